This is an optimization exercise on Yosys and OpenROAD, whose aim is a short achievable clock period and few clock cycles, not a production implementation. RTL that was checked went through simulation tests only; none was proved equivalent to the original. Runs are listed by start time; runs that overlapped did not see each other's results, and the first one shown may already differ from the original design. The series may have gaps, and a smaller design here may also do less where the tests do not look. Function not checked in run 4: the RTL went through the layout flow alone. Power is estimated from default activity; no workload was simulated.

`flow/design.v`:
```
package definesPkg;
   parameter IF_ID_WIDTH = 32;
   parameter ID_EX_WIDTH = (16 * 6) + (2 * 3) + (2 * 1);
   parameter EX_WB_WIDTH = (16 * 5);
endpackage
module ALU(
	clk,
	reset,
   ALUop,
   ALUop1,
   ALUop2,
   o_N,
   o_Z,
	N,
	Z,
	update_flags,
   ALUout
);
	input clk, reset;
   input [2:0] ALUop;
   input [15:0] ALUop1;
   input [15:0] ALUop2;
   output logic o_N;
   output logic o_Z;
	output logic N;
	output logic Z;
	input update_flags;
   output logic [15:0] ALUout;
   assign o_Z = ~|{ALUout};
   assign o_N = ALUout[15];
	always_ff @(posedge clk or posedge reset) begin
		if(reset) begin
			N <= '0;
			Z <= '0;
		end else begin
			if(update_flags) begin
				N <= o_N;
				Z <= o_Z;
			end
		end
	end
   always_comb begin
      case(ALUop)
         'b000: ALUout = ALUop1 + ALUop2;
         'b001: ALUout = ALUop1 - ALUop2;
         'b010: ALUout = ALUop1 + (ALUop2 << 1);                
         'b011: ALUout = ALUop1;                                
         'b100: ALUout = (ALUop2 << 8) | {8'b0, ALUop1[7:0]};  
         default: ALUout = '0;
      endcase
   end
endmodule
module RF
(
   clk, 
   reset,
   reg1,
   reg2,
   regw,
   dataw,
   data2,
   data1,
   RFWrite,
	regs
);
   input clk;
   input reset;
   output logic [7:0][15:0] regs;
   input [2:0] reg1;  
   input [2:0] reg2;  
   input [2:0] regw;  
   input RFWrite;
   input [15:0] dataw;
   output [15:0] data1;
   output [15:0] data2;
   assign data1 = regs[reg1];
   assign data2 = regs[reg2];
   always_ff @(posedge clk) begin
      if(reset) begin
         regs <= {16'hBADD, 16'hCAFE, 16'hBADD, 16'hCAFE, 16'hBADD, 16'hCAFE, 16'hBADD, 16'hCAFE};
      end else begin
         if(RFWrite) begin
            regs[regw] <= dataw;
         end
      end
   end
endmodule
import definesPkg::*;
module datapath_fetch
(
   clk,
   reset,
   BT,
   i_pc_rddata,
   IF_ID,
   PC,
	taken,
	f_valid
);
   input clk;
   input reset;
   input [15:0] BT;
	input taken;
   input [15:0] i_pc_rddata;
	output logic f_valid;
	assign f_valid = 1'b1;
   output logic [15:0] PC;
   output logic [IF_ID_WIDTH-1:0] IF_ID;
	wire [15:0] PC_input = (taken == 1'b1) ? (BT) : (PC + 16'd2); 
   always_ff @(posedge clk or posedge reset) begin
      if(reset) begin
         PC <= '0;
         IF_ID <= '0;
      end else begin
         PC <= PC_input;
         IF_ID[31:16] <= PC_input;
         IF_ID[15:0] <= '0;
      end
   end
endmodule
import definesPkg::*;
module datapath_RF_Read
(
   clk,
   reset,
	i_pc_rddata,
   Rx,
   Ry,
   data1,
   data2,
   IF_ID,
   ID_EX,
	dataw,
	regw,
	RFWrite,
	taken,
	f_valid,
	d_valid
);
	input clk;
	input reset;
	input taken;
	input f_valid;
	output d_valid;
	input [15:0] i_pc_rddata;
	input          [IF_ID_WIDTH-1:0] IF_ID;
	output logic   [ID_EX_WIDTH-1:0] ID_EX;   
	wire [15:0] PC = IF_ID[31:16];
	wire [15:0] instr = i_pc_rddata[15:0];
	output logic [2:0] Rx;
	output logic [2:0] Ry;
	logic Rx_valid, Ry_valid;
	input [15:0] data1;  
	input [15:0] data2;  
	logic [15:0] s_ext_imm8;
	logic [15:0] s_ext_imm11;
	logic d_valid;
	always_ff @(posedge clk or posedge reset) begin
		if(reset) begin
			d_valid <= '0;
		end else begin
			d_valid <= (taken) ? '0 : f_valid;
		end
	end
	wire [4:0] opcode = instr[4:0];
	input [15:0] dataw;
	input [2:0] regw;
	input RFWrite;
	logic [15:0] operand1;
	logic [15:0] operand2;
   always_comb begin
      Ry = instr[10:8];		
      Rx = instr[7:5];
		casex(opcode) 
			5'bx00xx, 5'b0010x, 5'b10110, 5'b0100x, 5'b01010, 5'b01100: Rx_valid = '1;
			default: Rx_valid = '0;
		endcase
		casex(opcode) 
			5'b000xx, 5'b0010x: Ry_valid = '1;
			default: Ry_valid = '0;
		endcase
   end
	always_comb begin
		operand1 = data1;
		operand2 = data2;
		if(RFWrite && (regw == Rx)) begin
			operand1 = dataw;
		end
		if(RFWrite && (regw == Ry)) begin
			operand2 = dataw;
		end
	end
   always_comb begin
      s_ext_imm8 = {{8{instr[15]}}, instr[15:8]};
   end
   always_comb begin
      s_ext_imm11 = {{5{instr[15]}}, instr[15:5]};
   end
   always_ff @(posedge clk or posedge reset) begin
      if(reset) begin
         ID_EX <= '0;   
      end else begin
         ID_EX <= {Rx_valid, Ry_valid, Rx, Ry, s_ext_imm8, s_ext_imm11, operand1, operand2, PC, instr};  
      end
   end
endmodule
import definesPkg::*;
module datapath_execute
(
   clk,
   reset,
   ID_EX,
   EX_WB,
	ALUop,
	ALUop1,
	ALUop2,
	ALUout,
	Z,
	N,
	update_flags,
   o_ldst_addr,
   o_ldst_rd,
   o_ldst_wr,
   o_ldst_wrdata,
	dataw,
	regw,
	RFWrite,
	BT,
	taken,
	d_valid,
	ex_valid
);
   input clk;
   input reset;   
   input d_valid;
	output logic [15:0] BT;
	output logic taken;
   input [ID_EX_WIDTH-1:0] ID_EX;
   output logic [EX_WB_WIDTH-1:0] EX_WB;
   wire [15:0] PC;
   wire [15:0] instr;
   wire [15:0] data1;  
   wire [15:0] data2;  
   wire [15:0] s_ext_imm8;
   wire [15:0] s_ext_imm11;
	output logic ex_valid;
	wire [2:0] Rx;
	wire [2:0] Ry;
	wire Rx_valid, Ry_valid;
   assign {Rx_valid, Ry_valid, Rx, Ry, s_ext_imm8, s_ext_imm11, data1, data2, PC, instr} = ID_EX;
	always_ff @(posedge clk or posedge reset) begin
		if(reset) begin
			ex_valid <= '0;
		end else begin
			ex_valid <= (taken) ? '0 : d_valid;
		end
	end
   output logic [2:0] ALUop;	
   output logic [15:0] ALUop1;
   output logic [15:0] ALUop2;
	input [15:0] ALUout;
	input Z, N;
	output logic update_flags;
	output logic [15:0] o_ldst_addr;
   output logic o_ldst_rd;
   output logic o_ldst_wr;
   output logic [15:0] o_ldst_wrdata;
	wire [4:0] opcode = instr[4:0];
	input [15:0] dataw;
	input [2:0] regw;
	input RFWrite;
	logic [15:0] operand1;
	logic [15:0] operand2;
	always_comb begin
		operand1 = data1;
		operand2 = data2;
		if((regw == Rx) & Rx_valid & RFWrite) begin
			operand1 = dataw;
		end
		if((regw == Ry) & Ry_valid & RFWrite) begin
			operand2 = dataw;
		end
	end
	always_comb begin
		taken = '0;
		if(ex_valid) begin
			casex(opcode)
				5'bx1x00: begin 
					taken = '1;
				end
				5'bx1001: begin
					taken = Z;
				end
				5'bx1010: begin
					taken = N;
				end
				default: begin
					taken = '0;
				end
			endcase
		end
	end
	always_comb begin
		BT = ALUout;
	end
	always_comb begin
		update_flags = '0;
		casex(opcode)
			5'b00000: begin
				ALUop1 = '0;
				ALUop2 = operand2;
			end
			5'b00001: begin
				ALUop1 = operand1;
				ALUop2 = operand2;
				update_flags = ex_valid;
			end
			5'b0001x: begin
				ALUop1 = operand1;
				ALUop2 = operand2;
				update_flags = ex_valid;
			end
			5'b10000: begin
				ALUop1 = '0;
				ALUop2 = s_ext_imm8;
			end
			5'b10001: begin
				ALUop1 = operand1;
				ALUop2 = s_ext_imm8;
				update_flags = ex_valid;
			end
			5'b1001x: begin
				ALUop1 = operand1;
				ALUop2 = s_ext_imm8;
				update_flags = ex_valid;
			end
			5'b10110: begin
				ALUop1 = operand1;
				ALUop2 = instr[15:8];  
			end
			5'b11100, 5'b11000, 5'b11001, 5'b11010: begin
				ALUop1 = PC;
				ALUop2 = s_ext_imm11;
			end
			5'b01100, 5'b01000, 5'b01001, 5'b01010: begin
				ALUop1 = operand1;
				ALUop2 = 'x;
			end
			default: begin
				ALUop1 = 'x;
				ALUop2 = 'x;
			end
		endcase
	end
   always_comb begin
      casex(opcode) 
         5'bx000x: ALUop = 3'b000; 
         5'bx001x: ALUop = 3'b001;
			5'b10110: ALUop = 3'b100;
			5'b1100x, 5'b11010, 5'b11100: ALUop = 3'b010;
			5'b0100x, 5'b01010, 5'b01100: ALUop = 3'b011;
         default: ALUop = '0;
      endcase
   end
	always_comb begin
		if(ex_valid) begin
			case(opcode)
				5'b00100: begin
					o_ldst_addr = operand2;
					o_ldst_rd = 1'b1;
					o_ldst_wr = 1'b0;
					o_ldst_wrdata = 'x;
				end
				5'b00101: begin
					o_ldst_addr = operand2;
					o_ldst_rd = 1'b0;
					o_ldst_wr = 1'b1;
					o_ldst_wrdata = operand1;
				end
				default: begin
					o_ldst_addr = 'x;
					o_ldst_wrdata = 'x;
					o_ldst_wr = '0;
					o_ldst_rd = '0;
				end
			endcase
		end else begin
			o_ldst_addr = 'x;
			o_ldst_wrdata = 'x;
			o_ldst_wr = '0;
			o_ldst_rd = '0;
		end
	end
	always_ff @(posedge clk or posedge reset) begin
		if(reset) begin
			EX_WB <= '0;
		end else begin
			EX_WB <= {PC, data1, data2, ALUout, instr};
		end
	end
endmodule
import definesPkg::*;
module datapath_writeback
(
   clk,
   reset,
   EX_WB,
	i_ldst_rddata,
	RFWrite,
	dataw,
	regw,
	ex_valid,
	wb_valid
);
   input clk;
   input reset;
	input ex_valid;
   input [EX_WB_WIDTH-1:0] EX_WB;
   input [15:0] i_ldst_rddata;
	wire [15:0] instr;
	wire [15:0] ALUout;
   wire [15:0] data1;  
   wire [15:0] data2;  
	output logic wb_valid;
	output logic RFWrite;
	output logic [15:0] dataw;
	output logic [2:0] regw;
	logic[15:0] PC;
	assign {PC, data1, data2, ALUout, instr} = EX_WB;
	wire [4:0] opcode = instr[4:0];
	always_ff @(posedge clk or posedge reset) begin
		if(reset) begin
			wb_valid <= '0;
		end else begin
			wb_valid <= ex_valid;
		end
	end
	always_comb begin
		RFWrite = 1'b0;
		if(wb_valid) begin
			casex(opcode)
				5'b0000x, 5'b00010, 5'b1000x, 5'b10010, 5'b10110: begin
					RFWrite = 1'b1;
					dataw = ALUout;
					regw = instr[7:5];
				end
				5'b11100, 5'b01100: begin
					RFWrite = 1'b1;
					dataw = PC;
					regw = 3'd7;
				end
				5'b00100: begin
					RFWrite = 1'b1;
					dataw = i_ldst_rddata;  
					regw = instr[7:5];  
				end
				default: begin
					RFWrite = 1'b0;
					dataw = 'x;
					regw = 'x;
				end
			endcase
		end else begin
			RFWrite = 1'b0;
			dataw = 'x;
			regw = 'x;
		end
	end
endmodule
import definesPkg::*;
module cpu
(
   input clk,
   input reset,
   output [15:0] o_pc_addr,
   output o_pc_rd,
   input [15:0] i_pc_rddata,
   output [15:0] o_ldst_addr,
   output o_ldst_rd,
   output o_ldst_wr,
   input [15:0] i_ldst_rddata,
   output [15:0] o_ldst_wrdata,
   output [127:0] o_tb_regs
);
   wire [15:0] PC;
   wire [15:0] BT;
   wire [IF_ID_WIDTH-1:0] IF_ID;
	wire taken;
   datapath_fetch f0(.*);
   assign o_pc_rd = '1;
   assign o_pc_addr = PC;
	wire f_valid;
   wire [15:0] data1;
   wire [15:0] data2;
   wire [15:0] dataw;
   wire [2:0] reg1; 
   wire [2:0] reg2; 
   wire [2:0] regw; 
	wire [7:0][15:0] regs;
   wire RFWrite;
   RF rf0(.*);
   assign o_tb_regs = regs;
	wire d_valid;
   wire [ID_EX_WIDTH-1:0] ID_EX;
   wire [2:0] Rx;
   wire [2:0] Ry;
   assign reg1 = Rx;
   assign reg2 = Ry;
   datapath_RF_Read r0(.*);
	wire ex_valid;
   wire [EX_WB_WIDTH-1:0] EX_WB;
   datapath_execute ex0(.*);
   wire [2:0] ALUop;
   wire [15:0] ALUop1;
   wire [15:0] ALUop2;
   wire logic o_N;
   wire logic o_Z;
	wire N, Z, update_flags;
   wire [15:0] ALUout;  
   ALU a0(.*);
   wire wb_valid;
   datapath_writeback wb0(.*);
endmodule
```
`flow/run.sh`:
```
#!/bin/bash
# synth_recipe.tcl (not shown) runs the flow's synth.tcl, then flattens the netlist and writes it again
# the make line also repeats each setting of config.mk as NAME=value (left out here)
make -C /OpenROAD-flow-scripts/flow DESIGN_CONFIG=/design/flow/config.mk WORK_HOME=/design/flow/orfs CLKGATE_MAP_FILE= SYNTH_SCRIPT=/design/flow/synth_recipe.tcl finish
```
`flow/config.mk`:
```
export PLATFORM = sky130hd
export DESIGN_NAME = cpu
export DESIGN_NICKNAME = cpu
export VERILOG_FILES = /design/flow/design.v
export SDC_FILE = /design/flow/constraint.sdc
export NUM_CORES = 4
export LEC_CHECK = 0
export CAP_MARGIN = 20
export CORE_MARGIN = 2
export CORE_UTILIZATION = 40
export PLACE_DENSITY = 0.6
export SLEW_MARGIN = 20
```
`flow/constraint.sdc`:
```
create_clock -name core_clock -period 5.6 [get_ports {clk}]
set_input_delay 1.1200 -clock core_clock [delete_from_list [all_inputs] [get_ports {clk}]]
set_output_delay 1.1200 -clock core_clock [all_outputs]
set_load 0.01 [all_outputs]
```
==> results.sh, run 1 <==
export IMPL_maxSlewHeadroom=0.286
export IMPL_yosysWarnings=6
export IMPL_use_met3=0.0442
export IMPL_vias=12500
export IMPL_cts_path_max_buffers=3
export IMPL_endpoint_kind="flip-flop"
export IMPL_grt_max_degree=69
export IMPL_synthFlopType="dfxtp_1"
export IMPL_synth_top_area_frac=0.226
export IMPL_synth_area_leaders="dfrtp_1 (23%), dfxtp_1 (18%), mux4_2 (10%)"
export IMPL_outcome="timing/DRC/antenna clean"
export IMPL_fp_coreArea_mm2=0.0345
export IMPL_drive_gt1_frac=0.207
export IMPL_finalPower_w=0.00654
export IMPL_yosysTopAreaCell="dfrtp_1"
export IMPL_p_sw_w=0.00225
export IMPL_fp_dieW_um=191
export IMPL_clk_pin_slew_ns=0.06
export IMPL_dp_hpwl_mm=39.3
export IMPL_swShare=0.344
export IMPL_cts_tree="yes"
export IMPL_hold_violations=0
export IMPL_ios=213
export IMPL_max_freq_mhz=184
export IMPL_drtAntennaViolNets=0
export IMPL_p_int_w=0.00429
export IMPL_diodes=0
export IMPL_seq_area_frac_synth=0.409
export IMPL_synth_seq_cells=255
export IMPL_async_reset_ff_frac=0.498
export IMPL_ys_types=91
export IMPL_grt_pass1_vias=12300
export IMPL_slew_viol_final=0
export IMPL_met2_usage=0.456
export IMPL_numCtsBuffers=28
export IMPL_worstPathRequired_ns=6.09
export IMPL_use_met1=0.402
export IMPL_clk_latency_ns=0.57
export IMPL_chipHeight_um=191
export IMPL_synth_edff_count=0
export IMPL_place_congestion=0.916
export IMPL_power_density_mw_per_mm2=353
export IMPL_cap_violations=0
export IMPL_dr_pass1_iters=7
export IMPL_synth_avg_cell_area_um2=10.7
export IMPL_grt_pass1_wl_mm=78.3
export IMPL_worstMarginPinSlew_ns=1.07
export IMPL_cts_root_buf="clkbuf_16"
export IMPL_arrival_ns=5.93
export IMPL_synthesis_area_mm2=0.0140
export IMPL_start_kind="flip-flop"
export IMPL_overflow=0
export IMPL_fp_dieArea_mm2=0.0366
export IMPL_nets=1679
export IMPL_drtIter0Drc=1183
export IMPL_clkSinkCount=255
export IMPL_crit_path_max_fanout=5
export IMPL_synthCells=1317
export IMPL_routed_wl_mm=53.1
export IMPL_pwr_share_comb=0.339
export IMPL_setup_viol=0
export IMPL_syn_to_final_growth_pct=31.9
export IMPL_top_usage_layer="met2"
export IMPL_dpl_worst_slack_ns=0.0209
export IMPL_antenna_found_initial=0
export IMPL_leakagePower_nw=7.28
export IMPL_initial_core_util=0.406
export IMPL_rsz0062_at_grt="yes"
export IMPL_pwr_share_seq=0.361
export IMPL_fin_crit_ns=5.44
export IMPL_h_tree_depth=1
export IMPL_post_route_drc_count=0
export IMPL_crit_type="flip-flop to flip-flop"
export IMPL_wl_per_cell_um=25.5
export IMPL_period_share=0.971
export IMPL_viasPerCell=6.01
export IMPL_track_usage=0.286
export IMPL_io_buffers=211
export IMPL_clockPowerShare=0.299
export IMPL_peakVddDrop_mv=0.244
export IMPL_fp_row_count=68
export IMPL_num_fill_cells=3099
export IMPL_min_delay_path_class="flip-flop to flip-flop"
export IMPL_clock_skew_ns=0.0260
export IMPL_setup_ws_ns=0.160
-- worst max-delay path: stages, from the launching register on --
cell       delay [ns]
dfrtp_2          0.41
buf_4            0.17
a2111oi_2        0.35
a21o_1           0.22
buf_4            0.14
inv_2            0.06
xnor2_2          0.22
a41oi_1          0.23
a211oi_1         0.37
nor2_1           0.11
ha_1             0.29
a21oi_1          0.08
buf_4            0.17
fa_1             0.43
a211oi_2         0.34
o21a_1           0.27
o21bai_1         0.11
xor2_1           0.15
a222oi_1         0.21
o21ai_0          0.18
nor4_1           0.29
nand4_1          0.18
nor4_2           0.21
nand4_1          0.11
nand2_1          0.08
-- cell usage after synthesis, drive strengths merged (6+ instances only) --
master    n
a21oi    46
a22o     11
or2       7
and2     15
a31oi     6
nor2     97
mux2i    45
o21ai    71
nor3     19
mux2     16
nor4     11
or3      12
dfrtp   127
nand2   100
a211oi    6
buf      18
a221o    98
xnor2    34
a21o     15
dfxtp   128
mux4     64
nand3    14
a22oi    56
nand4    11
xor2     32
nor2b    16
clkbuf   75
ha       38
inv      38
o211ai    6
o21a      8
nand2b    6
-- layout by cell type, fill, tap and decap left out, types with 36 or more instances in the layout --
cell / Yosys / final
dfxtp_1: 128 / 128
o21ai_0: 67 / 65
buf_4: 3 / 138
a221o_1: 98 / 98
ha_1: 38 / 38
a21oi_1: 43 / 43
nand2_1: 100 / 100
inv_1: 37 / 36
mux4_2: 64 / 64
nor2_1: 96 / 94
a22oi_1: 56 / 56
mux2i_1: 45 / 45
dfrtp_1: 127 / 124
clkdlybuf4s50_1: 0 / 206
-- power groups by stage --
stage / Combinational, W / Sequential (W) / Clock [W]
2_1_floorplan: 0.00115 / 0.00233 / 0
3_3_place_gp: 0.00214 / 0.00239 / 0
3_5_place_dp: 0.00214 / 0.00240 / 0
4_1_cts: 0.00215 / 0.00236 / 0.00198
5_1_grt: 0.00238 / 0.00239 / 0.00207
6_report: 0.00222 / 0.00236 / 0.00196
-- cell type report --
| cell class | instances | area, um^2 | share of cell area |
|---|---|---|---|
| clock buffer | 43 | 860 | 0.0464 |
| clock inverter | 9 | 124 | 0.00669 |
| tap | 455 | 569 | 0.0307 |
| inverter | 38 | 145 | 0.00784 |
| multi-input combinational | 930 | 7900 | 0.426 |
| sequential | 255 | 5740 | 0.310 |
| timing repair buffer | 352 | 3180 | 0.172 |
-- final timing paths --
| check | start | end | slack, ns | cells past startpoint |
|---|---|---|---|---|
| max in group asynchronous | reset | ex0.EX_WB[3] | 3.75 | 3 |
| worst max register to register | ex0.EX_WB[0] | a0.Z | 0.16 | 24 |
| worst min register to register | r0.ID_EX[21] | ex0.EX_WB[69] | 0.39 | 0 |
| worst max-delay path | ex0.EX_WB[0] | a0.Z | 0.16 | 24 |
| min in group asynchronous | reset | r0.ID_EX[43] | 1.00 | 2 |
| worst min-delay path | r0.ID_EX[21] | ex0.EX_WB[69] | 0.39 | 0 |
-- per-layer routing --
layer / vias up / part of all wire
met5: - / 0
met4: 0 / 0.029
met3: 101 / 0.076
met2: 594 / 0.46
met1: 6222 / 0.43
li1: 5593 / -
-- per-stage QoR --
step | TNS [ns] | cell area [um^2] | util | hold slack, ns | cells
2_1_floorplan | 0 | 14000 | - | 0.352 | 1317
3_3_place_gp | 0 | 17400 | 0.502 | 0.364 | 2022
3_5_place_dp | 0 | 17400 | 0.502 | 0.373 | 2022
4_1_cts | 0 | 18300 | 0.531 | 0.387 | 2074
5_1_grt | -0.114 | 18500 | 0.536 | 0.389 | 2082
6_report | 0 | 18500 | 0.536 | 0.385 | 2082
-- kinds of logic after synthesis --
kind of cell | share of synthesized area
compound gates | 0.210
simple gates | 0.112
flops | 0.409
buf+inv | 0.0390
mux | 0.148
xor+xnor | 0.0447
fa+ha+maj | 0.0374
other cells | 0.000267
-- flip-flops by register name, indices dropped and copies added (netlist names) --
name / cells
a0.N: 1
a0.Z: 1
ex0.EX_WB: 40
ex0.ex_valid: 1
f0.IF_ID: 1
f0.PC: 15
r0.ID_EX: 66
r0.d_valid: 1
rf0.regs: 128
wb0.wb_valid: 1
-- what timing repair did --
action	in CTS	in global routing
hold buffers	0	0
resized for setup	0	25
hold endpoints to repair	0	0
buffers inserted	0	8
setup endpoints to repair	0	8
Testbench counts, summed over its fixed seeds: cycles 64,986.
==> inputs of run 2 (changes only) <==
==> flow/design.v (replaced) <==
package definesPkg;
endpackage
module cpu
(
   input clk,
   input reset,
   output [15:0] o_pc_addr,
   output o_pc_rd,
   input [15:0] i_pc_rddata,
   output [15:0] o_ldst_addr,
   output o_ldst_rd,
   output o_ldst_wr,
   input [15:0] i_ldst_rddata,
   output [15:0] o_ldst_wrdata,
   output [127:0] o_tb_regs
);
   logic [15:0] pc;             
   logic        d_valid;
   logic [15:0] d_fa;           
   logic [15:0] d_pc;           
   logic        e_valid;
   logic [15:0] e_A, e_B;
   logic        e_sadd, e_ssub, e_sb, e_smrg;
   logic        e_wr;           
   logic [2:0]  e_rd;
   logic        e_flags;
   logic        e_ld, e_st;
   logic        e_br;
   logic        e_calw, e_calz, e_caln;
   logic        e_pred;
   logic [15:0] e_fix;
   logic        e_useA;
   logic        w_ld;
   logic [2:0]  w_rd;
   logic        fN, fZ;
   logic [15:0] regs [0:7];
   wire [15:0] sum  = e_A + e_B;
   wire [15:0] diff = e_A - e_B;
   wire [15:0] res = ({16{e_sadd}} & sum) | ({16{e_ssub}} & diff) |
                     ({16{e_sb}} & e_B) | ({16{e_smrg}} & {e_B[15:8], e_A[7:0]});
   wire        res_N = e_ssub ? diff[15] : sum[15];
   wire        res_Z = e_ssub ? (e_A == e_B) : (sum == 16'd0);
   wire taken = e_calw | (e_calz & fZ) | (e_caln & fN);
   wire mispE = e_valid & e_br & (taken ^ e_pred);
   wire [15:0] fixpc = e_useA ? e_A : e_fix;
   wire [15:0] instr = i_pc_rddata;
   wire [4:0]  op = instr[4:0];
   wire [2:0]  rx = instr[7:5];
   wire [2:0]  ry = instr[10:8];
   wire dv = d_valid & ~mispE;
   wire isMV    = op == 5'b00000;
   wire isADD   = op == 5'b00001;
   wire isSUB   = op == 5'b00010;
   wire isCMP   = op == 5'b00011;
   wire isLD    = op == 5'b00100;
   wire isST    = op == 5'b00101;
   wire isMVI   = op == 5'b10000;
   wire isADDI  = op == 5'b10001;
   wire isSUBI  = op == 5'b10010;
   wire isCMPI  = op == 5'b10011;
   wire isMVHI  = op == 5'b10110;
   wire isJR    = op == 5'b01000;
   wire isJZR   = op == 5'b01001;
   wire isJNR   = op == 5'b01010;
   wire isCALLR = op == 5'b01100;
   wire isJ     = op == 5'b11000;
   wire isJZ    = op == 5'b11001;
   wire isJN    = op == 5'b11010;
   wire isCALL  = op == 5'b11100;
   wire readA = isADD | isSUB | isCMP | isST | isADDI | isSUBI | isCMPI | isMVHI |
                isJR | isJZR | isJNR | isCALLR;
   wire readB = isMV | isADD | isSUB | isCMP | isLD | isST;
   wire regjump = isJR | isJZR | isJNR | isCALLR;
   wire dirjump = isJ | isJZ | isJN | isCALL;
   wire eA = e_valid & e_wr & (e_rd == rx);
   wire eB = e_valid & e_wr & (e_rd == ry);
   wire wA = w_ld & (w_rd == rx);
   wire wB = w_ld & (w_rd == ry);
   wire [15:0] rfA = regs[rx];
   wire [15:0] rfB = regs[ry];
   wire [15:0] A_early = wA ? i_ldst_rddata : rfA;
   wire [15:0] B_early = wB ? i_ldst_rddata : rfB;
   wire [15:0] A_val = eA ? res : A_early;
   wire [15:0] B_val = eB ? res : B_early;
   wire [15:0] imm8s = {{8{instr[15]}}, instr[15:8]};
   wire [15:0] B_next = readB ? B_val :
                        (isMVHI ? {instr[15:8], 8'd0} :
                        ((isCALL | isCALLR) ? d_pc : imm8s));
   wire [15:0] tgtD = d_pc + {{4{instr[15]}}, instr[15:5], 1'b0};
   wire stall = dv & e_valid & e_ld &
                ((readA & (e_rd == rx)) | (readB & (e_rd == ry)));
   wire eAany = e_valid & (e_wr | e_ld) & (e_rd == rx);
   wire predT_dir = isJ | isCALL | ((isJZ | isJN) & instr[15]);
   wire predT_reg = (isJR | isCALLR) & ~eAany;
   wire redirD = dv & ~stall & (predT_dir | predT_reg);
   wire [15:0] tgt_redir = predT_dir ? tgtD : A_early;
   wire [15:0] pc_inc = pc + 16'd2;
   wire [15:0] pc_next = mispE ? fixpc : (stall ? d_fa : (redirD ? tgt_redir : pc_inc));
   always_ff @(posedge clk or posedge reset) begin
      if (reset) begin
         pc <= '0;
         d_valid <= 1'b0;
         e_valid <= 1'b0;
         w_ld <= 1'b0;
         fN <= 1'b0;
         fZ <= 1'b0;
      end else begin
         pc <= pc_next;
         d_valid <= ~(mispE | stall | redirD);
         e_valid <= dv & ~stall;
         w_ld <= e_valid & e_ld;
         if (e_valid & e_flags) begin
            fN <= res_N;
            fZ <= res_Z;
         end
      end
   end
   always_ff @(posedge clk) begin
      d_fa <= pc;
      d_pc <= pc_inc;
      e_A <= A_val;
      e_B <= B_next;
      e_sadd <= isADD | isADDI;
      e_ssub <= isSUB | isCMP | isSUBI | isCMPI;
      e_sb <= isMV | isMVI | isCALL | isCALLR;
      e_smrg <= isMVHI;
      e_wr <= isMV | isADD | isSUB | isMVI | isADDI | isSUBI | isMVHI | isCALL | isCALLR;
      e_rd <= (isCALL | isCALLR) ? 3'd7 : rx;
      e_flags <= isADD | isSUB | isCMP | isADDI | isSUBI | isCMPI;
      e_ld <= isLD;
      e_st <= isST;
      e_br <= regjump | dirjump;
      e_calw <= isJR | isCALLR | isJ | isCALL;
      e_calz <= isJZR | isJZ;
      e_caln <= isJNR | isJN;
      e_pred <= predT_dir | predT_reg;
      e_fix <= (predT_dir | predT_reg) ? d_pc : tgtD;
      e_useA <= regjump & ~predT_reg;
      w_rd <= e_rd;
      if (reset) begin
         regs[0] <= 16'hCAFE; regs[1] <= 16'hBADD; regs[2] <= 16'hCAFE; regs[3] <= 16'hBADD;
         regs[4] <= 16'hCAFE; regs[5] <= 16'hBADD; regs[6] <= 16'hCAFE; regs[7] <= 16'hBADD;
      end else begin
         if (w_ld) regs[w_rd] <= i_ldst_rddata;
         if (e_valid & e_wr) regs[e_rd] <= res;
      end
   end
   assign o_pc_addr = pc;
   assign o_pc_rd = 1'b1;
   assign o_ldst_addr = e_B;
   assign o_ldst_wrdata = e_A;
   assign o_ldst_rd = 1'b1;
   assign o_ldst_wr = e_valid & e_st;
   assign o_tb_regs = {regs[7], regs[6], regs[5], regs[4], regs[3], regs[2], regs[1], regs[0]};
endmodule
--- a/flow/config.mk
+++ b/flow/config.mk
@@ -11,2 +11,4 @@
 export PLACE_DENSITY = 0.6
+export SETUP_SLACK_MARGIN = 3.0
 export SLEW_MARGIN = 20
+export TNS_END_PERCENT = 100
==> results.sh, run 2 <==
export IMPL_synth_avg_cell_area_um2=10.1
export IMPL_worstMarginPinSlew_ns=1.05
export IMPL_drtIter0Drc=1974
export IMPL_synth_top_area_frac=0.244
export IMPL_max_freq_mhz=341
export IMPL_fp_dieW_um=203
export IMPL_clk_pin_slew_ns=0.06
export IMPL_fp_dieArea_mm2=0.0410
export IMPL_hold_violations=0
export IMPL_ios=213
export IMPL_dp_hpwl_mm=45.6
export IMPL_power_density_mw_per_mm2=327
export IMPL_synthFlopType="edfxtp_1"
export IMPL_min_delay_path_class="flip-flop to flip-flop"
export IMPL_crit_type="flip-flop to flip-flop"
export IMPL_drtAntennaViolNets=0
export IMPL_crit_path_max_fanout=5
export IMPL_synthesis_area_mm2=0.0158
export IMPL_num_fill_cells=3329
export IMPL_wl_per_cell_um=28.8
export IMPL_nets=1945
export IMPL_worstPathRequired_ns=5.87
export IMPL_seq_area_frac_synth=0.403
export IMPL_fp_row_count=72
export IMPL_period_share=0.524
export IMPL_peakVddDrop_mv=0.220
export IMPL_setup_viol=0
export IMPL_yosysWarnings=1
export IMPL_fin_util=0.575
export IMPL_grt_pass1_wl_mm=98.2
export IMPL_leakagePower_nw=7.79
export IMPL_h_tree_depth=1
export IMPL_endpoint_kind="flip-flop"
export IMPL_arrival_ns=3.21
export IMPL_track_usage=0.319
export IMPL_start_kind="flip-flop"
export IMPL_cts_root_buf="clkbuf_16"
export IMPL_yosysTopAreaCell="edfxtp_1"
export IMPL_synth_seq_cells=248
export IMPL_clock_skew_ns=0.0293
export IMPL_clk_latency_ns=0.56
export IMPL_chipHeight_um=203
export IMPL_syn_to_final_growth_pct=41.6
export IMPL_place_congestion=0.927
export IMPL_synthCells=1564
export IMPL_rsz0062_at_grt="yes"
export IMPL_vias=15400
export IMPL_outcome="timing/DRC/antenna clean"
export IMPL_final_cell_mix="dlygate4sd2_1 (171), buf_4 (130), edfxtp_1 (128), nor3_1 (105), nand2_1 (87)"
export IMPL_regMostFlops="regs"
export IMPL_synth_area_leaders="edfxtp_1 (24%), dfxtp_1 (13%), mux4_2 (9.1%)"
export IMPL_clkSinkCount=248
export IMPL_finalPower_w=0.00732
export IMPL_post_route_drc_count=0
export IMPL_io_buffers=210
export IMPL_cap_violations=0
export IMPL_maxSlewHeadroom=0.291
export IMPL_multi_input_area_mm2=0.0102
export IMPL_viasPerCell=6.43
export IMPL_netlist_top_cells_count="edfxtp_1 (128), a21oi_1 (125), nor3_1 (118), o21ai_0 (113), dfxtp_1 (99)"
export IMPL_initial_core_util=0.406
export IMPL_cts_path_max_buffers=3
export IMPL_hold_buffers=0
export IMPL_largest_register_ffs=128
export IMPL_fin_crit_ns=2.94
export IMPL_tns_ns=0
export IMPL_layout_commonest_cell="dlygate4sd2_1"
export IMPL_dr_pass1_iters=6
export IMPL_drive_gt1_frac=0.341
export IMPL_grt_pass1_vias=14900
export IMPL_dpl_cell_count=2191
export IMPL_async_reset_ff_frac=0.0847
export IMPL_slew_viol_final=0
export IMPL_routed_wl_mm=69.1
export IMPL_grt_max_degree=33
export IMPL_register_area_mm2=0.00646
export IMPL_antenna_found_initial=2
export IMPL_yosysMostFrequentCell="edfxtp_1"
export IMPL_numCtsBuffers=27
export IMPL_fp_coreArea_mm2=0.0388
export IMPL_overflow=0
export IMPL_synth_edff_count=128
export IMPL_stdcell_count=2403
export IMPL_cts_tree="yes"
export IMPL_ys_types=94
==> run 2: cell count changes in the layout (fill, tap and decap cells not counted), moves of 34 or more <==
| cell | previous run | this run |
|---|---|---|
| dlygate4sd2_1 | 0 | 171 |
| a21oi_1 | 43 | 78 |
| a21oi_2 | 0 | 44 |
| nor3_1 | 15 | 105 |
| a22oi_1 | 56 | 3 |
| dfrtp_1 | 124 | 13 |
| clkdlybuf4s50_1 | 206 | 19 |
| nor2_1 | 94 | 48 |
| dfxtp_1 | 128 | 65 |
| nand3_1 | 14 | 57 |
| o21ai_1 | 2 | 36 |
| edfxtp_1 | 0 | 128 |
| a221o_1 | 98 | 7 |
==> run 2: final cells by class <==
type,count,share of cell area
clock buffer,36,0.0335
tap,518,0.0290
clock inverter,14,0.00442
multi-input combinational,1134,0.457
inverter,51,0.0104
timing repair buffer,401,0.177
sequential,248,0.289
antenna,1,0.000112
==> run 2: metal layers <==
layer  share of wire  track usage  vias to the layer above
met3            0.11       0.0547                      209
met2            0.46        0.504                     1079
met5               0            0                        -
li1                -            -                     6601
met4           0.046        0.122                        0
met1            0.38        0.438                     7554
==> run 2: final timing paths <==
path                       startpoint           to  slack, ns  cells past startpoint
min reg2reg                     pc[0]      d_pc[0]       0.41                      0
max in group asynchronous       reset        pc[9]       4.64                      2
max reg2reg                    e_A[0]  regs[4][10]       2.66                     14
min                             pc[0]      d_pc[0]       0.41                      0
min in group asynchronous       reset         w_ld       0.71                      2
max                            e_A[0]  regs[4][10]       2.66                     14
==> run 2: what timing repair did <==
| action | 4_1_cts | 5_1_grt |
|---|---|---|
| setup buffers | 99 | 45 |
| pin swaps | 58 | 90 |
| gates resized for setup | 472 | 210 |
| setup endpoints to repair | 481 | 284 |
| gates cloned | 8 | 9 |
==> run 2: kinds of logic (layout without fill, tap and decap cells) <==
family,count (synthesis),count (layout),synth area share
AND/OR/NAND/NOR,439,439,0.137
adder cells (fa/ha/maj),49,49,0.0401
buffers and inverters,185,502,0.0531
multiplexers,156,156,0.152
flip-flops,248,248,0.403
AO/OA/AOI/OAI,439,441,0.188
XOR/XNOR,47,47,0.0261
other,1,3,0.000238
==> run 2: critical path: stages (launching register included) <==
cell and delay (ns):
dfxtp_4 0.36, inv_4 0.06, ha_4 0.12, inv_2 0.04, fa_2 0.42, a21oi_4 0.17, o221ai_4 0.14, a21oi_4 0.20
buf_6 0.13, o221ai_2 0.12, a221o_1 0.33, a22oi_2 0.14, buf_6 0.18, buf_12 0.15, o21ai_0 0.12
==> run 2: power breakdown <==
part           switching [W]  internal (W)  total, W
logic                0.00160       0.00144   0.00304
registers           0.000312       0.00222   0.00253
clock network       0.000769      0.000984   0.00175
==> run 2: metrics by stage <==
step | setup WS [ns] | cell area (um^2) | hold WS, ns
floorplan | 2.65 | 16100 | 0.351
global placement | 1.46 | 18400 | 0.413
detailed placement | 1.35 | 18400 | 0.411
CTS | 2.77 | 21100 | 0.415
global route | 2.61 | 22300 | 0.412
finish | 2.66 | 22300 | 0.412
Testbench counts for the RTL of run 2, summed over its fixed seeds: cycles 62,127.
==> inputs of run 3 (changes only) <==
--- a/flow/config.mk
+++ b/flow/config.mk
@@ -11,4 +11,2 @@
 export PLACE_DENSITY = 0.6
-export SETUP_SLACK_MARGIN = 3.0
 export SLEW_MARGIN = 20
-export TNS_END_PERCENT = 100
==> results.sh, run 3 <==
export IMPL_synthSimpleGateAreaFrac=0.137
export IMPL_track_usage=0.295
export IMPL_antenna_found_initial=1
export IMPL_routed_wl_mm=62.2
export IMPL_yosysTopAreaCell="edfxtp_1"
export IMPL_num_fill_cells=3544
export IMPL_worstPathRequired_ns=5.91
export IMPL_drtIter0Drc=1583
export IMPL_p_sw_w=0.00231
export IMPL_leakagePower_nw=6.54
export IMPL_fp_dieArea_mm2=0.0410
export IMPL_register_area_mm2=0.00635
export IMPL_drive_gt1_frac=0.129
export IMPL_h_tree_depth=1
export IMPL_yosysWarnings=1
export IMPL_diodes=0
export IMPL_ys_types=94
export IMPL_regMostFlops="regs"
export IMPL_synth_area_leaders="edfxtp_1 (24%), dfxtp_1 (13%), mux4_2 (9.1%)"
export IMPL_outcome="timing/DRC/antenna clean"
export IMPL_synth_area_mux_share=0.152
export IMPL_ios=213
export IMPL_async_reset_ff_frac=0.0847
export IMPL_chipHeight_um=203
export IMPL_setup_viol=0
export IMPL_finalPower_w=0.00651
export IMPL_dr_pass1_iters=10
export IMPL_max_freq_mhz=230
export IMPL_synthCells=1564
export IMPL_cap_violations=0
export IMPL_cts_resized=0
export IMPL_crit_type="flip-flop to flip-flop"
export IMPL_fin_crit_ns=4.36
export IMPL_numCtsBuffers=29
export IMPL_synthFlopType="edfxtp_1"
export IMPL_slowest_delay_ns=0.83
export IMPL_grt_pass1_wl_mm=90.2
export IMPL_syn_to_final_growth_pct=21.3
export IMPL_clk_pin_slew_ns=0.06
export IMPL_synth_compound_area_frac=0.188
export IMPL_critical_path_slowest_cell="a21oi_1"
export IMPL_setup_ws_ns=1.24
export IMPL_start_kind="flip-flop"
export IMPL_synth_edff_count=128
export IMPL_initial_core_util=0.406
export IMPL_overflow=0
export IMPL_power_density_mw_per_mm2=340
export IMPL_cts_tree="yes"
export IMPL_clk_latency_ns=0.55
export IMPL_synth_xor_area_frac=0.0261
export IMPL_pwr_share_comb=0.329
export IMPL_cts_root_buf="clkbuf_16"
export IMPL_p_int_w=0.00420
export IMPL_yosysMostFrequentCell="edfxtp_1"
export IMPL_synth_fa_ha_area_frac=0.0401
export IMPL_grt_pass1_vias=13700
export IMPL_seq_area_frac_synth=0.403
export IMPL_drtAntennaViolNets=0
export IMPL_pwr_share_seq=0.386
export IMPL_worstMarginPinSlew_ns=1.17
export IMPL_fp_coreArea_mm2=0.0388
export IMPL_r2r_slack_ns=1.24
export IMPL_cts_setup_buffers=0
export IMPL_clkSinkCount=248
export IMPL_synthesis_area_mm2=0.0158
export IMPL_io_buffers=210
export IMPL_cp_cell_sequence="inv_1, ha_1, nor2b_1, o21ai_0, nand3_1, a31o_2, a21oi_1, a21oi_1, o21ai_0"
export IMPL_nets=1798
export IMPL_synth_avg_cell_area_um2=10.1
export IMPL_dpl_worst_slack_ns=1.15
export IMPL_peakVddDrop_mv=0.248
export IMPL_grt_max_degree=34
export IMPL_clock_skew_ns=0.0258
export IMPL_dp_hpwl_mm=46.2
export IMPL_swShare=0.356
export IMPL_viasPerCell=6.31
export IMPL_fp_dieW_um=203
export IMPL_hold_buffers=0
export IMPL_clockPowerShare=0.285
export IMPL_tns_ns=0
export IMPL_fp_row_count=72
export IMPL_vias=14200
export IMPL_place_congestion=0.942
export IMPL_period_share=0.778
export IMPL_multi_input_area_mm2=0.00861
export IMPL_synth_seq_cells=248
export IMPL_layout_commonest_cell="clkdlybuf4s50_1"
export IMPL_maxSlewHeadroom=0.211
export IMPL_rsz0062_at_grt="no"
export IMPL_endpoint_kind="flip-flop"
export IMPL_arrival_ns=4.67
export IMPL_netlist_top_cells_count="edfxtp_1 (128), a21oi_1 (125), nor3_1 (118), o21ai_0 (113), dfxtp_1 (99)"
export IMPL_crit_path_max_fanout=12
export IMPL_post_route_drc_count=0
export IMPL_largest_register_ffs=128
export IMPL_cts_path_max_buffers=3
export IMPL_final_cell_mix="clkdlybuf4s50_1 (206), edfxtp_1 (128), a21oi_1 (125), nor3_1 (116), o21ai_0 (113)"
export IMPL_hold_violations=0
export IMPL_slew_viol_final=0
export IMPL_synth_top_family_by_area="compound AO/OA/AOI/OAI gates"
export IMPL_min_delay_path_class="flip-flop to flip-flop"
export IMPL_synth_top_area_frac=0.244
export IMPL_wl_per_cell_um=27.6
run 3: cell types whose count changed in the layout (fill, tap and decap cells not counted), sizes merged, moves of 3 or more:
cell / change
buf: -144
bufbuf: -3
clkbuf: -6
clkdlybuf4s50: +187
clkinv: -4
dlygate4sd2: -171
dlymetal6s2s: -6
inv: +3
run 3: layout make-up:
type / instances / share of cell area
Clock inverter: 14 / 0.00667
Tap cell: 518 / 0.0339
Sequential cell: 248 / 0.332
Timing Repair Buffer: 254 / 0.126
Multi-Input combinational cell: 1132 / 0.450
Inverter: 51 / 0.0101
Clock buffer: 39 / 0.0415
run 3: metrics by stage:
step           area [um^2]  hold WS [ns]   util  cells
3_3_place_gp         18200         0.420  0.469   2203
5_1_grt              19100         0.441  0.493   2256
6_report             19100         0.430  0.493   2256
4_1_cts              19100         0.431  0.493   2256
2_1_floorplan        15800         0.351      -   1565
3_5_place_dp         18200         0.415  0.469   2203
run 3: path summary, 6_finish.rpt:
| check | start | endpoint | cells past startpoint |
|---|---|---|---|
| worst min register to register | pc[14] | d_fa[14] | 0 |
| worst min-delay path | pc[14] | d_fa[14] | 0 |
| min in group asynchronous | reset | w_ld | 2 |
| max in group asynchronous | reset | pc[15] | 2 |
| worst max register to register | e_B[3] | regs[0][13] | 9 |
| worst max-delay path | e_B[3] | regs[0][13] | 9 |
run 3: cell families (layout without fill, tap and decap cells):
family / after synthesis / in the layout
flops: 248 / 248
xor+xnor: 47 / 47
mux: 156 / 156
fa+ha+maj: 49 / 49
other cells: 1 / 2
simple gates: 439 / 439
buf+inv: 185 / 358
compound gates: 439 / 439
run 3: power groups by stage:
stage / sequential [W] / clock [W] / combinational (W)
floorplan: 0.00244 / 0 / 0.00137
global placement: 0.00254 / 0 / 0.00208
detailed placement: 0.00254 / 0 / 0.00209
CTS: 0.00251 / 0.00186 / 0.00211
global route: 0.00255 / 0.00194 / 0.00230
finish: 0.00251 / 0.00186 / 0.00214
run 3: routing by layer:
metal | wire length (um) | track usage | vias up
met2 | 29300 | 0.487 | 867
li1 | - | - | 6277
met4 | 2490 | 0.105 | 2
met5 | 13 | 0 | -
met3 | 5530 | 0.0372 | 150
met1 | 24900 | 0.399 | 6944
run 3: worst max-delay path: cells and delay by family (launching register included):
| kind | cells | cell delay [ns] |
|---|---|---|
| and+or+nand+nor | 2 | 0.37 |
| AOI/OAI and AO/OA | 5 | 2.67 |
| DFF | 1 | 0.45 |
| adders and majority gates | 1 | 0.55 |
| buffers and inverters | 1 | 0.09 |
==> inputs of run 4 (changes only) <==
--- a/flow/design.v
+++ b/flow/design.v
@@ -2,3 +2,3 @@
 endpackage
-module cpu
+module cpu #(parameter BTB_N = 8)
 (
@@ -18,2 +18,3 @@
    logic        d_valid;
+   logic        d_btb;          
    logic [15:0] d_fa;           
@@ -32,4 +33,6 @@
    logic        e_useA;
-   logic        w_ld;
+   logic        w_wr;           
+   logic        w_isld;         
    logic [2:0]  w_rd;
+   logic [15:0] w_res;          
    logic        fN, fZ;
@@ -38,4 +41,5 @@
    wire [15:0] diff = e_A - e_B;
-   wire [15:0] res = ({16{e_sadd}} & sum) | ({16{e_ssub}} & diff) |
-                     ({16{e_sb}} & e_B) | ({16{e_smrg}} & {e_B[15:8], e_A[7:0]});
+   wire e_simple = e_sb | e_smrg;
+   wire [15:0] res_simple = e_smrg ? {e_B[15:8], e_A[7:0]} : e_B;
+   wire [15:0] res = ({16{e_sadd}} & sum) | ({16{e_ssub}} & diff) | ({16{e_simple}} & res_simple);
    wire        res_N = e_ssub ? diff[15] : sum[15];
@@ -76,14 +80,18 @@
    wire eB = e_valid & e_wr & (e_rd == ry);
-   wire wA = w_ld & (w_rd == rx);
-   wire wB = w_ld & (w_rd == ry);
+   wire wA = w_wr & (w_rd == rx);
+   wire wB = w_wr & (w_rd == ry);
+   wire [15:0] w_val = w_isld ? i_ldst_rddata : w_res;
    wire [15:0] rfA = regs[rx];
    wire [15:0] rfB = regs[ry];
-   wire [15:0] A_early = wA ? i_ldst_rddata : rfA;
-   wire [15:0] B_early = wB ? i_ldst_rddata : rfB;
-   wire [15:0] A_val = eA ? res : A_early;
-   wire [15:0] B_val = eB ? res : B_early;
+   wire [15:0] A_early = wA ? w_val : rfA;
+   wire [15:0] B_early = wB ? w_val : rfB;
    wire [15:0] imm8s = {{8{instr[15]}}, instr[15:8]};
-   wire [15:0] B_next = readB ? B_val :
-                        (isMVHI ? {instr[15:8], 8'd0} :
-                        ((isCALL | isCALLR) ? d_pc : imm8s));
+   wire [15:0] B_other = readB ? B_early :
+                         (isMVHI ? {instr[15:8], 8'd0} :
+                         ((isCALL | isCALLR) ? d_pc : imm8s));
+   wire fB = readB & eB;
+   wire [15:0] A_next = ({16{eA & e_sadd}} & sum) | ({16{eA & e_ssub}} & diff) |
+                        ({16{eA & e_simple}} & res_simple) | ({16{~eA}} & A_early);
+   wire [15:0] B_next = ({16{fB & e_sadd}} & sum) | ({16{fB & e_ssub}} & diff) |
+                        ({16{fB & e_simple}} & res_simple) | ({16{~fB}} & B_other);
    wire [15:0] tgtD = d_pc + {{4{instr[15]}}, instr[15:5], 1'b0};
@@ -91,9 +99,26 @@
                 ((readA & (e_rd == rx)) | (readB & (e_rd == ry)));
-   wire eAany = e_valid & (e_wr | e_ld) & (e_rd == rx);
+   wire eAslow = e_valid & ((e_wr & ~e_simple) | e_ld) & (e_rd == rx);
    wire predT_dir = isJ | isCALL | ((isJZ | isJN) & instr[15]);
-   wire predT_reg = (isJR | isCALLR) & ~eAany;
-   wire redirD = dv & ~stall & (predT_dir | predT_reg);
-   wire [15:0] tgt_redir = predT_dir ? tgtD : A_early;
+   wire predT_reg = (isJR | isCALLR) & ~eAslow;
+   wire predT = d_btb | predT_dir | predT_reg;
+   wire redirD = dv & ~stall & ~d_btb & (predT_dir | predT_reg);
+   wire [15:0] tgt_redir = predT_dir ? tgtD : (eA ? res_simple : A_early);
+   localparam NB = BTB_N;
+   logic [NB-1:0]  btb_v;
+   logic [14:0]    btb_tag [0:NB-1];
+   logic [14:0]    btb_tgt [0:NB-1];
+   logic [$clog2(NB)-1:0] btb_ptr;
+   logic [NB-1:0]  btb_hitv;
+   logic [14:0]    btb_t;
+   always_comb begin
+      btb_t = '0;
+      for (int i = 0; i < NB; i++) begin
+         btb_hitv[i] = btb_v[i] & (btb_tag[i] == pc[15:1]);
+         btb_t = btb_t | ({15{btb_hitv[i]}} & btb_tgt[i]);
+      end
+   end
+   wire btb_hit = |btb_hitv;
+   wire btb_alloc = redirD & predT_dir;
    wire [15:0] pc_inc = pc + 16'd2;
-   wire [15:0] pc_next = mispE ? fixpc : (stall ? d_fa : (redirD ? tgt_redir : pc_inc));
+   wire [15:0] pc_next = mispE ? fixpc : (stall ? d_fa : (redirD ? tgt_redir : (btb_hit ? {btb_t, 1'b0} : pc_inc)));
    always_ff @(posedge clk or posedge reset) begin
@@ -103,3 +128,5 @@
          e_valid <= 1'b0;
-         w_ld <= 1'b0;
+         w_wr <= 1'b0;
+         btb_v <= '0;
+         btb_ptr <= '0;
          fN <= 1'b0;
@@ -110,3 +137,7 @@
          e_valid <= dv & ~stall;
-         w_ld <= e_valid & e_ld;
+         w_wr <= e_valid & (e_wr | e_ld);
+         if (btb_alloc) begin
+            btb_v[btb_ptr] <= 1'b1;
+            btb_ptr <= btb_ptr + 1'b1;
+         end
          if (e_valid & e_flags) begin
@@ -119,4 +150,9 @@
       d_fa <= pc;
+      d_btb <= btb_hit;
+      if (btb_alloc) begin
+         btb_tag[btb_ptr] <= d_fa[15:1];
+         btb_tgt[btb_ptr] <= tgtD[15:1];
+      end
       d_pc <= pc_inc;
-      e_A <= A_val;
+      e_A <= A_next;
       e_B <= B_next;
@@ -135,6 +171,8 @@
       e_caln <= isJNR | isJN;
-      e_pred <= predT_dir | predT_reg;
-      e_fix <= (predT_dir | predT_reg) ? d_pc : tgtD;
+      e_pred <= predT;
+      e_fix <= predT ? d_pc : tgtD;
       e_useA <= regjump & ~predT_reg;
       w_rd <= e_rd;
+      w_isld <= e_ld;
+      w_res <= res;
       if (reset) begin
@@ -143,4 +181,3 @@
       end else begin
-         if (w_ld) regs[w_rd] <= i_ldst_rddata;
-         if (e_valid & e_wr) regs[e_rd] <= res;
+         if (w_wr) regs[w_rd] <= w_val;
       end
--- a/flow/config.mk
+++ b/flow/config.mk
@@ -11,2 +11,4 @@
 export PLACE_DENSITY = 0.6
+export SETUP_SLACK_MARGIN = 2.8
 export SLEW_MARGIN = 20
+export TNS_END_PERCENT = 100
==> results.sh, run 4 <==
export IMPL_ios=213
export IMPL_hold_violations=0
export IMPL_synth_edff_count=368
export IMPL_drtIter0Drc=2180
export IMPL_final_cell_mix="edfxtp_1 (368), nand2_1 (193), buf_4 (161), clkdlybuf4s50_1 (160), xnor2_1 (145)"
export IMPL_fin_util=0.537
export IMPL_cts_path_max_buffers=3
export IMPL_peakVddDrop_mv=0.308
export IMPL_antenna_found_initial=11
export IMPL_synth_area_leaders="edfxtp_1 (45%), dfxtp_1 (9.5%), mux4_2 (5.8%)"
export IMPL_fp_dieW_um=253
export IMPL_clock_skew_ns=0.0635
export IMPL_clkSinkCount=517
export IMPL_p_int_w=0.00897
export IMPL_grt_pass1_vias=18700
export IMPL_power_density_mw_per_mm2=419
export IMPL_clockPowerShare=0.263
export IMPL_regMostFlops="regs"
export IMPL_numCtsBuffers=55
export IMPL_tns_ns=0
export IMPL_yosysMostFrequentCell="edfxtp_1"
export IMPL_clk_latency_ns=0.65
export IMPL_crit_type="flip-flop to flip-flop"
export IMPL_dr_pass1_iters=6
export IMPL_rsz0062_at_grt="yes"
export IMPL_syn_to_final_growth_pct=33.4
export IMPL_pwr_share_seq=0.410
export IMPL_seq_area_frac_synth=0.573
export IMPL_start_kind="flip-flop"
export IMPL_setup_viol=0
export IMPL_cap_violations=0
export IMPL_synthCells=1986
export IMPL_yosysTopAreaCell="edfxtp_1"
export IMPL_fp_dieArea_mm2=0.0639
export IMPL_grt_pass1_wl_mm=132
export IMPL_synth_avg_cell_area_um2=12.5
export IMPL_min_delay_path_class="flip-flop to flip-flop"
export IMPL_drive_gt1_frac=0.286
export IMPL_wl_per_cell_um=29.8
export IMPL_synth_seq_cells=517
export IMPL_synth_top_area_frac=0.446
export IMPL_viasPerCell=6.11
export IMPL_layout_commonest_cell="edfxtp_1"
export IMPL_hold_buffers=0
export IMPL_cts_root_buf="clkbuf_16"
export IMPL_slew_viol_final=0
export IMPL_clk_pin_slew_ns=0.06
export IMPL_dpl_cell_count=2912
export IMPL_leakagePower_nw=11.7
export IMPL_max_freq_mhz=318
export IMPL_initial_core_util=0.403
export IMPL_outcome="timing/DRC/antenna clean"
export IMPL_post_route_drc_count=0
export IMPL_track_usage=0.287
export IMPL_io_buffers=210
export IMPL_period_share=0.561
export IMPL_fp_row_count=91
export IMPL_overflow=0
export IMPL_swShare=0.353
export IMPL_biggestRegsByFlops="regs (128), btb_tag (120), btb_tgt (120)"
export IMPL_maxSlewHeadroom=0.228
export IMPL_pwr_share_comb=0.327
export IMPL_ys_types=76
export IMPL_endpoint_kind="flip-flop"
export IMPL_largest_register_ffs=128
export IMPL_place_congestion=0.916
export IMPL_yosysWarnings=1
export IMPL_stdcell_count=3196
export IMPL_routed_wl_mm=95.3
export IMPL_fp_coreArea_mm2=0.0615
export IMPL_arrival_ns=3.72
export IMPL_drtAntennaViolNets=0
export IMPL_netlist_top_cells_count="edfxtp_1 (368), nand2_1 (207), xnor2_1 (160), nor2_1 (124), dfxtp_1 (117)"
export IMPL_dp_hpwl_mm=60.7
export IMPL_vias=19500
export IMPL_h_tree_depth=2
export IMPL_crit_path_max_fanout=2
export IMPL_worstMarginPinSlew_ns=1.15
export IMPL_grt_max_degree=41
export IMPL_hold_ws_ns=0.441
export IMPL_synthesis_area_mm2=0.0248
export IMPL_chipHeight_um=253
export IMPL_cts_tree="yes"
export IMPL_num_fill_cells=5095
export IMPL_fin_crit_ns=3.14
export IMPL_async_reset_ff_frac=0.0619
export IMPL_worstPathRequired_ns=6.18
export IMPL_nets=2445
export IMPL_synthFlopType="edfxtp_1"
export IMPL_p_sw_w=0.00488
run 4: final cells by class:
cell class | count | area (um^2) | area share
sequential | 517 | 14300 | 0.434
multi-input combinational | 1294 | 11300 | 0.342
timing repair buffer | 432 | 4360 | 0.132
clock buffer | 72 | 1540 | 0.0467
tap | 790 | 988 | 0.0299
clock inverter | 31 | 269 | 0.00815
inverter | 59 | 229 | 0.00693
antenna | 1 | 2.50 | 0.0000758
run 4: kinds of logic (layout without fill, tap and decap cells):
| family | count (synthesis) | after routing | share of synthesized area |
|---|---|---|---|
| xor+xnor | 184 | 185 | 0.0651 |
| mux | 171 | 171 | 0.104 |
| other cells | 1 | 3 | 0.000152 |
| simple gates | 521 | 522 | 0.0990 |
| buf+inv | 178 | 594 | 0.0295 |
| compound gates | 362 | 362 | 0.102 |
| flops | 517 | 517 | 0.573 |
| fa+ha+maj | 52 | 52 | 0.0272 |
run 4: power groups by stage:
stage,sequential [W],combinational [W],clock [W]
6_report,0.00567,0.00453,0.00365
5_1_grt,0.00567,0.00475,0.00382
4_1_cts,0.00566,0.00404,0.00367
3_5_place_dp,0.00601,0.00304,0
3_3_place_gp,0.00600,0.00298,0
2_1_floorplan,0.00523,0.00228,0
run 4: path summary, 6_finish.rpt:
path                          from      end  slack, ns  cells past startpoint
max                         e_A[0]       fZ       2.46                      8
min                        e_rd[1]  w_rd[1]       0.44                      0
min in group asynchronous    reset  d_valid       1.20                      3
max in group asynchronous    reset    pc[1]       3.83                      3
max reg2reg                 e_A[0]       fZ       2.46                      8
min reg2reg                e_rd[1]  w_rd[1]       0.44                      0
run 4: critical path, stage by stage, from the launching register on:
cell	delay [ns]
dfxtp_4	0.37
ha_4	0.16
fa_2	0.37
xnor2_2	0.16
or4b_4	0.52
or4_4	0.43
or4_4	0.44
or4_4	0.51
o21ai_2	0.14
run 4: timing repair:
action,CTS,global route
gates cloned,5,9
resized for setup,289,161
pin swaps,43,90
setup endpoints to repair,590,382
setup buffers,96,70
run 4: metal layers:
metal	vias to the layer above	wire [um]	track usage
li1	8183	-	-
met1	9874	37700	0.390
met2	1186	44400	0.455
met3	255	8810	0.0549
met4	20	4240	0.113
met5	-	123	0
run 4: per-stage QoR:
step / worst slack (ns) / total power (W) / instance area [um^2]
6_report: 2.46 / 0.0139 / 33000
5_1_grt: 2.39 / 0.0142 / 33000
4_1_cts: 2.44 / 0.0134 / 31600
3_5_place_dp: 0.980 / 0.00905 / 28000
3_3_place_gp: 1.05 / 0.00899 / 28000
2_1_floorplan: 1.84 / 0.00751 / 25200
==> inputs of run 5 (changes only) <==
--- a/flow/design.v
+++ b/flow/design.v
@@ -2,3 +2,3 @@
 endpackage
-module cpu #(parameter BTB_N = 8)
+module cpu
 (
@@ -105,3 +105,3 @@
    wire [15:0] tgt_redir = predT_dir ? tgtD : (eA ? res_simple : A_early);
-   localparam NB = BTB_N;
+   localparam NB = 8;
    logic [NB-1:0]  btb_v;
@@ -109,3 +109,3 @@
    logic [14:0]    btb_tgt [0:NB-1];
-   logic [$clog2(NB)-1:0] btb_ptr;
+   logic [2:0]     btb_ptr;        
    logic [NB-1:0]  btb_hitv;
--- a/flow/config.mk
+++ b/flow/config.mk
@@ -11,3 +11,3 @@
 export PLACE_DENSITY = 0.6
-export SETUP_SLACK_MARGIN = 2.8
+export SETUP_SLACK_MARGIN = 3.3
 export SLEW_MARGIN = 20
==> results.sh, run 5 <==
export IMPL_fp_dieArea_mm2=0.0639
export IMPL_route_met2_wl_mm=47.6
export IMPL_min_delay_path_class="flip-flop to flip-flop"
export IMPL_holdCritStartpoint="e_ld"
export IMPL_grt_pass1_wl_mm=143
export IMPL_synth_edff_count=368
export IMPL_rsz0062_at_grt="yes"
export IMPL_seq_area_frac_synth=0.573
export IMPL_fin_crit_ns=3.22
export IMPL_drtIter0Drc=2562
export IMPL_place_congestion=0.932
export IMPL_clkSinkCount=517
export IMPL_synth_area_leaders="edfxtp_1 (45%), dfxtp_1 (9.5%), mux4_2 (5.8%)"
export IMPL_maxSlewHeadroom=0.206
export IMPL_arrival_ns=3.75
export IMPL_yosysTopAreaCell="edfxtp_1"
export IMPL_routed_top_layer="met5"
export IMPL_synthFlopType="edfxtp_1"
export IMPL_crit_path_max_fanout=2
export IMPL_final_cell_mix="edfxtp_1 (368), buf_4 (275), buf_6 (199), nand2_1 (179), xnor2_1 (140)"
export IMPL_clockPowerShare=0.243
export IMPL_vias=21100
export IMPL_async_reset_ff_frac=0.0619
export IMPL_slew_viol_final=0
export IMPL_fp_coreArea_mm2=0.0615
export IMPL_largest_register_ffs=128
export IMPL_hold_violations=0
export IMPL_endpoint_kind="flip-flop"
export IMPL_cts_root_buf="clkbuf_16"
export IMPL_syn_to_final_growth_pct=47.5
export IMPL_power_density_mw_per_mm2=407
export IMPL_overflow=0
export IMPL_start_kind="flip-flop"
export IMPL_synth_top_area_frac=0.446
export IMPL_drive_gt1_frac=0.459
export IMPL_pwr_share_comb=0.379
export IMPL_p_sw_w=0.00527
export IMPL_swShare=0.355
export IMPL_pwr_share_seq=0.378
export IMPL_peakVddDrop_mv=0.290
export IMPL_cap_violations=0
export IMPL_max_freq_mhz=310
export IMPL_grt_pass1_vias=20500
export IMPL_tns_ns=0
export IMPL_ys_types=76
export IMPL_h_tree_depth=2
export IMPL_leakagePower_nw=13.5
export IMPL_chipHeight_um=253
export IMPL_nets=2715
export IMPL_yosysMostFrequentCell="edfxtp_1"
export IMPL_dp_hpwl_mm=61.5
export IMPL_synth_seq_cells=517
export IMPL_setup_viol=0
export IMPL_clk_pin_slew_ns=0.07
export IMPL_biggestRegsByFlops="regs (128), btb_tag (120), btb_tgt (120)"
export IMPL_fp_dieW_um=253
export IMPL_netlist_top_cells_count="edfxtp_1 (368), nand2_1 (207), xnor2_1 (160), nor2_1 (124), dfxtp_1 (117)"
export IMPL_ios=213
export IMPL_clock_skew_ns=0.0630
export IMPL_synthesis_area_mm2=0.0248
export IMPL_antenna_found_initial=8
export IMPL_startpoint="e_B[0]"
export IMPL_cts_tree="yes"
export IMPL_multi_input_area_mm2=0.0121
export IMPL_p_int_w=0.00958
export IMPL_numCtsBuffers=55
export IMPL_num_fill_cells=4764
export IMPL_viasPerCell=6.08
export IMPL_dr_pass1_iters=8
export IMPL_clk_latency_ns=0.66
export IMPL_yosysWarnings=1
export IMPL_wl_per_cell_um=29.9
export IMPL_regToRegStartpoint="e_B[0]"
export IMPL_grt_max_degree=37
export IMPL_drtAntennaViolNets=0
export IMPL_register_area_mm2=0.0144
export IMPL_outcome="timing/DRC/antenna clean"
export IMPL_crit_type="flip-flop to flip-flop"
export IMPL_fin_util=0.594
export IMPL_routed_wl_mm=103
export IMPL_synthCells=1986
export IMPL_io_buffers=210
export IMPL_synth_avg_cell_area_um2=12.5
export IMPL_worstMarginPinSlew_ns=1.16
export IMPL_layout_commonest_cell="edfxtp_1"
export IMPL_initial_core_util=0.403
export IMPL_post_route_drc_count=0
export IMPL_period_share=0.575
export IMPL_track_usage=0.311
export IMPL_diodes=0
export IMPL_route_met3_wl_mm=11.0
export IMPL_fp_row_count=91
export IMPL_cts_path_max_buffers=3
export IMPL_regMostFlops="regs"
export IMPL_worstPathRequired_ns=6.13
export IMPL_wl_met1_mm=39.2
export IMPL_hold_buffers=0
==> run 5: through the flow <==
| step | cell area (um^2) | cells | hold WS [ns] | worst slack, ns | power [W] |
|---|---|---|---|---|---|
| 3_3_place_gp | 28300 | 2913 | 0.411 | 1.07 | 0.00911 |
| 2_1_floorplan | 25700 | 1987 | 0.345 | 1.84 | 0.00760 |
| 5_1_grt | 36500 | 3464 | 0.456 | 2.30 | 0.0152 |
| 3_5_place_dp | 28300 | 2913 | 0.414 | 0.973 | 0.00918 |
| 4_1_cts | 35000 | 3380 | 0.439 | 2.40 | 0.0143 |
| 6_report | 36500 | 3464 | 0.454 | 2.38 | 0.0149 |
==> run 5: worst max-delay path, stage by stage, from the launching register on <==
cell and delay [ns]:
dfxtp_4 0.36, ha_4 0.16, fa_2 0.39, xnor2_2 0.16, or4b_4 0.52, or4_4 0.43
or4_4 0.44, or4_4 0.51, o21ai_1 0.13
==> run 5: per-layer routing <==
metal | global-route usage | vias up
li1 | - | 8758
met1 | 0.406 | 10600
met2 | 0.494 | 1401
met3 | 0.0729 | 320
met4 | 0.140 | 14
met5 | 0 | -
==> run 5: final cells by class <==
type	instances	area share
Clock buffer	69	0.0391
Tap cell	790	0.0271
Clock inverter	33	0.00867
Timing Repair Buffer	703	0.195
Sequential cell	517	0.393
Multi-Input combinational cell	1293	0.330
Inverter	59	0.00634
==> run 5: power by group through the flow <==
stage / sequential, W / combinational (W) / clock [W]
floorplan: 0.00523 / 0.00237 / 0
global placement: 0.00587 / 0.00324 / 0
detailed placement: 0.00589 / 0.00329 / 0
CTS: 0.00557 / 0.00506 / 0.00362
global route: 0.00561 / 0.00584 / 0.00377
finish: 0.00561 / 0.00563 / 0.00361
==> run 5: timing repair <==
| item | 4_1_cts | 5_1_grt |
|---|---|---|
| pin swaps | 125 | 86 |
| buffers inserted | 333 | 76 |
| endpoints found under the setup margin | 850 | 633 |
| cloned | 32 | 8 |
| gates resized for setup | 1304 | 190 |
==> run 5: cell families after synthesis <==
logic type / Yosys count / synth area share
XOR/XNOR: 184 / 0.0651
AO/OA/AOI/OAI: 362 / 0.102
AND/OR/NAND/NOR: 521 / 0.0990
multiplexers: 171 / 0.104
flip-flops: 517 / 0.573
buffers and inverters: 178 / 0.0295
adder cells (fa/ha/maj): 52 / 0.0272
other: 1 / 0.000152
==> run 5: path summary, 6_finish.rpt <==
check | endpoint | slack [ns] | cells past startpoint
worst max-delay path | fZ | 2.38 | 8
worst min-delay path | w_isld | 0.45 | 0
worst max register to register | fZ | 2.38 | 8
worst min register to register | w_isld | 0.45 | 0
max in group asynchronous | pc[9] | 4.21 | 5
min in group asynchronous | w_wr | 0.97 | 4
Testbench counts for the RTL of run 5, summed over its fixed seeds: cycles 59,437.
==> inputs of run 6 (changes only) <==
--- a/flow/design.v
+++ b/flow/design.v
@@ -19,2 +19,4 @@
    logic        d_btb;          
+   logic        d_replay;       
+   logic [15:0] d_hold;
    logic [15:0] d_fa;           
@@ -39,4 +41,25 @@
    logic [15:0] regs [0:7];
-   wire [15:0] sum  = e_A + e_B;
-   wire [15:0] diff = e_A - e_B;
+   function automatic [15:0] ks_add(input [15:0] a, input [15:0] b, input cin);
+      logic [15:0] g, p, x;
+      logic [15:0] gn, pn;
+      g = a & b;
+      p = a | b;
+      x = a ^ b;
+      g[0] = g[0] | (p[0] & cin);
+      for (int d = 1; d < 16; d = d * 2) begin
+         gn = g;
+         pn = p;
+         for (int i = d; i < 16; i++) begin
+            gn[i] = g[i] | (p[i] & g[i-d]);
+            pn[i] = p[i] & p[i-d];
+         end
+         g = gn;
+         p = pn;
+      end
+      ks_add = x ^ {g[14:0], cin};
+   endfunction
+   wire [15:0] sum  = ks_add(e_A, e_B, 1'b0);
+   wire [15:0] diff = ks_add(e_A, ~e_B, 1'b1);
+   wire [15:0] e_or = e_A | e_B;
+   wire        sum_zero = &(~((e_A ^ e_B) ^ {e_or[14:0], 1'b0}));
    wire e_simple = e_sb | e_smrg;
@@ -45,3 +68,3 @@
    wire        res_N = e_ssub ? diff[15] : sum[15];
-   wire        res_Z = e_ssub ? (e_A == e_B) : (sum == 16'd0);
+   wire        res_Z = e_ssub ? (e_A == e_B) : sum_zero;
    wire taken = e_calw | (e_calz & fZ) | (e_caln & fN);
@@ -49,3 +72,3 @@
    wire [15:0] fixpc = e_useA ? e_A : e_fix;
-   wire [15:0] instr = i_pc_rddata;
+   wire [15:0] instr = d_replay ? d_hold : i_pc_rddata;
    wire [4:0]  op = instr[4:0];
@@ -96,3 +119,3 @@
                         ({16{fB & e_simple}} & res_simple) | ({16{~fB}} & B_other);
-   wire [15:0] tgtD = d_pc + {{4{instr[15]}}, instr[15:5], 1'b0};
+   wire [15:0] tgtD = ks_add(d_pc, {{4{instr[15]}}, instr[15:5], 1'b0}, 1'b0);
    wire stall = dv & e_valid & e_ld &
@@ -109,2 +132,3 @@
    logic [14:0]    btb_tgt [0:NB-1];
+   logic [NB-1:0]  btb_r7;         
    logic [2:0]     btb_ptr;        
@@ -119,6 +143,15 @@
    end
-   wire btb_hit = |btb_hitv;
-   wire btb_alloc = redirD & predT_dir;
+   wire hit_dir = |(btb_hitv & ~btb_r7);
+   wire hit_r7 = |(btb_hitv & btb_r7);
+   wire dWr7 = dv & ((((isMV | isADD | isSUB | isLD | isMVI | isADDI | isSUBI | isMVHI)) & (rx == 3'd7)) |
+                     isCALL | isCALLR);
+   wire r7_busy = dWr7 | (e_valid & (e_wr | e_ld) & (e_rd == 3'd7)) | (w_wr & (w_rd == 3'd7));
+   wire btb_pred = hit_dir | (hit_r7 & ~r7_busy);
+   wire [15:0] btb_target = hit_r7 ? regs[7] : {btb_t, 1'b0};
+   wire alloc_r7 = predT_reg & (rx == 3'd7);
+   wire btb_alloc = redirD & (predT_dir | alloc_r7);
+   logic        al_q, al_r7;
+   logic [14:0] al_tag, al_tgt;
    wire [15:0] pc_inc = pc + 16'd2;
-   wire [15:0] pc_next = mispE ? fixpc : (stall ? d_fa : (redirD ? tgt_redir : (btb_hit ? {btb_t, 1'b0} : pc_inc)));
+   wire [15:0] pc_next = mispE ? fixpc : (stall ? pc : (redirD ? tgt_redir : (btb_pred ? btb_target : pc_inc)));
    always_ff @(posedge clk or posedge reset) begin
@@ -127,2 +160,3 @@
          d_valid <= 1'b0;
+         d_replay <= 1'b0;
          e_valid <= 1'b0;
@@ -130,2 +164,4 @@
          btb_v <= '0;
+         al_q <= 1'b0;
+         btb_r7 <= '0;
          btb_ptr <= '0;
@@ -135,7 +171,10 @@
          pc <= pc_next;
-         d_valid <= ~(mispE | stall | redirD);
+         d_valid <= ~(mispE | redirD);
+         d_replay <= stall;
          e_valid <= dv & ~stall;
          w_wr <= e_valid & (e_wr | e_ld);
-         if (btb_alloc) begin
+         al_q <= btb_alloc;
+         if (al_q) begin
             btb_v[btb_ptr] <= 1'b1;
+            btb_r7[btb_ptr] <= al_r7;
             btb_ptr <= btb_ptr + 1'b1;
@@ -149,9 +188,15 @@
    always_ff @(posedge clk) begin
-      d_fa <= pc;
-      d_btb <= btb_hit;
-      if (btb_alloc) begin
-         btb_tag[btb_ptr] <= d_fa[15:1];
-         btb_tgt[btb_ptr] <= tgtD[15:1];
-      end
-      d_pc <= pc_inc;
+      d_hold <= instr;
+      if (!stall) begin
+         d_fa <= pc;
+         d_pc <= pc_inc;
+            d_btb <= btb_pred;
+      end
+      al_r7 <= alloc_r7;
+      al_tag <= d_fa[15:1];
+      al_tgt <= tgtD[15:1];
+      if (al_q) begin
+         btb_tag[btb_ptr] <= al_tag;
+         btb_tgt[btb_ptr] <= al_tgt;
+      end
       e_A <= A_next;
==> results.sh, run 6 <==
export IMPL_yosysWarnings=1
export IMPL_grt_pass1_vias=24000
export IMPL_yosysTopAreaCell="edfxtp_1"
export IMPL_power_density_mw_per_mm2=376
export IMPL_worstPathRequired_ns=6.16
export IMPL_hold_violations=0
export IMPL_setup_viol=0
export IMPL_fp_row_count=97
export IMPL_clkSinkCount=574
export IMPL_chipHeight_um=270
export IMPL_dr_pass1_iters=6
export IMPL_diodes=0
export IMPL_synth_avg_cell_area_um2=11.3
export IMPL_cts_root_buf="clkbuf_16"
export IMPL_layout_commonest_cell="buf_4"
export IMPL_crit_type="input pin to flip-flop"
export IMPL_cts_tree="yes"
export IMPL_dp_hpwl_mm=76.9
export IMPL_drtAntennaViolNets=0
export IMPL_netlist_top_cells_count="edfxtp_1 (400), nand2_1 (370), nor2_1 (140), dfxtp_1 (132), xnor2_1 (124)"
export IMPL_ios=213
export IMPL_largest_register_ffs=128
export IMPL_fin_crit_ns=3.19
export IMPL_outcome="timing/DRC/antenna clean"
export IMPL_synth_edff_count=400
export IMPL_clock_skew_ns=0.0623
export IMPL_vias=25000
export IMPL_crit_path_max_fanout=8
export IMPL_reg2reg_depth=12
export IMPL_leakagePower_nw=15.7
export IMPL_arrival_ns=3.76
export IMPL_maxSlewHeadroom=0.158
export IMPL_fp_coreArea_mm2=0.0701
export IMPL_regMostFlops="regs"
export IMPL_holdPathEnd="al_tag[0]"
export IMPL_regToRegStartpoint="d_replay"
export IMPL_period_share=0.570
export IMPL_place_congestion=0.980
export IMPL_nets=3374
export IMPL_fp_dieArea_mm2=0.0730
export IMPL_synth_top_area_frac=0.424
export IMPL_rsz0062_at_grt="yes"
export IMPL_wl_per_cell_um=28.3
export IMPL_syn_to_final_growth_pct=46.0
export IMPL_yosysMostFrequentCell="edfxtp_1"
export IMPL_holdCritStartpoint="d_fa[1]"
export IMPL_fp_dieW_um=270
export IMPL_drtIter0Drc=2680
export IMPL_fin_util=0.590
export IMPL_seq_area_frac_synth=0.554
export IMPL_min_delay_path_class="flip-flop to flip-flop"
export IMPL_track_usage=0.309
export IMPL_viasPerCell=5.90
export IMPL_synthFlopType="edfxtp_1"
export IMPL_grt_pass1_wl_mm=166
export IMPL_initial_core_util=0.404
export IMPL_cap_violations=0
export IMPL_worstReg2RegEnd="pc[12]"
export IMPL_drive_gt1_frac=0.425
export IMPL_r2r_slack_ns=2.42
export IMPL_biggestRegsByFlops="regs (128), btb_tag (120), btb_tgt (120)"
export IMPL_fin_area_mm2=0.0414
export IMPL_critical_path_slowest_cell="mux4_2"
export IMPL_start_kind="input pin"
export IMPL_endpoint_kind="flip-flop"
export IMPL_max_freq_mhz=313
export IMPL_synthCells=2498
export IMPL_synth_seq_cells=574
export IMPL_synth_area_leaders="edfxtp_1 (42%), dfxtp_1 (9.3%), nand2_1 (4.9%)"
export IMPL_grt_max_degree=66
export IMPL_tns_ns=0
export IMPL_worstMarginPinSlew_ns=1.24
export IMPL_slowest_delay_ns=0.49
export IMPL_synthesis_area_mm2=0.0283
export IMPL_holdPathStages=0
export IMPL_antenna_found_initial=0
export IMPL_detailed_place_area_mm2=0.0321
export IMPL_peakVddDrop_mv=0.280
export IMPL_cts_path_max_buffers=3
export IMPL_clk_pin_slew_ns=0.06
export IMPL_final_cell_mix="buf_4 (426), edfxtp_1 (400), nand2_1 (353), buf_2 (133), buf_6 (132)"
export IMPL_routed_wl_mm=120
export IMPL_cp_cell_sequence="clkdlybuf4s15_2, mux2i_4, buf_12, buf_4, mux4_2, nand2_1, nand2_1, o21ai_1, o211ai_1, o21ai_1, a221oi_1, a22o_1"
export IMPL_post_route_drc_count=0
export IMPL_io_buffers=210
export IMPL_ys_types=85
export IMPL_async_reset_ff_frac=0.0732
export IMPL_slew_viol_final=0
export IMPL_overflow=0
export IMPL_numCtsBuffers=59
export IMPL_h_tree_depth=2
export IMPL_clk_latency_ns=0.68
run 6: cell families after synthesis:
group,count (synthesis),synth area share
mux,120,0.0600
compound gates,419,0.104
xor+xnor,199,0.0618
flops,574,0.554
buf+inv,250,0.0392
other cells,1,0.000132
simple gates,841,0.139
fa+ha+maj,94,0.0423
run 6: power by group:
part	switching (W)	total, W	internal, W	leakage [nW]
Clock	0.00176	0.00418	0.00242	0.988
Sequential	0.000766	0.00609	0.00533	5.17
Combinational	0.00287	0.00529	0.00242	9.51
run 6: how the worst max path moves through the flow:
stage                   startpoint  slack (ns)  endpoint
floorplan           i_pc_rddata[5]        1.89    pc[15]
global placement    i_pc_rddata[7]        1.07    pc[15]
detailed placement  i_pc_rddata[7]        1.02    pc[15]
CTS                       d_replay        2.48    pc[15]
global route              d_replay        2.36    pc[14]
finish              i_pc_rddata[6]        2.41    pc[12]
run 6: layout make-up:
cell class / count / area (um^2)
clock buffer: 78 / 1590
clock inverter: 33 / 459
fill: 5660 / 28800
inverter: 126 / 534
multi-input combinational: 1682 / 14400
sequential: 574 / 15900
tap: 940 / 1180
timing repair buffer: 798 / 7250
timing repair inverter: 5 / 80.1
run 6: repair_timing:
| action | in CTS | in global routing |
|---|---|---|
| setup buffers | 385 | 124 |
| hold endpoints to repair | 0 | 0 |
| resized for setup | 1236 | 262 |
| gates cloned | 17 | 11 |
| pin swaps | 116 | 109 |
| endpoints found under the setup margin | 599 | 346 |
| hold buffers | 0 | 0 |
run 6: stage by stage:
stage | worst slack (ns) | instances | power [W] | hold WS [ns]
6_report | 2.41 | 4236 | 0.0156 | 0.338
5_1_grt | 2.36 | 4236 | 0.0160 | 0.342
4_1_cts | 2.48 | 4101 | 0.0149 | 0.340
3_5_place_dp | 1.02 | 3588 | 0.00946 | 0.327
3_3_place_gp | 1.07 | 3588 | 0.00944 | 0.324
2_1_floorplan | 1.89 | 2499 | 0.00793 | 0.323
run 6: critical path: cells and delay by family:
kind | cells | cell delay, ns
AO/OA/AOI/OAI | 5 | 0.93
buffers and inverters | 3 | 0.56
multiplexers | 2 | 0.82
AND/OR/NAND/NOR | 2 | 0.32
run 6: layer usage:
metal / wire [um] / track usage
met3: 10100 / 0.0454
met4: 7920 / 0.172
met2: 56500 / 0.508
met1: 45400 / 0.393
met5: 0 / 0
Testbench counts for the RTL of run 6, summed over its fixed seeds: cycles 58,138.
==> inputs of run 7 (changes only) <==
--- a/flow/design.v
+++ b/flow/design.v
@@ -119,3 +119,3 @@
                         ({16{fB & e_simple}} & res_simple) | ({16{~fB}} & B_other);
-   wire [15:0] tgtD = ks_add(d_pc, {{4{instr[15]}}, instr[15:5], 1'b0}, 1'b0);
+   wire [15:0] tgtD = ks_add(d_pc, {{4{i_pc_rddata[15]}}, i_pc_rddata[15:5], 1'b0}, 1'b0);
    wire stall = dv & e_valid & e_ld &
@@ -123,3 +123,5 @@
    wire eAslow = e_valid & ((e_wr & ~e_simple) | e_ld) & (e_rd == rx);
-   wire predT_dir = isJ | isCALL | ((isJZ | isJN) & instr[15]);
+      wire [4:0] op_raw = i_pc_rddata[4:0];
+   wire predT_dir = ~d_replay & ((op_raw == 5'b11000) | (op_raw == 5'b11100) |
+                                 (((op_raw == 5'b11001) | (op_raw == 5'b11010)) & i_pc_rddata[15]));
    wire predT_reg = (isJR | isCALLR) & ~eAslow;
@@ -127,3 +129,3 @@
    wire redirD = dv & ~stall & ~d_btb & (predT_dir | predT_reg);
-   wire [15:0] tgt_redir = predT_dir ? tgtD : (eA ? res_simple : A_early);
+   wire [15:0] tgt_reg = eA ? res_simple : A_early;
    localparam NB = 8;
@@ -155,3 +157,5 @@
    wire [15:0] pc_inc = pc + 16'd2;
-   wire [15:0] pc_next = mispE ? fixpc : (stall ? pc : (redirD ? tgt_redir : (btb_pred ? btb_target : pc_inc)));
+   wire sel_tgtD = redirD & predT_dir;
+   wire [15:0] pc_other = mispE ? fixpc : (stall ? pc : (redirD ? tgt_reg : (btb_pred ? btb_target : pc_inc)));
+   wire [15:0] pc_next = sel_tgtD ? tgtD : pc_other;
    always_ff @(posedge clk or posedge reset) begin
==> results.sh, run 7 <==
export IMPL_nets=3462
export IMPL_io_buffers=210
export IMPL_seq_area_frac_synth=0.552
export IMPL_synth_top_area_frac=0.422
export IMPL_fp_dieW_um=271
export IMPL_fp_row_count=97
export IMPL_outcome="timing/DRC/antenna clean"
export IMPL_worstPathRequired_ns=6.08
export IMPL_dp_hpwl_mm=77.0
export IMPL_yosysMostFrequentCell="nand2_1"
export IMPL_multi_input_area_mm2=0.0150
export IMPL_slew_viol_final=0
export IMPL_clk_pin_slew_ns=0.07
export IMPL_regToRegStartpoint="pc[4]"
export IMPL_overflow=0
export IMPL_clkSinkCount=574
export IMPL_fp_coreArea_mm2=0.0703
export IMPL_r2r_slack_ns=2.51
export IMPL_synthFlopType="edfxtp_1"
export IMPL_fin_crit_ns=3.09
export IMPL_post_route_drc_count=0
export IMPL_dr_pass1_iters=6
export IMPL_place_congestion=0.961
export IMPL_cap_violations=0
export IMPL_chipHeight_um=271
export IMPL_routed_wl_mm=120
export IMPL_reg2reg_depth=13
export IMPL_yosysTopAreaCell="edfxtp_1"
export IMPL_clock_skew_ns=0.0305
export IMPL_vias=25900
export IMPL_antenna_found_initial=6
export IMPL_synth_edff_count=400
export IMPL_track_usage=0.316
export IMPL_setup_viol=0
export IMPL_synth_avg_cell_area_um2=10.9
export IMPL_synthesis_area_mm2=0.0285
export IMPL_layout_commonest_cell="edfxtp_1"
export IMPL_yosysWarnings=1
export IMPL_leakagePower_nw=15.9
export IMPL_grt_max_degree=35
export IMPL_holdPathStages=0
export IMPL_clk_latency_ns=0.62
export IMPL_cts_root_buf="clkbuf_16"
export IMPL_fin_area_mm2=0.0420
export IMPL_setup_ws_ns=2.51
export IMPL_power_density_mw_per_mm2=382
export IMPL_peakVddDrop_mv=0.196
export IMPL_min_delay_path_class="flip-flop to flip-flop"
export IMPL_worstMarginPinSlew_ns=1.14
export IMPL_detailed_place_area_mm2=0.0324
export IMPL_register_area_mm2=0.0159
export IMPL_drtAntennaViolNets=0
export IMPL_holdCritStartpoint="d_fa[9]"
export IMPL_crit_type="flip-flop to flip-flop"
export IMPL_async_reset_ff_frac=0.0732
export IMPL_hold_ws_ns=0.337
export IMPL_synthCells=2602
export IMPL_ios=213
export IMPL_grt_pass1_vias=25100
export IMPL_finalPower_w=0.0160
export IMPL_drtIter0Drc=3203
export IMPL_regMostFlops="regs"
export IMPL_worstReg2RegEnd="pc[1]"
export IMPL_grt_pass1_wl_mm=171
export IMPL_max_freq_mhz=324
export IMPL_viasPerCell=5.98
export IMPL_hold_violations=0
export IMPL_period_share=0.551
export IMPL_holdPathEnd="al_tag[8]"
export IMPL_initial_core_util=0.405
export IMPL_hold_buffers=0
export IMPL_final_cell_mix="edfxtp_1 (400), buf_4 (399), nand2_1 (325), buf_6 (142), buf_2 (138)"
export IMPL_tns_ns=0
export IMPL_fp_dieArea_mm2=0.0733
export IMPL_rsz0062_at_grt="yes"
export IMPL_cts_tree="yes"
export IMPL_cts_path_max_buffers=3
export IMPL_start_kind="flip-flop"
export IMPL_h_tree_depth=3
export IMPL_numCtsBuffers=66
export IMPL_crit_path_max_fanout=6
export IMPL_netlist_top_cells_count="nand2_1 (411), edfxtp_1 (400), nor2_1 (135), inv_1 (133), dfxtp_1 (132)"
export IMPL_syn_to_final_growth_pct=47.5
export IMPL_ys_types=84
export IMPL_arrival_ns=3.57
export IMPL_dpl_worst_slack_ns=0.951
export IMPL_synth_seq_cells=574
export IMPL_biggestRegsByFlops="regs (128), btb_tag (120), btb_tgt (120)"
export IMPL_drive_gt1_frac=0.428
export IMPL_endpoint_kind="flip-flop"
export IMPL_synth_area_leaders="edfxtp_1 (42%), dfxtp_1 (9.3%), nand2_1 (5.4%)"
export IMPL_wl_per_cell_um=27.8
export IMPL_largest_register_ffs=128
export IMPL_maxSlewHeadroom=0.242
export IMPL_num_fill_cells=5573
run 7: metal layers:
metal	global-route usage	up-vias	part of all wire
li1	-	11000	-
met1	0.415	13000	0.40
met2	0.506	1486	0.46
met3	0.0552	365	0.086
met4	0.155	4	0.056
met5	0	-	0.00016
run 7: power by group:
group | switching [W] | internal (W) | leakage [nW]
Clock | 0.00181 | 0.00241 | 1.02
Combinational | 0.00314 | 0.00254 | 9.68
Sequential | 0.000762 | 0.00536 | 5.15
run 7: cell type report:
type                            count  share of cell area
Clock inverter                     28             0.00554
Sequential cell                   574               0.378
Multi-Input combinational cell   1768               0.358
Tap cell                          940              0.0280
Inverter                          138              0.0141
Timing Repair Buffer              786               0.172
Clock buffer                       92              0.0438
Antenna cell                        4            0.000238
run 7: repair_timing:
| action | 4_1_cts | 5_1_grt |
|---|---|---|
| buffers inserted | 386 | 118 |
| gates cloned | 23 | 2 |
| pin swaps | 131 | 114 |
| resized for setup | 1387 | 223 |
| endpoints found under the setup margin | 538 | 401 |
run 7: worst max path at each step:
stage | start | slack [ns] | end
detailed placement | i_pc_rddata[6] | 0.95 | pc[14]
finish | pc[4] | 2.51 | pc[1]
floorplan | i_pc_rddata[5] | 2.34 | pc[14]
global placement | i_pc_rddata[6] | 0.99 | pc[14]
global route | d_replay | 2.42 | pc[2]
CTS | pc[7] | 2.49 | pc[14]
run 7: kinds of logic after synthesis:
family | after synthesis | synth area share
AOI/OAI and AO/OA | 434 | 0.105
xor gates and xnor gates | 200 | 0.0615
adders and majority gates | 94 | 0.0421
buffers and inverters | 268 | 0.0375
DFF | 574 | 0.552
muxes | 81 | 0.0441
other | 1 | 0.000132
and+or+nand+nor | 950 | 0.158
run 7: critical path: stages (launching register included):
cell and delay (ns):
dfrtp_4 0.56, xor2_1 0.20, or4_4 0.58, or3_4 0.36, o22ai_4 0.18, nor4_4 0.09
o211ai_1 0.17, buf_4 0.18, buf_8 0.14, buf_12 0.12, buf_12 0.10, o211ai_1 0.07
a31oi_1 0.15, a21oi_1 0.05
run 7: through the flow:
| step | std cells | utilization |
|---|---|---|
| 2_1_floorplan | 2603 | - |
| 3_3_place_gp | 3674 | 0.460 |
| 3_5_place_dp | 3677 | 0.460 |
| 4_1_cts | 4206 | 0.568 |
| 5_1_grt | 4328 | 0.597 |
| 6_report | 4330 | 0.597 |
Testbench counts for the RTL of run 7, summed over its fixed seeds: cycles 58,138.
==> inputs of run 8 (changes only) <==
--- a/flow/design.v
+++ b/flow/design.v
@@ -106,4 +106,4 @@
    wire [15:0] w_val = w_isld ? i_ldst_rddata : w_res;
-   wire [15:0] rfA = regs[rx];
-   wire [15:0] rfB = regs[ry];
+   wire [15:0] rfA = d_replay ? regs[d_hold[7:5]] : regs[i_pc_rddata[7:5]];
+   wire [15:0] rfB = d_replay ? regs[d_hold[10:8]] : regs[i_pc_rddata[10:8]];
    wire [15:0] A_early = wA ? w_val : rfA;
@@ -122,3 +122,6 @@
                 ((readA & (e_rd == rx)) | (readB & (e_rd == ry)));
-   wire eAslow = e_valid & ((e_wr & ~e_simple) | e_ld) & (e_rd == rx);
+   wire e7 = e_valid & (e_wr | e_ld) & (e_rd == 3'd7);
+   wire e7slow = e7 & ~e_simple;
+   wire w7 = w_wr & (w_rd == 3'd7);
+   wire [15:0] r7_fwd = e7 ? res_simple : (w7 ? w_val : regs[7]);
       wire [4:0] op_raw = i_pc_rddata[4:0];
@@ -126,6 +129,6 @@
                                  (((op_raw == 5'b11001) | (op_raw == 5'b11010)) & i_pc_rddata[15]));
-   wire predT_reg = (isJR | isCALLR) & ~eAslow;
+   wire predT_reg = (isJR | isCALLR) & (rx == 3'd7) & ~e7slow;
    wire predT = d_btb | predT_dir | predT_reg;
    wire redirD = dv & ~stall & ~d_btb & (predT_dir | predT_reg);
-   wire [15:0] tgt_reg = eA ? res_simple : A_early;
+   wire [15:0] tgt_reg = r7_fwd;
    localparam NB = 8;
@@ -149,6 +152,6 @@
                      isCALL | isCALLR);
-   wire r7_busy = dWr7 | (e_valid & (e_wr | e_ld) & (e_rd == 3'd7)) | (w_wr & (w_rd == 3'd7));
+   wire r7_busy = dWr7 | e7 | w7;
    wire btb_pred = hit_dir | (hit_r7 & ~r7_busy);
    wire [15:0] btb_target = hit_r7 ? regs[7] : {btb_t, 1'b0};
-   wire alloc_r7 = predT_reg & (rx == 3'd7);
+   wire alloc_r7 = predT_reg;
    wire btb_alloc = redirD & (predT_dir | alloc_r7);
--- a/flow/config.mk
+++ b/flow/config.mk
@@ -11,3 +11,3 @@
 export PLACE_DENSITY = 0.6
-export SETUP_SLACK_MARGIN = 3.3
+export SETUP_SLACK_MARGIN = 3.0
 export SLEW_MARGIN = 20
==> results.sh, run 8 <==
export IMPL_synth_top_area_frac=0.402
export IMPL_clk_pin_slew_ns=0.06
export IMPL_chipHeight_um=277
export IMPL_grt_pass1_wl_mm=164
export IMPL_clkSinkCount=574
export IMPL_ys_types=84
export IMPL_fin_crit_ns=3.23
export IMPL_synthFlopType="edfxtp_1"
export IMPL_overflow=0
export IMPL_holdPathEnd="al_tag[11]"
export IMPL_pwr_share_comb=0.309
export IMPL_regMostFlops="regs"
export IMPL_vias=24300
export IMPL_num_fill_cells=6212
export IMPL_track_usage=0.292
export IMPL_syn_to_final_growth_pct=31.9
export IMPL_endpoint_kind="flip-flop"
export IMPL_period_share=0.576
export IMPL_setup_ws_ns=2.37
export IMPL_wl_per_cell_um=29.1
export IMPL_arrival_ns=3.73
export IMPL_rsz0062_at_grt="yes"
export IMPL_initial_core_util=0.403
export IMPL_yosysMostFrequentCell="edfxtp_1"
export IMPL_p_int_w=0.00987
export IMPL_io_buffers=210
export IMPL_synth_edff_count=400
export IMPL_dr_pass1_iters=6
export IMPL_holdCritStartpoint="d_fa[12]"
export IMPL_tns_ns=0
export IMPL_ios=213
export IMPL_crit_buf_inv=2
export IMPL_swShare=0.338
export IMPL_slew_viol_final=0
export IMPL_fp_dieArea_mm2=0.0770
export IMPL_cap_violations=0
export IMPL_finalPower_w=0.0149
export IMPL_netlist_top_cells_count="edfxtp_1 (400), nand2_1 (222), nor2_1 (178), xnor2_1 (162), dfxtp_1 (132)"
export IMPL_synthesis_area_mm2=0.0299
export IMPL_crit_path_max_fanout=10
export IMPL_post_route_drc_count=0
export IMPL_drtAntennaViolNets=0
export IMPL_routed_wl_mm=115
export IMPL_worstMarginPinSlew_ns=1.08
export IMPL_min_delay_path_class="flip-flop to flip-flop"
export IMPL_drtIter0Drc=3067
export IMPL_setup_viol=0
export IMPL_r2r_slack_ns=2.42
export IMPL_regToRegStartpoint="pc[12]"
export IMPL_clockPowerShare=0.274
export IMPL_power_density_mw_per_mm2=378
export IMPL_nets=3070
export IMPL_place_congestion=0.964
export IMPL_worstReg2RegEnd="pc[12]"
export IMPL_numCtsBuffers=59
export IMPL_synthCells=2461
export IMPL_fp_coreArea_mm2=0.0742
export IMPL_drive_gt1_frac=0.315
export IMPL_peakVddDrop_mv=0.284
export IMPL_cts_tree="yes"
export IMPL_critical_path_slowest_cell="fa_2"
export IMPL_viasPerCell=6.12
export IMPL_clock_skew_ns=0.0552
export IMPL_crit_type="input pin to flip-flop"
export IMPL_dp_hpwl_mm=74.9
export IMPL_leakagePower_nw=14.1
export IMPL_grt_pass1_vias=23400
export IMPL_path_delay_family="compound AO/OA/AOI/OAI gates"
export IMPL_clk_latency_ns=0.66
export IMPL_h_tree_depth=2
export IMPL_pwr_share_seq=0.417
export IMPL_yosysWarnings=1
export IMPL_synth_avg_cell_area_um2=12.1
export IMPL_grt_max_degree=43
export IMPL_fp_dieW_um=277
export IMPL_synth_area_leaders="edfxtp_1 (40%), mux4_2 (9.6%), dfxtp_1 (8.8%)"
export IMPL_seq_area_frac_synth=0.525
export IMPL_holdPathStages=0
export IMPL_cts_path_max_buffers=3
export IMPL_start_kind="input pin"
export IMPL_diodes=0
export IMPL_final_cell_mix="edfxtp_1 (400), buf_4 (280), nand2_1 (205), nor2_1 (162), xnor2_1 (150)"
export IMPL_slowest_delay_ns=0.41
export IMPL_outcome="timing/DRC/antenna clean"
export IMPL_biggestRegsByFlops="regs (128), btb_tag (120), btb_tgt (120)"
export IMPL_cpMostUsedCell="a221oi_2"
export IMPL_dpl_worst_slack_ns=1.03
export IMPL_hold_violations=0
export IMPL_worstPathRequired_ns=6.10
export IMPL_max_freq_mhz=310
export IMPL_largest_register_ffs=128
export IMPL_cp_cell_sequence="buf_12, inv_4, fa_2, o21ba_4, o311a_4, a211oi_4, a221oi_2, a221oi_2, a21oi_1, o21bai_1, xnor2_2, mux2_4"
export IMPL_reg2reg_depth=14
export IMPL_maxSlewHeadroom=0.279
export IMPL_cts_root_buf="clkbuf_16"
export IMPL_yosysTopAreaCell="edfxtp_1"
export IMPL_fp_row_count=100
export IMPL_synth_seq_cells=574
export IMPL_async_reset_ff_frac=0.0732
export IMPL_layout_commonest_cell="edfxtp_1"
export IMPL_p_sw_w=0.00505
export IMPL_antenna_found_initial=8
==> run 8: cell count changes after synthesis, moves of 50 or more <==
cell / previous run / this run
xor2_1: 98 / 35
nand2_1: 411 / 222
xnor2_1: 102 / 162
nor4_1: 57 / 7
mux4_2: 32 / 128
o22ai_1: 13 / 67
nand3_1: 97 / 36
==> run 8: timing repair <==
action                     CTS  global route
pin swaps                   92            59
hold buffers                 0             0
buffers inserted           249            41
setup endpoints to repair  497           219
gates cloned                 7             4
resized for setup          612           115
==> run 8: metrics by stage <==
step	cells	hold WS, ns	utilization	instance area, um^2
after floorplan	2462	0.323	-	30400
after global placement	3549	0.324	0.449	33300
final	3961	0.337	0.531	39400
after CTS	3916	0.338	0.521	38600
after global routing	3961	0.350	0.531	39400
after detailed placement	3549	0.331	0.449	33300
==> run 8: worst max-delay path by stage <==
| stage | start | slack, ns | endpoint | cells after the start |
|---|---|---|---|---|
| finish | i_pc_rddata[6] | 2.37 | e_fix[15] | 12 |
| global route | i_pc_rddata[5] | 2.29 | e_fix[15] | 13 |
| CTS | i_pc_rddata[5] | 2.41 | e_fix[15] | 13 |
| detailed placement | i_pc_rddata[1] | 1.03 | pc[2] | 10 |
| global placement | i_pc_rddata[1] | 1.14 | pc[11] | 10 |
| floorplan | i_pc_rddata[6] | 2.02 | pc[15] | 13 |
==> run 8: worst register-to-register path, delay by kind of cell (launching register included) <==
kind,cells,cell delay [ns]
muxes,2,0.37
and+or+nand+nor,3,0.78
buffers and inverters,5,0.70
AOI/OAI and AO/OA,3,0.59
DFF,1,0.52
xor gates and xnor gates,1,0.16
==> run 8: cells by family (layout without fill, tap and decap cells) <==
logic type               count (synthesis)  count (layout)  share of synthesized area
XOR/XNOR                               200             200                     0.0593
buffers and inverters                  282             808                     0.0411
adder cells (fa/ha/maj)                 95              95                     0.0404
other                                    1               2                   0.000125
AND/OR/NAND/NOR                        641             645                      0.105
flip-flops                             574             574                      0.525
multiplexers                           211             211                      0.126
AO/OA/AOI/OAI                          457             457                      0.103
==> run 8: routing by layer <==
layer  part of all wire  global-route usage  vias to the layer above  wire length [um]
met3               0.11              0.0622                      262             12900
met5            0.00058                   0                        -                67
met2               0.45               0.451                     1544             51700
met4              0.043               0.109                       10              4900
met1               0.40               0.403                    12200             45600
li1                   -                   -                    10200                 -
==> run 8: final cells by class <==
class / count / area (um^2) / share of cell area
repair inverters: 1 / 7.51 / 0.000190
inverters: 125 / 503 / 0.0128
well taps: 969 / 1210 / 0.0308
clock inverters: 24 / 319 / 0.00809
multi-input cells: 1610 / 14600 / 0.370
clock buffers: 87 / 1680 / 0.0427
repair buffers: 571 / 5250 / 0.133
flip-flops and latches: 574 / 15900 / 0.402
==> run 8: power by group through the flow <==
stage | clock [W] | combinational, W | sequential, W
global placement | 0 | 0.00320 | 0.00644
CTS | 0.00411 | 0.00427 | 0.00623
finish | 0.00409 | 0.00460 | 0.00622
detailed placement | 0 | 0.00322 | 0.00646
global route | 0.00428 | 0.00482 | 0.00628
floorplan | 0 | 0.00238 | 0.00585
Testbench counts for the RTL of run 8, summed over its fixed seeds: cycles 58,138.
==> inputs of run 9 (changes only) <==
--- a/flow/design.v
+++ b/flow/design.v
@@ -21,4 +21,7 @@
    logic [15:0] d_hold;
+   logic        d_hwr7;         
+   logic [15:0] pc_out;         
    logic [15:0] d_fa;           
    logic [15:0] d_pc;           
+   logic [3:0]  d_hip, d_him;   
    logic        e_valid;
@@ -33,3 +36,4 @@
    logic        e_pred;
-   logic [15:0] e_fix;
+   logic [15:0] e_pcf;          
+   logic [15:0] e_tgt;          
    logic        e_useA;
@@ -71,3 +75,3 @@
    wire mispE = e_valid & e_br & (taken ^ e_pred);
-   wire [15:0] fixpc = e_useA ? e_A : e_fix;
+   wire [15:0] fixpc = e_useA ? e_A : (e_pred ? e_pcf : e_tgt);
    wire [15:0] instr = d_replay ? d_hold : i_pc_rddata;
@@ -119,5 +123,17 @@
                         ({16{fB & e_simple}} & res_simple) | ({16{~fB}} & B_other);
-   wire [15:0] tgtD = ks_add(d_pc, {{4{i_pc_rddata[15]}}, i_pc_rddata[15:5], 1'b0}, 1'b0);
+   wire [11:0] tlo = {1'b0, d_pc[11:1]} + {1'b0, i_pc_rddata[15:5]};
+   wire [3:0]  thi = i_pc_rddata[15] ? (tlo[11] ? d_pc[15:12] : d_him) : (tlo[11] ? d_hip : d_pc[15:12]);
+   wire [15:0] tgtD = {thi, tlo[10:0], 1'b0};
+   wire [2:0] rx_r = i_pc_rddata[7:5];
+   wire [2:0] ry_r = i_pc_rddata[10:8];
+   wire readA_r = (op_raw == 5'b00001) | (op_raw == 5'b00010) | (op_raw == 5'b00011) | (op_raw == 5'b00101) |
+                  (op_raw == 5'b10001) | (op_raw == 5'b10010) | (op_raw == 5'b10011) | (op_raw == 5'b10110) |
+                  (op_raw == 5'b01000) | (op_raw == 5'b01001) | (op_raw == 5'b01010) | (op_raw == 5'b01100);
+   wire readB_r = (op_raw == 5'b00000) | (op_raw == 5'b00001) | (op_raw == 5'b00010) | (op_raw == 5'b00011) |
+                  (op_raw == 5'b00100) | (op_raw == 5'b00101);
+   wire wr7_r = ((((op_raw == 5'b00000) | (op_raw == 5'b00001) | (op_raw == 5'b00010) | (op_raw == 5'b00100) |
+                   (op_raw == 5'b10000) | (op_raw == 5'b10001) | (op_raw == 5'b10010) | (op_raw == 5'b10110)) &
+                  (rx_r == 3'd7)) | (op_raw == 5'b11100) | (op_raw == 5'b01100));
    wire stall = dv & e_valid & e_ld &
-                ((readA & (e_rd == rx)) | (readB & (e_rd == ry)));
+                ((readA_r & (e_rd == rx_r)) | (readB_r & (e_rd == ry_r)));
    wire e7 = e_valid & (e_wr | e_ld) & (e_rd == 3'd7);
@@ -129,3 +145,3 @@
                                  (((op_raw == 5'b11001) | (op_raw == 5'b11010)) & i_pc_rddata[15]));
-   wire predT_reg = (isJR | isCALLR) & (rx == 3'd7) & ~e7slow;
+   wire predT_reg = ~d_replay & ((op_raw == 5'b01000) | (op_raw == 5'b01100)) & (rx_r == 3'd7) & ~e7slow;
    wire predT = d_btb | predT_dir | predT_reg;
@@ -150,4 +166,3 @@
    wire hit_r7 = |(btb_hitv & btb_r7);
-   wire dWr7 = dv & ((((isMV | isADD | isSUB | isLD | isMVI | isADDI | isSUBI | isMVHI)) & (rx == 3'd7)) |
-                     isCALL | isCALLR);
+   wire dWr7 = dv & (d_replay ? d_hwr7 : wr7_r);
    wire r7_busy = dWr7 | e7 | w7;
@@ -158,3 +173,3 @@
    logic        al_q, al_r7;
-   logic [14:0] al_tag, al_tgt;
+   logic [14:0] al_tag;
    wire [15:0] pc_inc = pc + 16'd2;
@@ -196,2 +211,4 @@
       d_hold <= instr;
+      d_hwr7 <= wr7_r;
+      pc_out <= reset ? 16'd0 : pc_next;
       if (!stall) begin
@@ -199,2 +216,4 @@
          d_pc <= pc_inc;
+         d_hip <= pc_inc[15:12] + 4'd1;
+         d_him <= pc_inc[15:12] - 4'd1;
             d_btb <= btb_pred;
@@ -203,6 +222,5 @@
       al_tag <= d_fa[15:1];
-      al_tgt <= tgtD[15:1];
       if (al_q) begin
          btb_tag[btb_ptr] <= al_tag;
-         btb_tgt[btb_ptr] <= al_tgt;
+         btb_tgt[btb_ptr] <= e_tgt[15:1];
       end
@@ -224,3 +242,4 @@
       e_pred <= predT;
-      e_fix <= predT ? d_pc : tgtD;
+      e_pcf <= d_pc;
+      e_tgt <= tgtD;
       e_useA <= regjump & ~predT_reg;
@@ -236,3 +255,3 @@
    end
-   assign o_pc_addr = pc;
+   assign o_pc_addr = pc_out;
    assign o_pc_rd = 1'b1;
--- a/flow/config.mk
+++ b/flow/config.mk
@@ -11,3 +11,3 @@
 export PLACE_DENSITY = 0.6
-export SETUP_SLACK_MARGIN = 3.0
+export SETUP_SLACK_MARGIN = 3.3
 export SLEW_MARGIN = 20
==> results.sh, run 9 <==
export IMPL_hold_ws_ns=0.338
export IMPL_max_freq_mhz=334
export IMPL_layout_commonest_cell="buf_4"
export IMPL_crit_type="flip-flop to flip-flop"
export IMPL_leakagePower_nw=16.4
export IMPL_route_met2_wl_mm=58.0
export IMPL_synthCells=2680
export IMPL_finalPower_w=0.0174
export IMPL_fin_crit_ns=2.99
export IMPL_nets=3494
export IMPL_clock_skew_ns=0.0390
export IMPL_dp_hpwl_mm=84.9
export IMPL_synth_area_leaders="edfxtp_1 (39%), dfxtp_1 (9.4%), mux4_2 (9.1%)"
export IMPL_cts_path_max_buffers=3
export IMPL_numCtsBuffers=66
export IMPL_grt_pass1_wl_mm=185
export IMPL_io_buffers=210
export IMPL_synthesis_area_mm2=0.0317
export IMPL_outcome="timing/DRC/antenna clean"
export IMPL_hold_violations=0
export IMPL_endpoint_kind="flip-flop"
export IMPL_yosysWarnings=1
export IMPL_cap_violations=0
export IMPL_synth_seq_cells=598
export IMPL_synth_top_area_frac=0.385
export IMPL_antenna_found_initial=8
export IMPL_drive_gt1_frac=0.453
export IMPL_stdcell_count=4487
export IMPL_largest_register_ffs=128
export IMPL_worstPathRequired_ns=6.14
export IMPL_viasPerCell=6.08
export IMPL_h_tree_depth=3
export IMPL_vias=27300
export IMPL_arrival_ns=3.53
export IMPL_ios=213
export IMPL_synthFlopType="edfxtp_1"
export IMPL_tns_ns=0
export IMPL_synth_avg_cell_area_um2=11.8
export IMPL_rsz0062_at_grt="yes"
export IMPL_synth_edff_count=407
export IMPL_grt_max_degree=52
export IMPL_route_met3_wl_mm=15.0
export IMPL_wl_met1_mm=51.9
export IMPL_routed_wl_mm=131
export IMPL_chipHeight_um=286
export IMPL_fp_dieArea_mm2=0.0816
export IMPL_crit_path_max_fanout=6
export IMPL_routed_top_layer="met5"
export IMPL_setup_viol=0
export IMPL_num_fill_cells=6221
export IMPL_dpl_cell_count=3849
export IMPL_power_density_mw_per_mm2=384
export IMPL_peakVddDrop_mv=0.243
export IMPL_initial_core_util=0.403
export IMPL_drtIter0Drc=3604
export IMPL_fp_dieW_um=286
export IMPL_yosysMostFrequentCell="edfxtp_1"
export IMPL_fp_coreArea_mm2=0.0787
export IMPL_period_share=0.534
export IMPL_grt_pass1_vias=26000
export IMPL_clk_latency_ns=0.63
export IMPL_worstMarginPinSlew_ns=1.04
export IMPL_regMostFlops="regs"
export IMPL_post_route_drc_count=0
export IMPL_slew_viol_final=0
export IMPL_start_kind="flip-flop"
export IMPL_wl_per_cell_um=29.2
export IMPL_place_congestion=0.972
export IMPL_overflow=0
export IMPL_syn_to_final_growth_pct=42.5
export IMPL_final_cell_mix="buf_4 (426), edfxtp_1 (407), nand2_1 (224), nor2_1 (170), buf_2 (138)"
export IMPL_drtAntennaViolNets=0
export IMPL_clkSinkCount=598
export IMPL_dr_pass1_iters=5
export IMPL_netlist_top_cells_count="edfxtp_1 (407), nand2_1 (242), nor2_1 (192), xnor2_1 (154), dfxtp_1 (149)"
export IMPL_async_reset_ff_frac=0.0702
export IMPL_clk_pin_slew_ns=0.06
export IMPL_fp_row_count=103
export IMPL_fin_util=0.574
export IMPL_maxSlewHeadroom=0.296
export IMPL_cts_tree="yes"
export IMPL_seq_area_frac_synth=0.512
export IMPL_track_usage=0.311
export IMPL_yosysTopAreaCell="edfxtp_1"
export IMPL_ys_types=94
export IMPL_cts_root_buf="clkbuf_16"
export IMPL_biggestRegsByFlops="regs (128), btb_tag (120), btb_tgt (120)"
export IMPL_min_delay_path_class="flip-flop to flip-flop"
-- run 9: worst paths after layout --
path,from,endpoint,slack [ns],depth (start not counted)
worst max-delay path,pc[12],pc_out[2],2.61,11
worst min-delay path,d_fa[5],al_tag[4],0.34,0
worst max register to register,pc[12],pc_out[2],2.61,11
worst min register to register,d_fa[5],al_tag[4],0.34,0
max in group asynchronous,reset,pc[12],4.15,3
min in group asynchronous,reset,pc[3],0.96,3
-- run 9: power by group --
group          internal [W]  total, W  switching (W)
logic               0.00273   0.00586        0.00312
registers           0.00570   0.00682        0.00112
clock network       0.00276   0.00469        0.00193
-- run 9: through the flow --
stage / setup WS, ns / cell area (um^2)
2_1_floorplan: 2.12 / 32400
3_3_place_gp: 1.29 / 35400
3_5_place_dp: 1.18 / 35400
4_1_cts: 2.60 / 43100
5_1_grt: 2.51 / 45200
6_report: 2.61 / 45200
-- run 9: logic make-up after synthesis --
logic type,share of synthesized area
xor gates and xnor gates,0.0572
other,0.000118
buffers and inverters,0.0372
muxes,0.121
and+or+nand+nor,0.129
DFF,0.512
adders and majority gates,0.0326
AOI/OAI and AO/OA,0.111
-- run 9: worst max-delay path, stage by stage (launching register included) --
cell and delay (ns):
dfrtp_4 0.60, buf_12 0.21, xnor2_2 0.16, nand4_4 0.20, nor2_4 0.08, a2111oi_4 0.37
buf_6 0.22, a21oi_4 0.11, nor2_4 0.22, a211oi_1 0.08, or3_4 0.38, a221oi_2 0.25
-- run 9: repair_timing --
action / 4_1_cts / 5_1_grt
setup buffers: 374 / 125
resized for setup: 1382 / 206
gates cloned: 12 / 1
endpoints found under the setup margin: 633 / 323
pin swaps: 155 / 130
hold endpoints to repair: 0 / 0
hold buffers: 0 / 0
-- run 9: final cells by class --
cell class	count	area (um^2)	area share
Timing Repair Buffer	788	6970	0.154
Antenna cell	5	12.5	0.000277
Timing Repair inverter	1	7.51	0.000166
Multi-Input combinational cell	1821	17700	0.392
Inverter	103	420	0.00930
Clock buffer	85	1840	0.0406
Sequential cell	598	16500	0.364
Tap cell	1050	1310	0.0291
Clock inverter	36	473	0.0105
-- run 9: metal layers --
layer	track usage	vias up
met5	0	-
met4	0.126	4
met3	0.0747	314
met2	0.467	1770
met1	0.434	13700
li1	-	11500
Testbench counts for the RTL of run 9, summed over its fixed seeds: cycles 58,138.
==> inputs of run 10 (changes only) <==
--- a/flow/config.mk
+++ b/flow/config.mk
@@ -9,4 +9,4 @@
 export CORE_MARGIN = 2
-export CORE_UTILIZATION = 40
-export PLACE_DENSITY = 0.6
+export CORE_UTILIZATION = 55
+export PLACE_DENSITY = 0.7
 export SETUP_SLACK_MARGIN = 3.3
==> results.sh, run 10 <==
export IMPL_outcome="timing/DRC/antenna clean"
export IMPL_synthCells=2680
export IMPL_yosysMostFrequentCell="edfxtp_1"
export IMPL_regMostFlops="regs"
export IMPL_synth_top_area_frac=0.385
export IMPL_slowest_delay_ns=0.60
export IMPL_vias=28900
export IMPL_async_reset_ff_frac=0.0702
export IMPL_largest_register_ffs=128
export IMPL_cts_path_max_buffers=3
export IMPL_biggestRegsByFlops="regs (128), btb_tag (120), btb_tgt (120)"
export IMPL_antenna_found_initial=10
export IMPL_netlist_top_cells_count="edfxtp_1 (407), nand2_1 (242), nor2_1 (192), xnor2_1 (154), dfxtp_1 (149)"
export IMPL_grt_pass1_wl_mm=187
export IMPL_routed_top_layer="met5"
export IMPL_drtAntennaViolNets=0
export IMPL_rsz0062_at_grt="yes"
export IMPL_fin_area_mm2=0.0454
export IMPL_leakagePower_nw=16.7
export IMPL_grt_max_degree=52
export IMPL_p_int_w=0.0110
export IMPL_period_share=0.563
export IMPL_crit_type="flip-flop to flip-flop"
export IMPL_syn_to_final_growth_pct=43.0
export IMPL_synthFlopType="edfxtp_1"
export IMPL_viasPerCell=6.82
export IMPL_synthesis_area_mm2=0.0317
export IMPL_cts_root_buf="clkbuf_16"
export IMPL_nets=3540
export IMPL_endpoint_kind="flip-flop"
export IMPL_synth_top_family_by_area="simple AND/OR/NAND/NOR gates"
export IMPL_synth_seq_cells=598
export IMPL_maxSlewHeadroom=0.475
export IMPL_clk_pin_slew_ns=0.07
export IMPL_clk_latency_ns=0.70
export IMPL_h_tree_depth=2
export IMPL_slew_viol_final=0
export IMPL_io_buffers=210
export IMPL_synth_compound_area_frac=0.111
export IMPL_min_delay_path_class="flip-flop to flip-flop"
export IMPL_setup_ws_ns=2.44
export IMPL_drive_gt1_frac=0.474
export IMPL_synthSimpleGateAreaFrac=0.129
export IMPL_final_cell_mix="buf_4 (462), edfxtp_1 (407), nand2_1 (223), nor2_1 (165), buf_6 (152)"
export IMPL_detailed_place_area_mm2=0.0350
export IMPL_fin_crit_ns=3.16
export IMPL_finalPower_w=0.0174
export IMPL_arrival_ns=3.71
export IMPL_layout_commonest_cell="buf_4"
export IMPL_dp_hpwl_mm=82.9
export IMPL_peakVddDrop_mv=0.354
export IMPL_fp_row_count=88
export IMPL_wl_met1_mm=49.6
export IMPL_route_met2_wl_mm=57.6
export IMPL_tns_ns=0
export IMPL_synth_xor_area_frac=0.0572
export IMPL_max_freq_mhz=317
export IMPL_cp_cell_sequence="buf_12, buf_12, xnor2_4, nand4_1, buf_6, nor2_4, a2111oi_4, buf_6, buf_6, a21oi_4, o21ai_4, o21ai_2, a22oi_2, a211oi_2"
export IMPL_ys_types=94
export IMPL_synth_edff_count=407
export IMPL_setup_viol=0
export IMPL_yosysWarnings=1
export IMPL_dpl_worst_slack_ns=1.11
export IMPL_post_route_drc_count=0
export IMPL_grt_pass1_vias=26800
export IMPL_chipHeight_um=244
export IMPL_numCtsBuffers=61
export IMPL_cpMostUsedCell="buf_6"
export IMPL_cts_tree="yes"
export IMPL_pwr_share_seq=0.394
export IMPL_synth_area_leaders="edfxtp_1 (39%), dfxtp_1 (9.4%), mux4_2 (9.1%)"
export IMPL_pwr_share_comb=0.350
export IMPL_route_met3_wl_mm=21.5
export IMPL_drtIter0Drc=4627
export IMPL_track_usage=0.432
export IMPL_hold_violations=0
export IMPL_initial_core_util=0.553
export IMPL_fp_dieW_um=244
export IMPL_worstPathRequired_ns=6.16
export IMPL_synth_fa_ha_area_frac=0.0326
export IMPL_critical_path_slowest_cell="dfrtp_4"
export IMPL_cap_violations=0
export IMPL_dr_pass1_iters=6
export IMPL_power_density_mw_per_mm2=384
export IMPL_clockPowerShare=0.256
export IMPL_place_congestion=0.985
export IMPL_start_kind="flip-flop"
export IMPL_swShare=0.367
export IMPL_fp_dieArea_mm2=0.0596
export IMPL_fp_coreArea_mm2=0.0574
export IMPL_clkSinkCount=598
export IMPL_overflow=0
export IMPL_crit_path_max_fanout=6
export IMPL_worstMarginPinSlew_ns=0.786
export IMPL_p_sw_w=0.00640
export IMPL_routed_wl_mm=137
export IMPL_wl_per_cell_um=32.2
export IMPL_clock_skew_ns=0.0629
export IMPL_synth_area_mux_share=0.121
export IMPL_synth_avg_cell_area_um2=11.8
export IMPL_seq_area_frac_synth=0.512
export IMPL_yosysTopAreaCell="edfxtp_1"
export IMPL_ios=213
[run 10: cell types whose count changed in the layout (fill, tap and decap cells not counted), sizes merged]
cell | before | now
buf | 760 | 810
diode | 5 | 1
clkbuf | 89 | 86
clkinv | 18 | 21
dlygate4sd2 | 4 | 1
inv | 104 | 101
bufbuf | 1 | 3
clkinvlp | 9 | 11
bufinv | 9 | 8
dlymetal6s2s | 1 | 0
nand4 | 58 | 59
or4 | 5 | 4
[run 10: path summary, 6_finish.rpt]
check	slack (ns)	depth (start not counted)	end	start
worst max register to register	2.44	14	pc_out[13]	pc[7]
worst min register to register	0.34	0	al_tag[12]	d_fa[13]
worst max-delay path	2.44	14	pc_out[13]	pc[7]
worst min-delay path	0.34	0	al_tag[12]	d_fa[13]
min in group asynchronous	0.96	3	pc[3]	reset
max in group asynchronous	4.10	3	d_replay	reset
[run 10: final cells by class]
cell class,instances,area (um^2)
flip-flops and latches,598,16500
clock buffers,80,1710
diodes,1,2.50
multi-input cells,1821,17900
well taps,765,957
repair inverters,2,15.0
clock inverters,36,470
inverters,103,422
fillers,3345,12000
repair buffers,838,7450
[run 10: cells by family (layout without fill, tap and decap cells)]
kind of cell | Yosys count | count (layout)
AO/OA/AOI/OAI | 517 | 518
AND/OR/NAND/NOR | 796 | 799
multiplexers | 221 | 221
other | 1 | 3
XOR/XNOR | 200 | 200
flip-flops | 598 | 598
buffers and inverters | 266 | 1059
adder cells (fa/ha/maj) | 81 | 81
[run 10: power groups by stage]
stage,logic [W],clock network [W],registers [W]
2_1_floorplan,0.00277,0,0.00615
3_3_place_gp,0.00347,0,0.00688
3_5_place_dp,0.00354,0,0.00691
4_1_cts,0.00511,0.00439,0.00679
5_1_grt,0.00629,0.00458,0.00688
6_report,0.00610,0.00447,0.00687
[run 10: per-layer routing]
layer,vias to the layer above,global-route usage
met1,14100,0.606
met4,16,0.181
met2,2637,0.613
met5,-,0
met3,551,0.148
li1,11600,-
[run 10: through the flow]
stage          cells  utilization  hold WS [ns]
2_1_floorplan   2681            -         0.323
3_3_place_gp    3562        0.610         0.326
3_5_place_dp    3564        0.610         0.328
4_1_cts         4098        0.746         0.338
5_1_grt         4243        0.791         0.354
6_report        4244        0.791         0.343
[run 10: what timing repair did]
item                        CTS  global route
setup buffers               404           141
cloned                       14             4
pin swaps                   167           123
gates resized for setup    1401           276
setup endpoints to repair   626           325
hold buffers                  0             0
[run 10: critical path, delay by kind of cell (launching register included)]
family                    cells  cell delay (ns)
AOI/OAI and AO/OA             6             1.15
xor gates and xnor gates      1             0.14
buffers and inverters         5             0.79
DFF                           1             0.60
and+or+nand+nor               2             0.33
==> inputs of run 11 (changes only) <==
--- a/flow/config.mk
+++ b/flow/config.mk
@@ -9,5 +9,5 @@
 export CORE_MARGIN = 2
-export CORE_UTILIZATION = 55
-export PLACE_DENSITY = 0.7
-export SETUP_SLACK_MARGIN = 3.3
+export CORE_UTILIZATION = 40
+export PLACE_DENSITY = 0.6
+export SETUP_SLACK_MARGIN = 3.6
 export SLEW_MARGIN = 20
==> results.sh, run 11 <==
export IMPL_io_buffers=210
export IMPL_grt_pass1_wl_mm=187
export IMPL_start_kind="flip-flop"
export IMPL_multi_input_area_mm2=0.0185
export IMPL_cp_cell_sequence="buf_12, xnor2_2, nand4_1, buf_6, buf_6, nor4_4, a222oi_1, o211a_1, a21o_1, a221oi_2, o21ai_2, a211oi_2"
export IMPL_syn_to_final_growth_pct=47.2
export IMPL_clock_skew_ns=0.0229
export IMPL_leakagePower_nw=17.0
export IMPL_worstPathRequired_ns=6.14
export IMPL_crit_buf_inv=3
export IMPL_netlist_top_cells_count="edfxtp_1 (407), nand2_1 (242), nor2_1 (192), xnor2_1 (154), dfxtp_1 (149)"
export IMPL_synth_avg_cell_area_um2=11.8
export IMPL_antenna_found_initial=7
export IMPL_largest_register_ffs=128
export IMPL_grt_pass1_vias=26400
export IMPL_yosysMostFrequentCell="edfxtp_1"
export IMPL_numCtsBuffers=67
export IMPL_holdPathStages=0
export IMPL_crit_path_max_fanout=5
export IMPL_detailed_place_area_mm2=0.0357
export IMPL_register_area_mm2=0.0165
export IMPL_hold_violations=0
export IMPL_seq_area_frac_synth=0.512
export IMPL_fp_coreArea_mm2=0.0787
export IMPL_cpMostUsedCell="buf_6"
export IMPL_power_density_mw_per_mm2=382
export IMPL_min_delay_path_class="flip-flop to flip-flop"
export IMPL_fp_row_count=103
export IMPL_routed_wl_mm=133
export IMPL_track_usage=0.315
export IMPL_yosysWarnings=1
export IMPL_initial_core_util=0.403
export IMPL_max_freq_mhz=323
export IMPL_slowest_delay_ns=0.50
export IMPL_cts_root_buf="clkbuf_16"
export IMPL_rsz0062_at_grt="yes"
export IMPL_place_congestion=0.941
export IMPL_synth_area_leaders="edfxtp_1 (39%), dfxtp_1 (9.4%), mux4_2 (9.1%)"
export IMPL_slew_viol_final=0
export IMPL_peakVddDrop_mv=0.246
export IMPL_critical_path_slowest_cell="dfrtp_4"
export IMPL_fin_area_mm2=0.0467
export IMPL_ys_types=94
export IMPL_synthFlopType="edfxtp_1"
export IMPL_drtAntennaViolNets=0
export IMPL_drtIter0Drc=3898
export IMPL_post_route_drc_count=0
export IMPL_cts_path_max_buffers=3
export IMPL_crit_type="flip-flop to flip-flop"
export IMPL_cap_violations=0
export IMPL_endpoint_kind="flip-flop"
export IMPL_vias=27600
export IMPL_reg2reg_depth=12
export IMPL_viasPerCell=6.09
export IMPL_period_share=0.552
export IMPL_overflow=0
export IMPL_synthesis_area_mm2=0.0317
export IMPL_chipHeight_um=286
export IMPL_regMostFlops="regs"
export IMPL_synth_edff_count=407
export IMPL_synth_top_area_frac=0.385
export IMPL_hold_buffers=0
export IMPL_arrival_ns=3.63
export IMPL_synthCells=2680
export IMPL_dr_pass1_iters=8
export IMPL_worstMarginPinSlew_ns=0.785
export IMPL_cts_tree="yes"
export IMPL_async_reset_ff_frac=0.0702
export IMPL_fp_dieW_um=286
export IMPL_dp_hpwl_mm=85.3
export IMPL_tns_ns=0
export IMPL_clkSinkCount=598
export IMPL_nets=3537
export IMPL_fin_crit_ns=3.09
export IMPL_num_fill_cells=6051
export IMPL_setup_viol=0
export IMPL_biggestRegsByFlops="regs (128), btb_tag (120), btb_tgt (120)"
export IMPL_clk_latency_ns=0.64
export IMPL_maxSlewHeadroom=0.477
export IMPL_fp_dieArea_mm2=0.0816
export IMPL_path_delay_family="compound AO/OA/AOI/OAI gates"
export IMPL_synth_seq_cells=598
export IMPL_clk_pin_slew_ns=0.06
export IMPL_drive_gt1_frac=0.486
export IMPL_layout_commonest_cell="buf_4"
export IMPL_outcome="timing/DRC/antenna clean"
export IMPL_h_tree_depth=3
export IMPL_ios=213
export IMPL_final_cell_mix="buf_4 (438), edfxtp_1 (407), nand2_1 (211), nor2_1 (165), buf_6 (163)"
export IMPL_wl_per_cell_um=29.4
export IMPL_yosysTopAreaCell="edfxtp_1"
export IMPL_grt_max_degree=49
export IMPL_path_depth=12
run 11: cell count changes in the layout (fill, tap and decap cells not counted), sizes merged, moves of 3 or more:
cell | before | now
buf | 810 | 803
dlymetal6s2s | 0 | 3
clkbuf | 86 | 82
inv | 101 | 104
clkinvlp | 11 | 7
clkinv | 21 | 27
run 11: routing by layer:
metal | share of wire | vias to the layer above | routed length, um | GRT usage
met2 | 0.44 | 1826 | 59100 | 0.474
met4 | 0.045 | 2 | 6010 | 0.124
li1 | - | 11600 | - | -
met3 | 0.11 | 307 | 14800 | 0.0739
met1 | 0.40 | 13800 | 53200 | 0.440
met5 | 0.000098 | - | 13 | 0
run 11: kinds of logic after synthesis:
| kind of cell | synth area share |
|---|---|
| AO/OA/AOI/OAI | 0.111 |
| XOR/XNOR | 0.0572 |
| adder cells (fa/ha/maj) | 0.0326 |
| buffers and inverters | 0.0372 |
| flip-flops | 0.512 |
| multiplexers | 0.121 |
| other | 0.000118 |
| AND/OR/NAND/NOR | 0.129 |
run 11: timing repair:
action | 4_1_cts | 5_1_grt
endpoints found under the setup margin | 716 | 430
gates cloned | 15 | 0
pin swaps | 177 | 162
resized for setup | 1405 | 286
buffers inserted | 397 | 141
run 11: per-stage QoR:
step,hold WS [ns],utilization,worst slack [ns],power [W],instances
after floorplan,0.323,-,2.12,0.00898,2681
after global placement,0.324,0.453,1.32,0.0105,3848
after detailed placement,0.327,0.453,1.19,0.0105,3850
after CTS,0.332,0.560,2.58,0.0169,4385
after global routing,0.332,0.593,2.37,0.0183,4528
final,0.326,0.593,2.51,0.0178,4528
run 11: worst paths after layout:
path	start	end	slack [ns]
setup / recovery	pc[11]	pc_out[14]	2.51
hold / removal	d_fa[11]	al_tag[10]	0.33
min in group asynchronous	reset	w_wr	0.67
max in group asynchronous	reset	pc[12]	4.33
hold reg to reg	d_fa[11]	al_tag[10]	0.33
setup reg to reg	pc[11]	pc_out[14]	2.51
run 11: layout make-up:
cell class | count | share of cell area
multi-input combinational | 1820 | 0.396
sequential | 598 | 0.353
timing repair buffer | 831 | 0.165
clock buffer | 80 | 0.0374
tap | 1050 | 0.0281
clock inverter | 43 | 0.0112
inverter | 103 | 0.00940
timing repair inverter | 1 | 0.000161
antenna | 2 | 0.000107
run 11: power by group:
| part | switching, W | internal [W] |
|---|---|---|
| Sequential | 0.000990 | 0.00570 |
| Clock | 0.00196 | 0.00268 |
| Combinational | 0.00345 | 0.00305 |
| Total | 0.00640 | 0.0114 |
run 11: worst register-to-register path, cell delays in order, from the launching register on:
cell	delay [ns]
dfrtp_4	0.50
buf_12	0.17
xnor2_2	0.18
nand4_1	0.14
buf_6	0.17
buf_6	0.13
nor4_4	0.37
a222oi_1	0.23
o211a_1	0.19
a21o_1	0.25
a221oi_2	0.31
o21ai_2	0.11
a211oi_2	0.25
==> inputs of run 12 (changes only) <==
--- a/flow/config.mk
+++ b/flow/config.mk
@@ -7,2 +7,3 @@
 export LEC_CHECK = 0
+export ABC_CLOCK_PERIOD_IN_PS = 2800
 export CAP_MARGIN = 20
@@ -11,3 +12,3 @@
 export PLACE_DENSITY = 0.6
-export SETUP_SLACK_MARGIN = 3.6
+export SETUP_SLACK_MARGIN = 3.3
 export SLEW_MARGIN = 20
==> results.sh, run 12 <==
export IMPL_synthFlopType="edfxtp_1"
export IMPL_regMostFlops="regs"
export IMPL_routed_wl_mm=131
export IMPL_leakagePower_nw=16.4
export IMPL_nets=3494
export IMPL_clk_pin_slew_ns=0.06
export IMPL_clock_skew_ns=0.0390
export IMPL_fin_crit_ns=2.99
export IMPL_wl_per_cell_um=29.2
export IMPL_fp_dieArea_mm2=0.0816
export IMPL_synth_edff_count=407
export IMPL_clkSinkCount=598
export IMPL_holdCritStartpoint="d_fa[5]"
export IMPL_cts_tree="yes"
export IMPL_synth_xor_area_frac=0.0572
export IMPL_post_route_drc_count=0
export IMPL_syn_to_final_growth_pct=42.5
export IMPL_synth_top_area_frac=0.385
export IMPL_period_share=0.534
export IMPL_dp_hpwl_mm=84.9
export IMPL_antenna_found_initial=8
export IMPL_setup_ws_ns=2.61
export IMPL_synth_avg_cell_area_um2=11.8
export IMPL_synthSimpleGateAreaFrac=0.129
export IMPL_initial_core_util=0.403
export IMPL_endpoint_kind="flip-flop"
export IMPL_dr_pass1_iters=5
export IMPL_grt_pass1_vias=26000
export IMPL_synth_top_family_by_area="simple AND/OR/NAND/NOR gates"
export IMPL_crit_buf_inv=2
export IMPL_regToRegStartpoint="pc[12]"
export IMPL_synthCells=2680
export IMPL_synth_area_mux_share=0.121
export IMPL_biggestRegsByFlops="regs (128), btb_tag (120), btb_tgt (120)"
export IMPL_hold_violations=0
export IMPL_ios=213
export IMPL_cap_violations=0
export IMPL_outcome="timing/DRC/antenna clean"
export IMPL_grt_pass1_wl_mm=185
export IMPL_fp_row_count=103
export IMPL_stdcell_count=4487
export IMPL_yosysTopAreaCell="edfxtp_1"
export IMPL_async_reset_ff_frac=0.0702
export IMPL_fp_coreArea_mm2=0.0787
export IMPL_io_buffers=210
export IMPL_synth_compound_area_frac=0.111
export IMPL_fp_dieW_um=286
export IMPL_dpl_worst_slack_ns=1.18
export IMPL_maxSlewHeadroom=0.296
export IMPL_critical_path_slowest_cell="dfrtp_4"
export IMPL_largest_register_ffs=128
export IMPL_crit_type="flip-flop to flip-flop"
export IMPL_slowest_delay_ns=0.60
export IMPL_cp_cell_sequence="buf_12, xnor2_2, nand4_4, nor2_4, a2111oi_4, buf_6, a21oi_4, nor2_4, a211oi_1, or3_4, a221oi_2"
export IMPL_dpl_cell_count=3849
export IMPL_viasPerCell=6.08
export IMPL_grt_max_degree=52
export IMPL_min_delay_path_class="flip-flop to flip-flop"
export IMPL_layout_commonest_cell="buf_4"
export IMPL_synth_area_leaders="edfxtp_1 (39%), dfxtp_1 (9.4%), mux4_2 (9.1%)"
export IMPL_ys_types=94
export IMPL_numCtsBuffers=66
export IMPL_worstPathRequired_ns=6.14
export IMPL_arrival_ns=3.53
export IMPL_vias=27300
export IMPL_peakVddDrop_mv=0.243
export IMPL_place_congestion=0.972
export IMPL_yosysMostFrequentCell="edfxtp_1"
export IMPL_synth_fa_ha_area_frac=0.0326
export IMPL_worstMarginPinSlew_ns=1.04
export IMPL_crit_path_max_fanout=6
export IMPL_cpMostUsedCell="nor2_4"
export IMPL_synthesis_area_mm2=0.0317
export IMPL_drtIter0Drc=3604
export IMPL_startpoint="pc[12]"
export IMPL_track_usage=0.311
export IMPL_clk_latency_ns=0.63
export IMPL_drive_gt1_frac=0.453
export IMPL_seq_area_frac_synth=0.512
export IMPL_max_freq_mhz=334
export IMPL_yosysWarnings=1
export IMPL_power_density_mw_per_mm2=384
export IMPL_tns_ns=0
export IMPL_slew_viol_final=0
export IMPL_rsz0062_at_grt="yes"
export IMPL_finalPower_w=0.0174
export IMPL_drtAntennaViolNets=0
export IMPL_final_cell_mix="buf_4 (426), edfxtp_1 (407), nand2_1 (224), nor2_1 (170), buf_2 (138)"
export IMPL_hold_ws_ns=0.338
export IMPL_overflow=0
export IMPL_cts_path_max_buffers=3
export IMPL_start_kind="flip-flop"
export IMPL_chipHeight_um=286
export IMPL_path_delay_family="simple AND/OR/NAND/NOR gates"
export IMPL_netlist_top_cells_count="edfxtp_1 (407), nand2_1 (242), nor2_1 (192), xnor2_1 (154), dfxtp_1 (149)"
export IMPL_synth_seq_cells=598
export IMPL_h_tree_depth=3
export IMPL_setup_viol=0
export IMPL_cts_root_buf="clkbuf_16"
## run 12: what timing repair did
action	in CTS	in global routing
pin swaps	155	130
hold buffers	0	0
endpoints found under the setup margin	633	323
buffers inserted	374	125
gates resized for setup	1382	206
gates cloned	12	1
## run 12: logic make-up (layout without fill, tap and decap cells)
logic type	count (synthesis)	count (layout)
and+or+nand+nor	796	799
DFF	598	598
AOI/OAI and AO/OA	517	518
buffers and inverters	266	1013
muxes	221	221
xor gates and xnor gates	200	200
adders and majority gates	81	81
other	1	7
## run 12: routing by layer
layer,GRT usage,wire length (um),vias to the layer above
li1,-,-,11500
met1,0.434,51900,13700
met2,0.467,58000,1770
met3,0.0747,15000,314
met4,0.126,5950,4
met5,0,27,-
## run 12: cell type report
cell class | count | area (um^2)
multi-input cells | 1821 | 17700
well taps | 1050 | 1310
diodes | 5 | 12.5
repair buffers | 788 | 6970
clock inverters | 36 | 473
inverters | 103 | 420
repair inverters | 1 | 7.51
clock buffers | 85 | 1840
fillers | 6221 | 33500
flip-flops and latches | 598 | 16500
## run 12: final timing paths
check	to	slack (ns)	cells past startpoint
min in group asynchronous	pc[3]	0.96	3
worst min register to register	al_tag[4]	0.34	0
max in group asynchronous	pc[12]	4.15	3
worst max-delay path	pc_out[2]	2.61	11
worst min-delay path	al_tag[4]	0.34	0
worst max register to register	pc_out[2]	2.61	11
## run 12: power by group
group	switching [W]	leakage (nW)	internal, W
Sequential	0.00112	5.37	0.00570
Combinational	0.00312	9.93	0.00273
Clock	0.00193	1.13	0.00276
Total	0.00617	16.4	0.0112
## run 12: through the flow
stage                     cell area, um^2   util
after floorplan                     32400      -
after global placement              35400  0.449
after detailed placement            35400  0.449
after CTS                           43100  0.548
after global routing                45200  0.574
final                               45200  0.574
==> inputs of run 13 (changes only) <==
--- a/flow/design.v
+++ b/flow/design.v
@@ -119,6 +119,4 @@
    wire fB = readB & eB;
-   wire [15:0] A_next = ({16{eA & e_sadd}} & sum) | ({16{eA & e_ssub}} & diff) |
-                        ({16{eA & e_simple}} & res_simple) | ({16{~eA}} & A_early);
-   wire [15:0] B_next = ({16{fB & e_sadd}} & sum) | ({16{fB & e_ssub}} & diff) |
-                        ({16{fB & e_simple}} & res_simple) | ({16{~fB}} & B_other);
+   wire [15:0] A_next = eA ? res_simple : A_early;
+   wire [15:0] B_next = fB ? res_simple : B_other;
    wire [11:0] tlo = {1'b0, d_pc[11:1]} + {1'b0, i_pc_rddata[15:5]};
@@ -136,3 +134,3 @@
                   (rx_r == 3'd7)) | (op_raw == 5'b11100) | (op_raw == 5'b01100));
-   wire stall = dv & e_valid & e_ld &
+   wire stall = dv & e_valid & (e_ld | ((e_sadd | e_ssub) & e_wr)) &
                 ((readA_r & (e_rd == rx_r)) | (readB_r & (e_rd == ry_r)));
--- a/flow/config.mk
+++ b/flow/config.mk
@@ -7,3 +7,2 @@
 export LEC_CHECK = 0
-export ABC_CLOCK_PERIOD_IN_PS = 2800
 export CAP_MARGIN = 20
==> results.sh, run 13 <==
export IMPL_p_sw_w=0.00619
export IMPL_fin_crit_ns=3.09
export IMPL_fp_dieArea_mm2=0.0802
export IMPL_fin_area_mm2=0.0450
export IMPL_hold_buffers=0
export IMPL_worstPathRequired_ns=6.09
export IMPL_dp_hpwl_mm=82.5
export IMPL_maxSlewHeadroom=0.247
export IMPL_crit_type="flip-flop to flip-flop"
export IMPL_yosysTopAreaCell="edfxtp_1"
export IMPL_synth_seq_cells=598
export IMPL_numCtsBuffers=69
export IMPL_synth_area_leaders="edfxtp_1 (40%), mux4_2 (9.2%), dfxtp_1 (9.0%)"
export IMPL_arrival_ns=3.58
export IMPL_yosysMostFrequentCell="edfxtp_1"
export IMPL_initial_core_util=0.403
export IMPL_max_freq_mhz=324
export IMPL_start_kind="flip-flop"
export IMPL_power_density_mw_per_mm2=380
export IMPL_chipHeight_um=283
export IMPL_p_int_w=0.0109
export IMPL_layout_commonest_cell="edfxtp_1"
export IMPL_peakVddDrop_mv=0.249
export IMPL_cts_root_buf="clkbuf_16"
export IMPL_vias=27300
export IMPL_seq_area_frac_synth=0.524
export IMPL_track_usage=0.313
export IMPL_cp_cell_sequence="buf_4, buf_12, xor2_4, nor4_4, buf_4, nand2_4, o32ai_4, a2111o_1, a21o_4, buf_6, a41o_1, a2111oi_4, a21oi_1"
export IMPL_ys_types=89
export IMPL_clkSinkCount=598
export IMPL_setup_viol=0
export IMPL_min_delay_path_class="flip-flop to flip-flop"
export IMPL_synthesis_area_mm2=0.0312
export IMPL_synth_edff_count=415
export IMPL_ios=213
export IMPL_synthCells=2623
export IMPL_drtAntennaViolNets=0
export IMPL_grt_pass1_vias=25600
export IMPL_io_buffers=210
export IMPL_place_congestion=0.963
export IMPL_critical_path_slowest_cell="a2111o_1"
export IMPL_outcome="timing/DRC/antenna clean"
export IMPL_clk_latency_ns=0.63
export IMPL_fp_row_count=102
export IMPL_h_tree_depth=3
export IMPL_grt_max_degree=45
export IMPL_netlist_top_cells_count="edfxtp_1 (415), nand2_1 (252), nor2_1 (173), dfxtp_1 (141), mux4_2 (128)"
export IMPL_async_reset_ff_frac=0.0702
export IMPL_dr_pass1_iters=8
export IMPL_swShare=0.362
export IMPL_drive_gt1_frac=0.462
export IMPL_worstReg2RegEnd="pc[12]"
export IMPL_synth_avg_cell_area_um2=11.9
export IMPL_drtIter0Drc=4125
export IMPL_fp_coreArea_mm2=0.0773
export IMPL_final_cell_mix="edfxtp_1 (415), buf_4 (404), nand2_1 (228), buf_2 (153), nor2_1 (151)"
export IMPL_slew_viol_final=0
export IMPL_startpoint="pc[1]"
export IMPL_biggestRegsByFlops="regs (128), btb_tag (120), btb_tgt (120)"
export IMPL_path_delay_family="compound AO/OA/AOI/OAI gates"
export IMPL_cpMostUsedCell="buf_4"
export IMPL_reg2reg_depth=13
export IMPL_fp_dieW_um=283
export IMPL_nets=3439
export IMPL_overflow=0
export IMPL_routed_wl_mm=133
export IMPL_synthFlopType="edfxtp_1"
export IMPL_clockPowerShare=0.267
export IMPL_crit_buf_inv=4
export IMPL_synth_top_area_frac=0.399
export IMPL_clock_skew_ns=0.0314
export IMPL_worstMarginPinSlew_ns=1.12
export IMPL_r2r_slack_ns=2.51
export IMPL_path_depth=13
export IMPL_cap_violations=0
export IMPL_pwr_share_seq=0.399
export IMPL_finalPower_w=0.0171
export IMPL_leakagePower_nw=16.6
export IMPL_regMostFlops="regs"
export IMPL_endpoint_kind="flip-flop"
export IMPL_wl_per_cell_um=30.0
export IMPL_grt_pass1_wl_mm=183
export IMPL_viasPerCell=6.18
export IMPL_largest_register_ffs=128
export IMPL_antenna_found_initial=8
export IMPL_yosysWarnings=1
export IMPL_post_route_drc_count=0
export IMPL_crit_path_max_fanout=6
export IMPL_cts_tree="yes"
export IMPL_clk_pin_slew_ns=0.06
export IMPL_period_share=0.552
export IMPL_rsz0062_at_grt="yes"
export IMPL_regToRegStartpoint="pc[1]"
export IMPL_cts_path_max_buffers=3
export IMPL_detailed_place_area_mm2=0.0350
export IMPL_pwr_share_comb=0.334
export IMPL_fin_util=0.582
export IMPL_syn_to_final_growth_pct=44.4
export IMPL_slowest_delay_ns=0.52
export IMPL_tns_ns=0
export IMPL_crit_end="pc[12]"
export IMPL_hold_violations=0
[run 13: worst register-to-register path, stage by stage, from the launching register on]
cell,delay [ns]
dfrtp_2,0.50
buf_4,0.19
buf_12,0.12
xor2_4,0.21
nor4_4,0.07
buf_4,0.17
nand2_4,0.12
o32ai_4,0.10
a2111o_1,0.52
a21o_4,0.28
buf_6,0.14
a41o_1,0.25
a2111oi_4,0.24
a21oi_1,0.08
[run 13: cell families after synthesis]
logic type / after synthesis / synth area share
muxes: 240 / 0.129
other: 1 / 0.000120
xor gates and xnor gates: 205 / 0.0576
DFF: 598 / 0.524
buffers and inverters: 274 / 0.0369
and+or+nand+nor: 766 / 0.118
adders and majority gates: 81 / 0.0332
AOI/OAI and AO/OA: 458 / 0.101
[run 13: how the worst min path moves through the flow]
stage / startpoint / end / slack [ns] / cells after the start
detailed placement: d_fa[11] / al_tag[10] / 0.33 / 0
global route: d_fa[13] / al_tag[12] / 0.34 / 0
global placement: d_fa[11] / al_tag[10] / 0.33 / 0
CTS: d_fa[10] / al_tag[9] / 0.34 / 0
floorplan: d_fa[1] / al_tag[0] / 0.32 / 0
finish: d_fa[10] / al_tag[9] / 0.33 / 0
[run 13: what timing repair did]
item,in CTS,in global routing
pin swaps,163,154
setup buffers,377,109
setup endpoints to repair,602,367
resized for setup,1375,275
gates cloned,22,4
[run 13: final cells by class]
class	instances	area, um^2
inverters	101	425
repair buffers	794	7240
flip-flops and latches	598	16500
fillers	6058	32300
clock buffers	95	1910
well taps	1040	1300
multi-input cells	1760	17300
clock inverters	33	360
diodes	1	2.50
[run 13: power groups by stage]
stage	Clock, W	Combinational, W	Sequential [W]
after floorplan	0	0.00252	0.00618
after CTS	0.00458	0.00489	0.00680
final	0.00457	0.00572	0.00683
after global placement	0	0.00346	0.00695
after global routing	0.00477	0.00597	0.00686
after detailed placement	0	0.00349	0.00696
[run 13: through the flow]
step                      cells  hold WS [ns]  setup WS (ns)
after floorplan            2624         0.323           2.37
after global placement     3780         0.326           1.25
after detailed placement   3780         0.327           1.14
after CTS                  4307         0.337           2.58
after global routing       4421         0.342           2.41
final                      4422         0.329           2.51
[run 13: layer usage]
layer / part of all wire / global-route usage / routed length [um]
met5: 0.00037 / 0 / 49
met3: 0.12 / 0.0688 / 15600
met4: 0.056 / 0.126 / 7490
met1: 0.39 / 0.439 / 51600
met2: 0.44 / 0.473 / 58100
Testbench counts for the RTL of run 13, summed over its fixed seeds: cycles 59,059.
==> inputs of run 14 (changes only) <==
--- a/flow/config.mk
+++ b/flow/config.mk
@@ -10,3 +10,3 @@
 export CORE_UTILIZATION = 40
-export PLACE_DENSITY = 0.6
+export PLACE_DENSITY = 0.5
 export SETUP_SLACK_MARGIN = 3.3
==> results.sh, run 14 <==
export IMPL_outcome="timing/DRC/antenna clean"
export IMPL_cts_root_buf="clkbuf_16"
export IMPL_synth_avg_cell_area_um2=11.9
export IMPL_clk_latency_ns=0.63
export IMPL_synthFlopType="edfxtp_1"
export IMPL_grt_pass1_vias=25200
export IMPL_tns_ns=0
export IMPL_dp_hpwl_mm=88.3
export IMPL_hold_buffers=0
export IMPL_yosysWarnings=1
export IMPL_regMostFlops="regs"
export IMPL_reg2reg_depth=12
export IMPL_synthesis_area_mm2=0.0312
export IMPL_leakagePower_nw=16.3
export IMPL_cts_path_max_buffers=3
export IMPL_viasPerCell=6.09
export IMPL_num_fill_cells=6407
export IMPL_cpMostUsedCell="buf_4"
export IMPL_yosysTopAreaCell="edfxtp_1"
export IMPL_chipHeight_um=283
export IMPL_use_met1=0.505
export IMPL_cts_tree="yes"
export IMPL_drtIter0Drc=3567
export IMPL_startpoint="pc[3]"
export IMPL_slowest_delay_ns=0.53
export IMPL_crit_buf_inv=3
export IMPL_crit_end="pc_out[7]"
export IMPL_antenna_found_initial=7
export IMPL_wl_per_cell_um=31.5
export IMPL_worstReg2RegEnd="pc_out[7]"
export IMPL_dr_pass1_iters=7
export IMPL_finalPower_w=0.0174
export IMPL_fp_coreArea_mm2=0.0773
export IMPL_cp_cell_sequence="buf_4, xor2_2, nor4_4, buf_4, nand4_1, o2111ai_4, nor2_4, buf_6, and3_4, o211ai_1, o2111ai_2, a211oi_2"
export IMPL_rsz0062_at_grt="yes"
export IMPL_fp_row_count=102
export IMPL_post_route_drc_count=0
export IMPL_initial_core_util=0.403
export IMPL_clkSinkCount=598
export IMPL_clock_skew_ns=0.0177
export IMPL_drtAntennaViolNets=0
export IMPL_slew_viol_final=0
export IMPL_yosysMostFrequentCell="edfxtp_1"
export IMPL_peakVddDrop_mv=0.209
export IMPL_synth_area_leaders="edfxtp_1 (40%), mux4_2 (9.2%), dfxtp_1 (9.0%)"
export IMPL_final_cell_mix="edfxtp_1 (415), buf_4 (401), nand2_1 (225), nor2_1 (153), buf_6 (148)"
export IMPL_overflow=0
export IMPL_nets=3432
export IMPL_setup_ws_ns=2.38
export IMPL_fp_dieArea_mm2=0.0802
export IMPL_syn_to_final_growth_pct=43.7
export IMPL_critical_path_slowest_cell="dfrtp_4"
export IMPL_ys_types=89
export IMPL_min_delay_path_class="flip-flop to flip-flop"
export IMPL_synth_top_area_frac=0.399
export IMPL_dpl_worst_slack_ns=0.969
export IMPL_worstPathRequired_ns=6.14
export IMPL_path_delay_family="compound AO/OA/AOI/OAI gates"
export IMPL_netlist_top_cells_count="edfxtp_1 (415), nand2_1 (252), nor2_1 (173), dfxtp_1 (141), mux4_2 (128)"
export IMPL_max_freq_mhz=311
export IMPL_largest_register_ffs=128
export IMPL_met2_usage=0.487
export IMPL_endpoint_kind="flip-flop"
export IMPL_fin_crit_ns=3.22
export IMPL_crit_type="flip-flop to flip-flop"
export IMPL_use_met3=0.0622
export IMPL_worstMarginPinSlew_ns=0.932
export IMPL_vias=26900
export IMPL_path_depth=12
export IMPL_synth_edff_count=415
export IMPL_routed_wl_mm=139
export IMPL_synthCells=2623
export IMPL_async_reset_ff_frac=0.0702
export IMPL_synth_seq_cells=598
export IMPL_r2r_slack_ns=2.38
export IMPL_cap_violations=0
export IMPL_period_share=0.574
export IMPL_fp_dieW_um=283
export IMPL_h_tree_depth=3
export IMPL_grt_max_degree=35
export IMPL_ios=213
export IMPL_drive_gt1_frac=0.451
export IMPL_hold_violations=0
export IMPL_place_congestion=0.919
export IMPL_arrival_ns=3.76
export IMPL_io_buffers=210
export IMPL_power_density_mw_per_mm2=388
export IMPL_clk_pin_slew_ns=0.06
export IMPL_track_usage=0.334
export IMPL_regToRegStartpoint="pc[3]"
export IMPL_crit_path_max_fanout=6
export IMPL_numCtsBuffers=71
export IMPL_setup_viol=0
export IMPL_seq_area_frac_synth=0.524
export IMPL_layout_commonest_cell="edfxtp_1"
export IMPL_biggestRegsByFlops="regs (128), btb_tag (120), btb_tgt (120)"
export IMPL_start_kind="flip-flop"
export IMPL_maxSlewHeadroom=0.361
export IMPL_grt_pass1_wl_mm=192
export IMPL_top_usage_layer="met1"
## run 14: cell counts after synthesis
No cell type changed its count.
## run 14: where the power goes
part / switching, W / internal (W) / total, W
combinational: 0.00316 / 0.00260 / 0.00577
clock: 0.00199 / 0.00276 / 0.00475
sequential: 0.00115 / 0.00572 / 0.00687
## run 14: worst min-delay path by stage
stage | depth (start not counted) | from | endpoint
final | 0 | d_fa[8] | al_tag[7]
after global routing | 0 | d_fa[9] | al_tag[8]
after CTS | 0 | d_fa[9] | al_tag[8]
after detailed placement | 0 | d_fa[8] | al_tag[7]
after global placement | 0 | d_fa[11] | al_tag[10]
after floorplan | 0 | d_fa[1] | al_tag[0]
## run 14: worst register-to-register path: cells and delay by family, from the launching register on
| family | cells | cell delay (ns) |
|---|---|---|
| AO/OA/AOI/OAI | 4 | 1.08 |
| AND/OR/NAND/NOR | 4 | 0.79 |
| buffers and inverters | 3 | 0.54 |
| flip-flops | 1 | 0.53 |
| XOR/XNOR | 1 | 0.19 |
## run 14: layer usage
metal  vias up  wire, um
met1     13700     61000
li1      11300         -
met2      1645     59800
met5         -        22
met4         4      4620
met3       245     13700
## run 14: timing repair
item / in CTS / in global routing
endpoints found under the setup margin: 649 / 333
gates resized for setup: 1387 / 215
buffers inserted: 352 / 119
pin swaps: 180 / 128
gates cloned: 20 / 9
## run 14: logic make-up (layout without fill, tap and decap cells)
logic type                 after synthesis  count (layout)  share of synthesized area
AOI/OAI and AO/OA                      458             461                      0.101
xor gates and xnor gates               205             205                     0.0576
adders and majority gates               81              81                     0.0332
buffers and inverters                  274            1015                     0.0369
DFF                                    598             598                      0.524
muxes                                  240             240                      0.129
other                                    1               5                   0.000120
and+or+nand+nor                        766             772                      0.118
## run 14: area by class of cell
class	instances	area [um^2]	share of cell area
diodes	3	7.51	0.000167
clock buffers	85	1850	0.0413
clock inverters	45	497	0.0111
inverters	101	435	0.00971
multi-input cells	1761	17000	0.379
flip-flops and latches	598	16500	0.368
well taps	1040	1300	0.0290
repair buffers	783	7210	0.161
repair inverters	1	8.76	0.000195
## run 14: through the flow
step,util,std cells,instance area [um^2],hold WS [ns]
floorplan,-,2624,32000,0.323
global placement,0.453,3783,35000,0.325
detailed placement,0.453,3784,35100,0.327
CTS,0.551,4286,42600,0.340
global route,0.580,4415,44800,0.344
finish,0.580,4417,44800,0.339
==> inputs of run 15 (changes only) <==
--- a/flow/design.v
+++ b/flow/design.v
@@ -119,7 +119,9 @@
    wire fB = readB & eB;
-   wire [15:0] A_next = eA ? res_simple : A_early;
-   wire [15:0] B_next = fB ? res_simple : B_other;
+   wire [15:0] A_next = ({16{eA & e_sadd}} & sum) | ({16{eA & e_ssub}} & diff) |
+                        ({16{eA & e_simple}} & res_simple) | ({16{~eA}} & A_early);
+   wire [15:0] B_next = ({16{fB & e_sadd}} & sum) | ({16{fB & e_ssub}} & diff) |
+                        ({16{fB & e_simple}} & res_simple) | ({16{~fB}} & B_other);
    wire [11:0] tlo = {1'b0, d_pc[11:1]} + {1'b0, i_pc_rddata[15:5]};
    wire [3:0]  thi = i_pc_rddata[15] ? (tlo[11] ? d_pc[15:12] : d_him) : (tlo[11] ? d_hip : d_pc[15:12]);
-   wire [15:0] tgtD = {thi, tlo[10:0], 1'b0};
+   wire [15:0] tgtD = {thi, tlo[10:0], d_pc[0]};
    wire [2:0] rx_r = i_pc_rddata[7:5];
@@ -134,3 +136,3 @@
                   (rx_r == 3'd7)) | (op_raw == 5'b11100) | (op_raw == 5'b01100));
-   wire stall = dv & e_valid & (e_ld | ((e_sadd | e_ssub) & e_wr)) &
+   wire stall = dv & e_valid & e_ld &
                 ((readA_r & (e_rd == rx_r)) | (readB_r & (e_rd == ry_r)));
@@ -149,4 +151,4 @@
    logic [NB-1:0]  btb_v;
-   logic [14:0]    btb_tag [0:NB-1];
-   logic [14:0]    btb_tgt [0:NB-1];
+   logic [15:0]    btb_tag [0:NB-1];
+   logic [15:0]    btb_tgt [0:NB-1];
    logic [NB-1:0]  btb_r7;         
@@ -154,3 +156,3 @@
    logic [NB-1:0]  btb_hitv;
-   logic [14:0]    btb_t;
+   logic [15:0]    btb_t;
    always_comb begin
@@ -158,8 +160,10 @@
       for (int i = 0; i < NB; i++) begin
-         btb_hitv[i] = btb_v[i] & (btb_tag[i] == pc[15:1]);
-         btb_t = btb_t | ({15{btb_hitv[i]}} & btb_tgt[i]);
+         btb_hitv[i] = btb_v[i] & (btb_tag[i] == pc_inc);
+         btb_t = btb_t | ({16{btb_hitv[i]}} & btb_tgt[i]);
       end
    end
-   wire hit_dir = |(btb_hitv & ~btb_r7);
-   wire hit_r7 = |(btb_hitv & btb_r7);
+   logic        lk_seq, lk_dir, lk_r7;
+   logic [15:0] lk_t;
+   wire hit_dir = lk_seq & lk_dir;
+   wire hit_r7 = lk_seq & lk_r7;
    wire dWr7 = dv & (d_replay ? d_hwr7 : wr7_r);
@@ -167,3 +171,3 @@
    wire btb_pred = hit_dir | (hit_r7 & ~r7_busy);
-   wire [15:0] btb_target = hit_r7 ? regs[7] : {btb_t, 1'b0};
+   wire [15:0] btb_target = hit_r7 ? regs[7] : lk_t;
    wire alloc_r7 = predT_reg;
@@ -171,3 +175,3 @@
    logic        al_q, al_r7;
-   logic [14:0] al_tag;
+   logic [15:0] al_tag;
    wire [15:0] pc_inc = pc + 16'd2;
@@ -185,2 +189,3 @@
          al_q <= 1'b0;
+         lk_seq <= 1'b0;
          btb_r7 <= '0;
@@ -196,2 +201,3 @@
          al_q <= btb_alloc;
+         if (!stall) lk_seq <= ~(mispE | redirD | btb_pred);
          if (al_q) begin
@@ -209,2 +215,7 @@
       d_hold <= instr;
+      if (!stall) begin
+         lk_dir <= |(btb_hitv & ~btb_r7);
+         lk_r7 <= |(btb_hitv & btb_r7);
+         lk_t <= btb_t;
+      end
       d_hwr7 <= wr7_r;
@@ -219,6 +230,6 @@
       al_r7 <= alloc_r7;
-      al_tag <= d_fa[15:1];
+      al_tag <= d_fa;
       if (al_q) begin
          btb_tag[btb_ptr] <= al_tag;
-         btb_tgt[btb_ptr] <= e_tgt[15:1];
+         btb_tgt[btb_ptr] <= e_tgt;
       end
--- a/flow/config.mk
+++ b/flow/config.mk
@@ -10,3 +10,3 @@
 export CORE_UTILIZATION = 40
-export PLACE_DENSITY = 0.5
+export PLACE_DENSITY = 0.6
 export SETUP_SLACK_MARGIN = 3.3
==> results.sh, run 15 <==
export IMPL_outcome="timing/DRC/antenna clean"
export IMPL_maxSlewHeadroom=0.467
export IMPL_async_reset_ff_frac=0.0688
export IMPL_syn_to_final_growth_pct=40.2
export IMPL_nets=3643
export IMPL_max_freq_mhz=311
export IMPL_synth_seq_cells=625
export IMPL_worstMarginPinSlew_ns=0.799
export IMPL_wl_per_cell_um=29.8
export IMPL_drtAntennaViolNets=0
export IMPL_cap_violations=0
export IMPL_place_congestion=0.995
export IMPL_peakVddDrop_mv=0.321
export IMPL_post_route_drc_count=0
export IMPL_layout_commonest_cell="buf_4"
export IMPL_drtIter0Drc=4364
export IMPL_dp_hpwl_mm=87.0
export IMPL_startpoint="pc[2]"
export IMPL_cts_root_buf="clkbuf_16"
export IMPL_synthesis_area_mm2=0.0332
export IMPL_synth_top_area_frac=0.392
export IMPL_setup_ws_ns=2.39
export IMPL_ios=213
export IMPL_hold_violations=0
export IMPL_dpl_worst_slack_ns=1.07
export IMPL_clk_pin_slew_ns=0.06
export IMPL_crit_end="lk_t[3]"
export IMPL_routed_wl_mm=139
export IMPL_min_delay_path_class="flip-flop to flip-flop"
export IMPL_worstReg2RegEnd="lk_t[3]"
export IMPL_power_density_mw_per_mm2=379
export IMPL_chipHeight_um=292
export IMPL_numCtsBuffers=71
export IMPL_cts_tree="yes"
export IMPL_rsz0062_at_grt="yes"
export IMPL_start_kind="flip-flop"
export IMPL_antenna_found_initial=7
export IMPL_finalPower_w=0.0177
export IMPL_grt_pass1_vias=27900
export IMPL_leakagePower_nw=17.0
export IMPL_tns_ns=0
export IMPL_track_usage=0.312
export IMPL_drive_gt1_frac=0.434
export IMPL_slowest_delay_ns=0.68
export IMPL_crit_path_max_fanout=8
export IMPL_biggestRegsByFlops="btb_tag (128), regs (128), btb_tgt (120)"
export IMPL_endpoint_kind="flip-flop"
export IMPL_regToRegStartpoint="pc[2]"
export IMPL_vias=29300
export IMPL_num_fill_cells=6530
export IMPL_path_delay_family="simple AND/OR/NAND/NOR gates"
export IMPL_r2r_slack_ns=2.39
export IMPL_netlist_top_cells_count="edfxtp_1 (433), nand2_1 (227), nor2_1 (202), clkbuf_1 (157), dfxtp_1 (149)"
export IMPL_period_share=0.574
export IMPL_grt_max_degree=63
export IMPL_critical_path_slowest_cell="or4_4"
export IMPL_fp_dieArea_mm2=0.0853
export IMPL_cp_cell_sequence="ha_4, buf_4, xnor2_2, buf_6, xnor2_1, o22ai_2, o221ai_1, or4_4, buf_12, nor4b_4, a2111oi_2, nand3_1"
export IMPL_overflow=0
export IMPL_crit_type="flip-flop to flip-flop"
export IMPL_arrival_ns=3.69
export IMPL_fin_util=0.567
export IMPL_slew_viol_final=0
export IMPL_h_tree_depth=3
export IMPL_path_depth=12
export IMPL_synthCells=2839
export IMPL_final_cell_mix="buf_4 (453), edfxtp_1 (433), nand2_1 (207), nor2_1 (184), buf_6 (140)"
export IMPL_clock_skew_ns=0.0308
export IMPL_io_buffers=210
export IMPL_crit_buf_inv=3
export IMPL_clkSinkCount=625
export IMPL_synth_edff_count=433
export IMPL_viasPerCell=6.30
export IMPL_fp_row_count=105
export IMPL_reg2reg_depth=12
export IMPL_hold_ws_ns=0.341
export IMPL_ys_types=89
export IMPL_initial_core_util=0.404
export IMPL_yosysTopAreaCell="edfxtp_1"
export IMPL_fp_coreArea_mm2=0.0821
export IMPL_grt_pass1_wl_mm=195
export IMPL_clk_latency_ns=0.62
export IMPL_seq_area_frac_synth=0.514
export IMPL_yosysMostFrequentCell="edfxtp_1"
export IMPL_setup_viol=0
export IMPL_synth_avg_cell_area_um2=11.7
export IMPL_fin_crit_ns=3.21
export IMPL_yosysWarnings=1
export IMPL_synth_area_leaders="edfxtp_1 (39%), dfxtp_1 (9.0%), mux4_2 (8.7%)"
export IMPL_worstPathRequired_ns=6.08
export IMPL_cts_path_max_buffers=3
export IMPL_dr_pass1_iters=7
export IMPL_fp_dieW_um=292
export IMPL_synthFlopType="edfxtp_1"
[run 15: cell count changes after synthesis, sizes merged, moves of 20 or more]
cell / previous run / this run
inv: 100 / 142
xor2: 96 / 61
nand2: 252 / 227
clkbuf: 110 / 158
nand4: 46 / 23
a2111oi: 2 / 25
nand3: 35 / 75
buf: 63 / 43
nor2: 173 / 203
[run 15: cells by family after synthesis]
logic type	after synthesis	synth area share
AOI/OAI and AO/OA	541	0.113
other	1	0.000113
adders and majority gates	80	0.0308
xor gates and xnor gates	194	0.0591
muxes	232	0.119
and+or+nand+nor	819	0.124
buffers and inverters	347	0.0409
DFF	625	0.514
[run 15: worst min-delay path by stage]
stage	start	to	slack, ns	depth (start not counted)
6_report	d_fa[13]	al_tag[13]	0.34	0
2_1_floorplan	d_fa[10]	al_tag[10]	0.32	0
4_1_cts	d_fa[13]	al_tag[13]	0.34	0
5_1_grt	d_fa[14]	al_tag[14]	0.35	0
3_5_place_dp	d_fa[7]	al_tag[7]	0.33	0
3_3_place_gp	d_fa[11]	al_tag[11]	0.33	0
[run 15: final cells by class]
cell class / instances / area (um^2) / share of cell area
timing repair buffer: 813 / 7150 / 0.154
clock buffer: 93 / 1970 / 0.0424
sequential: 625 / 17300 / 0.371
clock inverter: 35 / 365 / 0.00785
tap: 1070 / 1340 / 0.0288
multi-input combinational: 1872 / 17900 / 0.384
inverter: 146 / 592 / 0.0127
antenna: 4 / 10.0 / 0.000215
[run 15: timing repair]
| item | in CTS | in global routing |
|---|---|---|
| hold buffers | 0 | 0 |
| setup buffers | 357 | 134 |
| gates cloned | 15 | 4 |
| pin swaps | 183 | 116 |
| resized for setup | 1336 | 216 |
| endpoints found under the setup margin | 770 | 318 |
[run 15: stage by stage]
step                area (um^2)  instances
floorplan                 34200       2840
global placement          37300       4016
detailed placement        37300       4016
CTS                       44500       4516
global route              46500       4654
finish                    46600       4658
[run 15: worst register-to-register path: stages (launching register included)]
cell	delay, ns
dfrtp_2	0.46
ha_4	0.22
buf_4	0.16
xnor2_2	0.19
buf_6	0.19
xnor2_1	0.08
o22ai_2	0.19
o221ai_1	0.20
or4_4	0.68
buf_12	0.21
nor4b_4	0.32
a2111oi_2	0.06
nand3_1	0.11
[run 15: layer usage]
metal,up-vias,GRT usage,share of wire
li1,12100,-,-
met1,14600,0.419,0.38
met2,2150,0.475,0.45
met3,472,0.0757,0.12
met4,6,0.147,0.058
met5,-,0,0.00030
[run 15: where the power goes]
part           leakage, nW  internal (W)  switching, W  total, W
combinational         10.2       0.00266       0.00336   0.00602
clock                 1.14       0.00277       0.00197   0.00475
sequential            5.69       0.00592      0.000968   0.00689
total                 17.0        0.0114       0.00630    0.0177
Testbench counts for the RTL of run 15, summed over its fixed seeds: cycles 58,398.
==> inputs of run 16 (changes only) <==
--- a/flow/design.v
+++ b/flow/design.v
@@ -119,6 +119,4 @@
    wire fB = readB & eB;
-   wire [15:0] A_next = ({16{eA & e_sadd}} & sum) | ({16{eA & e_ssub}} & diff) |
-                        ({16{eA & e_simple}} & res_simple) | ({16{~eA}} & A_early);
-   wire [15:0] B_next = ({16{fB & e_sadd}} & sum) | ({16{fB & e_ssub}} & diff) |
-                        ({16{fB & e_simple}} & res_simple) | ({16{~fB}} & B_other);
+   wire [15:0] A_next = eA ? res_simple : A_early;
+   wire [15:0] B_next = fB ? res_simple : B_other;
    wire [11:0] tlo = {1'b0, d_pc[11:1]} + {1'b0, i_pc_rddata[15:5]};
@@ -136,3 +134,3 @@
                   (rx_r == 3'd7)) | (op_raw == 5'b11100) | (op_raw == 5'b01100));
-   wire stall = dv & e_valid & e_ld &
+   wire stall = dv & e_valid & (e_ld | ((e_sadd | e_ssub) & e_wr)) &
                 ((readA_r & (e_rd == rx_r)) | (readB_r & (e_rd == ry_r)));
==> results.sh, run 16 <==
export IMPL_antenna_found_initial=6
export IMPL_critical_path_slowest_cell="or4_4"
export IMPL_endpoint_kind="flip-flop"
export IMPL_synthCells=2710
export IMPL_layout_commonest_cell="buf_4"
export IMPL_track_usage=0.305
export IMPL_netlist_top_cells_count="edfxtp_1 (441), nand2_1 (237), nor2_1 (180), clkbuf_1 (142), dfxtp_1 (141)"
export IMPL_hold_buffers=0
export IMPL_fp_row_count=105
export IMPL_max_freq_mhz=318
export IMPL_yosysMostFrequentCell="edfxtp_1"
export IMPL_synth_top_area_frac=0.402
export IMPL_biggestRegsByFlops="btb_tag (128), regs (128), btb_tgt (120)"
export IMPL_num_fill_cells=6496
export IMPL_period_share=0.561
export IMPL_tns_ns=0
export IMPL_drtAntennaViolNets=0
export IMPL_fp_coreArea_mm2=0.0818
export IMPL_chipHeight_um=291
export IMPL_wl_per_cell_um=29.3
export IMPL_drtIter0Drc=3479
export IMPL_cts_tree="yes"
export IMPL_finalPower_w=0.0179
export IMPL_peakVddDrop_mv=0.385
export IMPL_slowest_delay_ns=0.59
export IMPL_viasPerCell=6.03
export IMPL_min_delay_path_class="flip-flop to flip-flop"
export IMPL_outcome="timing/DRC/antenna clean"
export IMPL_io_buffers=210
export IMPL_hold_ws_ns=0.333
export IMPL_clock_skew_ns=0.0387
export IMPL_dp_hpwl_mm=85.8
export IMPL_yosysWarnings=1
export IMPL_nets=3548
export IMPL_grt_pass1_vias=26500
export IMPL_start_kind="flip-flop"
export IMPL_post_route_drc_count=0
export IMPL_dpl_worst_slack_ns=1.17
export IMPL_slew_viol_final=0
export IMPL_arrival_ns=3.48
export IMPL_async_reset_ff_frac=0.0688
export IMPL_synth_area_leaders="edfxtp_1 (40%), mux4_2 (8.7%), dfxtp_1 (8.6%)"
export IMPL_seq_area_frac_synth=0.520
export IMPL_multi_input_area_mm2=0.0175
export IMPL_clk_latency_ns=0.63
export IMPL_ys_types=82
export IMPL_dpl_cell_count=3895
export IMPL_crit_type="flip-flop to flip-flop"
export IMPL_crit_path_max_fanout=8
export IMPL_grt_pass1_wl_mm=188
export IMPL_clkSinkCount=625
export IMPL_fp_dieW_um=291
export IMPL_vias=27500
export IMPL_grt_max_degree=53
export IMPL_leakagePower_nw=17.8
export IMPL_setup_viol=0
export IMPL_hold_violations=0
export IMPL_fin_crit_ns=3.14
export IMPL_synth_avg_cell_area_um2=12.2
export IMPL_worstPathRequired_ns=5.94
export IMPL_overflow=0
export IMPL_fp_dieArea_mm2=0.0847
export IMPL_initial_core_util=0.403
export IMPL_syn_to_final_growth_pct=41.6
export IMPL_clk_pin_slew_ns=0.06
export IMPL_synth_seq_cells=625
export IMPL_dr_pass1_iters=6
export IMPL_cts_root_buf="clkbuf_16"
export IMPL_yosysTopAreaCell="edfxtp_1"
export IMPL_maxSlewHeadroom=0.370
export IMPL_power_density_mw_per_mm2=384
export IMPL_cts_path_max_buffers=3
export IMPL_ios=213
export IMPL_rsz0062_at_grt="yes"
export IMPL_place_congestion=0.946
export IMPL_cap_violations=0
export IMPL_setup_ws_ns=2.46
export IMPL_synthesis_area_mm2=0.0330
export IMPL_stdcell_count=4564
export IMPL_cp_cell_sequence="clkinvlp_4, or4_4, buf_4, xnor2_4, xnor2_2, and4_4, and4_4, buf_12, a22o_1, a2111o_1"
export IMPL_synthFlopType="edfxtp_1"
export IMPL_drive_gt1_frac=0.448
export IMPL_final_cell_mix="buf_4 (449), edfxtp_1 (441), nand2_1 (207), nor2_1 (155), buf_2 (136)"
export IMPL_worstMarginPinSlew_ns=0.944
export IMPL_register_area_mm2=0.0173
export IMPL_synth_edff_count=441
export IMPL_cpMostUsedCell="and4_4"
export IMPL_h_tree_depth=3
export IMPL_numCtsBuffers=73
export IMPL_routed_wl_mm=134
==> run 16: where the power goes <==
group | total (W) | internal (W) | switching (W)
combinational | 0.00605 | 0.00286 | 0.00319
clock | 0.00498 | 0.00295 | 0.00203
sequential | 0.00691 | 0.00595 | 0.000969
total | 0.0179 | 0.0118 | 0.00619
==> run 16: per-stage QoR <==
| stage | util | cell area [um^2] |
|---|---|---|
| after floorplan | - | 34200 |
| after global placement | 0.455 | 37200 |
| after detailed placement | 0.455 | 37200 |
| after CTS | 0.541 | 44300 |
| after global routing | 0.570 | 46700 |
| final | 0.570 | 46700 |
==> run 16: metal layers <==
metal	GRT usage	vias to the layer above	wire [um]
met5	0	-	25
met4	0.164	4	8190
met3	0.0638	422	13000
met2	0.491	1730	62900
met1	0.385	13700	49800
li1	-	11600	-
==> run 16: cell type report <==
cell class | count | area share
Multi-Input combinational cell | 1803 | 0.375
Sequential cell | 625 | 0.371
Timing Repair Buffer | 826 | 0.163
Clock buffer | 97 | 0.0446
Tap cell | 1070 | 0.0287
Inverter | 104 | 0.00925
Clock inverter | 35 | 0.00869
Timing Repair inverter | 1 | 0.000188
Antenna cell | 3 | 0.000161
==> run 16: final timing paths <==
kind                           from         end  slack, ns  depth (start not counted)
min                        d_fa[13]  al_tag[13]       0.33                          0
max                          pc[11]     lk_t[2]       2.46                         10
max reg2reg                  pc[11]     lk_t[2]       2.46                         10
min reg2reg                d_fa[13]  al_tag[13]       0.33                          0
max in group asynchronous     reset    d_replay       4.17                          3
min in group asynchronous     reset        w_wr       1.01                          3
==> run 16: kinds of logic (layout without fill, tap and decap cells) <==
family,Yosys count,after routing,share of synthesized area
AND/OR/NAND/NOR,797,800,0.119
flip-flops,625,625,0.520
AO/OA/AOI/OAI,449,450,0.0915
buffers and inverters,287,1063,0.0339
multiplexers,258,258,0.128
XOR/XNOR,213,213,0.0764
adder cells (fa/ha/maj),80,80,0.0310
other,1,5,0.000114
==> run 16: what timing repair did <==
action,in CTS,in global routing
setup endpoints to repair,800,465
hold endpoints to repair,0,0
resized for setup,1297,254
pin swaps,157,157
setup buffers,349,159
cloned,23,3
==> run 16: critical path, delay by kind of cell (launching register included) <==
kind	cells	cell delay, ns
AO/OA/AOI/OAI	2	0.65
AND/OR/NAND/NOR	3	0.93
buffers and inverters	3	0.53
XOR/XNOR	2	0.30
flip-flops	1	0.45
Testbench counts for the RTL of run 16, summed over its fixed seeds: cycles 59,323.
==> inputs of run 17 (changes only) <==
--- a/flow/design.v
+++ b/flow/design.v
@@ -158,3 +158,3 @@
       for (int i = 0; i < NB; i++) begin
-         btb_hitv[i] = btb_v[i] & (btb_tag[i] == pc_inc);
+         btb_hitv[i] = btb_v[i] & (btb_tag[i] == pc);
          btb_t = btb_t | ({16{btb_hitv[i]}} & btb_tgt[i]);
@@ -228,3 +228,3 @@
       al_r7 <= alloc_r7;
-      al_tag <= d_fa;
+      al_tag <= d_fa - 16'd2;    
       if (al_q) begin
==> results.sh, run 17 <==
export IMPL_synthSimpleGateAreaFrac=0.105
export IMPL_cts_path_max_buffers=3
export IMPL_clk_pin_slew_ns=0.06
export IMPL_power_density_mw_per_mm2=378
export IMPL_netlist_top_cells_count="edfxtp_1 (441), nand2_1 (235), xnor2_1 (157), dfxtp_1 (141), nor2_1 (130)"
export IMPL_tns_ns=0
export IMPL_async_reset_ff_frac=0.0688
export IMPL_clockPowerShare=0.281
export IMPL_stdcell_count=4431
export IMPL_period_share=0.490
export IMPL_ios=213
export IMPL_num_fill_cells=6211
export IMPL_worstMarginPinSlew_ns=0.824
export IMPL_synth_avg_cell_area_um2=12.3
export IMPL_endpoint_kind="flip-flop"
export IMPL_r2r_slack_ns=2.89
export IMPL_maxSlewHeadroom=0.449
export IMPL_synth_xor_area_frac=0.0625
export IMPL_synth_top_family_by_area="multiplexers"
export IMPL_initial_core_util=0.403
export IMPL_numCtsBuffers=69
export IMPL_holdPathEnd="w_isld"
export IMPL_crit_path_max_fanout=9
export IMPL_start_kind="input pin"
export IMPL_slew_viol_final=0
export IMPL_yosysTopAreaCell="edfxtp_1"
export IMPL_layout_commonest_cell="edfxtp_1"
export IMPL_clk_latency_ns=0.64
export IMPL_chipHeight_um=286
export IMPL_fp_coreArea_mm2=0.0789
export IMPL_swShare=0.349
export IMPL_p_sw_w=0.00605
export IMPL_drtAntennaViolNets=0
export IMPL_h_tree_depth=3
export IMPL_worstReg2RegEnd="pc_out[13]"
export IMPL_yosysWarnings=1
export IMPL_routed_wl_mm=135
export IMPL_max_freq_mhz=364
export IMPL_yosysMostFrequentCell="edfxtp_1"
export IMPL_final_cell_mix="edfxtp_1 (441), buf_4 (419), nand2_1 (214), buf_2 (149), buf_6 (143)"
export IMPL_leakagePower_nw=16.8
export IMPL_route_met2_wl_mm=61.2
export IMPL_pwr_share_seq=0.404
export IMPL_synth_compound_area_frac=0.0992
export IMPL_crit_type="input pin to flip-flop"
export IMPL_holdPathStages=0
export IMPL_register_area_mm2=0.0173
export IMPL_hold_buffers=0
export IMPL_clkSinkCount=625
export IMPL_critical_path_slowest_cell="nor4b_2"
export IMPL_ys_types=83
export IMPL_outcome="timing/DRC/antenna clean"
export IMPL_post_route_drc_count=0
export IMPL_fp_dieW_um=286
export IMPL_setup_viol=0
export IMPL_worstPathRequired_ns=6.16
export IMPL_route_met3_wl_mm=14.3
export IMPL_cts_tree="yes"
export IMPL_drive_gt1_frac=0.464
export IMPL_grt_pass1_vias=25800
export IMPL_dr_pass1_iters=6
export IMPL_min_delay_path_class="flip-flop to flip-flop"
export IMPL_fin_util=0.581
export IMPL_fp_row_count=103
export IMPL_syn_to_final_growth_pct=44.1
export IMPL_track_usage=0.317
export IMPL_seq_area_frac_synth=0.539
export IMPL_viasPerCell=6.17
export IMPL_cts_root_buf="clkbuf_16"
export IMPL_p_int_w=0.0113
export IMPL_biggestRegsByFlops="btb_tag (128), regs (128), btb_tgt (120)"
export IMPL_cp_cell_sequence="buf_2, a211oi_4, nand4_1, o31ai_4, buf_4, buf_6, a31oi_2, o211ai_1, a31oi_4, nor4b_2, and2_1"
export IMPL_wl_met1_mm=51.6
export IMPL_nets=3434
export IMPL_cap_violations=0
export IMPL_multi_input_area_mm2=0.0165
export IMPL_clock_skew_ns=0.0354
export IMPL_synth_area_mux_share=0.128
export IMPL_io_buffers=210
export IMPL_synth_edff_count=441
export IMPL_synth_seq_cells=625
export IMPL_wl_per_cell_um=30.5
export IMPL_regToRegStartpoint="w_wr"
export IMPL_synthFlopType="edfxtp_1"
export IMPL_slowest_delay_ns=0.33
export IMPL_routed_top_layer="met5"
export IMPL_peakVddDrop_mv=0.368
export IMPL_overflow=0
export IMPL_synth_fa_ha_area_frac=0.0326
export IMPL_dpl_cell_count=3755
export IMPL_place_congestion=0.986
export IMPL_fin_crit_ns=2.74
export IMPL_synth_top_area_frac=0.416
export IMPL_fp_dieArea_mm2=0.0818
export IMPL_antenna_found_initial=11
export IMPL_hold_violations=0
export IMPL_holdCritStartpoint="e_ld"
export IMPL_dp_hpwl_mm=84.7
export IMPL_synth_area_leaders="edfxtp_1 (42%), mux4_2 (9.1%), dfxtp_1 (8.9%)"
export IMPL_grt_max_degree=58
export IMPL_arrival_ns=3.30
export IMPL_synthCells=2583
export IMPL_pwr_share_comb=0.315
export IMPL_rsz0062_at_grt="yes"
export IMPL_synthesis_area_mm2=0.0318
export IMPL_drtIter0Drc=3555
export IMPL_grt_pass1_wl_mm=187
export IMPL_vias=27300
export IMPL_reg2reg_depth=9
run 17: changes by cell type after synthesis, moves of 25 or more:
cell and delta:
xnor3_1 -44, o21ai_0 -35, nand4_1 -25, nor2_1 -50, a21oi_1 -27, a221oi_1 +30, xnor2_1 +54, a22oi_1 +39
run 17: worst max path at each step:
stage,start,slack (ns),depth (start not counted),endpoint
after floorplan,i_pc_rddata[2],2.39,12,pc_out[10]
after global placement,i_pc_rddata[1],1.10,11,pc_out[13]
after detailed placement,i_pc_rddata[1],0.98,11,pc_out[13]
after CTS,e_A[0],2.85,12,w_res[12]
after global routing,e_smrg,2.81,10,pc_out[13]
final,i_pc_rddata[2],2.86,11,pc_out[13]
run 17: timing repair:
item	CTS	global route
setup buffers	356	151
setup endpoints to repair	695	407
resized for setup	1401	246
cloned	30	6
pin swaps	168	126
run 17: power groups by stage:
stage          clock [W]  combinational [W]  sequential (W)
2_1_floorplan          0            0.00253         0.00646
5_1_grt          0.00506            0.00570         0.00705
3_5_place_dp           0            0.00368         0.00715
3_3_place_gp           0            0.00364         0.00713
6_report         0.00486            0.00545         0.00700
4_1_cts          0.00486            0.00481         0.00698
run 17: final cells by class:
class / count / area share
tap: 1050 / 0.0287
timing repair inverter: 2 / 0.000355
antenna: 5 / 0.000273
timing repair buffer: 828 / 0.170
sequential: 625 / 0.377
multi-input combinational: 1692 / 0.361
clock inverter: 38 / 0.00999
inverter: 101 / 0.00952
clock buffer: 90 / 0.0426
run 17: stage by stage:
stage          hold slack (ns)  setup slack [ns]  cell area (um^2)  total power, W
3_5_place_dp             0.363             0.980             35600          0.0108
6_report                 0.380              2.86             45900          0.0173
4_1_cts                  0.381              2.85             43500          0.0166
5_1_grt                  0.391              2.81             45800          0.0178
2_1_floorplan            0.326              2.39             32500         0.00899
3_3_place_gp             0.361              1.10             35600          0.0108
run 17: per-layer routing:
layer  global-route usage  vias to the layer above
li1                     -                    11200
met1                0.423                    13700
met2                0.491                     1894
met3               0.0674                      489
met4                0.158                       12
met5                    0                        -
run 17: critical path: cells and delay by family:
| kind | cells | cell delay (ns) |
|---|---|---|
| AO/OA/AOI/OAI | 5 | 0.86 |
| AND/OR/NAND/NOR | 3 | 0.74 |
| buffers and inverters | 3 | 0.58 |
run 17: cells by family (layout without fill, tap and decap cells):
group                    count (synthesis)  count (layout)
XOR/XNOR                               227             227
other                                    1               7
AO/OA/AOI/OAI                          453             454
buffers and inverters                  273            1059
flip-flops                             625             625
AND/OR/NAND/NOR                        681             686
multiplexers                           242             242
adder cells (fa/ha/maj)                 81              81
Testbench counts for the RTL of run 17, summed over its fixed seeds: cycles 59,323.
==> inputs of run 18 (changes only) <==
--- a/flow/design.v
+++ b/flow/design.v
@@ -119,4 +119,6 @@
    wire fB = readB & eB;
-   wire [15:0] A_next = eA ? res_simple : A_early;
-   wire [15:0] B_next = fB ? res_simple : B_other;
+   wire [15:0] A_next = ({16{eA & e_sadd}} & sum) | ({16{eA & e_ssub}} & diff) |
+                        ({16{eA & e_simple}} & res_simple) | ({16{~eA}} & A_early);
+   wire [15:0] B_next = ({16{fB & e_sadd}} & sum) | ({16{fB & e_ssub}} & diff) |
+                        ({16{fB & e_simple}} & res_simple) | ({16{~fB}} & B_other);
    wire [11:0] tlo = {1'b0, d_pc[11:1]} + {1'b0, i_pc_rddata[15:5]};
@@ -134,3 +136,3 @@
                   (rx_r == 3'd7)) | (op_raw == 5'b11100) | (op_raw == 5'b01100));
-   wire stall = dv & e_valid & (e_ld | ((e_sadd | e_ssub) & e_wr)) &
+   wire stall = dv & e_valid & e_ld &
                 ((readA_r & (e_rd == rx_r)) | (readB_r & (e_rd == ry_r)));
==> results.sh, run 18 <==
export IMPL_routed_wl_mm=130
export IMPL_clkSinkCount=625
export IMPL_drive_gt1_frac=0.444
export IMPL_holdPathStages=0
export IMPL_diodes=0
export IMPL_place_congestion=0.947
export IMPL_synth_avg_cell_area_um2=12.2
export IMPL_ys_types=90
export IMPL_pwr_share_seq=0.417
export IMPL_cts_tree="yes"
export IMPL_chipHeight_um=285
export IMPL_cts_path_max_buffers=3
export IMPL_overflow=0
export IMPL_yosysMostFrequentCell="edfxtp_1"
export IMPL_max_freq_mhz=356
export IMPL_fp_dieArea_mm2=0.0814
export IMPL_p_int_w=0.0111
export IMPL_grt_pass1_vias=25600
export IMPL_synthesis_area_mm2=0.0316
export IMPL_period_share=0.501
export IMPL_pwr_share_comb=0.310
export IMPL_numCtsBuffers=70
export IMPL_post_route_drc_count=0
export IMPL_maxSlewHeadroom=0.382
export IMPL_r2r_slack_ns=2.80
export IMPL_yosysTopAreaCell="edfxtp_1"
export IMPL_synth_area_leaders="edfxtp_1 (41%), dfxtp_1 (9.4%), mux4_2 (9.1%)"
export IMPL_fin_crit_ns=2.81
export IMPL_drtIter0Drc=3856
export IMPL_regToRegStartpoint="w_rd[0]"
export IMPL_layout_commonest_cell="edfxtp_1"
export IMPL_setup_viol=0
export IMPL_netlist_top_cells_count="edfxtp_1 (433), nand2_1 (236), nor2_1 (192), dfxtp_1 (149), xnor2_1 (144)"
export IMPL_io_buffers=210
export IMPL_track_usage=0.301
export IMPL_hold_buffers=0
export IMPL_arrival_ns=3.37
export IMPL_clk_pin_slew_ns=0.06
export IMPL_grt_max_degree=35
export IMPL_num_fill_cells=6307
export IMPL_dp_hpwl_mm=80.4
export IMPL_vias=27100
export IMPL_ios=213
export IMPL_clk_latency_ns=0.65
export IMPL_reg2reg_depth=8
export IMPL_slew_viol_final=0
export IMPL_biggestRegsByFlops="btb_tag (128), regs (128), btb_tgt (120)"
export IMPL_startpoint="i_pc_rddata[7]"
export IMPL_holdCritStartpoint="e_ld"
export IMPL_nets=3418
export IMPL_p_sw_w=0.00579
export IMPL_fp_coreArea_mm2=0.0786
export IMPL_drtAntennaViolNets=0
export IMPL_cts_root_buf="clkbuf_16"
export IMPL_hold_violations=0
export IMPL_fp_row_count=103
export IMPL_synth_top_area_frac=0.411
export IMPL_antenna_found_initial=5
export IMPL_synth_seq_cells=625
export IMPL_syn_to_final_growth_pct=41.5
export IMPL_endpoint_kind="flip-flop"
export IMPL_clockPowerShare=0.273
export IMPL_h_tree_depth=3
export IMPL_fp_dieW_um=285
export IMPL_crit_type="input pin to flip-flop"
export IMPL_clock_skew_ns=0.0633
export IMPL_hold_ws_ns=0.418
export IMPL_worstPathRequired_ns=6.16
export IMPL_leakagePower_nw=16.4
export IMPL_viasPerCell=6.15
export IMPL_tns_ns=0
export IMPL_seq_area_frac_synth=0.539
export IMPL_start_kind="input pin"
export IMPL_peakVddDrop_mv=0.342
export IMPL_rsz0062_at_grt="yes"
export IMPL_outcome="timing/DRC/antenna clean"
export IMPL_synthCells=2601
export IMPL_initial_core_util=0.403
export IMPL_final_cell_mix="edfxtp_1 (433), buf_4 (409), nand2_1 (212), nor2_1 (172), buf_2 (155)"
export IMPL_dr_pass1_iters=6
export IMPL_synthFlopType="edfxtp_1"
export IMPL_cap_violations=0
export IMPL_power_density_mw_per_mm2=376
export IMPL_worstMarginPinSlew_ns=0.925
export IMPL_wl_per_cell_um=29.6
export IMPL_synth_edff_count=433
export IMPL_yosysWarnings=1
export IMPL_crit_path_max_fanout=6
export IMPL_min_delay_path_class="flip-flop to flip-flop"
export IMPL_async_reset_ff_frac=0.0688
export IMPL_finalPower_w=0.0169
export IMPL_swShare=0.343
export IMPL_grt_pass1_wl_mm=179
==> run 18: logic make-up after synthesis <==
logic type,count (synthesis),synth area share
XOR/XNOR,223,0.0617
AND/OR/NAND/NOR,707,0.107
other,1,0.000118
flip-flops,625,0.539
AO/OA/AOI/OAI,485,0.106
adder cells (fa/ha/maj),81,0.0327
multiplexers,214,0.119
buffers and inverters,265,0.0338
==> run 18: layout make-up <==
cell class,count,area (um^2),area share
timing repair buffer,787,7240,0.162
tap,1050,1310,0.0293
clock inverter,32,339,0.00757
multi-input combinational,1719,16300,0.363
clock buffer,95,1930,0.0430
sequential,625,17300,0.386
inverter,99,417,0.00930
timing repair inverter,1,11.3,0.000251
==> run 18: per-stage QoR <==
| stage | instance area (um^2) | setup slack [ns] | std cells | util |
|---|---|---|---|---|
| floorplan | 32500 | 1.99 | 2602 | - |
| global placement | 35400 | 1.20 | 3759 | 0.450 |
| detailed placement | 35400 | 1.11 | 3760 | 0.451 |
| CTS | 42000 | 2.78 | 4214 | 0.534 |
| global route | 44800 | 2.69 | 4408 | 0.570 |
| finish | 44800 | 2.79 | 4408 | 0.570 |
==> run 18: what timing repair did <==
action,in CTS,in global routing
gates resized for setup,1330,223
pin swaps,137,142
gates cloned,23,15
buffers inserted,304,178
setup endpoints to repair,664,467
==> run 18: power by group through the flow <==
stage	Combinational (W)	Clock, W	Sequential, W
floorplan	0.00250	0	0.00641
global placement	0.00329	0	0.00716
detailed placement	0.00334	0	0.00718
CTS	0.00448	0.00462	0.00698
global route	0.00549	0.00480	0.00708
finish	0.00523	0.00460	0.00703
==> run 18: per-layer routing <==
metal,global-route usage,up-vias,part of all wire
met2,0.489,1892,0.47
met1,0.385,13500,0.36
met4,0.163,8,0.067
met5,0,-,0.00042
li1,-,11200,-
met3,0.0538,479,0.098
==> run 18: critical path, cell delays in order <==
cell and delay [ns]:
buf_12 0.11, buf_8 0.13, ha_4 0.17, a211oi_4 0.20
o21ai_2 0.13, a2111oi_4 0.37, nor3_4 0.08, buf_6 0.15
buf_12 0.13, mux2i_1 0.11, mux2i_1 0.29, a2bb2oi_2 0.20
and2_1 0.15
==> run 18: final timing paths <==
check,to
min in group asynchronous,pc[10]
worst max register to register,pc_out[7]
worst min-delay path,w_isld
worst min register to register,w_isld
max in group asynchronous,pc[12]
worst max-delay path,pc_out[13]
Testbench counts for the RTL of run 18, summed over its fixed seeds: cycles 58,398.
==> inputs of run 19 (changes only) <==
--- a/flow/design.v
+++ b/flow/design.v
@@ -22,2 +22,3 @@
    logic        d_hwr7;         
+   logic        d_hreadB;       
    logic [15:0] pc_out;         
@@ -81,2 +82,13 @@
    wire dv = d_valid & ~mispE;
+   wire [4:0] op_raw = i_pc_rddata[4:0];
+   wire [2:0] rx_r = i_pc_rddata[7:5];
+   wire [2:0] ry_r = i_pc_rddata[10:8];
+   wire readA_r = (op_raw == 5'b00001) | (op_raw == 5'b00010) | (op_raw == 5'b00011) | (op_raw == 5'b00101) |
+                  (op_raw == 5'b10001) | (op_raw == 5'b10010) | (op_raw == 5'b10011) | (op_raw == 5'b10110) |
+                  (op_raw == 5'b01000) | (op_raw == 5'b01001) | (op_raw == 5'b01010) | (op_raw == 5'b01100);
+   wire readB_r = (op_raw == 5'b00000) | (op_raw == 5'b00001) | (op_raw == 5'b00010) | (op_raw == 5'b00011) |
+                  (op_raw == 5'b00100) | (op_raw == 5'b00101);
+   wire wr7_r = ((((op_raw == 5'b00000) | (op_raw == 5'b00001) | (op_raw == 5'b00010) | (op_raw == 5'b00100) |
+                   (op_raw == 5'b10000) | (op_raw == 5'b10001) | (op_raw == 5'b10010) | (op_raw == 5'b10110)) &
+                  (rx_r == 3'd7)) | (op_raw == 5'b11100) | (op_raw == 5'b01100));
    wire isMV    = op == 5'b00000;
@@ -105,6 +117,6 @@
    wire dirjump = isJ | isJZ | isJN | isCALL;
-   wire eA = e_valid & e_wr & (e_rd == rx);
-   wire eB = e_valid & e_wr & (e_rd == ry);
-   wire wA = w_wr & (w_rd == rx);
-   wire wB = w_wr & (w_rd == ry);
+   wire eA = ~d_replay & e_valid & e_wr & (e_rd == rx_r);
+   wire eB = ~d_replay & e_valid & e_wr & (e_rd == ry_r);
+   wire wA = w_wr & (d_replay ? (w_rd == d_hold[7:5]) : (w_rd == rx_r));
+   wire wB = w_wr & (d_replay ? (w_rd == d_hold[10:8]) : (w_rd == ry_r));
    wire [15:0] w_val = w_isld ? i_ldst_rddata : w_res;
@@ -118,7 +130,5 @@
                          ((isCALL | isCALLR) ? d_pc : imm8s));
-   wire fB = readB & eB;
-   wire [15:0] A_next = ({16{eA & e_sadd}} & sum) | ({16{eA & e_ssub}} & diff) |
-                        ({16{eA & e_simple}} & res_simple) | ({16{~eA}} & A_early);
-   wire [15:0] B_next = ({16{fB & e_sadd}} & sum) | ({16{fB & e_ssub}} & diff) |
-                        ({16{fB & e_simple}} & res_simple) | ({16{~fB}} & B_other);
+   wire fB = (d_replay ? d_hreadB : readB_r) & eB;
+   wire [15:0] A_next = eA ? res_simple : A_early;
+   wire [15:0] B_next = fB ? res_simple : B_other;
    wire [11:0] tlo = {1'b0, d_pc[11:1]} + {1'b0, i_pc_rddata[15:5]};
@@ -126,13 +136,3 @@
    wire [15:0] tgtD = {thi, tlo[10:0], d_pc[0]};
-   wire [2:0] rx_r = i_pc_rddata[7:5];
-   wire [2:0] ry_r = i_pc_rddata[10:8];
-   wire readA_r = (op_raw == 5'b00001) | (op_raw == 5'b00010) | (op_raw == 5'b00011) | (op_raw == 5'b00101) |
-                  (op_raw == 5'b10001) | (op_raw == 5'b10010) | (op_raw == 5'b10011) | (op_raw == 5'b10110) |
-                  (op_raw == 5'b01000) | (op_raw == 5'b01001) | (op_raw == 5'b01010) | (op_raw == 5'b01100);
-   wire readB_r = (op_raw == 5'b00000) | (op_raw == 5'b00001) | (op_raw == 5'b00010) | (op_raw == 5'b00011) |
-                  (op_raw == 5'b00100) | (op_raw == 5'b00101);
-   wire wr7_r = ((((op_raw == 5'b00000) | (op_raw == 5'b00001) | (op_raw == 5'b00010) | (op_raw == 5'b00100) |
-                   (op_raw == 5'b10000) | (op_raw == 5'b10001) | (op_raw == 5'b10010) | (op_raw == 5'b10110)) &
-                  (rx_r == 3'd7)) | (op_raw == 5'b11100) | (op_raw == 5'b01100));
-   wire stall = dv & e_valid & e_ld &
+   wire stall = dv & e_valid & (e_ld | ((e_sadd | e_ssub) & e_wr)) &
                 ((readA_r & (e_rd == rx_r)) | (readB_r & (e_rd == ry_r)));
@@ -142,3 +142,2 @@
    wire [15:0] r7_fwd = e7 ? res_simple : (w7 ? w_val : regs[7]);
-      wire [4:0] op_raw = i_pc_rddata[4:0];
    wire predT_dir = ~d_replay & ((op_raw == 5'b11000) | (op_raw == 5'b11100) |
@@ -221,2 +220,3 @@
       d_hwr7 <= wr7_r;
+      d_hreadB <= readB_r;
       pc_out <= reset ? 16'd0 : pc_next;
==> results.sh, run 19 <==
export IMPL_outcome="timing/DRC/antenna clean"
export IMPL_start_kind="input pin"
export IMPL_h_tree_depth=3
export IMPL_fp_dieArea_mm2=0.0815
export IMPL_overflow=0
export IMPL_setup_viol=0
export IMPL_layout_commonest_cell="edfxtp_1"
export IMPL_rsz0062_at_grt="yes"
export IMPL_drtIter0Drc=3298
export IMPL_chipHeight_um=285
export IMPL_min_delay_path_class="flip-flop to flip-flop"
export IMPL_drive_gt1_frac=0.441
export IMPL_numCtsBuffers=69
export IMPL_hold_buffers=0
export IMPL_synth_fa_ha_area_frac=0.0327
export IMPL_clock_skew_ns=0.0441
export IMPL_synthSimpleGateAreaFrac=0.106
export IMPL_fp_coreArea_mm2=0.0787
export IMPL_dr_pass1_iters=6
export IMPL_cts_tree="yes"
export IMPL_p_sw_w=0.00586
export IMPL_grt_pass1_wl_mm=184
export IMPL_leakagePower_nw=16.3
export IMPL_finalPower_w=0.0168
export IMPL_worstPathRequired_ns=6.09
export IMPL_synth_seq_cells=625
export IMPL_clk_latency_ns=0.64
export IMPL_wl_per_cell_um=30.0
export IMPL_synthFlopType="edfxtp_1"
export IMPL_arrival_ns=3.28
export IMPL_synthCells=2597
export IMPL_final_cell_mix="edfxtp_1 (441), buf_4 (399), nand2_1 (200), nor2_1 (151), xnor2_1 (141)"
export IMPL_synth_edff_count=441
export IMPL_synth_avg_cell_area_um2=12.2
export IMPL_synth_area_leaders="edfxtp_1 (42%), mux4_2 (9.1%), dfxtp_1 (8.9%)"
export IMPL_peakVddDrop_mv=0.320
export IMPL_yosysWarnings=1
export IMPL_biggestRegsByFlops="btb_tag (128), regs (128), btb_tgt (120)"
export IMPL_netlist_top_cells_count="edfxtp_1 (441), nand2_1 (220), nor2_1 (188), xnor2_1 (149), dfxtp_1 (141)"
export IMPL_place_congestion=0.938
export IMPL_ios=213
export IMPL_grt_pass1_vias=25600
export IMPL_pwr_share_seq=0.420
export IMPL_clockPowerShare=0.271
export IMPL_tns_ns=0
export IMPL_track_usage=0.311
export IMPL_synthesis_area_mm2=0.0317
export IMPL_initial_core_util=0.402
export IMPL_viasPerCell=6.09
export IMPL_yosysMostFrequentCell="edfxtp_1"
export IMPL_p_int_w=0.0109
export IMPL_slew_viol_final=0
export IMPL_io_buffers=210
export IMPL_pwr_share_comb=0.309
export IMPL_clkSinkCount=625
export IMPL_fin_crit_ns=2.79
export IMPL_swShare=0.350
export IMPL_hold_violations=0
export IMPL_drtAntennaViolNets=0
export IMPL_num_fill_cells=6327
export IMPL_crit_path_max_fanout=8
export IMPL_nets=3401
export IMPL_period_share=0.497
export IMPL_crit_type="input pin to flip-flop"
export IMPL_synth_top_family_by_area="multiplexers"
export IMPL_routed_wl_mm=132
export IMPL_synth_area_mux_share=0.124
export IMPL_max_freq_mhz=359
export IMPL_hold_ws_ns=0.426
export IMPL_syn_to_final_growth_pct=41.0
export IMPL_maxSlewHeadroom=0.519
export IMPL_ys_types=80
export IMPL_synth_xor_area_frac=0.0603
export IMPL_cts_path_max_buffers=3
export IMPL_cap_violations=0
export IMPL_clk_pin_slew_ns=0.06
export IMPL_synth_top_area_frac=0.418
export IMPL_synth_compound_area_frac=0.102
export IMPL_grt_max_degree=41
export IMPL_worstMarginPinSlew_ns=0.714
export IMPL_async_reset_ff_frac=0.0688
export IMPL_endpoint_kind="flip-flop"
export IMPL_dp_hpwl_mm=81.3
export IMPL_power_density_mw_per_mm2=375
export IMPL_antenna_found_initial=4
export IMPL_cts_root_buf="clkbuf_16"
export IMPL_yosysTopAreaCell="edfxtp_1"
export IMPL_vias=26800
export IMPL_fp_dieW_um=285
export IMPL_seq_area_frac_synth=0.541
export IMPL_fp_row_count=103
export IMPL_post_route_drc_count=0
==> run 19: changes by cell type after synthesis, sizes merged, moves of 9 or more <==
cell	delta
o22ai	-63
a21oi	+43
mux2i	+27
a211oi	+23
o21ai	-19
nand2	-18
nand3	+18
nor2b	+18
mux2	-10
xor2	-10
a221oi	+9
==> run 19: power by group through the flow <==
stage / sequential (W) / clock [W] / combinational, W
after floorplan: 0.00647 / 0 / 0.00257
after global placement: 0.00711 / 0 / 0.00357
after detailed placement: 0.00713 / 0 / 0.00360
after CTS: 0.00701 / 0.00454 / 0.00468
after global routing: 0.00710 / 0.00473 / 0.00544
final: 0.00704 / 0.00454 / 0.00518
==> run 19: routing by layer <==
metal	wire length, um	track usage
met1	48400	0.395
met2	61600	0.504
met3	13100	0.0627
met4	8730	0.165
met5	38	0
==> run 19: repair_timing <==
action	in CTS	in global routing
setup endpoints to repair	613	412
gates cloned	22	8
resized for setup	1350	223
buffers inserted	327	136
pin swaps	184	128
==> run 19: final cells by class <==
cell class	instances	area, um^2	share of cell area
multi-input combinational	1711	16100	0.361
timing repair buffer	779	7280	0.163
sequential	625	17300	0.388
clock buffer	99	1950	0.0437
inverter	99	442	0.00988
timing repair inverter	1	11.3	0.000252
antenna	1	2.50	0.0000560
clock inverter	28	256	0.00574
tap	1050	1310	0.0294
==> run 19: kinds of logic after synthesis <==
family | count (synthesis)
AOI/OAI and AO/OA | 475
xor gates and xnor gates | 218
adders and majority gates | 81
buffers and inverters | 264
DFF | 625
muxes | 231
other | 1
and+or+nand+nor | 702
==> run 19: final timing paths <==
check                               start  cells after the start  endpoint  slack (ns)
setup / recovery           i_pc_rddata[2]                     10    pc[14]        2.81
hold / removal                       e_ld                      0    w_isld        0.43
setup reg to reg                   e_sadd                     10    pc[14]        2.86
hold reg to reg                      e_ld                      0    w_isld        0.43
max in group asynchronous           reset                      5     pc[2]        4.02
min in group asynchronous           reset                      5    pc[11]        1.24
==> run 19: critical path: stages <==
cell	delay, ns
buf_6	0.12
a211oi_4	0.26
nor3b_2	0.10
or4_4	0.50
nand4b_4	0.21
buf_6	0.13
a21oi_1	0.04
a221o_1	0.32
a311oi_2	0.37
a211oi_1	0.11
==> run 19: metrics by stage <==
stage	worst slack (ns)	area [um^2]	util	instances
after floorplan	1.76	32600	-	2598
after global placement	1.14	35600	0.452	3771
after detailed placement	1.13	35600	0.452	3772
after CTS	2.89	42500	0.540	4248
after global routing	2.82	44700	0.568	4392
final	2.81	44700	0.568	4393
Testbench counts for the RTL of run 19, summed over its fixed seeds: cycles 59,323.
==> inputs of run 20 (changes only) <==
--- a/flow/design.v
+++ b/flow/design.v
@@ -131,4 +131,6 @@
    wire fB = (d_replay ? d_hreadB : readB_r) & eB;
-   wire [15:0] A_next = eA ? res_simple : A_early;
-   wire [15:0] B_next = fB ? res_simple : B_other;
+   wire [15:0] A_next = ({16{eA & e_sadd}} & sum) | ({16{eA & e_ssub}} & diff) |
+                        ({16{eA & e_simple}} & res_simple) | ({16{~eA}} & A_early);
+   wire [15:0] B_next = ({16{fB & e_sadd}} & sum) | ({16{fB & e_ssub}} & diff) |
+                        ({16{fB & e_simple}} & res_simple) | ({16{~fB}} & B_other);
    wire [11:0] tlo = {1'b0, d_pc[11:1]} + {1'b0, i_pc_rddata[15:5]};
@@ -136,3 +138,3 @@
    wire [15:0] tgtD = {thi, tlo[10:0], d_pc[0]};
-   wire stall = dv & e_valid & (e_ld | ((e_sadd | e_ssub) & e_wr)) &
+   wire stall = dv & e_valid & e_ld &
                 ((readA_r & (e_rd == rx_r)) | (readB_r & (e_rd == ry_r)));
==> results.sh, run 20 <==
export IMPL_synth_top_area_frac=0.413
export IMPL_hold_buffers=0
export IMPL_hold_violations=0
export IMPL_grt_pass1_wl_mm=179
export IMPL_drive_gt1_frac=0.425
export IMPL_numCtsBuffers=70
export IMPL_worstMarginPinSlew_ns=1.09
export IMPL_period_share=0.533
export IMPL_leakagePower_nw=16.2
export IMPL_cts_tree="yes"
export IMPL_initial_core_util=0.405
export IMPL_cp_cell_sequence="buf_4, buf_6, buf_6, buf_6, ha_4, fa_2, nand2b_1, a21oi_2, o31ai_2, buf_4, a21o_1, a21oi_2, or3_4, a311oi_4, a21oi_1"
export IMPL_slowest_delay_ns=0.36
export IMPL_synthFlopType="edfxtp_1"
export IMPL_worstPathRequired_ns=6.09
export IMPL_seq_area_frac_synth=0.542
export IMPL_drtIter0Drc=3615
export IMPL_swShare=0.339
export IMPL_overflow=0
export IMPL_grt_max_degree=52
export IMPL_ys_types=89
export IMPL_endpoint_kind="flip-flop"
export IMPL_synth_area_leaders="edfxtp_1 (41%), dfxtp_1 (9.5%), mux4_2 (9.2%)"
export IMPL_pwr_share_seq=0.415
export IMPL_max_freq_mhz=335
export IMPL_yosysWarnings=1
export IMPL_ios=213
export IMPL_peakVddDrop_mv=0.304
export IMPL_pwr_share_comb=0.291
export IMPL_yosysMostFrequentCell="edfxtp_1"
export IMPL_final_cell_mix="edfxtp_1 (433), buf_4 (426), nand2_1 (192), nor2_1 (159), buf_2 (144)"
export IMPL_io_buffers=210
export IMPL_syn_to_final_growth_pct=39.8
export IMPL_min_delay_path_class="flip-flop to flip-flop"
export IMPL_outcome="timing/DRC/antenna clean"
export IMPL_cpMostUsedCell="buf_6"
export IMPL_clk_latency_ns=0.65
export IMPL_cts_path_max_buffers=3
export IMPL_layout_commonest_cell="edfxtp_1"
export IMPL_viasPerCell=6.14
export IMPL_num_fill_cells=6206
export IMPL_post_route_drc_count=0
export IMPL_antenna_found_initial=4
export IMPL_grt_pass1_vias=25200
export IMPL_dr_pass1_iters=8
export IMPL_start_kind="flip-flop"
export IMPL_h_tree_depth=3
export IMPL_detailed_place_area_mm2=0.0357
export IMPL_drtAntennaViolNets=0
export IMPL_cts_root_buf="clkbuf_16"
export IMPL_crit_path_max_fanout=3
export IMPL_setup_viol=0
export IMPL_dp_hpwl_mm=81.9
export IMPL_synthCells=2567
export IMPL_crit_type="flip-flop to flip-flop"
export IMPL_netlist_top_cells_count="edfxtp_1 (433), nand2_1 (212), nor2_1 (188), dfxtp_1 (149), xnor2_1 (142)"
export IMPL_place_congestion=0.933
export IMPL_vias=26600
export IMPL_chipHeight_um=284
export IMPL_fp_row_count=102
export IMPL_cap_violations=0
export IMPL_clockPowerShare=0.294
export IMPL_routed_wl_mm=130
export IMPL_fp_coreArea_mm2=0.0777
export IMPL_yosysTopAreaCell="edfxtp_1"
export IMPL_nets=3357
export IMPL_p_int_w=0.0109
export IMPL_dpl_worst_slack_ns=0.807
export IMPL_p_sw_w=0.00561
export IMPL_clock_skew_ns=0.0521
export IMPL_maxSlewHeadroom=0.274
export IMPL_rsz0062_at_grt="yes"
export IMPL_tns_ns=0
export IMPL_track_usage=0.304
export IMPL_biggestRegsByFlops="btb_tag (128), regs (128), btb_tgt (120)"
export IMPL_synthesis_area_mm2=0.0315
export IMPL_clk_pin_slew_ns=0.06
export IMPL_power_density_mw_per_mm2=376
export IMPL_synth_seq_cells=625
export IMPL_synth_avg_cell_area_um2=12.3
export IMPL_setup_ws_ns=2.62
export IMPL_fin_crit_ns=2.98
export IMPL_critical_path_slowest_cell="dfxtp_4"
export IMPL_fp_dieArea_mm2=0.0809
export IMPL_synth_edff_count=433
export IMPL_wl_per_cell_um=30.0
export IMPL_arrival_ns=3.47
export IMPL_slew_viol_final=0
export IMPL_async_reset_ff_frac=0.0688
export IMPL_clkSinkCount=625
export IMPL_fin_area_mm2=0.0440
export IMPL_fp_dieW_um=284
[run 20: cell families after synthesis]
| logic type | share of synthesized area |
|---|---|
| multiplexers | 0.127 |
| AO/OA/AOI/OAI | 0.103 |
| flip-flops | 0.542 |
| adder cells (fa/ha/maj) | 0.0329 |
| other | 0.000119 |
| XOR/XNOR | 0.0610 |
| buffers and inverters | 0.0319 |
| AND/OR/NAND/NOR | 0.102 |
[run 20: cell type report]
class | instances | area, um^2 | area share
Clock inverter | 41 | 604 | 0.0137
Clock buffer | 86 | 1830 | 0.0416
Timing Repair inverter | 1 | 7.51 | 0.000171
Multi-Input combinational cell | 1689 | 15800 | 0.359
Inverter | 93 | 379 | 0.00862
Tap cell | 1040 | 1300 | 0.0296
Sequential cell | 625 | 17200 | 0.392
Antenna cell | 3 | 7.51 | 0.000171
Timing Repair Buffer | 762 | 6790 | 0.154
[run 20: worst paths after layout]
| check | slack, ns | startpoint | cells past startpoint | end |
|---|---|---|---|---|
| setup / recovery | 2.62 | e_B[0] | 15 | e_A[8] |
| hold / removal | 0.40 | e_ld | 0 | w_isld |
| setup reg to reg | 2.62 | e_B[0] | 15 | e_A[8] |
| hold reg to reg | 0.40 | e_ld | 0 | w_isld |
| max in group asynchronous | 4.13 | reset | 3 | e_valid |
| min in group asynchronous | 1.02 | reset | 3 | pc[4] |
[run 20: layer usage]
| layer | wire [um] | GRT usage |
|---|---|---|
| met3 | 14200 | 0.0629 |
| met2 | 59700 | 0.480 |
| met4 | 7710 | 0.144 |
| met1 | 48400 | 0.403 |
| met5 | 19 | 0 |
[run 20: timing repair]
action / CTS / global route
setup endpoints to repair: 666 / 323
buffers inserted: 322 / 123
gates cloned: 15 / 8
pin swaps: 155 / 83
resized for setup: 1193 / 180
[run 20: critical path: cells and delay by family (launching register included)]
family | cells | cell delay, ns
AO/OA/AOI/OAI | 6 | 0.89
buffers and inverters | 5 | 0.66
adder cells (fa/ha/maj) | 2 | 0.49
AND/OR/NAND/NOR | 2 | 0.44
flip-flops | 1 | 0.36
[run 20: power groups by stage]
stage	combinational [W]	sequential (W)	clock (W)
global route	0.00503	0.00692	0.00507
detailed placement	0.00345	0.00699	0
floorplan	0.00240	0.00641	0
global placement	0.00340	0.00697	0
finish	0.00481	0.00686	0.00487
CTS	0.00435	0.00683	0.00489
[run 20: metrics by stage]
stage                      util  instances  hold slack [ns]  total power (W)
after floorplan               -       2568            0.351          0.00881
after CTS                 0.541       4206            0.392           0.0161
final                     0.566       4340            0.395           0.0165
after global routing      0.566       4337            0.400           0.0170
after detailed placement  0.459       3742            0.381           0.0104
after global placement    0.459       3741            0.377           0.0104
Testbench counts for the RTL of run 20, summed over its fixed seeds: cycles 58,398.
==> inputs of run 21 (changes only) <==
--- a/flow/design.v
+++ b/flow/design.v
@@ -85,7 +85,4 @@
    wire [2:0] ry_r = i_pc_rddata[10:8];
-   wire readA_r = (op_raw == 5'b00001) | (op_raw == 5'b00010) | (op_raw == 5'b00011) | (op_raw == 5'b00101) |
-                  (op_raw == 5'b10001) | (op_raw == 5'b10010) | (op_raw == 5'b10011) | (op_raw == 5'b10110) |
-                  (op_raw == 5'b01000) | (op_raw == 5'b01001) | (op_raw == 5'b01010) | (op_raw == 5'b01100);
-   wire readB_r = (op_raw == 5'b00000) | (op_raw == 5'b00001) | (op_raw == 5'b00010) | (op_raw == 5'b00011) |
-                  (op_raw == 5'b00100) | (op_raw == 5'b00101);
+   wire readA_r = ~((op_raw == 5'b00000) | (op_raw == 5'b00100) | (op_raw == 5'b10000) | (op_raw[4:3] == 2'b11));
+   wire readB_r = (op_raw[4:3] == 2'b00) & ~(op_raw[2] & op_raw[1]);
    wire wr7_r = ((((op_raw == 5'b00000) | (op_raw == 5'b00001) | (op_raw == 5'b00010) | (op_raw == 5'b00100) |
@@ -131,6 +128,4 @@
    wire fB = (d_replay ? d_hreadB : readB_r) & eB;
-   wire [15:0] A_next = ({16{eA & e_sadd}} & sum) | ({16{eA & e_ssub}} & diff) |
-                        ({16{eA & e_simple}} & res_simple) | ({16{~eA}} & A_early);
-   wire [15:0] B_next = ({16{fB & e_sadd}} & sum) | ({16{fB & e_ssub}} & diff) |
-                        ({16{fB & e_simple}} & res_simple) | ({16{~fB}} & B_other);
+   wire [15:0] A_next = eA ? res_simple : A_early;
+   wire [15:0] B_next = fB ? res_simple : B_other;
    wire [11:0] tlo = {1'b0, d_pc[11:1]} + {1'b0, i_pc_rddata[15:5]};
@@ -138,3 +133,3 @@
    wire [15:0] tgtD = {thi, tlo[10:0], d_pc[0]};
-   wire stall = dv & e_valid & e_ld &
+   wire stall = dv & e_valid & (e_ld | ((e_sadd | e_ssub) & e_wr)) &
                 ((readA_r & (e_rd == rx_r)) | (readB_r & (e_rd == ry_r)));
==> results.sh, run 21 <==
export IMPL_post_route_drc_count=0
export IMPL_holdPathStages=0
export IMPL_synthCells=2579
export IMPL_h_tree_depth=3
export IMPL_yosysTopAreaCell="edfxtp_1"
export IMPL_synth_avg_cell_area_um2=12.3
export IMPL_slew_viol_final=0
export IMPL_initial_core_util=0.403
export IMPL_startpoint="i_ldst_rddata[11]"
export IMPL_final_cell_mix="edfxtp_1 (441), buf_4 (405), nand2_1 (249), buf_2 (147), xnor2_1 (132)"
export IMPL_wl_per_cell_um=29.6
export IMPL_fin_crit_ns=2.65
export IMPL_cts_tree="yes"
export IMPL_clk_latency_ns=0.62
export IMPL_outcome="timing/DRC/antenna clean"
export IMPL_dp_hpwl_mm=81.0
export IMPL_yosysMostFrequentCell="edfxtp_1"
export IMPL_netlist_top_cells_count="edfxtp_1 (441), nand2_1 (262), nor2_1 (147), xnor2_1 (144), dfxtp_1 (141)"
export IMPL_worstReg2RegEnd="fN"
export IMPL_crit_path_max_fanout=11
export IMPL_biggestRegsByFlops="btb_tag (128), regs (128), btb_tgt (120)"
export IMPL_seq_area_frac_synth=0.540
export IMPL_fp_dieW_um=286
export IMPL_cap_violations=0
export IMPL_fin_util=0.569
export IMPL_vias=26400
export IMPL_place_congestion=0.942
export IMPL_route_met3_wl_mm=12.6
export IMPL_wl_met1_mm=48.6
export IMPL_async_reset_ff_frac=0.0688
export IMPL_min_delay_path_class="flip-flop to flip-flop"
export IMPL_chipHeight_um=286
export IMPL_tns_ns=0
export IMPL_grt_pass1_vias=25400
export IMPL_peakVddDrop_mv=0.277
export IMPL_max_freq_mhz=377
export IMPL_cts_path_max_buffers=3
export IMPL_routed_top_layer="met5"
export IMPL_worstMarginPinSlew_ns=1.08
export IMPL_synthFlopType="edfxtp_1"
export IMPL_syn_to_final_growth_pct=41.1
export IMPL_worstPathRequired_ns=6.16
export IMPL_endpoint_kind="flip-flop"
export IMPL_viasPerCell=6.02
export IMPL_hold_ws_ns=0.408
export IMPL_holdPathEnd="w_isld"
export IMPL_clk_pin_slew_ns=0.06
export IMPL_maxSlewHeadroom=0.273
export IMPL_hold_violations=0
export IMPL_nets=3396
export IMPL_drive_gt1_frac=0.452
export IMPL_drtIter0Drc=3072
export IMPL_setup_viol=0
export IMPL_ios=213
export IMPL_fp_dieArea_mm2=0.0817
export IMPL_leakagePower_nw=16.4
export IMPL_clock_skew_ns=0.0361
export IMPL_route_met2_wl_mm=61.3
export IMPL_synth_area_leaders="edfxtp_1 (42%), mux4_2 (9.1%), dfxtp_1 (8.9%)"
export IMPL_cts_root_buf="clkbuf_16"
export IMPL_synth_seq_cells=625
export IMPL_arrival_ns=3.21
export IMPL_layout_commonest_cell="edfxtp_1"
export IMPL_grt_pass1_wl_mm=180
export IMPL_r2r_slack_ns=2.97
export IMPL_hold_buffers=0
export IMPL_clkSinkCount=625
export IMPL_rsz0062_at_grt="yes"
export IMPL_fp_row_count=103
export IMPL_grt_max_degree=41
export IMPL_routed_wl_mm=130
export IMPL_crit_type="input pin to flip-flop"
export IMPL_regToRegStartpoint="e_B[8]"
export IMPL_num_fill_cells=6296
export IMPL_reg2reg_depth=11
export IMPL_period_share=0.474
export IMPL_synthesis_area_mm2=0.0318
export IMPL_yosysWarnings=1
export IMPL_drtAntennaViolNets=0
export IMPL_dr_pass1_iters=8
export IMPL_synth_top_area_frac=0.417
export IMPL_numCtsBuffers=70
export IMPL_start_kind="input pin"
export IMPL_holdCritStartpoint="e_ld"
export IMPL_power_density_mw_per_mm2=372
export IMPL_io_buffers=210
export IMPL_track_usage=0.306
export IMPL_synth_edff_count=441
export IMPL_antenna_found_initial=9
export IMPL_ys_types=79
export IMPL_fp_coreArea_mm2=0.0787
export IMPL_overflow=0
==> run 21: cell count changes in the layout (fill, tap and decap cells not counted), sizes merged, moves of 11 or more <==
cell and change:
a22oi +11, o22ai -35, nand2 +48, buf +35, nor2 -39, o221ai +14, a211oi -14, mux2 +19
a21oi +16
==> run 21: how the worst max path moves through the flow <==
stage,to,slack [ns],cells after the start
global placement,pc_out[8],1.19,10
finish,pc_out[11],2.95,9
CTS,pc_out[13],3.01,9
floorplan,pc_out[14],2.58,12
detailed placement,pc_out[8],1.15,10
global route,pc_out[6],2.89,10
==> run 21: routing by layer <==
metal	up-vias	global-route usage
met1	13400	0.390
li1	11100	-
met5	-	0
met4	4	0.134
met2	1604	0.504
met3	372	0.0646
==> run 21: worst max-delay path, cell delays in order <==
cell and delay, ns:
clkdlybuf4s50_1 0.46, mux2i_1 0.07, buf_4 0.22, nor2_1 0.12, a211oi_1 0.06, a21oi_1 0.63, o221ai_2 0.22, o21ai_2 0.17
and2_1 0.13
==> run 21: area by class of cell <==
class / count / area, um^2 / share of cell area
sequential: 625 / 17300 / 0.387
clock inverter: 29 / 295 / 0.00659
inverter: 97 / 407 / 0.00908
clock buffer: 98 / 2000 / 0.0447
antenna: 6 / 15.0 / 0.000335
tap: 1050 / 1310 / 0.0293
timing repair buffer: 791 / 7360 / 0.164
multi-input combinational: 1696 / 16100 / 0.359
==> run 21: where the power goes <==
group	total, W	internal, W	switching (W)
logic	0.00497	0.00232	0.00266
registers	0.00708	0.00595	0.00112
clock network	0.00463	0.00266	0.00197
==> run 21: timing repair <==
item / in CTS / in global routing
gates resized for setup: 1317 / 273
buffers inserted: 361 / 124
gates cloned: 26 / 4
setup endpoints to repair: 738 / 409
pin swaps: 173 / 152
==> run 21: stage by stage <==
step | setup slack (ns) | std cells | cell area, um^2 | power, W
CTS | 3.01 | 4257 | 42400 | 0.0161
finish | 2.95 | 4392 | 44800 | 0.0167
global route | 2.89 | 4389 | 44800 | 0.0172
detailed placement | 1.15 | 3743 | 35400 | 0.0107
global placement | 1.19 | 3743 | 35400 | 0.0106
floorplan | 2.58 | 2580 | 32400 | 0.00904
==> run 21: cells by family after synthesis <==
group | synth area share
buffers and inverters | 0.0332
AOI/OAI and AO/OA | 0.0988
muxes | 0.133
xor gates and xnor gates | 0.0615
adders and majority gates | 0.0326
and+or+nand+nor | 0.101
other | 0.000118
DFF | 0.540
Testbench counts for the RTL of run 21, summed over its fixed seeds: cycles 59,323.
==> inputs of run 22 (changes only) <==
--- a/flow/config.mk
+++ b/flow/config.mk
@@ -11,3 +11,3 @@
 export PLACE_DENSITY = 0.6
-export SETUP_SLACK_MARGIN = 3.3
+export SETUP_SLACK_MARGIN = 3.5
 export SLEW_MARGIN = 20
==> results.sh, run 22 <==
export IMPL_outcome="timing/DRC/antenna clean"
export IMPL_min_delay_path_class="flip-flop to flip-flop"
export IMPL_dpl_worst_slack_ns=1.45
export IMPL_finalPower_w=0.0177
export IMPL_fp_coreArea_mm2=0.0787
export IMPL_seq_area_frac_synth=0.540
export IMPL_io_buffers=210
export IMPL_ios=213
export IMPL_cts_tree="yes"
export IMPL_layout_commonest_cell="edfxtp_1"
export IMPL_yosysTopAreaCell="edfxtp_1"
export IMPL_endpoint_kind="flip-flop"
export IMPL_cts_root_buf="clkbuf_16"
export IMPL_fp_dieArea_mm2=0.0817
export IMPL_crit_path_max_fanout=6
export IMPL_drtIter0Drc=3341
export IMPL_final_cell_mix="edfxtp_1 (441), buf_4 (430), nand2_1 (233), buf_6 (186), xnor2_1 (129)"
export IMPL_num_fill_cells=6027
export IMPL_biggestRegsByFlops="btb_tag (128), regs (128), btb_tgt (120)"
export IMPL_cap_violations=0
export IMPL_maxSlewHeadroom=0.412
export IMPL_yosysWarnings=1
export IMPL_overflow=0
export IMPL_worstMarginPinSlew_ns=0.873
export IMPL_wl_per_cell_um=30.2
export IMPL_fin_util=0.592
export IMPL_cts_path_max_buffers=3
export IMPL_period_share=0.489
export IMPL_clk_latency_ns=0.67
export IMPL_synthSimpleGateAreaFrac=0.101
export IMPL_dr_pass1_iters=6
export IMPL_antenna_found_initial=8
export IMPL_arrival_ns=3.29
export IMPL_grt_max_degree=57
export IMPL_place_congestion=0.978
export IMPL_async_reset_ff_frac=0.0688
export IMPL_synth_compound_area_frac=0.0988
export IMPL_fp_dieW_um=286
export IMPL_h_tree_depth=3
export IMPL_power_density_mw_per_mm2=379
export IMPL_routed_wl_mm=136
export IMPL_vias=27300
export IMPL_synth_area_leaders="edfxtp_1 (42%), mux4_2 (9.1%), dfxtp_1 (8.9%)"
export IMPL_netlist_top_cells_count="edfxtp_1 (441), nand2_1 (262), nor2_1 (147), xnor2_1 (144), dfxtp_1 (141)"
export IMPL_synth_seq_cells=625
export IMPL_synthFlopType="edfxtp_1"
export IMPL_clk_pin_slew_ns=0.07
export IMPL_slew_viol_final=0
export IMPL_yosysMostFrequentCell="edfxtp_1"
export IMPL_hold_ws_ns=0.409
export IMPL_ys_types=79
export IMPL_setup_ws_ns=2.86
export IMPL_max_freq_mhz=365
export IMPL_worstPathRequired_ns=6.16
export IMPL_track_usage=0.318
export IMPL_clkSinkCount=625
export IMPL_grt_pass1_wl_mm=187
export IMPL_synth_top_area_frac=0.417
export IMPL_post_route_drc_count=0
export IMPL_numCtsBuffers=71
export IMPL_hold_violations=0
export IMPL_synthCells=2579
export IMPL_setup_viol=0
export IMPL_crit_type="flip-flop to flip-flop"
export IMPL_drtAntennaViolNets=0
export IMPL_viasPerCell=6.09
export IMPL_peakVddDrop_mv=0.438
export IMPL_rsz0062_at_grt="yes"
export IMPL_clock_skew_ns=0.0570
export IMPL_dp_hpwl_mm=80.8
export IMPL_drive_gt1_frac=0.477
export IMPL_initial_core_util=0.403
export IMPL_synth_xor_area_frac=0.0615
export IMPL_synth_edff_count=441
export IMPL_nets=3488
export IMPL_start_kind="flip-flop"
export IMPL_synth_avg_cell_area_um2=12.3
export IMPL_grt_pass1_vias=26300
export IMPL_tns_ns=0
export IMPL_leakagePower_nw=17.1
export IMPL_synth_fa_ha_area_frac=0.0326
export IMPL_synth_area_mux_share=0.133
export IMPL_fp_row_count=103
export IMPL_synthesis_area_mm2=0.0318
export IMPL_fin_crit_ns=2.74
export IMPL_synth_top_family_by_area="multiplexers"
export IMPL_syn_to_final_growth_pct=46.8
export IMPL_chipHeight_um=286
-- run 22: cell counts after synthesis --
No cell type changed its count.
-- run 22: path summary, 6_finish.rpt --
path,start,to,slack [ns],cells past startpoint
worst max-delay path,e_valid,pc_out[5],2.86,10
worst min-delay path,e_ld,w_isld,0.41,0
worst max register to register,e_valid,pc_out[5],2.86,10
worst min register to register,e_ld,w_isld,0.41,0
max in group asynchronous,reset,pc[6],4.01,4
min in group asynchronous,reset,w_wr,0.97,4
-- run 22: per-layer routing --
layer	wire, um	GRT usage	vias to the layer above
li1	-	-	11300
met1	49400	0.402	13600
met2	61900	0.505	1860
met3	13900	0.0697	564
met4	10300	0.186	10
met5	110	0	-
-- run 22: power by group --
part / leakage [nW] / switching [W] / internal [W]
Combinational: 10.2 / 0.00311 / 0.00269
Clock: 1.21 / 0.00214 / 0.00279
Sequential: 5.69 / 0.000990 / 0.00594
-- run 22: metrics by stage --
step,instances,area (um^2)
global route,4484,46600
detailed placement,3758,35600
global placement,3757,35600
CTS,4323,44100
finish,4487,46600
floorplan,2580,32600
-- run 22: logic make-up after synthesis --
kind of cell,after synthesis
adder cells (fa/ha/maj),81
AND/OR/NAND/NOR,677
XOR/XNOR,222
multiplexers,258
other,1
flip-flops,625
buffers and inverters,260
AO/OA/AOI/OAI,455
-- run 22: final cells by class --
class / instances / area, um^2 / share of cell area
inverter: 97 / 414 / 0.00888
clock inverter: 47 / 569 / 0.0122
multi-input combinational: 1702 / 16500 / 0.353
timing repair buffer: 876 / 8610 / 0.185
tap: 1050 / 1310 / 0.0282
sequential: 625 / 17300 / 0.371
clock buffer: 85 / 1920 / 0.0412
antenna: 5 / 12.5 / 0.000268
-- run 22: critical path, cell delays in order (launching register included) --
cell     delay, ns
dfrtp_2       0.41
buf_4         0.14
o21a_2        0.24
and3_1        0.30
o31a_1        0.32
o22ai_2       0.13
a21o_4        0.28
buf_4         0.15
a311o_1       0.30
a31oi_1       0.23
and2_1        0.16
-- run 22: timing repair --
| item | 4_1_cts | 5_1_grt |
|---|---|---|
| endpoints found under the setup margin | 751 | 476 |
| hold buffers | 0 | 0 |
| buffers inserted | 405 | 151 |
| cloned | 28 | 8 |
| pin swaps | 190 | 152 |
| resized for setup | 1425 | 271 |
==> inputs of run 23 (changes only) <==
--- a/flow/design.v
+++ b/flow/design.v
@@ -38,3 +38,5 @@
    logic [15:0] e_pcf;          
-   logic [15:0] e_tgt;          
+   logic [11:0] e_tlo;          
+   logic        e_tsg;          
+   logic [3:0]  e_th0, e_thp, e_thm;  
    logic        e_useA;
@@ -43,3 +45,4 @@
    logic [2:0]  w_rd;
-   logic [15:0] w_res;          
+   logic [15:0] w_sum, w_diff, w_simp;   
+   logic        w_sadd, w_ssub;
    logic        fN, fZ;
@@ -71,3 +74,2 @@
    wire [15:0] res_simple = e_smrg ? {e_B[15:8], e_A[7:0]} : e_B;
-   wire [15:0] res = ({16{e_sadd}} & sum) | ({16{e_ssub}} & diff) | ({16{e_simple}} & res_simple);
    wire        res_N = e_ssub ? diff[15] : sum[15];
@@ -76,2 +78,4 @@
    wire mispE = e_valid & e_br & (taken ^ e_pred);
+   wire [3:0]  e_thi = e_tsg ? (e_tlo[11] ? e_th0 : e_thm) : (e_tlo[11] ? e_thp : e_th0);
+   wire [15:0] e_tgt = {e_thi, e_tlo[10:0], e_pcf[0]};
    wire [15:0] fixpc = e_useA ? e_A : (e_pred ? e_pcf : e_tgt);
@@ -118,2 +122,3 @@
    wire wB = w_wr & (d_replay ? (w_rd == d_hold[10:8]) : (w_rd == ry_r));
+   wire [15:0] w_res = w_sadd ? w_sum : (w_ssub ? w_diff : w_simp);
    wire [15:0] w_val = w_isld ? i_ldst_rddata : w_res;
@@ -249,3 +254,7 @@
       e_pcf <= d_pc;
-      e_tgt <= tgtD;
+      e_tlo <= tlo;
+      e_tsg <= i_pc_rddata[15];
+      e_th0 <= d_pc[15:12];
+      e_thp <= d_hip;
+      e_thm <= d_him;
       e_useA <= regjump & ~predT_reg;
@@ -253,3 +262,7 @@
       w_isld <= e_ld;
-      w_res <= res;
+      w_sum <= sum;
+      w_diff <= diff;
+      w_simp <= res_simple;
+      w_sadd <= e_sadd;
+      w_ssub <= e_ssub;
       if (reset) begin
--- a/flow/config.mk
+++ b/flow/config.mk
@@ -11,3 +11,3 @@
 export PLACE_DENSITY = 0.6
-export SETUP_SLACK_MARGIN = 3.5
+export SETUP_SLACK_MARGIN = 3.3
 export SLEW_MARGIN = 20
==> results.sh, run 23 <==
export IMPL_synth_seq_cells=663
export IMPL_clockPowerShare=0.270
export IMPL_max_freq_mhz=360
export IMPL_async_reset_ff_frac=0.0649
export IMPL_ys_types=87
export IMPL_crit_type="input pin to flip-flop"
export IMPL_final_cell_mix="edfxtp_1 (441), buf_4 (423), nand2_1 (241), xnor2_1 (142), buf_2 (139)"
export IMPL_synth_area_leaders="edfxtp_1 (41%), dfxtp_1 (11%), mux4_2 (8.8%)"
export IMPL_synth_area_mux_share=0.133
export IMPL_synthSimpleGateAreaFrac=0.101
export IMPL_p_sw_w=0.00601
export IMPL_fin_area_mm2=0.0451
export IMPL_h_tree_depth=3
export IMPL_clkSinkCount=663
export IMPL_tns_ns=0
export IMPL_netlist_top_cells_count="edfxtp_1 (441), nand2_1 (257), dfxtp_1 (179), nor2_1 (166), xnor2_1 (153)"
export IMPL_fin_util=0.560
export IMPL_critical_path_slowest_cell="o41ai_4"
export IMPL_fin_crit_ns=2.78
export IMPL_hold_buffers=0
export IMPL_cp_cell_sequence="buf_12, and4b_1, o211a_1, o41ai_4, buf_4, o311a_4, buf_6, mux2i_2, o2111ai_2, a31oi_1, and2_1"
export IMPL_yosysWarnings=1
export IMPL_viasPerCell=6.07
export IMPL_slowest_delay_ns=0.29
export IMPL_dp_hpwl_mm=81.0
export IMPL_clk_pin_slew_ns=0.06
export IMPL_swShare=0.346
export IMPL_drtAntennaViolNets=0
export IMPL_yosysTopAreaCell="edfxtp_1"
export IMPL_grt_pass1_wl_mm=177
export IMPL_worstPathRequired_ns=6.19
export IMPL_setup_viol=0
export IMPL_synth_fa_ha_area_frac=0.0317
export IMPL_drive_gt1_frac=0.427
export IMPL_chipHeight_um=290
export IMPL_grt_max_degree=55
export IMPL_io_buffers=210
export IMPL_synthFlopType="edfxtp_1"
export IMPL_wl_per_cell_um=29.3
export IMPL_cts_tree="yes"
export IMPL_syn_to_final_growth_pct=38.3
export IMPL_synth_edff_count=441
export IMPL_grt_pass1_vias=25000
export IMPL_nets=3434
export IMPL_detailed_place_area_mm2=0.0366
export IMPL_cts_path_max_buffers=3
export IMPL_post_route_drc_count=0
export IMPL_power_density_mw_per_mm2=385
export IMPL_ios=213
export IMPL_synth_top_family_by_area="multiplexers"
export IMPL_antenna_found_initial=7
export IMPL_maxSlewHeadroom=0.255
export IMPL_cts_root_buf="clkbuf_16"
export IMPL_clock_skew_ns=0.0680
export IMPL_synth_compound_area_frac=0.0930
export IMPL_routed_wl_mm=130
export IMPL_peakVddDrop_mv=0.311
export IMPL_crit_path_max_fanout=8
export IMPL_p_int_w=0.0114
export IMPL_overflow=0
export IMPL_yosysMostFrequentCell="edfxtp_1"
export IMPL_synth_top_area_frac=0.406
export IMPL_rsz0062_at_grt="yes"
export IMPL_synth_avg_cell_area_um2=12.4
export IMPL_synth_xor_area_frac=0.0604
export IMPL_path_delay_family="compound AO/OA/AOI/OAI gates"
export IMPL_pwr_share_comb=0.304
export IMPL_fp_dieArea_mm2=0.0839
export IMPL_endpoint_kind="flip-flop"
export IMPL_outcome="timing/DRC/antenna clean"
export IMPL_track_usage=0.293
export IMPL_period_share=0.496
export IMPL_initial_core_util=0.405
export IMPL_slew_viol_final=0
export IMPL_start_kind="input pin"
export IMPL_fp_coreArea_mm2=0.0807
export IMPL_pwr_share_seq=0.426
export IMPL_vias=26900
export IMPL_dr_pass1_iters=6
export IMPL_drtIter0Drc=3396
export IMPL_crit_buf_inv=3
export IMPL_stdcell_count=4439
export IMPL_arrival_ns=3.37
export IMPL_fp_dieW_um=290
export IMPL_biggestRegsByFlops="btb_tag (128), regs (128), btb_tgt (120)"
export IMPL_synthCells=2627
export IMPL_fp_row_count=104
export IMPL_dpl_cell_count=3812
export IMPL_numCtsBuffers=72
export IMPL_clk_latency_ns=0.66
export IMPL_cap_violations=0
export IMPL_seq_area_frac_synth=0.549
export IMPL_place_congestion=0.929
export IMPL_leakagePower_nw=16.7
export IMPL_min_delay_path_class="flip-flop to flip-flop"
export IMPL_synthesis_area_mm2=0.0326
export IMPL_hold_violations=0
export IMPL_layout_commonest_cell="edfxtp_1"
export IMPL_worstMarginPinSlew_ns=1.12
run 23: cell types whose count changed in the layout (fill, tap and decap cells not counted), moves of 13 or more:
cell and delta:
buf_6 -70, o21ai_0 +15, a21oi_1 -13, nor2_1 +24, buf_2 +15, clkbuf_1 +22
buf_12 -25, nor2b_1 +14, xnor2_1 +13, clkinv_2 -13, dfxtp_1 +42
run 23: power by group through the flow:
stage | sequential, W | clock (W) | combinational [W]
finish | 0.00740 | 0.00469 | 0.00527
global route | 0.00746 | 0.00491 | 0.00555
CTS | 0.00737 | 0.00472 | 0.00456
detailed placement | 0.00757 | 0 | 0.00373
global placement | 0.00755 | 0 | 0.00369
floorplan | 0.00688 | 0 | 0.00262
run 23: layer usage:
| metal | share of wire | track usage | wire length [um] |
|---|---|---|---|
| met1 | 0.38 | 0.385 | 49400 |
| met2 | 0.46 | 0.464 | 59500 |
| met3 | 0.099 | 0.0580 | 12900 |
| met4 | 0.064 | 0.148 | 8350 |
| met5 | 0.00031 | 0 | 40 |
run 23: area by class of cell:
| class | count | area, um^2 |
|---|---|---|
| fill | 6574 | 35500 |
| sequential | 663 | 18100 |
| multi-input combinational | 1715 | 16100 |
| timing repair buffer | 772 | 6960 |
| clock buffer | 108 | 2050 |
| tap | 1060 | 1330 |
| inverter | 95 | 379 |
| clock inverter | 25 | 256 |
| antenna | 1 | 2.50 |
run 23: final timing paths:
check | from | endpoint | slack (ns) | cells after the start
worst max-delay path | i_pc_rddata[5] | pc_out[15] | 2.82 | 11
worst min-delay path | e_sadd | w_sadd | 0.36 | 0
worst max register to register | w_ssub | pc_out[13] | 2.91 | 10
worst min register to register | e_sadd | w_sadd | 0.36 | 0
max in group asynchronous | reset | e_valid | 4.17 | 3
min in group asynchronous | reset | w_wr | 0.91 | 3
run 23: kinds of logic after synthesis:
kind of cell | Yosys count
AOI/OAI and AO/OA | 439
buffers and inverters | 258
other | 1
muxes | 269
adders and majority gates | 81
and+or+nand+nor | 691
xor gates and xnor gates | 225
DFF | 663
run 23: timing repair:
item	in CTS	in global routing
buffers inserted	251	211
pin swaps	134	145
cloned	15	15
gates resized for setup	1151	307
endpoints found under the hold margin	0	0
setup endpoints to repair	693	371
run 23: stage by stage:
step / worst slack [ns] / power (W) / hold WS [ns]
2_1_floorplan: 2.55 / 0.00950 / 0.332
3_3_place_gp: 1.17 / 0.0112 / 0.345
3_5_place_dp: 1.03 / 0.0113 / 0.350
4_1_cts: 2.93 / 0.0167 / 0.359
5_1_grt: 2.78 / 0.0179 / 0.367
6_report: 2.82 / 0.0174 / 0.359
run 23: worst register-to-register path: stages, from the launching register on:
cell and delay, ns:
dfxtp_4 0.47, buf_4 0.26, mux2i_1 0.09, o21ai_0 0.23, mux2i_2 0.11, buf_4 0.23, a21o_1 0.24, a2111oi_2 0.42
a221oi_2 0.08, o311a_1 0.34, nor3_1 0.13
Testbench counts for the RTL of run 23, summed over its fixed seeds: cycles 59,323.
==> inputs of run 24 (changes only) <==
--- a/flow/design.v
+++ b/flow/design.v
@@ -115,3 +115,2 @@
                 isJR | isJZR | isJNR | isCALLR;
-   wire readB = isMV | isADD | isSUB | isCMP | isLD | isST;
    wire regjump = isJR | isJZR | isJNR | isCALLR;
@@ -124,13 +123,18 @@
    wire [15:0] w_val = w_isld ? i_ldst_rddata : w_res;
-   wire [15:0] rfA = d_replay ? regs[d_hold[7:5]] : regs[i_pc_rddata[7:5]];
-   wire [15:0] rfB = d_replay ? regs[d_hold[10:8]] : regs[i_pc_rddata[10:8]];
-   wire [15:0] A_early = wA ? w_val : rfA;
-   wire [15:0] B_early = wB ? w_val : rfB;
+   wire [15:0] rfA_r = regs[i_pc_rddata[7:5]];
+   wire [15:0] rfB_r = regs[i_pc_rddata[10:8]];
+   wire [15:0] rfA_h = regs[d_hold[7:5]];
+   wire [15:0] rfB_h = regs[d_hold[10:8]];
+   wire readB_m = d_replay ? d_hreadB : readB_r;
+   wire fB = readB_m & eB;
+   wire selA_r = ~d_replay & ~wA & ~eA;
+   wire selB_r = ~d_replay & readB_r & ~wB & ~eB;
    wire [15:0] imm8s = {{8{instr[15]}}, instr[15:8]};
-   wire [15:0] B_other = readB ? B_early :
-                         (isMVHI ? {instr[15:8], 8'd0} :
-                         ((isCALL | isCALLR) ? d_pc : imm8s));
-   wire fB = (d_replay ? d_hreadB : readB_r) & eB;
-   wire [15:0] A_next = eA ? res_simple : A_early;
-   wire [15:0] B_next = fB ? res_simple : B_other;
+   wire [15:0] A_alt = eA ? res_simple : (wA ? w_val : rfA_h);
+   wire [15:0] B_alt = fB ? res_simple :
+                       (readB_m ? (wB ? w_val : rfB_h) :
+                       (isMVHI ? {instr[15:8], 8'd0} :
+                       ((isCALL | isCALLR) ? d_pc : imm8s)));
+   wire [15:0] A_next = selA_r ? rfA_r : A_alt;
+   wire [15:0] B_next = selB_r ? rfB_r : B_alt;
    wire [11:0] tlo = {1'b0, d_pc[11:1]} + {1'b0, i_pc_rddata[15:5]};
==> results.sh, run 24 <==
export IMPL_outcome="timing/DRC/antenna clean"
export IMPL_top_usage_layer="met2"
export IMPL_viasPerCell=6.13
export IMPL_arrival_ns=3.31
export IMPL_synthCells=2619
export IMPL_drtAntennaViolNets=0
export IMPL_slew_viol_final=0
export IMPL_use_met3=0.0782
export IMPL_layout_commonest_cell="edfxtp_1"
export IMPL_grt_max_degree=52
export IMPL_overflow=0
export IMPL_hold_buffers=0
export IMPL_synth_edff_count=441
export IMPL_grt_pass1_vias=26100
export IMPL_yosysMostFrequentCell="edfxtp_1"
export IMPL_fin_crit_ns=2.73
export IMPL_io_buffers=210
export IMPL_cts_path_max_buffers=3
export IMPL_maxSlewHeadroom=0.484
export IMPL_synth_seq_cells=664
export IMPL_max_freq_mhz=366
export IMPL_synth_top_area_frac=0.405
export IMPL_peakVddDrop_mv=0.303
export IMPL_tns_ns=0
export IMPL_rsz0062_at_grt="yes"
export IMPL_clockPowerShare=0.290
export IMPL_nets=3421
export IMPL_clkSinkCount=664
export IMPL_crit_buf_inv=3
export IMPL_yosysTopAreaCell="edfxtp_1"
export IMPL_register_area_mm2=0.0181
export IMPL_wl_per_cell_um=30.8
export IMPL_yosysWarnings=1
export IMPL_endpoint_kind="flip-flop"
export IMPL_leakagePower_nw=16.9
export IMPL_cap_violations=0
export IMPL_dp_hpwl_mm=83.9
export IMPL_fp_row_count=104
export IMPL_use_met1=0.413
export IMPL_drive_gt1_frac=0.434
export IMPL_path_delay_family="simple AND/OR/NAND/NOR gates"
export IMPL_clk_pin_slew_ns=0.06
export IMPL_fp_coreArea_mm2=0.0808
export IMPL_grt_pass1_wl_mm=190
export IMPL_synth_avg_cell_area_um2=12.5
export IMPL_biggestRegsByFlops="btb_tag (128), regs (128), btb_tgt (120)"
export IMPL_async_reset_ff_frac=0.0648
export IMPL_chipHeight_um=290
export IMPL_swShare=0.345
export IMPL_synth_area_leaders="edfxtp_1 (40%), dfxtp_1 (11%), mux4_2 (8.8%)"
export IMPL_routed_wl_mm=137
export IMPL_start_kind="input pin"
export IMPL_cp_cell_sequence="buf_16, xor2_2, nor4_4, a21oi_4, or4_4, nand2_8, buf_6, nor2_4, o31ai_4, buf_4"
export IMPL_hold_violations=0
export IMPL_worstPathRequired_ns=6.18
export IMPL_netlist_top_cells_count="edfxtp_1 (441), nand2_1 (217), dfxtp_1 (180), nor2_1 (167), xnor2_1 (148)"
export IMPL_fin_area_mm2=0.0462
export IMPL_fp_dieArea_mm2=0.0841
export IMPL_synthFlopType="edfxtp_1"
export IMPL_cts_tree="yes"
export IMPL_synthesis_area_mm2=0.0327
export IMPL_antenna_found_initial=5
export IMPL_post_route_drc_count=0
export IMPL_fp_dieW_um=290
export IMPL_drtIter0Drc=3222
export IMPL_seq_area_frac_synth=0.548
export IMPL_final_cell_mix="edfxtp_1 (441), buf_4 (368), nand2_1 (198), buf_6 (153)"
export IMPL_p_int_w=0.0119
export IMPL_place_congestion=0.939
export IMPL_multi_input_area_mm2=0.0164
export IMPL_finalPower_w=0.0181
export IMPL_pwr_share_seq=0.407
export IMPL_crit_type="input pin to flip-flop"
export IMPL_p_sw_w=0.00625
export IMPL_num_fill_cells=6359
export IMPL_numCtsBuffers=76
export IMPL_clock_skew_ns=0.0648
export IMPL_h_tree_depth=3
export IMPL_period_share=0.488
export IMPL_crit_path_max_fanout=18
export IMPL_critical_path_slowest_cell="or4_4"
export IMPL_power_density_mw_per_mm2=392
export IMPL_pwr_share_comb=0.304
export IMPL_met2_usage=0.478
export IMPL_stdcell_count=4433
export IMPL_initial_core_util=0.405
export IMPL_slowest_delay_ns=0.67
export IMPL_dpl_cell_count=3803
export IMPL_setup_viol=0
export IMPL_vias=27200
export IMPL_ys_types=80
export IMPL_detailed_place_area_mm2=0.0367
export IMPL_clk_latency_ns=0.67
export IMPL_min_delay_path_class="flip-flop to flip-flop"
export IMPL_worstMarginPinSlew_ns=0.774
export IMPL_dr_pass1_iters=10
export IMPL_ios=213
export IMPL_cts_root_buf="clkbuf_16"
export IMPL_syn_to_final_growth_pct=41.1
export IMPL_track_usage=0.312
run 24: logic make-up (layout without fill, tap and decap cells):
kind of cell,Yosys count,after routing,synth area share
simple gates,652,668,0.0962
fa+ha+maj,82,82,0.0320
mux,284,284,0.137
buf+inv,286,1020,0.0361
flops,664,664,0.548
other cells,1,5,0.000115
compound gates,421,421,0.0892
xor+xnor,229,229,0.0613
run 24: through the flow:
stage,hold slack [ns],worst slack [ns],utilization
6_report,0.355,2.87,0.571
5_1_grt,0.359,2.81,0.571
4_1_cts,0.356,2.87,0.545
3_5_place_dp,0.345,0.916,0.454
3_3_place_gp,0.350,0.993,0.453
2_1_floorplan,0.332,2.45,-
run 24: layout make-up:
| type | instances | area share |
|---|---|---|
| sequential | 664 | 0.392 |
| multi-input combinational | 1686 | 0.354 |
| timing repair buffer | 763 | 0.157 |
| clock buffer | 112 | 0.0465 |
| tap | 1060 | 0.0287 |
| clock inverter | 30 | 0.0110 |
| inverter | 115 | 0.0103 |
| antenna | 3 | 0.000163 |
run 24: routing by layer:
metal  wire length (um)  share of wire
met2              61200           0.45
met1              51900           0.38
met4               7710          0.057
met3              15600           0.11
met5                 38        0.00028
run 24: worst paths after layout:
path | startpoint | to | slack [ns] | cells past startpoint
worst min-delay path | e_sadd | w_sadd | 0.35 | 0
min in group asynchronous | reset | pc[7] | 1.28 | 3
max in group asynchronous | reset | d_replay | 3.68 | 3
worst min register to register | e_sadd | w_sadd | 0.35 | 0
worst max-delay path | i_pc_rddata[9] | pc[11] | 2.87 | 10
worst max register to register | d_replay | e_B[14] | 2.92 | 13
run 24: what timing repair did:
action | in CTS | in global routing
resized for setup | 1301 | 216
pin swaps | 156 | 129
gates cloned | 27 | 6
setup buffers | 348 | 104
endpoints found under the setup margin | 737 | 514
run 24: worst reg2reg max path, stage by stage (launching register included):
cell and delay, ns:
dfrtp_4 0.53, buf_6 0.14, buf_6 0.10, buf_12 0.13, mux2i_4 0.19, inv_2 0.07, nand4_1 0.22, buf_12 0.21
nor2b_4 0.15, a31oi_4 0.22, nor2_4 0.06, a211oi_2 0.17, a21oi_1 0.06, o31ai_1 0.28
run 24: power by group through the flow:
stage               Combinational [W]  Clock (W)  Sequential (W)
floorplan                     0.00268          0         0.00688
global placement              0.00379          0         0.00752
detailed placement            0.00383          0         0.00754
CTS                           0.00500    0.00526         0.00731
global route                  0.00572    0.00545         0.00743
finish                        0.00549    0.00524         0.00736
Testbench counts for the RTL of run 24, summed over its fixed seeds: cycles 59,323.
==> inputs of run 25 (changes only) <==
--- a/flow/design.v
+++ b/flow/design.v
@@ -152,3 +152,3 @@
    wire predT = d_btb | predT_dir | predT_reg;
-   wire redirD = dv & ~stall & ~d_btb & (predT_dir | predT_reg);
+   wire redirD = dv & ~d_btb & (predT_dir | predT_reg);
    wire [15:0] tgt_reg = r7_fwd;
@@ -183,4 +183,8 @@
    wire sel_tgtD = redirD & predT_dir;
-   wire [15:0] pc_other = mispE ? fixpc : (stall ? pc : (redirD ? tgt_reg : (btb_pred ? btb_target : pc_inc)));
-   wire [15:0] pc_next = sel_tgtD ? tgtD : pc_other;
+   wire sel_reg = redirD & ~predT_dir;
+   wire sel_st = ~mispE & stall;
+   wire seq = ~mispE & ~stall & ~redirD;
+   wire [15:0] pc_next = ({16{mispE}} & fixpc) | ({16{sel_st}} & pc) | ({16{sel_tgtD}} & tgtD) |
+                         ({16{sel_reg}} & tgt_reg) | ({16{seq & btb_pred}} & btb_target) |
+                         ({16{seq & ~btb_pred}} & pc_inc);
    always_ff @(posedge clk or posedge reset) begin
==> results.sh, run 25 <==
export IMPL_tns_ns=0
export IMPL_cp_cell_sequence="buf_12, buf_12, and4b_4, o21a_1, a221o_1, a311oi_4, buf_12, buf_8, a21oi_2, a221o_1, and2_1"
export IMPL_crit_path_max_fanout=6
export IMPL_cts_tree="yes"
export IMPL_drive_gt1_frac=0.416
export IMPL_endpoint_kind="flip-flop"
export IMPL_synth_edff_count=441
export IMPL_path_delay_family="compound AO/OA/AOI/OAI gates"
export IMPL_clkSinkCount=664
export IMPL_yosysMostFrequentCell="edfxtp_1"
export IMPL_synth_area_leaders="edfxtp_1 (41%), dfxtp_1 (11%), mux4_2 (8.9%)"
export IMPL_diodes=0
export IMPL_nets=3387
export IMPL_yosysWarnings=1
export IMPL_io_buffers=210
export IMPL_clock_skew_ns=0.0475
export IMPL_synthSimpleGateAreaFrac=0.0967
export IMPL_synth_top_area_frac=0.408
export IMPL_grt_pass1_vias=25500
export IMPL_yosysTopAreaCell="edfxtp_1"
export IMPL_netlist_top_cells_count="edfxtp_1 (441), nand2_1 (233), dfxtp_1 (180), xnor2_1 (155), nor2_1 (154)"
export IMPL_biggestRegsByFlops="btb_tag (128), regs (128), btb_tgt (120)"
export IMPL_holdCritStartpoint="d_hip[1]"
export IMPL_rsz0062_at_grt="yes"
export IMPL_slew_viol_final=0
export IMPL_hold_violations=0
export IMPL_max_freq_mhz=366
export IMPL_place_congestion=0.951
export IMPL_crit_buf_inv=4
export IMPL_peakVddDrop_mv=0.259
export IMPL_setup_viol=0
export IMPL_numCtsBuffers=76
export IMPL_cts_root_buf="clkbuf_16"
export IMPL_ios=213
export IMPL_power_density_mw_per_mm2=381
export IMPL_cpMostUsedCell="buf_12"
export IMPL_regToRegStartpoint="e_rd[0]"
export IMPL_antenna_found_initial=12
export IMPL_wl_per_cell_um=30.0
export IMPL_grt_max_degree=50
export IMPL_synth_top_family_by_area="multiplexers"
export IMPL_cap_violations=0
export IMPL_fp_dieArea_mm2=0.0835
export IMPL_period_share=0.488
export IMPL_start_kind="input pin"
export IMPL_final_cell_mix="edfxtp_1 (441), buf_4 (384), nand2_1 (213), buf_2 (150), xnor2_1 (141)"
export IMPL_crit_type="input pin to flip-flop"
export IMPL_h_tree_depth=3
export IMPL_startpoint="i_pc_rddata[7]"
export IMPL_dr_pass1_iters=6
export IMPL_clk_pin_slew_ns=0.06
export IMPL_synth_xor_area_frac=0.0617
export IMPL_track_usage=0.308
export IMPL_chipHeight_um=289
export IMPL_synth_avg_cell_area_um2=12.4
export IMPL_hold_ws_ns=0.356
export IMPL_grt_pass1_wl_mm=184
export IMPL_outcome="timing/DRC/antenna clean"
export IMPL_vias=26600
export IMPL_drtAntennaViolNets=0
export IMPL_fp_row_count=104
export IMPL_synth_seq_cells=664
export IMPL_maxSlewHeadroom=0.314
export IMPL_fp_coreArea_mm2=0.0804
export IMPL_critical_path_slowest_cell="a311oi_4"
export IMPL_async_reset_ff_frac=0.0648
export IMPL_fp_dieW_um=289
export IMPL_ys_types=78
export IMPL_viasPerCell=6.06
export IMPL_layout_commonest_cell="edfxtp_1"
export IMPL_drtIter0Drc=3549
export IMPL_leakagePower_nw=16.4
export IMPL_post_route_drc_count=0
export IMPL_slowest_delay_ns=0.37
export IMPL_synth_area_mux_share=0.131
export IMPL_seq_area_frac_synth=0.552
export IMPL_synthCells=2619
export IMPL_dp_hpwl_mm=80.9
export IMPL_arrival_ns=3.26
export IMPL_min_delay_path_class="flip-flop to flip-flop"
export IMPL_synth_compound_area_frac=0.0929
export IMPL_routed_wl_mm=132
export IMPL_synth_fa_ha_area_frac=0.0319
export IMPL_worstMarginPinSlew_ns=1.03
export IMPL_cts_path_max_buffers=3
export IMPL_overflow=0
export IMPL_initial_core_util=0.404
export IMPL_clk_latency_ns=0.67
export IMPL_worstPathRequired_ns=6.13
export IMPL_fin_crit_ns=2.73
export IMPL_synthFlopType="edfxtp_1"
export IMPL_synthesis_area_mm2=0.0325
export IMPL_syn_to_final_growth_pct=38.3
[run 25: per-layer routing]
metal | vias to the layer above | GRT usage | routed length (um) | part of all wire
li1 | 11100 | - | - | -
met1 | 13400 | 0.406 | 50400 | 0.38
met2 | 1691 | 0.481 | 59700 | 0.45
met3 | 414 | 0.0725 | 13400 | 0.10
met4 | 22 | 0.148 | 8210 | 0.062
met5 | - | 0 | 145 | 0.0011
[run 25: path summary, 6_finish.rpt]
kind	to	slack (ns)	cells after the start
max in group asynchronous	pc[13]	3.71	4
worst min register to register	e_thp[1]	0.36	0
worst min-delay path	e_thp[1]	0.36	0
worst max register to register	pc_out[0]	2.91	11
worst max-delay path	pc_out[10]	2.87	11
min in group asynchronous	w_wr	0.98	3
[run 25: timing repair]
item                                    in CTS  in global routing
gates resized for setup                   1192                240
buffers inserted                           324                101
pin swaps                                  115                133
cloned                                      33                  2
endpoints found under the setup margin     688                411
hold buffers                                 0                  0
[run 25: layout make-up]
type                    instances  area [um^2]
multi-input cells            1689        15700
clock inverters                35          432
well taps                    1060         1330
repair buffers                737         6830
clock buffers                 106         2110
fillers                      6520        35500
inverters                     104          455
flip-flops and latches        664        18100
[run 25: cell families (layout without fill, tap and decap cells)]
family	Yosys count	after routing
AO/OA/AOI/OAI	449	449
XOR/XNOR	229	229
adder cells (fa/ha/maj)	81	81
buffers and inverters	274	982
flip-flops	664	664
multiplexers	259	259
other	1	2
AND/OR/NAND/NOR	662	669
[run 25: stage by stage]
stage	cell area (um^2)	total power, W	std cells	util	worst slack, ns
after global routing	44900	0.0177	4395	0.559	2.86
after global placement	36300	0.0108	3794	0.451	1.10
after CTS	43000	0.0166	4292	0.535	2.90
final	44900	0.0171	4395	0.559	2.87
after floorplan	33200	0.00927	2620	-	2.25
after detailed placement	36300	0.0109	3794	0.451	1.07
[run 25: power breakdown]
group          switching (W)  internal, W  leakage, nW
logic                0.00269      0.00212         9.15
registers           0.000929      0.00633         6.06
clock network        0.00218      0.00287         1.23
total                0.00581       0.0113         16.4
[run 25: worst reg2reg max path, delay by kind of cell, from the launching register on]
kind	cells	cell delay, ns
buf+inv	3	0.42
compound gates	4	0.77
simple gates	4	0.91
flops	1	0.53
Testbench counts for the RTL of run 25, summed over its fixed seeds: cycles 59,323.
==> inputs of run 26 (changes only) <==
--- a/flow/design.v
+++ b/flow/design.v
@@ -38,5 +38,3 @@
    logic [15:0] e_pcf;          
-   logic [11:0] e_tlo;          
-   logic        e_tsg;          
-   logic [3:0]  e_th0, e_thp, e_thm;  
+   logic [15:0] e_tgt;          
    logic        e_useA;
@@ -45,4 +43,3 @@
    logic [2:0]  w_rd;
-   logic [15:0] w_sum, w_diff, w_simp;   
-   logic        w_sadd, w_ssub;
+   logic [15:0] w_res;          
    logic        fN, fZ;
@@ -74,2 +71,3 @@
    wire [15:0] res_simple = e_smrg ? {e_B[15:8], e_A[7:0]} : e_B;
+   wire [15:0] res = ({16{e_sadd}} & sum) | ({16{e_ssub}} & diff) | ({16{e_simple}} & res_simple);
    wire        res_N = e_ssub ? diff[15] : sum[15];
@@ -78,4 +76,2 @@
    wire mispE = e_valid & e_br & (taken ^ e_pred);
-   wire [3:0]  e_thi = e_tsg ? (e_tlo[11] ? e_th0 : e_thm) : (e_tlo[11] ? e_thp : e_th0);
-   wire [15:0] e_tgt = {e_thi, e_tlo[10:0], e_pcf[0]};
    wire [15:0] fixpc = e_useA ? e_A : (e_pred ? e_pcf : e_tgt);
@@ -115,2 +111,3 @@
                 isJR | isJZR | isJNR | isCALLR;
+   wire readB = isMV | isADD | isSUB | isCMP | isLD | isST;
    wire regjump = isJR | isJZR | isJNR | isCALLR;
@@ -121,20 +118,14 @@
    wire wB = w_wr & (d_replay ? (w_rd == d_hold[10:8]) : (w_rd == ry_r));
-   wire [15:0] w_res = w_sadd ? w_sum : (w_ssub ? w_diff : w_simp);
    wire [15:0] w_val = w_isld ? i_ldst_rddata : w_res;
-   wire [15:0] rfA_r = regs[i_pc_rddata[7:5]];
-   wire [15:0] rfB_r = regs[i_pc_rddata[10:8]];
-   wire [15:0] rfA_h = regs[d_hold[7:5]];
-   wire [15:0] rfB_h = regs[d_hold[10:8]];
-   wire readB_m = d_replay ? d_hreadB : readB_r;
-   wire fB = readB_m & eB;
-   wire selA_r = ~d_replay & ~wA & ~eA;
-   wire selB_r = ~d_replay & readB_r & ~wB & ~eB;
+   wire [15:0] rfA = d_replay ? regs[d_hold[7:5]] : regs[i_pc_rddata[7:5]];
+   wire [15:0] rfB = d_replay ? regs[d_hold[10:8]] : regs[i_pc_rddata[10:8]];
+   wire [15:0] A_early = wA ? w_val : rfA;
+   wire [15:0] B_early = wB ? w_val : rfB;
    wire [15:0] imm8s = {{8{instr[15]}}, instr[15:8]};
-   wire [15:0] A_alt = eA ? res_simple : (wA ? w_val : rfA_h);
-   wire [15:0] B_alt = fB ? res_simple :
-                       (readB_m ? (wB ? w_val : rfB_h) :
-                       (isMVHI ? {instr[15:8], 8'd0} :
-                       ((isCALL | isCALLR) ? d_pc : imm8s)));
-   wire [15:0] A_next = selA_r ? rfA_r : A_alt;
-   wire [15:0] B_next = selB_r ? rfB_r : B_alt;
+   wire [15:0] B_other = readB ? B_early :
+                         (isMVHI ? {instr[15:8], 8'd0} :
+                         ((isCALL | isCALLR) ? d_pc : imm8s));
+   wire fB = (d_replay ? d_hreadB : readB_r) & eB;
+   wire [15:0] A_next = eA ? res_simple : A_early;
+   wire [15:0] B_next = fB ? res_simple : B_other;
    wire [11:0] tlo = {1'b0, d_pc[11:1]} + {1'b0, i_pc_rddata[15:5]};
@@ -262,7 +253,3 @@
       e_pcf <= d_pc;
-      e_tlo <= tlo;
-      e_tsg <= i_pc_rddata[15];
-      e_th0 <= d_pc[15:12];
-      e_thp <= d_hip;
-      e_thm <= d_him;
+      e_tgt <= tgtD;
       e_useA <= regjump & ~predT_reg;
@@ -270,7 +257,3 @@
       w_isld <= e_ld;
-      w_sum <= sum;
-      w_diff <= diff;
-      w_simp <= res_simple;
-      w_sadd <= e_sadd;
-      w_ssub <= e_ssub;
+      w_res <= res;
       if (reset) begin
==> results.sh, run 26 <==
export IMPL_outcome="timing/DRC/antenna clean"
export IMPL_initial_core_util=0.406
export IMPL_swShare=0.338
export IMPL_fp_coreArea_mm2=0.0777
export IMPL_dp_hpwl_mm=79.3
export IMPL_grt_pass1_vias=25000
export IMPL_antenna_found_initial=4
export IMPL_maxSlewHeadroom=0.445
export IMPL_crit_type="input pin to flip-flop"
export IMPL_cap_violations=0
export IMPL_place_congestion=0.942
export IMPL_wl_per_cell_um=30.0
export IMPL_hold_violations=0
export IMPL_regToRegStartpoint="d_pc[1]"
export IMPL_chipHeight_um=285
export IMPL_netlist_top_cells_count="edfxtp_1 (441), nand2_1 (234), nor2_1 (147), xnor2_1 (146), dfxtp_1 (141)"
export IMPL_ys_types=78
export IMPL_min_delay_path_class="flip-flop to flip-flop"
export IMPL_period_share=0.510
export IMPL_hold_buffers=0
export IMPL_synth_top_area_frac=0.420
export IMPL_biggestRegsByFlops="btb_tag (128), regs (128), btb_tgt (120)"
export IMPL_path_delay_family="compound AO/OA/AOI/OAI gates"
export IMPL_fin_crit_ns=2.86
export IMPL_layout_commonest_cell="edfxtp_1"
export IMPL_clkSinkCount=625
export IMPL_synth_edff_count=441
export IMPL_yosysMostFrequentCell="edfxtp_1"
export IMPL_leakagePower_nw=16.1
export IMPL_seq_area_frac_synth=0.544
export IMPL_fp_row_count=102
export IMPL_cts_root_buf="clkbuf_16"
export IMPL_synthCells=2526
export IMPL_cts_path_max_buffers=3
export IMPL_async_reset_ff_frac=0.0688
export IMPL_track_usage=0.302
export IMPL_fp_dieW_um=285
export IMPL_fin_area_mm2=0.0436
export IMPL_yosysTopAreaCell="edfxtp_1"
export IMPL_cp_cell_sequence="buf_16, ha_4, fa_2, a21oi_2, o211ai_1, o41ai_2, o21ai_1, xor2_1, and2_1, a211o_1, and2_1"
export IMPL_synth_avg_cell_area_um2=12.5
export IMPL_tns_ns=0
export IMPL_synth_seq_cells=625
export IMPL_clk_latency_ns=0.63
export IMPL_peakVddDrop_mv=0.346
export IMPL_finalPower_w=0.0164
export IMPL_clk_pin_slew_ns=0.06
export IMPL_routed_wl_mm=128
export IMPL_dr_pass1_iters=6
export IMPL_grt_max_degree=57
export IMPL_numCtsBuffers=71
export IMPL_clock_skew_ns=0.0298
export IMPL_synthFlopType="edfxtp_1"
export IMPL_hold_ws_ns=0.425
export IMPL_vias=25700
export IMPL_clockPowerShare=0.287
export IMPL_final_cell_mix="edfxtp_1 (441), buf_4 (361), nand2_1 (215), buf_2 (141), xnor2_1 (136)"
export IMPL_post_route_drc_count=0
export IMPL_worstMarginPinSlew_ns=0.831
export IMPL_dpl_cell_count=3698
export IMPL_critical_path_slowest_cell="o41ai_2"
export IMPL_cts_tree="yes"
export IMPL_crit_path_max_fanout=3
export IMPL_ios=213
export IMPL_cpMostUsedCell="and2_1"
export IMPL_endpoint_kind="flip-flop"
export IMPL_holdCritStartpoint="e_ld"
export IMPL_h_tree_depth=3
export IMPL_detailed_place_area_mm2=0.0353
export IMPL_synthesis_area_mm2=0.0315
export IMPL_yosysWarnings=1
export IMPL_max_freq_mhz=350
export IMPL_setup_viol=0
export IMPL_p_sw_w=0.00554
export IMPL_drtIter0Drc=3523
export IMPL_pwr_share_seq=0.422
export IMPL_start_kind="input pin"
export IMPL_pwr_share_comb=0.291
export IMPL_p_int_w=0.0108
export IMPL_slew_viol_final=0
export IMPL_fp_dieArea_mm2=0.0811
export IMPL_grt_pass1_wl_mm=178
export IMPL_drtAntennaViolNets=0
export IMPL_overflow=0
export IMPL_syn_to_final_growth_pct=38.3
export IMPL_crit_buf_inv=1
export IMPL_io_buffers=210
export IMPL_startpoint="i_pc_rddata[5]"
export IMPL_slowest_delay_ns=0.38
export IMPL_drive_gt1_frac=0.425
export IMPL_synth_area_leaders="edfxtp_1 (42%), mux4_2 (9.1%), dfxtp_1 (9.0%)"
export IMPL_rsz0062_at_grt="yes"
export IMPL_arrival_ns=3.37
export IMPL_power_density_mw_per_mm2=376
export IMPL_nets=3279
export IMPL_stdcell_count=4264
export IMPL_worstPathRequired_ns=6.12
export IMPL_viasPerCell=6.04
run 26: cell count changes in the layout (fill, tap and decap cells not counted), sizes merged, moves of 12 or more:
cell,delta
nand3,-34
a22oi,+27
buf,-23
dfxtp,-39
a31oi,-12
a211oi,+15
o21ai,-12
run 26: worst register-to-register path, delay by kind of cell (launching register included):
kind,cells,cell delay [ns]
xor gates and xnor gates,1,0.18
DFF,1,0.47
and+or+nand+nor,2,0.35
adders and majority gates,2,0.58
AOI/OAI and AO/OA,5,1.09
run 26: power groups by stage:
stage | Combinational, W | Sequential, W | Clock (W)
floorplan | 0.00242 | 0.00641 | 0
global placement | 0.00332 | 0.00705 | 0
detailed placement | 0.00336 | 0.00708 | 0
CTS | 0.00426 | 0.00691 | 0.00473
global route | 0.00503 | 0.00697 | 0.00492
finish | 0.00477 | 0.00691 | 0.00470
run 26: layout make-up:
type / instances / area, um^2
flip-flops and latches: 625 / 17300
clock inverters: 32 / 358
repair buffers: 711 / 6470
well taps: 1040 / 1300
diodes: 1 / 2.50
fillers: 6234 / 34100
clock buffers: 100 / 1960
multi-input cells: 1663 / 15800
inverters: 92 / 393
run 26: worst paths after layout:
kind | endpoint | slack [ns] | cells after the start
setup reg to reg | pc_out[11] | 2.84 | 10
setup / recovery | pc_out[11] | 2.74 | 11
max in group asynchronous | d_replay | 4.36 | 5
min in group asynchronous | pc[3] | 0.89 | 5
hold / removal | w_isld | 0.42 | 0
hold reg to reg | w_isld | 0.42 | 0
run 26: kinds of logic after synthesis:
kind of cell	Yosys count	synth area share
compound gates	468	0.103
xor+xnor	220	0.0611
mux	256	0.133
other cells	1	0.000119
simple gates	629	0.0946
flops	625	0.544
fa+ha+maj	81	0.0329
buf+inv	246	0.0315
run 26: routing by layer:
metal  track usage  share of wire
met5             0              0
met2         0.503           0.48
met3        0.0534          0.090
met4         0.142          0.057
met1         0.383           0.37
run 26: repair_timing:
item / 4_1_cts / 5_1_grt
gates cloned: 16 / 8
pin swaps: 137 / 131
buffers inserted: 307 / 102
resized for setup: 1267 / 220
setup endpoints to repair: 577 / 500
run 26: metrics by stage:
step           utilization  worst slack [ns]
2_1_floorplan            -              2.15
3_3_place_gp         0.454              1.29
3_5_place_dp         0.454              1.29
4_1_cts              0.537              2.81
5_1_grt              0.561              2.70
6_report             0.561              2.74
Testbench counts for the RTL of run 26, summed over its fixed seeds: cycles 59,323.
==> inputs of run 27 (changes only) <==
--- a/flow/design.v
+++ b/flow/design.v
@@ -143,3 +143,3 @@
    wire predT = d_btb | predT_dir | predT_reg;
-   wire redirD = dv & ~d_btb & (predT_dir | predT_reg);
+   wire redirD = dv & ~stall & ~d_btb & (predT_dir | predT_reg);
    wire [15:0] tgt_reg = r7_fwd;
@@ -174,8 +174,4 @@
    wire sel_tgtD = redirD & predT_dir;
-   wire sel_reg = redirD & ~predT_dir;
-   wire sel_st = ~mispE & stall;
-   wire seq = ~mispE & ~stall & ~redirD;
-   wire [15:0] pc_next = ({16{mispE}} & fixpc) | ({16{sel_st}} & pc) | ({16{sel_tgtD}} & tgtD) |
-                         ({16{sel_reg}} & tgt_reg) | ({16{seq & btb_pred}} & btb_target) |
-                         ({16{seq & ~btb_pred}} & pc_inc);
+   wire [15:0] pc_other = mispE ? fixpc : (stall ? pc : (redirD ? tgt_reg : (btb_pred ? btb_target : pc_inc)));
+   wire [15:0] pc_next = sel_tgtD ? tgtD : pc_other;
    always_ff @(posedge clk or posedge reset) begin
--- a/flow/config.mk
+++ b/flow/config.mk
@@ -11,3 +11,3 @@
 export PLACE_DENSITY = 0.6
-export SETUP_SLACK_MARGIN = 3.3
+export SETUP_SLACK_MARGIN = 3.2
 export SLEW_MARGIN = 20
==> results.sh, run 27 <==
export IMPL_synthCells=2579
export IMPL_crit_path_max_fanout=6
export IMPL_arrival_ns=3.30
export IMPL_peakVddDrop_mv=0.323
export IMPL_synth_avg_cell_area_um2=12.3
export IMPL_maxSlewHeadroom=0.263
export IMPL_reg2reg_depth=6
export IMPL_io_buffers=210
export IMPL_tns_ns=0
export IMPL_viasPerCell=6.01
export IMPL_slew_viol_final=0
export IMPL_layout_commonest_cell="edfxtp_1"
export IMPL_cts_tree="yes"
export IMPL_pwr_share_comb=0.301
export IMPL_synth_compound_area_frac=0.0988
export IMPL_clk_latency_ns=0.66
export IMPL_fin_area_mm2=0.0437
export IMPL_detailed_place_area_mm2=0.0355
export IMPL_p_int_w=0.0112
export IMPL_fin_crit_ns=2.77
export IMPL_routed_wl_mm=127
export IMPL_seq_area_frac_synth=0.540
export IMPL_cts_root_buf="clkbuf_16"
export IMPL_netlist_top_cells_count="edfxtp_1 (441), nand2_1 (262), nor2_1 (147), xnor2_1 (144), dfxtp_1 (141)"
export IMPL_swShare=0.342
export IMPL_drtAntennaViolNets=0
export IMPL_drtIter0Drc=2813
export IMPL_clock_skew_ns=0.0540
export IMPL_place_congestion=0.933
export IMPL_fp_dieW_um=286
export IMPL_synth_area_leaders="edfxtp_1 (42%), mux4_2 (9.1%), dfxtp_1 (8.9%)"
export IMPL_final_cell_mix="edfxtp_1 (441), buf_4 (377), nand2_1 (243), buf_2 (135), xnor2_1 (133)"
export IMPL_num_fill_cells=6484
export IMPL_ios=213
export IMPL_dpl_cell_count=3751
export IMPL_drive_gt1_frac=0.418
export IMPL_holdCritStartpoint="e_ld"
export IMPL_start_kind="input pin"
export IMPL_holdPathStages=0
export IMPL_initial_core_util=0.403
export IMPL_fp_row_count=103
export IMPL_worstReg2RegEnd="pc_out[13]"
export IMPL_leakagePower_nw=15.7
export IMPL_grt_max_degree=58
export IMPL_synth_top_area_frac=0.417
export IMPL_fp_dieArea_mm2=0.0817
export IMPL_track_usage=0.300
export IMPL_finalPower_w=0.0170
export IMPL_biggestRegsByFlops="btb_tag (128), regs (128), btb_tgt (120)"
export IMPL_synth_edff_count=441
export IMPL_synth_seq_cells=625
export IMPL_synth_top_family_by_area="multiplexers"
export IMPL_numCtsBuffers=70
export IMPL_syn_to_final_growth_pct=37.7
export IMPL_worstPathRequired_ns=6.13
export IMPL_yosysWarnings=1
export IMPL_clk_pin_slew_ns=0.06
export IMPL_wl_per_cell_um=29.5
export IMPL_post_route_drc_count=0
export IMPL_vias=25900
export IMPL_dp_hpwl_mm=82.5
export IMPL_min_delay_path_class="flip-flop to flip-flop"
export IMPL_nets=3314
export IMPL_period_share=0.494
export IMPL_r2r_slack_ns=2.91
export IMPL_p_sw_w=0.00580
export IMPL_register_area_mm2=0.0173
export IMPL_synth_xor_area_frac=0.0615
export IMPL_outcome="timing/DRC/antenna clean"
export IMPL_regToRegStartpoint="lk_r7"
export IMPL_yosysMostFrequentCell="edfxtp_1"
export IMPL_cts_path_max_buffers=3
export IMPL_antenna_found_initial=9
export IMPL_multi_input_area_mm2=0.0158
export IMPL_synth_fa_ha_area_frac=0.0326
export IMPL_chipHeight_um=286
export IMPL_synth_area_mux_share=0.133
export IMPL_setup_ws_ns=2.83
export IMPL_hold_buffers=0
export IMPL_overflow=0
export IMPL_power_density_mw_per_mm2=388
export IMPL_dpl_worst_slack_ns=1.24
export IMPL_fp_coreArea_mm2=0.0787
export IMPL_clockPowerShare=0.291
export IMPL_hold_violations=0
export IMPL_setup_viol=0
export IMPL_ys_types=79
export IMPL_synthFlopType="edfxtp_1"
export IMPL_worstMarginPinSlew_ns=1.10
export IMPL_cap_violations=0
export IMPL_max_freq_mhz=361
export IMPL_dr_pass1_iters=9
export IMPL_synthesis_area_mm2=0.0318
export IMPL_yosysTopAreaCell="edfxtp_1"
export IMPL_pwr_share_seq=0.409
export IMPL_clkSinkCount=625
export IMPL_synthSimpleGateAreaFrac=0.101
export IMPL_rsz0062_at_grt="yes"
export IMPL_async_reset_ff_frac=0.0688
export IMPL_endpoint_kind="flip-flop"
export IMPL_grt_pass1_wl_mm=177
export IMPL_crit_type="input pin to flip-flop"
export IMPL_stdcell_count=4310
export IMPL_grt_pass1_vias=25100
export IMPL_h_tree_depth=3
export IMPL_holdPathEnd="w_isld"
==> run 27: changes by cell type after synthesis, sizes merged, moves of 5 or more <==
cell / before / now
nand2: 234 / 262
a22oi: 65 / 50
a31oi: 5 / 15
buf: 51 / 61
a211oi: 53 / 44
nand3: 44 / 52
mux2: 34 / 41
o221ai: 9 / 16
a222oi: 2 / 8
nand2b: 17 / 23
a221oi: 36 / 31
a2bb2oi: 0 / 5
mux2i: 94 / 89
or3: 2 / 7
==> run 27: logic make-up after synthesis <==
group / Yosys count
muxes: 258
xor gates and xnor gates: 222
and+or+nand+nor: 677
DFF: 625
other: 1
buffers and inverters: 260
adders and majority gates: 81
AOI/OAI and AO/OA: 455
==> run 27: layer usage <==
metal  vias to the layer above  part of all wire  track usage
li1                      10900                 -            -
met1                     13100              0.38        0.384
met2                      1513              0.47        0.490
met3                       385             0.094       0.0607
met4                         4             0.057        0.140
met5                         -           0.00021            0
==> run 27: stage by stage <==
stage | util | hold slack [ns]
global route | 0.555 | 0.417
CTS | 0.526 | 0.418
floorplan | - | 0.348
global placement | 0.450 | 0.367
detailed placement | 0.450 | 0.383
finish | 0.555 | 0.418
==> run 27: timing repair <==
action                     4_1_cts  5_1_grt
resized for setup             1098      276
cloned                          11        7
buffers inserted               301      107
setup endpoints to repair      676      303
pin swaps                      109      114
==> run 27: worst max path at each step <==
stage                         start         end  slack [ns]  cells after the start
floorplan            i_pc_rddata[5]  pc_out[14]        2.58                     12
global placement     i_pc_rddata[4]   pc_out[8]        1.38                     11
detailed placement  i_pc_rddata[10]  pc_out[10]        1.24                     11
CTS                          e_B[9]   w_res[14]        2.94                     10
global route         i_pc_rddata[3]  pc_out[13]        2.77                     10
finish               i_pc_rddata[3]  pc_out[13]        2.83                     10
==> run 27: power groups by stage <==
stage	sequential [W]	combinational (W)	clock, W
final	0.00693	0.00510	0.00493
after detailed placement	0.00716	0.00364	0
after floorplan	0.00645	0.00256	0
after global routing	0.00698	0.00537	0.00514
after CTS	0.00691	0.00453	0.00496
after global placement	0.00714	0.00359	0
==> run 27: layout make-up <==
cell class	instances	share of cell area
Timing Repair Buffer	709	0.145
Clock buffer	98	0.0477
Tap cell	1050	0.0300
Multi-Input combinational cell	1696	0.362
Sequential cell	625	0.396
Inverter	97	0.00936
Clock inverter	32	0.00982
Antenna cell	3	0.000172
==> run 27: critical path: stages <==
cell and delay, ns:
buf_8 0.10, nand4b_1 0.27, o31ai_4 0.33, o311ai_4 0.16, o21a_2 0.27, buf_12 0.15
mux2i_1 0.11, o2111a_1 0.28, or3_4 0.34, and2_4 0.16
Testbench counts for the RTL of run 27, summed over its fixed seeds: cycles 59,323.
==> inputs of run 28 (changes only) <==
--- a/flow/config.mk
+++ b/flow/config.mk
@@ -11,3 +11,3 @@
 export PLACE_DENSITY = 0.6
-export SETUP_SLACK_MARGIN = 3.2
+export SETUP_SLACK_MARGIN = 3.4
 export SLEW_MARGIN = 20
==> results.sh, run 28 <==
export IMPL_fp_dieArea_mm2=0.0817
export IMPL_clock_skew_ns=0.0580
export IMPL_yosysTopAreaCell="edfxtp_1"
export IMPL_netlist_top_cells_count="edfxtp_1 (441), nand2_1 (262), nor2_1 (147), xnor2_1 (144), dfxtp_1 (141)"
export IMPL_drtIter0Drc=3702
export IMPL_r2r_slack_ns=2.94
export IMPL_grt_pass1_wl_mm=184
export IMPL_outcome="timing/DRC/antenna clean"
export IMPL_rsz0062_at_grt="yes"
export IMPL_final_cell_mix="edfxtp_1 (441), buf_4 (425), nand2_1 (239), buf_6 (144), xnor2_1 (133)"
export IMPL_track_usage=0.312
export IMPL_seq_area_frac_synth=0.540
export IMPL_cts_tree="yes"
export IMPL_clk_pin_slew_ns=0.06
export IMPL_worstPathRequired_ns=6.14
export IMPL_place_congestion=0.966
export IMPL_antenna_found_initial=11
export IMPL_initial_core_util=0.403
export IMPL_syn_to_final_growth_pct=42.9
export IMPL_async_reset_ff_frac=0.0688
export IMPL_clk_latency_ns=0.66
export IMPL_maxSlewHeadroom=0.398
export IMPL_synth_top_area_frac=0.417
export IMPL_slew_viol_final=0
export IMPL_endpoint_kind="flip-flop"
export IMPL_crit_type="input pin to flip-flop"
export IMPL_wl_per_cell_um=29.8
export IMPL_register_area_mm2=0.0173
export IMPL_crit_path_max_fanout=5
export IMPL_chipHeight_um=286
export IMPL_fin_crit_ns=2.74
export IMPL_numCtsBuffers=69
export IMPL_yosysWarnings=1
export IMPL_h_tree_depth=3
export IMPL_viasPerCell=6.08
export IMPL_finalPower_w=0.0168
export IMPL_grt_pass1_vias=25800
export IMPL_vias=26900
export IMPL_hold_buffers=0
export IMPL_peakVddDrop_mv=0.328
export IMPL_drive_gt1_frac=0.455
export IMPL_setup_viol=0
export IMPL_drtAntennaViolNets=0
export IMPL_multi_input_area_mm2=0.0162
export IMPL_num_fill_cells=6113
export IMPL_min_delay_path_class="flip-flop to flip-flop"
export IMPL_cts_path_max_buffers=3
export IMPL_ys_types=79
export IMPL_fp_dieW_um=286
export IMPL_worstMarginPinSlew_ns=0.877
export IMPL_layout_commonest_cell="edfxtp_1"
export IMPL_nets=3427
export IMPL_fp_coreArea_mm2=0.0787
export IMPL_post_route_drc_count=0
export IMPL_synth_seq_cells=625
export IMPL_max_freq_mhz=364
export IMPL_tns_ns=0
export IMPL_ios=213
export IMPL_hold_ws_ns=0.386
export IMPL_biggestRegsByFlops="btb_tag (128), regs (128), btb_tgt (120)"
export IMPL_yosysMostFrequentCell="edfxtp_1"
export IMPL_cap_violations=0
export IMPL_synth_edff_count=441
export IMPL_period_share=0.490
export IMPL_routed_wl_mm=132
export IMPL_fp_row_count=103
export IMPL_overflow=0
export IMPL_dp_hpwl_mm=80.8
export IMPL_synth_area_leaders="edfxtp_1 (42%), mux4_2 (9.1%), dfxtp_1 (8.9%)"
export IMPL_leakagePower_nw=16.6
export IMPL_synth_avg_cell_area_um2=12.3
export IMPL_io_buffers=210
export IMPL_start_kind="input pin"
export IMPL_synthCells=2579
export IMPL_hold_violations=0
export IMPL_grt_max_degree=54
export IMPL_synthesis_area_mm2=0.0318
export IMPL_arrival_ns=3.28
export IMPL_power_density_mw_per_mm2=371
export IMPL_synthFlopType="edfxtp_1"
export IMPL_dr_pass1_iters=8
export IMPL_clkSinkCount=625
export IMPL_cts_root_buf="clkbuf_16"
==> run 28: path summary, 6_finish.rpt <==
| kind | startpoint | endpoint | depth (start not counted) |
|---|---|---|---|
| setup / recovery | i_pc_rddata[9] | pc_out[13] | 10 |
| hold / removal | e_ld | w_isld | 0 |
| setup reg to reg | fZ | pc_out[13] | 9 |
| hold reg to reg | e_ld | w_isld | 0 |
| max in group asynchronous | reset | pc[2] | 4 |
| min in group asynchronous | reset | w_wr | 4 |
==> run 28: repair_timing <==
item | 4_1_cts | 5_1_grt
pin swaps | 182 | 130
setup endpoints to repair | 725 | 487
cloned | 24 | 2
gates resized for setup | 1406 | 223
buffers inserted | 369 | 144
==> run 28: worst max-delay path, cell delays in order <==
cell	delay [ns]
buf_4	0.23
xnor2_2	0.15
nand4_1	0.18
o21a_4	0.19
or3_4	0.45
buf_6	0.16
a2bb2oi_2	0.12
o2111a_1	0.17
or3_4	0.34
and2_4	0.16
==> run 28: report_power, final <==
part           switching (W)  total (W)  internal (W)
sequential           0.00103    0.00698       0.00595
combinational        0.00279    0.00529       0.00250
clock                0.00205    0.00456       0.00252
total                0.00587     0.0168        0.0110
==> run 28: final cells by class <==
type / count / share of cell area
Timing Repair Buffer: 821 / 0.173
Sequential cell: 625 / 0.382
Tap cell: 1050 / 0.0289
Antenna cell: 8 / 0.000441
Multi-Input combinational cell: 1698 / 0.356
Inverter: 97 / 0.00993
Clock inverter: 41 / 0.00979
Clock buffer: 87 / 0.0395
==> run 28: logic make-up after synthesis <==
family                     share of synthesized area
and+or+nand+nor                                0.101
AOI/OAI and AO/OA                             0.0988
muxes                                          0.133
xor gates and xnor gates                      0.0615
other                                       0.000118
adders and majority gates                     0.0326
buffers and inverters                         0.0332
DFF                                            0.540
==> run 28: through the flow <==
step | setup slack [ns] | cell area, um^2 | utilization | cells
2_1_floorplan | 2.58 | 32500 | - | 2580
3_3_place_gp | 1.44 | 35600 | 0.452 | 3752
3_5_place_dp | 1.32 | 35600 | 0.452 | 3752
4_1_cts | 2.93 | 43200 | 0.548 | 4273
5_1_grt | 2.80 | 45400 | 0.576 | 4423
6_report | 2.86 | 45400 | 0.576 | 4427
==> run 28: routing by layer <==
layer,track usage,vias to the layer above,share of wire
met3,0.0786,451,0.11
li1,-,11100,-
met2,0.491,1821,0.46
met4,0.168,8,0.066
met5,0,-,0.00046
met1,0.398,13500,0.37
==> inputs of run 29 (changes only) <==
--- a/flow/config.mk
+++ b/flow/config.mk
@@ -10,4 +10,5 @@
 export CORE_UTILIZATION = 40
+export GPL_ROUTABILITY_DRIVEN = 0
 export PLACE_DENSITY = 0.6
-export SETUP_SLACK_MARGIN = 3.4
+export SETUP_SLACK_MARGIN = 3.3
 export SLEW_MARGIN = 20
==> results.sh, run 29 <==
export IMPL_biggestRegsByFlops="btb_tag (128), regs (128), btb_tgt (120)"
export IMPL_layout_commonest_cell="edfxtp_1"
export IMPL_crit_type="input pin to flip-flop"
export IMPL_power_density_mw_per_mm2=378
export IMPL_yosysWarnings=1
export IMPL_endpoint_kind="flip-flop"
export IMPL_synth_compound_area_frac=0.0988
export IMPL_h_tree_depth=3
export IMPL_clk_pin_slew_ns=0.06
export IMPL_synthFlopType="edfxtp_1"
export IMPL_antenna_found_initial=9
export IMPL_netlist_top_cells_count="edfxtp_1 (441), nand2_1 (262), nor2_1 (147), xnor2_1 (144), dfxtp_1 (141)"
export IMPL_drtIter0Drc=4144
export IMPL_seq_area_frac_synth=0.540
export IMPL_num_fill_cells=6198
export IMPL_slew_viol_final=0
export IMPL_critical_path_slowest_cell="or3_4"
export IMPL_fp_dieW_um=286
export IMPL_synth_area_leaders="edfxtp_1 (42%), mux4_2 (9.1%), dfxtp_1 (8.9%)"
export IMPL_fp_dieArea_mm2=0.0817
export IMPL_clk_latency_ns=0.64
export IMPL_period_share=0.483
export IMPL_dp_hpwl_mm=79.6
export IMPL_clkSinkCount=625
export IMPL_synth_top_area_frac=0.417
export IMPL_synth_edff_count=441
export IMPL_vias=27300
export IMPL_initial_core_util=0.403
export IMPL_chipHeight_um=286
export IMPL_synthesis_area_mm2=0.0318
export IMPL_ios=213
export IMPL_ys_types=79
export IMPL_dr_pass1_iters=14
export IMPL_synth_area_mux_share=0.133
export IMPL_yosysMostFrequentCell="edfxtp_1"
export IMPL_track_usage=0.304
export IMPL_synth_top_family_by_area="multiplexers"
export IMPL_yosysTopAreaCell="edfxtp_1"
export IMPL_maxSlewHeadroom=0.119
export IMPL_cap_violations=0
export IMPL_leakagePower_nw=16.4
export IMPL_rsz0062_at_grt="yes"
export IMPL_grt_pass1_wl_mm=180
export IMPL_cp_cell_sequence="buf_12, nand4b_1, o31ai_2, o311ai_4, o21a_4, mux2i_1, o2111a_1, or3_4, and2_4"
export IMPL_cts_root_buf="clkbuf_16"
export IMPL_arrival_ns=3.23
export IMPL_nets=3419
export IMPL_fin_crit_ns=2.70
export IMPL_hold_buffers=0
export IMPL_synth_xor_area_frac=0.0615
export IMPL_synth_seq_cells=625
export IMPL_drive_gt1_frac=0.452
export IMPL_hold_violations=0
export IMPL_grt_pass1_vias=25700
export IMPL_fp_coreArea_mm2=0.0787
export IMPL_finalPower_w=0.0170
export IMPL_start_kind="input pin"
export IMPL_io_buffers=210
export IMPL_final_cell_mix="edfxtp_1 (441), buf_4 (438), nand2_1 (240), buf_2 (148), xnor2_1 (132)"
export IMPL_drtAntennaViolNets=0
export IMPL_hold_ws_ns=0.393
export IMPL_clock_skew_ns=0.0411
export IMPL_min_delay_path_class="flip-flop to flip-flop"
export IMPL_fp_row_count=103
export IMPL_tns_ns=0
export IMPL_synth_fa_ha_area_frac=0.0326
export IMPL_overflow=0
export IMPL_viasPerCell=6.20
export IMPL_max_freq_mhz=370
export IMPL_slowest_delay_ns=0.34
export IMPL_worstMarginPinSlew_ns=1.31
export IMPL_setup_viol=0
export IMPL_grt_max_degree=54
export IMPL_synth_avg_cell_area_um2=12.3
export IMPL_syn_to_final_growth_pct=41.7
export IMPL_wl_per_cell_um=29.8
export IMPL_numCtsBuffers=69
export IMPL_async_reset_ff_frac=0.0688
export IMPL_synthCells=2579
export IMPL_outcome="timing/DRC/antenna clean"
export IMPL_cts_path_max_buffers=3
export IMPL_routed_wl_mm=131
export IMPL_post_route_drc_count=0
export IMPL_cts_tree="yes"
export IMPL_crit_path_max_fanout=6
export IMPL_synthSimpleGateAreaFrac=0.101
export IMPL_worstPathRequired_ns=6.13
export IMPL_peakVddDrop_mv=0.380
==> run 29: cell count changes in the layout (fill, tap and decap cells not counted), moves of 10 or more <==
| cell | delta |
|---|---|
| buf_8 | -13 |
| buf_16 | -10 |
| buf_6 | -24 |
| buf_4 | +13 |
| buf_2 | +22 |
==> run 29: repair_timing <==
action | in CTS | in global routing
setup endpoints to repair | 721 | 438
endpoints found under the hold margin | 0 | 0
resized for setup | 1292 | 261
setup buffers | 364 | 147
cloned | 20 | 12
pin swaps | 136 | 125
==> run 29: area by class of cell <==
class / count / area (um^2) / share of cell area
diodes: 2 / 5.00 / 0.000111
clock buffers: 97 / 1950 / 0.0434
clock inverters: 28 / 400 / 0.00890
inverters: 97 / 409 / 0.00909
multi-input cells: 1697 / 16100 / 0.357
flip-flops and latches: 625 / 17300 / 0.385
well taps: 1050 / 1310 / 0.0292
repair buffers: 814 / 7490 / 0.167
==> run 29: worst paths after layout <==
check                               start         end  slack [ns]  depth (start not counted)
min in group asynchronous           reset          fN        0.68                          2
max in group asynchronous           reset       pc[3]        3.90                          3
max                        i_pc_rddata[3]  pc_out[13]        2.90                          9
min reg2reg                          e_ld      w_isld        0.39                          0
min                                  e_ld      w_isld        0.39                          0
max reg2reg                        e_B[9]          fN        2.90                         11
==> run 29: kinds of logic after synthesis <==
logic type,Yosys count
and+or+nand+nor,677
DFF,625
AOI/OAI and AO/OA,455
buffers and inverters,260
muxes,258
xor gates and xnor gates,222
adders and majority gates,81
other,1
==> run 29: stage by stage <==
step                setup WS (ns)  cell area [um^2]  utilization  std cells
CTS                          3.00             42400        0.539       4249
global route                 2.84             45000        0.571       4410
floorplan                    2.58             32400            -       2580
finish                       2.90             45000        0.571       4410
detailed placement           1.26             35400        0.450       3740
global placement             1.39             35400        0.450       3740
==> run 29: metal layers <==
layer  track usage  up-vias  routed length (um)
met1         0.389    13600               46900
met3        0.0784      513               16300
met5       0.00640        -                 123
li1              -    11100                   -
met2         0.474     2080               59400
met4         0.160        8                8550
==> run 29: power breakdown <==
group	total, W	switching (W)	internal (W)
sequential	0.00704	0.00108	0.00596
combinational	0.00523	0.00282	0.00241
clock	0.00476	0.00196	0.00279
total	0.0170	0.00586	0.0112
==> run 29: worst max-delay path: cells and delay by family <==
family	cells	cell delay, ns
AOI/OAI and AO/OA	4	1.10
buffers and inverters	1	0.11
muxes	1	0.14
and+or+nand+nor	3	0.74
==> inputs of run 30 (changes only) <==
--- a/flow/config.mk
+++ b/flow/config.mk
@@ -9,5 +9,4 @@
 export CORE_MARGIN = 2
-export CORE_UTILIZATION = 40
-export GPL_ROUTABILITY_DRIVEN = 0
-export PLACE_DENSITY = 0.6
+export CORE_UTILIZATION = 45
+export PLACE_DENSITY = 0.65
 export SETUP_SLACK_MARGIN = 3.3
==> results.sh, run 30 <==
export IMPL_async_reset_ff_frac=0.0688
export IMPL_synthesis_area_mm2=0.0318
export IMPL_worstReg2RegEnd="w_res[13]"
export IMPL_clk_pin_slew_ns=0.06
export IMPL_overflow=0
export IMPL_synth_seq_cells=625
export IMPL_yosysTopAreaCell="edfxtp_1"
export IMPL_h_tree_depth=3
export IMPL_num_fill_cells=5012
export IMPL_fin_crit_ns=2.73
export IMPL_drtIter0Drc=3690
export IMPL_peakVddDrop_mv=0.327
export IMPL_fp_row_count=97
export IMPL_fin_area_mm2=0.0452
export IMPL_synth_top_area_frac=0.417
export IMPL_max_freq_mhz=367
export IMPL_cp_cell_sequence="clkdlybuf4s50_1, mux2i_1, buf_6, nand2_1, o211ai_1, o2111ai_2, o2111a_1, or3_4, and2_4"
export IMPL_track_usage=0.349
export IMPL_fp_dieArea_mm2=0.0727
export IMPL_nets=3438
export IMPL_clk_latency_ns=0.63
export IMPL_regToRegStartpoint="e_A[1]"
export IMPL_wl_per_cell_um=31.1
export IMPL_place_congestion=0.973
export IMPL_slowest_delay_ns=0.40
export IMPL_clkSinkCount=625
export IMPL_grt_pass1_wl_mm=184
export IMPL_drive_gt1_frac=0.453
export IMPL_r2r_slack_ns=2.89
export IMPL_syn_to_final_growth_pct=42.5
export IMPL_endpoint_kind="flip-flop"
export IMPL_cap_violations=0
export IMPL_crit_buf_inv=2
export IMPL_setup_viol=0
export IMPL_grt_max_degree=54
export IMPL_io_buffers=210
export IMPL_initial_core_util=0.454
export IMPL_layout_commonest_cell="edfxtp_1"
export IMPL_worstPathRequired_ns=6.11
export IMPL_synth_area_leaders="edfxtp_1 (42%), mux4_2 (9.1%), dfxtp_1 (8.9%)"
export IMPL_slew_viol_final=0
export IMPL_fp_coreArea_mm2=0.0699
export IMPL_dr_pass1_iters=8
export IMPL_cts_root_buf="clkbuf_16"
export IMPL_dpl_cell_count=3642
export IMPL_reg2reg_depth=11
export IMPL_crit_path_max_fanout=4
export IMPL_synth_edff_count=441
export IMPL_maxSlewHeadroom=0.329
export IMPL_rsz0062_at_grt="yes"
export IMPL_critical_path_slowest_cell="clkdlybuf4s50_1"
export IMPL_ios=213
export IMPL_start_kind="input pin"
export IMPL_worstMarginPinSlew_ns=0.979
export IMPL_seq_area_frac_synth=0.540
export IMPL_period_share=0.487
export IMPL_post_route_drc_count=0
export IMPL_arrival_ns=3.24
export IMPL_hold_buffers=0
export IMPL_tns_ns=0
export IMPL_synth_avg_cell_area_um2=12.3
export IMPL_synthFlopType="edfxtp_1"
export IMPL_hold_violations=0
export IMPL_power_density_mw_per_mm2=379
export IMPL_clock_skew_ns=0.0329
export IMPL_fp_dieW_um=270
export IMPL_drtAntennaViolNets=0
export IMPL_viasPerCell=6.38
export IMPL_biggestRegsByFlops="btb_tag (128), regs (128), btb_tgt (120)"
export IMPL_antenna_found_initial=8
export IMPL_outcome="timing/DRC/antenna clean"
export IMPL_yosysMostFrequentCell="edfxtp_1"
export IMPL_routed_wl_mm=134
export IMPL_detailed_place_area_mm2=0.0354
export IMPL_min_delay_path_class="flip-flop to flip-flop"
export IMPL_numCtsBuffers=68
export IMPL_final_cell_mix="edfxtp_1 (441), buf_4 (440), nand2_1 (243), buf_6 (135), buf_2 (135)"
export IMPL_chipHeight_um=270
export IMPL_yosysWarnings=1
export IMPL_ys_types=79
export IMPL_crit_end="pc_out[13]"
export IMPL_path_depth=9
export IMPL_netlist_top_cells_count="edfxtp_1 (441), nand2_1 (262), nor2_1 (147), xnor2_1 (144), dfxtp_1 (141)"
export IMPL_crit_type="input pin to flip-flop"
export IMPL_vias=27600
export IMPL_synthCells=2579
export IMPL_leakagePower_nw=16.6
export IMPL_dp_hpwl_mm=80.2
export IMPL_path_delay_family="compound AO/OA/AOI/OAI gates"
export IMPL_cts_tree="yes"
export IMPL_grt_pass1_vias=26400
export IMPL_stdcell_count=4326
export IMPL_startpoint="i_ldst_rddata[13]"
export IMPL_cts_path_max_buffers=3
run 30: through the flow:
| stage | util | setup WS (ns) | power [W] | hold WS, ns |
|---|---|---|---|---|
| global placement | 0.506 | 1.45 | 0.0107 | 0.363 |
| CTS | 0.613 | 2.94 | 0.0164 | 0.377 |
| global route | 0.647 | 2.80 | 0.0176 | 0.387 |
| finish | 0.647 | 2.87 | 0.0171 | 0.380 |
| floorplan | - | 2.58 | 0.00904 | 0.348 |
| detailed placement | 0.506 | 1.33 | 0.0107 | 0.363 |
run 30: kinds of logic (layout without fill, tap and decap cells):
kind of cell | after synthesis | in the layout | share of synthesized area
XOR/XNOR | 222 | 222 | 0.0615
buffers and inverters | 260 | 1055 | 0.0332
adder cells (fa/ha/maj) | 81 | 81 | 0.0326
multiplexers | 258 | 258 | 0.133
AND/OR/NAND/NOR | 677 | 681 | 0.101
flip-flops | 625 | 625 | 0.540
AO/OA/AOI/OAI | 455 | 455 | 0.0988
other | 1 | 9 | 0.000118
run 30: worst min path at each step:
stage	start	to	slack, ns	depth (start not counted)
2_1_floorplan	e_ld	w_isld	0.35	0
3_3_place_gp	e_ld	w_isld	0.36	0
3_5_place_dp	e_ld	w_isld	0.36	0
4_1_cts	e_ld	w_isld	0.38	0
5_1_grt	e_ld	w_isld	0.39	0
6_report	e_ld	w_isld	0.38	0
run 30: report_power, final:
part / internal [W] / total [W] / switching [W]
Sequential: 0.00595 / 0.00696 / 0.00101
Clock: 0.00272 / 0.00470 / 0.00198
Combinational: 0.00253 / 0.00548 / 0.00295
Total: 0.0112 / 0.0171 / 0.00594
run 30: metal layers:
layer  vias up  part of all wire  track usage
met1     13700              0.35        0.434
met3       608              0.12       0.0929
met5         -            0.0014            0
met2      2183              0.45        0.545
li1      11200                 -            -
met4        12             0.080        0.212
run 30: layout make-up:
type,instances,area (um^2),area share
timing repair inverter,1,7.51,0.000166
clock inverter,32,410,0.00907
sequential,625,17300,0.383
multi-input combinational,1699,16200,0.357
timing repair buffer,831,7840,0.173
clock buffer,94,1890,0.0418
inverter,97,404,0.00893
tap,940,1180,0.0260
antenna,7,17.5,0.000387
run 30: repair_timing:
item | in CTS | in global routing
cloned | 27 | 6
resized for setup | 1354 | 258
pin swaps | 187 | 146
endpoints found under the setup margin | 751 | 399
setup buffers | 380 | 137
run 30: worst register-to-register path, cell delays in order (launching register included):
cell      delay, ns
dfxtp_4        0.41
inv_4          0.06
ha_4           0.15
or2_4          0.26
a221oi_4       0.31
o221a_4        0.26
o41ai_4        0.08
buf_4          0.17
o311ai_4       0.39
buf_4          0.20
xor2_2         0.14
o221ai_2       0.13
==> inputs of run 31 (changes only) <==
==> flow/design.v: back to that of run 24 <==
--- a/flow/config.mk
+++ b/flow/config.mk
@@ -9,4 +9,5 @@
 export CORE_MARGIN = 2
-export CORE_UTILIZATION = 45
-export PLACE_DENSITY = 0.65
+export CORE_UTILIZATION = 40
+export GPL_ROUTABILITY_DRIVEN = 0
+export PLACE_DENSITY = 0.6
 export SETUP_SLACK_MARGIN = 3.3
==> results.sh, run 31 <==
export IMPL_outcome="timing/DRC/antenna clean"
export IMPL_pwr_share_seq=0.417
export IMPL_drive_gt1_frac=0.431
export IMPL_endpoint_kind="flip-flop"
export IMPL_grt_max_degree=49
export IMPL_period_share=0.501
export IMPL_worstPathRequired_ns=6.12
export IMPL_synthFlopType="edfxtp_1"
export IMPL_ys_types=80
export IMPL_slew_viol_final=0
export IMPL_p_int_w=0.0116
export IMPL_viasPerCell=6.21
export IMPL_overflow=0
export IMPL_fp_dieW_um=290
export IMPL_clk_pin_slew_ns=0.06
export IMPL_start_kind="input pin"
export IMPL_p_sw_w=0.00621
export IMPL_synthesis_area_mm2=0.0327
export IMPL_routed_wl_mm=137
export IMPL_worstMarginPinSlew_ns=0.818
export IMPL_drtIter0Drc=3836
export IMPL_numCtsBuffers=72
export IMPL_pwr_share_comb=0.305
export IMPL_synth_area_leaders="edfxtp_1 (40%), dfxtp_1 (11%), mux4_2 (8.8%)"
export IMPL_cts_path_max_buffers=3
export IMPL_clk_latency_ns=0.66
export IMPL_dp_hpwl_mm=83.6
export IMPL_clockPowerShare=0.278
export IMPL_arrival_ns=3.33
export IMPL_cap_violations=0
export IMPL_yosysTopAreaCell="edfxtp_1"
export IMPL_synth_top_area_frac=0.405
export IMPL_async_reset_ff_frac=0.0648
export IMPL_synth_seq_cells=664
export IMPL_seq_area_frac_synth=0.548
export IMPL_initial_core_util=0.405
export IMPL_clkSinkCount=664
export IMPL_post_route_drc_count=0
export IMPL_cts_root_buf="clkbuf_16"
export IMPL_clock_skew_ns=0.0477
export IMPL_hold_buffers=0
export IMPL_yosysMostFrequentCell="edfxtp_1"
export IMPL_synth_avg_cell_area_um2=12.5
export IMPL_antenna_found_initial=11
export IMPL_fp_coreArea_mm2=0.0808
export IMPL_crit_type="input pin to flip-flop"
export IMPL_min_delay_path_class="flip-flop to flip-flop"
export IMPL_layout_commonest_cell="edfxtp_1"
export IMPL_netlist_top_cells_count="edfxtp_1 (441), nand2_1 (217), dfxtp_1 (180), nor2_1 (167), xnor2_1 (148)"
export IMPL_max_freq_mhz=357
export IMPL_syn_to_final_growth_pct=39.3
export IMPL_io_buffers=210
export IMPL_hold_violations=0
export IMPL_cts_tree="yes"
export IMPL_track_usage=0.310
export IMPL_rsz0062_at_grt="yes"
export IMPL_maxSlewHeadroom=0.439
export IMPL_fin_util=0.564
export IMPL_nets=3375
export IMPL_tns_ns=0
export IMPL_fp_dieArea_mm2=0.0841
export IMPL_chipHeight_um=290
export IMPL_synthCells=2619
export IMPL_dr_pass1_iters=9
export IMPL_wl_per_cell_um=31.4
export IMPL_crit_path_max_fanout=8
export IMPL_synth_edff_count=441
export IMPL_vias=27200
export IMPL_power_density_mw_per_mm2=391
export IMPL_setup_viol=0
export IMPL_yosysWarnings=1
export IMPL_ios=213
export IMPL_grt_pass1_wl_mm=188
export IMPL_h_tree_depth=3
export IMPL_fp_row_count=104
export IMPL_fin_crit_ns=2.80
export IMPL_biggestRegsByFlops="btb_tag (128), regs (128), btb_tgt (120)"
export IMPL_grt_pass1_vias=26100
export IMPL_final_cell_mix="edfxtp_1 (441), buf_4 (354), nand2_1 (200), xnor2_1 (139)"
export IMPL_drtAntennaViolNets=0
export IMPL_peakVddDrop_mv=0.318
export IMPL_leakagePower_nw=16.6
export IMPL_swShare=0.349
==> run 31: cell count changes in the layout (fill, tap and decap cells not counted), sizes merged, moves of 9 or more <==
cell    before  now
nand2      262  218
nand2b      23   32
a21oi      116   97
inv         95  112
nor2       151  169
buf        800  706
mux2i       89  122
dfxtp      141  180
==> run 31: power groups by stage <==
stage / combinational, W / clock (W) / sequential [W]
global route: 0.00569 / 0.00515 / 0.00749
CTS: 0.00482 / 0.00496 / 0.00738
detailed placement: 0.00382 / 0 / 0.00755
finish: 0.00544 / 0.00495 / 0.00743
global placement: 0.00376 / 0 / 0.00753
floorplan: 0.00268 / 0 / 0.00688
==> run 31: logic make-up (layout without fill, tap and decap cells) <==
kind of cell / Yosys count / count (layout) / synth area share
other: 1 / 4 / 0.000115
xor gates and xnor gates: 229 / 229 / 0.0613
and+or+nand+nor: 652 / 657 / 0.0962
buffers and inverters: 286 / 980 / 0.0361
muxes: 284 / 284 / 0.137
adders and majority gates: 82 / 82 / 0.0320
AOI/OAI and AO/OA: 421 / 421 / 0.0892
DFF: 664 / 664 / 0.548
==> run 31: area by class of cell <==
class | count | area [um^2]
clock buffers | 100 | 2030
well taps | 1060 | 1330
flip-flops and latches | 664 | 18100
inverters | 115 | 477
diodes | 2 | 5.00
repair buffers | 732 | 6900
clock inverters | 33 | 443
fillers | 6430 | 35200
multi-input cells | 1675 | 16300
==> run 31: routing by layer <==
| metal | part of all wire | vias up | wire [um] | global-route usage |
|---|---|---|---|---|
| met1 | 0.37 | 13600 | 50700 | 0.403 |
| li1 | - | 11100 | - | - |
| met3 | 0.13 | 559 | 17300 | 0.0912 |
| met4 | 0.067 | 16 | 9160 | 0.164 |
| met5 | 0.0012 | - | 166 | 0 |
| met2 | 0.44 | 2011 | 60200 | 0.470 |
==> run 31: path summary, 6_finish.rpt <==
kind,from,to,slack (ns),cells past startpoint
max in group asynchronous,reset,pc[14],3.98,3
worst min-delay path,e_sadd,w_sadd,0.35,0
worst max-delay path,i_pc_rddata[4],pc_out[2],2.80,10
worst max register to register,e_B[8],fN,2.84,9
worst min register to register,e_sadd,w_sadd,0.35,0
min in group asynchronous,reset,w_wr,0.64,2
==> run 31: stage by stage <==
stage	cell area (um^2)	hold slack, ns	instances	setup WS, ns	power, W
floorplan	33500	0.332	2620	2.45	0.00956
global placement	36600	0.349	3796	0.905	0.0113
detailed placement	36600	0.354	3796	0.843	0.0114
CTS	43200	0.355	4251	2.85	0.0172
global route	45600	0.363	4379	2.76	0.0183
finish	45600	0.355	4381	2.80	0.0178
==> run 31: critical path: stages <==
cell	delay (ns)
buf_12	0.11
nand4b_1	0.21
or4_4	0.48
o22ai_4	0.24
o2111ai_4	0.20
buf_12	0.21
o32a_1	0.32
o2111ai_4	0.11
o221ai_2	0.13
and2_1	0.17
==> run 31: what timing repair did <==
item / 4_1_cts / 5_1_grt
resized for setup: 1269 / 261
cloned: 15 / 6
setup buffers: 307 / 122
pin swaps: 117 / 149
setup endpoints to repair: 734 / 415
Testbench counts for the RTL of run 31, summed over its fixed seeds: cycles 59,323.
==> inputs of run 32 (changes only) <==
--- a/flow/design.v
+++ b/flow/design.v
@@ -152,3 +152,3 @@
    wire predT = d_btb | predT_dir | predT_reg;
-   wire redirD = dv & ~stall & ~d_btb & (predT_dir | predT_reg);
+   wire redirD = dv & ~d_btb & (predT_dir | predT_reg);
    wire [15:0] tgt_reg = r7_fwd;
@@ -183,4 +183,8 @@
    wire sel_tgtD = redirD & predT_dir;
-   wire [15:0] pc_other = mispE ? fixpc : (stall ? pc : (redirD ? tgt_reg : (btb_pred ? btb_target : pc_inc)));
-   wire [15:0] pc_next = sel_tgtD ? tgtD : pc_other;
+   wire sel_reg = redirD & ~predT_dir;
+   wire sel_st = ~mispE & stall;
+   wire seq = ~mispE & ~stall & ~redirD;
+   wire [15:0] pc_next = ({16{mispE}} & fixpc) | ({16{sel_st}} & pc) | ({16{sel_tgtD}} & tgtD) |
+                         ({16{sel_reg}} & tgt_reg) | ({16{seq & btb_pred}} & btb_target) |
+                         ({16{seq & ~btb_pred}} & pc_inc);
    always_ff @(posedge clk or posedge reset) begin
==> results.sh, run 32 <==
export IMPL_setup_viol=0
export IMPL_clkSinkCount=664
export IMPL_holdPathStages=0
export IMPL_synthFlopType="edfxtp_1"
export IMPL_outcome="timing/DRC/antenna clean"
export IMPL_yosysWarnings=1
export IMPL_cts_tree="yes"
export IMPL_post_route_drc_count=0
export IMPL_dpl_worst_slack_ns=1.11
export IMPL_tns_ns=0
export IMPL_dp_hpwl_mm=78.4
export IMPL_fin_util=0.565
export IMPL_synth_avg_cell_area_um2=12.4
export IMPL_dr_pass1_iters=6
export IMPL_final_cell_mix="edfxtp_1 (441), buf_4 (381), nand2_1 (218), xnor2_1 (136), dfxtp_1 (136)"
export IMPL_netlist_top_cells_count="edfxtp_1 (441), nand2_1 (233), dfxtp_1 (180), xnor2_1 (155), nor2_1 (154)"
export IMPL_max_freq_mhz=368
export IMPL_synth_edff_count=441
export IMPL_cts_root_buf="clkbuf_16"
export IMPL_rsz0062_at_grt="yes"
export IMPL_drtAntennaViolNets=0
export IMPL_io_buffers=210
export IMPL_clk_latency_ns=0.66
export IMPL_ys_types=78
export IMPL_clk_pin_slew_ns=0.06
export IMPL_hold_ws_ns=0.361
export IMPL_worstReg2RegEnd="e_B[7]"
export IMPL_synth_area_leaders="edfxtp_1 (41%), dfxtp_1 (11%), mux4_2 (8.9%)"
export IMPL_yosysTopAreaCell="edfxtp_1"
export IMPL_track_usage=0.303
export IMPL_routed_wl_mm=131
export IMPL_grt_pass1_vias=25700
export IMPL_syn_to_final_growth_pct=40.0
export IMPL_setup_ws_ns=2.88
export IMPL_fp_row_count=104
export IMPL_crit_type="input pin to flip-flop"
export IMPL_fp_dieW_um=289
export IMPL_multi_input_area_mm2=0.0159
export IMPL_fin_crit_ns=2.72
export IMPL_peakVddDrop_mv=0.247
export IMPL_numCtsBuffers=74
export IMPL_overflow=0
export IMPL_endpoint_kind="flip-flop"
export IMPL_initial_core_util=0.404
export IMPL_synthCells=2619
export IMPL_synth_seq_cells=664
export IMPL_synth_top_area_frac=0.408
export IMPL_register_area_mm2=0.0181
export IMPL_power_density_mw_per_mm2=381
export IMPL_leakagePower_nw=16.7
export IMPL_antenna_found_initial=18
export IMPL_hold_violations=0
export IMPL_num_fill_cells=6317
export IMPL_fp_dieArea_mm2=0.0835
export IMPL_r2r_slack_ns=2.95
export IMPL_reg2reg_depth=9
export IMPL_regToRegStartpoint="d_replay"
export IMPL_worstMarginPinSlew_ns=1.23
export IMPL_vias=27000
export IMPL_wl_per_cell_um=29.7
export IMPL_cts_path_max_buffers=3
export IMPL_holdCritStartpoint="e_sadd"
export IMPL_arrival_ns=3.27
export IMPL_maxSlewHeadroom=0.172
export IMPL_period_share=0.485
export IMPL_worstPathRequired_ns=6.16
export IMPL_slew_viol_final=0
export IMPL_grt_max_degree=52
export IMPL_synthesis_area_mm2=0.0325
export IMPL_viasPerCell=6.10
export IMPL_yosysMostFrequentCell="edfxtp_1"
export IMPL_ios=213
export IMPL_drtIter0Drc=3790
export IMPL_cap_violations=0
export IMPL_holdPathEnd="w_sadd"
export IMPL_drive_gt1_frac=0.429
export IMPL_chipHeight_um=289
export IMPL_seq_area_frac_synth=0.552
export IMPL_start_kind="input pin"
export IMPL_layout_commonest_cell="edfxtp_1"
export IMPL_h_tree_depth=3
export IMPL_grt_pass1_wl_mm=181
export IMPL_min_delay_path_class="flip-flop to flip-flop"
export IMPL_biggestRegsByFlops="btb_tag (128), regs (128), btb_tgt (120)"
export IMPL_fp_coreArea_mm2=0.0804
export IMPL_crit_path_max_fanout=7
export IMPL_nets=3404
export IMPL_clock_skew_ns=0.0557
export IMPL_async_reset_ff_frac=0.0648
==> run 32: cell type report <==
class                      count  share of cell area
inverter                     104             0.00963
timing repair buffer         754               0.157
clock buffer                  99              0.0472
tap                         1060              0.0292
clock inverter                38             0.00971
sequential                   664               0.398
antenna                        7            0.000385
multi-input combinational   1691               0.349
==> run 32: critical path, stage by stage <==
cell and delay [ns]:
buf_12 0.11, buf_12 0.12, and4b_4 0.20, o21a_1 0.18, a221o_1 0.36, a311oi_4 0.25, buf_4 0.18, buf_12 0.13
buf_4 0.11, a21oi_2 0.05, a221o_1 0.32, and2_1 0.14
==> run 32: kinds of logic after synthesis <==
logic type	Yosys count	synth area share
buf+inv	274	0.0344
simple gates	662	0.0967
xor+xnor	229	0.0617
other cells	1	0.000115
compound gates	449	0.0929
flops	664	0.552
fa+ha+maj	81	0.0319
mux	259	0.131
==> run 32: worst max-delay path by stage <==
| stage | start | depth (start not counted) | slack, ns | to |
|---|---|---|---|---|
| finish | i_pc_rddata[5] | 12 | 2.88 | pc_out[9] |
| global route | i_pc_rddata[5] | 12 | 2.86 | pc_out[12] |
| CTS | i_pc_rddata[5] | 12 | 2.87 | pc_out[12] |
| detailed placement | i_pc_rddata[10] | 10 | 1.11 | e_B[15] |
| floorplan | i_pc_rddata[10] | 7 | 2.25 | d_btb |
| global placement | i_pc_rddata[10] | 10 | 1.22 | e_B[13] |
==> run 32: through the flow <==
stage          power, W  cells  instance area, um^2
6_report         0.0173   4417                45500
3_5_place_dp     0.0109   3787                36200
4_1_cts          0.0168   4298                43400
3_3_place_gp     0.0108   3787                36200
2_1_floorplan   0.00927   2620                33200
5_1_grt          0.0178   4411                45500
==> run 32: routing by layer <==
layer	vias up	GRT usage	share of wire
li1	11100	-	-
met1	13200	0.390	0.36
met2	2034	0.462	0.44
met3	531	0.0884	0.13
met4	20	0.164	0.067
met5	-	0	0.0011
==> run 32: timing repair <==
action,4_1_cts,5_1_grt
pin swaps,123,140
buffers inserted,339,110
gates cloned,35,2
resized for setup,1229,262
setup endpoints to repair,669,329
hold buffers,0,0
==> run 32: where the power goes <==
part / internal (W) / switching (W)
Combinational: 0.00221 / 0.00274
Sequential: 0.00633 / 0.000941
Clock: 0.00293 / 0.00216
Testbench counts for the RTL of run 32, summed over its fixed seeds: cycles 59,323.

## separate check: timing with driven ports
The flow's constraints put no driver on any port. The routed layouts listed below were extracted and timed again, unchanged, in two steps. Step 1 sets driving cells, clkbuf_16 on the clock port and buf_2 on the other inputs (assumed; they add their load-dependent delay and slew). Step 2 moves the port delays by t, midway between the first and last clock arrival at a register: inputs arrive t later, outputs are due t later. That takes back most of the time a late clock gives input paths. Slacks: ideal ports / drivers / drivers and shift; pairs: ideal ports / drivers.
run | t (ns) | setup slack, ns | worst setup path at the end | worst slew at a driven data input, ns
run 1 | 0.605 | 0.160 / 0.160 / 0.095 | input to register | 0.04
run 2 | 0.596 | 2.664 / 2.664 / 2.321 | input to register | 0.12
run 3 | 0.592 | 1.243 / 1.243 / 1.095 | input to register | 0.08
run 4 | 0.684 | 2.459 / 2.459 / 2.000 | input to register | 0.14
run 5 | 0.694 | 2.379 / 2.379 / 1.708 | input to register | 0.12
run 6 | 0.715 | 2.406 / 2.423 / 1.728 | input to register | 0.04
run 7 | 0.675 | 2.514 / 2.514 / 1.860 | input to register | 0.12
run 8 | 0.704 | 2.372 / 2.379 / 1.675 | input to register | 0.15
run 9 | 0.684 | 2.610 / 2.610 / 1.928 | input to register | 0.15
run 10 | 0.730 | 2.445 / 2.445 / 1.816 | input to register | 0.10
run 11 | 0.699 | 2.506 / 2.506 / 1.893 | input to register | 0.14
run 12 | 0.684 | 2.610 / 2.610 / 1.928 | input to register | 0.15
run 13 | 0.688 | 2.511 / 2.511 / 1.909 | input to register | 0.19
run 14 | 0.693 | 2.384 / 2.384 / 1.934 | input to register | 0.09
run 15 | 0.679 | 2.387 / 2.387 / 2.066 | input to register | 0.09
run 16 | 0.683 | 2.458 / 2.458 / 2.141 | input to register | 0.16
run 17 | 0.691 | 2.855 / 2.825 / 2.135 | input to register | 0.12
run 18 | 0.683 | 2.794 / 2.774 / 2.091 | input to register | 0.11
run 19 | 0.681 | 2.814 / 2.769 / 2.087 | input to register | 0.21
run 20 | 0.688 | 2.615 / 2.615 / 2.027 | input to register | 0.12
run 21 | 0.666 | 2.947 / 2.833 / 2.167 | input to register | 0.20
run 22 | 0.716 | 2.863 / 2.730 / 2.014 | input to register | 0.26
run 23 | 0.693 | 2.820 / 2.785 / 2.092 | input to register | 0.13
run 24 | 0.711 | 2.869 / 2.879 / 2.168 | input to register | 0.08
run 25 | 0.715 | 2.867 / 2.833 / 2.119 | input to register | 0.13
run 26 | 0.675 | 2.744 / 2.744 / 2.069 | input to register | 0.10
run 27 | 0.694 | 2.833 / 2.784 / 2.091 | input to register | 0.18
run 28 | 0.702 | 2.856 / 2.820 / 2.118 | input to register | 0.16
run 29 | 0.686 | 2.898 / 2.794 / 2.108 | input to register | 0.18
run 30 | 0.680 | 2.873 / 2.808 / 2.128 | input to register | 0.20
run 31 | 0.703 | 2.796 / 2.780 / 2.077 | input to register | 0.10
run 32 | 0.713 | 2.884 / 2.879 / 2.166 | input to register | 0.12
After both steps every run listed still meets setup and hold. For run 22, which loses most, drivers alone change the setup slack by -0.133 ns; drivers and shift together by -0.849 ns.
